What follows belongs to an exercise in optimizing a design on an open flow for small area, a short achievable clock period and few clock cycles; a production flow would make more cautious choices.
Where RTL was checked, it was by simulation tests only, not by an equivalence proof against the original.
The runs stand in the order in which they began. Some may have run side by side, so a run need not build on the results above it, and the first need not be the original design.
The series may have gaps, and a smaller design here may also do less where the tests do not look.
For runs 5 to 10, 12, 13, 15, 23, 24, 33 to 35 and 40, only the layout was checked, not whether the RTL still works.
Power is estimated from default activity; no workload was simulated.

[config.mk]
export PLATFORM = sky130hd
export DESIGN_NAME = simple_cpu
export DESIGN_NICKNAME = simple_cpu
export VERILOG_FILES = /design/flow/design.v
export SDC_FILE = /design/flow/constraint.sdc
export NUM_CORES = 4
export LEC_CHECK = 0
export CAP_MARGIN = 20
export CORE_MARGIN = 2
export CORE_UTILIZATION = 40
export SLEW_MARGIN = 20
[constraint.sdc]
create_clock -name core_clock -period 5.0 [get_ports {clk}]
set_input_delay 1.0000 -clock core_clock [delete_from_list [all_inputs] [get_ports {clk}]]
set_output_delay 1.0000 -clock core_clock [all_outputs]
set_load 0.01 [all_outputs]
[design.v]
module simple_cpu (
    input clk,
    input rst_n,
    input instr_valid,
    input [15:0] instr,
    output instr_ready,
    input [7:0] mem_rdata,
    input mem_ready,
    output reg mem_req,
    output reg mem_we,
    output reg [7:0] mem_addr,
    output reg [7:0] mem_wdata,
    output reg done,
    output reg [3:0] flags   
);
  localparam IDLE = 3'd0;
  localparam DECODE = 3'd1;
  localparam EXEC = 3'd2;
  localparam MEM = 3'd3;
  localparam WB = 3'd4;
  reg [2:0] state, next_state;
  reg [15:0] instr_reg;
  reg [7:0] regfile[0:7];
  reg [7:0] alu_result;
  wire [3:0] opcode = instr_reg[15:12];
  wire [2:0] rd = instr_reg[11:9];
  wire [2:0] rs = instr_reg[7:5];
  wire [3:0] imm = instr_reg[3:0];
  integer i;
  assign instr_ready = (state == IDLE);
  always @(posedge clk or negedge rst_n) begin
    if (!rst_n) begin
      state <= IDLE;
    end else begin
      state <= next_state;
    end
  end
  always @(*) begin
    next_state = state;
    case (state)
      IDLE: begin
        if (instr_valid) next_state = DECODE;
      end
      DECODE: begin
        next_state = EXEC;
      end
      EXEC: begin
        if (opcode == 4'h9 || opcode == 4'hA) begin
          next_state = MEM;
        end else if (opcode >= 4'h1 && opcode <= 4'h8) begin
          next_state = WB;
        end else begin
          next_state = IDLE;
        end
      end
      MEM: begin
        if (mem_ready) next_state = IDLE;
      end
      WB: begin
        next_state = IDLE;
      end
      default: next_state = IDLE;
    endcase
  end
  always @(posedge clk or negedge rst_n) begin
    if (!rst_n) begin
      instr_reg <= 16'h0;
      done <= 1'b0;
      mem_req <= 1'b0;
      mem_we <= 1'b0;
      mem_addr <= 8'h0;
      mem_wdata <= 8'h0;
      flags <= 4'b0;
      alu_result <= 8'h0;
      for (i = 0; i < 8; i = i + 1) begin
        regfile[i] <= 8'h0;
      end
    end else begin
      case (state)
        IDLE: begin
          mem_req <= 1'b0;
          mem_we <= 1'b0;
          if (instr_valid) begin
            instr_reg   <= instr;
          end
        end
        DECODE: begin
        end
        EXEC: begin
          case (opcode)
            4'h0: begin   
            end
            4'h1: begin   
              alu_result <= regfile[rd] + regfile[rs];
            end
            4'h2: begin   
              alu_result <= regfile[rd] - regfile[rs];
            end
            4'h3: begin   
              alu_result <= regfile[rd] & regfile[rs];
            end
            4'h4: begin   
              alu_result <= regfile[rd] | regfile[rs];
            end
            4'h5: begin   
              alu_result <= regfile[rd] ^ regfile[rs];
            end
            4'h6: begin   
              alu_result <= regfile[rd] + imm;
            end
            4'h7: begin   
              alu_result <= regfile[rd] << imm;
            end
            4'h8: begin   
              alu_result <= regfile[rd] >> imm;
            end
            4'h9: begin   
              mem_addr <= regfile[rs] + imm;
              mem_req  <= 1'b1;
              mem_we   <= 1'b0;
            end
            4'hA: begin   
              mem_addr <= regfile[rs] + imm;
              mem_wdata <= regfile[rd];
              mem_req <= 1'b1;
              mem_we <= 1'b1;
            end
            4'hB, 4'hC: begin   
            end
            4'hF: begin   
              done <= 1'b1;
            end
            default: begin
            end
          endcase
        end
        MEM: begin
          if (mem_ready) begin
            mem_req <= 1'b0;
            mem_we  <= 1'b0;
            if (opcode == 4'h9) begin
              regfile[rd] <= mem_rdata;
            end
          end
        end
        WB: begin
          regfile[rd] <= alu_result;
          flags[3]    <= (alu_result == 8'h0);   
          flags[2]    <= alu_result[7];   
          flags[1]    <= 1'b0;   
          flags[0]    <= 1'b0;   
        end
      endcase
    end
  end
endmodule
[run.sh]
#!/bin/bash
# synth_recipe.tcl (not shown) runs the flow's synth.tcl, then flattens the netlist and writes it again
# the make line also repeats each setting of config.mk as NAME=value (left out here)
make -C /OpenROAD-flow-scripts/flow DESIGN_CONFIG=/design/flow/config.mk WORK_HOME=/design/flow/orfs CLKGATE_MAP_FILE= SYNTH_SCRIPT=/design/flow/synth_recipe.tcl finish
==> results of run 1 <==
-- cells by family (layout without fill, tap and decap cells) --
| family | Yosys count | in the layout | synth area share (%) |
|---|---|---|---|
| compound gates | 239 | 239 | 21.0 |
| flops | 110 | 110 | 39.0 |
| other cells | 1 | 2 | 0.0531 |
| buf+inv | 84 | 124 | 5.06 |
| xor+xnor | 13 | 13 | 1.61 |
| mux | 62 | 62 | 9.97 |
| fa+ha+maj | 30 | 30 | 5.53 |
| simple gates | 264 | 264 | 17.8 |
-- power groups by stage --
stage / combinational (uW) / sequential [uW] / clock [uW]
after floorplan: 2680 / 1500 / 0
after global placement: 3650 / 1760 / 0
after detailed placement: 3670 / 1770 / 0
after CTS: 3690 / 1750 / 705
after global routing: 4130 / 1830 / 741
final: 3730 / 1760 / 687
-- routing by layer --
| layer | track usage, % | part of all wire, % | vias up |
|---|---|---|---|
| met4 | 7.33 | 2.3 | 0 |
| met2 | 33.7 | 42 | 262 |
| met3 | 4.26 | 8.1 | 32 |
| met5 | 0 | 0 | - |
| met1 | 36.8 | 47 | 2915 |
| li1 | - | - | 2948 |
-- worst max-delay path, cell delays in order, from the launching register on --
cell       delay (ns)
dfrtp_1          0.62
mux4_2           0.55
and2_1           0.16
o22ai_1          0.43
ha_1             0.26
nand2_1          0.09
nor2_1           0.17
nor3_1           0.06
a21oi_1          0.13
o22ai_1          0.10
ha_1             0.37
nand3_1          0.09
o2111ai_1        0.27
a21o_1           0.16
a21oi_1          0.07
xnor2_1          0.26
xnor2_1          0.16
nor3_1           0.06
o41ai_1          0.29
-- area by class of cell --
cell class              count  area (um^2)  share of cell area (%)
clock inverters             7         48.8                   0.603
repair buffers             76          698                    8.63
flip-flops and latches    110         2750                    34.0
well taps                 225          282                    3.48
clock buffers               9          225                    2.78
inverters                  32          120                    1.48
multi-input cells         610         3960                    49.0
-- synthesized netlist by cell type (all sizes together) (3+ instances only) --
master   instances
a211o            5
a211oi           9
a21o             7
a21oi           57
a221oi           6
a22oi            9
a31oi            4
and2             8
buf             14
clkbuf          38
dfrtp          110
ha              28
inv             30
mux2            17
mux2i           40
mux4             5
nand2           96
nand2b          16
nand3           14
nand3b           8
nand4b           4
nor2            68
nor2b           12
nor3            16
nor3b            7
nor4             3
o2111ai          3
o211ai           7
o21a             3
o21ai           86
o221ai           4
o22a             3
o22ai           11
o2bb2ai          4
or3              6
xnor2           11
-- worst max path at each step --
stage                                     end  slack [ns]  cells past startpoint
global route        alu_result[7]$_DFFE_PN0P_        0.11                     17
detailed placement  alu_result[7]$_DFFE_PN0P_        0.64                     17
finish              alu_result[7]$_DFFE_PN0P_        0.58                     18
global placement    alu_result[7]$_DFFE_PN0P_        0.69                     17
CTS                 alu_result[7]$_DFFE_PN0P_        0.56                     17
floorplan           alu_result[7]$_DFFE_PN0P_        1.24                     18
-- stage by stage --
| step | util [%] | total power (uW) | std cells |
|---|---|---|---|
| 2_1_floorplan | - | 4180 | 804 |
| 3_3_place_gp | 45.2 | 5410 | 1053 |
| 3_5_place_dp | 45.2 | 5430 | 1053 |
| 4_1_cts | 46.8 | 6150 | 1069 |
| 5_1_grt | 46.8 | 6700 | 1069 |
| 6_report | 46.8 | 6180 | 1069 |
==> results.toml, run 1 <==
[grt]
gr-total-overflow = 0
grt_first_pass_wirelength_um = 33600
grt_max_degree = 43
antenna_found_initial = 0
gr-usage-all-layers_pct = 23.9
grt_pass1_vias = 5752

[pwr]
leakage_uw = 0.00349
power_density_nw_per_um2 = 764
clkPwrFrac_pct = 11.1
p_sw_share_pct = 48.4
max-vdd-ir-drop_mv = 0.362
internal-power_uw = 3190
power.switching_uw = 2990
p_comb_share_pct = 60.4
seqPwrFrac_pct = 28.5

[routing]
drt_iter0_drc = 543
wl_per_cell_um = 19.7
via_count = 6157
drt_pre_antenna_iters = 6
drc = 0
via_per_inst = 5.76
postRouteAntennaNets = 0
routed_wl_um = 21100

[placement]
place_hpwl_um = 15300
portBuffers = 47
post-place-ws_ns = 0.639
place_congestion = 0.965
dpl_cell_area_um2 = 7820

[clock_network]
cts_sinks = 110
cts_max_level = 3
post-cts-setup-buffer-count = 0
cts_resized = 0
clkTransAtPathRegs_ns = 0.08
postCtsHoldBufs = 0
cts_root_buf = "clkbuf_16"
clock_latency_ns = 0.36
clockBufferDepth = 2
numCtsBuffers = 9
cts_tree = "built"

[setup_path]
start_kind = "flop"
cp-startpoint = "instr_reg[5]$_DFFE_PN0P_"
rr_worst_depth = 18
cp.required_ns = 5.23
critical_path_arrival_ns = 4.65
rrSetupSlack_ns = 0.58
rr_endpoint = "alu_result[7]$_DFFE_PN0P_"
cp-end-kind = "flop"
worstPathMaxFanout = 13
critPathKind = "reg -> reg"
r2r_start = "instr_reg[5]$_DFFE_PN0P_"

[worst_hold_path]
holdPathEnd = "done$_DFFE_PN0P_"
hold_depth = 1
min-delay-path-class = "reg -> reg"
hp-start = "done$_DFFE_PN0P_"

[logic_synthesis]
synth_seq_cells = 110
synth_seq_area_share_pct = 39.0
syn-mean-instance-area_um2 = 8.80
synth_cells = 803
ys.flop_type = "dfrtp_1"
synth-warning-count = 2
yosysTopAreaCell = "dfrtp_1"
synth_edf_count = 0
synthArstFlopShare_pct = 100
synth_area_um2 = 7070
synthTopCellsByArea = "dfrtp_1, o21ai_0, mux2i_1"
synth.top_cell.area_share_pct = 39.0
ys_types = 67

[sta]
fin_ws_ns = 0.582
tightest_slew_ns = 1.06
fmax_mhz = 226
hold_violations = 0
tns_ns = 0
finalCritPeriodShare_pct = 88.4
finalSetupViolations = 0
hold_slack_ns = 0.470
rsz0062_at_grt = "no"
finClkSkew_ns = 0.00804
slew_headroom_pct = 28.7
post-route-min-period_ns = 4.42
drv_slew = 0

[floorplan]
die_area_um2 = 18700
ios = 52
core-area_um2 = 17300
die_h_um = 137
initial_utilization_pct = 40.8
rows = 48
chipWidth_um = 137

[flow_run]
cap_violations = 0

[cells_and_area]
final_cell_mix = "dfrtp_1, nand2_1, o21ai_0"
final.fill_count = 1735
fin_nets = 897
drive_above_1_share_pct = 9.12
largest_reg_flops = 64
antenna_cells = 0
fin_area_um2 = 8090
layout_commonest_cell = "dfrtp_1"
syn_to_final_growth_pct = 14.5

[outcome]
outcome = "timing/DRC/antenna clean"
Testbench counts, summed over its fixed seeds: cycles 18,612.
==> run 2, diff against run 1 <==
==> design.v (replaced) <==
module simple_cpu (
    input clk,
    input rst_n,
    input instr_valid,
    input [15:0] instr,
    output instr_ready,
    input [7:0] mem_rdata,
    input mem_ready,
    output mem_req,
    output mem_we,
    output [7:0] mem_addr,
    output [7:0] mem_wdata,
    output reg done,
    output reg [3:0] flags   
);
  reg [7:0] regfile[0:7];
  reg x_alu;   
  reg x_ld;   
  reg x_st;   
  reg [2:0] x_rd;
  reg [3:0] x_op;
  reg [3:0] x_imm;
  reg [7:0] opa;   
  reg [7:0] opb;   
  integer i;
  wire m_pend = x_ld | x_st;
  assign instr_ready = ~m_pend | mem_ready;
  wire accept = instr_valid & instr_ready;
  assign mem_req = m_pend;
  assign mem_we = x_st;
  assign mem_addr = opb + {4'h0, x_imm};
  assign mem_wdata = opa;
  reg [7:0] alu_res;
  always @(*) begin
    case (x_op)
      4'h1: alu_res = opa + opb;
      4'h2: alu_res = opa - opb;
      4'h3: alu_res = opa & opb;
      4'h4: alu_res = opa | opb;
      4'h5: alu_res = opa ^ opb;
      4'h6: alu_res = opa + opb;
      4'h7: alu_res = opa << opb[3:0];
      4'h8: alu_res = opa >> opb[3:0];
      default: alu_res = 8'h00;
    endcase
  end
  wire wr_en = x_alu | (x_ld & mem_ready);
  wire [7:0] wr_val = x_ld ? mem_rdata : alu_res;
  wire [3:0] i_op = instr[15:12];
  wire [2:0] i_rd = instr[11:9];
  wire [2:0] i_rs = instr[7:5];
  wire [3:0] i_imm = instr[3:0];
  wire i_alu = (i_op >= 4'h1) && (i_op <= 4'h8);
  wire i_immop = (i_op == 4'h6) || (i_op == 4'h7) || (i_op == 4'h8);
  wire fwd_a = (x_alu | x_ld) && (x_rd == i_rd);
  wire fwd_b = (x_alu | x_ld) && (x_rd == i_rs);
  always @(posedge clk) begin
    if (instr_ready) begin
      x_rd  <= i_rd;
      x_op  <= i_op;
      x_imm <= i_imm;
      opa   <= fwd_a ? wr_val : regfile[i_rd];
      opb   <= i_immop ? {4'h0, i_imm} : (fwd_b ? wr_val : regfile[i_rs]);
    end
  end
  always @(posedge clk or negedge rst_n) begin
    if (!rst_n) begin
      x_alu <= 1'b0;
      x_ld <= 1'b0;
      x_st <= 1'b0;
      done <= 1'b0;
      flags <= 4'b0;
      for (i = 0; i < 8; i = i + 1) regfile[i] <= 8'h0;
    end else begin
      if (instr_ready) begin
        x_alu <= accept & i_alu;
        x_ld  <= accept & (i_op == 4'h9);
        x_st  <= accept & (i_op == 4'hA);
      end
      if (accept && i_op == 4'hF) done <= 1'b1;
      if (wr_en) regfile[x_rd] <= wr_val;
      if (x_alu) begin
        flags[3] <= (alu_res == 8'h0);
        flags[2] <= alu_res[7];
      end
    end
  end
endmodule
==> run 2 against run 1 <==
Effect of this change: still clean on timing, DRC and antenna; global-route usage decreased by 1.5 points; clock skew increased by 0.0012 ns; area after synthesis decreased by 4.7%; synthesized cell count decreased by 15%; die area decreased by 4.5%; fmax increased by 7.5%; critical endpoint is now opb[4]$_SDFFCE_PP0N_; largest power group unchanged.
==> results.toml, run 2 <==
[floorplan]
chipWidth_um = 134
rows = 47
ios = 52
die_h_um = 134
die_area_um2 = 17900
initial_utilization_pct = 40.8
core-area_um2 = 16500

[clock_network]
cts_resized = 0
cts_root_buf = "clkbuf_16"
cts_sinks = 97
numCtsBuffers = 9
clockBufferDepth = 2
cts_max_level = 3
postCtsHoldBufs = 0
clkTransAtPathRegs_ns = 0.07
post-cts-setup-buffer-count = 0
clock_latency_ns = 0.34
cts_tree = "built"

[cells_and_area]
layout_commonest_cell = "nand2_1"
antenna_cells = 0
fin_area_um2 = 7670
final_cell_mix = "nand2_1, dfrtp_1, o21ai_0"
fin_nets = 772
top_register = "regfile"
final.fill_count = 1598
syn_to_final_growth_pct = 13.9
largest_reg_flops = 64
drive_above_1_share_pct = 15.0

[routing]
drt_pre_antenna_iters = 5
via_per_inst = 5.91
drt_iter0_drc = 430
wl_per_cell_um = 20.7
drc = 0
via_count = 5543
postRouteAntennaNets = 0
routed_wl_um = 19400

[logic_synthesis]
synth_compound_area_share_pct = 16.8
muxShareOfSynthArea_pct = 16.9
ys_top_cells_by_count = "nand2_1, dfrtp_1, o21ai_0"
synth_edf_count = 27
ys.flop_type = "dfrtp_1"
yosysTopAreaCell = "dfrtp_1"
synth-warning-count = 2
yosys.area_share.simple_pct = 14.5
ys_types = 80
synthArstFlopShare_pct = 72.2
synth_area_um2 = 6740
synth-xor-area-share_pct = 3.25
synth_seq_area_share_pct = 38.0
synthTopCellsByArea = "dfrtp_1, edfxtp_1, mux2_2"
synth_fa_ha_area_share_pct = 5.98
synth.top_cell.area_share_pct = 26.0
yosys.cell_count.top_type = "nand2_1"
syn-mean-instance-area_um2 = 9.88
synth_cells = 682
synth_seq_cells = 97
synth_top_family_by_area = "multiplexers"

[pwr]
seqPwrFrac_pct = 38.2
max-vdd-ir-drop_mv = 0.217
p_comb_share_pct = 44.7
p_sw_share_pct = 39.2
clkPwrFrac_pct = 17.1
leakage_uw = 0.00320
internal-power_uw = 2270
power_density_nw_per_um2 = 487
power.switching_uw = 1470

[sta]
fmax_mhz = 243
tightest_slew_ns = 0.934
slew_headroom_pct = 37.1
tns_ns = 0
finClkSkew_ns = 0.00925
rsz0062_at_grt = "no"
hold_violations = 0
post-route-min-period_ns = 4.11
finalSetupViolations = 0
drv_slew = 0
finalCritPeriodShare_pct = 82.2

[grt]
grt_pass1_vias = 5635
gr-total-overflow = 0
grt_first_pass_wirelength_um = 30900
gr-usage-all-layers_pct = 22.4
antenna_found_initial = 0
grt_max_degree = 54

[flow_run]
cap_violations = 0

[setup_path]
path_cells = "nor4bb_1 -> or2_2 -> mux2_2 -> fa_1 -> a211oi_1 -> nor2_1 -> xor2_1 -> a211o_1 -> mux2_4 -> nor2_1 -> a211oi_1"
rr_worst_depth = 11
cp-end-kind = "flop"
worstPathMaxFanout = 22
critical_path_arrival_ns = 4.16
cpPeakStageDelay_ns = 0.68
critPathKind = "reg -> reg"
cp.required_ns = 5.05
start_kind = "flop"
crit_path_top_delay_cell = "edfxtp_1"

[placement]
place_congestion = 0.896
dpl_cell_area_um2 = 7400
portBuffers = 47
place_hpwl_um = 13900

[worst_hold_path]
min-delay-path-class = "reg -> reg"
hold_depth = 1

[outcome]
outcome = "timing/DRC/antenna clean"
-- run 2: changes by cell type in the layout (fill, tap and decap cells not counted), moves of 8 or more --
cell	before	now
a21oi_1	57	23
buf_4	29	14
mux2_2	17	47
mux2i_1	40	25
dfrtp_1	110	70
nor3_1	15	7
nor2_1	68	34
mux4_2	5	14
o21ai_0	83	65
edfxtp_1	0	27
-- run 2: power groups by stage --
| stage | clock [uW] | combinational, uW | sequential [uW] |
|---|---|---|---|
| 2_1_floorplan | 0 | 1190 | 1320 |
| 3_5_place_dp | 0 | 1660 | 1430 |
| 4_1_cts | 654 | 1670 | 1420 |
| 3_3_place_gp | 0 | 1620 | 1410 |
| 6_report | 640 | 1670 | 1430 |
| 5_1_grt | 686 | 1850 | 1460 |
-- run 2: worst paths after layout --
| path | startpoint | end | slack [ns] |
|---|---|---|---|
| worst max-delay path | x_op[0]$_DFFE_PN_ | opb[4]$_SDFFCE_PP0N_ | 0.89 |
| worst min-delay path | done$_DFFE_PN0P_ | done$_DFFE_PN0P_ | 0.49 |
| worst max register to register | x_op[0]$_DFFE_PN_ | opb[4]$_SDFFCE_PP0N_ | 0.89 |
| worst min register to register | done$_DFFE_PN0P_ | done$_DFFE_PN0P_ | 0.49 |
| max in group asynchronous | rst_n | regfile[6][7]$_DFFE_PN0P_ | 3.35 |
| min in group asynchronous | rst_n | regfile[7][3]$_DFFE_PN0P_ | 0.59 |
-- run 2: layout make-up --
class,count,area [um^2],share of cell area [%]
tap,220,275,3.59
multi-input combinational,514,3880,50.6
clock inverter,6,42.5,0.555
sequential,97,2560,33.4
clock buffer,10,229,2.98
inverter,30,113,1.47
timing repair buffer,61,571,7.44
-- run 2: metrics by stage --
step                utilization, %  setup WS (ns)  hold slack, ns  power, uW  instances
floorplan                        -           1.38           0.457       2510        683
global placement              44.8          0.962           0.467       3030        922
finish                        46.4          0.890           0.490       3740        938
CTS                           46.4          0.921           0.496       3740        938
global route                  46.4          0.721           0.502       4000        938
detailed placement            44.8          0.932           0.480       3090        922
-- run 2: kinds of logic after synthesis --
| logic type | Yosys count |
|---|---|
| xor gates and xnor gates | 25 |
| adders and majority gates | 31 |
| muxes | 88 |
| AOI/OAI and AO/OA | 166 |
| buffers and inverters | 72 |
| and+or+nand+nor | 202 |
| other | 1 |
| DFF | 97 |
-- run 2: layer usage --
| layer | vias to the layer above | routed length, um | GRT usage (%) |
|---|---|---|---|
| met5 | - | 0 | 0 |
| met4 | 0 | 670 | 9.34 |
| met3 | 47 | 1090 | 3.77 |
| met2 | 208 | 9770 | 38.4 |
| met1 | 2716 | 7910 | 27.9 |
| li1 | 2572 | - | - |
-- run 2: worst max-delay path: cells and delay by family, from the launching register on --
family	cells	cell delay, ns
AOI/OAI and AO/OA	3	0.74
xor gates and xnor gates	1	0.16
adders and majority gates	1	0.40
DFF	1	0.68
muxes	2	0.71
and+or+nand+nor	4	1.12
Testbench counts for the RTL of run 2, summed over its fixed seeds: cycles 4,872.
==> run 3, diff against run 2 <==
--- a/config.mk
+++ b/config.mk
@@ -5,7 +5,9 @@
 export SDC_FILE = /design/flow/constraint.sdc
 export NUM_CORES = 4
 export LEC_CHECK = 0
+export ABC_AREA = 1
 export CAP_MARGIN = 20
 export CORE_MARGIN = 2
 export CORE_UTILIZATION = 40
+export SETUP_SLACK_MARGIN = 2.6
 export SLEW_MARGIN = 20
==> run 3 against run 2 <==
Effect of this change: cell count up 31%; first-iteration DRC count up 23%; core utilization up 9.7 points; fmax up 42%; final area up 16%; worst setup slack better by 1.2 ns; flip-flop and latch count unchanged; sequential power down 17%; count of clock-buffer cells in the layout up 1; area after synthesis down 3.2%; largest power group unchanged; highest routed layer unchanged.
==> results.toml, run 3 <==
[outcome]
outcome = "timing/DRC/antenna clean"

[cells_and_area]
layout_commonest_cell = "nand2_1"
seqCellArea_um2 = 2560
final.fill_count = 1520
antenna_cells = 0
fin_nets = 1068
final_cell_mix = "nand2_1, inv_1, dfrtp_1"
top_register = "regfile"
multi_input_area_um2 = 4140
final_util_pct = 56.2
drive_above_1_share_pct = 28.2
largest_reg_flops = 64
syn_to_final_growth_pct = 36.9

[sta]
fmax_mhz = 344
tns_ns = 0
tightest_slew_ns = 0.740
drv_slew = 0
rsz0062_at_grt = "yes"
hold_slack_ns = 0.477
fin_ws_ns = 2.10
post-route-min-period_ns = 2.90
finalCritPeriodShare_pct = 58.1
slew_headroom_pct = 50.6
hold_violations = 0
finalSetupViolations = 0
finClkSkew_ns = 0.00892

[pwr]
leakage_uw = 0.00404
max-vdd-ir-drop_mv = 0.267
power_uw = 3640
power_density_nw_per_um2 = 408

[floorplan]
ios = 52
die_h_um = 132
chipWidth_um = 132
initial_utilization_pct = 41.0
die_area_um2 = 17300
rows = 46
core-area_um2 = 15900

[setup_path]
cp-end-kind = "primary output"
start_kind = "flop"
critical_path_arrival_ns = 1.90
crit_buf_inv = 3
path_cells = "buf_6 -> ha_4 -> nand3_2 -> nand2_2 -> a21oi_2 -> nor2_2 -> buf_4 -> xor2_1 -> buf_2"
critPathKind = "reg -> out"
rr_endpoint = "regfile[1][7]$_DFFE_PN0P_"
rrSetupSlack_ns = 2.13
crit_path_top_delay_cell = "edfxtp_1"
worstPathMaxFanout = 2
critPathTopFamily = "flip-flops"
rr_worst_depth = 19
r2r_start = "opb[0]$_DFFE_PN_"
cpPeakStageDelay_ns = 0.44
cp.required_ns = 4.00

[logic_synthesis]
ys.flop_type = "dfrtp_1"
synthArstFlopShare_pct = 72.2
ys_types = 47
synth_seq_cells = 97
synth_cells = 891
synthTopCellsByArea = "dfrtp_1, nand2_1, edfxtp_1"
syn-mean-instance-area_um2 = 7.31
synth_edf_count = 27
synth-warning-count = 2
synth.top_cell.area_share_pct = 26.9
yosys.cell_count.top_type = "nand2_1"
ys_top_cells_by_count = "nand2_1, inv_1, o21ai_0"
synth_area_um2 = 6520
yosysTopAreaCell = "dfrtp_1"
synth_seq_area_share_pct = 39.3

[routing]
routed_wl_um = 22000
drc = 0
via_count = 6655
drt_pre_antenna_iters = 5
postRouteAntennaNets = 0
via_per_inst = 5.41
drt_iter0_drc = 528
wl_per_cell_um = 17.9

[clock_network]
cts_tree = "built"
numCtsBuffers = 9
clock_latency_ns = 0.35
clkTransAtPathRegs_ns = 0.07
cts_root_buf = "clkbuf_16"
cts_max_level = 3
clockBufferDepth = 2
cts_sinks = 97
postCtsHoldBufs = 0

[grt]
gr-total-overflow = 0
grt_pass1_vias = 6300
gr-usage-all-layers_pct = 25.3
grt_max_degree = 27
antenna_found_initial = 0
grt_first_pass_wirelength_um = 34300

[worst_hold_path]
hp-start = "done$_DFFE_PN0P_"
hold_depth = 1
min-delay-path-class = "reg -> reg"
holdPathEnd = "done$_DFFE_PN0P_"

[flow_run]
cap_violations = 0

[placement]
place_hpwl_um = 15100
post-place-ws_ns = 1.12
place_congestion = 0.956
portBuffers = 47
-- run 3: logic make-up after synthesis --
kind of cell / Yosys count / share of synthesized area [%]
other: 1 / 0.0575
adders and majority gates: 31 / 6.18
AOI/OAI and AO/OA: 199 / 18.3
xor gates and xnor gates: 14 / 1.88
and+or+nand+nor: 408 / 25.9
buffers and inverters: 141 / 8.39
DFF: 97 / 39.3
-- run 3: layout make-up --
cell class | instances | area share [%]
Sequential cell | 97 | 28.7
Tap cell | 216 | 3.03
Inverter | 121 | 5.41
Clock buffer | 11 | 2.96
Multi-Input combinational cell | 654 | 46.3
Timing Repair Buffer | 124 | 12.7
Timing Repair inverter | 2 | 0.154
Clock inverter | 5 | 0.645
-- run 3: timing repair --
item	in CTS	in global routing
pin swaps	56	48
endpoints found under the setup margin	102	85
gates resized for setup	238	59
buffers inserted	61	14
gates cloned	2	0
-- run 3: worst max path at each step --
stage / start / endpoint / slack (ns) / cells after the start
after CTS: opb[1]$_DFFE_PN_ / mem_addr[7] / 2.05 / 9
after detailed placement: mem_ready / instr_ready / 1.12 / 4
after global placement: mem_ready / instr_ready / 1.15 / 4
after global routing: opb[0]$_DFFE_PN_ / regfile[3][7]$_DFFE_PN0P_ / 1.93 / 19
after floorplan: opb[1]$_DFFE_PN_ / opb[7]$_SDFFCE_PP0N_ / 2.29 / 17
final: opb[1]$_DFFE_PN_ / mem_addr[5] / 2.10 / 9
-- run 3: routing by layer --
layer / up-vias / share of wire [%] / track usage (%)
met2: 212 / 50 / 43.5
met3: 54 / 4.6 / 3.67
met4: 0 / 4.0 / 11.5
li1: 3213 / - / -
met1: 3176 / 41 / 31.6
met5: - / 0 / 0
-- run 3: through the flow --
stage          area (um^2)  cells
2_1_floorplan         6680    892
3_3_place_gp          7330   1137
3_5_place_dp          7330   1137
4_1_cts               8670   1216
5_1_grt               8920   1230
6_report              8920   1230
-- run 3: power by group --
part           switching [uW]  internal (uW)  leakage, uW
Sequential                170           1020      0.00124
Combinational             964            743      0.00264
Clock                     313            434     0.000161
==> run 4, diff against run 3 <==
--- a/config.mk
+++ b/config.mk
@@ -5,7 +5,7 @@
 export SDC_FILE = /design/flow/constraint.sdc
 export NUM_CORES = 4
 export LEC_CHECK = 0
-export ABC_AREA = 1
+export ABC_CLOCK_PERIOD_IN_PS = 2400
 export CAP_MARGIN = 20
 export CORE_MARGIN = 2
 export CORE_UTILIZATION = 40
==> run 4 against run 3 <==
Effect of this change: core utilization down 2.0 points; largest cell class unchanged; fmax down 14%; sequential share of layout area down 0.098 points; global-route usage down 1.2 points; critical path type is now reg -> reg.
==> results.toml, run 4 <==
[pwr]
seqPwrFrac_pct = 30.5
power.switching_uw = 1730
p_sw_share_pct = 38.8
internal-power_uw = 2740
max-vdd-ir-drop_mv = 0.236
power_density_nw_per_um2 = 499
clkPwrFrac_pct = 15.5
p_comb_share_pct = 54.0
leakage_uw = 0.00389

[grt]
grt_first_pass_wirelength_um = 32800
grt_pass1_vias = 5857
gr-total-overflow = 0
antenna_found_initial = 0
gr-usage-all-layers_pct = 24.1
grt_max_degree = 57

[sta]
rsz0062_at_grt = "yes"
drv_slew = 0
fmax_mhz = 295
post-route-min-period_ns = 3.39
tightest_slew_ns = 0.912
slew_headroom_pct = 39.1
finalCritPeriodShare_pct = 67.9
tns_ns = 0
finalSetupViolations = 0
finClkSkew_ns = 0.00757
hold_violations = 0

[floorplan]
ios = 52
initial_utilization_pct = 40.8
die_h_um = 134
core-area_um2 = 16500
die_area_um2 = 17900
rows = 47
chipWidth_um = 134

[cells_and_area]
syn_to_final_growth_pct = 32.9
final.fill_count = 1441
fin_cells = 1017
largest_reg_flops = 64
drive_above_1_share_pct = 35.6
layout_commonest_cell = "nand2_1"
top_register = "regfile"
final_cell_mix = "nand2_1, dfrtp_1, buf_4"
antenna_cells = 0
fin_nets = 851

[logic_synthesis]
ys_top_cells_by_count = "nand2_1, dfrtp_1, o21ai_0"
synthTopCellsByArea = "dfrtp_1, edfxtp_1, mux2_2"
synth_top_family_by_area = "multiplexers"
yosys.cell_count.top_type = "nand2_1"
synth_edf_count = 27
synth_seq_cells = 97
synthArstFlopShare_pct = 72.2
synth_cells = 682
synth_fa_ha_area_share_pct = 5.98
ys.flop_type = "dfrtp_1"
syn-mean-instance-area_um2 = 9.88
ys_types = 80
yosys.area_share.simple_pct = 14.5
synth-xor-area-share_pct = 3.25
synth_compound_area_share_pct = 16.8
synth.top_cell.area_share_pct = 26.0
synth_seq_area_share_pct = 38.0
synth-warning-count = 2
yosysTopAreaCell = "dfrtp_1"
muxShareOfSynthArea_pct = 16.9
synth_area_um2 = 6740

[clock_network]
cts_tree = "built"
clock_latency_ns = 0.35
clkTransAtPathRegs_ns = 0.07
cts_root_buf = "clkbuf_16"
numCtsBuffers = 9
clockBufferDepth = 2
postCtsHoldBufs = 0
cts_max_level = 3
cts_sinks = 97

[placement]
place_hpwl_um = 13800
portBuffers = 47
place_congestion = 0.895
dp.cells = 917

[setup_path]
worstPathMaxFanout = 5
critPathKind = "reg -> reg"
critical_path_arrival_ns = 3.46
cp-end-kind = "flop"
path_cells = "nor4bb_4 -> or2_4 -> mux2_4 -> fa_2 -> a211oi_2 -> nor2_1 -> xor2_1 -> a211o_1 -> mux2_4 -> nor2_4 -> a211oi_2"
cp.required_ns = 5.06
cpPeakStageDelay_ns = 0.49
crit_path_top_delay_cell = "edfxtp_1"
start_kind = "flop"

[routing]
drc = 0
routed_wl_um = 21300
drt_iter0_drc = 521
wl_per_cell_um = 21.0
postRouteAntennaNets = 0
via_per_inst = 5.92
drt_pre_antenna_iters = 5
via_count = 6016

[outcome]
outcome = "timing/DRC/antenna clean"

[flow_run]
cap_violations = 0

[worst_hold_path]
min-delay-path-class = "reg -> reg"
[run 4: cell count changes after synthesis, moves of 12 or more]
cell / before / now
mux2i_1: 0 / 25
nand2_1: 249 / 92
inv_1: 118 / 28
nand3_1: 59 / 19
o22ai_1: 18 / 3
clkbuf_1: 2 / 24
mux2_2: 0 / 47
a21oi_1: 37 / 23
mux4_2: 0 / 14
o21ai_0: 91 / 65
xnor2_1: 3 / 17
o21ai_2: 12 / 0
nor2_1: 71 / 34
[run 4: stage by stage]
stage / hold WS (ns) / area (um^2) / setup slack [ns] / util (%) / total power (uW)
6_report: 0.499 / 8950 / 1.61 / 54.2 / 4470
5_1_grt: 0.529 / 8950 / 1.51 / 54.2 / 4740
4_1_cts: 0.499 / 8620 / 1.58 / 52.2 / 4230
3_5_place_dp: 0.485 / 7530 / 1.06 / 45.6 / 3170
3_3_place_gp: 0.470 / 7530 / 1.15 / 45.6 / 3110
2_1_floorplan: 0.457 / 6950 / 1.69 / - / 2620
[run 4: layout make-up]
class / instances / area, um^2 / area share, %
multi-input combinational: 517 / 4440 / 49.6
sequential: 97 / 2560 / 28.6
timing repair buffer: 137 / 1240 / 13.9
tap: 220 / 275 / 3.08
clock buffer: 11 / 243 / 2.71
inverter: 30 / 131 / 1.47
clock inverter: 5 / 53.8 / 0.601
[run 4: logic make-up after synthesis]
kind of cell / Yosys count
flops: 97
compound gates: 166
other cells: 1
buf+inv: 72
xor+xnor: 25
fa+ha+maj: 31
simple gates: 202
mux: 88
[run 4: worst paths after layout]
path | slack [ns] | cells after the start | startpoint | endpoint
setup / recovery | 1.61 | 11 | x_op[3]$_DFFE_PN_ | opb[4]$_SDFFCE_PP0N_
hold / removal | 0.50 | 2 | regfile[1][0]$_DFFE_PN0P_ | regfile[1][0]$_DFFE_PN0P_
setup reg to reg | 1.61 | 11 | x_op[3]$_DFFE_PN_ | opb[4]$_SDFFCE_PP0N_
hold reg to reg | 0.50 | 2 | regfile[1][0]$_DFFE_PN0P_ | regfile[1][0]$_DFFE_PN0P_
max in group asynchronous | 3.44 | 2 | rst_n | regfile[5][7]$_DFFE_PN0P_
min in group asynchronous | 0.55 | 1 | rst_n | regfile[7][4]$_DFFE_PN0P_
[run 4: power groups by stage]
stage | combinational (uW) | sequential, uW | clock [uW]
global route | 2600 | 1400 | 740
floorplan | 1290 | 1330 | 0
detailed placement | 1720 | 1460 | 0
finish | 2410 | 1360 | 692
global placement | 1680 | 1430 | 0
CTS | 2170 | 1350 | 706
[run 4: worst max-delay path: cells and delay by family, from the launching register on]
kind            cells  cell delay, ns
compound gates      3            0.66
simple gates        4            0.77
fa+ha+maj           1            0.36
mux                 2            0.67
flops               1            0.49
xor+xnor            1            0.14
[run 4: repair_timing]
item,in CTS,in global routing
pin swaps,27,30
resized for setup,141,60
buffers inserted,63,17
setup endpoints to repair,100,91
cloned,4,0
[run 4: layer usage]
metal	part of all wire [%]	global-route usage, %
met5	0	0
met4	4.2	10.6
met3	4.9	3.39
met2	51	41.6
met1	40	30.2
==> run 5, diff against run 4 <==
==> design.v (replaced) <==
module simple_cpu (
    input clk,
    input rst_n,
    input instr_valid,
    input [15:0] instr,
    output instr_ready,
    input [7:0] mem_rdata,
    input mem_ready,
    output mem_req,
    output mem_we,
    output [7:0] mem_addr,
    output [7:0] mem_wdata,
    output reg done,
    output reg [3:0] flags   
);
  reg [7:0] regfile[0:7];
  reg x_alu;   
  reg x_ld;   
  reg x_st;   
  reg [2:0] x_rd;
  reg [2:0] x_rs;
  reg [3:0] x_imm;
  reg c_add, c_sub, c_and, c_or, c_xor, c_shl, c_shr;
  reg [7:0] opa;   
  reg [7:0] opb;   
  integer i;
  wire m_pend = x_ld | x_st;
  wire stall = m_pend & ~mem_ready;
  assign instr_ready = ~stall;
  wire accept = instr_valid & instr_ready;
  assign mem_req = m_pend;
  assign mem_we = x_st;
  assign mem_addr = opb + {4'h0, x_imm};
  assign mem_wdata = opa;
  wire [7:0] sum = opa + (opb ^ {8{c_sub}}) + {7'h0, c_sub};
  wire [7:0] shl = opa << opb[2:0];
  wire [7:0] shr = opa >> opb[2:0];
  wire [7:0] alu_res = ({8{c_add}} & sum) | ({8{c_and}} & (opa & opb)) |
                       ({8{c_or}} & (opa | opb)) | ({8{c_xor}} & (opa ^ opb)) |
                       ({8{c_shl}} & shl) | ({8{c_shr}} & shr);
  wire wr_en = x_alu | (x_ld & mem_ready);
  wire [7:0] wr_val = x_ld ? mem_rdata : alu_res;
  wire [3:0] i_op = instr[15:12];
  wire [2:0] i_rd = instr[11:9];
  wire [2:0] i_rs = instr[7:5];
  wire [3:0] i_imm = instr[3:0];
  wire i_alu = (i_op >= 4'h1) && (i_op <= 4'h8);
  wire i_immop = (i_op == 4'h6) || (i_op == 4'h7) || (i_op == 4'h8);
  wire [2:0] ra = stall ? x_rd : i_rd;
  wire [2:0] rb = stall ? x_rs : i_rs;
  wire fwd_a = wr_en && (x_rd == i_rd);
  wire fwd_b = wr_en && (x_rd == i_rs);
  always @(posedge clk) begin
    c_add <= (i_op == 4'h1) || (i_op == 4'h2) || (i_op == 4'h6);
    c_sub <= (i_op == 4'h2);
    c_and <= (i_op == 4'h3);
    c_or  <= (i_op == 4'h4);
    c_xor <= (i_op == 4'h5);
    c_shl <= (i_op == 4'h7) && !i_imm[3];
    c_shr <= (i_op == 4'h8) && !i_imm[3];
    opa   <= fwd_a ? wr_val : regfile[ra];
    opb   <= (i_immop && !stall) ? {4'h0, i_imm} : (fwd_b ? wr_val : regfile[rb]);
    if (instr_ready) begin
      x_rd  <= i_rd;
      x_rs  <= i_rs;
      x_imm <= i_imm;
    end
  end
  always @(posedge clk or negedge rst_n) begin
    if (!rst_n) begin
      x_alu <= 1'b0;
      x_ld <= 1'b0;
      x_st <= 1'b0;
      done <= 1'b0;
      flags <= 4'b0;
      for (i = 0; i < 8; i = i + 1) regfile[i] <= 8'h0;
    end else begin
      x_alu <= accept & i_alu;
      if (instr_ready) begin
        x_ld <= instr_valid & (i_op == 4'h9);
        x_st <= instr_valid & (i_op == 4'hA);
      end
      if (accept && i_op == 4'hF) done <= 1'b1;
      if (wr_en) regfile[x_rd] <= wr_val;
      if (x_alu) begin
        flags[3] <= (alu_res == 8'h0);
        flags[2] <= alu_res[7];
      end
    end
  end
endmodule
--- a/config.mk
+++ b/config.mk
@@ -5,9 +5,9 @@
 export SDC_FILE = /design/flow/constraint.sdc
 export NUM_CORES = 4
 export LEC_CHECK = 0
-export ABC_CLOCK_PERIOD_IN_PS = 2400
+export ABC_AREA = 1
 export CAP_MARGIN = 20
 export CORE_MARGIN = 2
 export CORE_UTILIZATION = 40
-export SETUP_SLACK_MARGIN = 2.6
+export SETUP_SLACK_MARGIN = 2.8
 export SLEW_MARGIN = 20
==> run 5 against run 4 <==
Effect of this change: clock power fell by 3%; critical path type is now reg -> out; worst setup slack improved by 0.51 ns; wire length rose by 20%; largest power group unchanged; flip-flop and latch count is 6 higher; still clean; sequential power shrank 9%; cell count grew 37%; highest routed layer unchanged.
==> results.toml, run 5 <==
[outcome]
outcome = "timing/DRC/antenna clean"

[floorplan]
rows = 48
chipWidth_um = 138
core-area_um2 = 17400
ios = 52
die_area_um2 = 19000
die_h_um = 138
initial_utilization_pct = 41.1

[routing]
via_per_inst = 5.64
routed_wl_um = 25600
drt_iter0_drc = 845
postRouteAntennaNets = 0
drt_pre_antenna_iters = 6
wl_per_cell_um = 18.4
via_count = 7833
drc = 0

[cells_and_area]
layout_commonest_cell = "nand2_1"
top_register = "regfile"
drive_above_1_share_pct = 27.9
largest_reg_flops = 64
final_cell_mix = "nand2_1, inv_1, nand3_1"
syn_to_final_growth_pct = 36.5
fin_cells = 1389
final_util_pct = 56.1
fin_nets = 1217
antenna_cells = 0

[clock_network]
cts_root_buf = "clkbuf_16"
numCtsBuffers = 9
postCtsHoldBufs = 0
clkTransAtPathRegs_ns = 0.07
cts_sinks = 103
cts_tree = "built"
clock_latency_ns = 0.36
cts_max_level = 3
clockBufferDepth = 2

[setup_path]
worstPathMaxFanout = 2
crit_path_top_delay_cell = "dfxtp_4"
path_cells = "ha_4 -> inv_2 -> fa_2 -> o21ai_2 -> buf_4 -> xor2_1 -> buf_2"
crit_buf_inv = 3
critPathTopFamily = "adder cells"
cpPeakStageDelay_ns = 0.39
cp.required_ns = 4.00
start_kind = "flop"
critical_path_arrival_ns = 1.88
critPathKind = "reg -> out"
cp-end-kind = "primary output"

[logic_synthesis]
syn-mean-instance-area_um2 = 6.83
synth_top_family_by_area = "simple AND/OR/NAND/NOR gates"
synthTopCellsByArea = "dfrtp_1, nand2_1, dfxtp_1"
synth_fa_ha_area_share_pct = 5.46
synthArstFlopShare_pct = 68.0
synth_seq_area_share_pct = 34.3
synth_edf_count = 4
synth_seq_cells = 103
synth.top_cell.area_share_pct = 24.5
yosysTopAreaCell = "dfrtp_1"
synth_cells = 1047
ys.flop_type = "dfrtp_1"
muxShareOfSynthArea_pct = 0
ys_types = 47
synth_compound_area_share_pct = 10.6
yosys.area_share.simple_pct = 37.8
synth_area_um2 = 7150
synth-warning-count = 2
synth-xor-area-share_pct = 1.71
ys_top_cells_by_count = "nand2_1, inv_1, nand3_1"
yosys.cell_count.top_type = "nand2_1"

[placement]
portBuffers = 47
place_hpwl_um = 15500
dp.cells = 1279
place_congestion = 0.953

[grt]
grt_max_degree = 71
gr-total-overflow = 0
grt_pass1_vias = 6764
gr-usage-all-layers_pct = 25.8
grt_first_pass_wirelength_um = 37100
antenna_found_initial = 0

[sta]
drv_slew = 0
finalCritPeriodShare_pct = 57.6
fmax_mhz = 347
rsz0062_at_grt = "yes"
hold_violations = 0
post-route-min-period_ns = 2.88
tns_ns = 0
finClkSkew_ns = 0.0103
slew_headroom_pct = 39.5
finalSetupViolations = 0
tightest_slew_ns = 0.908

[pwr]
leakage_uw = 0.00464
power_density_nw_per_um2 = 325
max-vdd-ir-drop_mv = 0.281
power_uw = 3180

[flow_run]
cap_violations = 0

[worst_hold_path]
min-delay-path-class = "reg -> reg"
## run 5: area by class of cell
type	instances	area, um^2
timing repair inverter	1	8.76
clock inverter	7	53.8
timing repair buffer	133	1290
sequential	103	2500
inverter	116	485
multi-input combinational	795	4920
tap	225	282
fill	1620	7650
clock buffer	9	225
## run 5: worst paths after layout
check	from	to	slack [ns]	cells past startpoint
worst min register to register	flags[3]$_DFFE_PN0P_	flags[3]$_DFFE_PN0P_	0.48	2
worst max register to register	opb[0]$_DFF_P_	regfile[7][1]$_DFFE_PN0P_	2.55	16
worst max-delay path	opb[0]$_DFF_P_	mem_addr[4]	2.12	7
worst min-delay path	flags[3]$_DFFE_PN0P_	flags[3]$_DFFE_PN0P_	0.48	2
max in group asynchronous	rst_n	regfile[5][7]$_DFFE_PN0P_	3.64	1
min in group asynchronous	rst_n	regfile[2][2]$_DFFE_PN0P_	0.77	1
## run 5: worst reg2reg max path, delay by kind of cell (launching register included)
kind	cells	cell delay, ns
AOI/OAI and AO/OA	1	0.08
adders and majority gates	1	0.54
buffers and inverters	6	0.47
DFF	1	0.37
and+or+nand+nor	8	0.89
## run 5: metrics by stage
step	setup slack (ns)	cell area, um^2	hold WS, ns
final	2.12	9760	0.483
after floorplan	2.56	7240	0.453
after global placement	1.26	7740	0.455
after CTS	2.10	8810	0.490
after detailed placement	1.26	7740	0.473
after global routing	2.02	9760	0.522
## run 5: kinds of logic after synthesis
group / after synthesis
and+or+nand+nor: 602
buffers and inverters: 164
AOI/OAI and AO/OA: 133
DFF: 103
adders and majority gates: 30
xor gates and xnor gates: 14
other: 1
## run 5: layer usage
metal | vias up | global-route usage (%) | part of all wire [%]
met2 | 424 | 44.3 | 49
met4 | 0 | 10.7 | 4.9
met5 | - | 0 | 0
met3 | 98 | 3.27 | 7.4
li1 | 3689 | - | -
met1 | 3622 | 32.7 | 39
## run 5: power breakdown
| group | internal [uW] | leakage [uW] | switching [uW] |
|---|---|---|---|
| clock | 342 | 0.000130 | 330 |
| sequential | 1020 | 0.00122 | 217 |
| combinational | 523 | 0.00329 | 741 |
| total | 1890 | 0.00464 | 1290 |
## run 5: timing repair
item,CTS,global route
gates resized for setup,164,196
setup endpoints to repair,111,88
setup buffers,44,33
gates cloned,9,8
pin swaps,30,82
==> run 6, diff against run 5 <==
--- a/config.mk
+++ b/config.mk
@@ -6,6 +6,7 @@
 export NUM_CORES = 4
 export LEC_CHECK = 0
 export ABC_AREA = 1
+export ABC_CLOCK_PERIOD_IN_PS = 2000
 export CAP_MARGIN = 20
 export CORE_MARGIN = 2
 export CORE_UTILIZATION = 40
==> run 6 against run 5 <==
Effect of this change: still clean; register-to-register slack about the same; final area unchanged; power unchanged; critical path type unchanged; largest power group unchanged.
==> results.toml, run 6 <==
[outcome]
outcome = "timing/DRC/antenna clean"

[logic_synthesis]
synth_seq_area_share_pct = 34.3
synth.top_cell.area_share_pct = 24.5
syn-mean-instance-area_um2 = 6.83
ys.flop_type = "dfrtp_1"
synth_edf_count = 4
synthArstFlopShare_pct = 68.0
synthTopCellsByArea = "dfrtp_1, nand2_1, dfxtp_1"
ys_top_cells_by_count = "nand2_1, inv_1, nand3_1"
yosysTopAreaCell = "dfrtp_1"
synth_seq_cells = 103
ys_types = 47
synth_cells = 1047
synth-warning-count = 2
yosys.cell_count.top_type = "nand2_1"
synth_area_um2 = 7150

[placement]
portBuffers = 47
post-place-ws_ns = 1.26
place_congestion = 0.953
dp.cells = 1279
place_hpwl_um = 15500
dpl_cell_area_um2 = 7740

[floorplan]
die_area_um2 = 19000
ios = 52
initial_utilization_pct = 41.1
chipWidth_um = 138
rows = 48
core-area_um2 = 17400
die_h_um = 138

[clock_network]
cts_sinks = 103
cts_root_buf = "clkbuf_16"
clock_latency_ns = 0.36
numCtsBuffers = 9
clkTransAtPathRegs_ns = 0.07
cts_max_level = 3
clockBufferDepth = 2
postCtsHoldBufs = 0
cts_tree = "built"

[setup_path]
worstPathMaxFanout = 2
cp.required_ns = 4.00
path_cells = "ha_4 -> inv_2 -> fa_2 -> o21ai_2 -> buf_4 -> xor2_1 -> buf_2"
start_kind = "flop"
critPathKind = "reg -> out"
cp-end-kind = "primary output"
crit_path_top_delay_cell = "dfxtp_4"
cpPeakStageDelay_ns = 0.39
critical_path_arrival_ns = 1.88

[pwr]
leakage_uw = 0.00464
max-vdd-ir-drop_mv = 0.281
power_density_nw_per_um2 = 325

[cells_and_area]
fin_area_um2 = 9760
fin_nets = 1217
top_register = "regfile"
layout_commonest_cell = "nand2_1"
fin_cells = 1389
final.fill_count = 1620
antenna_cells = 0
largest_reg_flops = 64
final_cell_mix = "nand2_1, inv_1, nand3_1"
drive_above_1_share_pct = 27.9
syn_to_final_growth_pct = 36.5

[grt]
grt_first_pass_wirelength_um = 37100
grt_max_degree = 71
gr-total-overflow = 0
gr-usage-all-layers_pct = 25.8
antenna_found_initial = 0
grt_pass1_vias = 6764

[sta]
rsz0062_at_grt = "yes"
tns_ns = 0
tightest_slew_ns = 0.908
post-route-min-period_ns = 2.88
drv_slew = 0
finalSetupViolations = 0
finClkSkew_ns = 0.0103
fin_ws_ns = 2.12
slew_headroom_pct = 39.5
hold_violations = 0
finalCritPeriodShare_pct = 57.6
fmax_mhz = 347

[routing]
drc = 0
routed_wl_um = 25600
drt_pre_antenna_iters = 6
wl_per_cell_um = 18.4
drt_iter0_drc = 845
via_per_inst = 5.64
via_count = 7833
postRouteAntennaNets = 0

[worst_hold_path]
min-delay-path-class = "reg -> reg"

[flow_run]
cap_violations = 0
[run 6: cell type report]
type	instances	area, um^2	area share, %
sequential	103	2500	25.6
tap	225	282	2.88
clock inverter	7	53.8	0.551
multi-input combinational	795	4920	50.4
inverter	116	485	4.97
timing repair buffer	133	1290	13.2
clock buffer	9	225	2.31
timing repair inverter	1	8.76	0.0897
[run 6: what timing repair did]
item | CTS | global route
pin swaps | 30 | 82
setup endpoints to repair | 111 | 88
setup buffers | 44 | 33
cloned | 9 | 8
hold endpoints to repair | 0 | 0
resized for setup | 164 | 196
[run 6: final timing paths]
check	from	to	slack, ns	cells past startpoint
setup / recovery	opb[0]$_DFF_P_	mem_addr[4]	2.12	7
hold / removal	flags[3]$_DFFE_PN0P_	flags[3]$_DFFE_PN0P_	0.48	2
setup reg to reg	opb[0]$_DFF_P_	regfile[7][1]$_DFFE_PN0P_	2.55	16
hold reg to reg	flags[3]$_DFFE_PN0P_	flags[3]$_DFFE_PN0P_	0.48	2
max in group asynchronous	rst_n	regfile[5][7]$_DFFE_PN0P_	3.64	1
min in group asynchronous	rst_n	regfile[2][2]$_DFFE_PN0P_	0.77	1
[run 6: routing by layer]
| layer | global-route usage [%] | routed length, um | vias to the layer above |
|---|---|---|---|
| met5 | 0 | 0 | - |
| met4 | 10.7 | 1240 | 0 |
| met3 | 3.27 | 1900 | 98 |
| met2 | 44.3 | 12400 | 424 |
| met1 | 32.7 | 10000 | 3622 |
| li1 | - | - | 3689 |
[run 6: per-stage QoR]
stage / hold WS, ns / utilization, % / total power [uW]
6_report: 0.483 / 56.1 / 3180
5_1_grt: 0.522 / 56.1 / 3370
4_1_cts: 0.490 / 50.6 / 2940
3_5_place_dp: 0.473 / 44.4 / 2150
3_3_place_gp: 0.455 / 44.4 / 2140
2_1_floorplan: 0.453 / - / 1810
[run 6: power by group]
| part | internal, uW | leakage, uW | switching, uW | total (uW) |
|---|---|---|---|---|
| combinational | 523 | 0.00329 | 741 | 1260 |
| sequential | 1020 | 0.00122 | 217 | 1240 |
| clock | 342 | 0.000130 | 330 | 673 |
| total | 1890 | 0.00464 | 1290 | 3180 |
[run 6: critical path, delay by kind of cell, from the launching register on]
| kind | cells | cell delay [ns] |
|---|---|---|
| adders and majority gates | 2 | 0.54 |
| DFF | 1 | 0.39 |
| buffers and inverters | 3 | 0.31 |
| AOI/OAI and AO/OA | 1 | 0.16 |
| xor gates and xnor gates | 1 | 0.13 |
[run 6: kinds of logic (layout without fill, tap and decap cells)]
group | after synthesis | in the layout | share of synthesized area (%)
xor gates and xnor gates | 14 | 14 | 1.71
adders and majority gates | 30 | 30 | 5.46
AOI/OAI and AO/OA | 133 | 139 | 10.6
DFF | 103 | 103 | 34.3
other | 1 | 2 | 0.0524
and+or+nand+nor | 602 | 610 | 37.8
buffers and inverters | 164 | 266 | 10.1
==> run 7, diff against run 6 <==
==> design.v (replaced) <==
module simple_cpu (
    input clk,
    input rst_n,
    input instr_valid,
    input [15:0] instr,
    output instr_ready,
    input [7:0] mem_rdata,
    input mem_ready,
    output reg mem_req,
    output reg mem_we,
    output reg [7:0] mem_addr,
    output [7:0] mem_wdata,
    output reg done,
    output reg [3:0] flags   
);
  reg [7:0] regfile[0:7];
  reg x_alu;   
  reg x_fix;   
  reg [2:0] x_rd;
  reg [2:0] x_rs;
  reg [3:0] x_imm;
  reg c_add, c_sub, c_and, c_or, c_xor, c_shl, c_shr;
  reg [7:0] opa;   
  reg [7:0] opb;   
  integer i;
  wire x_ld = mem_req & ~mem_we;
  wire stall = x_fix | (mem_req & ~mem_ready);
  assign instr_ready = ~stall;
  wire accept = instr_valid & instr_ready;
  assign mem_wdata = opa;
  wire ld_done = x_ld & mem_ready;
  wire [7:0] sum = opa + (opb ^ {8{c_sub}}) + {7'h0, c_sub};
  wire [7:0] shl = opa << opb[2:0];
  wire [7:0] shr = opa >> opb[2:0];
  wire [7:0] alu_res = ({8{c_add}} & sum) | ({8{c_and}} & (opa & opb)) |
                       ({8{c_or}} & (opa | opb)) | ({8{c_xor}} & (opa ^ opb)) |
                       ({8{c_shl}} & shl) | ({8{c_shr}} & shr);
  wire [7:0] wr_val = ({8{x_alu}} & alu_res) | ({8{x_ld}} & mem_rdata);
  wire wr_en = x_alu | ld_done;
  wire [3:0] i_op = instr[15:12];
  wire [2:0] i_rd = instr[11:9];
  wire [2:0] i_rs = instr[7:5];
  wire [3:0] i_imm = instr[3:0];
  wire i_alu = (i_op >= 4'h1) && (i_op <= 4'h8);
  wire i_mem = (i_op == 4'h9) || (i_op == 4'hA);
  wire i_immop = (i_op == 4'h6) || (i_op == 4'h7) || (i_op == 4'h8);
  wire [2:0] ra = stall ? x_rd : i_rd;
  wire [2:0] rb = stall ? x_rs : i_rs;
  wire [3:0] ri = stall ? x_imm : i_imm;
  wire [7:0] rf_b = regfile[rb];
  wire fwd_a = wr_en && (x_rd == i_rd);
  wire fwd_b = wr_en && (x_rd == i_rs);
  always @(posedge clk) begin
    c_add <= (i_op == 4'h1) || (i_op == 4'h2) || (i_op == 4'h6);
    c_sub <= (i_op == 4'h2);
    c_and <= (i_op == 4'h3);
    c_or  <= (i_op == 4'h4);
    c_xor <= (i_op == 4'h5);
    c_shl <= (i_op == 4'h7) && !i_imm[3];
    c_shr <= (i_op == 4'h8) && !i_imm[3];
    opa   <= fwd_a ? wr_val : regfile[ra];
    opb   <= (i_immop && !stall) ? {4'h0, i_imm} : (fwd_b ? wr_val : rf_b);
    mem_addr <= rf_b + {4'h0, ri};
    if (instr_ready) begin
      x_rd  <= i_rd;
      x_rs  <= i_rs;
      x_imm <= i_imm;
      mem_we <= (i_op == 4'hA);
    end
  end
  always @(posedge clk or negedge rst_n) begin
    if (!rst_n) begin
      x_alu <= 1'b0;
      x_fix <= 1'b0;
      mem_req <= 1'b0;
      done <= 1'b0;
      flags <= 4'b0;
      for (i = 0; i < 8; i = i + 1) regfile[i] <= 8'h0;
    end else begin
      x_alu <= accept & i_alu;
      if (x_fix) begin
        x_fix <= 1'b0;
        mem_req <= 1'b1;
      end else if (instr_ready) begin
        x_fix <= accept & i_mem & fwd_b;
        mem_req <= accept & i_mem & ~fwd_b;
      end
      if (accept && i_op == 4'hF) done <= 1'b1;
      if (wr_en) regfile[x_rd] <= wr_val;
      if (x_alu) begin
        flags[3] <= (alu_res == 8'h0);
        flags[2] <= alu_res[7];
      end
    end
  end
endmodule
--- a/config.mk
+++ b/config.mk
@@ -6,9 +6,8 @@
 export NUM_CORES = 4
 export LEC_CHECK = 0
 export ABC_AREA = 1
-export ABC_CLOCK_PERIOD_IN_PS = 2000
 export CAP_MARGIN = 20
 export CORE_MARGIN = 2
 export CORE_UTILIZATION = 40
-export SETUP_SLACK_MARGIN = 2.8
+export SETUP_SLACK_MARGIN = 2.5
 export SLEW_MARGIN = 20
==> run 7 against run 6 <==
Effect of this change: sequential share of layout area is 2.5 points higher; area after synthesis is 1.8% lower; clock skew is 0.00077 ns higher; sequential power is 12% higher; flip-flop and latch count is 9 higher; largest cell class unchanged.
==> results.toml, run 7 <==
[worst_hold_path]
hold_depth = 1
min-delay-path-class = "reg -> reg"
hp-start = "done$_DFFE_PN0P_"
holdPathEnd = "done$_DFFE_PN0P_"

[clock_network]
clkTransAtPathRegs_ns = 0.08
clock_latency_ns = 0.37
cts_tree = "built"
numCtsBuffers = 9
clockBufferDepth = 2
cts_root_buf = "clkbuf_16"
cts_max_level = 3
cts_sinks = 112

[setup_path]
cp-end-kind = "flop"
worstPathMaxFanout = 12
rr_endpoint = "mem_addr[6]$_DFF_P_"
critPathKind = "in -> reg"
rrSetupSlack_ns = 2.33
rr_worst_depth = 17
critical_path_arrival_ns = 3.16
start_kind = "primary input"
cp.required_ns = 5.27
r2r_start = "mem_req$_DFFE_PN0P_"

[sta]
tns_ns = 0
slew_headroom_pct = 36.1
rsz0062_at_grt = "yes"
drv_slew = 0
tightest_slew_ns = 0.958
finClkSkew_ns = 0.0111
finalSetupViolations = 0
hold_violations = 0
hold_slack_ns = 0.459
post-route-min-period_ns = 2.89
fmax_mhz = 346
finalCritPeriodShare_pct = 57.8

[routing]
postRouteAntennaNets = 0
via_count = 6979
drt_pre_antenna_iters = 7
drt_iter0_drc = 734
via_per_inst = 5.34
wl_per_cell_um = 17.9
routed_wl_um = 23300
drc = 0

[floorplan]
initial_utilization_pct = 40.7
core-area_um2 = 17200
rows = 48
die_h_um = 136
chipWidth_um = 136
ios = 52
die_area_um2 = 18600

[logic_synthesis]
synthArstFlopShare_pct = 62.5
synth_compound_area_share_pct = 16.9
synth_area_um2 = 7020
synth_top_family_by_area = "simple AND/OR/NAND/NOR gates"
synth-warning-count = 2
syn-mean-instance-area_um2 = 7.25
muxShareOfSynthArea_pct = 0
yosys.cell_count.top_type = "nand2_1"
synth.top_cell.area_share_pct = 24.9
yosys.area_share.simple_pct = 29.0
yosysTopAreaCell = "dfrtp_1"
synthTopCellsByArea = "dfrtp_1, nand2_1, dfxtp_1"
synth_seq_cells = 112
synth-xor-area-share_pct = 1.62
ys_types = 58
synth_fa_ha_area_share_pct = 5.56
synth_cells = 968
synth_edf_count = 1
ys.flop_type = "dfrtp_1"
ys_top_cells_by_count = "nand2_1, inv_1, nor2_1"
synth_seq_area_share_pct = 37.1

[cells_and_area]
top_register = "regfile"
layout_commonest_cell = "nand2_1"
seqCellArea_um2 = 2630
largest_reg_flops = 64
final_util_pct = 54.2
syn_to_final_growth_pct = 33.1
final_cell_mix = "nand2_1, inv_1, nor2_1"
multi_input_area_um2 = 4350
fin_nets = 1134
final.fill_count = 1623
antenna_cells = 0
drive_above_1_share_pct = 21.9

[pwr]
seqPwrFrac_pct = 37.1
power_uw = 3750
power.switching_uw = 1500
clkPwrFrac_pct = 20.6
power_density_nw_per_um2 = 402
p_sw_share_pct = 39.8
internal-power_uw = 2260
leakage_uw = 0.00421
p_comb_share_pct = 42.3
max-vdd-ir-drop_mv = 0.223

[grt]
antenna_found_initial = 0
grt_max_degree = 71
gr-total-overflow = 0
gr-usage-all-layers_pct = 25.1
grt_first_pass_wirelength_um = 35400
grt_pass1_vias = 6417

[placement]
place_congestion = 0.915
portBuffers = 47
place_hpwl_um = 15500

[outcome]
outcome = "timing/DRC/antenna clean"

[flow_run]
cap_violations = 0
-- run 7: cell count changes after synthesis, moves of 8 or more --
cell,delta
dfxtp_1,+12
buf_2,-9
a21oi_1,+8
inv_1,+14
nand4_1,-45
nand2_1,-40
o22ai_1,+29
o211ai_1,+10
or2_2,-9
nand3_1,-75
-- run 7: metal layers --
| metal | GRT usage, % | vias up | share of wire, % |
|---|---|---|---|
| li1 | - | 3385 | - |
| met1 | 37.2 | 3299 | 47 |
| met2 | 36.4 | 252 | 44 |
| met3 | 4.22 | 43 | 6.7 |
| met4 | 9.26 | 0 | 2.3 |
| met5 | 0 | - | 0 |
-- run 7: cell type report --
class	count	area share [%]
inverter	135	6.01
clock buffer	12	3.09
tap	225	3.01
sequential	112	28.1
multi-input combinational	698	46.5
clock inverter	4	0.321
timing repair buffer	120	13.0
-- run 7: timing repair --
action,CTS,global route
resized for setup,113,55
pin swaps,46,39
setup endpoints to repair,92,68
cloned,2,2
buffers inserted,44,26
hold buffers,0,0
-- run 7: worst max-delay path, stage by stage --
cell      delay (ns)
buf_12          0.11
inv_12          0.05
nand2_8         0.08
nand3_1         0.20
nand2_8         0.14
nand3_4         0.16
o22ai_1         0.10
nor2_1          0.12
nand2_1         0.10
nand2_2         0.11
inv_2           0.05
ha_4            0.16
fa_2            0.37
a31oi_4         0.22
nor2_2          0.05
nand3b_1        0.08
nand2_1         0.05
-- run 7: cells by family after synthesis --
| kind of cell | after synthesis |
|---|---|
| buffers and inverters | 163 |
| flip-flops | 112 |
| XOR/XNOR | 13 |
| other | 1 |
| AND/OR/NAND/NOR | 448 |
| adder cells (fa/ha/maj) | 30 |
| AO/OA/AOI/OAI | 201 |
-- run 7: how the worst max path moves through the flow --
stage                         start                  end  slack [ns]
final                     mem_ready  mem_addr[6]$_DFF_P_        2.11
after global routing      mem_ready  mem_addr[6]$_DFF_P_        2.00
after CTS                 mem_ready  mem_addr[6]$_DFF_P_        2.14
after detailed placement  mem_ready  mem_addr[6]$_DFF_P_        0.61
after global placement    mem_ready  mem_addr[7]$_DFF_P_        0.65
after floorplan           mem_ready  mem_addr[7]$_DFF_P_        1.97
-- run 7: metrics by stage --
step / instances / worst slack, ns / area (um^2)
floorplan: 969 / 1.97 / 7160
global placement: 1215 / 0.654 / 7760
detailed placement: 1216 / 0.609 / 7770
CTS: 1278 / 2.14 / 8850
global route: 1306 / 2.00 / 9340
finish: 1306 / 2.11 / 9340
-- run 7: power by group through the flow --
| stage | Clock (uW) | Sequential [uW] | Combinational [uW] |
|---|---|---|---|
| 2_1_floorplan | 0 | 1340 | 921 |
| 3_3_place_gp | 0 | 1400 | 1310 |
| 3_5_place_dp | 0 | 1400 | 1330 |
| 4_1_cts | 782 | 1380 | 1470 |
| 5_1_grt | 821 | 1430 | 1770 |
| 6_report | 773 | 1390 | 1590 |
==> run 8, diff against run 7 <==
--- a/config.mk
+++ b/config.mk
@@ -5,7 +5,6 @@
 export SDC_FILE = /design/flow/constraint.sdc
 export NUM_CORES = 4
 export LEC_CHECK = 0
-export ABC_AREA = 1
 export CAP_MARGIN = 20
 export CORE_MARGIN = 2
 export CORE_UTILIZATION = 40
==> run 8 against run 7 <==
Effect of this change: largest power group is now registers; critical path type unchanged; final area shrank 2.1%; highest routed layer unchanged; critical path depth fell by 2; still clean; clock skew rose by 0.0039 ns; worst setup slack got worse by 0.57 ns.
==> results.toml, run 8 <==
[clock_network]
numCtsBuffers = 9
cts_tree = "built"
cts_root_buf = "clkbuf_16"
clock_latency_ns = 0.36
cts_sinks = 112
cts_max_level = 3
postCtsHoldBufs = 0
clockBufferDepth = 2
clkTransAtPathRegs_ns = 0.08

[setup_path]
r2r_start = "mem_req$_DFFE_PN0P_"
rr_worst_depth = 14
worstPathMaxFanout = 5
rr_endpoint = "mem_addr[7]$_DFF_P_"
cp-end-kind = "flop"
rrSetupSlack_ns = 1.75
cp.required_ns = 5.24
critPathKind = "in -> reg"
start_kind = "primary input"
critical_path_arrival_ns = 3.71

[logic_synthesis]
yosysTopAreaCell = "dfrtp_1"
synthArstFlopShare_pct = 62.5
synth_edf_count = 1
synth_area_um2 = 6750
synth-warning-count = 2
synth_seq_cells = 112
synthTopCellsByArea = "dfrtp_1, dfxtp_1, nand2_1"
ys_types = 79
syn-mean-instance-area_um2 = 8.98
synth_seq_area_share_pct = 38.6
synth_cells = 751
ys_top_cells_by_count = "nand2_1, o21ai_0, dfrtp_1"
yosys.cell_count.top_type = "nand2_1"
synth.top_cell.area_share_pct = 26.0
ys.flop_type = "dfrtp_1"

[routing]
via_per_inst = 5.92
drc = 0
wl_per_cell_um = 21.1
postRouteAntennaNets = 0
routed_wl_um = 23000
drt_iter0_drc = 605
via_count = 6455
drt_pre_antenna_iters = 5

[cells_and_area]
multi_input_area_um2 = 4260
final_util_pct = 55.3
final_cell_mix = "nand2_1, dfrtp_1, buf_4"
largest_reg_flops = 64
fin_nets = 924
drive_above_1_share_pct = 27.7
syn_to_final_growth_pct = 35.6
antenna_cells = 0
top_register = "regfile"
layout_commonest_cell = "nand2_1"
final.fill_count = 1462
seqCellArea_um2 = 2630

[floorplan]
rows = 47
chipWidth_um = 134
die_h_um = 134
die_area_um2 = 17900
ios = 52
initial_utilization_pct = 40.8
core-area_um2 = 16500

[placement]
portBuffers = 47
place_congestion = 0.956
place_hpwl_um = 15100

[grt]
gr-total-overflow = 0
grt_pass1_vias = 6000
grt_first_pass_wirelength_um = 33400
antenna_found_initial = 0
gr-usage-all-layers_pct = 24.3
grt_max_degree = 42

[flow_run]
cap_violations = 0

[pwr]
power_density_nw_per_um2 = 350
internal-power_uw = 2030
leakage_uw = 0.00378
seqPwrFrac_pct = 41.0
p_sw_share_pct = 36.5
max-vdd-ir-drop_mv = 0.171
power.switching_uw = 1170
clkPwrFrac_pct = 21.9
p_comb_share_pct = 37.1

[sta]
fmax_mhz = 288
finalSetupViolations = 0
tightest_slew_ns = 0.939
hold_violations = 0
slew_headroom_pct = 37.4
rsz0062_at_grt = "yes"
drv_slew = 0
tns_ns = 0
finClkSkew_ns = 0.0150
hold_slack_ns = 0.503
post-route-min-period_ns = 3.47
finalCritPeriodShare_pct = 69.3

[worst_hold_path]
hp-start = "done$_DFFE_PN0P_"
holdPathEnd = "done$_DFFE_PN0P_"
min-delay-path-class = "reg -> reg"
hold_depth = 1

[outcome]
outcome = "timing/DRC/antenna clean"
[run 8: changes by cell type in the layout (fill, tap and decap cells not counted), moves of 12 or more]
cell     change
nand2_1    -125
nand4_1     -18
nand2_4     -18
o22ai_1     -16
buf_4       +20
nand3_1     -12
inv_1       -84
mux2i_1     +23
a21oi_1     +15
nor2_1      -41
[run 8: logic make-up after synthesis]
group | synth area share (%)
adders and majority gates | 5.79
DFF | 38.6
buffers and inverters | 5.58
xor gates and xnor gates | 3.51
AOI/OAI and AO/OA | 21.5
and+or+nand+nor | 15.4
muxes | 9.61
other | 0.0556
[run 8: what timing repair did]
| action | CTS | global route |
|---|---|---|
| setup buffers | 32 | 46 |
| setup endpoints to repair | 104 | 87 |
| hold endpoints to repair | 0 | 0 |
| gates resized for setup | 66 | 91 |
| cloned | 0 | 5 |
| pin swaps | 24 | 36 |
[run 8: metrics by stage]
stage | worst slack [ns] | power [uW] | std cells | cell area, um^2
6_report | 1.53 | 3200 | 1091 | 9150
5_1_grt | 1.42 | 3370 | 1091 | 9150
4_1_cts | 1.56 | 3060 | 1040 | 8360
3_5_place_dp | 0.270 | 2260 | 992 | 7470
3_3_place_gp | 0.360 | 2220 | 992 | 7470
2_1_floorplan | 1.39 | 1900 | 752 | 6810
[run 8: worst max-delay path by stage]
stage	startpoint	to	slack, ns	depth (start not counted)
finish	mem_ready	mem_addr[7]$_DFF_P_	1.53	15
global route	mem_ready	mem_addr[7]$_DFF_P_	1.42	16
CTS	mem_ready	mem_addr[7]$_DFF_P_	1.56	16
detailed placement	mem_ready	mem_addr[7]$_DFF_P_	0.27	13
global placement	mem_ready	mem_addr[6]$_DFF_P_	0.36	14
floorplan	mem_ready	mem_addr[7]$_DFF_P_	1.39	17
[run 8: cell type report]
type	count	share of cell area (%)
Tap cell	220	3.01
Clock buffer	10	2.50
Multi-Input combinational cell	558	46.6
Inverter	37	1.96
Clock inverter	6	0.561
Sequential cell	112	28.7
Timing Repair Buffer	148	16.7
[run 8: layer usage]
layer / share of wire, % / track usage, % / wire, um
met1: 42 / 30.8 / 9540
met2: 49 / 41.8 / 11300
met3: 5.3 / 2.57 / 1220
met4: 4.1 / 11.1 / 934
met5: 0 / 0 / 0
[run 8: power groups by stage]
| stage | Sequential (uW) | Clock, uW | Combinational [uW] |
|---|---|---|---|
| floorplan | 1240 | 0 | 660 |
| global placement | 1310 | 0 | 918 |
| detailed placement | 1310 | 0 | 945 |
| CTS | 1290 | 709 | 1050 |
| global route | 1330 | 749 | 1290 |
| finish | 1310 | 700 | 1190 |
[run 8: worst max-delay path, stage by stage]
cell      delay (ns)
buf_8           0.08
nor2b_4         0.03
or2_4           0.27
buf_6           0.14
buf_12          0.13
a31o_4          0.26
a221oi_2        0.23
nor2_1          0.06
o32a_1          0.39
ha_1            0.32
a21o_1          0.18
a21o_1          0.20
a21oi_2         0.17
nor4b_2         0.08
xor2_1          0.17
==> run 9, diff against run 8 <==
==> design.v (replaced) <==
module simple_cpu (
    input clk,
    input rst_n,
    input instr_valid,
    input [15:0] instr,
    output instr_ready,
    input [7:0] mem_rdata,
    input mem_ready,
    output reg mem_req,
    output reg mem_we,
    output reg [7:0] mem_addr,
    output [7:0] mem_wdata,
    output reg done,
    output reg [3:0] flags   
);
  reg [7:0] regfile[0:7];
  reg sk_v;
  reg [13:0] sk;   
  reg x_alu;   
  reg x_fix;   
  reg [2:0] x_rd;
  reg [2:0] x_rs;
  reg [3:0] x_imm;
  reg c_add, c_sub, c_and, c_or, c_xor, c_shl, c_shr;
  reg [7:0] opa;   
  reg [7:0] opb;   
  integer i;
  assign instr_ready = ~sk_v;
  wire accept = instr_valid & ~sk_v;
  wire x_ld = mem_req & ~mem_we;
  wire mwait = mem_req & ~mem_ready;
  wire stall = x_fix | mwait;
  assign mem_wdata = opa;
  wire ld_done = x_ld & mem_ready;
  wire [7:0] sum = opa + (opb ^ {8{c_sub}}) + {7'h0, c_sub};
  wire [7:0] shl = opa << opb[2:0];
  wire [7:0] shr = opa >> opb[2:0];
  wire [7:0] alu_res = ({8{c_add}} & sum) | ({8{c_and}} & (opa & opb)) |
                       ({8{c_or}} & (opa | opb)) | ({8{c_xor}} & (opa ^ opb)) |
                       ({8{c_shl}} & shl) | ({8{c_shr}} & shr);
  wire [7:0] wr_val = ({8{x_alu}} & alu_res) | ({8{x_ld}} & mem_rdata);
  wire wr_en = x_alu | ld_done;
  wire s_valid = sk_v | instr_valid;
  wire [13:0] s = sk_v ? sk : {instr[15:9], instr[7:5], instr[3:0]};
  wire [3:0] s_op = s[13:10];
  wire [2:0] s_rd = s[9:7];
  wire [2:0] s_rs = s[6:4];
  wire [3:0] s_imm = s[3:0];
  wire s_alu = (s_op >= 4'h1) && (s_op <= 4'h8);
  wire s_mem = (s_op == 4'h9) || (s_op == 4'hA);
  wire s_immop = (s_op == 4'h6) || (s_op == 4'h7) || (s_op == 4'h8);
  wire take = s_valid & ~stall;
  wire [2:0] ra = stall ? x_rd : s_rd;
  wire [2:0] rb = x_fix ? x_rs : s_rs;
  wire [3:0] ri = x_fix ? x_imm : s_imm;
  wire [7:0] rf_b = regfile[rb];
  wire fwd_a = wr_en && (x_rd == s_rd);
  wire fwd_b = wr_en && (x_rd == s_rs);
  always @(posedge clk) begin
    c_add <= (s_op == 4'h1) || (s_op == 4'h2) || (s_op == 4'h6);
    c_sub <= (s_op == 4'h2);
    c_and <= (s_op == 4'h3);
    c_or  <= (s_op == 4'h4);
    c_xor <= (s_op == 4'h5);
    c_shl <= (s_op == 4'h7) && !s_imm[3];
    c_shr <= (s_op == 4'h8) && !s_imm[3];
    opa   <= fwd_a ? wr_val : regfile[ra];
    opb   <= s_immop ? {4'h0, s_imm} : (fwd_b ? wr_val : rf_b);
    if (!mwait) mem_addr <= rf_b + {4'h0, ri};
    if (!stall) begin
      x_rd  <= s_rd;
      x_rs  <= s_rs;
      x_imm <= s_imm;
      mem_we <= (s_op == 4'hA);
    end
    if (!sk_v) sk <= {instr[15:9], instr[7:5], instr[3:0]};
  end
  always @(posedge clk or negedge rst_n) begin
    if (!rst_n) begin
      sk_v <= 1'b0;
      x_alu <= 1'b0;
      x_fix <= 1'b0;
      mem_req <= 1'b0;
      done <= 1'b0;
      flags <= 4'b0;
      for (i = 0; i < 8; i = i + 1) regfile[i] <= 8'h0;
    end else begin
      sk_v <= (sk_v | instr_valid) & stall;
      x_alu <= take & s_alu;
      if (x_fix) begin
        x_fix <= 1'b0;
        mem_req <= 1'b1;
      end else if (!mwait) begin
        x_fix <= take & s_mem & fwd_b;
        mem_req <= take & s_mem & ~fwd_b;
      end
      if (accept && instr[15:12] == 4'hF) done <= 1'b1;
      if (wr_en) regfile[x_rd] <= wr_val;
      if (x_alu) begin
        flags[3] <= (alu_res == 8'h0);
        flags[2] <= alu_res[7];
      end
    end
  end
endmodule
--- a/config.mk
+++ b/config.mk
@@ -5,6 +5,7 @@
 export SDC_FILE = /design/flow/constraint.sdc
 export NUM_CORES = 4
 export LEC_CHECK = 0
+export ABC_AREA = 1
 export CAP_MARGIN = 20
 export CORE_MARGIN = 2
 export CORE_UTILIZATION = 40
==> run 9 against run 8 <==
Effect of this change: still clean on timing, DRC and antenna; non-clock buffer count is 36 lower; worst setup slack better by 0.45 ns; sequential power is about 30% higher; sequential share of layout area is 2.4 points higher; wire length is 3.0% higher; die area is 13% higher; critical path depth is 3 higher; count of clock-buffer cells in the layout is 11 higher; fmax is 15% higher; core utilization is 2.4 points lower.
==> results.toml, run 9 <==
[outcome]
outcome = "timing/DRC/antenna clean"

[clock_network]
cts_sinks = 127
numCtsBuffers = 17
cts_root_buf = "clkbuf_16"
cts_tree = "built"
clockBufferDepth = 2
clkTransAtPathRegs_ns = 0.06
clock_latency_ns = 0.43
postCtsHoldBufs = 0
cts_max_level = 4

[sta]
hold_slack_ns = 0.488
drv_slew = 0
post-route-min-period_ns = 3.02
hold_violations = 0
tightest_slew_ns = 0.939
finalCritPeriodShare_pct = 60.4
rsz0062_at_grt = "yes"
tns_ns = 0
finalSetupViolations = 0
slew_headroom_pct = 37.4
finClkSkew_ns = 0.0105
fin_ws_ns = 1.98
fmax_mhz = 331

[setup_path]
cpPeakStageDelay_ns = 0.35
critical_path_arrival_ns = 3.20
cp-end-kind = "flop"
critPathKind = "in -> reg"
worstPathMaxFanout = 5
cp.required_ns = 5.18
path_cells = "buf_6 -> nand2_4 -> nand3_4 -> nand2_8 -> buf_12 -> buf_6 -> nand2_4 -> o22ai_4 -> nor2_4 -> a21boi_2 -> ha_2 -> inv_2 -> fa_2 -> nor2_2 -> a211oi_2 -> nand3b_1 -> o21ai_1 -> nand2_1"
crit_buf_inv = 4
critPathTopFamily = "simple AND/OR/NAND/NOR gates"
crit_path_top_delay_cell = "fa_2"
start_kind = "primary input"

[placement]
post-place-ws_ns = 0.830
place_congestion = 0.945
place_hpwl_um = 16800
dp.cells = 1288
portBuffers = 47

[floorplan]
core-area_um2 = 18700
rows = 50
initial_utilization_pct = 40.8
die_h_um = 142
die_area_um2 = 20200
chipWidth_um = 142
ios = 52

[logic_synthesis]
ys.flop_type = "dfrtp_1"
yosysTopAreaCell = "dfrtp_1"
synth-warning-count = 2
ys_top_cells_by_count = "nand2_1, inv_1, o21ai_0"
syn-mean-instance-area_um2 = 7.41
synth_cells = 1031
synthTopCellsByArea = "dfrtp_1, nand2_1, dfxtp_1"
synth_area_um2 = 7640
synth_edf_count = 16
synth_seq_area_share_pct = 40.0
yosys.cell_count.top_type = "nand2_1"
synth.top_cell.area_share_pct = 23.3
ys_types = 52
synthArstFlopShare_pct = 55.9
synth_seq_cells = 127

[grt]
grt_pass1_vias = 7054
gr-total-overflow = 0
grt_first_pass_wirelength_um = 38100
antenna_found_initial = 0
gr-usage-all-layers_pct = 24.7
grt_max_degree = 72

[cells_and_area]
final.fill_count = 1744
multi_input_area_um2 = 4380
fin_cells = 1380
drive_above_1_share_pct = 21.0
largest_reg_flops = 64
top_register = "regfile"
seqCellArea_um2 = 3080
layout_commonest_cell = "nand2_1"
final_util_pct = 53.0
syn_to_final_growth_pct = 29.8
fin_nets = 1191
antenna_cells = 0
final_cell_mix = "nand2_1, inv_1, o21ai_0"

[flow_run]
cap_violations = 0

[routing]
drc = 0
postRouteAntennaNets = 0
wl_per_cell_um = 17.2
via_per_inst = 5.27
drt_iter0_drc = 425
via_count = 7279
drt_pre_antenna_iters = 6
routed_wl_um = 23700

[pwr]
max-vdd-ir-drop_mv = 0.280
leakage_uw = 0.00450
power_density_nw_per_um2 = 494

[worst_hold_path]
min-delay-path-class = "reg -> reg"
## run 9: cell types whose count changed after synthesis, moves of 8 or more
cell	change
mux4_2	-9
mux2i_1	-27
o21ai_0	+16
nor2_1	+38
a22oi_1	-10
nand3_1	+37
mux2_2	-8
edfxtp_1	+15
o22ai_1	+18
nand2_1	+161
clkbuf_1	-15
nand4_1	+10
nand2_2	+10
inv_1	+100
## run 9: cell families after synthesis
group | count (synthesis) | share of synthesized area [%]
buf+inv | 172 | 9.50
compound gates | 206 | 15.2
simple gates | 477 | 28.0
flops | 127 | 40.0
other cells | 1 | 0.0491
fa+ha+maj | 30 | 5.11
xor+xnor | 18 | 2.06
## run 9: cell type report
type	count	area share (%)
multi-input cells	734	44.2
flip-flops and latches	127	31.1
repair buffers	112	10.1
inverters	141	5.77
clock buffers	21	4.76
well taps	234	2.95
clock inverters	11	1.10
## run 9: worst reg2reg max path, cell delays in order, from the launching register on
cell      delay [ns]
dfrtp_4         0.57
inv_8           0.13
nand2_8         0.06
nand3_4         0.08
nand2_8         0.10
nor2_4          0.17
nand2_4         0.09
o22ai_4         0.17
nor2_4          0.06
a21boi_2        0.18
ha_2            0.21
inv_2           0.04
fa_2            0.35
nor2_2          0.11
a211oi_2        0.05
nand3b_1        0.20
o21ai_1         0.15
nand2_1         0.06
## run 9: worst paths after layout
| path | startpoint | endpoint | slack, ns | depth (start not counted) |
|---|---|---|---|---|
| max | instr[7] | mem_addr[6]$_DFFE_PN_ | 1.98 | 18 |
| min | flags[2]$_DFFE_PN0P_ | flags[2]$_DFFE_PN0P_ | 0.49 | 2 |
| max reg2reg | sk_v$_DFF_PN0_ | mem_addr[6]$_DFFE_PN_ | 1.99 | 17 |
| min reg2reg | flags[2]$_DFFE_PN0P_ | flags[2]$_DFFE_PN0P_ | 0.49 | 2 |
| max in group asynchronous | rst_n | sk_v$_DFF_PN0_ | 3.58 | 1 |
| min in group asynchronous | rst_n | regfile[6][7]$_DFFE_PN0P_ | 0.72 | 1 |
## run 9: timing repair
action / CTS / global route
endpoints found under the setup margin: 102 / 51
pin swaps: 30 / 26
resized for setup: 102 / 45
cloned: 1 / 0
buffers inserted: 47 / 12
## run 9: report_power, final
group          switching [uW]  leakage, uW  internal, uW
clock                     481     0.000283           730
sequential                283      0.00141          1420
combinational            1190      0.00281           791
total                    1950      0.00450          2940
## run 9: per-stage QoR
step | power (uW) | cell area (um^2)
finish | 4890 | 9910
global route | 5230 | 9910
CTS | 4790 | 9640
detailed placement | 3420 | 8350
global placement | 3390 | 8350
floorplan | 2820 | 7730
## run 9: per-layer routing
metal,routed length (um),up-vias,global-route usage (%)
li1,-,3570,-
met2,11300,225,40.6
met1,10600,3435,32.7
met5,0,-,0
met4,671,0,10.2
met3,1100,49,3.50
==> run 10, diff against run 9 <==
--- a/config.mk
+++ b/config.mk
@@ -9,5 +9,5 @@
 export CAP_MARGIN = 20
 export CORE_MARGIN = 2
 export CORE_UTILIZATION = 40
-export SETUP_SLACK_MARGIN = 2.5
+export SETUP_SLACK_MARGIN = 2.8
 export SLEW_MARGIN = 20
==> run 10 against run 9 <==
Effect of this change: still clean on timing, DRC and antenna; area after synthesis stayed put; final area grew 7.5%; die area did not move; global-route usage up 0.35 points; clock skew down 0.0015 ns; worst setup slack got worse by 0.0042 ns; fmax decreased by 0.14%; cell count grew 3.1%; wire length rose by 5.1%; largest cell class unchanged.
==> results.toml, run 10 <==
[setup_path]
cp-startpoint = "instr[5]"
worstPathMaxFanout = 6
rr_worst_depth = 17
r2r_start = "sk_v$_DFF_PN0_"
cp-end-kind = "flop"
start_kind = "primary input"
critical_path_arrival_ns = 3.21
critPathKind = "in -> reg"
cp.required_ns = 5.19

[logic_synthesis]
synth_edf_count = 16
yosys.cell_count.top_type = "nand2_1"
synth_top_family_by_area = "simple AND/OR/NAND/NOR gates"
ys.flop_type = "dfrtp_1"
synth_seq_area_share_pct = 40.0
synth_cells = 1031
synth_area_um2 = 7640
synth-xor-area-share_pct = 2.06
synth.top_cell.area_share_pct = 23.3
yosysTopAreaCell = "dfrtp_1"
synth_compound_area_share_pct = 15.2
yosys.area_share.simple_pct = 28.0
ys_top_cells_by_count = "nand2_1, inv_1, o21ai_0"
muxShareOfSynthArea_pct = 0
synth-warning-count = 2
synth_seq_cells = 127
syn-mean-instance-area_um2 = 7.41
ys_types = 52
synthTopCellsByArea = "dfrtp_1, nand2_1, dfxtp_1"
synthArstFlopShare_pct = 55.9
synth_fa_ha_area_share_pct = 5.11

[clock_network]
numCtsBuffers = 17
postCtsHoldBufs = 0
cts_max_level = 4
clock_latency_ns = 0.43
cts_tree = "built"
cts_sinks = 127
clkTransAtPathRegs_ns = 0.06
clockBufferDepth = 2
cts_root_buf = "clkbuf_16"

[cells_and_area]
antenna_cells = 0
largest_reg_flops = 64
final_cell_mix = "nand2_1, inv_1, buf_4"
layout_commonest_cell = "nand2_1"
top_register = "regfile"
fin_nets = 1234
fin_area_um2 = 10700
fin_cells = 1423
final.fill_count = 1663
drive_above_1_share_pct = 29.0
syn_to_final_growth_pct = 39.5

[routing]
postRouteAntennaNets = 0
via_per_inst = 5.27
via_count = 7498
routed_wl_um = 24900
wl_per_cell_um = 17.5
drt_pre_antenna_iters = 6
drc = 0
drt_iter0_drc = 574

[sta]
drv_slew = 0
hold_violations = 0
finalCritPeriodShare_pct = 60.4
post-route-min-period_ns = 3.02
tightest_slew_ns = 0.937
rsz0062_at_grt = "yes"
finClkSkew_ns = 0.00902
slew_headroom_pct = 37.5
finalSetupViolations = 0
tns_ns = 0
fmax_mhz = 331

[floorplan]
die_area_um2 = 20200
ios = 52
die_h_um = 142
core-area_um2 = 18700
chipWidth_um = 142
initial_utilization_pct = 40.8
rows = 50

[grt]
gr-usage-all-layers_pct = 25.1
gr-total-overflow = 0
antenna_found_initial = 0
grt_first_pass_wirelength_um = 38800
grt_pass1_vias = 7247
grt_max_degree = 72

[flow_run]
cap_violations = 0

[placement]
portBuffers = 47
dpl_cell_area_um2 = 8380
dp.cells = 1288
place_hpwl_um = 16700
place_congestion = 0.922

[outcome]
outcome = "timing/DRC/antenna clean"

[worst_hold_path]
hp-start = "done$_DFFE_PN0P_"
hold_depth = 1
min-delay-path-class = "reg -> reg"

[pwr]
max-vdd-ir-drop_mv = 0.305
power_density_nw_per_um2 = 478
leakage_uw = 0.00495
run 10: cell counts after synthesis:
No cell type changed its count.
run 10: where the power goes:
part	switching (uW)	internal [uW]	total (uW)
Clock	503	743	1250
Combinational	1280	855	2130
Sequential	288	1430	1720
run 10: critical path, cell delays in order:
cell and delay (ns):
buf_4 0.11, nand2_8 0.05, nand3_4 0.07, nand2_8 0.09, nor2_4 0.22, nand2_4 0.10
o22ai_2 0.16, nor2_2 0.08, a21boi_2 0.16, ha_2 0.21, inv_2 0.04, fa_2 0.36
nor2_2 0.13, a211oi_2 0.04, nand3b_1 0.18, o21ai_1 0.14, nand2_1 0.06
run 10: final timing paths:
check / to / slack, ns
max in group asynchronous: sk_v$_DFF_PN0_ / 3.58
worst min-delay path: done$_DFFE_PN0P_ / 0.48
worst max-delay path: mem_addr[6]$_DFFE_PN_ / 1.98
worst max register to register: mem_addr[6]$_DFFE_PN_ / 1.98
min in group asynchronous: regfile[6][7]$_DFFE_PN0P_ / 0.72
worst min register to register: done$_DFFE_PN0P_ / 0.48
run 10: through the flow:
step	power, uW	setup slack, ns	util, %	hold slack, ns
after floorplan	2830	1.84	-	0.457
after global placement	3400	0.907	44.8	0.473
after detailed placement	3420	0.895	44.8	0.467
after CTS	4810	2.00	52.8	0.487
after global routing	5440	1.86	56.9	0.522
final	5090	1.98	56.9	0.479
run 10: timing repair:
action | CTS | global route
pin swaps | 52 | 29
setup endpoints to repair | 115 | 89
gates resized for setup | 158 | 127
buffers inserted | 57 | 41
cloned | 2 | 3
run 10: kinds of logic (layout without fill, tap and decap cells):
logic type,after synthesis,after routing
simple gates,477,479
compound gates,206,206
buf+inv,172,327
flops,127,127
fa+ha+maj,30,30
xor+xnor,18,18
other cells,1,2
run 10: final cells by class:
type / count / area [um^2] / area share (%)
clock buffers: 18 / 429 / 4.03
clock inverters: 14 / 156 / 1.47
inverters: 141 / 577 / 5.42
multi-input cells: 735 / 4670 / 43.8
flip-flops and latches: 127 / 3100 / 29.1
well taps: 234 / 293 / 2.75
repair buffers: 153 / 1430 / 13.4
repair inverters: 1 / 8.76 / 0.0822
run 10: metal layers:
layer	vias to the layer above	global-route usage, %	share of wire, %	wire length, um
met4	0	10.5	3.3	831
met2	277	41.3	48	12000
met1	3511	32.4	43	10700
met5	-	0	0	0
li1	3657	-	-	-
met3	53	4.58	5.6	1380
==> run 11, diff against run 10 <==
==> design.v (replaced) <==
module simple_cpu (
    input clk,
    input rst_n,
    input instr_valid,
    input [15:0] instr,
    output instr_ready,
    input [7:0] mem_rdata,
    input mem_ready,
    output reg mem_req,
    output reg mem_we,
    output [7:0] mem_addr,
    output [7:0] mem_wdata,
    output reg done,
    output reg [3:0] flags   
);
  reg [7:0] regfile[0:7];
  reg x_alu;   
  reg x_fix;   
  reg [2:0] x_rd;
  reg [2:0] x_rs;
  reg [3:0] x_imm;
  reg c_add, c_sub, c_and, c_or, c_xor, c_shl, c_shr;
  reg [7:0] opa;   
  reg [7:0] opb;   
  reg a_c4;   
  integer i;
  wire x_ld = mem_req & ~mem_we;
  wire mwait = mem_req & ~mem_ready;
  wire stall = x_fix | mwait;
  assign instr_ready = ~stall;
  wire accept = instr_valid & ~stall;
  assign mem_wdata = opa;
  assign mem_addr = {opb[7:4] + {3'b000, a_c4}, opb[3:0]};
  wire [8:0] sum9 = {opa, 1'b1} + {opb ^ {8{c_sub}}, c_sub};
  wire [7:0] sum = sum9[8:1];
  wire [7:0] shl = opa << opb[2:0];
  wire [7:0] shr = opa >> opb[2:0];
  wire [7:0] alu_res = ({8{c_add}} & sum) | ({8{c_and}} & (opa & opb)) |
                       ({8{c_or}} & (opa | opb)) | ({8{c_xor}} & (opa ^ opb)) |
                       ({8{c_shl}} & shl) | ({8{c_shr}} & shr);
  wire [7:0] wr_val = alu_res | ({8{x_ld}} & mem_rdata);
  wire wr_en = x_alu | (x_ld & mem_ready);
  wire [3:0] i_op = instr[15:12];
  wire [2:0] i_rd = instr[11:9];
  wire [2:0] i_rs = instr[7:5];
  wire [3:0] i_imm = instr[3:0];
  wire i_alu = (i_op >= 4'h1) && (i_op <= 4'h8);
  wire i_mem = (i_op == 4'h9) || (i_op == 4'hA);
  wire i_immop = (i_op == 4'h6) || (i_op == 4'h7) || (i_op == 4'h8);
  wire [2:0] ra = stall ? x_rd : i_rd;
  wire [2:0] rb = stall ? x_rs : i_rs;
  wire [3:0] ri = stall ? x_imm : i_imm;
  wire b_mem = stall | i_mem;
  wire [7:0] ra_oh = 8'b1 << ra;
  wire [7:0] rb_oh = 8'b1 << rb;
  reg [7:0] rf_a, rf_b;
  always @(*) begin
    rf_a = 8'h00;
    rf_b = 8'h00;
    for (i = 0; i < 8; i = i + 1) begin
      rf_a = rf_a | ({8{ra_oh[i]}} & regfile[i]);
      rf_b = rf_b | ({8{rb_oh[i]}} & regfile[i]);
    end
  end
  wire [4:0] lo = {1'b0, rf_b[3:0]} + {1'b0, ri};
  wire fwd_a = wr_en && (x_rd == i_rd);
  wire fwd_b = wr_en && (x_rd == i_rs) && !i_immop && !b_mem;
  wire [7:0] opb_rf = b_mem ? {rf_b[7:4], lo[3:0]} : (i_immop ? {4'h0, i_imm} : rf_b);
  always @(posedge clk) begin
    opa <= fwd_a ? wr_val : rf_a;
    opb <= fwd_b ? wr_val : opb_rf;
    a_c4 <= lo[4];
    if (!stall) begin
      x_rd  <= i_rd;
      x_rs  <= i_rs;
      x_imm <= i_imm;
      mem_we <= (i_op == 4'hA);
    end
  end
  always @(posedge clk or negedge rst_n) begin
    if (!rst_n) begin
      x_alu <= 1'b0;
      x_fix <= 1'b0;
      mem_req <= 1'b0;
      c_add <= 1'b0;
      c_sub <= 1'b0;
      c_and <= 1'b0;
      c_or  <= 1'b0;
      c_xor <= 1'b0;
      c_shl <= 1'b0;
      c_shr <= 1'b0;
      done <= 1'b0;
      flags <= 4'b0;
      for (i = 0; i < 8; i = i + 1) regfile[i] <= 8'h0;
    end else begin
      x_alu <= accept & i_alu;
      c_add <= accept & ((i_op == 4'h1) || (i_op == 4'h2) || (i_op == 4'h6));
      c_sub <= accept & (i_op == 4'h2);
      c_and <= accept & (i_op == 4'h3);
      c_or  <= accept & (i_op == 4'h4);
      c_xor <= accept & (i_op == 4'h5);
      c_shl <= accept & (i_op == 4'h7) & !i_imm[3];
      c_shr <= accept & (i_op == 4'h8) & !i_imm[3];
      if (x_fix) begin
        x_fix <= 1'b0;
        mem_req <= 1'b1;
      end else if (!mwait) begin
        x_fix <= accept & i_mem & wr_en & (x_rd == i_rs);
        mem_req <= accept & i_mem & ~(wr_en & (x_rd == i_rs));
      end
      if (accept && i_op == 4'hF) done <= 1'b1;
      if (wr_en) regfile[x_rd] <= wr_val;
      if (x_alu) begin
        flags[3] <= (alu_res == 8'h0);
        flags[2] <= alu_res[7];
      end
    end
  end
endmodule
--- a/config.mk
+++ b/config.mk
@@ -9,5 +9,5 @@
 export CAP_MARGIN = 20
 export CORE_MARGIN = 2
 export CORE_UTILIZATION = 40
-export SETUP_SLACK_MARGIN = 2.8
+export SETUP_SLACK_MARGIN = 2.0
 export SLEW_MARGIN = 20
==> run 11 against run 10 <==
Effect of this change: critical path type unchanged; worst setup slack gained 0.10 ns; largest power group unchanged; clock skew grew 0.0055 ns; die area shrank 8.3%; sequential power shrank about 20%; via count shrank 7.7%; area after synthesis shrank 8.5%; wire length shrank 10%; power shrank 32%.
==> results.toml, run 11 <==
[outcome]
outcome = "timing/DRC/antenna clean"

[clock_network]
cts_root_buf = "clkbuf_16"
clkTransAtPathRegs_ns = 0.06
cts_sinks = 105
cts_max_level = 3
clock_latency_ns = 0.36
numCtsBuffers = 9
postCtsHoldBufs = 0
clockBufferDepth = 2
cts_tree = "built"

[sta]
rsz0062_at_grt = "yes"
hold_violations = 0
post-route-min-period_ns = 2.92
hold_slack_ns = 0.485
tightest_slew_ns = 0.741
finClkSkew_ns = 0.0145
drv_slew = 0
slew_headroom_pct = 50.5
finalSetupViolations = 0
fin_ws_ns = 2.08
fmax_mhz = 343
finalCritPeriodShare_pct = 58.4
tns_ns = 0

[floorplan]
die_h_um = 136
core-area_um2 = 17200
ios = 52
initial_utilization_pct = 40.7
die_area_um2 = 18500
chipWidth_um = 136
rows = 48

[pwr]
power.switching_uw = 1440
seqPwrFrac_pct = 39.4
p_comb_share_pct = 40.8
p_sw_share_pct = 41.5
clkPwrFrac_pct = 19.7
max-vdd-ir-drop_mv = 0.235
power_density_nw_per_um2 = 412
leakage_uw = 0.00400
internal-power_uw = 2030

[cells_and_area]
top_register = "regfile"
layout_commonest_cell = "nand2_1"
drive_above_1_share_pct = 12.1
largest_reg_flops = 64
fin_area_um2 = 8440
fin_nets = 1124
final_util_pct = 49.1
antenna_cells = 0
syn_to_final_growth_pct = 20.8
final_cell_mix = "nand2_1, inv_1, nor2_1"

[routing]
drt_pre_antenna_iters = 5
drc = 0
via_per_inst = 5.35
postRouteAntennaNets = 0
wl_per_cell_um = 17.2
via_count = 6924
drt_iter0_drc = 667
routed_wl_um = 22300

[placement]
dpl_cell_area_um2 = 7580
post-place-ws_ns = 0.871
portBuffers = 47
place_hpwl_um = 16100
place_congestion = 0.902

[grt]
grt_pass1_vias = 6630
grt_max_degree = 78
grt_first_pass_wirelength_um = 35500
gr-usage-all-layers_pct = 25.0
antenna_found_initial = 0
gr-total-overflow = 0

[setup_path]
path_cells = "buf_2 -> inv_4 -> nand2_8 -> buf_6 -> buf_4 -> buf_4 -> nand2_4 -> o21ai_1 -> nand3_1 -> o22ai_1 -> nor2_1 -> nand3_1 -> nand2_1 -> inv_1"
start_kind = "primary input"
critPathKind = "in -> reg"
crit_buf_inv = 6
crit_path_top_delay_cell = "nand3_1"
cpPeakStageDelay_ns = 0.47
cp.required_ns = 5.30
critical_path_arrival_ns = 3.22
critPathTopFamily = "simple AND/OR/NAND/NOR gates"
cp-end-kind = "flop"
worstPathMaxFanout = 13

[logic_synthesis]
ys_types = 43
synth_cells = 1001
synthArstFlopShare_pct = 73.3
synth_seq_cells = 105
ys_top_cells_by_count = "nand2_1, inv_1, nor2_1"
synth_area_um2 = 6980
synthTopCellsByArea = "dfrtp_1, nand2_1, dfxtp_1"
synth.top_cell.area_share_pct = 27.6
synth_seq_area_share_pct = 35.8
yosysTopAreaCell = "dfrtp_1"
yosys.cell_count.top_type = "nand2_1"
synth-warning-count = 2
ys.flop_type = "dfrtp_1"
synth_edf_count = 1
syn-mean-instance-area_um2 = 6.98

[worst_hold_path]
min-delay-path-class = "reg -> reg"

[flow_run]
cap_violations = 0
[run 11: cell count changes in the layout (fill, tap and decap cells not counted), moves of 14 or more]
cell             delta
buf_4              -52
buf_6              -14
clkdlybuf4s50_1    +24
dlygate4sd2_1      -18
edfxtp_1           -15
nand2_1            +16
nand2_2            -30
nand2_4            -22
nand3_1            +42
nand4_1            +17
nor2_1             +33
[run 11: cell families after synthesis]
kind of cell | count (synthesis) | synth area share (%)
and+or+nand+nor | 508 | 32.2
AOI/OAI and AO/OA | 171 | 14.0
adders and majority gates | 32 | 5.84
xor gates and xnor gates | 16 | 2.01
DFF | 105 | 35.8
buffers and inverters | 168 | 10.1
other | 1 | 0.0537
[run 11: layer usage]
layer | wire [um] | up-vias | GRT usage (%)
li1 | - | 3406 | -
met1 | 9960 | 3184 | 34.1
met2 | 10300 | 281 | 40.4
met3 | 1370 | 53 | 3.36
met4 | 686 | 0 | 9.43
met5 | 0 | - | 0
[run 11: cell type report]
type,instances,area (um^2)
well taps,225,282
inverters,134,518
fillers,1780,8740
clock buffers,11,243
repair buffers,83,761
clock inverters,5,36.3
multi-input cells,731,4100
flip-flops and latches,105,2500
[run 11: timing repair]
item / in CTS / in global routing
endpoints found under the hold margin: 0 / 0
pin swaps: 17 / 20
gates resized for setup: 41 / 42
gates cloned: 2 / 1
setup endpoints to repair: 7 / 23
buffers inserted: 22 / 10
[run 11: power by group through the flow]
stage	clock network, uW	logic (uW)	registers, uW
floorplan	0	958	1280
global placement	0	1300	1370
detailed placement	0	1320	1370
CTS	700	1360	1360
global route	735	1610	1400
finish	686	1420	1370
[run 11: metrics by stage]
step | total power, uW | std cells
after detailed placement | 2690 | 1243
final | 3480 | 1294
after global routing | 3750 | 1294
after floorplan | 2240 | 1002
after CTS | 3420 | 1283
after global placement | 2670 | 1243
[run 11: path summary, 6_finish.rpt]
kind	from	slack [ns]	endpoint	cells past startpoint
worst min-delay path	done$_DFFE_PN0P_	0.48	done$_DFFE_PN0P_	1
max in group asynchronous	rst_n	3.78	c_sub$_DFF_PN0_	1
worst min register to register	done$_DFFE_PN0P_	0.48	done$_DFFE_PN0P_	1
min in group asynchronous	rst_n	0.67	regfile[7][3]$_DFFE_PN0P_	1
worst max register to register	c_sub$_DFF_PN0_	2.23	opa[3]$_DFF_P_	10
worst max-delay path	mem_ready	2.08	opa[5]$_DFF_P_	14
Testbench counts for the RTL of run 11, summed over its fixed seeds: cycles 4,970.
==> run 12, diff against run 11 <==
--- a/design.v
+++ b/design.v
@@ -47,10 +47,10 @@
   wire i_alu = (i_op >= 4'h1) && (i_op <= 4'h8);
   wire i_mem = (i_op == 4'h9) || (i_op == 4'hA);
   wire i_immop = (i_op == 4'h6) || (i_op == 4'h7) || (i_op == 4'h8);
-  wire [2:0] ra = stall ? x_rd : i_rd;
-  wire [2:0] rb = stall ? x_rs : i_rs;
-  wire [3:0] ri = stall ? x_imm : i_imm;
-  wire b_mem = stall | i_mem;
+  wire [2:0] ra = x_fix ? x_rd : i_rd;
+  wire [2:0] rb = x_fix ? x_rs : i_rs;
+  wire [3:0] ri = x_fix ? x_imm : i_imm;
+  wire b_mem = x_fix | i_mem;
   wire [7:0] ra_oh = 8'b1 << ra;
   wire [7:0] rb_oh = 8'b1 << rb;
   reg [7:0] rf_a, rf_b;
@@ -63,13 +63,13 @@
     end
   end
   wire [4:0] lo = {1'b0, rf_b[3:0]} + {1'b0, ri};
-  wire fwd_a = wr_en && (x_rd == i_rd);
+  wire fwd_a = wr_en && (x_rd == i_rd) && !x_fix;
   wire fwd_b = wr_en && (x_rd == i_rs) && !i_immop && !b_mem;
   wire [7:0] opb_rf = b_mem ? {rf_b[7:4], lo[3:0]} : (i_immop ? {4'h0, i_imm} : rf_b);
   always @(posedge clk) begin
-    opa <= fwd_a ? wr_val : rf_a;
-    opb <= fwd_b ? wr_val : opb_rf;
-    a_c4 <= lo[4];
+    opa <= ({8{mwait}} & opa) | ({8{~mwait & fwd_a}} & wr_val) | ({8{~mwait & ~fwd_a}} & rf_a);
+    opb <= ({8{mwait}} & opb) | ({8{~mwait & fwd_b}} & wr_val) | ({8{~mwait & ~fwd_b}} & opb_rf);
+    a_c4 <= (mwait & a_c4) | (~mwait & lo[4]);
     if (!stall) begin
       x_rd  <= i_rd;
       x_rs  <= i_rs;
--- a/config.mk
+++ b/config.mk
@@ -9,5 +9,5 @@
 export CAP_MARGIN = 20
 export CORE_MARGIN = 2
 export CORE_UTILIZATION = 40
-export SETUP_SLACK_MARGIN = 2.0
+export SETUP_SLACK_MARGIN = 2.3
 export SLEW_MARGIN = 20
==> run 12 against run 11 <==
Effect of this change: still clean on timing, DRC and antenna; highest routed layer unchanged; register-to-register slack got worse by 0.02 ns; first-iteration DRC count decreased by 23%; sequential power shrank 6%; critical path type unchanged; power down 7.5%.
==> results.toml, run 12 <==
[logic_synthesis]
ys_types = 49
synth-xor-area-share_pct = 1.47
synthArstFlopShare_pct = 73.3
yosys.cell_count.top_type = "nand2_1"
synth_compound_area_share_pct = 12.6
yosys.area_share.simple_pct = 34.5
synth.top_cell.area_share_pct = 26.9
yosysTopAreaCell = "dfrtp_1"
synth-warning-count = 2
muxShareOfSynthArea_pct = 0
synthTopCellsByArea = "dfrtp_1, nand2_1, nand3_1"
synth_area_um2 = 7170
synth_fa_ha_area_share_pct = 5.69
ys_top_cells_by_count = "nand2_1, inv_1, nor2_1"
synth_seq_cells = 105
synth_cells = 1025
synth_seq_area_share_pct = 36.4
syn-mean-instance-area_um2 = 6.99
synth_top_family_by_area = "simple AND/OR/NAND/NOR gates"
ys.flop_type = "dfrtp_1"
synth_edf_count = 12

[routing]
wl_per_cell_um = 17.1
via_per_inst = 5.35
drt_pre_antenna_iters = 5
postRouteAntennaNets = 0
drt_iter0_drc = 512
drc = 0
routed_wl_um = 22900
via_count = 7165

[floorplan]
chipWidth_um = 138
rows = 48
die_area_um2 = 19000
ios = 52
die_h_um = 138
initial_utilization_pct = 41.2
core-area_um2 = 17400

[grt]
gr-total-overflow = 0
gr-usage-all-layers_pct = 24.9
grt_pass1_vias = 6675
antenna_found_initial = 0
grt_max_degree = 78
grt_first_pass_wirelength_um = 35700

[pwr]
power_density_nw_per_um2 = 368
leakage_uw = 0.00413
power_uw = 3220
max-vdd-ir-drop_mv = 0.213

[sta]
fmax_mhz = 349
finalCritPeriodShare_pct = 57.3
drv_slew = 0
tns_ns = 0
slew_headroom_pct = 43.8
finalSetupViolations = 0
finClkSkew_ns = 0.0134
rsz0062_at_grt = "yes"
post-route-min-period_ns = 2.86
tightest_slew_ns = 0.842
hold_violations = 0

[setup_path]
cpPeakStageDelay_ns = 0.36
critPathTopFamily = "simple AND/OR/NAND/NOR gates"
path_cells = "buf_12 -> inv_12 -> o21ai_4 -> buf_6 -> buf_6 -> nor3_4 -> nand2_1 -> o21ai_1 -> nor2_1 -> nand2_1 -> ha_2 -> fa_2 -> or2_4 -> a21oi_2 -> nor2_1 -> nand2_1 -> nand2_1"
critical_path_arrival_ns = 3.11
crit_path_top_delay_cell = "fa_2"
cp-end-kind = "flop"
critPathKind = "in -> reg"
crit_top_cell = "nand2_1"
crit_buf_inv = 4
cp.required_ns = 5.25
start_kind = "primary input"
worstPathMaxFanout = 4

[clock_network]
clockBufferDepth = 2
numCtsBuffers = 9
cts_root_buf = "clkbuf_16"
cts_sinks = 105
cts_tree = "built"
cts_max_level = 3
clock_latency_ns = 0.36
postCtsHoldBufs = 0
clkTransAtPathRegs_ns = 0.08

[placement]
place_hpwl_um = 15800
place_congestion = 0.894
portBuffers = 47

[cells_and_area]
drive_above_1_share_pct = 14.3
fin_nets = 1170
syn_to_final_growth_pct = 22.0
antenna_cells = 0
layout_commonest_cell = "nand2_1"
final_cell_mix = "nand2_1, inv_1, nor2_1"
largest_reg_flops = 64
top_register = "regfile"
final_util_pct = 50.2

[worst_hold_path]
min-delay-path-class = "reg -> reg"

[flow_run]
cap_violations = 0

[outcome]
outcome = "timing/DRC/antenna clean"
[run 12: path summary, 6_finish.rpt]
check	from	slack, ns	endpoint	cells after the start
setup / recovery	instr[5]	2.14	opb[2]$_DFF_P_	17
hold / removal	done$_DFFE_PN0P_	0.48	done$_DFFE_PN0P_	1
max in group asynchronous	rst_n	3.72	x_fix$_DFF_PN0_	1
hold reg to reg	done$_DFFE_PN0P_	0.48	done$_DFFE_PN0P_	1
setup reg to reg	x_fix$_DFF_PN0_	2.21	opb[2]$_DFF_P_	15
min in group asynchronous	rst_n	0.65	regfile[3][0]$_DFFE_PN0P_	1
[run 12: report_power, final]
group,internal (uW),switching (uW),leakage (uW)
Sequential,1090,204,0.00124
Clock,396,351,0.000150
Combinational,466,710,0.00273
Total,1950,1260,0.00413
[run 12: worst reg2reg max path, cell delays in order, from the launching register on]
cell	delay, ns
dfrtp_4	0.57
buf_4	0.18
o21ai_4	0.22
buf_4	0.17
nor2_4	0.05
nand2_4	0.07
o21ai_1	0.05
nor2_1	0.16
nand2_1	0.12
ha_2	0.20
fa_2	0.36
or2_4	0.24
a21oi_2	0.11
nor2_1	0.07
nand2_1	0.07
nand2_1	0.04
[run 12: logic make-up (layout without fill, tap and decap cells)]
family / after synthesis / in the layout
AO/OA/AOI/OAI: 156 / 156
other: 1 / 2
AND/OR/NAND/NOR: 564 / 565
adder cells (fa/ha/maj): 32 / 32
flip-flops: 105 / 105
XOR/XNOR: 12 / 12
buffers and inverters: 155 / 243
[run 12: per-layer routing]
metal  global-route usage (%)  vias to the layer above  share of wire (%)
li1                         -                     3474                  -
met1                     33.5                     3350                 44
met2                     40.7                      276                 46
met4                     10.1                        0                3.6
met3                     3.18                       65                6.0
met5                        0                        -                  0
[run 12: per-stage QoR]
step	hold slack, ns	area [um^2]	setup WS, ns	std cells
after floorplan	0.458	7240	2.07	1026
after global routing	0.512	8750	2.06	1340
final	0.482	8750	2.14	1340
after detailed placement	0.459	7820	0.910	1272
after global placement	0.455	7820	0.981	1272
after CTS	0.487	8490	2.21	1323
[run 12: what timing repair did]
item                       CTS  global route
gates cloned                 1             0
pin swaps                   27            24
buffers inserted            34            17
setup endpoints to repair   35            55
gates resized for setup     62            30
[run 12: layout make-up]
class	instances	area (um^2)
clock buffers	10	229
clock inverters	6	77.6
fillers	1722	8670
inverters	125	500
multi-input cells	767	4090
flip-flops and latches	105	2620
well taps	225	282
repair buffers	102	948
==> run 13, diff against run 12 <==
--- a/config.mk
+++ b/config.mk
@@ -9,5 +9,5 @@
 export CAP_MARGIN = 20
 export CORE_MARGIN = 2
 export CORE_UTILIZATION = 40
-export SETUP_SLACK_MARGIN = 2.3
+export SETUP_SLACK_MARGIN = 2.45
 export SLEW_MARGIN = 20
==> run 13 against run 12 <==
Effect of this change: still clean on timing, DRC and antenna; worst setup slack better by 0.061 ns; clock power is 0.5% higher; register-to-register slack better by 0.07 ns; sequential power hardly changed; first-iteration DRC count is 14% higher; cell count stayed put; clock skew is 0.00052 ns lower.
==> results.toml, run 13 <==
[grt]
grt_first_pass_wirelength_um = 36200
grt_max_degree = 78
antenna_found_initial = 0
gr-total-overflow = 0
grt_pass1_vias = 6799
gr-usage-all-layers_pct = 25.3

[clock_network]
cts_root_buf = "clkbuf_16"
cts_tree = "built"
cts_sinks = 105
postCtsHoldBufs = 0
cts_max_level = 3
clockBufferDepth = 2
clock_latency_ns = 0.36
clkTransAtPathRegs_ns = 0.08
numCtsBuffers = 9

[cells_and_area]
layout_commonest_cell = "nand2_1"
antenna_cells = 0
final_cell_mix = "nand2_1, inv_1, nand3_1"
largest_reg_flops = 64
fin_nets = 1170
fin_area_um2 = 8850
drive_above_1_share_pct = 16.8
syn_to_final_growth_pct = 23.5
top_register = "regfile"

[pwr]
clkPwrFrac_pct = 23.2
p_sw_share_pct = 39.6
internal-power_uw = 1950
leakage_uw = 0.00418
power_density_nw_per_um2 = 365
max-vdd-ir-drop_mv = 0.213
p_comb_share_pct = 36.5
power.switching_uw = 1280
seqPwrFrac_pct = 40.2

[flow_run]
cap_violations = 0

[placement]
dpl_cell_area_um2 = 7820
place_congestion = 0.894
portBuffers = 47
place_hpwl_um = 15800

[logic_synthesis]
synth.top_cell.area_share_pct = 26.9
synth-warning-count = 2
ys_types = 49
syn-mean-instance-area_um2 = 6.99
synth_seq_cells = 105
ys_top_cells_by_count = "nand2_1, inv_1, nor2_1"
synth_area_um2 = 7170
synth_seq_area_share_pct = 36.4
synth_edf_count = 12
synthTopCellsByArea = "dfrtp_1, nand2_1, nand3_1"
ys.flop_type = "dfrtp_1"
yosysTopAreaCell = "dfrtp_1"
yosys.cell_count.top_type = "nand2_1"
synth_cells = 1025
synthArstFlopShare_pct = 73.3

[sta]
tns_ns = 0
post-route-min-period_ns = 2.80
fmax_mhz = 357
finalSetupViolations = 0
drv_slew = 0
tightest_slew_ns = 0.843
rsz0062_at_grt = "yes"
finalCritPeriodShare_pct = 56.1
slew_headroom_pct = 43.8
finClkSkew_ns = 0.0129
hold_violations = 0
hold_slack_ns = 0.481

[floorplan]
die_area_um2 = 19000
core-area_um2 = 17400
die_h_um = 138
chipWidth_um = 138
ios = 52
initial_utilization_pct = 41.2
rows = 48

[routing]
drt_pre_antenna_iters = 5
via_per_inst = 5.33
via_count = 7142
postRouteAntennaNets = 0
routed_wl_um = 22900
wl_per_cell_um = 17.1
drc = 0
drt_iter0_drc = 585

[setup_path]
rr_endpoint = "opb[2]$_DFF_P_"
rrSetupSlack_ns = 2.28
start_kind = "primary input"
cp.required_ns = 5.25
r2r_start = "x_fix$_DFF_PN0_"
rr_worst_depth = 15
critPathKind = "in -> reg"
cp-end-kind = "flop"
worstPathMaxFanout = 3
critical_path_arrival_ns = 3.05

[outcome]
outcome = "timing/DRC/antenna clean"

[worst_hold_path]
holdPathEnd = "done$_DFFE_PN0P_"
hp-start = "done$_DFFE_PN0P_"
min-delay-path-class = "reg -> reg"
hold_depth = 1
run 13: cell counts after synthesis:
Identical to the previous run, type by type.
run 13: timing repair:
| action | in CTS | in global routing |
|---|---|---|
| endpoints found under the setup margin | 79 | 49 |
| resized for setup | 84 | 56 |
| gates cloned | 1 | 0 |
| pin swaps | 28 | 33 |
| setup buffers | 38 | 13 |
run 13: power by group through the flow:
stage,registers (uW),logic [uW],clock network [uW]
after global routing,1330,1340,796
after detailed placement,1300,1100,0
after global placement,1300,1080,0
after floorplan,1230,782,0
final,1300,1180,751
after CTS,1290,1130,755
run 13: worst max-delay path by stage:
stage	from	endpoint	slack, ns	cells past startpoint
6_report	instr[5]	opb[2]$_DFF_P_	2.20	17
5_1_grt	instr[5]	opb[2]$_DFF_P_	2.10	17
4_1_cts	instr[5]	opb[1]$_DFF_P_	2.21	16
3_5_place_dp	instr[5]	opb[1]$_DFF_P_	0.91	15
3_3_place_gp	instr[5]	opb[1]$_DFF_P_	0.98	15
2_1_floorplan	instr[5]	opb[1]$_DFF_P_	2.07	14
run 13: cell type report:
cell class              instances  area [um^2]
flip-flops and latches        105         2620
fillers                      1705         8560
repair buffers                102          953
clock buffers                  10          229
clock inverters                 6         77.6
well taps                     225          282
inverters                     125          503
multi-input cells             767         4180
run 13: logic make-up (layout without fill, tap and decap cells):
group | after synthesis | after routing | synth area share (%)
AND/OR/NAND/NOR | 564 | 565 | 34.5
AO/OA/AOI/OAI | 156 | 156 | 12.6
buffers and inverters | 155 | 243 | 9.32
flip-flops | 105 | 105 | 36.4
adder cells (fa/ha/maj) | 32 | 32 | 5.69
XOR/XNOR | 12 | 12 | 1.47
other | 1 | 2 | 0.0523
run 13: stage by stage:
| step | cells | util, % | total power [uW] | setup WS [ns] |
|---|---|---|---|---|
| floorplan | 1026 | - | 2010 | 2.07 |
| global route | 1340 | 50.8 | 3460 | 2.10 |
| CTS | 1327 | 49.2 | 3170 | 2.21 |
| finish | 1340 | 50.8 | 3230 | 2.20 |
| global placement | 1272 | 44.9 | 2380 | 0.981 |
| detailed placement | 1272 | 44.9 | 2400 | 0.910 |
run 13: per-layer routing:
metal | global-route usage (%) | part of all wire [%] | vias to the layer above
li1 | - | - | 3483
met1 | 33.8 | 44 | 3367
met2 | 41.5 | 47 | 223
met3 | 3.22 | 4.8 | 69
met4 | 10.3 | 3.9 | 0
met5 | 0 | 0 | -
run 13: worst max-delay path, stage by stage:
cell and delay (ns):
buf_12 0.09, inv_12 0.03, o21ai_4 0.20, buf_12 0.14
buf_6 0.11, nor3_4 0.05, nand2_1 0.06, o21ai_1 0.08
nor2_2 0.14, nand2_2 0.10, ha_4 0.18, fa_2 0.36
or2_4 0.24, a21oi_2 0.13, nor2_1 0.06, nand2_1 0.06
nand2_1 0.04
==> run 14, diff against run 13 <==
--- a/design.v
+++ b/design.v
@@ -47,10 +47,10 @@
   wire i_alu = (i_op >= 4'h1) && (i_op <= 4'h8);
   wire i_mem = (i_op == 4'h9) || (i_op == 4'hA);
   wire i_immop = (i_op == 4'h6) || (i_op == 4'h7) || (i_op == 4'h8);
-  wire [2:0] ra = x_fix ? x_rd : i_rd;
-  wire [2:0] rb = x_fix ? x_rs : i_rs;
-  wire [3:0] ri = x_fix ? x_imm : i_imm;
-  wire b_mem = x_fix | i_mem;
+  wire [2:0] ra = stall ? x_rd : i_rd;
+  wire [2:0] rb = stall ? x_rs : i_rs;
+  wire [3:0] ri = stall ? x_imm : i_imm;
+  wire b_mem = stall | i_mem;
   wire [7:0] ra_oh = 8'b1 << ra;
   wire [7:0] rb_oh = 8'b1 << rb;
   reg [7:0] rf_a, rf_b;
@@ -63,13 +63,13 @@
     end
   end
   wire [4:0] lo = {1'b0, rf_b[3:0]} + {1'b0, ri};
-  wire fwd_a = wr_en && (x_rd == i_rd) && !x_fix;
+  wire fwd_a = wr_en && (x_rd == i_rd);
   wire fwd_b = wr_en && (x_rd == i_rs) && !i_immop && !b_mem;
   wire [7:0] opb_rf = b_mem ? {rf_b[7:4], lo[3:0]} : (i_immop ? {4'h0, i_imm} : rf_b);
   always @(posedge clk) begin
-    opa <= ({8{mwait}} & opa) | ({8{~mwait & fwd_a}} & wr_val) | ({8{~mwait & ~fwd_a}} & rf_a);
-    opb <= ({8{mwait}} & opb) | ({8{~mwait & fwd_b}} & wr_val) | ({8{~mwait & ~fwd_b}} & opb_rf);
-    a_c4 <= (mwait & a_c4) | (~mwait & lo[4]);
+    opa <= fwd_a ? wr_val : rf_a;
+    opb <= fwd_b ? wr_val : opb_rf;
+    a_c4 <= lo[4];
     if (!stall) begin
       x_rd  <= i_rd;
       x_rs  <= i_rs;
--- a/config.mk
+++ b/config.mk
@@ -9,5 +9,5 @@
 export CAP_MARGIN = 20
 export CORE_MARGIN = 2
 export CORE_UTILIZATION = 40
-export SETUP_SLACK_MARGIN = 2.45
+export SETUP_SLACK_MARGIN = 2.4
 export SLEW_MARGIN = 20
==> run 14 against run 13 <==
Effect of this change: die area decreased by 2.5%; area after synthesis down 2.6%; fmax down 1.2%; largest cell class unchanged; clock power decreased by 8.8%; final area down 2.4%; combinational power increased by 22%; first-iteration DRC count grew 14%.
==> results.toml, run 14 <==
[logic_synthesis]
synthArstFlopShare_pct = 73.3
ys_types = 43
synth_cells = 1001
synth_seq_area_share_pct = 35.8
synth_seq_cells = 105
syn-mean-instance-area_um2 = 6.98
ys.flop_type = "dfrtp_1"
ys_top_cells_by_count = "nand2_1, inv_1, nor2_1"
yosys.cell_count.top_type = "nand2_1"
synth_area_um2 = 6980
synth.top_cell.area_share_pct = 27.6
yosysTopAreaCell = "dfrtp_1"
synthTopCellsByArea = "dfrtp_1, nand2_1, dfxtp_1"
synth_edf_count = 1
synth-warning-count = 2

[cells_and_area]
fin_cells = 1296
fin_area_um2 = 8640
antenna_cells = 0
fin_nets = 1126
final_util_pct = 50.3
top_register = "regfile"
syn_to_final_growth_pct = 23.7
largest_reg_flops = 64
final_cell_mix = "nand2_1, inv_1, nor2_1"
drive_above_1_share_pct = 16.0
layout_commonest_cell = "nand2_1"

[setup_path]
cp-end-kind = "flop"
cp-startpoint = "mem_ready"
r2r_start = "x_fix$_DFF_PN0_"
path_cells = "buf_12 -> inv_12 -> nand2_8 -> nand2_8 -> nand2_4 -> o21ai_4 -> buf_12 -> nor3_4 -> nand2_1 -> nand2_1 -> nor2_2 -> nand2_1 -> ha_2 -> fa_2 -> a21oi_2 -> a21oi_2 -> nand3_1 -> nand2_1"
critPathKind = "in -> reg"
cpPeakStageDelay_ns = 0.44
cp.required_ns = 5.26
start_kind = "primary input"
critical_path_arrival_ns = 3.09
crit_top_cell = "nand2_1"
worstPathMaxFanout = 6
crit_path_top_delay_cell = "fa_2"
rr_worst_depth = 16

[worst_hold_path]
min-delay-path-class = "reg -> reg"
hp-start = "done$_DFFE_PN0P_"
hold_depth = 1

[routing]
drt_pre_antenna_iters = 6
via_count = 6991
via_per_inst = 5.39
wl_per_cell_um = 17.2
routed_wl_um = 22300
drc = 0
drt_iter0_drc = 665
postRouteAntennaNets = 0

[grt]
grt_pass1_vias = 6503
antenna_found_initial = 0
gr-usage-all-layers_pct = 25.0
grt_max_degree = 78
gr-total-overflow = 0
grt_first_pass_wirelength_um = 35400

[floorplan]
chipWidth_um = 136
die_h_um = 136
ios = 52
core-area_um2 = 17200
initial_utilization_pct = 40.7
rows = 48
die_area_um2 = 18500

[placement]
post-place-ws_ns = 0.843
portBuffers = 47
place_congestion = 0.931
dpl_cell_area_um2 = 7610
place_hpwl_um = 15500
dp.cells = 1241

[pwr]
leakage_uw = 0.00408
max-vdd-ir-drop_mv = 0.269
power_density_nw_per_um2 = 404

[clock_network]
cts_tree = "built"
cts_sinks = 105
clock_latency_ns = 0.36
clockBufferDepth = 2
cts_max_level = 3
numCtsBuffers = 9
cts_root_buf = "clkbuf_16"
clkTransAtPathRegs_ns = 0.07

[sta]
finClkSkew_ns = 0.00878
rsz0062_at_grt = "yes"
hold_violations = 0
fin_ws_ns = 2.16
drv_slew = 0
post-route-min-period_ns = 2.84
tns_ns = 0
slew_headroom_pct = 47.9
finalSetupViolations = 0
tightest_slew_ns = 0.779
finalCritPeriodShare_pct = 56.7
fmax_mhz = 352

[outcome]
outcome = "timing/DRC/antenna clean"

[flow_run]
cap_violations = 0
## run 14: final cells by class
class | count | area [um^2]
fillers | 1701 | 8540
clock inverters | 7 | 53.8
multi-input cells | 734 | 4280
well taps | 225 | 282
repair buffers | 82 | 768
clock buffers | 9 | 225
flip-flops and latches | 105 | 2500
inverters | 134 | 523
## run 14: logic make-up (layout without fill, tap and decap cells)
logic type,count (synthesis),count (layout),synth area share (%)
XOR/XNOR,16,16,2.01
AO/OA/AOI/OAI,171,171,14.0
other,1,2,0.0537
adder cells (fa/ha/maj),32,32,5.84
buffers and inverters,168,232,10.1
flip-flops,105,105,35.8
AND/OR/NAND/NOR,508,513,32.2
## run 14: stage by stage
| step | total power, uW | hold WS (ns) |
|---|---|---|
| after floorplan | 2240 | 0.447 |
| after global placement | 2670 | 0.456 |
| after detailed placement | 2680 | 0.466 |
| after CTS | 3430 | 0.483 |
| after global routing | 3770 | 0.509 |
| final | 3490 | 0.481 |
## run 14: path summary, 6_finish.rpt
path                                             end  slack [ns]
max                                   opb[1]$_DFF_P_        2.16
min reg2reg                         done$_DFFE_PN0P_        0.48
min in group asynchronous  regfile[0][3]$_DFFE_PN0P_        0.67
max reg2reg                           opb[1]$_DFF_P_        2.36
min                                 done$_DFFE_PN0P_        0.48
max in group asynchronous            c_sub$_DFF_PN0_        3.78
## run 14: what timing repair did
| item | 4_1_cts | 5_1_grt |
|---|---|---|
| pin swaps | 31 | 22 |
| hold buffers | 0 | 0 |
| setup endpoints to repair | 62 | 57 |
| hold endpoints to repair | 0 | 0 |
| setup buffers | 29 | 5 |
| cloned | 5 | 0 |
| gates resized for setup | 89 | 42 |
## run 14: worst max-delay path: cells and delay by family
family	cells	cell delay, ns
fa+ha+maj	2	0.63
buf+inv	3	0.26
compound gates	3	0.27
simple gates	10	0.90
## run 14: per-layer routing
layer	vias to the layer above	share of wire, %	GRT usage, %
li1	3409	-	-
met1	3261	44	33.7
met2	265	46	40.5
met5	-	0	0
met4	0	3.3	8.68
met3	56	6.0	4.29
## run 14: power by group
group          switching, uW  internal [uW]  total, uW
Sequential               256           1110       1370
Clock                    342            343        685
Combinational            867            570       1440
Testbench counts for the RTL of run 14, summed over its fixed seeds: cycles 4,970.
==> run 15, diff against run 14 <==
--- a/design.v
+++ b/design.v
@@ -47,10 +47,10 @@
   wire i_alu = (i_op >= 4'h1) && (i_op <= 4'h8);
   wire i_mem = (i_op == 4'h9) || (i_op == 4'hA);
   wire i_immop = (i_op == 4'h6) || (i_op == 4'h7) || (i_op == 4'h8);
-  wire [2:0] ra = stall ? x_rd : i_rd;
-  wire [2:0] rb = stall ? x_rs : i_rs;
-  wire [3:0] ri = stall ? x_imm : i_imm;
-  wire b_mem = stall | i_mem;
+  wire [2:0] ra = x_fix ? x_rd : i_rd;
+  wire [2:0] rb = x_fix ? x_rs : i_rs;
+  wire [3:0] ri = x_fix ? x_imm : i_imm;
+  wire b_mem = x_fix | i_mem;
   wire [7:0] ra_oh = 8'b1 << ra;
   wire [7:0] rb_oh = 8'b1 << rb;
   reg [7:0] rf_a, rf_b;
@@ -62,14 +62,27 @@
       rf_b = rf_b | ({8{rb_oh[i]}} & regfile[i]);
     end
   end
-  wire [4:0] lo = {1'b0, rf_b[3:0]} + {1'b0, ri};
-  wire fwd_a = wr_en && (x_rd == i_rd);
+  wire [3:0] lp = rf_b[3:0] ^ ri;
+  wire [3:0] lg = rf_b[3:0] & ri;
+  wire lc1 = lg[0];
+  wire lc2 = lg[1] | (lp[1] & lg[0]);
+  wire lc3 = lg[2] | (lp[2] & lg[1]) | (lp[2] & lp[1] & lg[0]);
+  wire lc4 = lg[3] | (lp[3] & lg[2]) | (lp[3] & lp[2] & lg[1]) | (lp[3] & lp[2] & lp[1] & lg[0]);
+  wire [4:0] lo = {lc4, lp[3] ^ lc3, lp[2] ^ lc2, lp[1] ^ lc1, lp[0]};
+  wire fwd_a = wr_en && (x_rd == i_rd) && !x_fix;
   wire fwd_b = wr_en && (x_rd == i_rs) && !i_immop && !b_mem;
   wire [7:0] opb_rf = b_mem ? {rf_b[7:4], lo[3:0]} : (i_immop ? {4'h0, i_imm} : rf_b);
   always @(posedge clk) begin
-    opa <= fwd_a ? wr_val : rf_a;
-    opb <= fwd_b ? wr_val : opb_rf;
-    a_c4 <= lo[4];
+    c_add <= accept & ((i_op == 4'h1) || (i_op == 4'h2) || (i_op == 4'h6));
+    c_sub <= accept & (i_op == 4'h2);
+    c_and <= accept & (i_op == 4'h3);
+    c_or  <= accept & (i_op == 4'h4);
+    c_xor <= accept & (i_op == 4'h5);
+    c_shl <= accept & (i_op == 4'h7) & !i_imm[3];
+    c_shr <= accept & (i_op == 4'h8) & !i_imm[3];
+    opa <= ({8{mwait}} & opa) | ({8{~mwait & fwd_a}} & wr_val) | ({8{~mwait & ~fwd_a}} & rf_a);
+    opb <= ({8{mwait}} & opb) | ({8{~mwait & fwd_b}} & wr_val) | ({8{~mwait & ~fwd_b}} & opb_rf);
+    a_c4 <= (mwait & a_c4) | (~mwait & lo[4]);
     if (!stall) begin
       x_rd  <= i_rd;
       x_rs  <= i_rs;
@@ -82,25 +95,11 @@
       x_alu <= 1'b0;
       x_fix <= 1'b0;
       mem_req <= 1'b0;
-      c_add <= 1'b0;
-      c_sub <= 1'b0;
-      c_and <= 1'b0;
-      c_or  <= 1'b0;
-      c_xor <= 1'b0;
-      c_shl <= 1'b0;
-      c_shr <= 1'b0;
       done <= 1'b0;
       flags <= 4'b0;
       for (i = 0; i < 8; i = i + 1) regfile[i] <= 8'h0;
     end else begin
       x_alu <= accept & i_alu;
-      c_add <= accept & ((i_op == 4'h1) || (i_op == 4'h2) || (i_op == 4'h6));
-      c_sub <= accept & (i_op == 4'h2);
-      c_and <= accept & (i_op == 4'h3);
-      c_or  <= accept & (i_op == 4'h4);
-      c_xor <= accept & (i_op == 4'h5);
-      c_shl <= accept & (i_op == 4'h7) & !i_imm[3];
-      c_shr <= accept & (i_op == 4'h8) & !i_imm[3];
       if (x_fix) begin
         x_fix <= 1'b0;
         mem_req <= 1'b1;
--- a/config.mk
+++ b/config.mk
@@ -9,5 +9,5 @@
 export CAP_MARGIN = 20
 export CORE_MARGIN = 2
 export CORE_UTILIZATION = 40
-export SETUP_SLACK_MARGIN = 2.4
+export SETUP_SLACK_MARGIN = 2.45
 export SLEW_MARGIN = 20
==> run 15 against run 14 <==
Effect of this change: count of clock-buffer cells in the layout up 1; hold slack got worse by 0.013 ns; sequential power about the same; flip-flop and latch count stayed put; via count grew 0.97%; area after synthesis unchanged; wire length increased by 3.2%; global-route usage about the same; synthesized cell count is 1.0% higher.
==> results.toml, run 15 <==
[sta]
post-route-min-period_ns = 2.69
tightest_slew_ns = 0.940
slew_headroom_pct = 37.3
finalCritPeriodShare_pct = 53.8
finalSetupViolations = 0
tns_ns = 0
fin_ws_ns = 2.31
finClkSkew_ns = 0.0105
hold_violations = 0
fmax_mhz = 371
drv_slew = 0
rsz0062_at_grt = "yes"

[floorplan]
rows = 48
die_area_um2 = 18500
core-area_um2 = 17200
ios = 52
die_h_um = 136
initial_utilization_pct = 40.7
chipWidth_um = 136

[placement]
portBuffers = 47
place_hpwl_um = 15400
dp.cells = 1259
post-place-ws_ns = 1.13
place_congestion = 0.972

[cells_and_area]
final_util_pct = 51.2
largest_reg_flops = 64
drive_above_1_share_pct = 17.0
fin_nets = 1160
top_register = "regfile"
fin_cells = 1330
syn_to_final_growth_pct = 25.8
layout_commonest_cell = "nand2_1"
final.fill_count = 1713
final_cell_mix = "nand2_1, inv_1, nor2_1"
antenna_cells = 0

[grt]
gr-usage-all-layers_pct = 25.0
antenna_found_initial = 0
grt.busiest_layer = "met2"
use_met3_pct = 5.67
gr-total-overflow = 0
grt_max_degree = 71
grt_pass1_vias = 6346
met1_usage_pct = 35.7
grt_first_pass_wirelength_um = 35100
grt_use_met2_pct = 37.7

[logic_synthesis]
synth_area_um2 = 6980
synthArstFlopShare_pct = 66.7
yosysTopAreaCell = "dfrtp_1"
synth_seq_cells = 105
synth.top_cell.area_share_pct = 25.1
syn-mean-instance-area_um2 = 6.91
synth-warning-count = 2
ys_types = 46
synth_cells = 1011
synth_seq_area_share_pct = 36.8
synthTopCellsByArea = "dfrtp_1, nand2_1, dfxtp_1"
ys_top_cells_by_count = "nand2_1, inv_1, nor2_1"
synth_edf_count = 12
yosys.cell_count.top_type = "nand2_1"
ys.flop_type = "dfrtp_1"

[clock_network]
postCtsHoldBufs = 0
clkTransAtPathRegs_ns = 0.08
cts_sinks = 105
cts_max_level = 3
cts_tree = "built"
clockBufferDepth = 2
cts_root_buf = "clkbuf_16"
numCtsBuffers = 9
clock_latency_ns = 0.37

[setup_path]
cp-end-kind = "flop"
rr_worst_depth = 16
worstPathMaxFanout = 6
cp.required_ns = 5.26
critical_path_arrival_ns = 2.95
critPathKind = "in -> reg"
rrSetupSlack_ns = 2.38
start_kind = "primary input"

[routing]
postRouteAntennaNets = 0
via_count = 7059
drc = 0
drt_pre_antenna_iters = 5
via_per_inst = 5.31
wl_per_cell_um = 17.3
routed_wl_um = 23000
drt_iter0_drc = 705

[outcome]
outcome = "timing/DRC/antenna clean"

[worst_hold_path]
min-delay-path-class = "reg -> reg"
hold_depth = 1

[flow_run]
cap_violations = 0

[pwr]
max-vdd-ir-drop_mv = 0.237
power_density_nw_per_um2 = 380
leakage_uw = 0.00410
power_uw = 3340
[run 15: cell count changes after synthesis, moves of 11 or more]
cell      delta
nand2_1     +66
edfxtp_1    +11
nand4_1     -19
o22ai_1     +16
a31oi_1     -14
a21oi_1     -28
nor2_1      -22
[run 15: power by group]
group	internal, uW	switching [uW]
sequential	1110	223
combinational	513	796
clock	345	351
[run 15: final timing paths]
kind,startpoint,end
worst max-delay path,instr[6],opb[3]$_DFF_P_
min in group asynchronous,rst_n,regfile[7][7]$_DFFE_PN0P_
worst min register to register,done$_DFFE_PN0P_,done$_DFFE_PN0P_
worst max register to register,x_fix$_DFF_PN0_,opb[3]$_DFF_P_
worst min-delay path,done$_DFFE_PN0P_,done$_DFFE_PN0P_
max in group asynchronous,rst_n,x_fix$_DFF_PN0_
[run 15: logic make-up (layout without fill, tap and decap cells)]
kind of cell             after synthesis  count (layout)  share of synthesized area [%]
AO/OA/AOI/OAI                        164             164                           13.8
AND/OR/NAND/NOR                      537             537                           32.7
buffers and inverters                162             255                           9.53
adder cells (fa/ha/maj)               32              32                           5.84
XOR/XNOR                              10              10                           1.25
flip-flops                           105             105                           36.8
other                                  1               2                         0.0537
[run 15: critical path: stages]
cell and delay, ns:
buf_12 0.11, inv_12 0.04, o21ai_4 0.05, buf_12 0.13, buf_6 0.11, nor3_4 0.25
buf_4 0.16, buf_6 0.09, nand2_1 0.04, o21ai_1 0.07, nor2_1 0.08, nand2_1 0.10
ha_4 0.20, or2_4 0.22, a21oi_2 0.14, nor3_2 0.05, nand2_1 0.06, nand2_1 0.04
[run 15: layout make-up]
| type | instances | area [um^2] | area share (%) |
|---|---|---|---|
| tap | 225 | 282 | 3.20 |
| clock buffer | 10 | 229 | 2.61 |
| clock inverter | 6 | 52.6 | 0.598 |
| sequential | 105 | 2590 | 29.5 |
| multi-input combinational | 745 | 4110 | 46.7 |
| timing repair buffer | 104 | 981 | 11.2 |
| inverter | 135 | 547 | 6.22 |
[run 15: metrics by stage]
step	hold slack, ns	instance area (um^2)
floorplan	0.464	7060
global placement	0.457	7660
detailed placement	0.457	7660
CTS	0.475	8520
global route	0.506	8790
finish	0.467	8790
[run 15: layer usage]
metal	vias up	part of all wire, %
met1	3256	46
li1	3458	-
met5	-	0
met4	0	2.4
met2	302	44
met3	43	7.8
[run 15: timing repair]
action / 4_1_cts / 5_1_grt
resized for setup: 93 / 50
setup endpoints to repair: 81 / 41
buffers inserted: 42 / 12
gates cloned: 1 / 0
pin swaps: 29 / 26
==> run 16, diff against run 15 <==
--- a/design.v
+++ b/design.v
@@ -17,7 +17,6 @@
   reg x_alu;   
   reg x_fix;   
   reg [2:0] x_rd;
-  reg [2:0] x_rs;
   reg [3:0] x_imm;
   reg c_add, c_sub, c_and, c_or, c_xor, c_shl, c_shr;
   reg [7:0] opa;   
@@ -47,10 +46,9 @@
   wire i_alu = (i_op >= 4'h1) && (i_op <= 4'h8);
   wire i_mem = (i_op == 4'h9) || (i_op == 4'hA);
   wire i_immop = (i_op == 4'h6) || (i_op == 4'h7) || (i_op == 4'h8);
-  wire [2:0] ra = x_fix ? x_rd : i_rd;
-  wire [2:0] rb = x_fix ? x_rs : i_rs;
-  wire [3:0] ri = x_fix ? x_imm : i_imm;
-  wire b_mem = x_fix | i_mem;
+  wire [2:0] ra = i_rd;
+  wire [2:0] rb = i_rs;
+  wire [3:0] ri = i_imm;
   wire [7:0] ra_oh = 8'b1 << ra;
   wire [7:0] rb_oh = 8'b1 << rb;
   reg [7:0] rf_a, rf_b;
@@ -69,9 +67,11 @@
   wire lc3 = lg[2] | (lp[2] & lg[1]) | (lp[2] & lp[1] & lg[0]);
   wire lc4 = lg[3] | (lp[3] & lg[2]) | (lp[3] & lp[2] & lg[1]) | (lp[3] & lp[2] & lp[1] & lg[0]);
   wire [4:0] lo = {lc4, lp[3] ^ lc3, lp[2] ^ lc2, lp[1] ^ lc1, lp[0]};
-  wire fwd_a = wr_en && (x_rd == i_rd) && !x_fix;
-  wire fwd_b = wr_en && (x_rd == i_rs) && !i_immop && !b_mem;
-  wire [7:0] opb_rf = b_mem ? {rf_b[7:4], lo[3:0]} : (i_immop ? {4'h0, i_imm} : rf_b);
+  wire [4:0] lo_fix = {1'b0, opb[3:0]} + {1'b0, x_imm};
+  wire fwd_a = wr_en && (x_rd == i_rd);
+  wire hz_b = wr_en && (x_rd == i_rs);   
+  wire fwd_b = hz_b && !i_immop;
+  wire [7:0] opb_rf = i_mem ? {rf_b[7:4], lo[3:0]} : (i_immop ? {4'h0, i_imm} : rf_b);
   always @(posedge clk) begin
     c_add <= accept & ((i_op == 4'h1) || (i_op == 4'h2) || (i_op == 4'h6));
     c_sub <= accept & (i_op == 4'h2);
@@ -80,12 +80,12 @@
     c_xor <= accept & (i_op == 4'h5);
     c_shl <= accept & (i_op == 4'h7) & !i_imm[3];
     c_shr <= accept & (i_op == 4'h8) & !i_imm[3];
-    opa <= ({8{mwait}} & opa) | ({8{~mwait & fwd_a}} & wr_val) | ({8{~mwait & ~fwd_a}} & rf_a);
-    opb <= ({8{mwait}} & opb) | ({8{~mwait & fwd_b}} & wr_val) | ({8{~mwait & ~fwd_b}} & opb_rf);
-    a_c4 <= (mwait & a_c4) | (~mwait & lo[4]);
+    opa <= ({8{stall}} & opa) | ({8{~stall & fwd_a}} & wr_val) | ({8{~stall & ~fwd_a}} & rf_a);
+    opb <= ({8{mwait}} & opb) | ({8{x_fix}} & {opb[7:4], lo_fix[3:0]}) |
+           ({8{~stall & fwd_b}} & wr_val) | ({8{~stall & ~fwd_b}} & opb_rf);
+    a_c4 <= (mwait & a_c4) | (x_fix & lo_fix[4]) | (~stall & lo[4]);
     if (!stall) begin
       x_rd  <= i_rd;
-      x_rs  <= i_rs;
       x_imm <= i_imm;
       mem_we <= (i_op == 4'hA);
     end
@@ -104,8 +104,8 @@
         x_fix <= 1'b0;
         mem_req <= 1'b1;
       end else if (!mwait) begin
-        x_fix <= accept & i_mem & wr_en & (x_rd == i_rs);
-        mem_req <= accept & i_mem & ~(wr_en & (x_rd == i_rs));
+        x_fix <= accept & i_mem & hz_b;
+        mem_req <= accept & i_mem & ~hz_b;
       end
       if (accept && i_op == 4'hF) done <= 1'b1;
       if (wr_en) regfile[x_rd] <= wr_val;
==> run 16 against run 15 <==
Effect of this change: die area down 0.33%; critical path depth down 17; wire length down 6.0%; clock power down 1%; flip-flop and latch count down 3; still clean on timing, DRC and antenna; register-to-register slack better by 0.28 ns; critical path type is now reg -> out; non-clock buffer count down 39.
==> results.toml, run 16 <==
[outcome]
outcome = "timing/DRC/antenna clean"

[routing]
via_count = 6599
wl_per_cell_um = 17.5
drc = 0
via_per_inst = 5.33
routed_wl_um = 21600
drt_iter0_drc = 625
drt_pre_antenna_iters = 5
postRouteAntennaNets = 0

[sta]
rsz0062_at_grt = "yes"
finClkSkew_ns = 0.00943
fmax_mhz = 397
slew_headroom_pct = 44.1
tns_ns = 0
post-route-min-period_ns = 2.52
tightest_slew_ns = 0.839
finalSetupViolations = 0
drv_slew = 0
finalCritPeriodShare_pct = 50.4
hold_violations = 0

[cells_and_area]
layout_commonest_cell = "nand2_1"
final_cell_mix = "nand2_1, inv_1, nor2_1"
antenna_cells = 0
fin_area_um2 = 8150
largest_reg_flops = 64
drive_above_1_share_pct = 14.2
top_register = "regfile"
fin_nets = 1073
fin_cells = 1237
syn_to_final_growth_pct = 17.1

[grt]
gr-total-overflow = 0
grt_max_degree = 39
grt_pass1_vias = 5976
grt_first_pass_wirelength_um = 33300
antenna_found_initial = 0
gr-usage-all-layers_pct = 23.8

[placement]
portBuffers = 47
dpl_cell_area_um2 = 7590
dp.cells = 1206
place_congestion = 0.916
place_hpwl_um = 15500

[logic_synthesis]
synth_edf_count = 8
synth_area_um2 = 6960
ys.flop_type = "dfrtp_1"
ys_top_cells_by_count = "nand2_1, inv_1, nor2_1"
syn-mean-instance-area_um2 = 7.26
yosysTopAreaCell = "dfrtp_1"
synth_seq_cells = 102
synth.top_cell.area_share_pct = 25.2
ys_types = 52
synth_cells = 959
synth-warning-count = 2
synth_seq_area_share_pct = 35.5
synthTopCellsByArea = "dfrtp_1, nand2_1, inv_1"
yosys.cell_count.top_type = "nand2_1"
synthArstFlopShare_pct = 68.6

[setup_path]
cp-end-kind = "primary output"
critPathKind = "reg -> out"
critPathTopFamily = "buffers and inverters"
cp.required_ns = 4.00
start_kind = "flop"
crit_buf_inv = 1
path_cells = "clkdlybuf4s50_1"
cpPeakStageDelay_ns = 0.61
critical_path_arrival_ns = 1.52
crit_path_top_delay_cell = "clkdlybuf4s50_1"
worstPathMaxFanout = 7

[floorplan]
initial_utilization_pct = 40.5
ios = 52
die_h_um = 136
rows = 48
core-area_um2 = 17200
chipWidth_um = 136
die_area_um2 = 18500

[pwr]
max-vdd-ir-drop_mv = 0.169
power_density_nw_per_um2 = 410
power_uw = 3340
leakage_uw = 0.00379

[clock_network]
postCtsHoldBufs = 0
cts_max_level = 3
clock_latency_ns = 0.36
numCtsBuffers = 9
cts_sinks = 102
cts_root_buf = "clkbuf_16"
cts_tree = "built"
clockBufferDepth = 2
clkTransAtPathRegs_ns = 0.07

[flow_run]
cap_violations = 0

[worst_hold_path]
min-delay-path-class = "reg -> reg"
run 16: cell count changes after synthesis, moves of 12 or more:
| cell | previous run | this run |
|---|---|---|
| a21oi_1 | 13 | 29 |
| inv_1 | 119 | 136 |
| o21ai_1 | 14 | 36 |
| nand2_2 | 1 | 13 |
| o22ai_1 | 41 | 58 |
| nand2_1 | 320 | 213 |
| o21ai_0 | 74 | 54 |
run 16: logic make-up after synthesis:
| kind of cell | Yosys count | share of synthesized area [%] |
|---|---|---|
| fa+ha+maj | 38 | 7.05 |
| buf+inv | 175 | 10.9 |
| simple gates | 434 | 28.7 |
| other cells | 1 | 0.0539 |
| compound gates | 197 | 16.3 |
| flops | 102 | 35.5 |
| xor+xnor | 12 | 1.51 |
run 16: report_power, final:
part	switching, uW	leakage, uW	internal (uW)	total [uW]
sequential	183	0.00117	1080	1270
combinational	867	0.00249	524	1390
clock	343	0.000133	343	686
total	1390	0.00379	1950	3340
run 16: what timing repair did:
action                     CTS  global route
buffers inserted             1            14
resized for setup           59            25
setup endpoints to repair   47            38
pin swaps                    2             9
run 16: final cells by class:
| type | count | area [um^2] |
|---|---|---|
| fillers | 1754 | 9020 |
| multi-input cells | 683 | 3940 |
| well taps | 225 | 282 |
| inverters | 146 | 558 |
| clock buffers | 10 | 229 |
| flip-flops and latches | 102 | 2480 |
| clock inverters | 6 | 45.0 |
| repair buffers | 65 | 611 |
run 16: path summary, 6_finish.rpt:
kind / startpoint / end / slack [ns] / cells past startpoint
worst max register to register: opb[0]$_DFF_P_ / opb[2]$_DFF_P_ / 2.66 / 13
max in group asynchronous: rst_n / regfile[2][5]$_DFFE_PN0P_ / 3.28 / 2
worst min-delay path: done$_DFFE_PN0P_ / done$_DFFE_PN0P_ / 0.47 / 1
min in group asynchronous: rst_n / regfile[1][0]$_DFFE_PN0P_ / 0.72 / 1
worst min register to register: done$_DFFE_PN0P_ / done$_DFFE_PN0P_ / 0.47 / 1
worst max-delay path: opa[0]$_DFF_P_ / mem_wdata[0] / 2.48 / 1
run 16: per-stage QoR:
| stage | utilization, % | setup slack (ns) | hold slack (ns) |
|---|---|---|---|
| 3_5_place_dp | 44.2 | 1.21 | 0.462 |
| 5_1_grt | 47.5 | 2.35 | 0.495 |
| 3_3_place_gp | 44.2 | 1.23 | 0.451 |
| 4_1_cts | 46.4 | 2.39 | 0.480 |
| 6_report | 47.5 | 2.48 | 0.474 |
| 2_1_floorplan | - | 2.34 | 0.446 |
run 16: per-layer routing:
metal	share of wire, %	GRT usage (%)	wire length (um)
met1	47	34.8	10200
met2	44	35.7	9460
met3	6.4	3.99	1380
met4	2.4	7.87	524
met5	0	0	0
Testbench counts for the RTL of run 16, summed over its fixed seeds: cycles 4,970.
==> run 17, diff against run 16 <==
==> flow/run.sh (new file) <==
#!/bin/bash
# Standard layout, with plain buf_1 cells as the port buffers.
set -euo pipefail
bash standard.sh "BUFFER_PORTS_ARGS=-buffer_cell sky130_fd_sc_hd__buf_1" finish > make_finish.log 2>&1
==> standard.sh (new file) <==
#!/bin/bash
# synth_recipe.tcl (not shown) runs the flow's synth.tcl, then flattens the netlist and writes it again
# the make line also repeats each setting of config.mk as NAME=value (left out here)
make -C /OpenROAD-flow-scripts/flow DESIGN_CONFIG=/design/flow/config.mk WORK_HOME=/design/flow/orfs CLKGATE_MAP_FILE= SYNTH_SCRIPT=/design/flow/synth_recipe.tcl "${@:-finish}"
removed: run.sh
==> run 17 against run 16 <==
Effect of this change: still clean; via count grew 0.45%; global-route usage grew 0.23 points; die area is the same; critical path depth grew 14; core utilization shrank 1.2 points; wire length grew 0.43%; synthesized cell count is the same; largest power group unchanged; highest routed layer unchanged.
==> results.toml, run 17 <==
[clock_network]
clkTransAtPathRegs_ns = 0.07
numCtsBuffers = 9
cts_sinks = 102
postCtsHoldBufs = 0
clockBufferDepth = 2
cts_root_buf = "clkbuf_16"
clock_latency_ns = 0.35
cts_tree = "built"
cts_max_level = 3

[setup_path]
cp.required_ns = 5.30
r2r_start = "c_sub$_DFF_P_"
start_kind = "primary input"
crit_top_cell = "nand2_1"
critPathTopFamily = "simple AND/OR/NAND/NOR gates"
cp-startpoint = "instr[7]"
critical_path_arrival_ns = 2.81
crit_path_top_delay_cell = "clkinvlp_4"
cp-end-kind = "flop"
crit_buf_inv = 3
worstPathMaxFanout = 5
path_cells = "buf_12 -> clkinvlp_4 -> nand3_4 -> o22ai_2 -> nor2_1 -> nand2_2 -> ha_4 -> buf_4 -> nand2_1 -> nand2_1 -> a21o_1 -> and2_4 -> o21ai_2 -> o2111ai_2 -> nand2_1"
critPathKind = "in -> reg"
cpPeakStageDelay_ns = 0.18

[logic_synthesis]
synthArstFlopShare_pct = 68.6
yosys.area_share.simple_pct = 28.7
synth_fa_ha_area_share_pct = 7.05
synth-warning-count = 2
synth-xor-area-share_pct = 1.51
synth_seq_area_share_pct = 35.5
synth_top_family_by_area = "simple AND/OR/NAND/NOR gates"
synth_compound_area_share_pct = 16.3
synth_seq_cells = 102
yosysTopAreaCell = "dfrtp_1"
synth_area_um2 = 6960
muxShareOfSynthArea_pct = 0
syn-mean-instance-area_um2 = 7.26
synthTopCellsByArea = "dfrtp_1, nand2_1, inv_1"
synth_cells = 959
synth_edf_count = 8
ys_types = 52
yosys.cell_count.top_type = "nand2_1"
ys.flop_type = "dfrtp_1"
synth.top_cell.area_share_pct = 25.2
ys_top_cells_by_count = "nand2_1, inv_1, nor2_1"

[grt]
grt_max_degree = 71
antenna_found_initial = 0
grt_first_pass_wirelength_um = 33600
grt_pass1_vias = 6050
gr-total-overflow = 0
gr-usage-all-layers_pct = 24.0

[sta]
finalSetupViolations = 0
finClkSkew_ns = 0.00725
hold_violations = 0
fin_ws_ns = 2.50
post-route-min-period_ns = 2.50
tns_ns = 0
rsz0062_at_grt = "yes"
fmax_mhz = 400
finalCritPeriodShare_pct = 50.1
tightest_slew_ns = 0.953
drv_slew = 0
slew_headroom_pct = 36.5

[placement]
place_hpwl_um = 15500
post-place-ws_ns = 1.57
place_congestion = 0.948
portBuffers = 47

[floorplan]
rows = 48
die_area_um2 = 18500
ios = 52
core-area_um2 = 17200
initial_utilization_pct = 40.5
die_h_um = 136
chipWidth_um = 136

[worst_hold_path]
min-delay-path-class = "reg -> reg"
hp-start = "done$_DFFE_PN0P_"

[cells_and_area]
largest_reg_flops = 64
syn_to_final_growth_pct = 14.2
fin_nets = 1078
antenna_cells = 0
final_cell_mix = "nand2_1, inv_1, nor2_1"
layout_commonest_cell = "nand2_1"
final.fill_count = 1804
drive_above_1_share_pct = 13.6
top_register = "regfile"

[routing]
wl_per_cell_um = 17.5
drt_pre_antenna_iters = 5
routed_wl_um = 21700
drc = 0
drt_iter0_drc = 524
via_count = 6629
postRouteAntennaNets = 0
via_per_inst = 5.34

[pwr]
clkPwrFrac_pct = 21.5
seqPwrFrac_pct = 38.1
power.switching_uw = 1390
p_sw_share_pct = 41.8
max-vdd-ir-drop_mv = 0.199
internal-power_uw = 1940
power_density_nw_per_um2 = 418
leakage_uw = 0.00368
p_comb_share_pct = 40.3

[flow_run]
cap_violations = 0

[outcome]
outcome = "timing/DRC/antenna clean"
run 17: cells by family after synthesis:
family | after synthesis
simple gates | 434
compound gates | 197
buf+inv | 175
flops | 102
fa+ha+maj | 38
xor+xnor | 12
other cells | 1
run 17: worst reg2reg max path: cells and delay by family, from the launching register on:
kind                     cells  cell delay (ns)
AO/OA/AOI/OAI                3             0.49
XOR/XNOR                     1             0.31
flip-flops                   1             0.52
AND/OR/NAND/NOR              5             0.64
adder cells (fa/ha/maj)      1             0.35
run 17: cell type report:
type	instances	area, um^2	area share (%)
timing repair buffer	70	393	4.94
inverter	146	559	7.04
multi-input combinational	683	3940	49.6
clock inverter	5	60.1	0.756
sequential	102	2480	31.2
tap	225	282	3.54
clock buffer	11	233	2.93
run 17: layer usage:
layer	part of all wire [%]	vias up	GRT usage, %
li1	-	3252	-
met1	48	3097	34.9
met2	42	230	34.8
met3	6.5	50	5.22
met4	3.2	0	9.32
met5	0	-	0
run 17: stage by stage:
| step | total power (uW) | instance area (um^2) | util, % | cells | hold slack [ns] |
|---|---|---|---|---|---|
| 3_3_place_gp | 2520 | 7300 | 42.5 | 1205 | 0.447 |
| 2_1_floorplan | 2180 | 7040 | - | 960 | 0.446 |
| 6_report | 3320 | 7950 | 46.3 | 1242 | 0.464 |
| 3_5_place_dp | 2540 | 7300 | 42.5 | 1205 | 0.452 |
| 4_1_cts | 3290 | 7790 | 45.4 | 1237 | 0.468 |
| 5_1_grt | 3570 | 7950 | 46.3 | 1242 | 0.496 |
run 17: timing repair:
item,4_1_cts,5_1_grt
pin swaps,8,17
setup buffers,16,5
endpoints found under the setup margin,36,18
resized for setup,25,26
run 17: power groups by stage:
stage               clock [uW]  sequential, uW  combinational, uW
floorplan                    0            1210                970
global placement             0            1270               1250
detailed placement           0            1280               1260
CTS                        726            1260               1290
global route               753            1300               1520
finish                     716            1270               1340
run 17: path summary, 6_finish.rpt:
kind	to	slack (ns)	depth (start not counted)
max in group asynchronous	regfile[4][5]$_DFFE_PN0P_	3.59	1
min	done$_DFFE_PN0P_	0.46	1
max reg2reg	opa[6]$_DFF_P_	2.57	10
min reg2reg	done$_DFFE_PN0P_	0.46	1
min in group asynchronous	regfile[0][0]$_DFFE_PN0P_	0.80	1
max	opb[3]$_DFF_P_	2.50	15
==> run 18, diff against run 17 <==
--- a/design.v
+++ b/design.v
@@ -18,7 +18,7 @@
   reg x_fix;   
   reg [2:0] x_rd;
   reg [3:0] x_imm;
-  reg c_add, c_sub, c_and, c_or, c_xor, c_shl, c_shr;
+  reg c_add, c_sub, c_g, c_p, c_shl, c_shr;
   reg [7:0] opa;   
   reg [7:0] opb;   
   reg a_c4;   
@@ -30,12 +30,41 @@
   wire accept = instr_valid & ~stall;
   assign mem_wdata = opa;
   assign mem_addr = {opb[7:4] + {3'b000, a_c4}, opb[3:0]};
-  wire [8:0] sum9 = {opa, 1'b1} + {opb ^ {8{c_sub}}, c_sub};
-  wire [7:0] sum = sum9[8:1];
+  wire [7:0] bx = opb ^ {8{c_sub}};
+  wire [7:0] p = opa ^ bx;
+  wire [7:0] g = opa & bx;
+  wire [7:0] g1, p1, g2, p2, g3, p3;
+  genvar k;
+  generate
+    for (k = 0; k < 8; k = k + 1) begin : pfx
+      if (k % 2 == 1) begin : l1a
+        assign g1[k] = g[k] | (p[k] & g[k-1]);
+        assign p1[k] = p[k] & p[k-1];
+      end else begin : l1b
+        assign g1[k] = g[k];
+        assign p1[k] = p[k];
+      end
+      if (k % 4 >= 2) begin : l2a
+        assign g2[k] = g1[k] | (p1[k] & g1[(k/4)*4+1]);
+        assign p2[k] = p1[k] & p1[(k/4)*4+1];
+      end else begin : l2b
+        assign g2[k] = g1[k];
+        assign p2[k] = p1[k];
+      end
+      if (k >= 4) begin : l3a
+        assign g3[k] = g2[k] | (p2[k] & g2[3]);
+        assign p3[k] = p2[k] & p2[3];
+      end else begin : l3b
+        assign g3[k] = g2[k];
+        assign p3[k] = p2[k];
+      end
+    end
+  endgenerate
+  wire [7:0] cy = {g3[6:0] | (p3[6:0] & {7{c_sub}}), c_sub};
+  wire [7:0] sum = p ^ cy;
   wire [7:0] shl = opa << opb[2:0];
   wire [7:0] shr = opa >> opb[2:0];
-  wire [7:0] alu_res = ({8{c_add}} & sum) | ({8{c_and}} & (opa & opb)) |
-                       ({8{c_or}} & (opa | opb)) | ({8{c_xor}} & (opa ^ opb)) |
+  wire [7:0] alu_res = ({8{c_add}} & sum) | ({8{c_g}} & g) | ({8{c_p}} & p) |
                        ({8{c_shl}} & shl) | ({8{c_shr}} & shr);
   wire [7:0] wr_val = alu_res | ({8{x_ld}} & mem_rdata);
   wire wr_en = x_alu | (x_ld & mem_ready);
@@ -75,9 +104,8 @@
   always @(posedge clk) begin
     c_add <= accept & ((i_op == 4'h1) || (i_op == 4'h2) || (i_op == 4'h6));
     c_sub <= accept & (i_op == 4'h2);
-    c_and <= accept & (i_op == 4'h3);
-    c_or  <= accept & (i_op == 4'h4);
-    c_xor <= accept & (i_op == 4'h5);
+    c_g   <= accept & ((i_op == 4'h3) || (i_op == 4'h4));   
+    c_p   <= accept & ((i_op == 4'h4) || (i_op == 4'h5));   
     c_shl <= accept & (i_op == 4'h7) & !i_imm[3];
     c_shr <= accept & (i_op == 4'h8) & !i_imm[3];
     opa <= ({8{stall}} & opa) | ({8{~stall & fwd_a}} & wr_val) | ({8{~stall & ~fwd_a}} & rf_a);
--- a/config.mk
+++ b/config.mk
@@ -9,5 +9,5 @@
 export CAP_MARGIN = 20
 export CORE_MARGIN = 2
 export CORE_UTILIZATION = 40
-export SETUP_SLACK_MARGIN = 2.45
+export SETUP_SLACK_MARGIN = 2.7
 export SLEW_MARGIN = 20
==> run 18 against run 17 <==
Effect of this change: worst setup slack worse by 0.12 ns; fmax down 4.6%; area after synthesis down 5.8%; sequential power about the same; largest power group is now registers; highest routed layer unchanged; critical path depth down 1; core utilization up 1.2 points; global-route usage up 0.48 points; via count down 3.1%.
==> results.toml, run 18 <==
[outcome]
outcome = "timing/DRC/antenna clean"

[pwr]
leakage_uw = 0.00348
clkPwrFrac_pct = 22.8
max-vdd-ir-drop_mv = 0.228
power.switching_uw = 1290
power_density_nw_per_um2 = 421
internal-power_uw = 1890
p_sw_share_pct = 40.6
p_comb_share_pct = 37.2
seqPwrFrac_pct = 40.0

[setup_path]
critical_path_arrival_ns = 2.87
rr_endpoint = "regfile[0][7]$_DFFE_PN0P_"
critPathTopFamily = "simple AND/OR/NAND/NOR gates"
cpPeakStageDelay_ns = 0.33
cp.required_ns = 5.25
critPathKind = "in -> reg"
path_cells = "buf_12 -> nor2_2 -> nand2_2 -> o22ai_2 -> nor3_1 -> nand4_1 -> ha_2 -> inv_2 -> fa_2 -> xnor2_1 -> o22ai_1 -> nor2_1 -> o21ai_1 -> nand2_1"
worstPathMaxFanout = 7
rrSetupSlack_ns = 2.62
r2r_start = "opb[2]$_DFF_P_"
start_kind = "primary input"
rr_worst_depth = 12
crit_path_top_delay_cell = "fa_2"
cp-end-kind = "flop"
crit_buf_inv = 2

[logic_synthesis]
synth-warning-count = 2
syn-mean-instance-area_um2 = 7.16
synth_cells = 916
synthTopCellsByArea = "dfrtp_1, nand2_1, inv_1"
synth_seq_cells = 101
ys_top_cells_by_count = "nand2_1, inv_1, nor2_1"
synth.top_cell.area_share_pct = 26.7
ys_types = 54
yosys.cell_count.top_type = "nand2_1"
synth_seq_area_share_pct = 37.4
synth_area_um2 = 6560
synth_edf_count = 8
yosysTopAreaCell = "dfrtp_1"
synthArstFlopShare_pct = 69.3
ys.flop_type = "dfrtp_1"

[grt]
grt_first_pass_wirelength_um = 32900
gr-usage-all-layers_pct = 24.5
grt_pass1_vias = 5874
grt_max_degree = 71
gr-total-overflow = 0
antenna_found_initial = 0

[floorplan]
initial_utilization_pct = 41.1
die_h_um = 132
ios = 52
core-area_um2 = 15900
rows = 46
die_area_um2 = 17400
chipWidth_um = 132

[sta]
rsz0062_at_grt = "yes"
tightest_slew_ns = 0.950
hold_slack_ns = 0.486
hold_violations = 0
finalSetupViolations = 0
post-route-min-period_ns = 2.62
tns_ns = 0
slew_headroom_pct = 36.7
finClkSkew_ns = 0.0108
finalCritPeriodShare_pct = 52.5
fmax_mhz = 381
drv_slew = 0

[clock_network]
clkTransAtPathRegs_ns = 0.07
cts_sinks = 101
cts_max_level = 3
cts_root_buf = "clkbuf_16"
clockBufferDepth = 2
clock_latency_ns = 0.36
numCtsBuffers = 9
cts_tree = "built"

[worst_hold_path]
hold_depth = 1
holdPathEnd = "flags[2]$_DFFE_PN0P_"
min-delay-path-class = "reg -> reg"
hp-start = "x_alu$_DFF_PN0_"

[cells_and_area]
layout_commonest_cell = "nand2_1"
largest_reg_flops = 64
top_register = "regfile"
syn_to_final_growth_pct = 15.4
drive_above_1_share_pct = 13.4
final.fill_count = 1625
multi_input_area_um2 = 3570
antenna_cells = 0
fin_nets = 1022
seqCellArea_um2 = 2470
final_cell_mix = "nand2_1, inv_1, nor2_1"
fin_cells = 1192

[routing]
routed_wl_um = 21500
via_count = 6423
drt_pre_antenna_iters = 5
drc = 0
via_per_inst = 5.39
drt_iter0_drc = 622
postRouteAntennaNets = 0
wl_per_cell_um = 18.0

[flow_run]
cap_violations = 0

[placement]
place_congestion = 0.922
portBuffers = 47
place_hpwl_um = 15200
dp.cells = 1153
-- run 18: changes by cell type in the layout (fill, tap and decap cells not counted), sizes merged, moves of 8 or more --
cell,before,now
a21oi,30,14
ha,36,20
inv,145,133
nand2,228,256
nand3,81,72
nor2,108,86
o21ai,92,84
o22ai,58,48
-- run 18: worst max path at each step --
stage | startpoint | end | cells past startpoint
6_report | instr[5] | opb[2]$_DFF_P_ | 14
5_1_grt | instr[6] | opb[2]$_DFF_P_ | 15
4_1_cts | instr[7] | opb[2]$_DFF_P_ | 14
3_5_place_dp | instr[7] | a_c4$_DFF_P_ | 13
3_3_place_gp | instr[6] | opb[2]$_DFF_P_ | 15
2_1_floorplan | instr[7] | opb[2]$_DFF_P_ | 14
-- run 18: power by group through the flow --
stage	clock (uW)	combinational, uW	sequential (uW)
after detailed placement	0	1120	1280
after CTS	731	1160	1270
after floorplan	0	835	1200
final	726	1180	1270
after global placement	0	1100	1280
after global routing	765	1330	1300
-- run 18: routing by layer --
metal | wire length (um) | GRT usage (%) | part of all wire, % | vias to the layer above
met5 | 0 | 0 | 0 | -
met4 | 706 | 9.96 | 3.3 | 0
met3 | 1570 | 5.19 | 7.3 | 52
met2 | 9480 | 37.0 | 44 | 256
met1 | 9730 | 34.3 | 45 | 3015
li1 | - | - | - | 3100
-- run 18: repair_timing --
action | 4_1_cts | 5_1_grt
endpoints found under the setup margin | 89 | 85
hold buffers | 0 | 0
pin swaps | 15 | 12
buffers inserted | 17 | 6
gates cloned | 1 | 0
gates resized for setup | 50 | 13
-- run 18: logic make-up after synthesis --
family                     synth area share (%)
buffers and inverters                      10.5
adders and majority gates                  4.43
other                                    0.0572
AOI/OAI and AO/OA                          15.1
xor gates and xnor gates                   2.00
and+or+nand+nor                            30.5
DFF                                        37.4
-- run 18: through the flow --
stage | worst slack (ns) | area, um^2 | util, % | total power (uW)
after global placement | 1.56 | 6860 | 43.1 | 2380
after detailed placement | 1.51 | 6860 | 43.1 | 2390
after floorplan | 2.27 | 6620 | - | 2040
final | 2.38 | 7570 | 47.5 | 3180
after global routing | 2.31 | 7570 | 47.5 | 3390
after CTS | 2.41 | 7480 | 46.9 | 3160
-- run 18: cell type report --
type	count	area share, %
Clock buffer	12	3.39
Tap cell	216	3.57
Sequential cell	101	32.6
Inverter	134	6.86
Multi-Input combinational cell	655	47.2
Timing Repair inverter	1	0.0661
Clock inverter	3	0.595
Timing Repair Buffer	70	5.77
-- run 18: worst register-to-register path, cell delays in order, from the launching register on --
cell and delay, ns:
dfxtp_1 0.58, xor2_1 0.20, ha_1 0.29, nand2_1 0.11
inv_1 0.05, nand3_1 0.10, nand2_1 0.10, nand2_1 0.10
nand3b_1 0.08, nand3_1 0.19, nand3_4 0.22, nand2_1 0.13
o21ai_1 0.09
Testbench counts for the RTL of run 18, summed over its fixed seeds: cycles 4,970.
==> run 19, diff against run 18 <==
--- a/config.mk
+++ b/config.mk
@@ -9,5 +9,5 @@
 export CAP_MARGIN = 20
 export CORE_MARGIN = 2
 export CORE_UTILIZATION = 40
-export SETUP_SLACK_MARGIN = 2.7
+export SETUP_SLACK_MARGIN = 2.5
 export SLEW_MARGIN = 20
==> run 19 against run 18 <==
Effect of this change: core utilization down 0.95 points; flip-flop and latch count is the same; critical path depth rose by 1; count of clock-buffer cells in the layout shrank 1; cell count shrank 1.0%; area after synthesis unchanged; wire length down 1.5%; register-to-register slack lost 0.08 ns; global-route usage rose by 0.11 points; power is 0.86% lower; sequential power barely moved; combinational power is essentially flat; critical path type unchanged; largest cell class unchanged; largest power group unchanged.
==> results.toml, run 19 <==
[pwr]
max-vdd-ir-drop_mv = 0.158
leakage_uw = 0.00341
power_density_nw_per_um2 = 426
power_uw = 3160

[grt]
antenna_found_initial = 0
gr-total-overflow = 0
gr-usage-all-layers_pct = 24.6
grt_pass1_vias = 5787
grt_max_degree = 71
grt_first_pass_wirelength_um = 33100

[setup_path]
path_cells = "buf_12 -> inv_8 -> nor3_4 -> inv_2 -> nor2_2 -> nor3_1 -> nand4_1 -> ha_2 -> inv_2 -> fa_2 -> xnor2_1 -> o22ai_1 -> nor2_1 -> o21ai_1 -> nand2_1"
cp.required_ns = 5.24
critPathTopFamily = "simple AND/OR/NAND/NOR gates"
cpPeakStageDelay_ns = 0.33
crit_top_cell = "inv_2"
crit_path_top_delay_cell = "fa_2"
critical_path_arrival_ns = 2.80
crit_buf_inv = 4
worstPathMaxFanout = 5
start_kind = "primary input"
critPathKind = "in -> reg"
cp-end-kind = "flop"

[logic_synthesis]
yosysTopAreaCell = "dfrtp_1"
synth_seq_cells = 101
ys_top_cells_by_count = "nand2_1, inv_1, nor2_1"
synth.top_cell.area_share_pct = 26.7
synth_edf_count = 8
syn-mean-instance-area_um2 = 7.16
ys_types = 54
synthTopCellsByArea = "dfrtp_1, nand2_1, inv_1"
synth-warning-count = 2
synth_cells = 916
synth_area_um2 = 6560
yosys.cell_count.top_type = "nand2_1"
synthArstFlopShare_pct = 69.3
ys.flop_type = "dfrtp_1"
synth_seq_area_share_pct = 37.4

[floorplan]
core-area_um2 = 15900
initial_utilization_pct = 41.1
die_h_um = 132
chipWidth_um = 132
die_area_um2 = 17400
ios = 52
rows = 46

[sta]
tightest_slew_ns = 0.986
hold_slack_ns = 0.484
drv_slew = 0
post-route-min-period_ns = 2.55
rsz0062_at_grt = "yes"
finalSetupViolations = 0
hold_violations = 0
fmax_mhz = 392
finalCritPeriodShare_pct = 51.1
fin_ws_ns = 2.45
tns_ns = 0
slew_headroom_pct = 33.9
finClkSkew_ns = 0.0118

[worst_hold_path]
min-delay-path-class = "reg -> reg"

[routing]
postRouteAntennaNets = 0
drt_iter0_drc = 671
drc = 0
via_count = 6299
wl_per_cell_um = 17.9
routed_wl_um = 21200
drt_pre_antenna_iters = 6
via_per_inst = 5.34

[cells_and_area]
final.fill_count = 1644
drive_above_1_share_pct = 11.5
syn_to_final_growth_pct = 13.1
antenna_cells = 0
final_cell_mix = "nand2_1, inv_1, nor2_1"
final_util_pct = 46.5
layout_commonest_cell = "nand2_1"
largest_reg_flops = 64
fin_nets = 1009
top_register = "regfile"

[clock_network]
numCtsBuffers = 9
clkTransAtPathRegs_ns = 0.06
clockBufferDepth = 2
cts_sinks = 101
cts_tree = "built"
cts_root_buf = "clkbuf_16"
cts_max_level = 3
postCtsHoldBufs = 0
clock_latency_ns = 0.36

[placement]
portBuffers = 47
post-place-ws_ns = 1.50
place_congestion = 0.944
place_hpwl_um = 15200

[outcome]
outcome = "timing/DRC/antenna clean"

[flow_run]
cap_violations = 0
[run 19: cell types whose count changed in the layout (fill, tap and decap cells not counted), moves of 3 or more]
cell | before | now
nor3_4 | 6 | 3
buf_1 | 38 | 41
dfxtp_4 | 3 | 0
buf_2 | 3 | 0
nor3_2 | 1 | 4
buf_6 | 1 | 4
buf_4 | 23 | 9
[run 19: final timing paths]
kind,start,to,slack (ns),depth (start not counted)
worst max-delay path,instr[6],opb[2]$_DFF_P_,2.45,15
worst min register to register,done$_DFFE_PN0P_,done$_DFFE_PN0P_,0.48,1
worst max register to register,opb[1]$_DFF_P_,regfile[5][5]$_DFFE_PN0P_,2.54,12
worst min-delay path,done$_DFFE_PN0P_,done$_DFFE_PN0P_,0.48,1
max in group asynchronous,rst_n,done$_DFFE_PN0P_,3.59,1
min in group asynchronous,rst_n,regfile[0][5]$_DFFE_PN0P_,0.80,1
[run 19: timing repair]
| item | in CTS | in global routing |
|---|---|---|
| pin swaps | 10 | 6 |
| buffers inserted | 6 | 1 |
| endpoints found under the setup margin | 40 | 44 |
| cloned | 1 | 0 |
| resized for setup | 43 | 7 |
[run 19: where the power goes]
group | switching (uW) | leakage [uW] | total [uW] | internal, uW
logic | 764 | 0.00208 | 1150 | 391
clock network | 325 | 0.000152 | 741 | 416
registers | 194 | 0.00117 | 1260 | 1070
[run 19: final cells by class]
| type | instances | area [um^2] | share of cell area [%] |
|---|---|---|---|
| well taps | 216 | 270 | 3.64 |
| clock buffers | 11 | 253 | 3.41 |
| clock inverters | 5 | 57.6 | 0.776 |
| inverters | 134 | 524 | 7.07 |
| flip-flops and latches | 101 | 2460 | 33.1 |
| repair buffers | 57 | 322 | 4.33 |
| multi-input cells | 655 | 3530 | 47.6 |
| repair inverters | 1 | 5.00 | 0.0675 |
[run 19: cells by family after synthesis]
family / Yosys count / synth area share [%]
AO/OA/AOI/OAI: 170 / 15.1
XOR/XNOR: 15 / 2.00
adder cells (fa/ha/maj): 22 / 4.43
buffers and inverters: 161 / 10.5
flip-flops: 101 / 37.4
other: 1 / 0.0572
AND/OR/NAND/NOR: 446 / 30.5
[run 19: routing by layer]
metal	vias up	track usage (%)	part of all wire [%]
li1	3084	-	-
met1	2922	36.1	46
met2	255	36.1	43
met3	38	5.07	8.1
met4	0	8.21	2.5
met5	-	0	0
[run 19: metrics by stage]
stage,cell area (um^2),instances
final,7420,1180
after global placement,6870,1155
after detailed placement,6880,1156
after global routing,7420,1180
after floorplan,6610,917
after CTS,7390,1179
==> run 20, diff against run 19 <==
==> flow/run.sh (replaced) <==
#!/bin/bash
# Standard layout, with plain buf_1 cells as the port buffers, resizing not held
# to each cell's footprint, and downsizing of non-critical cells after repair.
set -euo pipefail
bash standard.sh "BUFFER_PORTS_ARGS=-buffer_cell sky130_fd_sc_hd__buf_1" MATCH_CELL_FOOTPRINT=0 RECOVER_POWER=100 finish > make_finish.log 2>&1
==> run 20 against run 19 <==
Effect of this change: the layout now fails its checks (max-capacitance violations, max-slew violations); count of clock-buffer cells in the layout unchanged; first-iteration DRC count shrank 8.5%; cell count grew 0.51%; power about the same; fmax is 19% lower; area after synthesis unchanged; clock skew about the same; worst setup slack lost 0.60 ns.
==> results.toml, run 20 <==
[clock_network]
clkTransAtPathRegs_ns = 0.06
cts_max_level = 3
cts_root_buf = "clkbuf_16"
cts_tree = "built"
clockBufferDepth = 2
clock_latency_ns = 0.36
numCtsBuffers = 9
postCtsHoldBufs = 0
cts_sinks = 101

[sta]
slew_headroom_pct = -26.1
fmax_mhz = 317
hold_violations = 0
post-route-min-period_ns = 3.15
tns_ns = 0
finClkSkew_ns = 0.0120
drv_slew = 71
tightest_slew_ns = 1.89
rsz0062_at_grt = "yes"
finalSetupViolations = 0
hold_slack_ns = 0.485
finalCritPeriodShare_pct = 63.1

[logic_synthesis]
synth.top_cell.area_share_pct = 26.7
synth_area_um2 = 6560
syn-mean-instance-area_um2 = 7.16
yosysTopAreaCell = "dfrtp_1"
synthTopCellsByArea = "dfrtp_1, nand2_1, inv_1"
ys.flop_type = "dfrtp_1"
synthArstFlopShare_pct = 69.3
synth_edf_count = 8
synth_cells = 916
synth_seq_cells = 101
synth_seq_area_share_pct = 37.4
ys_types = 54
ys_top_cells_by_count = "nand2_1, inv_1, nor2_1"
yosys.cell_count.top_type = "nand2_1"
synth-warning-count = 2

[grt]
grt_first_pass_wirelength_um = 33000
grt_pass1_vias = 5776
grt_max_degree = 71
gr-total-overflow = 0
gr-usage-all-layers_pct = 24.6
antenna_found_initial = 0

[placement]
dp.cells = 1156
place_hpwl_um = 15200
portBuffers = 47
place_congestion = 0.944

[routing]
via_count = 6323
drc = 0
routed_wl_um = 21300
wl_per_cell_um = 18.0
drt_pre_antenna_iters = 5
drt_iter0_drc = 614
postRouteAntennaNets = 0
via_per_inst = 5.33

[floorplan]
initial_utilization_pct = 41.1
core-area_um2 = 15900
die_h_um = 132
die_area_um2 = 17400
chipWidth_um = 132
ios = 52
rows = 46

[setup_path]
rrSetupSlack_ns = 1.85
critPathKind = "reg -> reg"
cp-end-kind = "flop"
r2r_start = "opb[1]$_DFF_P_"
crit_buf_inv = 1
rr_worst_depth = 8
critPathTopFamily = "simple AND/OR/NAND/NOR gates"
path_cells = "clkinvlp_2 -> or2_2 -> nand3_1 -> nand3_1 -> nor2_1 -> nand2_1 -> a21oi_1 -> nand2_1"
cp.required_ns = 5.25
worstPathMaxFanout = 15
critical_path_arrival_ns = 3.40
cpPeakStageDelay_ns = 0.81
crit_path_top_delay_cell = "dfxtp_1"
start_kind = "flop"
rr_endpoint = "opb[2]$_DFF_P_"

[cells_and_area]
drive_above_1_share_pct = 10.2
final.fill_count = 1657
syn_to_final_growth_pct = 12.9
multi_input_area_um2 = 3500
final_cell_mix = "nand2_1, inv_1, o21ai_0"
layout_commonest_cell = "nand2_1"
fin_cells = 1186
seqCellArea_um2 = 2450
antenna_cells = 0
top_register = "regfile"
final_util_pct = 46.4
fin_nets = 1015
largest_reg_flops = 64

[worst_hold_path]
holdPathEnd = "done$_DFFE_PN0P_"
hold_depth = 1
min-delay-path-class = "reg -> reg"
hp-start = "done$_DFFE_PN0P_"

[outcome]
so_faults = "max-capacitance violations, max-slew violations"
outcome = "failed layout checks"

[pwr]
p_sw_share_pct = 40.8
power.switching_uw = 1290
max-vdd-ir-drop_mv = 0.159
internal-power_uw = 1870
clkPwrFrac_pct = 23.7
power_density_nw_per_um2 = 426
p_comb_share_pct = 36.4
leakage_uw = 0.00340
seqPwrFrac_pct = 39.9

[flow_run]
cap_violations = 1
run 20: worst max path at each step:
stage | from | end | slack [ns] | depth (start not counted)
floorplan | instr[7] | opb[2]$_DFF_P_ | 2.27 | 14
global placement | instr[7] | a_c4$_DFF_P_ | 1.53 | 13
detailed placement | instr[7] | a_c4$_DFF_P_ | 1.50 | 13
CTS | instr[5] | opb[2]$_DFF_P_ | 2.44 | 15
global route | opb[1]$_DFF_P_ | opb[2]$_DFF_P_ | 1.66 | 8
finish | opb[1]$_DFF_P_ | opb[2]$_DFF_P_ | 1.85 | 8
run 20: final cells by class:
cell class / count / share of cell area [%]
Timing Repair Buffer: 63 / 4.65
Multi-Input combinational cell: 655 / 47.3
Timing Repair inverter: 1 / 0.0676
Inverter: 134 / 7.05
Sequential cell: 101 / 33.1
Clock buffer: 11 / 3.41
Clock inverter: 5 / 0.777
Tap cell: 216 / 3.65
run 20: repair_timing:
item | CTS | global route
setup endpoints to repair | 40 | 44
cloned | 1 | 0
buffers inserted | 6 | 7
resized for setup | 50 | 14
pin swaps | 10 | 9
run 20: layer usage:
layer / share of wire (%) / up-vias / global-route usage [%]
met3: 9.0 / 38 / 4.73
met1: 46 / 2913 / 36.4
met4: 2.4 / 0 / 7.85
met5: 0 / - / 0
met2: 43 / 281 / 36.1
li1: - / 3091 / -
run 20: cell families after synthesis:
logic type	synth area share, %
buffers and inverters	10.5
other	0.0572
xor gates and xnor gates	2.00
adders and majority gates	4.43
DFF	37.4
AOI/OAI and AO/OA	15.1
and+or+nand+nor	30.5
run 20: stage by stage:
stage / cell area (um^2) / power (uW) / setup slack, ns
floorplan: 6610 / 2040 / 2.27
global placement: 6870 / 2370 / 1.53
detailed placement: 6880 / 2380 / 1.50
CTS: 7380 / 3150 / 2.44
global route: 7400 / 3370 / 1.66
finish: 7400 / 3160 / 1.85
run 20: power by group through the flow:
stage	combinational, uW	clock (uW)	sequential (uW)
2_1_floorplan	835	0	1200
3_3_place_gp	1100	0	1270
3_5_place_dp	1110	0	1270
4_1_cts	1140	751	1260
5_1_grt	1300	783	1290
6_report	1150	746	1260
==> run 21, diff against run 20 <==
--- a/design.v
+++ b/design.v
@@ -62,10 +62,17 @@
   endgenerate
   wire [7:0] cy = {g3[6:0] | (p3[6:0] & {7{c_sub}}), c_sub};
   wire [7:0] sum = p ^ cy;
-  wire [7:0] shl = opa << opb[2:0];
-  wire [7:0] shr = opa >> opb[2:0];
+  wire [2:0] rot = opb[2:0];
+  wire [7:0] r1 = rot[0] ? {opa[6:0], opa[7]} : opa;
+  wire [7:0] r2 = rot[1] ? {r1[5:0], r1[7:6]} : r1;
+  wire [7:0] r3 = rot[2] ? {r2[3:0], r2[7:4]} : r2;
+  reg [7:0] shmask;
+  always @(*) begin
+    for (i = 0; i < 8; i = i + 1)
+      shmask[i] = (c_shl & (i >= rot)) | (c_shr & ((rot == 3'd0) | (i < rot)));
+  end
   wire [7:0] alu_res = ({8{c_add}} & sum) | ({8{c_g}} & g) | ({8{c_p}} & p) |
-                       ({8{c_shl}} & shl) | ({8{c_shr}} & shr);
+                       (shmask & r3);
   wire [7:0] wr_val = alu_res | ({8{x_ld}} & mem_rdata);
   wire wr_en = x_alu | (x_ld & mem_ready);
   wire [3:0] i_op = instr[15:12];
@@ -100,7 +107,8 @@
   wire fwd_a = wr_en && (x_rd == i_rd);
   wire hz_b = wr_en && (x_rd == i_rs);   
   wire fwd_b = hz_b && !i_immop;
-  wire [7:0] opb_rf = i_mem ? {rf_b[7:4], lo[3:0]} : (i_immop ? {4'h0, i_imm} : rf_b);
+  wire [2:0] i_rot = (i_op == 4'h8) ? 3'd0 - i_imm[2:0] : i_imm[2:0];
+  wire [7:0] opb_rf = i_mem ? {rf_b[7:4], lo[3:0]} : (i_immop ? {4'h0, i_imm[3], i_rot} : rf_b);
   always @(posedge clk) begin
     c_add <= accept & ((i_op == 4'h1) || (i_op == 4'h2) || (i_op == 4'h6));
     c_sub <= accept & (i_op == 4'h2);
==> flow/run.sh (replaced) <==
#!/bin/bash
# Standard layout, with plain buf_1 cells as the port buffers.
set -euo pipefail
bash standard.sh "BUFFER_PORTS_ARGS=-buffer_cell sky130_fd_sc_hd__buf_1" finish > make_finish.log 2>&1
==> run 21 against run 20 <==
Effect of this change: now clean on timing, DRC and antenna; hold slack better by 0.00055 ns; sequential share of layout area fell by 0.11 points; fmax increased by 24%; final area rose by 0.63%; critical path type is now in -> reg; critical endpoint is now opb[3]$_DFF_P_; largest cell class unchanged.
==> results.toml, run 21 <==
[outcome]
outcome = "timing/DRC/antenna clean"

[logic_synthesis]
ys_top_cells_by_count = "nand2_1, inv_1, o21ai_0"
synthTopCellsByArea = "dfrtp_1, nand2_1, inv_1"
synth_area_um2 = 6400
yosys.cell_count.top_type = "nand2_1"
synth.top_cell.area_share_pct = 27.3
ys.flop_type = "dfrtp_1"
synth-warning-count = 2
synth_edf_count = 8
synth_seq_cells = 101
synth_seq_area_share_pct = 38.3
synth_cells = 895
ys_types = 46
synthArstFlopShare_pct = 69.3
yosysTopAreaCell = "dfrtp_1"
syn-mean-instance-area_um2 = 7.16

[sta]
fmax_mhz = 394
slew_headroom_pct = 30.3
finalSetupViolations = 0
finClkSkew_ns = 0.00948
finalCritPeriodShare_pct = 50.8
tns_ns = 0
tightest_slew_ns = 1.04
post-route-min-period_ns = 2.54
hold_violations = 0
drv_slew = 0
rsz0062_at_grt = "yes"

[grt]
gr-usage-all-layers_pct = 24.0
grt_pass1_vias = 5743
antenna_found_initial = 0
gr-total-overflow = 0
grt_max_degree = 71
grt_first_pass_wirelength_um = 31300

[routing]
drt_pre_antenna_iters = 5
via_per_inst = 5.36
drt_iter0_drc = 622
routed_wl_um = 20200
via_count = 6248
postRouteAntennaNets = 0
wl_per_cell_um = 17.4
drc = 0

[pwr]
power_density_nw_per_um2 = 424
leakage_uw = 0.00343
power_uw = 3160
max-vdd-ir-drop_mv = 0.198

[setup_path]
path_cells = "buf_12 -> inv_2 -> nand3_4 -> o22ai_1 -> nor2_1 -> nand2_2 -> ha_1 -> nand2_1 -> nand2_1 -> a21o_1 -> and2_1 -> o21ai_0 -> o21ai_1 -> o21ai_1"
worstPathMaxFanout = 7
critical_path_arrival_ns = 2.82
cp-end-kind = "flop"
rrSetupSlack_ns = 2.60
start_kind = "primary input"
cpPeakStageDelay_ns = 0.24
critPathKind = "in -> reg"
cp.required_ns = 5.28
crit_path_top_delay_cell = "ha_1"

[cells_and_area]
layout_commonest_cell = "nand2_1"
fin_area_um2 = 7450
final.fill_count = 1594
multi_input_area_um2 = 3520
largest_reg_flops = 64
final_util_pct = 47.2
fin_nets = 994
top_register = "regfile"
antenna_cells = 0
fin_cells = 1165
final_cell_mix = "nand2_1, inv_1, dfrtp_1"
drive_above_1_share_pct = 13.0
syn_to_final_growth_pct = 16.3
seqCellArea_um2 = 2460

[clock_network]
cts_max_level = 3
postCtsHoldBufs = 0
cts_tree = "built"
clkTransAtPathRegs_ns = 0.07
cts_root_buf = "clkbuf_16"
clockBufferDepth = 2
numCtsBuffers = 9
clock_latency_ns = 0.35
cts_sinks = 101

[flow_run]
cap_violations = 0

[placement]
dp.cells = 1130
place_hpwl_um = 14200
dpl_cell_area_um2 = 6740
portBuffers = 47
place_congestion = 0.902

[floorplan]
core-area_um2 = 15800
die_h_um = 131
die_area_um2 = 17000
ios = 52
initial_utilization_pct = 40.6
chipWidth_um = 131
rows = 46

[worst_hold_path]
min-delay-path-class = "reg -> reg"
==> run 21: cell count changes in the layout (fill, tap and decap cells not counted), sizes merged, moves of 5 or more <==
cell | before | now
nand2 | 256 | 242
o22ai | 48 | 56
nor2 | 86 | 67
buf | 52 | 66
clkbuf | 21 | 14
nor3 | 12 | 7
o21ai | 84 | 94
==> run 21: kinds of logic after synthesis <==
kind of cell,Yosys count,share of synthesized area (%)
fa+ha+maj,22,4.53
buf+inv,162,10.6
flops,101,38.3
simple gates,405,27.5
other cells,1,0.0585
xor+xnor,14,1.91
compound gates,190,17.2
==> run 21: worst paths after layout <==
kind / cells after the start / start / end
max reg2reg: 10 / c_sub$_DFF_P_ / regfile[5][7]$_DFFE_PN0P_
min reg2reg: 2 / done$_DFFE_PN0P_ / done$_DFFE_PN0P_
min in group asynchronous: 1 / rst_n / regfile[2][6]$_DFFE_PN0P_
max: 14 / instr[6] / opb[3]$_DFF_P_
max in group asynchronous: 1 / rst_n / mem_req$_DFFE_PN0P_
min: 2 / done$_DFFE_PN0P_ / done$_DFFE_PN0P_
==> run 21: worst max-delay path: cells and delay by family <==
kind / cells / cell delay [ns]
buf+inv: 2 / 0.23
fa+ha+maj: 1 / 0.24
compound gates: 5 / 0.72
simple gates: 6 / 0.63
==> run 21: per-stage QoR <==
step	setup WS [ns]	hold slack [ns]
6_report	2.46	0.485
5_1_grt	2.37	0.519
4_1_cts	2.44	0.482
3_5_place_dp	1.45	0.467
3_3_place_gp	1.48	0.455
2_1_floorplan	2.30	0.446
==> run 21: timing repair <==
action                     CTS  global route
pin swaps                   10            18
buffers inserted             5            14
gates resized for setup     34            33
setup endpoints to repair   54            57
==> run 21: layout make-up <==
class,instances,area share [%]
Multi-Input combinational cell,633,47.2
Sequential cell,101,33.0
Inverter,132,6.85
Timing Repair Buffer,67,5.06
Clock buffer,13,3.64
Tap cell,216,3.63
Clock inverter,3,0.554
==> run 21: power breakdown <==
part           total [uW]  switching (uW)  internal (uW)
clock                 743             311            433
combinational        1170             767            405
sequential           1240             180           1060
total                3160            1260           1900
==> run 21: metal layers <==
metal | global-route usage [%] | up-vias | wire (um)
li1 | - | 3050 | -
met1 | 33.5 | 2911 | 9340
met2 | 38.4 | 246 | 9120
met3 | 4.36 | 41 | 1360
met4 | 6.70 | 0 | 387
met5 | 0 | - | 0
Testbench counts for the RTL of run 21, summed over its fixed seeds: cycles 4,970.
==> run 22, diff against run 21 <==
==> flow/run.sh (replaced) <==
#!/bin/bash
# Standard layout, with plain buf_1 cells as the port buffers and resizing not
# held to each cell's footprint.
set -euo pipefail
bash standard.sh "BUFFER_PORTS_ARGS=-buffer_cell sky130_fd_sc_hd__buf_1" MATCH_CELL_FOOTPRINT=0 finish > make_finish.log 2>&1
==> run 22 against run 21 <==
Effect of this change: still clean on timing, DRC and antenna; flip-flop and latch count did not move; global-route usage is the same; sequential share of layout area is essentially flat; combinational power about the same; critical path type unchanged.
==> results.toml, run 22 <==
[outcome]
outcome = "timing/DRC/antenna clean"

[clock_network]
numCtsBuffers = 9
clkTransAtPathRegs_ns = 0.07
clockBufferDepth = 2
cts_max_level = 3
clock_latency_ns = 0.35
cts_tree = "built"
cts_sinks = 101
cts_root_buf = "clkbuf_16"

[pwr]
p_comb_share_pct = 37.1
p_sw_share_pct = 39.8
seqPwrFrac_pct = 39.4
leakage_uw = 0.00343
power.switching_uw = 1260
clkPwrFrac_pct = 23.6
internal-power_uw = 1900
max-vdd-ir-drop_mv = 0.198
power_density_nw_per_um2 = 424
power_uw = 3160

[logic_synthesis]
synth-warning-count = 2
synth_area_um2 = 6400
synth_edf_count = 8
synthTopCellsByArea = "dfrtp_1, nand2_1, inv_1"
yosysTopAreaCell = "dfrtp_1"
yosys.cell_count.top_type = "nand2_1"
syn-mean-instance-area_um2 = 7.16
synth.top_cell.area_share_pct = 27.3
synth_seq_area_share_pct = 38.3
synth_cells = 895
ys.flop_type = "dfrtp_1"
ys_types = 46
synth_seq_cells = 101
ys_top_cells_by_count = "nand2_1, inv_1, o21ai_0"
synthArstFlopShare_pct = 69.3

[routing]
via_per_inst = 5.37
postRouteAntennaNets = 0
via_count = 6261
drt_pre_antenna_iters = 5
routed_wl_um = 20200
wl_per_cell_um = 17.3
drt_iter0_drc = 622
drc = 0

[cells_and_area]
fin_nets = 994
final_cell_mix = "nand2_1, inv_1, dfrtp_1"
final.fill_count = 1592
syn_to_final_growth_pct = 16.3
drive_above_1_share_pct = 12.9
antenna_cells = 0
layout_commonest_cell = "nand2_1"
top_register = "regfile"
largest_reg_flops = 64
fin_cells = 1165

[flow_run]
cap_violations = 0

[placement]
place_hpwl_um = 14200
dp.cells = 1130
post-place-ws_ns = 1.45
place_congestion = 0.902
portBuffers = 47

[setup_path]
critPathKind = "in -> reg"
worstPathMaxFanout = 7
cp-end-kind = "flop"
crit_buf_inv = 3
critical_path_arrival_ns = 2.81
start_kind = "primary input"
cp.required_ns = 5.28
critPathTopFamily = "simple AND/OR/NAND/NOR gates"
cpPeakStageDelay_ns = 0.27
crit_path_top_delay_cell = "ha_1"
path_cells = "buf_12 -> nor2_4 -> nand2_4 -> buf_4 -> buf_4 -> o22ai_1 -> nor2_1 -> nand2_1 -> ha_1 -> and2_1 -> o21ai_0 -> o21ai_1 -> o21ai_1"

[sta]
tightest_slew_ns = 1.04
tns_ns = 0
fmax_mhz = 395
post-route-min-period_ns = 2.53
fin_ws_ns = 2.47
hold_violations = 0
finClkSkew_ns = 0.00983
rsz0062_at_grt = "yes"
slew_headroom_pct = 30.7
finalSetupViolations = 0
finalCritPeriodShare_pct = 50.7
drv_slew = 0
hold_slack_ns = 0.487

[floorplan]
chipWidth_um = 131
initial_utilization_pct = 40.6
core-area_um2 = 15800
die_h_um = 131
rows = 46
die_area_um2 = 17000
ios = 52

[worst_hold_path]
min-delay-path-class = "reg -> reg"

[grt]
grt_first_pass_wirelength_um = 31300
gr-total-overflow = 0
grt_pass1_vias = 5743
antenna_found_initial = 0
gr-usage-all-layers_pct = 24.0
grt_max_degree = 71
## run 22: kinds of logic after synthesis
kind of cell | share of synthesized area [%]
compound gates | 17.2
xor+xnor | 1.91
fa+ha+maj | 4.53
buf+inv | 10.6
flops | 38.3
other cells | 0.0585
simple gates | 27.5
## run 22: through the flow
stage	instance area [um^2]	util [%]
floorplan	6490	-
global placement	6740	42.8
detailed placement	6740	42.8
CTS	7200	45.7
global route	7450	47.2
finish	7450	47.2
## run 22: layout make-up
class	count	area, um^2	share of cell area (%)
Multi-Input combinational cell	633	3520	47.2
Sequential cell	101	2460	33.0
Inverter	132	510	6.85
Timing Repair Buffer	67	375	5.04
Clock buffer	13	272	3.65
Tap cell	216	270	3.63
Clock inverter	3	41.3	0.554
## run 22: repair_timing
action	in CTS	in global routing
pin swaps	10	18
gates resized for setup	40	32
setup endpoints to repair	54	57
setup buffers	5	14
hold buffers	0	0
## run 22: path summary, 6_finish.rpt
check	slack, ns	cells past startpoint	from	end
setup / recovery	2.47	13	instr[6]	opb[3]$_DFF_P_
hold / removal	0.49	2	done$_DFFE_PN0P_	done$_DFFE_PN0P_
setup reg to reg	2.60	10	c_sub$_DFF_P_	regfile[5][7]$_DFFE_PN0P_
hold reg to reg	0.49	2	done$_DFFE_PN0P_	done$_DFFE_PN0P_
max in group asynchronous	3.58	1	rst_n	mem_req$_DFFE_PN0P_
min in group asynchronous	0.80	1	rst_n	regfile[2][6]$_DFFE_PN0P_
## run 22: worst register-to-register path, delay by kind of cell (launching register included)
family          cells  cell delay, ns
xor+xnor            1            0.25
fa+ha+maj           1            0.29
compound gates      2            0.38
simple gates        6            0.82
flops               1            0.52
## run 22: power groups by stage
stage / clock, uW / combinational (uW) / sequential (uW)
final: 745 / 1170 / 1240
after global routing: 781 / 1320 / 1270
after CTS: 750 / 1120 / 1240
after detailed placement: 0 / 1090 / 1250
after global placement: 0 / 1080 / 1250
after floorplan: 0 / 844 / 1180
## run 22: routing by layer
metal	part of all wire (%)	track usage (%)	wire length, um	up-vias
met3	6.6	4.36	1330	43
met4	2.0	6.70	403	0
met5	0	0	0	-
met2	45	38.4	9110	233
li1	-	-	-	3053
met1	46	33.5	9370	2932
==> run 23, diff against run 22 <==
--- a/design.v
+++ b/design.v
@@ -21,6 +21,7 @@
   reg c_add, c_sub, c_g, c_p, c_shl, c_shr;
   reg [7:0] opa;   
   reg [7:0] opb;   
+  reg [3:0] a_lo;   
   reg a_c4;   
   integer i;
   wire x_ld = mem_req & ~mem_we;
@@ -29,10 +30,9 @@
   assign instr_ready = ~stall;
   wire accept = instr_valid & ~stall;
   assign mem_wdata = opa;
-  assign mem_addr = {opb[7:4] + {3'b000, a_c4}, opb[3:0]};
-  wire [7:0] bx = opb ^ {8{c_sub}};
-  wire [7:0] p = opa ^ bx;
-  wire [7:0] g = opa & bx;
+  assign mem_addr = {opb[7:4] + {3'b000, a_c4}, a_lo};
+  wire [7:0] p = opa ^ opb;
+  wire [7:0] g = opa & opb;
   wire [7:0] g1, p1, g2, p2, g3, p3;
   genvar k;
   generate
@@ -107,8 +107,10 @@
   wire fwd_a = wr_en && (x_rd == i_rd);
   wire hz_b = wr_en && (x_rd == i_rs);   
   wire fwd_b = hz_b && !i_immop;
+  wire [7:0] inv_b = {8{i_op == 4'h2}};   
   wire [2:0] i_rot = (i_op == 4'h8) ? 3'd0 - i_imm[2:0] : i_imm[2:0];
-  wire [7:0] opb_rf = i_mem ? {rf_b[7:4], lo[3:0]} : (i_immop ? {4'h0, i_imm[3], i_rot} : rf_b);
+  wire [7:0] opb_rf = i_immop ? {4'h0, i_imm[3], i_rot} : rf_b;
+  wire [7:0] b_new = (fwd_b ? wr_val : opb_rf) ^ inv_b;
   always @(posedge clk) begin
     c_add <= accept & ((i_op == 4'h1) || (i_op == 4'h2) || (i_op == 4'h6));
     c_sub <= accept & (i_op == 4'h2);
@@ -117,8 +119,8 @@
     c_shl <= accept & (i_op == 4'h7) & !i_imm[3];
     c_shr <= accept & (i_op == 4'h8) & !i_imm[3];
     opa <= ({8{stall}} & opa) | ({8{~stall & fwd_a}} & wr_val) | ({8{~stall & ~fwd_a}} & rf_a);
-    opb <= ({8{mwait}} & opb) | ({8{x_fix}} & {opb[7:4], lo_fix[3:0]}) |
-           ({8{~stall & fwd_b}} & wr_val) | ({8{~stall & ~fwd_b}} & opb_rf);
+    opb <= ({8{stall}} & opb) | ({8{~stall}} & b_new);
+    a_lo <= ({4{mwait}} & a_lo) | ({4{x_fix}} & lo_fix[3:0]) | ({4{~stall}} & lo[3:0]);
     a_c4 <= (mwait & a_c4) | (x_fix & lo_fix[4]) | (~stall & lo[4]);
     if (!stall) begin
       x_rd  <= i_rd;
==> run 23 against run 22 <==
Effect of this change: combinational power rose by 16%; still clean on timing, DRC and antenna; critical path type unchanged; power rose by 5.3%; worst setup slack got worse by 0.041 ns; global-route usage rose by 0.74 points.
==> results.toml, run 23 <==
[logic_synthesis]
synthTopCellsByArea = "dfrtp_1, nand2_1, edfxtp_1"
ys.flop_type = "dfrtp_1"
synth.top_cell.area_share_pct = 26.5
syn-mean-instance-area_um2 = 7.30
synth_area_um2 = 6620
synth-warning-count = 2
ys_types = 46
yosys.cell_count.top_type = "nand2_1"
synth_seq_area_share_pct = 39.5
synthArstFlopShare_pct = 66.7
synth_seq_cells = 105
synth_cells = 907
yosysTopAreaCell = "dfrtp_1"
synth_edf_count = 16
ys_top_cells_by_count = "nand2_1, inv_1, nand3_1"

[pwr]
power_density_nw_per_um2 = 419
leakage_uw = 0.00353
max-vdd-ir-drop_mv = 0.158

[setup_path]
critPathTopFamily = "buffers and inverters"
start_kind = "primary input"
worstPathMaxFanout = 4
cp.required_ns = 5.23
critPathKind = "in -> reg"
crit_buf_inv = 5
cpPeakStageDelay_ns = 0.33
crit_top_cell = "buf_12"
critical_path_arrival_ns = 2.80
cp-end-kind = "flop"
path_cells = "buf_12 -> clkinvlp_4 -> nand3_4 -> buf_12 -> o22ai_2 -> nor2_1 -> nand3b_1 -> ha_2 -> inv_2 -> buf_4 -> fa_2 -> xor2_1 -> o211ai_1"
crit_path_top_delay_cell = "fa_2"

[grt]
gr-usage-all-layers_pct = 24.7
grt.busiest_layer = "met2"
grt_pass1_vias = 5844
use_met3_pct = 4.75
met1_usage_pct = 36.1
grt_use_met2_pct = 36.6
grt_max_degree = 71
grt_first_pass_wirelength_um = 33300
antenna_found_initial = 0
gr-total-overflow = 0

[clock_network]
cts_max_level = 3
cts_root_buf = "clkbuf_16"
postCtsHoldBufs = 0
clkTransAtPathRegs_ns = 0.07
clockBufferDepth = 2
clock_latency_ns = 0.37
cts_sinks = 105
cts_tree = "built"
numCtsBuffers = 9

[sta]
finClkSkew_ns = 0.00899
fmax_mhz = 388
hold_violations = 0
tightest_slew_ns = 1.08
tns_ns = 0
drv_slew = 0
finalCritPeriodShare_pct = 51.5
fin_ws_ns = 2.43
rsz0062_at_grt = "yes"
post-route-min-period_ns = 2.57
finalSetupViolations = 0
slew_headroom_pct = 27.2

[floorplan]
rows = 47
die_area_um2 = 17600
die_h_um = 133
initial_utilization_pct = 40.4
ios = 52
chipWidth_um = 133
core-area_um2 = 16400

[routing]
routed_wl_um = 21500
drt_pre_antenna_iters = 5
wl_per_cell_um = 17.7
drc = 0
drt_iter0_drc = 628
postRouteAntennaNets = 0
via_per_inst = 5.38
via_count = 6538

[placement]
place_hpwl_um = 14400
place_congestion = 0.947
dp.cells = 1155
portBuffers = 47
post-place-ws_ns = 1.53

[cells_and_area]
seqCellArea_um2 = 2610
largest_reg_flops = 64
layout_commonest_cell = "nand2_1"
final.fill_count = 1578
final_cell_mix = "nand2_1, inv_1, dfrtp_1"
syn_to_final_growth_pct = 20.1
multi_input_area_um2 = 3730
antenna_cells = 0
top_register = "regfile"
fin_nets = 1041
fin_cells = 1216
drive_above_1_share_pct = 14.9

[outcome]
outcome = "timing/DRC/antenna clean"

[worst_hold_path]
min-delay-path-class = "reg -> reg"

[flow_run]
cap_violations = 0
[run 23: what timing repair did]
action | CTS | global route
cloned | 1 | 0
resized for setup | 32 | 39
setup buffers | 29 | 15
pin swaps | 12 | 19
endpoints found under the setup margin | 78 | 34
[run 23: logic make-up (layout without fill, tap and decap cells)]
family	Yosys count	in the layout	share of synthesized area [%]
and+or+nand+nor	448	449	30.4
AOI/OAI and AO/OA	182	182	16.1
buffers and inverters	144	231	8.84
DFF	105	105	39.5
adders and majority gates	22	22	4.50
xor gates and xnor gates	5	5	0.661
other	1	2	0.0566
[run 23: worst paths after layout]
check                                     start                        end  slack, ns  depth (start not counted)
min reg2reg                flags[3]$_DFFE_PN0P_       flags[3]$_DFFE_PN0P_       0.48                          2
max                                    instr[7]            a_lo[2]$_DFF_P_       2.43                         13
max in group asynchronous                 rst_n  regfile[0][4]$_DFFE_PN0P_       3.61                          1
min in group asynchronous                 rst_n  regfile[6][0]$_DFFE_PN0P_       0.77                          1
min                        flags[3]$_DFFE_PN0P_       flags[3]$_DFFE_PN0P_       0.48                          2
max reg2reg                    mem_we$_DFFE_PP_  regfile[3][2]$_DFFE_PN0P_       2.64                          6
[run 23: worst register-to-register path, stage by stage, from the launching register on]
cell and delay (ns):
edfxtp_1 0.43, nor2_4 0.31, nand2_1 0.11, nand2_2 0.14
inv_2 0.17, nor4_4 0.85, o21ai_0 0.18
[run 23: final cells by class]
class | count | area share (%)
multi-input cells | 660 | 46.9
flip-flops and latches | 105 | 32.8
repair buffers | 91 | 7.25
inverters | 124 | 6.10
well taps | 220 | 3.46
clock buffers | 9 | 2.83
clock inverters | 7 | 0.566
[run 23: where the power goes]
group / internal, uW / switching, uW / leakage, uW
clock network: 338 / 337 / 0.000140
registers: 1130 / 165 / 0.00122
logic: 504 / 853 / 0.00217
total: 1980 / 1350 / 0.00353
[run 23: routing by layer]
layer / wire, um / share of wire (%)
met3: 1860 / 8.6
met5: 0 / 0
met1: 9610 / 45
met4: 377 / 1.8
met2: 9640 / 45
[run 23: through the flow]
| stage | util (%) | power, uW | hold WS (ns) | area, um^2 |
|---|---|---|---|---|
| 3_5_place_dp | 42.9 | 2480 | 0.466 | 7040 |
| 5_1_grt | 48.5 | 3570 | 0.500 | 7950 |
| 6_report | 48.5 | 3330 | 0.480 | 7950 |
| 2_1_floorplan | - | 2120 | 0.446 | 6720 |
| 4_1_cts | 46.6 | 3220 | 0.489 | 7650 |
| 3_3_place_gp | 42.9 | 2460 | 0.463 | 7040 |
==> run 24, diff against run 23 <==
--- a/design.v
+++ b/design.v
@@ -21,7 +21,6 @@
   reg c_add, c_sub, c_g, c_p, c_shl, c_shr;
   reg [7:0] opa;   
   reg [7:0] opb;   
-  reg [3:0] a_lo;   
   reg a_c4;   
   integer i;
   wire x_ld = mem_req & ~mem_we;
@@ -30,7 +29,7 @@
   assign instr_ready = ~stall;
   wire accept = instr_valid & ~stall;
   assign mem_wdata = opa;
-  assign mem_addr = {opb[7:4] + {3'b000, a_c4}, a_lo};
+  assign mem_addr = {opb[7:4] + {3'b000, a_c4}, opb[3:0]};
   wire [7:0] p = opa ^ opb;
   wire [7:0] g = opa & opb;
   wire [7:0] g1, p1, g2, p2, g3, p3;
@@ -107,10 +106,9 @@
   wire fwd_a = wr_en && (x_rd == i_rd);
   wire hz_b = wr_en && (x_rd == i_rs);   
   wire fwd_b = hz_b && !i_immop;
-  wire [7:0] inv_b = {8{i_op == 4'h2}};   
   wire [2:0] i_rot = (i_op == 4'h8) ? 3'd0 - i_imm[2:0] : i_imm[2:0];
-  wire [7:0] opb_rf = i_immop ? {4'h0, i_imm[3], i_rot} : rf_b;
-  wire [7:0] b_new = (fwd_b ? wr_val : opb_rf) ^ inv_b;
+  wire [7:0] opb_rf = i_mem ? {rf_b[7:4], lo[3:0]} : (i_immop ? {4'h0, i_imm[3], i_rot} : rf_b);
+  wire [7:0] b_new = (fwd_b ? wr_val : opb_rf) ^ {8{i_op == 4'h2}};
   always @(posedge clk) begin
     c_add <= accept & ((i_op == 4'h1) || (i_op == 4'h2) || (i_op == 4'h6));
     c_sub <= accept & (i_op == 4'h2);
@@ -119,8 +117,8 @@
     c_shl <= accept & (i_op == 4'h7) & !i_imm[3];
     c_shr <= accept & (i_op == 4'h8) & !i_imm[3];
     opa <= ({8{stall}} & opa) | ({8{~stall & fwd_a}} & wr_val) | ({8{~stall & ~fwd_a}} & rf_a);
-    opb <= ({8{stall}} & opb) | ({8{~stall}} & b_new);
-    a_lo <= ({4{mwait}} & a_lo) | ({4{x_fix}} & lo_fix[3:0]) | ({4{~stall}} & lo[3:0]);
+    opb <= ({8{mwait}} & opb) | ({8{x_fix}} & {opb[7:4], lo_fix[3:0]}) |
+           ({8{~stall}} & b_new);
     a_c4 <= (mwait & a_c4) | (x_fix & lo_fix[4]) | (~stall & lo[4]);
     if (!stall) begin
       x_rd  <= i_rd;
==> run 24 against run 23 <==
Effect of this change: combinational power is 9.6% lower; die area decreased by 2.0%; critical path depth rose by 6; clock skew is essentially flat; hold slack gained 0.0051 ns; sequential power about the same; core utilization grew 0.88 points; global-route usage up 0.50 points; critical path type unchanged; non-clock buffer count down 6; final area fell by 1.4%; via count up 1.8%.
==> results.toml, run 24 <==
[logic_synthesis]
synth-warning-count = 2
synthArstFlopShare_pct = 69.3
synth_area_um2 = 6480
yosys.cell_count.top_type = "nand2_1"
syn-mean-instance-area_um2 = 6.92
synth_edf_count = 8
ys.flop_type = "dfrtp_1"
synth_cells = 937
synth.top_cell.area_share_pct = 27.0
ys_types = 54
synth_seq_area_share_pct = 37.8
synth_seq_cells = 101
synthTopCellsByArea = "dfrtp_1, nand2_1, inv_1"
yosysTopAreaCell = "dfrtp_1"
ys_top_cells_by_count = "nand2_1, inv_1, o21ai_0"

[sta]
tightest_slew_ns = 1.12
tns_ns = 0
post-route-min-period_ns = 2.68
finClkSkew_ns = 0.00864
rsz0062_at_grt = "yes"
finalSetupViolations = 0
finalCritPeriodShare_pct = 53.6
slew_headroom_pct = 25.2
fin_ws_ns = 2.32
hold_slack_ns = 0.485
fmax_mhz = 373
drv_slew = 0
hold_violations = 0

[routing]
via_per_inst = 5.41
drt_pre_antenna_iters = 5
wl_per_cell_um = 17.7
routed_wl_um = 21800
via_count = 6655
drc = 0
postRouteAntennaNets = 0
drt_iter0_drc = 641

[pwr]
power_density_nw_per_um2 = 408
leakage_uw = 0.00360
max-vdd-ir-drop_mv = 0.187

[setup_path]
critPathTopFamily = "simple AND/OR/NAND/NOR gates"
start_kind = "primary input"
crit_buf_inv = 5
critical_path_arrival_ns = 2.93
crit_top_cell = "nand2_1"
endpoint = "opb[1]$_DFF_P_"
worstPathMaxFanout = 6
rr_worst_depth = 9
cp.depth = 19
rrSetupSlack_ns = 2.69
crit_path_top_delay_cell = "fa_2"
path_cells = "buf_12 -> clkinv_8 -> nand3_4 -> inv_4 -> nand2_2 -> nand2_4 -> nor2_4 -> nand2_2 -> ha_4 -> inv_2 -> fa_2 -> inv_2 -> o22ai_2 -> nor2_1 -> nand2_1 -> nand2_1 -> nand2_1 -> nand3_1 -> nand3_1"
cp-end-kind = "flop"
critPathKind = "in -> reg"
cp-startpoint = "instr[7]"
cpPeakStageDelay_ns = 0.42
cp.required_ns = 5.25
rr_endpoint = "opa[7]$_DFF_P_"
r2r_start = "opb[3]$_DFF_P_"

[clock_network]
clock_latency_ns = 0.36
cts_tree = "built"
clkTransAtPathRegs_ns = 0.07
clockBufferDepth = 2
numCtsBuffers = 9
cts_root_buf = "clkbuf_16"
cts_max_level = 3
cts_sinks = 101

[floorplan]
initial_utilization_pct = 40.8
chipWidth_um = 131
ios = 52
die_h_um = 131
core-area_um2 = 15900
rows = 46
die_area_um2 = 17200

[cells_and_area]
final.fill_count = 1635
layout_commonest_cell = "nand2_1"
largest_reg_flops = 64
fin_nets = 1058
final_cell_mix = "nand2_1, inv_1, o21ai_0"
top_register = "regfile"
drive_above_1_share_pct = 14.2
seqCellArea_um2 = 2460
final_util_pct = 49.4
syn_to_final_growth_pct = 20.9
antenna_cells = 0
multi_input_area_um2 = 3760
fin_area_um2 = 7840

[placement]
post-place-ws_ns = 1.37
portBuffers = 47
dpl_cell_area_um2 = 6920
place_hpwl_um = 15100
place_congestion = 0.965

[grt]
gr-total-overflow = 0
grt_pass1_vias = 5930
antenna_found_initial = 0
gr-usage-all-layers_pct = 25.2
grt_first_pass_wirelength_um = 33600
grt_max_degree = 71

[outcome]
outcome = "timing/DRC/antenna clean"

[worst_hold_path]
min-delay-path-class = "reg -> reg"

[flow_run]
cap_violations = 0
==> run 24: cell count changes after synthesis, sizes merged, moves of 5 or more <==
| cell | before | now |
|---|---|---|
| nor3 | 5 | 13 |
| nor2 | 71 | 61 |
| inv | 123 | 134 |
| clkbuf | 2 | 10 |
| edfxtp | 16 | 8 |
| a21oi | 19 | 24 |
| nand2 | 276 | 289 |
| nand4 | 3 | 10 |
| o21ai | 78 | 91 |
| o22ai | 57 | 32 |
| nor4 | 9 | 3 |
==> run 24: kinds of logic (layout without fill, tap and decap cells) <==
logic type,count (synthesis),after routing,share of synthesized area [%]
adder cells (fa/ha/maj),22,22,4.59
XOR/XNOR,8,8,1.08
AND/OR/NAND/NOR,459,459,29.9
buffers and inverters,163,238,10.1
other,1,2,0.0578
flip-flops,101,101,37.8
AO/OA/AOI/OAI,183,183,16.5
==> run 24: through the flow <==
step	std cells	total power, uW
after floorplan	938	2050
after global placement	1181	2390
after detailed placement	1181	2400
after CTS	1221	3130
after global routing	1229	3420
final	1229	3200
==> run 24: layout make-up <==
class	count	area share [%]
clock inverter	3	0.255
timing repair buffer	85	6.81
clock buffer	13	3.34
tap	216	3.45
multi-input combinational	674	48.0
sequential	101	31.3
inverter	137	6.86
==> run 24: metal layers <==
metal,GRT usage [%],wire [um],vias up
met5,0,0,-
met4,11.7,853,0
met3,2.82,1430,61
met2,37.9,9470,319
met1,36.3,10000,3055
li1,-,-,3220
==> run 24: how the worst min path moves through the flow <==
stage | startpoint | endpoint | slack (ns) | cells after the start
5_1_grt | done$_DFFE_PN0P_ | done$_DFFE_PN0P_ | 0.50 | 1
6_report | flags[3]$_DFFE_PN0P_ | flags[3]$_DFFE_PN0P_ | 0.49 | 2
3_3_place_gp | done$_DFFE_PN0P_ | done$_DFFE_PN0P_ | 0.46 | 1
2_1_floorplan | a_c4$_DFF_P_ | a_c4$_DFF_P_ | 0.45 | 2
3_5_place_dp | done$_DFFE_PN0P_ | done$_DFFE_PN0P_ | 0.46 | 1
4_1_cts | done$_DFFE_PN0P_ | done$_DFFE_PN0P_ | 0.48 | 1
==> run 24: where the power goes <==
part           internal [uW]  total [uW]  switching [uW]  leakage (uW)
sequential              1080        1280             202       0.00116
combinational            431        1230             801       0.00231
clock                    368         689             321      0.000131
total                   1880        3200            1320       0.00360
==> run 24: worst reg2reg max path: cells and delay by family, from the launching register on <==
family / cells / cell delay, ns
AOI/OAI and AO/OA: 2 / 0.55
adders and majority gates: 1 / 0.34
DFF: 1 / 0.48
and+or+nand+nor: 6 / 0.83
==> run 24: timing repair <==
action                                 in CTS  in global routing
cloned                                      0                  0
setup endpoints to repair                  54                 68
pin swaps                                  22                 27
hold buffers                                0                  0
buffers inserted                           24                  8
resized for setup                          57                 42
endpoints found under the hold margin       0                  0
==> run 25, diff against run 24 <==
--- a/design.v
+++ b/design.v
@@ -30,8 +30,9 @@
   wire accept = instr_valid & ~stall;
   assign mem_wdata = opa;
   assign mem_addr = {opb[7:4] + {3'b000, a_c4}, opb[3:0]};
-  wire [7:0] p = opa ^ opb;
-  wire [7:0] g = opa & opb;
+  wire [7:0] bx = opb ^ {8{c_sub}};
+  wire [7:0] p = opa ^ bx;
+  wire [7:0] g = opa & bx;
   wire [7:0] g1, p1, g2, p2, g3, p3;
   genvar k;
   generate
@@ -108,7 +109,6 @@
   wire fwd_b = hz_b && !i_immop;
   wire [2:0] i_rot = (i_op == 4'h8) ? 3'd0 - i_imm[2:0] : i_imm[2:0];
   wire [7:0] opb_rf = i_mem ? {rf_b[7:4], lo[3:0]} : (i_immop ? {4'h0, i_imm[3], i_rot} : rf_b);
-  wire [7:0] b_new = (fwd_b ? wr_val : opb_rf) ^ {8{i_op == 4'h2}};
   always @(posedge clk) begin
     c_add <= accept & ((i_op == 4'h1) || (i_op == 4'h2) || (i_op == 4'h6));
     c_sub <= accept & (i_op == 4'h2);
@@ -118,7 +118,7 @@
     c_shr <= accept & (i_op == 4'h8) & !i_imm[3];
     opa <= ({8{stall}} & opa) | ({8{~stall & fwd_a}} & wr_val) | ({8{~stall & ~fwd_a}} & rf_a);
     opb <= ({8{mwait}} & opb) | ({8{x_fix}} & {opb[7:4], lo_fix[3:0]}) |
-           ({8{~stall}} & b_new);
+           ({8{~stall & fwd_b}} & wr_val) | ({8{~stall & ~fwd_b}} & opb_rf);
     a_c4 <= (mwait & a_c4) | (x_fix & lo_fix[4]) | (~stall & lo[4]);
     if (!stall) begin
       x_rd  <= i_rd;
--- a/config.mk
+++ b/config.mk
@@ -9,5 +9,5 @@
 export CAP_MARGIN = 20
 export CORE_MARGIN = 2
 export CORE_UTILIZATION = 40
-export SETUP_SLACK_MARGIN = 2.5
+export SETUP_SLACK_MARGIN = 2.3
 export SLEW_MARGIN = 20
==> run 25 against run 24 <==
Effect of this change: die area down 1.2%; still clean; worst setup slack better by 0.017 ns; sequential power down 3%; combinational power down 9%; largest power group unchanged; sequential share of layout area up 3.2 points; register-to-register slack worse by 0.04 ns; power down 6.4%; critical path type is now in -> out; cell count down 6.6%.
==> results.toml, run 25 <==
[outcome]
outcome = "timing/DRC/antenna clean"

[placement]
place_congestion = 0.879
post-place-ws_ns = 1.38
dpl_cell_area_um2 = 6740
place_hpwl_um = 14000
portBuffers = 47

[sta]
fmax_mhz = 376
slew_headroom_pct = 31.0
drv_slew = 0
finClkSkew_ns = 0.00601
post-route-min-period_ns = 2.66
finalCritPeriodShare_pct = 53.2
fin_ws_ns = 2.34
hold_violations = 0
tns_ns = 0
finalSetupViolations = 0
tightest_slew_ns = 1.03
rsz0062_at_grt = "no"

[setup_path]
critical_path_arrival_ns = 1.66
endpoint = "instr_ready"
rr_worst_depth = 10
cp-startpoint = "mem_ready"
rrSetupSlack_ns = 2.65
rr_endpoint = "regfile[5][7]$_DFFE_PN0P_"
r2r_start = "c_sub$_DFF_P_"
cp.required_ns = 4.00
worstPathMaxFanout = 5
start_kind = "primary input"
cp-end-kind = "primary output"
critPathKind = "in -> out"

[grt]
gr-total-overflow = 0
gr-usage-all-layers_pct = 23.7
antenna_found_initial = 0
grt_pass1_vias = 5606
grt.busiest_layer = "met2"
grt_max_degree = 71
met1_usage_pct = 34.8
grt_use_met2_pct = 35.3
grt_first_pass_wirelength_um = 30700
use_met3_pct = 3.34

[pwr]
leakage_uw = 0.00330
power_density_nw_per_um2 = 420
max-vdd-ir-drop_mv = 0.216

[clock_network]
clockBufferDepth = 2
cts_tree = "built"
cts_root_buf = "clkbuf_16"
numCtsBuffers = 9
clkTransAtPathRegs_ns = 0.07
cts_sinks = 101
clock_latency_ns = 0.34
cts_max_level = 3

[cells_and_area]
antenna_cells = 0
syn_to_final_growth_pct = 11.3
seqCellArea_um2 = 2460
fin_nets = 978
top_register = "regfile"
final_cell_mix = "nand2_1, inv_1, o21ai_0, dfrtp_1, nand3_1"
multi_input_area_um2 = 3410
fin_area_um2 = 7130
final.fill_count = 1626
layout_commonest_cell = "nand2_1"
drive_above_1_share_pct = 9.12
final_util_pct = 45.2
largest_reg_flops = 64

[logic_synthesis]
synthArstFlopShare_pct = 69.3
synthTopCellsByArea = "dfrtp_1, nand2_1, inv_1"
synth_seq_cells = 101
synth_area_um2 = 6400
synth_edf_count = 8
ys_types = 46
syn-mean-instance-area_um2 = 7.16
synth.top_cell.area_share_pct = 27.3
yosysTopAreaCell = "dfrtp_1"
ys.flop_type = "dfrtp_1"
synth-warning-count = 2
ys_top_cells_by_count = "nand2_1, inv_1, o21ai_0"
yosys.cell_count.top_type = "nand2_1"
synth_cells = 895
synth_seq_area_share_pct = 38.3

[routing]
wl_per_cell_um = 17.0
drt_pre_antenna_iters = 5
via_per_inst = 5.40
drt_iter0_drc = 627
via_count = 6203
drc = 0
postRouteAntennaNets = 0
routed_wl_um = 19500

[floorplan]
ios = 52
core-area_um2 = 15800
rows = 46
die_h_um = 131
initial_utilization_pct = 40.6
chipWidth_um = 131
die_area_um2 = 17000

[worst_hold_path]
min-delay-path-class = "reg -> reg"

[flow_run]
cap_violations = 0
==> run 25: per-layer routing <==
layer	vias to the layer above	part of all wire (%)	wire (um)
met5	-	0	0
met3	44	6.9	1350
li1	3032	-	-
met4	0	2.9	562
met1	2876	47	9220
met2	251	43	8390
==> run 25: critical path, stage by stage <==
cell    delay (ns)
buf_1         0.09
nor2_1        0.36
nor2_4        0.08
buf_1         0.14
==> run 25: timing repair <==
| item | 4_1_cts | 5_1_grt |
|---|---|---|
| hold buffers | 0 | 0 |
| setup endpoints to repair | 11 | 52 |
| pin swaps | 2 | 3 |
| buffers inserted | 1 | 2 |
| gates resized for setup | 20 | 18 |
==> run 25: area by class of cell <==
class	instances	area share [%]
clock inverter	4	0.369
sequential	101	34.5
tap	216	3.79
timing repair buffer	51	3.27
clock buffer	11	3.27
multi-input combinational	633	47.8
inverter	132	6.99
==> run 25: cells by family (layout without fill, tap and decap cells) <==
group,Yosys count,after routing,share of synthesized area [%]
XOR/XNOR,14,14,1.91
AND/OR/NAND/NOR,405,405,27.5
AO/OA/AOI/OAI,190,190,17.2
adder cells (fa/ha/maj),22,22,4.53
other,1,2,0.0585
buffers and inverters,162,198,10.6
flip-flops,101,101,38.3
==> run 25: worst min path at each step <==
stage,startpoint,end,depth (start not counted)
4_1_cts,done$_DFFE_PN0P_,done$_DFFE_PN0P_,2
5_1_grt,done$_DFFE_PN0P_,done$_DFFE_PN0P_,2
6_report,done$_DFFE_PN0P_,done$_DFFE_PN0P_,2
3_5_place_dp,done$_DFFE_PN0P_,done$_DFFE_PN0P_,2
2_1_floorplan,a_c4$_DFF_P_,a_c4$_DFF_P_,2
3_3_place_gp,done$_DFFE_PN0P_,done$_DFFE_PN0P_,2
==> run 25: through the flow <==
step / hold slack [ns] / cells / total power (uW)
after CTS: 0.470 / 1146 / 2980
final: 0.468 / 1148 / 2990
after global routing: 0.492 / 1148 / 3220
after detailed placement: 0.453 / 1130 / 2340
after floorplan: 0.446 / 896 / 2030
after global placement: 0.475 / 1130 / 2320
==> run 25: power breakdown <==
group / leakage (uW) / internal [uW] / total (uW) / switching (uW)
clock: 0.000125 / 335 / 640 / 305
combinational: 0.00201 / 378 / 1120 / 737
sequential: 0.00117 / 1060 / 1240 / 175
total: 0.00330 / 1780 / 2990 / 1220
Testbench counts for the RTL of run 25, summed over its fixed seeds: cycles 4,970.
==> run 26, diff against run 25 <==
--- a/config.mk
+++ b/config.mk
@@ -9,5 +9,5 @@
 export CAP_MARGIN = 20
 export CORE_MARGIN = 2
 export CORE_UTILIZATION = 40
-export SETUP_SLACK_MARGIN = 2.3
+export SETUP_SLACK_MARGIN = 2.4
 export SLEW_MARGIN = 20
==> run 26 against run 25 <==
Effect of this change: core utilization is 0.48 points higher; power is 5.2% higher; via count is 1.7% lower; worst setup slack better by 0.12 ns; highest routed layer unchanged; area after synthesis stayed put; hold slack better by 0.027 ns.
==> results.toml, run 26 <==
[pwr]
power_uw = 3150
max-vdd-ir-drop_mv = 0.189
leakage_uw = 0.00333
power_density_nw_per_um2 = 437

[placement]
place_congestion = 0.917
place_hpwl_um = 14100
portBuffers = 47

[clock_network]
cts_max_level = 3
numCtsBuffers = 9
postCtsHoldBufs = 0
cts_tree = "built"
cts_root_buf = "clkbuf_16"
clockBufferDepth = 2
cts_sinks = 101
clock_latency_ns = 0.36
clkTransAtPathRegs_ns = 0.07

[logic_synthesis]
yosys.cell_count.top_type = "nand2_1"
syn-mean-instance-area_um2 = 7.16
synth_edf_count = 8
synth-warning-count = 2
yosysTopAreaCell = "dfrtp_1"
synthTopCellsByArea = "dfrtp_1, nand2_1, inv_1"
synth_area_um2 = 6400
ys_top_cells_by_count = "nand2_1, inv_1, o21ai_0"
synth.top_cell.area_share_pct = 27.3
synth_seq_cells = 101
synthArstFlopShare_pct = 69.3
synth_seq_area_share_pct = 38.3
ys.flop_type = "dfrtp_1"
synth_cells = 895
ys_types = 46

[grt]
gr-total-overflow = 0
grt_pass1_vias = 5644
antenna_found_initial = 0
grt_first_pass_wirelength_um = 30900
grt_max_degree = 71
gr-usage-all-layers_pct = 24.1

[cells_and_area]
final.fill_count = 1622
fin_nets = 978
final_cell_mix = "nand2_1, inv_1, o21ai_0, dfrtp_1, nand3_1"
top_register = "regfile"
layout_commonest_cell = "nand2_1"
drive_above_1_share_pct = 9.23
largest_reg_flops = 64
antenna_cells = 0
syn_to_final_growth_pct = 12.5

[sta]
slew_headroom_pct = 26.6
tns_ns = 0
finalSetupViolations = 0
tightest_slew_ns = 1.10
post-route-min-period_ns = 2.54
fmax_mhz = 394
rsz0062_at_grt = "yes"
finClkSkew_ns = 0.0104
hold_violations = 0
finalCritPeriodShare_pct = 50.7
drv_slew = 0

[outcome]
outcome = "timing/DRC/antenna clean"

[routing]
routed_wl_um = 19600
via_per_inst = 5.31
wl_per_cell_um = 17.1
drc = 0
postRouteAntennaNets = 0
drt_pre_antenna_iters = 6
via_count = 6098
drt_iter0_drc = 581

[floorplan]
initial_utilization_pct = 40.6
chipWidth_um = 131
core-area_um2 = 15800
die_h_um = 131
ios = 52
die_area_um2 = 17000
rows = 46

[setup_path]
critPathKind = "in -> out"
cp-end-kind = "primary output"
cp.required_ns = 4.00
start_kind = "primary input"
critical_path_arrival_ns = 1.54
worstPathMaxFanout = 5

[worst_hold_path]
min-delay-path-class = "reg -> reg"

[flow_run]
cap_violations = 0
[run 26: power by group]
| part | total [uW] | switching, uW | internal [uW] |
|---|---|---|---|
| combinational | 1120 | 743 | 381 |
| sequential | 1230 | 172 | 1060 |
| clock | 790 | 322 | 467 |
| total | 3150 | 1240 | 1910 |
[run 26: worst max-delay path, stage by stage]
cell    delay, ns
buf_1        0.10
nor2_2       0.24
nor2_2       0.07
buf_1        0.13
[run 26: area by class of cell]
| type | instances | area (um^2) | share of cell area, % |
|---|---|---|---|
| inverter | 132 | 498 | 6.91 |
| tap | 216 | 270 | 3.75 |
| multi-input combinational | 633 | 3410 | 47.3 |
| timing repair buffer | 51 | 236 | 3.28 |
| clock buffer | 10 | 250 | 3.47 |
| sequential | 101 | 2460 | 34.1 |
| clock inverter | 5 | 81.3 | 1.13 |
[run 26: cells by family after synthesis]
logic type                 after synthesis  synth area share, %
DFF                                    101                 38.3
adders and majority gates               22                 4.53
buffers and inverters                  162                 10.6
xor gates and xnor gates                14                 1.91
AOI/OAI and AO/OA                      190                 17.2
and+or+nand+nor                        405                 27.5
other                                    1               0.0585
[run 26: routing by layer]
| layer | global-route usage, % | share of wire, % |
|---|---|---|
| met1 | 33.5 | 46 |
| met2 | 37.7 | 45 |
| met3 | 4.23 | 6.8 |
| met4 | 9.57 | 2.5 |
| met5 | 0 | 0 |
[run 26: final timing paths]
kind,start,end,slack [ns],cells after the start
max,mem_ready,instr_ready,2.46,4
min,done$_DFFE_PN0P_,done$_DFFE_PN0P_,0.50,2
max reg2reg,opb[1]$_DFF_P_,regfile[3][4]$_DFFE_PN0P_,2.64,12
min reg2reg,done$_DFFE_PN0P_,done$_DFFE_PN0P_,0.50,2
max in group asynchronous,rst_n,done$_DFFE_PN0P_,3.60,1
min in group asynchronous,rst_n,regfile[1][6]$_DFFE_PN0P_,0.79,1
[run 26: repair_timing]
action                                  4_1_cts  5_1_grt
pin swaps                                     2        2
setup buffers                                 2        0
resized for setup                            26       10
endpoints found under the setup margin        7       52
[run 26: through the flow]
step / util [%] / worst slack, ns / area, um^2 / instances / hold WS [ns]
6_report: 45.7 / 2.46 / 7200 / 1148 / 0.495
5_1_grt: 45.7 / 2.33 / 7200 / 1148 / 0.517
4_1_cts: 45.4 / 2.39 / 7160 / 1147 / 0.502
3_5_place_dp: 42.8 / 1.48 / 6740 / 1130 / 0.480
3_3_place_gp: 42.7 / 1.53 / 6740 / 1130 / 0.478
2_1_floorplan: - / 2.29 / 6480 / 896 / 0.446
==> run 27, diff against run 26 <==
--- a/config.mk
+++ b/config.mk
@@ -5,7 +5,6 @@
 export SDC_FILE = /design/flow/constraint.sdc
 export NUM_CORES = 4
 export LEC_CHECK = 0
-export ABC_AREA = 1
 export CAP_MARGIN = 20
 export CORE_MARGIN = 2
 export CORE_UTILIZATION = 40
==> run 27 against run 26 <==
Effect of this change: still clean; sequential share of layout area is 3.2 points lower; fmax is 6.8% lower; via count is 7.4% lower; hold slack worse by 0.0073 ns; die area is 0.36% higher; sequential power is 5% higher; final area is 11% higher; area after synthesis is 0.37% higher; first-iteration DRC count is 22% lower; critical path depth is 7 higher; combinational power is about 20% higher; clock power is 2.9% lower; critical path type is now in -> reg; largest power group is now combinational cells.
==> results.toml, run 27 <==
[setup_path]
path_cells = "buf_12 -> mux2_4 -> a221oi_2 -> o22ai_2 -> ha_2 -> inv_2 -> fa_2 -> a211oi_2 -> o21ai_1 -> o31a_1 -> o21ai_1"
cpPeakStageDelay_ns = 0.43
critPathKind = "in -> reg"
crit_buf_inv = 2
start_kind = "primary input"
crit_path_top_delay_cell = "fa_2"
cp-end-kind = "flop"
cp.required_ns = 5.29
critPathTopFamily = "compound AO/OA/AOI/OAI gates"
critical_path_arrival_ns = 3.01
worstPathMaxFanout = 8
crit_top_cell = "o21ai_1"

[cells_and_area]
final_cell_mix = "nand2_1, dfrtp_1, o21ai_0"
layout_commonest_cell = "nand2_1"
syn_to_final_growth_pct = 23.9
drive_above_1_share_pct = 23.5
fin_area_um2 = 7970
top_register = "regfile"
fin_cells = 964
antenna_cells = 0
largest_reg_flops = 64
fin_nets = 793

[routing]
drc = 0
drt_iter0_drc = 454
via_count = 5645
wl_per_cell_um = 20.1
drt_pre_antenna_iters = 5
via_per_inst = 5.86
routed_wl_um = 19400
postRouteAntennaNets = 0

[clock_network]
cts_root_buf = "clkbuf_16"
cts_sinks = 101
cts_tree = "built"
clkTransAtPathRegs_ns = 0.07
cts_max_level = 3
clock_latency_ns = 0.36
clockBufferDepth = 2
numCtsBuffers = 9

[floorplan]
ios = 52
rows = 46
die_h_um = 131
initial_utilization_pct = 40.8
die_area_um2 = 17100
chipWidth_um = 131
core-area_um2 = 15800

[sta]
fmax_mhz = 367
tns_ns = 0
finClkSkew_ns = 0.00711
finalCritPeriodShare_pct = 54.4
tightest_slew_ns = 0.887
slew_headroom_pct = 40.9
finalSetupViolations = 0
fin_ws_ns = 2.28
rsz0062_at_grt = "yes"
drv_slew = 0
post-route-min-period_ns = 2.72
hold_violations = 0

[placement]
place_congestion = 0.963
place_hpwl_um = 13000
dp.cells = 901
portBuffers = 47
post-place-ws_ns = 1.18
dpl_cell_area_um2 = 6780

[grt]
gr-usage-all-layers_pct = 23.4
antenna_found_initial = 0
grt_max_degree = 38
grt_first_pass_wirelength_um = 30300
grt_pass1_vias = 5605
gr-total-overflow = 0

[logic_synthesis]
synth_seq_cells = 101
synthArstFlopShare_pct = 69.3
synth.top_cell.area_share_pct = 27.2
ys_top_cells_by_count = "nand2_1, dfrtp_1, o21ai_0"
ys.flop_type = "dfrtp_1"
yosysTopAreaCell = "dfrtp_1"
synth_seq_area_share_pct = 38.1
syn-mean-instance-area_um2 = 9.43
synth_area_um2 = 6430
synth_cells = 682
synth_edf_count = 8
synthTopCellsByArea = "dfrtp_1, dfxtp_1, mux4_2"
synth-warning-count = 2
ys_types = 76
yosys.cell_count.top_type = "nand2_1"

[pwr]
leakage_uw = 0.00324
max-vdd-ir-drop_mv = 0.205
power_density_nw_per_um2 = 425

[outcome]
outcome = "timing/DRC/antenna clean"

[worst_hold_path]
min-delay-path-class = "reg -> reg"

[flow_run]
cap_violations = 0
run 27: cell types whose count changed in the layout (fill, tap and decap cells not counted), moves of 24 or more:
cell	delta
inv_1	-113
buf_4	+39
nand3_1	-49
a21oi_1	+24
nand2_1	-158
o22ai_1	-52
run 27: logic make-up (layout without fill, tap and decap cells):
family	after synthesis	count (layout)	synth area share, %
adder cells (fa/ha/maj)	22	22	4.52
flip-flops	101	101	38.1
multiplexers	59	59	12.9
XOR/XNOR	25	25	3.41
other	1	2	0.0583
buffers and inverters	68	132	4.85
AND/OR/NAND/NOR	202	203	15.4
AO/OA/AOI/OAI	204	204	20.8
run 27: final cells by class:
| class | count | area (um^2) |
|---|---|---|
| multi-input cells | 515 | 4040 |
| clock buffers | 11 | 243 |
| repair buffers | 104 | 806 |
| fillers | 1490 | 7800 |
| clock inverters | 5 | 83.8 |
| flip-flops and latches | 101 | 2460 |
| well taps | 216 | 270 |
| inverters | 12 | 57.6 |
run 27: worst register-to-register path, stage by stage (launching register included):
cell and delay [ns]:
dfxtp_1 0.57, ha_1 0.34, a211o_4 0.38, a31o_4 0.27, a41oi_2 0.20, nand4b_1 0.18
and4bb_4 0.29, mux2_2 0.27, o21ai_1 0.11
run 27: where the power goes:
group          internal, uW  switching [uW]  total (uW)
Clock                   453             314         767
Sequential             1040             244        1290
Combinational           641             694        1340
run 27: path summary, 6_finish.rpt:
| kind | start | endpoint | slack (ns) | cells after the start |
|---|---|---|---|---|
| min in group asynchronous | rst_n | flags[2]$_DFFE_PN0P_ | 0.77 | 1 |
| max in group asynchronous | rst_n | regfile[5][6]$_DFFE_PN0P_ | 3.22 | 2 |
| max | instr[7] | opb[1]$_DFF_P_ | 2.28 | 11 |
| max reg2reg | opa[0]$_DFF_P_ | opa[7]$_DFF_P_ | 2.33 | 8 |
| min reg2reg | done$_DFFE_PN0P_ | done$_DFFE_PN0P_ | 0.49 | 1 |
| min | done$_DFFE_PN0P_ | done$_DFFE_PN0P_ | 0.49 | 1 |
run 27: layer usage:
| layer | up-vias | wire (um) | track usage, % |
|---|---|---|---|
| met3 | 40 | 909 | 3.91 |
| met1 | 2772 | 7840 | 27.9 |
| met2 | 200 | 10000 | 40.9 |
| met5 | - | 0 | 0 |
| met4 | 0 | 585 | 11.7 |
| li1 | 2633 | - | - |
run 27: what timing repair did:
item	CTS	global route
hold buffers	0	0
gates cloned	2	0
pin swaps	28	18
endpoints found under the setup margin	82	60
setup buffers	29	16
gates resized for setup	81	19
run 27: metrics by stage:
| step | power [uW] | hold WS (ns) | utilization (%) |
|---|---|---|---|
| final | 3390 | 0.488 | 50.5 |
| after global routing | 3590 | 0.536 | 50.5 |
| after CTS | 3280 | 0.491 | 48.8 |
| after detailed placement | 2350 | 0.471 | 43.0 |
| after global placement | 2300 | 0.460 | 42.9 |
| after floorplan | 2040 | 0.443 | - |
==> run 28, diff against run 27 <==
==> flow/run.sh (replaced) <==
#!/bin/bash
# Standard synthesis; then the combinational logic between the registers is
# mapped again for area (registers untouched); then the standard layout, with
# plain buf_1 cells as the port buffers and resizing not held to footprints.
set -euo pipefail
W=$PWD
R=$W/orfs/results/$FLOW_PLATFORM/simple_cpu/base
ARGS=("BUFFER_PORTS_ARGS=-buffer_cell sky130_fd_sc_hd__buf_1" MATCH_CELL_FOOTPRINT=0)
bash standard.sh "${ARGS[@]}" synth > make_synth.log 2>&1
cp "$R/1_2_yosys.v" "$W/1_2_yosys_standard.v"
LIB=$FLOW_HOME/platforms/$FLOW_PLATFORM/lib/sky130_fd_sc_hd__tt_025C_1v80.lib
sed -e "s|@LIB@|$LIB|g" -e "s|@IN@|$W/1_2_yosys_standard.v|" -e "s|@OUT@|$W/1_2_yosys_remap.v|" flow/remap.ys > remap_run.ys
yosys -s remap_run.ys > yosys_remap.log 2>&1
cp "$W/1_2_yosys_remap.v" "$R/1_2_yosys.v"
rm -f "$R/1_synth.odb" "$R/1_synth.sdc"
bash standard.sh "${ARGS[@]}" finish > make_finish.log 2>&1
==> flow/remap.ys (new file) <==
# Area re-mapping of the standard synthesis's combinational logic. The
# registers stay as they are: same instances, names and cell types.
read_liberty -ignore_miss_func @LIB@
setattr -mod -set keep_hierarchy 1 sky130_fd_sc_hd__df* sky130_fd_sc_hd__edf* sky130_fd_sc_hd__sdf* sky130_fd_sc_hd__dl*
read_verilog @IN@
hierarchy -top simple_cpu
flatten
delete t:$scopeinfo
opt -purge
abc -liberty @LIB@ -dont_use *probe* -dont_use *lpflow* -script +strash;dch;map,-a;topo simple_cpu
opt_clean -purge
splitnets
opt_clean -purge
hilomap -singleton -hicell sky130_fd_sc_hd__conb_1 HI -locell sky130_fd_sc_hd__conb_1 LO
insbuf -buf sky130_fd_sc_hd__buf_4 A X
select simple_cpu
tee -o remap_stat.txt stat -liberty @LIB@
write_verilog -noattr -noexpr -nohex -nodec -selected @OUT@
--- a/config.mk
+++ b/config.mk
@@ -5,6 +5,7 @@
 export SDC_FILE = /design/flow/constraint.sdc
 export NUM_CORES = 4
 export LEC_CHECK = 0
+export ABC_AREA = 1
 export CAP_MARGIN = 20
 export CORE_MARGIN = 2
 export CORE_UTILIZATION = 40
==> run 28 against run 27 <==
Effect of this change: combinational power about the same; core utilization grew 2.6 points; clock power shrank 9.8%; critical path type unchanged; largest power group is now registers; highest routed layer unchanged.
==> results.toml, run 28 <==
[outcome]
outcome = "timing/DRC/antenna clean"

[grt]
gr-usage-all-layers_pct = 26.7
grt_first_pass_wirelength_um = 30500
antenna_found_initial = 0
grt_pass1_vias = 5715
gr-total-overflow = 0
grt_max_degree = 37

[floorplan]
die_h_um = 124
initial_utilization_pct = 41.2
chipWidth_um = 124
rows = 43
core-area_um2 = 14000
ios = 52
die_area_um2 = 15400

[clock_network]
cts_max_level = 3
clockBufferDepth = 2
numCtsBuffers = 9
cts_tree = "built"
cts_sinks = 101
clock_latency_ns = 0.36
cts_root_buf = "clkbuf_16"
postCtsHoldBufs = 0
clkTransAtPathRegs_ns = 0.07

[setup_path]
crit_buf_inv = 4
cp.required_ns = 5.24
crit_path_top_delay_cell = "a221oi_4"
cpPeakStageDelay_ns = 0.28
critical_path_arrival_ns = 2.87
start_kind = "primary input"
cp-end-kind = "flop"
critPathTopFamily = "compound AO/OA/AOI/OAI gates"
worstPathMaxFanout = 5
critPathKind = "in -> reg"
path_cells = "buf_12 -> clkinvlp_4 -> nor3_4 -> buf_4 -> a221oi_2 -> nand2_1 -> a221oi_4 -> nor2_1 -> inv_2 -> nand2_2 -> xor2_1 -> o2111ai_1 -> o211ai_1"

[placement]
place_congestion = 0.926
portBuffers = 47
place_hpwl_um = 14000

[pwr]
power_density_nw_per_um2 = 459
leakage_uw = 0.00294
max-vdd-ir-drop_mv = 0.237

[cells_and_area]
layout_commonest_cell = "nor2_1"
antenna_cells = 0
fin_nets = 889
seqCellArea_um2 = 2470
final_cell_mix = "nor2_1, nand2_1, a21oi_1"
top_register = "regfile"
final.fill_count = 1337
largest_reg_flops = 64
multi_input_area_um2 = 3280
drive_above_1_share_pct = 22.1
syn_to_final_growth_pct = 28.9

[sta]
rsz0062_at_grt = "yes"
tns_ns = 0
finalCritPeriodShare_pct = 52.6
finalSetupViolations = 0
hold_slack_ns = 0.504
finClkSkew_ns = 0.00861
fmax_mhz = 380
drv_slew = 0
slew_headroom_pct = 36.8
hold_violations = 0
tightest_slew_ns = 0.948
post-route-min-period_ns = 2.63

[flow_run]
cap_violations = 0

[routing]
drc = 0
postRouteAntennaNets = 0
drt_iter0_drc = 556
wl_per_cell_um = 19.5
routed_wl_um = 20400
via_count = 6129
via_per_inst = 5.86
drt_pre_antenna_iters = 5

[logic_synthesis]
synth-warning-count = 2
syn-mean-instance-area_um2 = 7.70
synth_area_um2 = 5770
synth_cells = 749

[worst_hold_path]
min-delay-path-class = "reg -> reg"
[run 28: cell count changes in the layout (fill, tap and decap cells not counted), moves of 12 or more]
cell,previous run,this run
mux2i_1,22,1
ha_1,15,0
a21oi_1,42,79
nor2_1,45,108
o21ai_1,13,1
clkinv_1,1,62
mux4_2,17,0
o21ai_0,51,34
nand2_1,73,89
inv_2,2,16
a22oi_1,8,53
buf_4,44,57
[run 28: routing by layer]
metal	track usage (%)	part of all wire, %
met1	33.1	40
met4	13.4	4.7
met2	44.3	48
met5	0	0
met3	5.17	6.7
[run 28: cell type report]
cell class / count / area share, %
Inverter: 84 / 4.54
Sequential cell: 101 / 33.3
Clock buffer: 9 / 3.03
Timing Repair Buffer: 116 / 11.1
Tap cell: 180 / 3.03
Clock inverter: 7 / 0.875
Multi-Input combinational cell: 549 / 44.2
[run 28: final timing paths]
path / slack [ns] / cells past startpoint / end / from
hold reg to reg: 0.50 / 1 / done$_DFFE_PN0P_ / done$_DFFE_PN0P_
setup reg to reg: 2.45 / 10 / opa[1]$_DFF_P_ / opb[0]$_DFF_P_
hold / removal: 0.50 / 1 / done$_DFFE_PN0P_ / done$_DFFE_PN0P_
setup / recovery: 2.37 / 13 / opb[2]$_DFF_P_ / instr[5]
min in group asynchronous: 0.74 / 1 / regfile[2][2]$_DFFE_PN0P_ / rst_n
max in group asynchronous: 3.30 / 2 / regfile[5][4]$_DFFE_PN0P_ / rst_n
[run 28: report_power, final]
| group | internal, uW | switching, uW | total (uW) |
|---|---|---|---|
| registers | 1100 | 303 | 1410 |
| logic | 517 | 796 | 1310 |
| clock network | 350 | 342 | 692 |
[run 28: through the flow]
stage | util (%) | instances | total power (uW) | area (um^2) | setup slack [ns]
after CTS | 50.1 | 1028 | 3260 | 7010 | 2.35
after global placement | 45.0 | 978 | 2440 | 6290 | 1.32
after floorplan | - | 750 | 2150 | 5870 | 2.36
final | 53.1 | 1046 | 3410 | 7430 | 2.37
after detailed placement | 45.0 | 978 | 2480 | 6290 | 1.26
after global routing | 53.1 | 1046 | 3630 | 7430 | 2.28
[run 28: worst register-to-register path, cell delays in order (launching register included)]
cell	delay [ns]
dfxtp_4	0.36
clkinvlp_4	0.11
nor2_4	0.04
inv_2	0.05
o21ai_0	0.15
mux2i_1	0.34
nor2_1	0.07
nand2_1	0.06
o311ai_0	0.20
a21oi_1	0.79
o221ai_1	0.21
[run 28: repair_timing]
action | 4_1_cts | 5_1_grt
gates resized for setup | 48 | 78
buffers inserted | 34 | 17
pin swaps | 16 | 33
gates cloned | 0 | 1
setup endpoints to repair | 84 | 53
==> run 29, diff against run 28 <==
--- a/flow/remap.ys
+++ b/flow/remap.ys
@@ -7,7 +7,7 @@
 flatten
 delete t:$scopeinfo
 opt -purge
-abc -liberty @LIB@ -dont_use *probe* -dont_use *lpflow* -script +strash;dch;map,-a;topo simple_cpu
+abc -liberty @LIB@ -dont_use *probe* -dont_use *lpflow* -script +strash;dch;map,-a;topo;stime,-c;buffer,-c;upsize,-c;dnsize,-c simple_cpu
 opt_clean -purge
 splitnets
 opt_clean -purge
==> run 29 against run 28 <==
Effect of this change: combinational power down 7%; synthesized cell count up 1.2%; sequential share of layout area up 0.84 points; hold slack worse by 0.021 ns; sequential power about the same; largest power group unchanged.
==> results.toml, run 29 <==
[placement]
dp.cells = 980
portBuffers = 47
place_congestion = 0.938
place_hpwl_um = 14200

[routing]
postRouteAntennaNets = 0
drc = 0
via_per_inst = 5.89
routed_wl_um = 20300
via_count = 6032
wl_per_cell_um = 19.8
drt_pre_antenna_iters = 5
drt_iter0_drc = 528

[clock_network]
clockBufferDepth = 2
clock_latency_ns = 0.36
clkTransAtPathRegs_ns = 0.07
cts_max_level = 3
cts_root_buf = "clkbuf_16"
postCtsHoldBufs = 0
cts_tree = "built"
numCtsBuffers = 9
cts_sinks = 101

[sta]
finalCritPeriodShare_pct = 51.2
hold_violations = 0
finClkSkew_ns = 0.00743
rsz0062_at_grt = "yes"
drv_slew = 0
slew_headroom_pct = 49.1
finalSetupViolations = 0
tightest_slew_ns = 0.755
fmax_mhz = 391
hold_slack_ns = 0.482
tns_ns = 0
post-route-min-period_ns = 2.56

[cells_and_area]
multi_input_area_um2 = 3290
syn_to_final_growth_pct = 19.0
fin_nets = 859
final_cell_mix = "nor2_1, nand2_1, a21oi_1"
largest_reg_flops = 64
top_register = "regfile"
drive_above_1_share_pct = 17.6
antenna_cells = 0
layout_commonest_cell = "nor2_1"
seqCellArea_um2 = 2470
fin_cells = 1024
final.fill_count = 1462
final_util_pct = 48.1

[setup_path]
start_kind = "primary input"
worstPathMaxFanout = 5
critical_path_arrival_ns = 2.77
cp-end-kind = "flop"
cp.required_ns = 5.21
critPathKind = "in -> reg"

[grt]
grt_pass1_vias = 5752
antenna_found_initial = 0
gr-total-overflow = 0
gr-usage-all-layers_pct = 25.4
grt_first_pass_wirelength_um = 31600
grt_max_degree = 39

[logic_synthesis]
synth-warning-count = 2
synth_area_um2 = 6080
syn-mean-instance-area_um2 = 8.02
synth_cells = 758

[floorplan]
rows = 45
initial_utilization_pct = 40.4
chipWidth_um = 127
core-area_um2 = 15000
ios = 52
die_h_um = 127
die_area_um2 = 16200

[pwr]
leakage_uw = 0.00305
power.switching_uw = 1410
clkPwrFrac_pct = 21.6
max-vdd-ir-drop_mv = 0.289
power_density_nw_per_um2 = 466
seqPwrFrac_pct = 42.2
p_sw_share_pct = 41.8
internal-power_uw = 1960
p_comb_share_pct = 36.2

[flow_run]
cap_violations = 0

[outcome]
outcome = "timing/DRC/antenna clean"

[worst_hold_path]
min-delay-path-class = "reg -> reg"
## run 29: routing by layer
layer	part of all wire (%)	track usage, %	routed length [um]
met1	41	31.8	8310
met2	50	42.9	10100
met3	5.8	4.44	1180
met4	3.5	11.7	710
met5	0	0	0
## run 29: per-stage QoR
stage          cell area, um^2  power, uW  setup WS (ns)
3_5_place_dp              6420       2550           1.53
4_1_cts                   6930       3300           2.38
2_1_floorplan             6090       2210           2.49
6_report                  7240       3370           2.44
5_1_grt                   7240       3600           2.30
3_3_place_gp              6420       2510           1.62
## run 29: final timing paths
kind	end	depth (start not counted)	startpoint	slack (ns)
worst max-delay path	opb[3]$_DFF_P_	16	instr[6]	2.44
worst min-delay path	done$_DFFE_PN0P_	1	done$_DFFE_PN0P_	0.48
worst max register to register	regfile[3][3]$_DFFE_PN0P_	6	mem_we$_DFFE_PP_	2.55
worst min register to register	done$_DFFE_PN0P_	1	done$_DFFE_PN0P_	0.48
max in group asynchronous	regfile[2][0]$_DFFE_PN0P_	2	rst_n	3.31
min in group asynchronous	regfile[6][5]$_DFFE_PN0P_	1	rst_n	0.70
## run 29: repair_timing
item,CTS,global route
cloned,0,0
hold endpoints to repair,0,0
buffers inserted,16,12
setup endpoints to repair,61,41
pin swaps,9,16
gates resized for setup,31,32
## run 29: worst max-delay path: stages
cell,delay (ns)
buf_6,0.13
clkinv_8,0.08
nor3_4,0.33
a22oi_2,0.10
nand3_1,0.12
nor2_2,0.07
inv_2,0.05
nand2_1,0.06
inv_2,0.11
nor2_4,0.05
a21oi_2,0.18
nand2_1,0.07
nand2_1,0.10
nand2_1,0.06
a21oi_1,0.14
o221ai_1,0.11
## run 29: power groups by stage
stage,sequential (uW),clock (uW),combinational [uW]
final,1420,729,1220
after global routing,1460,776,1360
after CTS,1410,735,1160
after detailed placement,1420,0,1130
after global placement,1410,0,1100
after floorplan,1320,0,897
## run 29: area by class of cell
class,count,share of cell area (%)
clock buffer,9,3.11
clock inverter,7,1.09
inverter,84,4.88
multi-input combinational,549,45.4
sequential,101,34.1
tap,188,3.25
timing repair buffer,86,8.18
==> run 30, diff against run 29 <==
--- a/flow/remap.ys
+++ b/flow/remap.ys
@@ -7,7 +7,7 @@
 flatten
 delete t:$scopeinfo
 opt -purge
-abc -liberty @LIB@ -dont_use *probe* -dont_use *lpflow* -script +strash;dch;map,-a;topo;stime,-c;buffer,-c;upsize,-c;dnsize,-c simple_cpu
+abc -liberty @LIB@ -dont_use *probe* -dont_use *lpflow* -script +strash;dch;map,-B,0.9;topo simple_cpu
 opt_clean -purge
 splitnets
 opt_clean -purge
==> run 30 against run 29 <==
Effect of this change: sequential share of layout area down 0.087 points; cell count up 14%; first-iteration DRC count up 11%; core utilization down 0.36 points; wire length up 1.6%; count of clock-buffer cells in the layout unchanged; power down 5.4%; critical path type is now in -> out.
==> results.toml, run 30 <==
[floorplan]
core-area_um2 = 15100
initial_utilization_pct = 40.9
chipWidth_um = 128
rows = 45
ios = 52
die_h_um = 128
die_area_um2 = 16500

[routing]
wl_per_cell_um = 17.6
via_count = 6397
drt_iter0_drc = 587
postRouteAntennaNets = 0
routed_wl_um = 20600
drc = 0
via_per_inst = 5.47
drt_pre_antenna_iters = 5

[sta]
tns_ns = 0
finClkSkew_ns = 0.0145
finalSetupViolations = 0
tightest_slew_ns = 0.923
post-route-min-period_ns = 2.61
hold_slack_ns = 0.478
fmax_mhz = 383
drv_slew = 0
rsz0062_at_grt = "yes"
hold_violations = 0
finalCritPeriodShare_pct = 52.2
slew_headroom_pct = 38.5

[clock_network]
clkTransAtPathRegs_ns = 0.07
cts_sinks = 101
numCtsBuffers = 9
cts_max_level = 3
cts_root_buf = "clkbuf_16"
clockBufferDepth = 2
clock_latency_ns = 0.36
cts_tree = "built"
postCtsHoldBufs = 0

[grt]
grt_first_pass_wirelength_um = 31700
gr-total-overflow = 0
antenna_found_initial = 0
grt_pass1_vias = 5762
grt_max_degree = 71
gr-usage-all-layers_pct = 25.3

[setup_path]
cp-end-kind = "primary output"
critPathKind = "in -> out"
crit_buf_inv = 5
worstPathMaxFanout = 4
start_kind = "primary input"
critical_path_arrival_ns = 1.61
critPathTopFamily = "buffers and inverters"
crit_path_top_delay_cell = "nor2_4"
path_cells = "buf_1 -> inv_2 -> nand2_4 -> inv_4 -> nor2_4 -> buf_12 -> buf_6"
cp.required_ns = 4.00
cpPeakStageDelay_ns = 0.14

[worst_hold_path]
min-delay-path-class = "reg -> reg"

[logic_synthesis]
synth-warning-count = 2
synth_cells = 913
synth_area_um2 = 6190
syn-mean-instance-area_um2 = 6.78

[placement]
portBuffers = 47
place_hpwl_um = 14800
place_congestion = 0.953
dpl_cell_area_um2 = 6610

[cells_and_area]
syn_to_final_growth_pct = 16.9
largest_reg_flops = 64
final_cell_mix = "nand2_1, clkinv_1, o21ai_0"
final_util_pct = 47.8
antenna_cells = 0
fin_nets = 1004
drive_above_1_share_pct = 10.2
fin_area_um2 = 7240
top_register = "regfile"
layout_commonest_cell = "nand2_1"

[outcome]
outcome = "timing/DRC/antenna clean"

[pwr]
power_density_nw_per_um2 = 440
leakage_uw = 0.00300
max-vdd-ir-drop_mv = 0.230

[flow_run]
cap_violations = 0
==> run 30: power by group <==
group / switching [uW] / internal (uW)
logic: 752 / 374
registers: 197 / 1070
clock network: 342 / 447
==> run 30: path summary, 6_finish.rpt <==
| path | endpoint | slack, ns | cells past startpoint | start |
|---|---|---|---|---|
| hold reg to reg | done$_DFFE_PN0P_ | 0.48 | 1 | done$_DFFE_PN0P_ |
| min in group asynchronous | regfile[4][4]$_DFFE_PN0P_ | 0.77 | 1 | rst_n |
| setup / recovery | instr_ready | 2.39 | 7 | mem_ready |
| max in group asynchronous | x_alu$_DFF_PN0_ | 3.63 | 1 | rst_n |
| setup reg to reg | regfile[2][6]$_DFFE_PN0P_ | 2.64 | 13 | opb[2]$_DFF_P_ |
| hold / removal | done$_DFFE_PN0P_ | 0.48 | 1 | done$_DFFE_PN0P_ |
==> run 30: final cells by class <==
type                    instances  area, um^2
clock buffers                   9         225
clock inverters                 7         103
fillers                      1572        7910
inverters                     138         543
multi-input cells             659        3300
flip-flops and latches        101        2460
well taps                     188         235
repair buffers                 67         373
==> run 30: metal layers <==
| metal | track usage, % | vias up | wire (um) |
|---|---|---|---|
| met5 | 0 | - | 0 |
| met3 | 4.99 | 45 | 1310 |
| met1 | 34.8 | 2926 | 9240 |
| met4 | 7.18 | 0 | 543 |
| li1 | - | 3175 | - |
| met2 | 40.9 | 251 | 9480 |
==> run 30: worst register-to-register path: cells and delay by family (launching register included) <==
| family | cells | cell delay (ns) |
|---|---|---|
| buffers and inverters | 1 | 0.23 |
| DFF | 1 | 0.54 |
| and+or+nand+nor | 11 | 1.39 |
| AOI/OAI and AO/OA | 1 | 0.08 |
==> run 30: stage by stage <==
step / instances / power [uW] / setup WS (ns)
global route: 1169 / 3410 / 2.32
floorplan: 914 / 2050 / 2.14
global placement: 1143 / 2350 / 1.60
CTS: 1161 / 3160 / 2.40
detailed placement: 1143 / 2360 / 1.58
finish: 1169 / 3190 / 2.39
==> run 30: what timing repair did <==
| action | CTS | global route |
|---|---|---|
| gates resized for setup | 30 | 37 |
| setup endpoints to repair | 71 | 62 |
| buffers inserted | 2 | 8 |
| pin swaps | 2 | 3 |
==> run 31, diff against run 30 <==
==> flow/run.sh (replaced) <==
#!/bin/bash
# Standard layout, with plain buf_1 cells as the port buffers and resizing not
# held to each cell's footprint.
set -euo pipefail
bash standard.sh "BUFFER_PORTS_ARGS=-buffer_cell sky130_fd_sc_hd__buf_1" MATCH_CELL_FOOTPRINT=0 finish > make_finish.log 2>&1
--- a/config.mk
+++ b/config.mk
@@ -11,3 +11,4 @@
 export CORE_UTILIZATION = 40
 export SETUP_SLACK_MARGIN = 2.4
 export SLEW_MARGIN = 20
+export TNS_END_PERCENT = 10
removed: flow/remap.ys
==> run 31 against run 30 <==
Effect of this change: still clean on timing, DRC and antenna; power down 5.2%; clock skew down 0.0071 ns; final area down 0.93%; critical path depth down 3; cell count down 1.4%; core utilization down 2.3 points; hold slack better by 0.0090 ns; non-clock buffer count down 12; die area up 3.4%; synthesized cell count down 2.0%; first-iteration DRC count down 12%; critical path type unchanged; largest cell class unchanged; largest power group unchanged.
==> results.toml, run 31 <==
[setup_path]
critPathKind = "in -> out"
cp-end-kind = "primary output"
rr_endpoint = "regfile[5][7]$_DFFE_PN0P_"
cp.required_ns = 4.00
r2r_start = "c_sub$_DFF_P_"
endpoint = "instr_ready"
cp-startpoint = "mem_ready"
critical_path_arrival_ns = 1.62
rrSetupSlack_ns = 2.63
rr_worst_depth = 10
worstPathMaxFanout = 5
start_kind = "primary input"

[logic_synthesis]
yosysTopAreaCell = "dfrtp_1"
synth-warning-count = 2
yosys.cell_count.top_type = "nand2_1"
synthArstFlopShare_pct = 69.3
synth.top_cell.area_share_pct = 27.3
synth_seq_area_share_pct = 38.3
ys_types = 46
ys.flop_type = "dfrtp_1"
synth_area_um2 = 6400
synth_edf_count = 8
synth_seq_cells = 101
syn-mean-instance-area_um2 = 7.16
ys_top_cells_by_count = "nand2_1, inv_1, o21ai_0"
synth_cells = 895
synthTopCellsByArea = "dfrtp_1, nand2_1, inv_1"

[cells_and_area]
antenna_cells = 0
fin_cells = 1153
drive_above_1_share_pct = 9.61
fin_area_um2 = 7170
layout_commonest_cell = "nand2_1"
syn_to_final_growth_pct = 11.9
fin_nets = 982
final_util_pct = 45.5
top_register = "regfile"
largest_reg_flops = 64
final_cell_mix = "nand2_1, inv_1, o21ai_0, dfrtp_1, nand3_1"

[clock_network]
postCtsHoldBufs = 0
clockBufferDepth = 2
cts_root_buf = "clkbuf_16"
clock_latency_ns = 0.35
cts_sinks = 101
clkTransAtPathRegs_ns = 0.07
cts_tree = "built"
numCtsBuffers = 9
cts_max_level = 3

[sta]
fmax_mhz = 381
finalSetupViolations = 0
finalCritPeriodShare_pct = 52.5
rsz0062_at_grt = "yes"
hold_violations = 0
post-route-min-period_ns = 2.62
tightest_slew_ns = 1.00
finClkSkew_ns = 0.00740
slew_headroom_pct = 33.0
tns_ns = 0
drv_slew = 0

[routing]
postRouteAntennaNets = 0
via_per_inst = 5.36
via_count = 6179
drt_iter0_drc = 515
drt_pre_antenna_iters = 5
drc = 0
routed_wl_um = 20100
wl_per_cell_um = 17.4

[pwr]
power_density_nw_per_um2 = 421
leakage_uw = 0.00332
power_uw = 3020
max-vdd-ir-drop_mv = 0.179

[floorplan]
chipWidth_um = 131
die_area_um2 = 17000
ios = 52
rows = 46
initial_utilization_pct = 40.6
core-area_um2 = 15800
die_h_um = 131

[grt]
gr-usage-all-layers_pct = 24.0
grt_pass1_vias = 5526
gr-total-overflow = 0
grt_use_met2_pct = 36.5
antenna_found_initial = 0
grt.busiest_layer = "met2"
met1_usage_pct = 34.1
use_met3_pct = 5.13
grt_first_pass_wirelength_um = 30800
grt_max_degree = 71

[placement]
place_hpwl_um = 14300
portBuffers = 47
dp.cells = 1130
place_congestion = 0.893
dpl_cell_area_um2 = 6740

[outcome]
outcome = "timing/DRC/antenna clean"

[worst_hold_path]
min-delay-path-class = "reg -> reg"
hp-start = "done$_DFFE_PN0P_"

[flow_run]
cap_violations = 0
-- run 31: where the power goes --
group / internal [uW] / switching [uW]
clock network: 337 / 313
registers: 1060 / 182
logic: 382 / 744
-- run 31: how the worst min path moves through the flow --
| stage | to | slack (ns) | cells past startpoint |
|---|---|---|---|
| 2_1_floorplan | a_c4$_DFF_P_ | 0.45 | 2 |
| 3_3_place_gp | done$_DFFE_PN0P_ | 0.47 | 2 |
| 3_5_place_dp | done$_DFFE_PN0P_ | 0.46 | 2 |
| 4_1_cts | done$_DFFE_PN0P_ | 0.48 | 2 |
| 5_1_grt | done$_DFFE_PN0P_ | 0.50 | 2 |
| 6_report | done$_DFFE_PN0P_ | 0.49 | 2 |
-- run 31: cells by family (layout without fill, tap and decap cells) --
logic type                 after synthesis  in the layout  synth area share [%]
other                                    1              2                0.0585
adders and majority gates               22             22                  4.53
xor gates and xnor gates                14             14                  1.91
DFF                                    101            101                  38.3
and+or+nand+nor                        405            405                  27.5
AOI/OAI and AO/OA                      190            190                  17.2
buffers and inverters                  162            203                  10.6
-- run 31: metrics by stage --
step	setup slack, ns	hold WS, ns
global placement	1.45	0.470
finish	2.38	0.487
global route	2.30	0.499
detailed placement	1.38	0.456
floorplan	2.29	0.446
CTS	2.37	0.481
-- run 31: metal layers --
| layer | vias up | wire (um) |
|---|---|---|
| met4 | 0 | 512 |
| met3 | 46 | 1510 |
| met1 | 2839 | 9200 |
| met2 | 265 | 8860 |
| li1 | 3029 | - |
| met5 | - | 0 |
-- run 31: critical path: stages --
cell and delay (ns):
buf_1 0.09, nor2_1 0.33, nor2_2 0.07, buf_1 0.13
-- run 31: cell type report --
cell class / instances / area (um^2)
Clock buffer: 10 / 229
Clock inverter: 6 / 38.8
Fill cell: 1631 / 8600
Inverter: 132 / 498
Multi-Input combinational cell: 633 / 3410
Sequential cell: 101 / 2460
Tap cell: 216 / 270
Timing Repair Buffer: 55 / 270
-- run 31: timing repair --
item                                    in CTS  in global routing
pin swaps                                    4                  2
setup buffers                                4                  3
endpoints found under the setup margin       7                 64
resized for setup                           30                  9
==> run 32, diff against run 31 <==
--- a/config.mk
+++ b/config.mk
@@ -8,7 +8,6 @@
 export ABC_AREA = 1
 export CAP_MARGIN = 20
 export CORE_MARGIN = 2
-export CORE_UTILIZATION = 40
+export CORE_UTILIZATION = 50
 export SETUP_SLACK_MARGIN = 2.4
 export SLEW_MARGIN = 20
-export TNS_END_PERCENT = 10
==> run 32 against run 31 <==
Effect of this change: clock power up 6.8%; first-iteration DRC count up 30%; flip-flop and latch count unchanged.
==> results.toml, run 32 <==
[grt]
antenna_found_initial = 0
gr-total-overflow = 0
grt_first_pass_wirelength_um = 30800
grt_max_degree = 45
grt_pass1_vias = 5738
gr-usage-all-layers_pct = 30.1

[routing]
wl_per_cell_um = 18.0
drc = 0
via_per_inst = 5.75
drt_pre_antenna_iters = 5
postRouteAntennaNets = 0
routed_wl_um = 19900
via_count = 6386
drt_iter0_drc = 670

[pwr]
power_density_nw_per_um2 = 427
leakage_uw = 0.00335
internal-power_uw = 1800
p_sw_share_pct = 41.5
p_comb_share_pct = 37.4
seqPwrFrac_pct = 40.1
power.switching_uw = 1280
clkPwrFrac_pct = 22.5
max-vdd-ir-drop_mv = 0.244

[sta]
finalCritPeriodShare_pct = 51.9
post-route-min-period_ns = 2.60
finClkSkew_ns = 0.0105
fmax_mhz = 385
tightest_slew_ns = 0.984
slew_headroom_pct = 34.2
tns_ns = 0
rsz0062_at_grt = "yes"
hold_violations = 0
drv_slew = 0
finalSetupViolations = 0
fin_ws_ns = 2.40

[clock_network]
cts_max_level = 3
clkTransAtPathRegs_ns = 0.07
cts_tree = "built"
cts_root_buf = "clkbuf_16"
postCtsHoldBufs = 0
clock_latency_ns = 0.36
clockBufferDepth = 2
numCtsBuffers = 9
cts_sinks = 101

[flow_run]
cap_violations = 0

[cells_and_area]
final.fill_count = 1216
fin_nets = 983
final_util_pct = 57.4
largest_reg_flops = 64
drive_above_1_share_pct = 11.2
top_register = "regfile"
layout_commonest_cell = "nand2_1"
final_cell_mix = "nand2_1, inv_1, o21ai_0, dfrtp_1, nand3_1"
fin_area_um2 = 7220
antenna_cells = 0
syn_to_final_growth_pct = 12.7

[setup_path]
path_cells = "buf_6 -> inv_2 -> nand3_4 -> inv_2 -> a22oi_2 -> nand3_2 -> ha_4 -> inv_2 -> fa_2 -> a22oi_1 -> o21ai_1 -> o21ai_1"
critical_path_arrival_ns = 2.88
crit_path_top_delay_cell = "fa_2"
rrSetupSlack_ns = 2.60
critPathTopFamily = "adder cells"
crit_top_cell = "inv_2"
critPathKind = "in -> reg"
start_kind = "primary input"
worstPathMaxFanout = 7
crit_buf_inv = 4
cpPeakStageDelay_ns = 0.42
cp.required_ns = 5.29
cp-end-kind = "flop"

[logic_synthesis]
muxShareOfSynthArea_pct = 0
synth_top_family_by_area = "simple AND/OR/NAND/NOR gates"
ys_top_cells_by_count = "nand2_1, inv_1, o21ai_0"
synth_compound_area_share_pct = 17.2
synth-xor-area-share_pct = 1.91
synth_cells = 895
synth_edf_count = 8
syn-mean-instance-area_um2 = 7.16
synth.top_cell.area_share_pct = 27.3
ys_types = 46
ys.flop_type = "dfrtp_1"
yosysTopAreaCell = "dfrtp_1"
synth_seq_cells = 101
synthTopCellsByArea = "dfrtp_1, nand2_1, inv_1"
synth_area_um2 = 6400
synth-warning-count = 2
yosys.cell_count.top_type = "nand2_1"
synthArstFlopShare_pct = 69.3
synth_seq_area_share_pct = 38.3
synth_fa_ha_area_share_pct = 4.53
yosys.area_share.simple_pct = 27.5

[placement]
dpl_cell_area_um2 = 6690
post-place-ws_ns = 1.50
place_congestion = 0.981
portBuffers = 47
place_hpwl_um = 14500

[floorplan]
initial_utilization_pct = 51.0
core-area_um2 = 12600
die_h_um = 117
ios = 52
rows = 41
die_area_um2 = 13700
chipWidth_um = 117

[outcome]
outcome = "timing/DRC/antenna clean"

[worst_hold_path]
min-delay-path-class = "reg -> reg"
-- run 32: power by group through the flow --
stage / Clock, uW / Sequential [uW] / Combinational, uW
floorplan: 0 / 1180 / 844
global placement: 0 / 1240 / 1070
detailed placement: 0 / 1240 / 1100
CTS: 706 / 1230 / 1120
global route: 738 / 1260 / 1300
finish: 694 / 1240 / 1150
-- run 32: final timing paths --
check,to,cells past startpoint,start
max,opb[1]$_DFF_P_,12,instr[5]
min,done$_DFFE_PN0P_,2,done$_DFFE_PN0P_
max reg2reg,flags[3]$_DFFE_PN0P_,12,c_sub$_DFF_P_
min reg2reg,done$_DFFE_PN0P_,2,done$_DFFE_PN0P_
max in group asynchronous,x_alu$_DFF_PN0_,2,rst_n
min in group asynchronous,regfile[0][7]$_DFFE_PN0P_,1,rst_n
-- run 32: worst min-delay path: stages, from the launching register on --
cell     delay [ns]
dfrtp_1        0.34
inv_1          0.04
o41ai_1        0.05
-- run 32: cell families (layout without fill, tap and decap cells) --
| kind of cell | count (synthesis) | after routing |
|---|---|---|
| compound gates | 190 | 190 |
| xor+xnor | 14 | 14 |
| fa+ha+maj | 22 | 22 |
| buf+inv | 162 | 204 |
| flops | 101 | 101 |
| other cells | 1 | 2 |
| simple gates | 405 | 405 |
-- run 32: routing by layer --
| layer | vias up | global-route usage, % | routed length [um] |
|---|---|---|---|
| li1 | 3032 | - | - |
| met1 | 3003 | 44.8 | 9210 |
| met2 | 309 | 44.8 | 8400 |
| met3 | 42 | 5.56 | 1810 |
| met4 | 0 | 8.55 | 522 |
| met5 | - | 0 | 0 |
-- run 32: through the flow --
| stage | hold slack [ns] | cells | power [uW] |
|---|---|---|---|
| after floorplan | 0.446 | 896 | 2030 |
| after global placement | 0.445 | 1087 | 2310 |
| after detailed placement | 0.451 | 1087 | 2340 |
| after CTS | 0.466 | 1105 | 3050 |
| after global routing | 0.510 | 1110 | 3300 |
| final | 0.458 | 1110 | 3080 |
-- run 32: final cells by class --
class / count / area, um^2 / share of cell area [%]
clock inverter: 6 / 62.6 / 0.867
inverter: 132 / 498 / 6.90
timing repair buffer: 56 / 282 / 3.90
multi-input combinational: 633 / 3470 / 48.1
sequential: 101 / 2460 / 34.0
clock buffer: 10 / 229 / 3.17
tap: 172 / 215 / 2.98
-- run 32: timing repair --
| action | 4_1_cts | 5_1_grt |
|---|---|---|
| setup endpoints to repair | 6 | 65 |
| buffers inserted | 2 | 4 |
| resized for setup | 31 | 20 |
| pin swaps | 4 | 10 |
==> run 33, diff against run 32 <==
--- a/design.v
+++ b/design.v
@@ -15,21 +15,29 @@
 );
   reg [7:0] regfile[0:7];
   reg x_alu;   
-  reg x_fix;   
   reg [2:0] x_rd;
   reg [3:0] x_imm;
   reg c_add, c_sub, c_g, c_p, c_shl, c_shr;
   reg [7:0] opa;   
   reg [7:0] opb;   
-  reg a_c4;   
   integer i;
   wire x_ld = mem_req & ~mem_we;
-  wire mwait = mem_req & ~mem_ready;
-  wire stall = x_fix | mwait;
+  wire stall = mem_req & ~mem_ready;
   assign instr_ready = ~stall;
   wire accept = instr_valid & ~stall;
+  wire [3:0] ag = opb[3:0] & x_imm;
+  wire [3:0] at = opb[3:0] | x_imm;
+  wire [3:0] ap = opb[3:0] ^ x_imm;
+  wire ac1 = ag[0];
+  wire ac2 = ag[1] | (at[1] & ag[0]);
+  wire ac3 = ag[2] | (at[2] & ag[1]) | (at[2] & at[1] & ag[0]);
+  wire ac4 = ag[3] | (at[3] & ag[2]) | (at[3] & at[2] & ag[1]) | (at[3] & at[2] & at[1] & ag[0]);
+  assign mem_addr = {opb[7] ^ (ac4 & opb[6] & opb[5] & opb[4]),
+                     opb[6] ^ (ac4 & opb[5] & opb[4]),
+                     opb[5] ^ (ac4 & opb[4]),
+                     opb[4] ^ ac4,
+                     ap[3] ^ ac3, ap[2] ^ ac2, ap[1] ^ ac1, ap[0]};
   assign mem_wdata = opa;
-  assign mem_addr = {opb[7:4] + {3'b000, a_c4}, opb[3:0]};
   wire [7:0] bx = opb ^ {8{c_sub}};
   wire [7:0] p = opa ^ bx;
   wire [7:0] g = opa & bx;
@@ -82,11 +90,8 @@
   wire i_alu = (i_op >= 4'h1) && (i_op <= 4'h8);
   wire i_mem = (i_op == 4'h9) || (i_op == 4'hA);
   wire i_immop = (i_op == 4'h6) || (i_op == 4'h7) || (i_op == 4'h8);
-  wire [2:0] ra = i_rd;
-  wire [2:0] rb = i_rs;
-  wire [3:0] ri = i_imm;
-  wire [7:0] ra_oh = 8'b1 << ra;
-  wire [7:0] rb_oh = 8'b1 << rb;
+  wire [7:0] ra_oh = 8'b1 << i_rd;
+  wire [7:0] rb_oh = 8'b1 << i_rs;
   reg [7:0] rf_a, rf_b;
   always @(*) begin
     rf_a = 8'h00;
@@ -96,19 +101,10 @@
       rf_b = rf_b | ({8{rb_oh[i]}} & regfile[i]);
     end
   end
-  wire [3:0] lp = rf_b[3:0] ^ ri;
-  wire [3:0] lg = rf_b[3:0] & ri;
-  wire lc1 = lg[0];
-  wire lc2 = lg[1] | (lp[1] & lg[0]);
-  wire lc3 = lg[2] | (lp[2] & lg[1]) | (lp[2] & lp[1] & lg[0]);
-  wire lc4 = lg[3] | (lp[3] & lg[2]) | (lp[3] & lp[2] & lg[1]) | (lp[3] & lp[2] & lp[1] & lg[0]);
-  wire [4:0] lo = {lc4, lp[3] ^ lc3, lp[2] ^ lc2, lp[1] ^ lc1, lp[0]};
-  wire [4:0] lo_fix = {1'b0, opb[3:0]} + {1'b0, x_imm};
   wire fwd_a = wr_en && (x_rd == i_rd);
-  wire hz_b = wr_en && (x_rd == i_rs);   
-  wire fwd_b = hz_b && !i_immop;
+  wire fwd_b = wr_en && (x_rd == i_rs) && !i_immop;
   wire [2:0] i_rot = (i_op == 4'h8) ? 3'd0 - i_imm[2:0] : i_imm[2:0];
-  wire [7:0] opb_rf = i_mem ? {rf_b[7:4], lo[3:0]} : (i_immop ? {4'h0, i_imm[3], i_rot} : rf_b);
+  wire [7:0] opb_rf = i_immop ? {4'h0, i_imm[3], i_rot} : rf_b;
   always @(posedge clk) begin
     c_add <= accept & ((i_op == 4'h1) || (i_op == 4'h2) || (i_op == 4'h6));
     c_sub <= accept & (i_op == 4'h2);
@@ -117,32 +113,23 @@
     c_shl <= accept & (i_op == 4'h7) & !i_imm[3];
     c_shr <= accept & (i_op == 4'h8) & !i_imm[3];
     opa <= ({8{stall}} & opa) | ({8{~stall & fwd_a}} & wr_val) | ({8{~stall & ~fwd_a}} & rf_a);
-    opb <= ({8{mwait}} & opb) | ({8{x_fix}} & {opb[7:4], lo_fix[3:0]}) |
-           ({8{~stall & fwd_b}} & wr_val) | ({8{~stall & ~fwd_b}} & opb_rf);
-    a_c4 <= (mwait & a_c4) | (x_fix & lo_fix[4]) | (~stall & lo[4]);
+    opb <= ({8{stall}} & opb) | ({8{~stall & fwd_b}} & wr_val) | ({8{~stall & ~fwd_b}} & opb_rf);
+    x_imm <= ({4{stall}} & x_imm) | ({4{~stall}} & i_imm);
     if (!stall) begin
       x_rd  <= i_rd;
-      x_imm <= i_imm;
       mem_we <= (i_op == 4'hA);
     end
   end
   always @(posedge clk or negedge rst_n) begin
     if (!rst_n) begin
       x_alu <= 1'b0;
-      x_fix <= 1'b0;
       mem_req <= 1'b0;
       done <= 1'b0;
       flags <= 4'b0;
       for (i = 0; i < 8; i = i + 1) regfile[i] <= 8'h0;
     end else begin
       x_alu <= accept & i_alu;
-      if (x_fix) begin
-        x_fix <= 1'b0;
-        mem_req <= 1'b1;
-      end else if (!mwait) begin
-        x_fix <= accept & i_mem & hz_b;
-        mem_req <= accept & i_mem & ~hz_b;
-      end
+      if (!stall) mem_req <= accept & i_mem;
       if (accept && i_op == 4'hF) done <= 1'b1;
       if (wr_en) regfile[x_rd] <= wr_val;
       if (x_alu) begin
--- a/config.mk
+++ b/config.mk
@@ -8,6 +8,6 @@
 export ABC_AREA = 1
 export CAP_MARGIN = 20
 export CORE_MARGIN = 2
-export CORE_UTILIZATION = 50
+export CORE_UTILIZATION = 40
 export SETUP_SLACK_MARGIN = 2.4
 export SLEW_MARGIN = 20
==> run 33 against run 32 <==
Effect of this change: via count fell by 4.3%; hold slack improved by 0.026 ns; cell count rose by 1.3%; fmax is 12% lower; clock skew is 0.0061 ns lower; synthesized cell count fell by 3.7%; largest cell class unchanged; global-route usage shrank 5.6 points; wire length is 0.55% higher; power decreased by 1.9%; still clean on timing, DRC and antenna; sequential power decreased by 4%.
==> results.toml, run 33 <==
[routing]
routed_wl_um = 20000
drt_iter0_drc = 640
via_count = 6113
wl_per_cell_um = 17.8
drc = 0
postRouteAntennaNets = 0
drt_pre_antenna_iters = 8
via_per_inst = 5.44

[sta]
drv_slew = 0
hold_violations = 0
finalSetupViolations = 0
tightest_slew_ns = 0.799
tns_ns = 0
slew_headroom_pct = 46.7
post-route-min-period_ns = 2.95
hold_slack_ns = 0.484
rsz0062_at_grt = "yes"
fmax_mhz = 339
finalCritPeriodShare_pct = 59.0
finClkSkew_ns = 0.00442

[worst_hold_path]
min-delay-path-class = "reg -> reg"

[logic_synthesis]
synth_area_um2 = 6250
synth.top_cell.area_share_pct = 27.6
ys_top_cells_by_count = "nand2_1, inv_1, nand3_1"
ys.flop_type = "dfrtp_1"
ys_types = 48
synth_seq_cells = 99
synth_seq_area_share_pct = 38.5
synthTopCellsByArea = "dfrtp_1, nand2_1, dfxtp_1"
synth-warning-count = 2
yosys.cell_count.top_type = "nand2_1"
syn-mean-instance-area_um2 = 7.25
yosysTopAreaCell = "dfrtp_1"
synth_cells = 862
synthArstFlopShare_pct = 69.7
synth_edf_count = 8

[setup_path]
crit_path_top_delay_cell = "edfxtp_1"
start_kind = "flop"
crit_top_cell = "o21bai_4"
cp-end-kind = "primary output"
critical_path_arrival_ns = 1.95
cp.required_ns = 4.00
worstPathMaxFanout = 2
critPathKind = "reg -> out"
cpPeakStageDelay_ns = 0.42
path_cells = "inv_2 -> ha_4 -> o21bai_4 -> a21oi_4 -> o21bai_4 -> ha_2 -> xor2_2 -> buf_2"

[floorplan]
die_area_um2 = 16600
chipWidth_um = 129
core-area_um2 = 15300
initial_utilization_pct = 41.0
rows = 45
die_h_um = 129
ios = 52

[placement]
place_hpwl_um = 14000
portBuffers = 47
place_congestion = 0.911

[cells_and_area]
final_cell_mix = "nand2_1, inv_1, nand3_1"
seqCellArea_um2 = 2420
top_register = "regfile"
final.fill_count = 1569
largest_reg_flops = 64
fin_nets = 955
multi_input_area_um2 = 3320
antenna_cells = 0
drive_above_1_share_pct = 10.1
layout_commonest_cell = "nand2_1"
syn_to_final_growth_pct = 13.8
final_util_pct = 46.6

[grt]
grt_max_degree = 70
grt_first_pass_wirelength_um = 30500
antenna_found_initial = 0
gr-total-overflow = 0
gr-usage-all-layers_pct = 24.4
grt_pass1_vias = 5449

[clock_network]
cts_max_level = 3
cts_root_buf = "clkbuf_16"
clockBufferDepth = 2
clkTransAtPathRegs_ns = 0.07
clock_latency_ns = 0.36
postCtsHoldBufs = 0
cts_sinks = 99
cts_tree = "built"
numCtsBuffers = 9

[pwr]
leakage_uw = 0.00327
max-vdd-ir-drop_mv = 0.244
power_density_nw_per_um2 = 425

[outcome]
outcome = "timing/DRC/antenna clean"

[flow_run]
cap_violations = 0
[run 33: final cells by class]
class | instances | share of cell area (%)
clock inverters | 2 | 0.845
clock buffers | 14 | 3.57
inverters | 125 | 6.78
repair buffers | 60 | 4.36
well taps | 211 | 3.71
multi-input cells | 613 | 46.7
flip-flops and latches | 99 | 34.0
[run 33: repair_timing]
item	CTS	global route
pin swaps	7	6
setup endpoints to repair	8	40
resized for setup	38	7
buffers inserted	8	2
cloned	0	1
[run 33: cells by family after synthesis]
| logic type | after synthesis | share of synthesized area (%) |
|---|---|---|
| AND/OR/NAND/NOR | 405 | 28.4 |
| AO/OA/AOI/OAI | 167 | 16.3 |
| buffers and inverters | 152 | 10.1 |
| flip-flops | 99 | 38.5 |
| XOR/XNOR | 19 | 2.66 |
| adder cells (fa/ha/maj) | 19 | 3.92 |
| other | 1 | 0.0600 |
[run 33: report_power, final]
group | switching, uW | internal [uW]
registers | 164 | 1030
logic | 688 | 380
clock network | 308 | 454
[run 33: critical path, delay by kind of cell, from the launching register on]
family                   cells  cell delay, ns
adder cells (fa/ha/maj)      2            0.39
flip-flops                   1            0.42
XOR/XNOR                     1            0.16
buffers and inverters        2            0.23
AO/OA/AOI/OAI                3            0.38
[run 33: stage by stage]
stage,std cells,instance area (um^2),setup WS (ns),total power (uW)
2_1_floorplan,863,6250,2.40,1880
3_3_place_gp,1096,6550,1.63,2170
6_report,1124,7110,2.05,3020
4_1_cts,1120,7030,2.00,3000
5_1_grt,1124,7110,1.96,3210
3_5_place_dp,1096,6550,1.61,2180
[run 33: path summary, 6_finish.rpt]
kind,start,to,slack (ns),cells past startpoint
max,flop,mem_addr[5],2.05,8
min,done$_DFFE_PN0P_,done$_DFFE_PN0P_,0.48,1
max reg2reg,opb[2]$_DFF_P_,regfile[4][7]$_DFFE_PN0P_,2.59,15
min reg2reg,done$_DFFE_PN0P_,done$_DFFE_PN0P_,0.48,1
max in group asynchronous,rst_n,regfile[1][4]$_DFFE_PN0P_,3.77,2
min in group asynchronous,rst_n,regfile[1][0]$_DFFE_PN0P_,0.64,1
[run 33: routing by layer]
layer  part of all wire (%)  vias to the layer above  global-route usage, %
met5                      0                        -                      0
met3                    8.6                       49                   3.66
met1                     46                     2837                   36.1
met2                     42                      284                   35.5
li1                       -                     2943                      -
met4                    3.3                        0                   10.3
==> run 34, diff against run 33 <==
--- a/config.mk
+++ b/config.mk
@@ -9,5 +9,5 @@
 export CAP_MARGIN = 20
 export CORE_MARGIN = 2
 export CORE_UTILIZATION = 40
-export SETUP_SLACK_MARGIN = 2.4
+export SETUP_SLACK_MARGIN = 2.5
 export SLEW_MARGIN = 20
==> run 34 against run 33 <==
Effect of this change: still clean; global-route usage down 0.19 points; flip-flop and latch count stayed put; fmax grew 0.73%; area after synthesis stayed put; via count is 2.0% lower; worst setup slack better by 0.021 ns; first-iteration DRC count is 3.1% higher; register-to-register slack about the same; combinational power is essentially flat; critical path type unchanged; largest power group unchanged.
==> results.toml, run 34 <==
[sta]
rsz0062_at_grt = "yes"
drv_slew = 0
finClkSkew_ns = 0.00924
hold_violations = 0
hold_slack_ns = 0.483
finalCritPeriodShare_pct = 58.6
finalSetupViolations = 0
fmax_mhz = 341
tns_ns = 0
post-route-min-period_ns = 2.93
tightest_slew_ns = 0.981
slew_headroom_pct = 34.6

[setup_path]
cp.required_ns = 4.00
critical_path_arrival_ns = 1.93
worstPathMaxFanout = 2
cp-end-kind = "primary output"
start_kind = "flop"
critPathKind = "reg -> out"

[logic_synthesis]
synthTopCellsByArea = "dfrtp_1, nand2_1, dfxtp_1"
synth.top_cell.area_share_pct = 27.6
syn-mean-instance-area_um2 = 7.25
synth_seq_cells = 99
yosysTopAreaCell = "dfrtp_1"
synth-warning-count = 2
ys_types = 48
synth_area_um2 = 6250
ys_top_cells_by_count = "nand2_1, inv_1, nand3_1"
yosys.cell_count.top_type = "nand2_1"
synth_seq_area_share_pct = 38.5
synth_cells = 862
synth_edf_count = 8
synthArstFlopShare_pct = 69.7
ys.flop_type = "dfrtp_1"

[placement]
dpl_cell_area_um2 = 6550
portBuffers = 47
place_hpwl_um = 14100
place_congestion = 0.907
dp.cells = 1095

[grt]
gr-usage-all-layers_pct = 24.2
gr-total-overflow = 0
grt_pass1_vias = 5516
grt_max_degree = 70
grt_first_pass_wirelength_um = 30400
antenna_found_initial = 0

[clock_network]
clkTransAtPathRegs_ns = 0.07
cts_sinks = 99
clock_latency_ns = 0.36
clockBufferDepth = 2
cts_max_level = 3
numCtsBuffers = 9
cts_tree = "built"
postCtsHoldBufs = 0
cts_root_buf = "clkbuf_16"

[routing]
drc = 0
wl_per_cell_um = 17.6
via_count = 5988
drt_pre_antenna_iters = 6
drt_iter0_drc = 660
via_per_inst = 5.33
routed_wl_um = 19800
postRouteAntennaNets = 0

[cells_and_area]
syn_to_final_growth_pct = 14.0
drive_above_1_share_pct = 11.3
final_util_pct = 46.7
final_cell_mix = "nand2_1, inv_1, nand3_1"
layout_commonest_cell = "nand2_1"
top_register = "regfile"
antenna_cells = 0
final.fill_count = 1563
largest_reg_flops = 64
fin_nets = 954
fin_area_um2 = 7120
fin_cells = 1123

[flow_run]
cap_violations = 0

[floorplan]
die_area_um2 = 16600
initial_utilization_pct = 41.0
ios = 52
rows = 45
core-area_um2 = 15300
die_h_um = 129
chipWidth_um = 129

[pwr]
power_density_nw_per_um2 = 415
max-vdd-ir-drop_mv = 0.180
leakage_uw = 0.00327

[worst_hold_path]
min-delay-path-class = "reg -> reg"

[outcome]
outcome = "timing/DRC/antenna clean"
run 34: final timing paths:
path	endpoint	start	slack [ns]	cells after the start
max	mem_addr[7]	flop	2.07	9
min	done$_DFFE_PN0P_	done$_DFFE_PN0P_	0.48	1
max reg2reg	regfile[5][7]$_DFFE_PN0P_	opb[1]$_DFF_P_	2.58	14
min reg2reg	done$_DFFE_PN0P_	done$_DFFE_PN0P_	0.48	1
max in group asynchronous	regfile[7][1]$_DFFE_PN0P_	rst_n	3.54	1
min in group asynchronous	regfile[1][0]$_DFFE_PN0P_	rst_n	0.80	1
run 34: per-layer routing:
metal	track usage (%)	wire length, um	up-vias	part of all wire [%]
met4	9.85	556	0	2.8
met3	4.07	1690	33	8.6
li1	-	-	2933	-
met1	35.2	8960	2768	45
met2	35.9	8570	254	43
met5	0	0	-	0
run 34: critical path: stages (launching register included):
cell,delay [ns]
edfxtp_1,0.41
inv_2,0.08
ha_4,0.17
o21bai_4,0.13
a21oi_4,0.09
o21bai_4,0.21
nand3_2,0.11
nor2_2,0.10
xor2_1,0.13
buf_2,0.14
run 34: layout make-up:
type	instances	area, um^2	share of cell area, %
timing repair buffer	58	292	4.09
clock buffer	11	243	3.41
multi-input combinational	614	3390	47.6
tap	211	264	3.71
clock inverter	5	36.3	0.509
sequential	99	2420	33.9
inverter	125	480	6.75
run 34: timing repair:
action / in CTS / in global routing
pin swaps: 6 / 11
gates cloned: 0 / 2
gates resized for setup: 37 / 24
setup endpoints to repair: 18 / 54
buffers inserted: 7 / 3
run 34: through the flow:
step,setup slack [ns],total power (uW)
finish,2.07,2960
global route,1.95,3160
CTS,2.02,2900
detailed placement,1.74,2180
global placement,1.72,2170
floorplan,2.44,1880
run 34: where the power goes:
part | internal, uW | switching, uW | total [uW] | leakage (uW)
clock network | 354 | 320 | 674 | 0.000140
registers | 1030 | 164 | 1190 | 0.00114
logic | 388 | 701 | 1090 | 0.00199
run 34: kinds of logic after synthesis:
kind of cell,synth area share (%)
adders and majority gates,3.92
and+or+nand+nor,28.4
AOI/OAI and AO/OA,16.3
DFF,38.5
xor gates and xnor gates,2.66
buffers and inverters,10.1
other,0.0600
==> run 35, diff against run 34 <==
--- a/design.v
+++ b/design.v
@@ -15,29 +15,21 @@
 );
   reg [7:0] regfile[0:7];
   reg x_alu;   
+  reg x_fix;   
   reg [2:0] x_rd;
   reg [3:0] x_imm;
   reg c_add, c_sub, c_g, c_p, c_shl, c_shr;
   reg [7:0] opa;   
   reg [7:0] opb;   
+  reg a_c4;   
   integer i;
   wire x_ld = mem_req & ~mem_we;
-  wire stall = mem_req & ~mem_ready;
+  wire mwait = mem_req & ~mem_ready;
+  wire stall = x_fix | mwait;
   assign instr_ready = ~stall;
   wire accept = instr_valid & ~stall;
-  wire [3:0] ag = opb[3:0] & x_imm;
-  wire [3:0] at = opb[3:0] | x_imm;
-  wire [3:0] ap = opb[3:0] ^ x_imm;
-  wire ac1 = ag[0];
-  wire ac2 = ag[1] | (at[1] & ag[0]);
-  wire ac3 = ag[2] | (at[2] & ag[1]) | (at[2] & at[1] & ag[0]);
-  wire ac4 = ag[3] | (at[3] & ag[2]) | (at[3] & at[2] & ag[1]) | (at[3] & at[2] & at[1] & ag[0]);
-  assign mem_addr = {opb[7] ^ (ac4 & opb[6] & opb[5] & opb[4]),
-                     opb[6] ^ (ac4 & opb[5] & opb[4]),
-                     opb[5] ^ (ac4 & opb[4]),
-                     opb[4] ^ ac4,
-                     ap[3] ^ ac3, ap[2] ^ ac2, ap[1] ^ ac1, ap[0]};
   assign mem_wdata = opa;
+  assign mem_addr = {opb[7:4] + {3'b000, a_c4}, opb[3:0]};
   wire [7:0] bx = opb ^ {8{c_sub}};
   wire [7:0] p = opa ^ bx;
   wire [7:0] g = opa & bx;
@@ -90,8 +82,11 @@
   wire i_alu = (i_op >= 4'h1) && (i_op <= 4'h8);
   wire i_mem = (i_op == 4'h9) || (i_op == 4'hA);
   wire i_immop = (i_op == 4'h6) || (i_op == 4'h7) || (i_op == 4'h8);
-  wire [7:0] ra_oh = 8'b1 << i_rd;
-  wire [7:0] rb_oh = 8'b1 << i_rs;
+  wire [2:0] ra = i_rd;
+  wire [2:0] rb = i_rs;
+  wire [3:0] ri = i_imm;
+  wire [7:0] ra_oh = 8'b1 << ra;
+  wire [7:0] rb_oh = 8'b1 << rb;
   reg [7:0] rf_a, rf_b;
   always @(*) begin
     rf_a = 8'h00;
@@ -101,10 +96,24 @@
       rf_b = rf_b | ({8{rb_oh[i]}} & regfile[i]);
     end
   end
-  wire fwd_a = wr_en && (x_rd == i_rd);
-  wire fwd_b = wr_en && (x_rd == i_rs) && !i_immop;
+  wire [3:0] lp = rf_b[3:0] ^ ri;
+  wire [3:0] lg = rf_b[3:0] & ri;
+  wire lc1 = lg[0];
+  wire lc2 = lg[1] | (lp[1] & lg[0]);
+  wire lc3 = lg[2] | (lp[2] & lg[1]) | (lp[2] & lp[1] & lg[0]);
+  wire lc4 = lg[3] | (lp[3] & lg[2]) | (lp[3] & lp[2] & lg[1]) | (lp[3] & lp[2] & lp[1] & lg[0]);
+  wire [4:0] lo = {lc4, lp[3] ^ lc3, lp[2] ^ lc2, lp[1] ^ lc1, lp[0]};
+  wire [4:0] lo_fix = {1'b0, opb[3:0]} + {1'b0, x_imm};
+  wire x_wr = x_alu | x_ld;
+  wire fwd_a = x_wr && (x_rd == i_rd);
+  wire hz_b = x_wr && (x_rd == i_rs);   
+  wire fwd_b = hz_b && !i_immop;
   wire [2:0] i_rot = (i_op == 4'h8) ? 3'd0 - i_imm[2:0] : i_imm[2:0];
-  wire [7:0] opb_rf = i_immop ? {4'h0, i_imm[3], i_rot} : rf_b;
+  wire s_fwd = ~stall & fwd_b;
+  wire s_new = ~stall & ~fwd_b;
+  wire s_lo = s_new & i_mem;
+  wire s_imm = s_new & i_immop;
+  wire s_rf = s_new & ~i_mem & ~i_immop;
   always @(posedge clk) begin
     c_add <= accept & ((i_op == 4'h1) || (i_op == 4'h2) || (i_op == 4'h6));
     c_sub <= accept & (i_op == 4'h2);
@@ -113,8 +122,11 @@
     c_shl <= accept & (i_op == 4'h7) & !i_imm[3];
     c_shr <= accept & (i_op == 4'h8) & !i_imm[3];
     opa <= ({8{stall}} & opa) | ({8{~stall & fwd_a}} & wr_val) | ({8{~stall & ~fwd_a}} & rf_a);
-    opb <= ({8{stall}} & opb) | ({8{~stall & fwd_b}} & wr_val) | ({8{~stall & ~fwd_b}} & opb_rf);
-    x_imm <= ({4{stall}} & x_imm) | ({4{~stall}} & i_imm);
+    opb <= ({8{mwait}} & opb) | ({8{x_fix}} & {opb[7:4], lo_fix[3:0]}) |
+           ({8{s_fwd}} & wr_val) | ({8{s_lo}} & {rf_b[7:4], lo[3:0]}) |
+           ({8{s_imm}} & {4'h0, i_imm[3], i_rot}) | ({8{s_rf}} & rf_b);
+    a_c4 <= (mwait & a_c4) | (x_fix & lo_fix[4]) | (~stall & lo[4]);
+    x_imm <= i_imm;   
     if (!stall) begin
       x_rd  <= i_rd;
       mem_we <= (i_op == 4'hA);
@@ -123,13 +135,20 @@
   always @(posedge clk or negedge rst_n) begin
     if (!rst_n) begin
       x_alu <= 1'b0;
+      x_fix <= 1'b0;
       mem_req <= 1'b0;
       done <= 1'b0;
       flags <= 4'b0;
       for (i = 0; i < 8; i = i + 1) regfile[i] <= 8'h0;
     end else begin
       x_alu <= accept & i_alu;
-      if (!stall) mem_req <= accept & i_mem;
+      if (x_fix) begin
+        x_fix <= 1'b0;
+        mem_req <= 1'b1;
+      end else if (!mwait) begin
+        x_fix <= accept & i_mem & hz_b;
+        mem_req <= accept & i_mem & ~hz_b;
+      end
       if (accept && i_op == 4'hF) done <= 1'b1;
       if (wr_en) regfile[x_rd] <= wr_val;
       if (x_alu) begin
--- a/config.mk
+++ b/config.mk
@@ -9,5 +9,5 @@
 export CAP_MARGIN = 20
 export CORE_MARGIN = 2
 export CORE_UTILIZATION = 40
-export SETUP_SLACK_MARGIN = 2.5
+export SETUP_SLACK_MARGIN = 2.4
 export SLEW_MARGIN = 20
==> run 35 against run 34 <==
Effect of this change: clock skew barely moved; die area grew 5.6%; synthesized cell count increased by 6.6%; via count rose by 4.0%; largest power group unchanged; flip-flop and latch count is 2 higher; critical endpoint is now opb[3]$_DFF_P_; wire length rose by 0.53%; clock power up 6.8%; final area grew 4.4%; global-route usage fell by 0.91 points; hold slack worse by 0.0080 ns; first-iteration DRC count shrank 5.3%.
==> results.toml, run 35 <==
[grt]
grt_pass1_vias = 5865
gr-total-overflow = 0
gr-usage-all-layers_pct = 23.3
grt_max_degree = 71
grt_first_pass_wirelength_um = 32400
antenna_found_initial = 0

[logic_synthesis]
yosysTopAreaCell = "dfrtp_1"
ys_types = 55
synth_seq_area_share_pct = 36.5
synth.top_cell.area_share_pct = 26.5
synth_seq_cells = 101
synth_edf_count = 4
ys_top_cells_by_count = "nand2_1, inv_1, nand3_1"
syn-mean-instance-area_um2 = 7.20
synth_area_um2 = 6610
ys.flop_type = "dfrtp_1"
synth-warning-count = 2
synthArstFlopShare_pct = 69.3
synth_cells = 919
yosys.cell_count.top_type = "nand2_1"
synthTopCellsByArea = "dfrtp_1, nand2_1, dfxtp_1"

[clock_network]
cts_tree = "built"
cts_sinks = 101
clkTransAtPathRegs_ns = 0.07
cts_max_level = 3
numCtsBuffers = 9
clock_latency_ns = 0.36
clockBufferDepth = 2
cts_root_buf = "clkbuf_16"

[setup_path]
critical_path_arrival_ns = 2.86
rrSetupSlack_ns = 2.58
cp-end-kind = "flop"
cp.required_ns = 5.26
start_kind = "primary input"
critPathKind = "in -> reg"
worstPathMaxFanout = 6

[sta]
finalCritPeriodShare_pct = 52.1
rsz0062_at_grt = "yes"
drv_slew = 0
fin_ws_ns = 2.39
hold_violations = 0
post-route-min-period_ns = 2.61
tightest_slew_ns = 0.902
slew_headroom_pct = 39.9
finalSetupViolations = 0
finClkSkew_ns = 0.00883
hold_slack_ns = 0.475
fmax_mhz = 384
tns_ns = 0

[cells_and_area]
drive_above_1_share_pct = 12.3
largest_reg_flops = 64
final_cell_mix = "nand2_1, inv_1, nand3_1, dfrtp_1, nor2_1"
fin_nets = 1015
final_util_pct = 45.5
fin_area_um2 = 7440
final.fill_count = 1714
layout_commonest_cell = "nand2_1"
antenna_cells = 0
top_register = "regfile"
syn_to_final_growth_pct = 12.4

[routing]
drt_iter0_drc = 625
postRouteAntennaNets = 0
drc = 0
wl_per_cell_um = 16.7
drt_pre_antenna_iters = 6
via_count = 6229
routed_wl_um = 19900
via_per_inst = 5.23

[pwr]
p_comb_share_pct = 36.0
clkPwrFrac_pct = 23.3
max-vdd-ir-drop_mv = 0.267
seqPwrFrac_pct = 40.6
power.switching_uw = 1260
p_sw_share_pct = 40.7
leakage_uw = 0.00349
power_density_nw_per_um2 = 415
internal-power_uw = 1830

[placement]
dpl_cell_area_um2 = 6920
portBuffers = 47
place_hpwl_um = 15100
place_congestion = 0.968
post-place-ws_ns = 1.47

[floorplan]
ios = 52
initial_utilization_pct = 40.5
core-area_um2 = 16300
die_area_um2 = 17600
rows = 47
chipWidth_um = 133
die_h_um = 133

[outcome]
outcome = "timing/DRC/antenna clean"

[flow_run]
cap_violations = 0

[worst_hold_path]
min-delay-path-class = "reg -> reg"
-- run 35: cell types whose count changed in the layout (fill, tap and decap cells not counted), moves of 5 or more --
cell,delta
inv_1,+11
buf_4,+7
nand2_2,+7
nor2_1,+7
o21ai_0,+6
nand2_1,+18
buf_2,-6
a22oi_1,-6
a31oi_1,-5
-- run 35: worst paths after layout --
check	startpoint	endpoint	cells past startpoint
worst max register to register	c_sub$_DFF_P_	regfile[4][7]$_DFFE_PN0P_	10
worst min-delay path	done$_DFFE_PN0P_	done$_DFFE_PN0P_	2
min in group asynchronous	rst_n	regfile[6][1]$_DFFE_PN0P_	1
max in group asynchronous	rst_n	regfile[0][6]$_DFFE_PN0P_	1
worst max-delay path	instr[7]	opb[3]$_DFF_P_	12
worst min register to register	done$_DFFE_PN0P_	done$_DFFE_PN0P_	2
-- run 35: stage by stage --
| step | power [uW] | cells |
|---|---|---|
| floorplan | 2010 | 920 |
| global placement | 2330 | 1161 |
| detailed placement | 2340 | 1161 |
| CTS | 3080 | 1184 |
| global route | 3310 | 1190 |
| finish | 3090 | 1190 |
-- run 35: repair_timing --
| action | CTS | global route |
|---|---|---|
| setup buffers | 7 | 6 |
| setup endpoints to repair | 15 | 66 |
| pin swaps | 4 | 12 |
| hold buffers | 0 | 0 |
| resized for setup | 20 | 28 |
-- run 35: area by class of cell --
type	instances	area, um^2	area share, %
multi-input combinational	657	3580	48.2
sequential	101	2420	32.5
inverter	135	523	7.03
timing repair buffer	61	337	4.53
tap	220	275	3.70
clock buffer	10	229	3.08
clock inverter	6	70.1	0.942
-- run 35: power by group through the flow --
stage	clock network (uW)	logic [uW]	registers (uW)
finish	720	1110	1250
global route	765	1260	1280
CTS	733	1090	1250
detailed placement	0	1080	1260
global placement	0	1060	1260
floorplan	0	829	1190
-- run 35: cells by family (layout without fill, tap and decap cells) --
logic type	after synthesis	in the layout	synth area share [%]
AO/OA/AOI/OAI	168	168	15.1
XOR/XNOR	14	14	1.85
multiplexers	2	2	0.397
buffers and inverters	162	212	10.5
AND/OR/NAND/NOR	449	449	31.2
adder cells (fa/ha/maj)	22	22	4.39
other	1	2	0.0567
flip-flops	101	101	36.5
-- run 35: critical path, stage by stage --
cell	delay, ns
buf_12	0.12
inv_6	0.08
nor3_4	0.06
buf_4	0.16
a221oi_1	0.32
nand2_1	0.20
ha_1	0.34
a21o_1	0.21
xor2_1	0.12
o21ai_1	0.09
nor2_1	0.09
nand2_1	0.05
-- run 35: per-layer routing --
layer,share of wire (%),global-route usage [%],vias up
li1,-,-,3103
met3,5.5,3.60,39
met1,46,32.2,2874
met4,2.3,6.33,0
met5,0,0,-
met2,46,38.2,213
==> run 36, diff against run 35 <==
--- a/design.v
+++ b/design.v
@@ -104,16 +104,11 @@
   wire lc4 = lg[3] | (lp[3] & lg[2]) | (lp[3] & lp[2] & lg[1]) | (lp[3] & lp[2] & lp[1] & lg[0]);
   wire [4:0] lo = {lc4, lp[3] ^ lc3, lp[2] ^ lc2, lp[1] ^ lc1, lp[0]};
   wire [4:0] lo_fix = {1'b0, opb[3:0]} + {1'b0, x_imm};
-  wire x_wr = x_alu | x_ld;
-  wire fwd_a = x_wr && (x_rd == i_rd);
-  wire hz_b = x_wr && (x_rd == i_rs);   
+  wire fwd_a = wr_en && (x_rd == i_rd);
+  wire hz_b = wr_en && (x_rd == i_rs);   
   wire fwd_b = hz_b && !i_immop;
   wire [2:0] i_rot = (i_op == 4'h8) ? 3'd0 - i_imm[2:0] : i_imm[2:0];
-  wire s_fwd = ~stall & fwd_b;
-  wire s_new = ~stall & ~fwd_b;
-  wire s_lo = s_new & i_mem;
-  wire s_imm = s_new & i_immop;
-  wire s_rf = s_new & ~i_mem & ~i_immop;
+  wire [7:0] opb_rf = i_mem ? {rf_b[7:4], lo[3:0]} : (i_immop ? {4'h0, i_imm[3], i_rot} : rf_b);
   always @(posedge clk) begin
     c_add <= accept & ((i_op == 4'h1) || (i_op == 4'h2) || (i_op == 4'h6));
     c_sub <= accept & (i_op == 4'h2);
@@ -123,12 +118,11 @@
     c_shr <= accept & (i_op == 4'h8) & !i_imm[3];
     opa <= ({8{stall}} & opa) | ({8{~stall & fwd_a}} & wr_val) | ({8{~stall & ~fwd_a}} & rf_a);
     opb <= ({8{mwait}} & opb) | ({8{x_fix}} & {opb[7:4], lo_fix[3:0]}) |
-           ({8{s_fwd}} & wr_val) | ({8{s_lo}} & {rf_b[7:4], lo[3:0]}) |
-           ({8{s_imm}} & {4'h0, i_imm[3], i_rot}) | ({8{s_rf}} & rf_b);
+           ({8{~stall & fwd_b}} & wr_val) | ({8{~stall & ~fwd_b}} & opb_rf);
     a_c4 <= (mwait & a_c4) | (x_fix & lo_fix[4]) | (~stall & lo[4]);
-    x_imm <= i_imm;   
     if (!stall) begin
       x_rd  <= i_rd;
+      x_imm <= i_imm;
       mem_we <= (i_op == 4'hA);
     end
   end
--- a/config.mk
+++ b/config.mk
@@ -9,5 +9,7 @@
 export CAP_MARGIN = 20
 export CORE_MARGIN = 2
 export CORE_UTILIZATION = 40
+export CTS_BUF_LIST = sky130_fd_sc_hd__clkbuf_8
+export CTS_CLUSTER_SIZE = 30
 export SETUP_SLACK_MARGIN = 2.4
 export SLEW_MARGIN = 20
==> run 36 against run 35 <==
Effect of this change: hold slack improved by 0.031 ns; first-iteration DRC count rose by 1.8%; count of clock-buffer cells in the layout fell by 1; global-route usage rose by 0.63 points; clock power fell by 13%; via count fell by 2.0%; final area fell by 3.9%; core utilization fell by 0.15 points; wire length fell by 0.62%; largest power group unchanged.
==> results.toml, run 36 <==
[outcome]
outcome = "timing/DRC/antenna clean"

[logic_synthesis]
ys_types = 46
synth-warning-count = 2
synth_seq_area_share_pct = 38.3
ys.flop_type = "dfrtp_1"
synthTopCellsByArea = "dfrtp_1, nand2_1, inv_1"
yosys.area_share.simple_pct = 27.5
yosysTopAreaCell = "dfrtp_1"
synth_seq_cells = 101
synth_fa_ha_area_share_pct = 4.53
yosys.cell_count.top_type = "nand2_1"
synth_compound_area_share_pct = 17.2
synth_top_family_by_area = "simple AND/OR/NAND/NOR gates"
synth.top_cell.area_share_pct = 27.3
synth-xor-area-share_pct = 1.91
synth_cells = 895
synthArstFlopShare_pct = 69.3
synth_edf_count = 8
ys_top_cells_by_count = "nand2_1, inv_1, o21ai_0"
syn-mean-instance-area_um2 = 7.16
synth_area_um2 = 6400
muxShareOfSynthArea_pct = 0

[setup_path]
cp.required_ns = 4.00
critPathKind = "reg -> out"
critical_path_arrival_ns = 1.56
rrSetupSlack_ns = 2.66
r2r_start = "opb[1]$_DFF_P_"
cp-end-kind = "primary output"
worstPathMaxFanout = 2
start_kind = "flop"
rr_endpoint = "regfile[5][4]$_DFFE_PN0P_"
rr_worst_depth = 12

[sta]
tightest_slew_ns = 1.14
finalSetupViolations = 0
hold_violations = 0
finClkSkew_ns = 0.0113
finalCritPeriodShare_pct = 51.3
drv_slew = 0
slew_headroom_pct = 23.9
fmax_mhz = 390
rsz0062_at_grt = "yes"
post-route-min-period_ns = 2.56
tns_ns = 0

[floorplan]
die_h_um = 131
initial_utilization_pct = 40.6
die_area_um2 = 17000
ios = 52
core-area_um2 = 15800
chipWidth_um = 131
rows = 46

[clock_network]
clkTransAtPathRegs_ns = 0.09
clockBufferDepth = 2
cts_max_level = 3
cts_tree = "built"
clock_latency_ns = 0.39
postCtsHoldBufs = 0
numCtsBuffers = 9
cts_sinks = 101
cts_root_buf = "clkbuf_8"

[routing]
postRouteAntennaNets = 0
drt_pre_antenna_iters = 5
drc = 0
drt_iter0_drc = 636
via_count = 6106
via_per_inst = 5.29
routed_wl_um = 19800
wl_per_cell_um = 17.1

[cells_and_area]
multi_input_area_um2 = 3400
final_util_pct = 45.3
drive_above_1_share_pct = 10.1
antenna_cells = 0
top_register = "regfile"
syn_to_final_growth_pct = 11.6
fin_cells = 1155
final_cell_mix = "nand2_1, inv_1, o21ai_0, dfrtp_1, nand3_1"
layout_commonest_cell = "nand2_1"
final.fill_count = 1630
seqCellArea_um2 = 2460
fin_nets = 985
largest_reg_flops = 64

[placement]
dp.cells = 1130
portBuffers = 47
place_congestion = 0.917
place_hpwl_um = 14100

[grt]
grt_max_degree = 71
gr-total-overflow = 0
gr-usage-all-layers_pct = 24.0
grt_first_pass_wirelength_um = 30700
grt_pass1_vias = 5633
antenna_found_initial = 0

[pwr]
max-vdd-ir-drop_mv = 0.194
p_sw_share_pct = 40.7
p_comb_share_pct = 37.7
seqPwrFrac_pct = 41.3
power_density_nw_per_um2 = 419
internal-power_uw = 1770
leakage_uw = 0.00332
clkPwrFrac_pct = 21.0
power.switching_uw = 1220
power_uw = 2990

[worst_hold_path]
holdPathEnd = "done$_DFFE_PN0P_"
min-delay-path-class = "reg -> reg"
hp-start = "done$_DFFE_PN0P_"
hold_depth = 2

[flow_run]
cap_violations = 0
==> run 36: changes by cell type in the layout (fill, tap and decap cells not counted), moves of 6 or more <==
cell,before,now
clkbuf_16,9,0
clkbuf_8,0,9
nand2_1,264,231
nand3_1,70,64
o21ai_0,45,70
o21ai_1,36,20
o22ai_1,33,56
==> run 36: stage by stage <==
step                area (um^2)  setup WS (ns)  hold WS, ns
floorplan                  6480           2.29        0.446
global placement           6740           1.53        0.478
detailed placement         6740           1.48        0.480
CTS                        7040           2.39        0.508
global route               7150           2.32        0.524
finish                     7150           2.44        0.506
==> run 36: power by group through the flow <==
stage          clock network [uW]  logic (uW)  registers [uW]
2_1_floorplan                   0         844            1180
3_3_place_gp                    0        1080            1240
3_5_place_dp                    0        1100            1250
5_1_grt                       670        1290            1260
4_1_cts                       639        1110            1230
6_report                      628        1130            1240
==> run 36: critical path, cell delays in order (launching register included) <==
cell and delay (ns):
dfxtp_1 0.41, ha_1 0.20, ha_1 0.17, xor2_1 0.23
clkbuf_2 0.18
==> run 36: worst max path at each step <==
stage	cells past startpoint	slack, ns	endpoint	from
final	4	2.44	mem_addr[6]	a_c4$_DFF_P_
after global routing	14	2.32	opb[2]$_DFF_P_	instr[6]
after CTS	14	2.39	opb[3]$_DFF_P_	instr[7]
after detailed placement	12	1.48	opb[1]$_DFF_P_	instr[7]
after global placement	12	1.53	opb[1]$_DFF_P_	instr[7]
after floorplan	14	2.29	opb[2]$_DFF_P_	instr[6]
==> run 36: cell type report <==
type,count,share of cell area (%)
Clock buffer,9,1.73
Tap cell,216,3.78
Sequential cell,101,34.4
Multi-Input combinational cell,633,47.5
Inverter,132,6.97
Timing Repair Buffer,58,4.06
Clock inverter,6,1.56
==> run 36: timing repair <==
| item | 4_1_cts | 5_1_grt |
|---|---|---|
| cloned | 0 | 0 |
| setup buffers | 0 | 9 |
| pin swaps | 1 | 6 |
| setup endpoints to repair | 7 | 53 |
| gates resized for setup | 22 | 16 |
==> run 36: layer usage <==
metal	track usage (%)	part of all wire (%)	vias up
met1	33.4	46	2793
met5	0	0	-
li1	-	-	3042
met2	37.3	44	231
met4	8.57	2.5	0
met3	4.76	7.0	40
==> run 36: logic make-up (layout without fill, tap and decap cells) <==
kind of cell | after synthesis | after routing
flip-flops | 101 | 101
adder cells (fa/ha/maj) | 22 | 22
other | 1 | 2
AND/OR/NAND/NOR | 405 | 405
buffers and inverters | 162 | 205
AO/OA/AOI/OAI | 190 | 190
XOR/XNOR | 14 | 14
Testbench counts for the RTL of run 36, summed over its fixed seeds: cycles 4,970.
==> run 37, diff against run 36 <==
--- a/config.mk
+++ b/config.mk
@@ -11,5 +11,5 @@
 export CORE_UTILIZATION = 40
 export CTS_BUF_LIST = sky130_fd_sc_hd__clkbuf_8
 export CTS_CLUSTER_SIZE = 30
-export SETUP_SLACK_MARGIN = 2.4
+export SETUP_SLACK_MARGIN = 2.45
 export SLEW_MARGIN = 20
==> run 37 against run 36 <==
Effect of this change: still clean; flip-flop and latch count stayed put; clock skew is 0.0016 ns higher; die area stayed put; via count is 1.8% higher; first-iteration DRC count is 28% lower; sequential share of layout area is 0.59 points lower; critical endpoint is now opb[2]$_DFF_P_; synthesized cell count stayed put; area after synthesis stayed put; combinational power hardly changed; worst setup slack better by 0.023 ns; power is 2.2% lower.
==> results.toml, run 37 <==
[outcome]
outcome = "timing/DRC/antenna clean"

[grt]
gr-usage-all-layers_pct = 23.9
antenna_found_initial = 0
grt_pass1_vias = 5629
grt_first_pass_wirelength_um = 30900
gr-total-overflow = 0
grt_max_degree = 71

[sta]
fmax_mhz = 393
finalCritPeriodShare_pct = 50.8
fin_ws_ns = 2.46
hold_slack_ns = 0.477
finClkSkew_ns = 0.0129
tightest_slew_ns = 1.03
finalSetupViolations = 0
drv_slew = 0
slew_headroom_pct = 30.9
hold_violations = 0
post-route-min-period_ns = 2.54
rsz0062_at_grt = "yes"
tns_ns = 0

[clock_network]
clockBufferDepth = 2
cts_root_buf = "clkbuf_8"
numCtsBuffers = 9
cts_tree = "built"
clkTransAtPathRegs_ns = 0.10
cts_sinks = 101
clock_latency_ns = 0.38
cts_max_level = 3

[worst_hold_path]
hold_depth = 2
holdPathEnd = "done$_DFFE_PN0P_"
min-delay-path-class = "reg -> reg"
hp-start = "done$_DFFE_PN0P_"

[routing]
drt_iter0_drc = 457
routed_wl_um = 19800
drc = 0
drt_pre_antenna_iters = 5
wl_per_cell_um = 17.0
postRouteAntennaNets = 0
via_per_inst = 5.35
via_count = 6218

[logic_synthesis]
synth.top_cell.area_share_pct = 27.3
syn-mean-instance-area_um2 = 7.16
synthTopCellsByArea = "dfrtp_1, nand2_1, inv_1"
ys_top_cells_by_count = "nand2_1, inv_1, o21ai_0"
synth_seq_cells = 101
synth_edf_count = 8
ys_types = 46
synth_seq_area_share_pct = 38.3
synth_area_um2 = 6400
synth_cells = 895
synth-warning-count = 2
yosysTopAreaCell = "dfrtp_1"
synthArstFlopShare_pct = 69.3
ys.flop_type = "dfrtp_1"
yosys.cell_count.top_type = "nand2_1"

[cells_and_area]
final.fill_count = 1589
layout_commonest_cell = "nand2_1"
largest_reg_flops = 64
drive_above_1_share_pct = 11.9
multi_input_area_um2 = 3490
antenna_cells = 0
seqCellArea_um2 = 2460
top_register = "regfile"
final_cell_mix = "nand2_1, inv_1, dfrtp_1"
syn_to_final_growth_pct = 13.6
final_util_pct = 46.1
fin_nets = 991

[floorplan]
rows = 46
die_area_um2 = 17000
initial_utilization_pct = 40.6
ios = 52
core-area_um2 = 15800
chipWidth_um = 131
die_h_um = 131

[setup_path]
cp-end-kind = "flop"
r2r_start = "c_sub$_DFF_P_"
start_kind = "primary input"
critical_path_arrival_ns = 2.81
rr_endpoint = "regfile[5][7]$_DFFE_PN0P_"
worstPathMaxFanout = 7
cp-startpoint = "instr[5]"
cp.required_ns = 5.27
rr_worst_depth = 10
rrSetupSlack_ns = 2.59
critPathKind = "in -> reg"

[pwr]
power_density_nw_per_um2 = 402
leakage_uw = 0.00336
max-vdd-ir-drop_mv = 0.180

[flow_run]
cap_violations = 0

[placement]
place_congestion = 0.899
place_hpwl_um = 14200
post-place-ws_ns = 1.38
portBuffers = 47
[run 37: how the worst max path moves through the flow]
stage	endpoint	slack (ns)
finish	opb[2]$_DFF_P_	2.46
global route	regfile[5][6]$_DFFE_PN0P_	2.38
CTS	opb[1]$_DFF_P_	2.43
detailed placement	opb[1]$_DFF_P_	1.38
global placement	opb[1]$_DFF_P_	1.45
floorplan	opb[2]$_DFF_P_	2.30
[run 37: what timing repair did]
item / 4_1_cts / 5_1_grt
endpoints found under the setup margin: 24 / 66
setup buffers: 7 / 8
pin swaps: 8 / 10
hold buffers: 0 / 0
gates resized for setup: 31 / 29
cloned: 0 / 0
[run 37: per-layer routing]
layer / wire (um) / global-route usage, % / up-vias / share of wire (%)
met4: 666 / 8.20 / 0 / 3.4
met2: 8760 / 37.4 / 259 / 44
met1: 8890 / 33.3 / 2846 / 45
met3: 1430 / 4.76 / 57 / 7.3
li1: - / - / 3056 / -
met5: 0 / 0 / - / 0
[run 37: cell type report]
class                      instances  area share, %
clock buffer                      10           1.89
clock inverter                     6          0.877
inverter                         132           6.85
multi-input combinational        633           48.0
sequential                       101           33.8
tap                              216           3.72
timing repair buffer              64           4.85
[run 37: power breakdown]
group          internal [uW]  switching [uW]
sequential              1060             182
clock                    245             288
combinational            402             748
total                   1710            1220
[run 37: cell families (layout without fill, tap and decap cells)]
logic type | count (synthesis) | count (layout) | synth area share [%]
AND/OR/NAND/NOR | 405 | 405 | 27.5
AO/OA/AOI/OAI | 190 | 190 | 17.2
buffers and inverters | 162 | 212 | 10.6
flip-flops | 101 | 101 | 38.3
adder cells (fa/ha/maj) | 22 | 22 | 4.53
XOR/XNOR | 14 | 14 | 1.91
other | 1 | 2 | 0.0585
[run 37: metrics by stage]
step / std cells / cell area [um^2] / power (uW)
global placement: 1130 / 6740 / 2320
CTS: 1154 / 7090 / 2880
finish: 1162 / 7270 / 2930
detailed placement: 1131 / 6750 / 2340
floorplan: 896 / 6490 / 2030
global route: 1162 / 7270 / 3160
[run 37: worst max-delay path: stages]
cell,delay [ns]
buf_8,0.13
inv_2,0.10
nand3_4,0.10
buf_4,0.16
o22ai_1,0.17
nor2_1,0.07
nand2_2,0.14
inv_1,0.07
fa_2,0.36
xnor2_2,0.14
nor2_1,0.08
nor3_1,0.05
o21ai_1,0.13
nand3_1,0.10
==> run 38, diff against run 37 <==
--- a/config.mk
+++ b/config.mk
@@ -9,7 +9,7 @@
 export CAP_MARGIN = 20
 export CORE_MARGIN = 2
 export CORE_UTILIZATION = 40
-export CTS_BUF_LIST = sky130_fd_sc_hd__clkbuf_8
-export CTS_CLUSTER_SIZE = 30
-export SETUP_SLACK_MARGIN = 2.45
+export CTS_BUF_LIST = sky130_fd_sc_hd__clkbuf_16
+export CTS_CLUSTER_SIZE = 50
+export SETUP_SLACK_MARGIN = 2.4
 export SLEW_MARGIN = 20
==> run 38 against run 37 <==
Effect of this change: flip-flop and latch count unchanged; sequential share of layout area up 0.31 points; largest power group unchanged; fmax up 0.18%; cell count down 1.2%; still clean; die area unchanged; count of clock-buffer cells in the layout unchanged.
==> results.toml, run 38 <==
[clock_network]
cts_tree = "built"
clockBufferDepth = 2
cts_sinks = 101
clkTransAtPathRegs_ns = 0.07
clock_latency_ns = 0.36
cts_root_buf = "clkbuf_16"
numCtsBuffers = 9
cts_max_level = 3

[grt]
gr-usage-all-layers_pct = 24.1
grt_max_degree = 71
use_met3_pct = 4.23
grt_use_met2_pct = 37.7
antenna_found_initial = 0
gr-total-overflow = 0
grt.busiest_layer = "met2"
met1_usage_pct = 33.5
grt_pass1_vias = 5644
grt_first_pass_wirelength_um = 30900

[sta]
tns_ns = 0
finalCritPeriodShare_pct = 50.7
slew_headroom_pct = 26.6
rsz0062_at_grt = "yes"
tightest_slew_ns = 1.10
fmax_mhz = 394
hold_violations = 0
finClkSkew_ns = 0.0104
post-route-min-period_ns = 2.54
drv_slew = 0
fin_ws_ns = 2.46
hold_slack_ns = 0.495
finalSetupViolations = 0

[logic_synthesis]
synth_seq_cells = 101
synth_area_um2 = 6400
yosysTopAreaCell = "dfrtp_1"
synthTopCellsByArea = "dfrtp_1, nand2_1, inv_1"
synth_seq_area_share_pct = 38.3
ys_top_cells_by_count = "nand2_1, inv_1, o21ai_0"
synth_cells = 895
synth.top_cell.area_share_pct = 27.3
yosys.cell_count.top_type = "nand2_1"
synth-warning-count = 2
synth_edf_count = 8
ys_types = 46
syn-mean-instance-area_um2 = 7.16
synthArstFlopShare_pct = 69.3
ys.flop_type = "dfrtp_1"

[pwr]
max-vdd-ir-drop_mv = 0.189
power_uw = 3150
clkPwrFrac_pct = 25.1
seqPwrFrac_pct = 39.2
power_density_nw_per_um2 = 437
internal-power_uw = 1910
power.switching_uw = 1240
p_sw_share_pct = 39.3
leakage_uw = 0.00333
p_comb_share_pct = 35.7

[routing]
drc = 0
drt_iter0_drc = 581
drt_pre_antenna_iters = 6
via_per_inst = 5.31
via_count = 6098
routed_wl_um = 19600
postRouteAntennaNets = 0
wl_per_cell_um = 17.1

[cells_and_area]
fin_nets = 978
final_util_pct = 45.7
top_register = "regfile"
final.fill_count = 1622
final_cell_mix = "nand2_1, inv_1, o21ai_0, dfrtp_1, nand3_1"
drive_above_1_share_pct = 9.23
layout_commonest_cell = "nand2_1"
largest_reg_flops = 64
antenna_cells = 0
syn_to_final_growth_pct = 12.5
multi_input_area_um2 = 3410
seqCellArea_um2 = 2460

[setup_path]
worstPathMaxFanout = 5
cp-end-kind = "primary output"
critPathKind = "in -> out"
path_cells = "buf_1 -> nor2_2 -> nor2_2 -> buf_1"
start_kind = "primary input"
critical_path_arrival_ns = 1.54
crit_buf_inv = 2
cpPeakStageDelay_ns = 0.24
critPathTopFamily = "simple AND/OR/NAND/NOR gates"
cp.depth = 4
crit_path_top_delay_cell = "nor2_2"
rr_worst_depth = 12
cp.required_ns = 4.00

[floorplan]
initial_utilization_pct = 40.6
core-area_um2 = 15800
rows = 46
chipWidth_um = 131
ios = 52
die_area_um2 = 17000
die_h_um = 131

[placement]
place_congestion = 0.917
place_hpwl_um = 14100
portBuffers = 47
post-place-ws_ns = 1.48

[worst_hold_path]
hold_depth = 2
min-delay-path-class = "reg -> reg"

[outcome]
outcome = "timing/DRC/antenna clean"

[flow_run]
cap_violations = 0
run 38: kinds of logic after synthesis:
kind of cell | after synthesis | synth area share (%)
other | 1 | 0.0585
adders and majority gates | 22 | 4.53
AOI/OAI and AO/OA | 190 | 17.2
DFF | 101 | 38.3
xor gates and xnor gates | 14 | 1.91
and+or+nand+nor | 405 | 27.5
buffers and inverters | 162 | 10.6
run 38: what timing repair did:
item | in CTS | in global routing
endpoints found under the setup margin | 7 | 52
gates cloned | 0 | 0
buffers inserted | 2 | 0
resized for setup | 26 | 10
hold buffers | 0 | 0
pin swaps | 2 | 2
run 38: layer usage:
metal	vias up	wire length (um)
li1	3031	-
met1	2814	9070
met2	210	8760
met3	43	1330
met4	0	487
met5	-	0
run 38: layout make-up:
cell class                      count  area share [%]
Inverter                          132            6.91
Timing Repair Buffer               51            3.28
Tap cell                          216            3.75
Multi-Input combinational cell    633            47.3
Clock buffer                       10            3.47
Clock inverter                      5            1.13
Sequential cell                   101            34.1
run 38: power groups by stage:
stage	logic, uW	clock network (uW)	registers (uW)
after CTS	1110	800	1230
after global routing	1280	831	1260
final	1120	790	1230
after floorplan	844	0	1180
after global placement	1080	0	1240
after detailed placement	1100	0	1250
run 38: worst paths after layout:
check | slack, ns | to | startpoint
max in group asynchronous | 3.60 | done$_DFFE_PN0P_ | rst_n
max | 2.46 | instr_ready | mem_ready
min reg2reg | 0.50 | done$_DFFE_PN0P_ | done$_DFFE_PN0P_
max reg2reg | 2.64 | regfile[3][4]$_DFFE_PN0P_ | opb[1]$_DFF_P_
min in group asynchronous | 0.79 | regfile[1][6]$_DFFE_PN0P_ | rst_n
min | 0.50 | done$_DFFE_PN0P_ | done$_DFFE_PN0P_
run 38: worst reg2reg max path, stage by stage, from the launching register on:
cell and delay [ns]:
dfxtp_2 0.58, xor2_1 0.13, ha_1 0.33, inv_1 0.07, nand2_1 0.12, nand3_2 0.13, nand2_2 0.11, nand2_1 0.07
nand3_1 0.07, nand3_1 0.09, a21o_1 0.32, nand2_1 0.13, o21ai_0 0.09
run 38: through the flow:
stage | area [um^2] | std cells
floorplan | 6480 | 896
global placement | 6740 | 1130
detailed placement | 6740 | 1130
CTS | 7160 | 1147
global route | 7200 | 1148
finish | 7200 | 1148
==> run 39, diff against run 38 <==
--- a/config.mk
+++ b/config.mk
@@ -9,7 +9,8 @@
 export CAP_MARGIN = 20
 export CORE_MARGIN = 2
 export CORE_UTILIZATION = 40
-export CTS_BUF_LIST = sky130_fd_sc_hd__clkbuf_16
-export CTS_CLUSTER_SIZE = 50
+export CTS_BUF_LIST = sky130_fd_sc_hd__clkbuf_8
+export CTS_CLUSTER_SIZE = 30
+export GPL_TIMING_DRIVEN = 0
 export SETUP_SLACK_MARGIN = 2.4
 export SLEW_MARGIN = 20
==> run 39 against run 38 <==
Effect of this change: core utilization rose by 0.47 points; critical path depth rose by 8; via count rose by 1.5%; global-route usage fell by 0.19 points; non-clock buffer count rose by 26; cell count rose by 2.4%; combinational power rose by 9%; critical endpoint is now opb[1]$_DFF_P_.
==> results.toml, run 39 <==
[routing]
wl_per_cell_um = 16.9
postRouteAntennaNets = 0
drc = 0
routed_wl_um = 19800
via_per_inst = 5.27
drt_iter0_drc = 610
via_count = 6191
drt_pre_antenna_iters = 5

[logic_synthesis]
yosys.cell_count.top_type = "nand2_1"
synth_edf_count = 8
synthArstFlopShare_pct = 69.3
ys_types = 46
synth-warning-count = 2
syn-mean-instance-area_um2 = 7.16
synthTopCellsByArea = "dfrtp_1, nand2_1, inv_1"
ys.flop_type = "dfrtp_1"
synth_seq_area_share_pct = 38.3
synth.top_cell.area_share_pct = 27.3
synth_area_um2 = 6400
ys_top_cells_by_count = "nand2_1, inv_1, o21ai_0"
synth_seq_cells = 101
yosysTopAreaCell = "dfrtp_1"
synth_cells = 895

[worst_hold_path]
hp-start = "flags[3]$_DFFE_PN0P_"
holdPathEnd = "flags[3]$_DFFE_PN0P_"
hold_depth = 2
min-delay-path-class = "reg -> reg"

[sta]
finalCritPeriodShare_pct = 51.2
fmax_mhz = 391
hold_violations = 0
fin_ws_ns = 2.44
tightest_slew_ns = 0.621
slew_headroom_pct = 58.5
finClkSkew_ns = 0.0145
tns_ns = 0
post-route-min-period_ns = 2.56
drv_slew = 0
rsz0062_at_grt = "yes"
finalSetupViolations = 0

[cells_and_area]
antenna_cells = 0
fin_area_um2 = 7280
top_register = "regfile"
drive_above_1_share_pct = 11.6
largest_reg_flops = 64
fin_nets = 1004
syn_to_final_growth_pct = 13.6
final_cell_mix = "nand2_1, inv_1, o21ai_0, dfrtp_1, nand3_1"
layout_commonest_cell = "nand2_1"

[clock_network]
clock_latency_ns = 0.40
cts_max_level = 3
clockBufferDepth = 2
cts_tree = "built"
cts_root_buf = "clkbuf_8"
cts_sinks = 101
postCtsHoldBufs = 0
numCtsBuffers = 9
clkTransAtPathRegs_ns = 0.11

[setup_path]
cpPeakStageDelay_ns = 0.43
cp-end-kind = "flop"
rrSetupSlack_ns = 2.63
crit_path_top_delay_cell = "fa_2"
critPathKind = "in -> reg"
critPathTopFamily = "adder cells"
critical_path_arrival_ns = 2.90
cp.required_ns = 5.34
rr_endpoint = "regfile[2][7]$_DFFE_PN0P_"
start_kind = "primary input"
r2r_start = "opb[2]$_DFF_P_"
rr_worst_depth = 14
crit_buf_inv = 4
path_cells = "buf_6 -> inv_2 -> nand3_4 -> inv_1 -> a22oi_2 -> nand3_2 -> ha_4 -> inv_2 -> fa_2 -> a22oi_2 -> o21ai_1 -> o21ai_1"
worstPathMaxFanout = 7

[pwr]
max-vdd-ir-drop_mv = 0.201
leakage_uw = 0.00342
power_density_nw_per_um2 = 407

[grt]
grt_pass1_vias = 5603
grt_first_pass_wirelength_um = 30900
gr-total-overflow = 0
antenna_found_initial = 0
grt_max_degree = 37
gr-usage-all-layers_pct = 23.9

[placement]
place_congestion = 0.937
portBuffers = 45
place_hpwl_um = 15300
post-place-ws_ns = 1.40
dpl_cell_area_um2 = 6950

[floorplan]
ios = 52
core-area_um2 = 15800
initial_utilization_pct = 40.6
die_h_um = 131
die_area_um2 = 17000
chipWidth_um = 131
rows = 46

[flow_run]
cap_violations = 0

[outcome]
outcome = "timing/DRC/antenna clean"
## run 39: cell count changes in the layout (fill, tap and decap cells not counted), sizes merged
cell	delta
bufinv	-2
clkinv	-1
inv	+4
buf	+21
clkbuf	+5
## run 39: layer usage
layer / track usage, % / wire length [um] / vias up
met2: 37.2 / 8900 / 199
met4: 8.01 / 312 / 0
li1: - / - / 3075
met1: 34.1 / 9600 / 2893
met3: 3.87 / 1020 / 24
met5: 0 / 0 / -
## run 39: worst max path at each step
stage / from / end / slack [ns] / cells after the start
final: instr[5] / opb[1]$_DFF_P_ / 2.44 / 12
after global routing: instr[5] / opb[1]$_DFF_P_ / 2.36 / 12
after CTS: instr[7] / opb[2]$_DFF_P_ / 2.40 / 14
after global placement: rst_n / x_alu$_DFF_PN0_ / 0.07 / 1
after detailed placement: instr[7] / opb[1]$_DFF_P_ / 1.40 / 12
after floorplan: instr[6] / opb[2]$_DFF_P_ / 2.29 / 14
## run 39: through the flow
step	hold slack (ns)	power, uW	util, %	instances
after detailed placement	0.473	2400	44.0	1158
after global placement	0.471	2380	43.9	1157
after global routing	0.521	3190	46.1	1175
after CTS	0.498	2940	45.7	1175
after floorplan	0.446	2030	-	896
final	0.491	2970	46.1	1175
## run 39: worst reg2reg max path: stages, from the launching register on
cell and delay [ns]:
dfxtp_1 0.46, buf_2 0.29, xor2_1 0.10, ha_1 0.34, nand2_1 0.06, inv_1 0.06, nand3_2 0.11, nand2_2 0.11
nand2_1 0.09, nand2_1 0.07, nand2_1 0.04, nand3_1 0.14, nand3_4 0.20, nand2_1 0.11, o21ai_0 0.08
## run 39: repair_timing
action	in CTS	in global routing
setup endpoints to repair	6	47
gates resized for setup	17	15
pin swaps	3	0
setup buffers	1	0
## run 39: where the power goes
group / internal [uW] / switching, uW / total [uW] / leakage, uW
clock network: 204 / 326 / 530 / 0.0000976
logic: 425 / 799 / 1220 / 0.00215
registers: 1060 / 151 / 1210 / 0.00117
total: 1690 / 1280 / 2970 / 0.00342
## run 39: logic make-up (layout without fill, tap and decap cells)
logic type | count (synthesis) | count (layout) | share of synthesized area, %
buf+inv | 162 | 225 | 10.6
flops | 101 | 101 | 38.3
compound gates | 190 | 190 | 17.2
xor+xnor | 14 | 14 | 1.91
other cells | 1 | 2 | 0.0585
fa+ha+maj | 22 | 22 | 4.53
simple gates | 405 | 405 | 27.5
## run 39: cell type report
| class | instances | area (um^2) |
|---|---|---|
| fillers | 1636 | 8490 |
| multi-input cells | 633 | 3450 |
| flip-flops and latches | 101 | 2460 |
| inverters | 132 | 498 |
| well taps | 216 | 270 |
| repair buffers | 47 | 209 |
| plain buffers | 30 | 203 |
| clock buffers | 10 | 138 |
| clock inverters | 6 | 50.0 |
==> run 40, diff against run 39 <==
--- a/design.v
+++ b/design.v
@@ -104,11 +104,16 @@
   wire lc4 = lg[3] | (lp[3] & lg[2]) | (lp[3] & lp[2] & lg[1]) | (lp[3] & lp[2] & lp[1] & lg[0]);
   wire [4:0] lo = {lc4, lp[3] ^ lc3, lp[2] ^ lc2, lp[1] ^ lc1, lp[0]};
   wire [4:0] lo_fix = {1'b0, opb[3:0]} + {1'b0, x_imm};
-  wire fwd_a = wr_en && (x_rd == i_rd);
-  wire hz_b = wr_en && (x_rd == i_rs);   
+  wire x_wr = x_alu | x_ld;
+  wire fwd_a = x_wr && (x_rd == i_rd);
+  wire hz_b = x_wr && (x_rd == i_rs);   
   wire fwd_b = hz_b && !i_immop;
   wire [2:0] i_rot = (i_op == 4'h8) ? 3'd0 - i_imm[2:0] : i_imm[2:0];
-  wire [7:0] opb_rf = i_mem ? {rf_b[7:4], lo[3:0]} : (i_immop ? {4'h0, i_imm[3], i_rot} : rf_b);
+  wire s_fwd = ~stall & fwd_b;
+  wire s_new = ~stall & ~fwd_b;
+  wire s_lo = s_new & i_mem;
+  wire s_imm = s_new & i_immop;
+  wire s_rf = s_new & ~i_mem & ~i_immop;
   always @(posedge clk) begin
     c_add <= accept & ((i_op == 4'h1) || (i_op == 4'h2) || (i_op == 4'h6));
     c_sub <= accept & (i_op == 4'h2);
@@ -118,11 +123,12 @@
     c_shr <= accept & (i_op == 4'h8) & !i_imm[3];
     opa <= ({8{stall}} & opa) | ({8{~stall & fwd_a}} & wr_val) | ({8{~stall & ~fwd_a}} & rf_a);
     opb <= ({8{mwait}} & opb) | ({8{x_fix}} & {opb[7:4], lo_fix[3:0]}) |
-           ({8{~stall & fwd_b}} & wr_val) | ({8{~stall & ~fwd_b}} & opb_rf);
+           ({8{s_fwd}} & wr_val) | ({8{s_lo}} & {rf_b[7:4], lo[3:0]}) |
+           ({8{s_imm}} & {4'h0, i_imm[3], i_rot}) | ({8{s_rf}} & rf_b);
     a_c4 <= (mwait & a_c4) | (x_fix & lo_fix[4]) | (~stall & lo[4]);
+    x_imm <= i_imm;   
     if (!stall) begin
       x_rd  <= i_rd;
-      x_imm <= i_imm;
       mem_we <= (i_op == 4'hA);
     end
   end
--- a/config.mk
+++ b/config.mk
@@ -11,6 +11,5 @@
 export CORE_UTILIZATION = 40
 export CTS_BUF_LIST = sky130_fd_sc_hd__clkbuf_8
 export CTS_CLUSTER_SIZE = 30
-export GPL_TIMING_DRIVEN = 0
 export SETUP_SLACK_MARGIN = 2.4
 export SLEW_MARGIN = 20
==> run 40 against run 39 <==
Effect of this change: clock power rose by 2%; sequential share of layout area decreased by 0.74 points; cell count is 1.2% higher; fmax up 0.27%; core utilization decreased by 1.3 points; still clean on timing, DRC and antenna; global-route usage shrank 0.64 points; non-clock buffer count shrank 17; sequential power rose by 3%; count of clock-buffer cells in the layout down 1; via count rose by 0.31%; area after synthesis rose by 3.3%; flip-flop and latch count is the same.
==> results.toml, run 40 <==
[logic_synthesis]
ys_top_cells_by_count = "nand2_1, inv_1, nand3_1"
synth_fa_ha_area_share_pct = 4.39
synth_seq_area_share_pct = 36.5
yosysTopAreaCell = "dfrtp_1"
muxShareOfSynthArea_pct = 0.397
ys_types = 55
ys.flop_type = "dfrtp_1"
synth-xor-area-share_pct = 1.85
synth_area_um2 = 6610
synth_cells = 919
yosys.area_share.simple_pct = 31.2
synth_edf_count = 4
synth.top_cell.area_share_pct = 26.5
synth_top_family_by_area = "simple AND/OR/NAND/NOR gates"
synth_compound_area_share_pct = 15.1
synth_seq_cells = 101
syn-mean-instance-area_um2 = 7.20
synthArstFlopShare_pct = 69.3
synthTopCellsByArea = "dfrtp_1, nand2_1, dfxtp_1"
synth-warning-count = 2
yosys.cell_count.top_type = "nand2_1"

[setup_path]
rr_worst_depth = 10
critPathKind = "in -> reg"
start_kind = "primary input"
cp-end-kind = "flop"
rrSetupSlack_ns = 2.60
worstPathMaxFanout = 6
cp.required_ns = 5.29
critical_path_arrival_ns = 2.84

[routing]
drc = 0
wl_per_cell_um = 16.7
drt_iter0_drc = 552
routed_wl_um = 19800
via_per_inst = 5.22
postRouteAntennaNets = 0
drt_pre_antenna_iters = 6
via_count = 6210

[cells_and_area]
syn_to_final_growth_pct = 10.7
fin_nets = 1014
drive_above_1_share_pct = 12.0
final.fill_count = 1725
fin_cells = 1189
antenna_cells = 0
layout_commonest_cell = "nand2_1"
largest_reg_flops = 64
top_register = "regfile"
final_cell_mix = "nand2_1, inv_1, nand3_1, dfrtp_1, nor2_1"

[grt]
grt_max_degree = 71
grt_pass1_vias = 5856
grt_first_pass_wirelength_um = 32200
gr-usage-all-layers_pct = 23.3
antenna_found_initial = 0
gr-total-overflow = 0

[outcome]
outcome = "timing/DRC/antenna clean"

[floorplan]
core-area_um2 = 16300
rows = 47
ios = 52
chipWidth_um = 133
die_area_um2 = 17600
die_h_um = 133
initial_utilization_pct = 40.5

[clock_network]
cts_max_level = 3
clockBufferDepth = 2
clock_latency_ns = 0.39
cts_sinks = 101
numCtsBuffers = 9
cts_tree = "built"
cts_root_buf = "clkbuf_8"
clkTransAtPathRegs_ns = 0.11

[placement]
place_hpwl_um = 15100
dp.cells = 1161
place_congestion = 0.968
portBuffers = 47

[sta]
finalCritPeriodShare_pct = 51.0
hold_violations = 0
tns_ns = 0
slew_headroom_pct = 38.9
finClkSkew_ns = 0.0154
finalSetupViolations = 0
post-route-min-period_ns = 2.55
rsz0062_at_grt = "yes"
fmax_mhz = 392
drv_slew = 0
tightest_slew_ns = 0.916

[flow_run]
cap_violations = 0

[worst_hold_path]
min-delay-path-class = "reg -> reg"
hold_depth = 2

[pwr]
leakage_uw = 0.00344
power_uw = 2900
seqPwrFrac_pct = 43.1
power.switching_uw = 1230
internal-power_uw = 1670
max-vdd-ir-drop_mv = 0.277
p_sw_share_pct = 42.5
clkPwrFrac_pct = 18.7
power_density_nw_per_um2 = 396
p_comb_share_pct = 38.2
==> run 40: changes by cell type after synthesis, sizes merged, moves of 5 or more <==
cell,delta
o31ai,+5
nand3,+8
o21ai,-9
o22ai,-23
o2111ai,+6
nand2,+37
a22oi,-5
==> run 40: cell families after synthesis <==
group / after synthesis
simple gates: 449
xor+xnor: 14
mux: 2
compound gates: 168
fa+ha+maj: 22
other cells: 1
flops: 101
buf+inv: 162
==> run 40: cell type report <==
cell class,instances,area [um^2],area share (%)
clock buffer,9,124,1.69
inverter,135,523,7.14
multi-input combinational,657,3580,48.9
timing repair buffer,60,328,4.48
sequential,101,2420,33.0
clock inverter,7,73.8,1.01
tap,220,275,3.76
==> run 40: timing repair <==
item,CTS,global route
endpoints found under the setup margin,18,65
hold buffers,0,0
resized for setup,17,29
pin swaps,4,10
buffers inserted,7,5
==> run 40: metal layers <==
layer / vias up / part of all wire [%] / GRT usage (%)
met3: 29 / 5.7 / 4.25
li1: 3094 / - / -
met2: 209 / 46 / 37.8
met1: 2878 / 46 / 32.3
met5: - / 0 / 0
met4: 0 / 1.9 / 5.62
==> run 40: through the flow <==
stage          utilization [%]  setup slack (ns)  cell area (um^2)  hold slack, ns
2_1_floorplan                -              2.32              6650           0.433
3_3_place_gp              42.3              1.54              6920           0.467
3_5_place_dp              42.3              1.47              6920           0.465
4_1_cts                   44.1              2.37              7200           0.491
5_1_grt                   44.8              2.33              7320           0.509
6_report                  44.8              2.45              7320           0.483
==> run 40: path summary, 6_finish.rpt <==
| path | from | to |
|---|---|---|
| setup reg to reg | c_sub$_DFF_P_ | regfile[4][7]$_DFFE_PN0P_ |
| min in group asynchronous | rst_n | regfile[6][1]$_DFFE_PN0P_ |
| max in group asynchronous | rst_n | regfile[2][4]$_DFFE_PN0P_ |
| setup / recovery | instr[7] | opb[3]$_DFF_P_ |
| hold reg to reg | done$_DFFE_PN0P_ | done$_DFFE_PN0P_ |
| hold / removal | done$_DFFE_PN0P_ | done$_DFFE_PN0P_ |
==> run 40: critical path, cell delays in order <==
cell and delay, ns:
buf_12 0.12, inv_6 0.08, nor3_4 0.06, buf_4 0.16, a221oi_1 0.32, nand2_1 0.20
ha_1 0.34, a21o_1 0.21, xor2_1 0.13, o21ai_1 0.09, nor2_1 0.09, nand2_1 0.05
==> run 40: power groups by stage <==
stage	combinational [uW]	clock [uW]	sequential [uW]
floorplan	829	0	1190
global placement	1060	0	1260
detailed placement	1080	0	1260
CTS	1090	554	1250
global route	1260	589	1280
finish	1110	543	1250
==> run 41, diff against run 40 <==
--- a/design.v
+++ b/design.v
@@ -104,16 +104,11 @@
   wire lc4 = lg[3] | (lp[3] & lg[2]) | (lp[3] & lp[2] & lg[1]) | (lp[3] & lp[2] & lp[1] & lg[0]);
   wire [4:0] lo = {lc4, lp[3] ^ lc3, lp[2] ^ lc2, lp[1] ^ lc1, lp[0]};
   wire [4:0] lo_fix = {1'b0, opb[3:0]} + {1'b0, x_imm};
-  wire x_wr = x_alu | x_ld;
-  wire fwd_a = x_wr && (x_rd == i_rd);
-  wire hz_b = x_wr && (x_rd == i_rs);   
+  wire fwd_a = wr_en && (x_rd == i_rd);
+  wire hz_b = wr_en && (x_rd == i_rs);   
   wire fwd_b = hz_b && !i_immop;
   wire [2:0] i_rot = (i_op == 4'h8) ? 3'd0 - i_imm[2:0] : i_imm[2:0];
-  wire s_fwd = ~stall & fwd_b;
-  wire s_new = ~stall & ~fwd_b;
-  wire s_lo = s_new & i_mem;
-  wire s_imm = s_new & i_immop;
-  wire s_rf = s_new & ~i_mem & ~i_immop;
+  wire [7:0] opb_rf = i_mem ? {rf_b[7:4], lo[3:0]} : (i_immop ? {4'h0, i_imm[3], i_rot} : rf_b);
   always @(posedge clk) begin
     c_add <= accept & ((i_op == 4'h1) || (i_op == 4'h2) || (i_op == 4'h6));
     c_sub <= accept & (i_op == 4'h2);
@@ -123,8 +118,7 @@
     c_shr <= accept & (i_op == 4'h8) & !i_imm[3];
     opa <= ({8{stall}} & opa) | ({8{~stall & fwd_a}} & wr_val) | ({8{~stall & ~fwd_a}} & rf_a);
     opb <= ({8{mwait}} & opb) | ({8{x_fix}} & {opb[7:4], lo_fix[3:0]}) |
-           ({8{s_fwd}} & wr_val) | ({8{s_lo}} & {rf_b[7:4], lo[3:0]}) |
-           ({8{s_imm}} & {4'h0, i_imm[3], i_rot}) | ({8{s_rf}} & rf_b);
+           ({8{~stall & fwd_b}} & wr_val) | ({8{~stall & ~fwd_b}} & opb_rf);
     a_c4 <= (mwait & a_c4) | (x_fix & lo_fix[4]) | (~stall & lo[4]);
     x_imm <= i_imm;   
     if (!stall) begin
==> run 41 against run 40 <==
Effect of this change: die area shrank 0.47%; flip-flop and latch count is the same; largest cell class unchanged; cell count shrank 2.7%; still clean on timing, DRC and antenna; register-to-register slack gained 0.13 ns; first-iteration DRC count shrank 1.4%; synthesized cell count shrank 1.4%; via count shrank 1.3%; largest power group unchanged; hold slack lost 0.0019 ns; power shrank 0.85%; clock skew grew 0.0062 ns; sequential share of layout area grew 0.57 points.
==> results.toml, run 41 <==
[grt]
gr-total-overflow = 0
grt_first_pass_wirelength_um = 31500
gr-usage-all-layers_pct = 23.2
antenna_found_initial = 0
grt_pass1_vias = 5597
grt_max_degree = 71

[logic_synthesis]
synthTopCellsByArea = "dfrtp_1, nand2_1, dfxtp_1"
synth_cells = 906
yosysTopAreaCell = "dfrtp_1"
synth_area_um2 = 6580
ys_top_cells_by_count = "nand2_1, inv_1, dfrtp_1, nand3_1, o21ai_0"
synthArstFlopShare_pct = 69.3
syn-mean-instance-area_um2 = 7.26
ys_types = 56
yosys.cell_count.top_type = "nand2_1"
synth_edf_count = 4
ys.flop_type = "dfrtp_1"
synth.top_cell.area_share_pct = 26.6
synth_seq_area_share_pct = 36.7
synth-warning-count = 2
synth_seq_cells = 101

[clock_network]
clockBufferDepth = 2
cts_root_buf = "clkbuf_8"
postCtsHoldBufs = 0
clkTransAtPathRegs_ns = 0.10
cts_max_level = 3
cts_sinks = 101
cts_tree = "built"
clock_latency_ns = 0.41
numCtsBuffers = 9

[setup_path]
critPathTopFamily = "buffers and inverters"
critical_path_arrival_ns = 1.54
path_cells = "buf_1 -> nor2_4 -> nor2_4 -> buf_1"
cp.depth = 4
cpPeakStageDelay_ns = 0.16
endpoint = "instr_ready"
rrSetupSlack_ns = 2.73
critPathKind = "in -> out"
rr_endpoint = "regfile[1][7]$_DFFE_PN0P_"
cp-startpoint = "mem_ready"
crit_path_top_delay_cell = "buf_1"
worstPathMaxFanout = 5
crit_buf_inv = 2
cp-end-kind = "primary output"
cp.required_ns = 4.00
rr_worst_depth = 12
start_kind = "primary input"
r2r_start = "opb[1]$_DFF_P_"

[routing]
routed_wl_um = 19800
via_per_inst = 5.30
via_count = 6130
drt_iter0_drc = 544
drc = 0
postRouteAntennaNets = 0
wl_per_cell_um = 17.2
drt_pre_antenna_iters = 5

[cells_and_area]
multi_input_area_um2 = 3570
antenna_cells = 0
fin_area_um2 = 7200
seqCellArea_um2 = 2420
fin_nets = 986
drive_above_1_share_pct = 11.1
final_cell_mix = "nand2_1, inv_1, dfrtp_1"
syn_to_final_growth_pct = 9.37
largest_reg_flops = 64
fin_cells = 1157
layout_commonest_cell = "nand2_1"
top_register = "regfile"
final.fill_count = 1689

[sta]
finalCritPeriodShare_pct = 50.8
fmax_mhz = 394
hold_violations = 0
drv_slew = 0
tns_ns = 0
post-route-min-period_ns = 2.54
finalSetupViolations = 0
slew_headroom_pct = 36.8
rsz0062_at_grt = "no"
finClkSkew_ns = 0.0216
tightest_slew_ns = 0.947

[outcome]
outcome = "timing/DRC/antenna clean"

[placement]
place_congestion = 0.965
dp.cells = 1139
portBuffers = 47
dpl_cell_area_um2 = 6860
place_hpwl_um = 14300

[worst_hold_path]
min-delay-path-class = "reg -> reg"
hold_depth = 2

[floorplan]
ios = 52
die_h_um = 132
core-area_um2 = 16000
chipWidth_um = 132
rows = 46
initial_utilization_pct = 41.1
die_area_um2 = 17500

[pwr]
power_density_nw_per_um2 = 400
max-vdd-ir-drop_mv = 0.165
leakage_uw = 0.00330

[flow_run]
cap_violations = 0
run 41: changes by cell type after synthesis, sizes merged, moves of 3 or more:
cell | before | now
nand2 | 279 | 264
nand3 | 84 | 78
nor2 | 66 | 60
a21oi | 17 | 22
nor3 | 11 | 6
xnor2 | 1 | 6
a221oi | 3 | 7
o31ai | 5 | 1
a211oi | 1 | 4
buf | 25 | 28
nand4 | 4 | 7
o22ai | 33 | 36
xor2 | 13 | 10
run 41: worst min-delay path: cells and delay by family, from the launching register on:
kind | cells | cell delay [ns]
flops | 1 | 0.37
buf+inv | 1 | 0.04
compound gates | 1 | 0.04
run 41: power breakdown:
part           internal [uW]  switching, uW
clock                    249            324
combinational            373            698
sequential              1050            189
run 41: cells by family (layout without fill, tap and decap cells):
family / Yosys count / in the layout / synth area share (%)
AND/OR/NAND/NOR: 421 / 421 / 29.3
adder cells (fa/ha/maj): 22 / 22 / 4.41
buffers and inverters: 165 / 199 / 10.8
flip-flops: 101 / 101 / 36.7
XOR/XNOR: 16 / 16 / 2.13
other: 1 / 2 / 0.0570
AO/OA/AOI/OAI: 180 / 180 / 16.6
run 41: worst min path at each step:
stage,startpoint,endpoint
2_1_floorplan,a_c4$_DFF_P_,a_c4$_DFF_P_
3_3_place_gp,done$_DFFE_PN0P_,done$_DFFE_PN0P_
5_1_grt,flags[3]$_DFFE_PN0P_,flags[3]$_DFFE_PN0P_
4_1_cts,done$_DFFE_PN0P_,done$_DFFE_PN0P_
3_5_place_dp,done$_DFFE_PN0P_,done$_DFFE_PN0P_
6_report,done$_DFFE_PN0P_,done$_DFFE_PN0P_
run 41: cell type report:
cell class,instances,share of cell area (%)
clock buffers,10,1.91
clock inverters,6,0.973
inverters,133,7.04
multi-input cells,641,49.6
flip-flops and latches,101,33.6
well taps,216,3.75
repair buffers,50,3.18
run 41: per-layer routing:
| layer | global-route usage, % | vias up | share of wire [%] |
|---|---|---|---|
| met3 | 3.88 | 34 | 6.5 |
| met2 | 34.5 | 224 | 43 |
| met1 | 34.6 | 2832 | 48 |
| met4 | 6.93 | 0 | 2.3 |
| li1 | - | 3040 | - |
| met5 | 0 | - | 0 |
run 41: timing repair:
item / CTS / global route
pin swaps: 1 / 2
endpoints found under the setup margin: 5 / 63
gates resized for setup: 18 / 19
buffers inserted: 1 / 1
run 41: stage by stage:
stage / total power [uW] / utilization (%) / hold slack (ns) / setup WS, ns
floorplan: 2000 / - / 0.433 / 2.35
global placement: 2280 / 42.9 / 0.460 / 1.72
detailed placement: 2290 / 42.9 / 0.455 / 1.70
CTS: 2860 / 44.6 / 0.487 / 2.41
global route: 3100 / 45.0 / 0.563 / 2.39
finish: 2880 / 45.0 / 0.481 / 2.46
Testbench counts for the RTL of run 41, summed over its fixed seeds: cycles 4,970.
==> run 42, diff against run 41 <==
--- a/config.mk
+++ b/config.mk
@@ -11,5 +11,5 @@
 export CORE_UTILIZATION = 40
 export CTS_BUF_LIST = sky130_fd_sc_hd__clkbuf_8
 export CTS_CLUSTER_SIZE = 30
-export SETUP_SLACK_MARGIN = 2.4
+export SETUP_SLACK_MARGIN = 2.35
 export SLEW_MARGIN = 20
==> run 42 against run 41 <==
Effect of this change: still clean on timing, DRC and antenna; clock skew is 0.0044 ns lower; fmax is 1.8% lower; cell count hardly changed; flip-flop and latch count stayed put.
==> results.toml, run 42 <==
[setup_path]
critical_path_arrival_ns = 1.59
worstPathMaxFanout = 5
cp-end-kind = "primary output"
start_kind = "primary input"
cp.required_ns = 4.00
critPathKind = "in -> out"

[sta]
fmax_mhz = 387
finClkSkew_ns = 0.0172
rsz0062_at_grt = "no"
finalCritPeriodShare_pct = 51.7
hold_violations = 0
tightest_slew_ns = 0.662
drv_slew = 0
hold_slack_ns = 0.476
fin_ws_ns = 2.41
slew_headroom_pct = 55.9
post-route-min-period_ns = 2.59
tns_ns = 0
finalSetupViolations = 0

[logic_synthesis]
ys_types = 56
synthArstFlopShare_pct = 69.3
synth_fa_ha_area_share_pct = 4.41
synth.top_cell.area_share_pct = 26.6
ys_top_cells_by_count = "nand2_1, inv_1, dfrtp_1, nand3_1, o21ai_0"
synth_top_family_by_area = "simple AND/OR/NAND/NOR gates"
synth_seq_area_share_pct = 36.7
synth_cells = 906
synth_seq_cells = 101
synth-warning-count = 2
ys.flop_type = "dfrtp_1"
synthTopCellsByArea = "dfrtp_1, nand2_1, dfxtp_1"
yosysTopAreaCell = "dfrtp_1"
synth-xor-area-share_pct = 2.13
syn-mean-instance-area_um2 = 7.26
muxShareOfSynthArea_pct = 0
synth_compound_area_share_pct = 16.6
yosys.cell_count.top_type = "nand2_1"
synth_area_um2 = 6580
synth_edf_count = 4
yosys.area_share.simple_pct = 29.3

[cells_and_area]
drive_above_1_share_pct = 10.4
largest_reg_flops = 64
top_register = "regfile"
syn_to_final_growth_pct = 8.76
fin_nets = 985
fin_area_um2 = 7160
final_cell_mix = "nand2_1, inv_1, dfrtp_1"
antenna_cells = 0
final.fill_count = 1663
layout_commonest_cell = "nand2_1"

[routing]
drt_pre_antenna_iters = 5
routed_wl_um = 20000
via_per_inst = 5.34
postRouteAntennaNets = 0
wl_per_cell_um = 17.3
drc = 0
drt_iter0_drc = 562
via_count = 6176

[pwr]
p_comb_share_pct = 37.7
seqPwrFrac_pct = 43.7
leakage_uw = 0.00329
power.switching_uw = 1220
clkPwrFrac_pct = 18.6
power_density_nw_per_um2 = 396
max-vdd-ir-drop_mv = 0.168
p_sw_share_pct = 43.0
internal-power_uw = 1620

[floorplan]
core-area_um2 = 16000
chipWidth_um = 132
ios = 52
die_area_um2 = 17500
die_h_um = 132
rows = 46
initial_utilization_pct = 41.1

[clock_network]
cts_tree = "built"
cts_max_level = 3
postCtsHoldBufs = 0
clockBufferDepth = 2
cts_sinks = 101
clock_latency_ns = 0.40
clkTransAtPathRegs_ns = 0.10
numCtsBuffers = 9
cts_root_buf = "clkbuf_8"

[placement]
place_congestion = 0.941
portBuffers = 47
dpl_cell_area_um2 = 6850
place_hpwl_um = 14400
post-place-ws_ns = 1.61

[flow_run]
cap_violations = 0

[grt]
gr-usage-all-layers_pct = 23.1
gr-total-overflow = 0
grt_pass1_vias = 5568
grt_first_pass_wirelength_um = 31500
antenna_found_initial = 0
grt_max_degree = 50

[outcome]
outcome = "timing/DRC/antenna clean"

[worst_hold_path]
min-delay-path-class = "reg -> reg"
==> run 42: cell types whose count changed in the layout (fill, tap and decap cells not counted), sizes merged <==
cell      delta
bufinv       -1
clkinvlp     -2
clkinv       +2
buf          -1
inv          +1
==> run 42: cells by family (layout without fill, tap and decap cells) <==
family | after synthesis | in the layout
and+or+nand+nor | 421 | 421
AOI/OAI and AO/OA | 180 | 180
buffers and inverters | 165 | 198
DFF | 101 | 101
adders and majority gates | 22 | 22
xor gates and xnor gates | 16 | 16
other | 1 | 2
==> run 42: worst max-delay path, cell delays in order <==
cell and delay [ns]:
buf_1 0.10, nor2_2 0.27, nor2_4 0.09, buf_1 0.13
==> run 42: cell type report <==
type | count | area (um^2) | area share, %
timing repair buffer | 49 | 221 | 3.09
inverter | 133 | 507 | 7.08
tap | 216 | 270 | 3.78
clock inverter | 6 | 51.3 | 0.717
sequential | 101 | 2420 | 33.8
multi-input combinational | 641 | 3550 | 49.7
clock buffer | 10 | 138 | 1.92
==> run 42: metal layers <==
| metal | vias up | wire length, um | track usage (%) |
|---|---|---|---|
| met5 | - | 0 | 0 |
| met1 | 2861 | 9700 | 34.9 |
| met4 | 0 | 311 | 6.33 |
| met3 | 25 | 1270 | 3.73 |
| met2 | 242 | 8690 | 34.1 |
| li1 | 3048 | - | - |
==> run 42: worst paths after layout <==
path                                       start                         to  slack [ns]  cells after the start
min in group asynchronous                  rst_n  regfile[6][0]$_DFFE_PN0P_        0.51                      1
worst max register to register    opb[0]$_DFF_P_  regfile[7][4]$_DFFE_PN0P_        2.56                     12
worst min-delay path            done$_DFFE_PN0P_           done$_DFFE_PN0P_        0.48                      2
worst max-delay path                   mem_ready                instr_ready        2.41                      4
max in group asynchronous                  rst_n  regfile[7][4]$_DFFE_PN0P_        3.49                      2
worst min register to register  done$_DFFE_PN0P_           done$_DFFE_PN0P_        0.48                      2
==> run 42: timing repair <==
action,CTS,global route
resized for setup,10,25
buffers inserted,1,0
setup endpoints to repair,5,44
pin swaps,1,2
==> run 42: power by group through the flow <==
| stage | Sequential, uW | Clock (uW) | Combinational, uW |
|---|---|---|---|
| detailed placement | 1250 | 0 | 1040 |
| CTS | 1230 | 531 | 1050 |
| global route | 1260 | 562 | 1210 |
| finish | 1240 | 526 | 1070 |
| floorplan | 1180 | 0 | 819 |
| global placement | 1250 | 0 | 1030 |
==> run 42: stage by stage <==
| step | utilization (%) | std cells | power (uW) |
|---|---|---|---|
| 6_report | 44.7 | 1156 | 2830 |
| 5_1_grt | 44.7 | 1156 | 3030 |
| 4_1_cts | 44.3 | 1156 | 2820 |
| 3_5_place_dp | 42.8 | 1139 | 2290 |
| 3_3_place_gp | 42.8 | 1139 | 2280 |
| 2_1_floorplan | - | 907 | 2000 |
==> run 43, diff against run 42 <==
--- a/config.mk
+++ b/config.mk
@@ -11,5 +11,5 @@
 export CORE_UTILIZATION = 40
 export CTS_BUF_LIST = sky130_fd_sc_hd__clkbuf_8
 export CTS_CLUSTER_SIZE = 30
-export SETUP_SLACK_MARGIN = 2.35
+export SETUP_SLACK_MARGIN = 2.45
 export SLEW_MARGIN = 20
==> run 43 against run 42 <==
Effect of this change: via count unchanged; core utilization up 0.81 points; non-clock buffer count up 9; largest cell class unchanged; clock skew up 0.0023 ns; highest routed layer unchanged.
==> results.toml, run 43 <==
[cells_and_area]
layout_commonest_cell = "nand2_1"
fin_area_um2 = 7290
top_register = "regfile"
drive_above_1_share_pct = 12.8
final_cell_mix = "nand2_1, inv_1, dfrtp_1"
largest_reg_flops = 64
antenna_cells = 0
fin_cells = 1165
fin_nets = 994
final_util_pct = 45.5
syn_to_final_growth_pct = 10.7

[grt]
grt_first_pass_wirelength_um = 31500
gr-total-overflow = 0
gr-usage-all-layers_pct = 23.1
antenna_found_initial = 0
grt_pass1_vias = 5719
grt_max_degree = 71

[clock_network]
clkTransAtPathRegs_ns = 0.11
clock_latency_ns = 0.40
cts_max_level = 3
cts_root_buf = "clkbuf_8"
postCtsHoldBufs = 0
clockBufferDepth = 2
numCtsBuffers = 9
cts_tree = "built"
cts_sinks = 101

[routing]
via_per_inst = 5.30
postRouteAntennaNets = 0
via_count = 6176
routed_wl_um = 19900
wl_per_cell_um = 17.1
drc = 0
drt_iter0_drc = 618
drt_pre_antenna_iters = 5

[sta]
finalSetupViolations = 0
post-route-min-period_ns = 2.48
rsz0062_at_grt = "no"
drv_slew = 0
finClkSkew_ns = 0.0196
tns_ns = 0
tightest_slew_ns = 0.945
hold_violations = 0
finalCritPeriodShare_pct = 49.7
slew_headroom_pct = 37.0
fmax_mhz = 402

[logic_synthesis]
ys_top_cells_by_count = "nand2_1, inv_1, dfrtp_1, nand3_1, o21ai_0"
synth_seq_cells = 101
synth_seq_area_share_pct = 36.7
yosysTopAreaCell = "dfrtp_1"
synth.top_cell.area_share_pct = 26.6
synth-warning-count = 2
synthTopCellsByArea = "dfrtp_1, nand2_1, dfxtp_1"
synth_cells = 906
yosys.cell_count.top_type = "nand2_1"
ys_types = 56
synthArstFlopShare_pct = 69.3
syn-mean-instance-area_um2 = 7.26
synth_edf_count = 4
ys.flop_type = "dfrtp_1"
synth_area_um2 = 6580

[placement]
place_congestion = 0.949
place_hpwl_um = 14300
dp.cells = 1138
dpl_cell_area_um2 = 6860
portBuffers = 47

[worst_hold_path]
holdPathEnd = "done$_DFFE_PN0P_"
hold_depth = 2
min-delay-path-class = "reg -> reg"
hp-start = "done$_DFFE_PN0P_"

[pwr]
power_uw = 2840
power_density_nw_per_um2 = 390
leakage_uw = 0.00335
max-vdd-ir-drop_mv = 0.165

[setup_path]
worstPathMaxFanout = 5
r2r_start = "c_sub$_DFF_P_"
cp-startpoint = "mem_ready"
rrSetupSlack_ns = 2.74
start_kind = "primary input"
cp-end-kind = "primary output"
cp.required_ns = 4.00
rr_worst_depth = 10
critical_path_arrival_ns = 1.48
rr_endpoint = "regfile[1][4]$_DFFE_PN0P_"
critPathKind = "in -> out"

[outcome]
outcome = "timing/DRC/antenna clean"

[floorplan]
rows = 46
ios = 52
core-area_um2 = 16000
die_h_um = 132
die_area_um2 = 17500
chipWidth_um = 132
initial_utilization_pct = 41.1

[flow_run]
cap_violations = 0
-- run 43: cell counts after synthesis --
No cell type changed its count.
-- run 43: final cells by class --
| type | count | area (um^2) |
|---|---|---|
| repair buffers | 58 | 310 |
| clock inverters | 6 | 45.0 |
| multi-input cells | 641 | 3590 |
| well taps | 216 | 270 |
| clock buffers | 10 | 138 |
| inverters | 133 | 510 |
| flip-flops and latches | 101 | 2420 |
| fillers | 1679 | 8710 |
-- run 43: logic make-up after synthesis --
group | after synthesis | share of synthesized area [%]
adders and majority gates | 22 | 4.41
DFF | 101 | 36.7
and+or+nand+nor | 421 | 29.3
AOI/OAI and AO/OA | 180 | 16.6
other | 1 | 0.0570
xor gates and xnor gates | 16 | 2.13
buffers and inverters | 165 | 10.8
-- run 43: how the worst max path moves through the flow --
stage / to / cells after the start
final: instr_ready / 4
after floorplan: opb[3]$_DFF_P_ / 15
after CTS: opb[3]$_DFF_P_ / 15
after global placement: a_c4$_DFF_P_ / 13
after global routing: opb[3]$_DFF_P_ / 13
after detailed placement: a_c4$_DFF_P_ / 14
-- run 43: worst max-delay path, cell delays in order --
cell and delay [ns]:
clkbuf_2 0.11, nor2_4 0.17, nor2_4 0.07, clkbuf_2 0.13
-- run 43: repair_timing --
action	CTS	global route
setup buffers	1	10
endpoints found under the setup margin	22	58
gates resized for setup	19	33
pin swaps	1	11
-- run 43: through the flow --
| stage | worst slack, ns | hold slack, ns |
|---|---|---|
| after detailed placement | 1.72 | 0.455 |
| after global routing | 2.43 | 0.551 |
| after floorplan | 2.35 | 0.433 |
| after global placement | 1.72 | 0.459 |
| after CTS | 2.46 | 0.486 |
| final | 2.52 | 0.481 |
-- run 43: routing by layer --
metal	part of all wire [%]	global-route usage, %	vias to the layer above
li1	-	-	3054
met5	0	0	-
met3	8.0	4.81	28
met1	47	33.5	2823
met4	1.7	6.93	0
met2	44	34.4	271
-- run 43: report_power, final --
part	total, uW	internal (uW)	switching (uW)
Sequential	1240	1050	189
Combinational	1090	380	708
Clock	520	200	320
==> run 44, diff against run 43 <==
--- a/config.mk
+++ b/config.mk
@@ -11,5 +11,5 @@
 export CORE_UTILIZATION = 40
 export CTS_BUF_LIST = sky130_fd_sc_hd__clkbuf_8
 export CTS_CLUSTER_SIZE = 30
-export SETUP_SLACK_MARGIN = 2.45
+export SETUP_SLACK_MARGIN = 2.5
 export SLEW_MARGIN = 20
==> run 44 against run 43 <==
Effect of this change: register-to-register slack gained 0.04 ns; flip-flop and latch count stayed put; synthesized cell count stayed put; combinational power hardly changed; wire length rose by 0.97%; critical path type is now in -> reg; largest power group unchanged; clock power about the same; die area unchanged; first-iteration DRC count is 0.65% lower; sequential share of layout area shrank 0.096 points; critical path depth increased by 11; cell count up 0.17%.
==> results.toml, run 44 <==
[logic_synthesis]
synth-warning-count = 2
synth_area_um2 = 6580
ys.flop_type = "dfrtp_1"
synth.top_cell.area_share_pct = 26.6
synthArstFlopShare_pct = 69.3
synth_edf_count = 4
yosys.cell_count.top_type = "nand2_1"
synth_seq_cells = 101
synth_seq_area_share_pct = 36.7
ys_top_cells_by_count = "nand2_1, inv_1, dfrtp_1, nand3_1, o21ai_0"
syn-mean-instance-area_um2 = 7.26
ys_types = 56
synth_cells = 906
yosysTopAreaCell = "dfrtp_1"
synthTopCellsByArea = "dfrtp_1, nand2_1, dfxtp_1"

[pwr]
internal-power_uw = 1630
p_comb_share_pct = 38.3
p_sw_share_pct = 42.9
clkPwrFrac_pct = 18.3
max-vdd-ir-drop_mv = 0.165
leakage_uw = 0.00336
power_density_nw_per_um2 = 390
seqPwrFrac_pct = 43.4
power_uw = 2850
power.switching_uw = 1220

[sta]
drv_slew = 0
slew_headroom_pct = 36.6
tns_ns = 0
fmax_mhz = 402
finalCritPeriodShare_pct = 49.7
rsz0062_at_grt = "yes"
finalSetupViolations = 0
finClkSkew_ns = 0.0189
hold_violations = 0
post-route-min-period_ns = 2.48
tightest_slew_ns = 0.951

[cells_and_area]
final.fill_count = 1670
final_cell_mix = "nand2_1, inv_1, dfrtp_1"
seqCellArea_um2 = 2420
top_register = "regfile"
layout_commonest_cell = "nand2_1"
fin_nets = 996
multi_input_area_um2 = 3600
antenna_cells = 0
drive_above_1_share_pct = 13.1
syn_to_final_growth_pct = 11.2
largest_reg_flops = 64

[clock_network]
numCtsBuffers = 9
cts_tree = "built"
clockBufferDepth = 2
postCtsHoldBufs = 0
clock_latency_ns = 0.40
cts_root_buf = "clkbuf_8"
cts_max_level = 3
clkTransAtPathRegs_ns = 0.11
cts_sinks = 101

[setup_path]
cpPeakStageDelay_ns = 0.20
cp-end-kind = "flop"
crit_top_cell = "nand2_1"
critPathTopFamily = "simple AND/OR/NAND/NOR gates"
worstPathMaxFanout = 7
path_cells = "buf_12 -> nor2_4 -> nand2_2 -> inv_4 -> nand2_1 -> o2111ai_2 -> or2_4 -> ha_4 -> nand2_1 -> nand2_1 -> a21o_1 -> and2_4 -> o21ai_2 -> nand2_1 -> o21ai_2"
crit_path_top_delay_cell = "ha_4"
cp.required_ns = 5.34
start_kind = "primary input"
critical_path_arrival_ns = 2.83
crit_buf_inv = 2
critPathKind = "in -> reg"

[routing]
postRouteAntennaNets = 0
drc = 0
routed_wl_um = 20100
drt_pre_antenna_iters = 5
via_count = 6258
wl_per_cell_um = 17.2
drt_iter0_drc = 614
via_per_inst = 5.36

[floorplan]
ios = 52
die_area_um2 = 17500
initial_utilization_pct = 41.1
core-area_um2 = 16000
chipWidth_um = 132
rows = 46
die_h_um = 132

[grt]
antenna_found_initial = 0
grt_first_pass_wirelength_um = 31500
grt_pass1_vias = 5711
gr-usage-all-layers_pct = 23.0
grt_max_degree = 71
gr-total-overflow = 0

[flow_run]
cap_violations = 0

[placement]
place_hpwl_um = 14300
place_congestion = 0.949
portBuffers = 47

[worst_hold_path]
min-delay-path-class = "reg -> reg"

[outcome]
outcome = "timing/DRC/antenna clean"
-- run 44: cell counts after synthesis --
No cell type changed its count.
-- run 44: routing by layer --
metal	vias to the layer above	global-route usage, %	routed length, um
met5	-	0	0
met4	0	6.87	393
met3	39	4.81	1610
met2	263	34.4	8720
met1	2898	33.5	9340
li1	3058	-	-
-- run 44: through the flow --
step           instance area, um^2  hold slack, ns  utilization [%]  setup slack (ns)  instances
2_1_floorplan                 6650           0.433                -              2.35        907
3_3_place_gp                  6860           0.459             42.9              1.72       1138
3_5_place_dp                  6860           0.455             42.9              1.72       1138
4_1_cts                       7120           0.486             44.5              2.46       1155
5_1_grt                       7320           0.551             45.7              2.42       1167
6_report                      7320           0.482             45.7              2.52       1167
-- run 44: worst paths after layout --
| check | end | depth (start not counted) | slack, ns | from |
|---|---|---|---|---|
| min | done$_DFFE_PN0P_ | 2 | 0.48 | done$_DFFE_PN0P_ |
| min in group asynchronous | regfile[0][0]$_DFFE_PN0P_ | 1 | 0.72 | rst_n |
| min reg2reg | done$_DFFE_PN0P_ | 2 | 0.48 | done$_DFFE_PN0P_ |
| max in group asynchronous | regfile[4][4]$_DFFE_PN0P_ | 1 | 3.62 | rst_n |
| max reg2reg | regfile[2][4]$_DFFE_PN0P_ | 10 | 2.78 | opb[3]$_DFF_P_ |
| max | opb[3]$_DFF_P_ | 15 | 2.52 | instr[5] |
-- run 44: tightest hold or removal path, stage by stage, from the launching register on --
cell and delay, ns:
dfrtp_1 0.37, inv_1 0.04, o41ai_1 0.05
-- run 44: layout make-up --
cell class	count	share of cell area, %
inverter	133	6.98
sequential	101	33.1
tap	216	3.69
clock buffer	10	1.88
clock inverter	6	0.616
timing repair buffer	60	4.48
multi-input combinational	641	49.2
-- run 44: cell families after synthesis --
family	Yosys count	synth area share (%)
adders and majority gates	22	4.41
and+or+nand+nor	421	29.3
AOI/OAI and AO/OA	180	16.6
xor gates and xnor gates	16	2.13
buffers and inverters	165	10.8
other	1	0.0570
DFF	101	36.7
-- run 44: timing repair --
item                                    4_1_cts  5_1_grt
resized for setup                            27       29
pin swaps                                     1       11
gates cloned                                  0        0
setup buffers                                 1       12
endpoints found under the setup margin       36       64
-- run 44: power by group through the flow --
stage	logic (uW)	registers, uW	clock network, uW
after detailed placement	1050	1250	0
final	1090	1240	523
after global routing	1230	1260	551
after CTS	1060	1230	526
after floorplan	824	1180	0
after global placement	1030	1240	0
==> run 45, diff against run 44 <==
==> flow/run.sh (replaced) <==
#!/bin/bash
# Standard synthesis; then every combinational cell is set to its smallest drive
# strength (registers untouched); then the standard layout, with plain buf_1
# cells as the port buffers and resizing not held to footprints.
set -euo pipefail
W=$PWD
R=$W/orfs/results/$FLOW_PLATFORM/simple_cpu/base
ARGS=("BUFFER_PORTS_ARGS=-buffer_cell sky130_fd_sc_hd__buf_1" MATCH_CELL_FOOTPRINT=0)
bash standard.sh "${ARGS[@]}" synth > make_synth.log 2>&1
cp "$R/1_2_yosys.v" "$W/1_2_yosys_standard.v"
LIB=$FLOW_HOME/platforms/$FLOW_PLATFORM/lib/sky130_fd_sc_hd__tt_025C_1v80.lib
python3 flow/downsize.py "$LIB" "$R/1_2_yosys.v" > downsize.log 2>&1
rm -f "$R/1_synth.odb" "$R/1_synth.sdc"
bash standard.sh "${ARGS[@]}" finish > make_finish.log 2>&1
==> flow/downsize.py (new file) <==
# Sets every combinational cell of the synthesized netlist to the smallest-area
# drive strength of the same function (same name but the _N suffix), leaving the
# registers as they are; the layout's repair steps size cells up where timing
# needs it.
import re, sys
lib, net = sys.argv[1], sys.argv[2]
text_lib = open(lib).read()
area = {}
for m in re.finditer(r'cell\s*\(\s*"?(sky130_fd_sc_hd__\w+)"?\s*\)', text_lib):
    a = re.search(r'area\s*:\s*([\d.]+)', text_lib[m.end():m.end() + 100000])
    area[m.group(1)] = float(a.group(1))
groups = {}
for c in area:
    b = re.match(r'(sky130_fd_sc_hd__\w+?)_(\d+)$', c)
    if b:
        groups.setdefault(b.group(1), []).append(c)
seq = re.compile(r'sky130_fd_sc_hd__(df|edf|sdf|dl|conb|clk|lpflow|probe)')
def small(m):
    name = m.group(0)
    b = re.match(r'(sky130_fd_sc_hd__\w+?)_(\d+)$', name)
    if seq.match(name) or not b or name not in area:
        return name
    best = min(groups[b.group(1)], key=lambda c: (area[c], c))
    print(name, '->', best)
    return best
net_text = open(net).read()
net_text = re.sub(r'sky130_fd_sc_hd__\w+', small, net_text)
open(net, 'w').write(net_text)
--- a/config.mk
+++ b/config.mk
@@ -11,5 +11,5 @@
 export CORE_UTILIZATION = 40
 export CTS_BUF_LIST = sky130_fd_sc_hd__clkbuf_8
 export CTS_CLUSTER_SIZE = 30
-export SETUP_SLACK_MARGIN = 2.5
+export SETUP_SLACK_MARGIN = 2.45
 export SLEW_MARGIN = 20
==> run 45 against run 44 <==
Effect of this change: worst setup slack got worse by 0.056 ns; still clean; combinational power about the same; critical path type unchanged; die area decreased by 5.0%; wire length decreased by 0.31%; flip-flop and latch count unchanged.
==> results.toml, run 45 <==
[pwr]
p_comb_share_pct = 38.0
max-vdd-ir-drop_mv = 0.203
power.switching_uw = 1180
power_density_nw_per_um2 = 388
leakage_uw = 0.00333
p_sw_share_pct = 42.2
seqPwrFrac_pct = 44.5
clkPwrFrac_pct = 17.5
internal-power_uw = 1610

[cells_and_area]
final_cell_mix = "nand2_1, inv_1, o21ai_0"
drive_above_1_share_pct = 9.45
top_register = "regfile"
fin_nets = 997
layout_commonest_cell = "nand2_1"
syn_to_final_growth_pct = 14.9
largest_reg_flops = 64
fin_area_um2 = 7170
antenna_cells = 0
fin_cells = 1140

[sta]
fin_ws_ns = 2.46
finClkSkew_ns = 0.0190
drv_slew = 0
finalSetupViolations = 0
tightest_slew_ns = 0.956
hold_slack_ns = 0.472
finalCritPeriodShare_pct = 50.8
post-route-min-period_ns = 2.54
tns_ns = 0
fmax_mhz = 394
rsz0062_at_grt = "yes"
slew_headroom_pct = 36.3
hold_violations = 0

[routing]
drt_pre_antenna_iters = 5
routed_wl_um = 20000
drt_iter0_drc = 632
via_count = 6232
drc = 0
postRouteAntennaNets = 0
wl_per_cell_um = 17.5
via_per_inst = 5.47

[floorplan]
chipWidth_um = 129
die_h_um = 129
ios = 52
initial_utilization_pct = 41.0
core-area_um2 = 15200
die_area_um2 = 16600
rows = 45

[grt]
grt_first_pass_wirelength_um = 31500
gr-total-overflow = 0
gr-usage-all-layers_pct = 25.0
antenna_found_initial = 0
grt_max_degree = 71
grt_pass1_vias = 5587

[setup_path]
cpPeakStageDelay_ns = 0.28
start_kind = "primary input"
path_cells = "buf_4 -> inv_2 -> nand3_2 -> inv_2 -> nand2_1 -> o2111ai_1 -> or2_4 -> ha_4 -> nand2_1 -> nand2_1 -> a21o_1 -> and2_4 -> o21ai_2 -> nand2_1 -> o21ai_1"
cp-end-kind = "flop"
critical_path_arrival_ns = 2.87
crit_path_top_delay_cell = "or2_4"
critPathKind = "in -> reg"
worstPathMaxFanout = 7
cp.required_ns = 5.33
crit_top_cell = "nand2_1"

[placement]
post-place-ws_ns = 1.55
portBuffers = 47
place_congestion = 0.922
dpl_cell_area_um2 = 6600
dp.cells = 1113
place_hpwl_um = 14100

[flow_run]
cap_violations = 0

[logic_synthesis]
synth-warning-count = 2
synth_area_um2 = 6240
synth_cells = 906
syn-mean-instance-area_um2 = 6.89

[worst_hold_path]
min-delay-path-class = "reg -> reg"

[clock_network]
clkTransAtPathRegs_ns = 0.10
postCtsHoldBufs = 0
clockBufferDepth = 2
numCtsBuffers = 9
cts_sinks = 101
cts_tree = "built"
cts_max_level = 3
clock_latency_ns = 0.39
cts_root_buf = "clkbuf_8"

[outcome]
outcome = "timing/DRC/antenna clean"
## run 45: cell count changes in the layout (fill, tap and decap cells not counted), sizes merged
cell and change:
buf +5, clkbuf -4, clkinv +1, inv -1
## run 45: final timing paths
path	from	to	slack, ns	cells after the start
worst max-delay path	instr[6]	opb[3]$_DFF_P_	2.46	15
worst min-delay path	done$_DFFE_PN0P_	done$_DFFE_PN0P_	0.47	2
worst max register to register	opb[1]$_DFF_P_	opb[2]$_DFF_P_	2.66	11
worst min register to register	done$_DFFE_PN0P_	done$_DFFE_PN0P_	0.47	2
max in group asynchronous	rst_n	flags[2]$_DFFE_PN0P_	3.62	1
min in group asynchronous	rst_n	regfile[5][0]$_DFFE_PN0P_	0.74	1
## run 45: worst max-delay path: cells and delay by family
| family | cells | cell delay, ns |
|---|---|---|
| AOI/OAI and AO/OA | 4 | 0.47 |
| adders and majority gates | 1 | 0.21 |
| buffers and inverters | 3 | 0.37 |
| and+or+nand+nor | 7 | 0.80 |
## run 45: timing repair
action	CTS	global route
resized for setup	51	41
pin swaps	7	16
hold endpoints to repair	0	0
setup endpoints to repair	72	58
setup buffers	5	6
## run 45: power by group through the flow
stage          Clock (uW)  Sequential (uW)  Combinational (uW)
6_report              486             1240                1060
5_1_grt               519             1270                1210
4_1_cts               489             1230                1020
3_5_place_dp            0             1250                 986
3_3_place_gp            0             1240                 980
2_1_floorplan           0             1170                 745
## run 45: cell type report
| type | count | area (um^2) |
|---|---|---|
| Fill cell | 1568 | 8030 |
| Multi-Input combinational cell | 641 | 3500 |
| Sequential cell | 101 | 2420 |
| Inverter | 133 | 513 |
| Timing Repair Buffer | 61 | 325 |
| Tap cell | 188 | 235 |
| Clock buffer | 10 | 138 |
| Clock inverter | 6 | 30.0 |
## run 45: routing by layer
layer / vias to the layer above / share of wire, % / track usage [%]
met3: 34 / 7.7 / 3.58
met5: - / 0 / 0
met2: 265 / 43 / 35.6
li1: 3047 / - / -
met4: 0 / 2.2 / 8.63
met1: 2886 / 47 / 38.4
## run 45: through the flow
stage	util (%)	power, uW
2_1_floorplan	-	1920
3_3_place_gp	43.4	2220
3_5_place_dp	43.4	2230
4_1_cts	45.8	2740
5_1_grt	47.2	2990
6_report	47.2	2780
==> run 46, diff against run 45 <==
==> flow/run.sh (replaced) <==
#!/bin/bash
# Standard layout, with plain buf_1 cells as the port buffers and resizing not
# held to each cell's footprint.
set -euo pipefail
bash standard.sh "BUFFER_PORTS_ARGS=-buffer_cell sky130_fd_sc_hd__buf_1" MATCH_CELL_FOOTPRINT=0 finish > make_finish.log 2>&1
--- a/config.mk
+++ b/config.mk
@@ -8,7 +8,7 @@
 export ABC_AREA = 1
 export CAP_MARGIN = 20
 export CORE_MARGIN = 2
-export CORE_UTILIZATION = 40
+export CORE_UTILIZATION = 45
 export CTS_BUF_LIST = sky130_fd_sc_hd__clkbuf_8
 export CTS_CLUSTER_SIZE = 30
 export SETUP_SLACK_MARGIN = 2.45
removed: flow/downsize.py
==> run 46 against run 45 <==
Effect of this change: worst setup slack improved by 0.012 ns; sequential share of layout area fell by 0.33 points; synthesized cell count did not move; hold slack improved by 0.013 ns; non-clock buffer count fell by 7; critical path type is now in -> out; critical endpoint is now instr_ready; highest routed layer unchanged.
==> results.toml, run 46 <==
[outcome]
outcome = "timing/DRC/antenna clean"

[grt]
antenna_found_initial = 0
grt_max_degree = 71
grt_first_pass_wirelength_um = 32300
grt_pass1_vias = 5880
gr-total-overflow = 0
gr-usage-all-layers_pct = 26.4

[cells_and_area]
syn_to_final_growth_pct = 9.79
largest_reg_flops = 64
top_register = "regfile"
drive_above_1_share_pct = 11.5
final_util_pct = 50.1
fin_nets = 990
layout_commonest_cell = "nand2_1"
fin_area_um2 = 7230
antenna_cells = 0
final_cell_mix = "nand2_1, inv_1, dfrtp_1"

[sta]
hold_violations = 0
finalSetupViolations = 0
finalCritPeriodShare_pct = 50.6
finClkSkew_ns = 0.0136
post-route-min-period_ns = 2.53
tightest_slew_ns = 0.944
rsz0062_at_grt = "yes"
tns_ns = 0
fmax_mhz = 395
slew_headroom_pct = 37.1
drv_slew = 0

[flow_run]
cap_violations = 0

[logic_synthesis]
ys_top_cells_by_count = "nand2_1, inv_1, dfrtp_1, nand3_1, o21ai_0"
yosys.cell_count.top_type = "nand2_1"
synth-warning-count = 2
synthTopCellsByArea = "dfrtp_1, nand2_1, dfxtp_1"
synth.top_cell.area_share_pct = 26.6
ys_types = 56
synthArstFlopShare_pct = 69.3
synth_seq_cells = 101
yosysTopAreaCell = "dfrtp_1"
syn-mean-instance-area_um2 = 7.26
synth_edf_count = 4
synth_cells = 906
synth_seq_area_share_pct = 36.7
synth_area_um2 = 6580
ys.flop_type = "dfrtp_1"

[setup_path]
critPathKind = "in -> out"
crit_path_top_delay_cell = "nor2_4"
cp-end-kind = "primary output"
path_cells = "clkbuf_2 -> nor2_4 -> nor2_4 -> clkbuf_2"
critical_path_arrival_ns = 1.53
critPathTopFamily = "simple AND/OR/NAND/NOR gates"
worstPathMaxFanout = 5
crit_buf_inv = 2
cpPeakStageDelay_ns = 0.21
start_kind = "primary input"
cp.required_ns = 4.00

[pwr]
max-vdd-ir-drop_mv = 0.219
leakage_uw = 0.00333
power_uw = 2860
power_density_nw_per_um2 = 396

[clock_network]
cts_max_level = 3
cts_sinks = 101
postCtsHoldBufs = 0
clock_latency_ns = 0.40
clkTransAtPathRegs_ns = 0.10
cts_tree = "built"
clockBufferDepth = 2
numCtsBuffers = 9
cts_root_buf = "clkbuf_8"

[floorplan]
ios = 52
initial_utilization_pct = 45.6
core-area_um2 = 14400
die_area_um2 = 15600
rows = 44
die_h_um = 125
chipWidth_um = 125

[placement]
place_hpwl_um = 14300
portBuffers = 47
place_congestion = 0.914
dpl_cell_area_um2 = 6820

[routing]
via_count = 6240
drt_pre_antenna_iters = 6
routed_wl_um = 19900
via_per_inst = 5.53
postRouteAntennaNets = 0
drc = 0
drt_iter0_drc = 658
wl_per_cell_um = 17.7

[worst_hold_path]
min-delay-path-class = "reg -> reg"
-- run 46: what timing repair did --
item                                    4_1_cts  5_1_grt
setup buffers                                 1        6
endpoints found under the setup margin        6       60
pin swaps                                     1        5
hold endpoints to repair                      0        0
resized for setup                            19       27
-- run 46: cell type report --
| class | count | area [um^2] |
|---|---|---|
| tap | 184 | 230 |
| clock buffer | 10 | 138 |
| sequential | 101 | 2420 |
| clock inverter | 6 | 70.1 |
| multi-input combinational | 641 | 3580 |
| timing repair buffer | 54 | 279 |
| inverter | 133 | 512 |
| fill | 1518 | 7200 |
-- run 46: where the power goes --
| group | internal [uW] | switching [uW] | total, uW |
|---|---|---|---|
| clock | 250 | 307 | 557 |
| combinational | 374 | 689 | 1060 |
| sequential | 1050 | 197 | 1240 |
-- run 46: metal layers --
layer / part of all wire [%] / vias to the layer above / GRT usage, %
li1: - / 3050 / -
met1: 48 / 2903 / 39.5
met2: 43 / 253 / 39.7
met3: 6.8 / 34 / 4.58
met4: 2.1 / 0 / 7.32
met5: 0 / - / 0
-- run 46: stage by stage --
stage / worst slack [ns] / hold WS (ns) / cells
after global routing: 2.39 / 0.527 / 1129
after detailed placement: 1.67 / 0.451 / 1106
after CTS: 2.41 / 0.481 / 1123
final: 2.47 / 0.484 / 1129
after floorplan: 2.35 / 0.433 / 907
after global placement: 1.73 / 0.455 / 1106
-- run 46: logic make-up after synthesis --
family	synth area share, %
XOR/XNOR	2.13
AND/OR/NAND/NOR	29.3
adder cells (fa/ha/maj)	4.41
other	0.0570
AO/OA/AOI/OAI	16.6
buffers and inverters	10.8
flip-flops	36.7
-- run 46: worst paths after layout --
path	slack, ns	to	startpoint	cells past startpoint
worst max-delay path	2.47	instr_ready	mem_ready	4
worst min-delay path	0.48	done$_DFFE_PN0P_	done$_DFFE_PN0P_	2
worst max register to register	2.73	regfile[5][7]$_DFFE_PN0P_	c_sub$_DFF_P_	10
worst min register to register	0.48	done$_DFFE_PN0P_	done$_DFFE_PN0P_	2
max in group asynchronous	3.64	flags[3]$_DFFE_PN0P_	rst_n	1
min in group asynchronous	0.72	regfile[6][0]$_DFFE_PN0P_	rst_n	1
-- run 46: worst reg2reg max path, delay by kind of cell (launching register included) --
family,cells,cell delay (ns)
xor gates and xnor gates,1,0.30
adders and majority gates,1,0.30
and+or+nand+nor,6,0.74
DFF,1,0.46
AOI/OAI and AO/OA,2,0.32
==> run 47, diff against run 46 <==
--- a/config.mk
+++ b/config.mk
@@ -8,8 +8,9 @@
 export ABC_AREA = 1
 export CAP_MARGIN = 20
 export CORE_MARGIN = 2
-export CORE_UTILIZATION = 45
+export CORE_UTILIZATION = 40
 export CTS_BUF_LIST = sky130_fd_sc_hd__clkbuf_8
 export CTS_CLUSTER_SIZE = 30
+export GPL_ROUTABILITY_DRIVEN = 0
 export SETUP_SLACK_MARGIN = 2.45
 export SLEW_MARGIN = 20
==> run 47 against run 46 <==
Effect of this change: via count is 0.26% higher; cell count rose by 3.3%; count of clock-buffer cells in the layout down 1; power down 1.9%; hold slack worse by 0.0052 ns; critical endpoint unchanged.
==> results.toml, run 47 <==
[logic_synthesis]
synthTopCellsByArea = "dfrtp_1, nand2_1, dfxtp_1"
yosysTopAreaCell = "dfrtp_1"
ys_types = 56
syn-mean-instance-area_um2 = 7.26
synthArstFlopShare_pct = 69.3
synth-warning-count = 2
synth_seq_cells = 101
synth_cells = 906
ys.flop_type = "dfrtp_1"
yosys.cell_count.top_type = "nand2_1"
synth_area_um2 = 6580
synth_edf_count = 4
ys_top_cells_by_count = "nand2_1, inv_1, dfrtp_1, nand3_1, o21ai_0"
synth_seq_area_share_pct = 36.7
synth.top_cell.area_share_pct = 26.6

[pwr]
p_comb_share_pct = 38.6
leakage_uw = 0.00334
max-vdd-ir-drop_mv = 0.170
p_sw_share_pct = 42.7
clkPwrFrac_pct = 17.5
seqPwrFrac_pct = 44.0
internal-power_uw = 1610
power_uw = 2810
power.switching_uw = 1200
power_density_nw_per_um2 = 385

[clock_network]
clockBufferDepth = 2
clock_latency_ns = 0.39
cts_tree = "built"
cts_max_level = 3
numCtsBuffers = 9
cts_root_buf = "clkbuf_8"
clkTransAtPathRegs_ns = 0.10
cts_sinks = 101

[routing]
via_per_inst = 5.37
routed_wl_um = 19900
drt_pre_antenna_iters = 7
wl_per_cell_um = 17.1
via_count = 6256
drt_iter0_drc = 507
postRouteAntennaNets = 0
drc = 0

[sta]
rsz0062_at_grt = "no"
hold_violations = 0
fmax_mhz = 403
drv_slew = 0
finalCritPeriodShare_pct = 49.7
slew_headroom_pct = 38.3
finClkSkew_ns = 0.0171
tns_ns = 0
hold_slack_ns = 0.479
post-route-min-period_ns = 2.48
finalSetupViolations = 0
tightest_slew_ns = 0.926
fin_ws_ns = 2.52

[placement]
place_hpwl_um = 14300
portBuffers = 47
post-place-ws_ns = 1.71

[floorplan]
core-area_um2 = 16000
initial_utilization_pct = 41.1
die_area_um2 = 17500
ios = 52
chipWidth_um = 132
die_h_um = 132
rows = 46

[cells_and_area]
antenna_cells = 0
fin_nets = 995
final_util_pct = 45.7
drive_above_1_share_pct = 12.4
top_register = "regfile"
final.fill_count = 1666
multi_input_area_um2 = 3610
syn_to_final_growth_pct = 11.0
final_cell_mix = "nand2_1, inv_1, dfrtp_1"
seqCellArea_um2 = 2420
layout_commonest_cell = "nand2_1"
largest_reg_flops = 64

[grt]
grt_max_degree = 71
gr-usage-all-layers_pct = 23.0
grt_pass1_vias = 5667
gr-total-overflow = 0
grt_first_pass_wirelength_um = 31400
antenna_found_initial = 0

[setup_path]
cp-end-kind = "primary output"
rrSetupSlack_ns = 2.69
cp.required_ns = 4.00
critical_path_arrival_ns = 1.48
worstPathMaxFanout = 5
start_kind = "primary input"
critPathKind = "in -> out"

[worst_hold_path]
min-delay-path-class = "reg -> reg"

[outcome]
outcome = "timing/DRC/antenna clean"

[flow_run]
cap_violations = 0
[run 47: cell counts after synthesis]
No cell type changed its count.
[run 47: per-stage QoR]
stage | std cells | instance area (um^2)
after floorplan | 907 | 6650
after global placement | 1138 | 6860
after detailed placement | 1138 | 6860
after CTS | 1155 | 7100
after global routing | 1166 | 7300
final | 1166 | 7300
[run 47: power groups by stage]
stage	Combinational (uW)	Clock, uW	Sequential [uW]
6_report	1080	491	1230
3_5_place_dp	1040	0	1240
2_1_floorplan	824	0	1180
5_1_grt	1230	531	1260
4_1_cts	1060	504	1230
3_3_place_gp	1030	0	1250
[run 47: path summary, 6_finish.rpt]
kind	from	end	cells after the start
worst min register to register	done$_DFFE_PN0P_	done$_DFFE_PN0P_	2
min in group asynchronous	rst_n	regfile[5][0]$_DFFE_PN0P_	1
worst max register to register	opb[1]$_DFF_P_	regfile[5][4]$_DFFE_PN0P_	12
worst max-delay path	mem_ready	instr_ready	4
worst min-delay path	done$_DFFE_PN0P_	done$_DFFE_PN0P_	2
max in group asynchronous	rst_n	regfile[4][4]$_DFFE_PN0P_	1
[run 47: cell type report]
type | instances | share of cell area [%]
tap | 216 | 3.70
multi-input combinational | 641 | 49.4
inverter | 133 | 7.06
sequential | 101 | 33.1
clock inverter | 7 | 0.634
clock buffer | 9 | 1.70
timing repair buffer | 59 | 4.40
[run 47: per-layer routing]
| metal | GRT usage, % | wire [um] |
|---|---|---|
| met2 | 34.4 | 8690 |
| met1 | 34.0 | 9410 |
| met4 | 8.12 | 444 |
| met5 | 0 | 0 |
| met3 | 3.19 | 1360 |
[run 47: critical path, cell delays in order]
cell	delay, ns
clkbuf_2	0.11
nor2_4	0.18
nor2_4	0.07
clkbuf_2	0.13
[run 47: logic make-up after synthesis]
logic type | after synthesis | share of synthesized area [%]
buf+inv | 165 | 10.8
flops | 101 | 36.7
xor+xnor | 16 | 2.13
fa+ha+maj | 22 | 4.41
compound gates | 180 | 16.6
simple gates | 421 | 29.3
other cells | 1 | 0.0570
[run 47: repair_timing]
| action | 4_1_cts | 5_1_grt |
|---|---|---|
| pin swaps | 1 | 11 |
| hold buffers | 0 | 0 |
| setup buffers | 1 | 11 |
| endpoints found under the setup margin | 16 | 49 |
| resized for setup | 21 | 30 |

==> static timing again, ports no longer ideal <==
Ports are ideal in the flow. The routed layouts listed here were re-timed in OpenROAD.
Step 1, drivers: a clkbuf_16 drives clk and a buf_2 each remaining input, both assumed.
Step 2 also shifts input and output timing later by t, the mid clock arrival at the registers, as if the neighbouring blocks saw the same clock.
Slacks: no drivers / after step 1 / after step 2; pairs: no drivers / after step 1.
run	t (ns)	setup slack, ns	worst setup path after step 2	slew at the worst register clock pin (ns)
run 1	0.397	0.582 / 0.582 / 0.582	register to register	0.08 / 0.08
run 2	0.378	0.890 / 0.890 / 0.890	register to register	0.07 / 0.07
run 3	0.386	2.096 / 2.056 / 2.128	register to register	0.07 / 0.07
run 4	0.388	1.607 / 1.607 / 1.607	register to register	0.07 / 0.07
run 5	0.400	2.122 / 2.078 / 2.148	input to register	0.08 / 0.08
run 6	0.400	2.122 / 2.078 / 2.148	input to register	0.08 / 0.08
run 7	0.402	2.108 / 2.088 / 1.685	input to register	0.08 / 0.08
run 8	0.394	1.533 / 1.519 / 1.125	input to register	0.08 / 0.08
run 9	0.472	1.982 / 1.989 / 1.526	input to register	0.06 / 0.06
run 10	0.471	1.978 / 1.980 / 1.527	input to register	0.06 / 0.06
run 11	0.395	2.080 / 2.100 / 1.706	input to register	0.08 / 0.08
run 12	0.402	2.137 / 2.121 / 1.719	input to register	0.08 / 0.08
run 13	0.400	2.197 / 2.181 / 1.780	input to register	0.08 / 0.08
run 14	0.402	2.163 / 2.146 / 1.744	input to register	0.08 / 0.08
run 15	0.403	2.308 / 2.302 / 1.899	input to register	0.08 / 0.08
run 16	0.407	2.480 / 2.432 / 2.093	input to register	0.08 / 0.08
run 17	0.393	2.497 / 2.476 / 2.083	input to register	0.07 / 0.07
run 18	0.395	2.377 / 2.371 / 1.976	input to register	0.07 / 0.07
run 19	0.398	2.447 / 2.427 / 2.029	input to register	0.08 / 0.08
run 20	0.397	1.847 / 1.847 / 1.500	input to register	0.08 / 0.08
run 21	0.380	2.460 / 2.449 / 2.069	input to register	0.07 / 0.07
run 22	0.379	2.466 / 2.456 / 2.077	input to register	0.07 / 0.07
run 23	0.408	2.425 / 2.428 / 2.020	input to register	0.08 / 0.08
run 24	0.397	2.322 / 2.299 / 1.902	input to register	0.07 / 0.07
run 25	0.383	2.338 / 2.319 / 2.010	input to register	0.07 / 0.07
run 26	0.401	2.463 / 2.432 / 2.053	input to register	0.07 / 0.07
run 27	0.397	2.279 / 2.259 / 1.862	input to register	0.07 / 0.07
run 28	0.397	2.368 / 2.363 / 1.966	input to register	0.07 / 0.07
run 29	0.393	2.442 / 2.440 / 2.047	input to register	0.07 / 0.07
run 30	0.396	2.389 / 2.365 / 2.047	input to register	0.08 / 0.08
run 31	0.386	2.377 / 2.357 / 1.994	input to register	0.07 / 0.07
run 32	0.394	2.405 / 2.410 / 2.016	input to register	0.08 / 0.08
run 33	0.396	2.049 / 2.009 / 2.234	input to register	0.07 / 0.07
run 34	0.400	2.071 / 2.028 / 2.311	input to register	0.07 / 0.07
run 35	0.392	2.395 / 2.367 / 1.975	input to register	0.07 / 0.07
run 36	0.423	2.436 / 2.397 / 2.047	input to register	0.10 / 0.10
run 37	0.408	2.459 / 2.442 / 2.033	input to register	0.10 / 0.10
run 38	0.401	2.463 / 2.432 / 2.053	input to register	0.07 / 0.07
run 39	0.436	2.441 / 2.432 / 1.996	input to register	0.11 / 0.11
run 40	0.415	2.448 / 2.426 / 2.011	input to register	0.11 / 0.11
run 41	0.434	2.460 / 2.437 / 2.053	input to register	0.11 / 0.11
run 42	0.427	2.413 / 2.391 / 2.051	input to register	0.12 / 0.12
run 43	0.426	2.515 / 2.495 / 2.095	input to register	0.11 / 0.11
run 44	0.428	2.515 / 2.509 / 2.080	input to register	0.11 / 0.11
run 45	0.419	2.459 / 2.440 / 2.020	input to register	0.10 / 0.10
run 46	0.429	2.471 / 2.451 / 2.060	input to register	0.11 / 0.11
run 47	0.420	2.516 / 2.494 / 2.081	input to register	0.11 / 0.11
The setup slack of run 9, which loses most, moves by +0.007 ns with the drivers and by -0.456 ns with both steps.
